This is an optimization exercise on Yosys and OpenROAD, whose aim is small area and a short achievable clock period, not a production implementation.
At most, simulation tests tie the RTL to the original design; equivalence was not proved.
The runs stand in the order in which they began. Some may have run side by side, so a run need not build on the results above it, and the first need not be the original design.
Some runs may be left out. An edit can pass the tests and still lose a function that they never use.
For runs 2, 3, 7 to 10, 15 to 24, 26 to 29, 31 to 33, 36, 41 to 43, 46 to 50, 57, 59, 61, 62 and 65 to 69, only the layout was checked, not whether the RTL still works.

$ cat constraint.sdc
create_clock -name core_clock -period 7.2 [get_ports {clk}]
set_input_delay 1.4400 -clock core_clock [delete_from_list [all_inputs] [get_ports {clk}]]
set_output_delay 1.4400 -clock core_clock [all_outputs]
set_load 0.01 [all_outputs]
$ cat run.sh
#!/bin/bash
# synth_recipe.tcl (not shown) runs the flow's synth.tcl, then flattens the netlist and writes it again
# the make line also repeats each setting of config.mk as NAME=value (left out here)
make -C /OpenROAD-flow-scripts/flow DESIGN_CONFIG=/design/flow/config.mk WORK_HOME=/design/flow/orfs CLKGATE_MAP_FILE= SYNTH_SCRIPT=/design/flow/synth_recipe.tcl finish
$ cat config.mk
export PLATFORM = sky130hd
export DESIGN_NAME = alu16bit
export DESIGN_NICKNAME = alu16bit
export VERILOG_FILES = /design/flow/design.v
export SDC_FILE = /design/flow/constraint.sdc
export NUM_CORES = 4
export LEC_CHECK = 0
export CAP_MARGIN = 20
export CORE_MARGIN = 2
export CORE_UTILIZATION = 40
export SLEW_MARGIN = 20
$ cat design.v
module alu16bit (
  input clk,                 
  input reset,               
  input [2:0] operation,     
  input [15:0] operand_A,
  input [15:0] operand_B,
  output reg [31:0] result, 
  output reg carry_flag,
  output reg zero_flag
);
parameter [2:0] ADD  = 3'b000,
                SUB  = 3'b001,
                MUL  = 3'b010,
                AND  = 3'b011,
                OR   = 3'b100,
                NAND = 3'b101,
                NOR  = 3'b110,
                XOR  = 3'b111;
reg [31:0] alu_result;  
reg alu_carry;
reg alu_zero;
always @(*) begin
  alu_result = 32'b0;
  alu_carry  = 1'b0;
  alu_zero   = 1'b0;
  case (operation)
    ADD: begin
      {alu_carry, alu_result} = {1'b0, operand_A} + {1'b0, operand_B};
      alu_zero = (alu_result[15:0] == 16'b0);
    end
    SUB: begin
      {alu_carry, alu_result} = {1'b0, operand_A} - {1'b0, operand_B};
      alu_zero = (alu_result[15:0] == 16'b0);
    end
    MUL: begin
      alu_result = operand_A * operand_B;   
      alu_zero = (alu_result == 32'b0);
    end
    AND: begin
      alu_result = {16'b0, (operand_A & operand_B)};
      alu_zero = (alu_result[15:0] == 16'b0);
    end
    OR: begin
      alu_result = {16'b0, (operand_A | operand_B)};
      alu_zero = (alu_result[15:0] == 16'b0);
    end
    NAND: begin
      alu_result = {16'b0, ~(operand_A & operand_B)};
      alu_zero = (alu_result[15:0] == 16'b0);
    end
    NOR: begin
      alu_result = {16'b0, ~(operand_A | operand_B)};
      alu_zero = (alu_result[15:0] == 16'b0);
    end
    XOR: begin
      alu_result = {16'b0, (operand_A ^ operand_B)};
      alu_zero = (alu_result[15:0] == 16'b0);
    end
    default: begin
      alu_result = 32'b0;
      alu_carry  = 1'b0;
      alu_zero   = 1'b1;
    end
  endcase
end
always @(posedge clk) begin
  if (reset) begin
    result     <= 32'b0;
    carry_flag <= 1'b0;
    zero_flag  <= 1'b0;
  end else begin
    result     <= alu_result;
    carry_flag <= alu_carry;
    zero_flag  <= alu_zero;
  end
end
endmodule
==> results.tsv, run 1 <==
metric	value	unit
cts_tree	yes	
setup_violations	0	
fin_util	0.5454	
min_period_over_period	0.9787	
fmax	141.9	MHz
drt_pass1_iterations	6	
n_fill_cell	2911	
die_h	181.5	µm
synthArstFlopShare	0	
finalMaxSlewViolations	0	
gp_congestion	0.9970	
status	finished clean	
antenna_found_initial	0	
cts_buffers	5	
clock_path_buffers	2	
slew_headroom	0.4246	
hp-class	input port to flip-flop	
dpl.hpwl	39.58	mm
drt_wl_total	48.14	mm
crit_required	7.41	ns
grt_first_pass_wirelength	74.21	mm
critPathKind	input port to flip-flop	
synth_enable_flop_cells	0	
post-route-min-period	7.046	ns
ys.flop_type	dfxtp_1	
die_x	181.5	µm
multi_input_area	11080	µm²
finalNonFillerCells	2311	
h-tree-depth	2	
drc_errors	0	
worst_slew_pin_slew	0.8606	ns
grt_util_all_layers	0.2923	
synth_cell_types	79	
seq_area	680.7	µm²
critPathLaunchType	input port	
final_antenna_net_count	0	
synth_area_leaders	fa_1 (31%), ha_1 (15%), inv_1 (8.4%)	
seq_area_frac_synth	0.05401	
cp_data_arrival_time	7.26	ns
port_buffers	70	
wl_per_cell	20.83	µm
cts_root_buf	clkbuf_16	
drive_gt1_frac	0.2585	
syn_inst	1602	
synth_top_area_cell	fa_1	
initial_utilization	0.4088	
synth_seq_cells	34	
hold_violations	0	
rsz0062_at_grt	yes	
syn_to_final_growth	33.42	%
vias	12749	
cts.sinks	34	
grt_overflow	0	
postCtsHoldBufs	0	
avgSynthCellArea	7.866	µm²
cts.clk_slew.worst_paths	0.05	ns
finalNetCount	2299	
num_io_pins	71	
die-area	32940	µm²
dp.cells	2255	
viasPerCell	5.517	
syn_nets	1987	
synth_area	12600	µm²
fp-row-count	64	
grt_pass1_vias	13276	
crit_fanout	4	
drv_cap	0	
insertedDiodeCount	0	
core_area	30830	µm²
grt_max_degree	40	
yosysWarnings	1	
drt_iter0_markers	1039	
synth_top_area_share	0.3114	
cp-end-kind	flip-flop	
-- cell usage in the layout, fill, tap and decap left out, types with 10 or more instances in the layout --
cell type,instances
a21oi_1,58
a31oi_1,10
nor2_1,171
ha_4,13
a21o_1,12
o21ai_0,45
nand3_1,16
dfxtp_1,34
clkdlybuf4s50_1,38
o21a_1,12
a211oi_1,14
buf_12,12
or3_1,10
nor4_1,13
xnor2_1,29
fa_2,13
nand2_1,188
nor3_1,33
nand4_1,21
buf_6,25
nor2_2,12
xor2_1,22
inv_2,26
clkbuf_2,15
buf_4,271
fa_1,183
inv_1,252
ha_1,134
-- cells in the mapped netlist (all sizes together), types with 4 or more instances --
master   instances
a2111oi          4
a211oi          16
a21o            12
a21oi           70
a221oi           8
a22oi            4
a31oi           11
and4             4
buf             13
clkbuf          61
clkinv           7
dfxtp           34
fa             196
ha             152
inv            286
mux2i            8
nand2          194
nand2b           7
nand3           19
nand3b           4
nand4           21
nor2           187
nor2b            8
nor3            33
nor4            15
o2111ai          6
o211ai           8
o21a            12
o21ai           59
o21bai          10
o221ai           4
o311ai           4
o31ai            4
or2              4
or3             12
or4              4
xnor2           29
xor2            24
-- cells by family after synthesis --
group	count (synthesis)	synth area share
buf+inv	369	0.1153
mux	11	0.009035
fa+ha+maj	348	0.4623
flops	34	0.05401
xor+xnor	53	0.03683
compound gates	261	0.1378
simple gates	526	0.1848
-- registers in the layout, summed over array words and instances, names as in the netlist --
register    cells
result         32
carry_flag      1
zero_flag       1
-- layer usage --
metal	part of all wire	wire length [µm]	global-route usage
met1	0.43	20500	0.3870
met2	0.48	22890	0.4976
met3	0.067	3241	0.04192
met4	0.031	1507	0.08520
met5	0	0	0
-- timing repair --
action	4_1_cts	5_1_grt
setup buffers	23	23
cloned	3	2
endpoints found under the setup margin	18	14
pin swaps	53	66
resized for setup	160	143
-- per-stage QoR --
step | area [µm²] | setup slack [ns] | setup TNS (ns) | hold WS [ns]
after floorplan | 12610 | -0.01739 | -0.01739 | 1.722
after global placement | 15530 | -0.7762 | -9.616 | 2.176
after detailed placement | 15530 | -0.8637 | -10.19 | 2.175
final | 16810 | 0.1537 | 0 | 1.887
after global routing | 16810 | -0.04118 | -0.09659 | 1.918
after CTS | 16410 | 0.005824 | 0 | 2.183
-- final timing paths --
path,start,endpoint,slack (ns),depth (start not counted)
setup / recovery,operand_A[5],zero_flag,0.15,24
hold / removal,operation[0],result[15],1.89,4
-- critical path, stage by stage --
cell,delay [ns]
buf_2,0.18
buf_4,0.15
buf_4,0.12
nand2_1,0.08
fa_2,0.55
inv_1,0.06
fa_1,0.55
fa_2,0.47
fa_1,0.51
fa_1,0.51
inv_1,0.05
fa_1,0.52
inv_2,0.05
ha_4,0.25
nand3_4,0.08
nor2_4,0.06
a221oi_4,0.28
o221a_4,0.26
o21ai_2,0.07
xor2_1,0.17
or3_4,0.34
nor4_4,0.25
nand4_1,0.12
o21ai_1,0.13
-- cell type report --
type	instances	share of cell area
Tap cell	396	0.02947
Sequential cell	34	0.04048
Timing Repair inverter	1	0.0004465
Clock inverter	3	0.004093
Timing Repair Buffer	380	0.1913
Clock buffer	5	0.007442
Multi-Input combinational cell	1199	0.6591
Inverter	293	0.06764
Power of run 1 is not shown: default switching activity piles up to over one toggle a cycle in this logic, so the estimate is an artifact.
--- run 2: outline of the changes from run 1 ---
design.v: 77 -> 507 lines; modules unchanged: 0
  alu16bit: edited, 77 -> 507 lines, shown in part
==> module alu16bit, changes in run 2, first 33 of 576 lines <==
@@ -1,77 +1,507 @@
 module alu16bit (
-  input clk,                 
-  input reset,               
-  input [2:0] operation,     
+  input clk,
+  input reset,
+  input [2:0] operation,
   input [15:0] operand_A,
   input [15:0] operand_B,
-  output reg [31:0] result, 
+  output reg [31:0] result,
   output reg carry_flag,
   output reg zero_flag
 );
-parameter [2:0] ADD  = 3'b000,
-                SUB  = 3'b001,
-                MUL  = 3'b010,
-                AND  = 3'b011,
-                OR   = 3'b100,
-                NAND = 3'b101,
-                NOR  = 3'b110,
-                XOR  = 3'b111;
-reg [31:0] alu_result;  
-reg alu_carry;
-reg alu_zero;
-always @(*) begin
-  alu_result = 32'b0;
-  alu_carry  = 1'b0;
-  alu_zero   = 1'b0;
-  case (operation)
-    ADD: begin
-      {alu_carry, alu_result} = {1'b0, operand_A} + {1'b0, operand_B};
==> run 2 against run 1 <==
  * Still clean on timing, DRC and antenna
  * First-iteration DRC count fell by 21%
  * Sequential share of layout area rose by 0.57 points
  * Worst setup slack improved by 0.013 ns
  * Clock-buffer cell count rose by 3
  * Wire length fell by 27%
  * Non-clock buffer count fell by 29
  * Via count fell by 20%
  * Maximum frequency rose by 0.18%
  * Utilization rose by 0.32 points
  * Die area fell by 13%
  * Synthesized cell count fell by 19%
  * Critical endpoint is now result[29]
==> results.tsv, run 2 <==
metric	value	unit	change
seq_area	680.7	µm²	unchanged
slowest_delay	0.57	ns	+0.02 ns
grt-busiest-layer	met2		
critPathLaunchType	input port		
synthArstFlopShare	0		unchanged
seq_cells	34		unchanged
yosysWarnings	1		unchanged
tns	0	ns	unchanged
drt_iter0_markers	826		-21%
seq_area_frac_synth	0.06234		+0.008324
cts.clk_slew.worst_paths	0.05	ns	about the same
status	finished clean		
wl_per_cell	18.43	µm	-12%
cts_root_buf	clkbuf_16		
dr_wl_met2	16.03	mm	-30%
hp-class	input port to flip-flop		
cp.depth	23		-4.2%
cts.sinks	34		unchanged
h-tree-depth	2		unchanged
finalMaxSlewViolations	0		unchanged
viasPerCell	5.327		-3.4%
grt_first_pass_wirelength	55.08	mm	-26%
buffers_excl_clock	351		-7.6%
slew_headroom	0.6464		+0.2217
die-area	28640	µm²	-13%
drt_pass1_iterations	5		-1
grt_max_degree	52		+30%
mostFrequentLayoutCell	buf_4		
largest_register_ffs	32		unchanged
grt_overflow	0		unchanged
synth_cell_types	64		-19%
taps	341		-14%
clkbuf_count	8		+3
grt_util_all_layers	0.2461		-0.04619
cp_common_cell	fa_1		
setup_violations	0		unchanged
post-route-min-period	7.033	ns	-0.01288 ns
gp_congestion	0.9455		-5.2%
grt_use_met3	0.04011		-0.001805
drive_gt1_frac	0.2551		-0.003409
nonClkBufAreaFrac	0.2063		+0.01499
whs_path_depth	3		-1
drc_errors	0		unchanged
grt_pass1_vias	10208		-23%
synth_enable_flop_cells	0		unchanged
crit_fanout	4		unchanged
ys.flop_type	dfxtp_1		
antenna_found_initial	0		unchanged
drt_wl_total	35.34	mm	-27%
die_h	169.2	µm	-6.8%
core_area	26880	µm²	-13%
crit_buf_inv	7		+1
final_antenna_net_count	0		unchanged
dpl.hpwl	28.24	mm	-29%
syn_inst	1300		-19%
fp-row-count	60		-6.3%
synth_area_leaders	fa_1 (39%), ha_1 (9.1%), inv_1 (8.4%)		
synth_top_area_cell	fa_1		
synth_commonest_cells	inv_1 (243), fa_1 (212), nand2_1 (167), and3_1 (139), ha_1 (79)		
drt-met1-wl	15.38	mm	-25%
n_fill_cell	2497		-14%
yosysMostFrequentCell	inv_1		
cts_tree	yes		
avgSynthCellArea	8.399	µm²	+6.8%
largestRegisters	result: 32 flops, carry_flag: 1 flops, zero_flag: 1 flops		
grt_use_met1	0.3457		-0.04125
critPathKind	input port to flip-flop		
dominant-cell-class	multi-input gates		
worst_slew_pin_slew	0.5247	ns	-0.3359 ns
syn_to_final_growth	35.02	%	
clock_path_buffers	2		unchanged
-- run 2: cell count changes in the layout (fill, tap and decap cells not counted), moves of 14 or more --
cell / delta
and2_1: +14
buf_4: -17
inv_1: -30
and3_1: +137
nand2_1: -23
nor2_1: -139
fa_2: +14
dlymetal6s2s_1: +14
ha_1: -68
o21ai_0: -19
a21oi_1: -14
nor3_1: -27
clkbuf_2: -15
-- run 2: kinds of logic (layout without fill, tap and decap cells) --
| group | Yosys count | after routing | synth area share |
|---|---|---|---|
| simple gates | 427 | 427 | 0.1975 |
| buf+inv | 327 | 603 | 0.1130 |
| fa+ha+maj | 291 | 291 | 0.4792 |
| compound gates | 173 | 173 | 0.1071 |
| flops | 34 | 34 | 0.06234 |
| xor+xnor | 32 | 32 | 0.02567 |
| mux | 16 | 16 | 0.01513 |
-- run 2: per-stage QoR --
stage	std cells	util	hold slack (ns)	setup WS, ns	area, µm²
after floorplan	1300	-	1.512	-0.01729	11250
after global placement	1866	0.5148	2.175	-0.6326	13840
after detailed placement	1866	0.5148	2.175	-0.6872	13840
after CTS	1879	0.5263	1.921	0.001497	14140
after global routing	1917	0.5486	1.936	-0.02699	14740
final	1917	0.5486	1.914	0.1666	14740
-- run 2: repair_timing --
| action | in CTS | in global routing |
|---|---|---|
| cloned | 0 | 2 |
| setup endpoints to repair | 13 | 15 |
| endpoints found under the hold margin | 0 | 0 |
| pin swaps | 16 | 69 |
| hold buffers | 0 | 0 |
| gates resized for setup | 27 | 104 |
| buffers inserted | 5 | 36 |
-- run 2: path summary, 6_finish.rpt --
kind / start / end / slack [ns]
min: reset / result[16] / 1.91
max: operand_B[1] / result[29] / 0.17
Power of run 2 is not shown: the default activity estimate is doubtful for this run.
==> inputs of run 3 (changes only) <==
--- a/design.v
+++ b/design.v
@@ -487,7 +487,123 @@
   wire c452 = (pp[14][15] & pp[15][14]) | (pp[14][15] & c448) | (pp[15][14] & c448);
   wire [31:0] x = {1'b0, pp[15][15], c450, c446, c440, c432, c422, c410, c396, c380, c362, c342, c320, c296, c270, c242, c212, s209, c158, c134, c112, s109, c74, s71, s55, s41, s29, s19, s11, c4, cv[1], cv[0]};
   wire [31:0] y = {1'b0, c452, s451, s449, s445, s439, s431, s421, s409, s395, s379, s361, s341, s319, s295, s269, s241, s211, s183, s157, s133, s111, s91, s73, s57, s43, s31, s21, s13, s7, s3, s1};
-  wire [31:0] S = x + y;
+  wire [31:0] g = x & y;
+  wire [31:0] p = x ^ y;
+  wire G453 = g[1] | (p[1] & g[0]);
+  wire P454 = p[1] & p[0];
+  wire G455 = g[3] | (p[3] & g[2]);
+  wire P456 = p[3] & p[2];
+  wire G457 = g[5] | (p[5] & g[4]);
+  wire P458 = p[5] & p[4];
+  wire G459 = g[7] | (p[7] & g[6]);
+  wire P460 = p[7] & p[6];
+  wire G461 = g[9] | (p[9] & g[8]);
+  wire P462 = p[9] & p[8];
+  wire G463 = g[11] | (p[11] & g[10]);
+  wire P464 = p[11] & p[10];
+  wire G465 = g[13] | (p[13] & g[12]);
+  wire P466 = p[13] & p[12];
+  wire G467 = g[15] | (p[15] & g[14]);
+  wire P468 = p[15] & p[14];
+  wire G469 = g[17] | (p[17] & g[16]);
+  wire P470 = p[17] & p[16];
+  wire G471 = g[19] | (p[19] & g[18]);
+  wire P472 = p[19] & p[18];
+  wire G473 = g[21] | (p[21] & g[20]);
+  wire P474 = p[21] & p[20];
+  wire G475 = g[23] | (p[23] & g[22]);
+  wire P476 = p[23] & p[22];
+  wire G477 = g[25] | (p[25] & g[24]);
+  wire P478 = p[25] & p[24];
+  wire G479 = g[27] | (p[27] & g[26]);
+  wire P480 = p[27] & p[26];
+  wire G481 = g[29] | (p[29] & g[28]);
+  wire P482 = p[29] & p[28];
+  wire G483 = g[31] | (p[31] & g[30]);
+  wire P484 = p[31] & p[30];
+  wire G485 = G455 | (P456 & G453);
+  wire P486 = P456 & P454;
+  wire G487 = G459 | (P460 & G457);
+  wire P488 = P460 & P458;
+  wire G489 = G463 | (P464 & G461);
+  wire P490 = P464 & P462;
+  wire G491 = G467 | (P468 & G465);
+  wire P492 = P468 & P466;
+  wire G493 = G471 | (P472 & G469);
+  wire P494 = P472 & P470;
+  wire G495 = G475 | (P476 & G473);
+  wire P496 = P476 & P474;
+  wire G497 = G479 | (P480 & G477);
+  wire P498 = P480 & P478;
+  wire G499 = G483 | (P484 & G481);
+  wire P500 = P484 & P482;
+  wire G501 = G487 | (P488 & G485);
+  wire P502 = P488 & P486;
+  wire G503 = G491 | (P492 & G489);
+  wire P504 = P492 & P490;
+  wire G505 = G495 | (P496 & G493);
+  wire P506 = P496 & P494;
+  wire G507 = G499 | (P500 & G497);
+  wire P508 = P500 & P498;
+  wire G509 = G503 | (P504 & G501);
+  wire P510 = P504 & P502;
+  wire G511 = G507 | (P508 & G505);
+  wire P512 = P508 & P506;
+  wire G513 = G511 | (P512 & G509);
+  wire P514 = P512 & P510;
+  wire G515 = G505 | (P506 & G509);
+  wire P516 = P506 & P510;
+  wire G517 = G489 | (P490 & G501);
+  wire P518 = P490 & P502;
+  wire G519 = G493 | (P494 & G509);
+  wire P520 = P494 & P510;
+  wire G521 = G497 | (P498 & G515);
+  wire P522 = P498 & P516;
+  wire G523 = G457 | (P458 & G485);
+  wire P524 = P458 & P486;
+  wire G525 = G461 | (P462 & G501);
+  wire P526 = P462 & P502;
+  wire G527 = G465 | (P466 & G517);
+  wire P528 = P466 & P518;
+  wire G529 = G469 | (P470 & G509);
+  wire P530 = P470 & P510;
+  wire G531 = G473 | (P474 & G519);
+  wire P532 = P474 & P520;
+  wire G533 = G477 | (P478 & G515);
+  wire P534 = P478 & P516;
+  wire G535 = G481 | (P482 & G521);
+  wire P536 = P482 & P522;
+  wire G537 = g[2] | (p[2] & G453);
+  wire P538 = p[2] & P454;
+  wire G539 = g[4] | (p[4] & G485);
+  wire P540 = p[4] & P486;
+  wire G541 = g[6] | (p[6] & G523);
+  wire P542 = p[6] & P524;
+  wire G543 = g[8] | (p[8] & G501);
+  wire P544 = p[8] & P502;
+  wire G545 = g[10] | (p[10] & G525);
+  wire P546 = p[10] & P526;
+  wire G547 = g[12] | (p[12] & G517);
+  wire P548 = p[12] & P518;
+  wire G549 = g[14] | (p[14] & G527);
+  wire P550 = p[14] & P528;
+  wire G551 = g[16] | (p[16] & G509);
+  wire P552 = p[16] & P510;
+  wire G553 = g[18] | (p[18] & G529);
+  wire P554 = p[18] & P530;
+  wire G555 = g[20] | (p[20] & G519);
+  wire P556 = p[20] & P520;
+  wire G557 = g[22] | (p[22] & G531);
+  wire P558 = p[22] & P532;
+  wire G559 = g[24] | (p[24] & G515);
+  wire P560 = p[24] & P516;
+  wire G561 = g[26] | (p[26] & G533);
+  wire P562 = p[26] & P534;
+  wire G563 = g[28] | (p[28] & G521);
+  wire P564 = p[28] & P522;
+  wire G565 = g[30] | (p[30] & G535);
+  wire P566 = p[30] & P536;
+  wire [31:0] S = {p[31] ^ G565, p[30] ^ G535, p[29] ^ G563, p[28] ^ G521, p[27] ^ G561, p[26] ^ G533, p[25] ^ G559, p[24] ^ G515, p[23] ^ G557, p[22] ^ G531, p[21] ^ G555, p[20] ^ G519, p[19] ^ G553, p[18] ^ G529, p[17] ^ G551, p[16] ^ G509, p[15] ^ G549, p[14] ^ G527, p[13] ^ G547, p[12] ^ G517, p[11] ^ G545, p[10] ^ G525, p[9] ^ G543, p[8] ^ G501, p[7] ^ G541, p[6] ^ G523, p[5] ^ G539, p[4] ^ G485, p[3] ^ G537, p[2] ^ G453, p[1] ^ g[0], p[0]};
   wire borrow = is_sub & ~S[16];
   wire zero_lo = (S[15:0] == 16'd0);
   wire zero_mul = (a == 16'd0) | (b == 16'd0);
==> run 3 against run 2 <==
  * Still clean
  * Flip-flop and latch count unchanged
  * Die area decreased by 1.8%
  * Utilization decreased by 0.58 points
  * Non-clock buffer count decreased by 40
  * Worst hold slack got worse by 0.14 ns
  * Maximum frequency decreased by 1.1%
  * First-iteration DRC count decreased by 18%
  * Critical path depth increased by 4
  * Worst setup slack got worse by 0.075 ns
  * Global-route usage decreased by 0.57 points
  * Final cell count decreased by 5.9%
  * Largest cell class unchanged
==> results.tsv, run 3 <==
metric	value	unit	change
status	finished clean		
final_antenna_net_count	0		unchanged
drt-met1-wl	14.31	mm	-7.0%
critPathKind	input port to flip-flop		
synthArstFlopShare	0		unchanged
drt_wl_total	33.43	mm	-5.4%
grt_pass1_vias	9745		-4.5%
dpl_worst_slack	-0.7175	ns	-0.03030 ns
ys.flop_type	dfxtp_1		
synthSimpleGateAreaFrac	0.2080		+0.01044
syn_inst	1227		-5.6%
synth_commonest_cells	inv_1 (244), fa_1 (227), nand2_1 (162), and3_1 (130), ha_1 (77)		
synthAdderAreaFrac	0.5141		+0.03487
drt_iter0_markers	674		-18%
die-area	28110	µm²	-1.8%
worst_slew_pin_slew	0.7043	ns	+0.1796 ns
cp_common_cell	fa_1		
synth_area_leaders	fa_1 (42%), ha_1 (9.0%), inv_1 (8.5%)		
grt_overflow	0		unchanged
slew_headroom	0.5305		-0.1159
dp.cells	1746		-6.4%
fin_ws	0.09121	ns	-0.07537 ns
die_h	167.7	µm	-0.92%
seq_area_frac_synth	0.06353		+0.001194
final_cell_area	14220	µm²	-3.5%
synth_top_area_cell	fa_1		
setup_violations	0		unchanged
muxShareOfSynthArea	0.01144		-0.003681
cts_root_buf	clkbuf_16		
drc_errors	0		unchanged
postCtsHoldBufs	0		unchanged
finalMaxSlewViolations	0		unchanged
rsz0062_at_grt	yes		
tns	0	ns	unchanged
core_area	26210	µm²	-2.5%
synth_enable_flop_cells	0		unchanged
dpl.hpwl	26.72	mm	-5.4%
antenna_found_initial	0		unchanged
largest_register_ffs	32		unchanged
synth_cell_types	55		-14%
hp-class	input port to flip-flop		
crit_fanout	5		+1
n_fill_cell	2388		-4.4%
drt_pass1_iterations	7		+2
place_area	13090	µm²	-5.4%
die_x	167.7	µm	
gp_congestion	0.9650		+2.1%
cts.sinks	34		unchanged
drive_gt1_frac	0.2561		+0.001055
yosysMostFrequentCell	inv_1		
critPathLaunchType	input port		
seq_area	680.7	µm²	unchanged
post-route-min-period	7.109	ns	+0.07537 ns
fin_util	0.5428		-0.005802
hold_slack	1.777	ns	-0.1371 ns
synth_xor_area_frac	0.01880		-0.006866
clock_path_buffers	2		unchanged
wl_per_cell	18.54	µm	+0.58%
dr_wl_met2	15.72	mm	-2.0%
synth-compound-area-share	0.06820		-0.03894
cts_tree	yes		
viasPerCell	5.208		-2.2%
grt_first_pass_wirelength	52.16	mm	-5.3%
syn_to_final_growth	32.76	%	
avgSynthCellArea	8.732	µm²	+4.0%
grt_util_all_layers	0.2404		-0.005736
largestRegisters	result: 32 flops, carry_flag: 1 flops, zero_flag: 1 flops		
h-tree-depth	2		unchanged
yosysWarnings	1		unchanged
finalNonFillerCells	1803		-5.9%
mostFrequentLayoutCell	inv_1		
==> run 3: cell count changes after synthesis, moves of 10 or more <==
cell and delta:
xnor2_1 -14, fa_1 +15, buf_2 +10, o21ai_1 +10, clkbuf_1 -13, o21ai_0 -11, nor4_1 -17, nor2_1 +24
a21oi_1 -20
==> run 3: critical path: cells and delay by family <==
family,cells,cell delay [ns]
adder cells (fa/ha/maj),8,3.79
buffers and inverters,10,0.92
AND/OR/NAND/NOR,6,0.71
AO/OA/AOI/OAI,3,0.42
==> run 3: cell type report <==
cell class                      instances  area share
Sequential cell                        34     0.04785
Clock buffer                            7     0.01003
Inverter                              245     0.06518
Multi-Input combinational cell        870      0.6496
Clock inverter                          1   0.0003519
Tap cell                              335     0.02947
Timing Repair Buffer                  311      0.1975
==> run 3: layer usage <==
metal	global-route usage	vias up
li1	-	4306
met5	0	-
met3	0.04940	43
met4	0.05595	0
met2	0.3940	347
met1	0.3291	4694
==> run 3: what timing repair did <==
| action | in CTS | in global routing |
|---|---|---|
| gates resized for setup | 76 | 106 |
| buffers inserted | 32 | 14 |
| endpoints found under the setup margin | 19 | 18 |
| pin swaps | 44 | 49 |
| gates cloned | 2 | 1 |
==> run 3: worst paths after layout <==
path | slack [ns] | end | from
worst max-delay path | 0.09 | result[26] | operation[1]
worst min-delay path | 1.78 | zero_flag | operation[2]
Power of run 3 is not shown: the default activity estimate is doubtful for this run.
==> run 4: too many edits to list; what changed since run 3 <==
design.v: 623 -> 631 lines; modules unchanged: 0
  alu16bit: edited, 623 -> 623 lines, shown in part
  fa: new, 4 lines
  ha: new, 4 lines
==> module alu16bit as of run 4, first 15 of 623 lines <==
module alu16bit (
  input clk,
  input reset,
  input [2:0] operation,
  input [15:0] operand_A,
  input [15:0] operand_B,
  output reg [31:0] result,
  output reg carry_flag,
  output reg zero_flag
);
  wire [15:0] a = operand_A;
  wire [15:0] b = operand_B;
  wire is_add = (operation == 3'd0);
  wire is_sub = (operation == 3'd1);
  wire is_mul = (operation == 3'd2);
==> module fa as of run 4 <==
module fa (input a, input b, input c, output s, output co);
  assign s = a ^ b ^ c;
  assign co = (a & b) | (a & c) | (b & c);
endmodule
==> module ha as of run 4 <==
module ha (input a, input b, output s, output co);
  assign s = a ^ b;
  assign co = a & b;
endmodule
--- a/config.mk
+++ b/config.mk
@@ -8,4 +8,6 @@
 export CAP_MARGIN = 20
 export CORE_MARGIN = 2
 export CORE_UTILIZATION = 40
+export GPL_TIMING_DRIVEN = 0
 export SLEW_MARGIN = 20
+export SYNTH_HIERARCHICAL = 1
==> run 4 against run 3 <==
  * The layout now fails its checks (negative setup slack)
  * Final area decreased by 9.2%
  * Wire length increased by 6.3%
  * Worst hold slack improved by 0.061 ns
  * Sequential share of layout area increased by 0.48 points
  * Worst setup slack got worse by 0.17 ns
  * Die area decreased by 6.2%
  * Final cell count decreased by 19%
  * Global-route usage increased by 3.3 points
  * Critical path depth decreased by 7
  * Synthesized cell count decreased by 19%
==> results.tsv, run 4 <==
metric	value	unit	change
status	failed layout checks		
failed_checks	negative setup slack		
drt_iter0_markers	887		+32%
fin_util	0.5282		-0.01460
critPathLaunchType	input port		
final_cell_area	12920	µm²	-9.2%
dr_wl_met2	16.13	mm	+2.6%
drt-met1-wl	14.97	mm	+4.6%
postCtsHoldBufs	0		unchanged
place_area	11220	µm²	-14%
final_antenna_net_count	0		unchanged
rsz0062_at_grt	yes		
dpl.hpwl	26.69	mm	-0.11%
finalMaxSlewViolations	0		unchanged
grt_pass1_vias	8899		-8.7%
hp-class	input port to flip-flop		
grt_use_met2	0.4170		+0.02301
synthArstFlopShare	0		unchanged
wl_per_cell	24.47	µm	+32%
largestRegisters	result: 32 flops, carry_flag: 1 flops, zero_flag: 1 flops		
post-cts-setup-buffers	35		+9.4%
setup_violations	7		+7
hold_slack	1.838	ns	+0.06096 ns
drive_gt1_frac	0.2760		+0.01982
grt-busiest-layer	met2		
syn_inst	997		-19%
grt_overflow	0		unchanged
synth_commonest_cells	and3_1 (241), fa_1 (227), clkbuf_1 (82), ha_1 (77), inv_1 (39)		
crit_fanout	10		+5
synth_area_leaders	fa_1 (45%), and3_1 (15%), ha_1 (9.6%)		
startpoint	operand_A[1]		
synth_cell_types	52		-5.5%
dpl_worst_slack	-1.972	ns	-1.254 ns
clock_path_buffers	2		unchanged
cp_common_cell	fa_2		
die_x	162.4	µm	-3.1%
mostFrequentLayoutCell	and3_1		
yosysMostFrequentCell	and3_1		
avgSynthCellArea	10.06	µm²	+15%
cts_tree	yes		
worst_slew_pin_slew	1.043	ns	+0.3389 ns
grt_first_pass_wirelength	53.82	mm	+3.2%
die-area	26370	µm²	-6.2%
post-route-min-period	7.283	ns	+0.1740 ns
seq_area_frac_synth	0.06783		+0.004301
top_layer	met4		
post_cts_resized	326		+330%
tns	-0.3253	ns	-0.3253 ns
synth_enable_flop_cells	0		unchanged
h-tree-depth	2		unchanged
core_area	24460	µm²	-6.7%
critPathKind	input port to flip-flop		
antenna_found_initial	0		unchanged
endpoint	result[27]		
drt_wl_total	35.53	mm	+6.3%
hp-start	reset		
crit_required	7.34	ns	
largest_register_ffs	32		unchanged
grt_use_met1	0.3843		+0.05514
viasPerCell	5.935		+14%
slew_headroom	0.3045		-0.2259
syn_to_final_growth	28.75	%	
finalNonFillerCells	1452		-19%
cts.sinks	34		unchanged
synth_top_area_cell	fa_1		
fin_ws	-0.08277	ns	-0.1740 ns
grt_use_met3	0.06392		+0.01452
min_to	result[2]		
fmax	137.3	MHz	
dp.cells	1391		-20%
gp_congestion	0.9540		-1.1%
run 4: cell types whose count changed after synthesis, sizes merged, moves of 10 or more:
| cell | previous run | this run |
|---|---|---|
| xor2 | 17 | 0 |
| nor2 | 57 | 36 |
| nand2 | 162 | 33 |
| xnor2 | 6 | 16 |
| and3 | 130 | 242 |
| inv | 245 | 39 |
| nor4 | 23 | 9 |
| buf | 18 | 8 |
| a211oi | 3 | 13 |
| clkbuf | 60 | 82 |
| o21ai | 36 | 25 |
| mux2 | 0 | 14 |
run 4: logic make-up (layout without fill, tap and decap cells):
group                      after synthesis  count (layout)  share of synthesized area
other                                    0               1                          0
adders and majority gates              304             304                     0.5489
xor gates and xnor gates                16              16                    0.01396
DFF                                     34              34                    0.06783
buffers and inverters                  130             260                    0.04950
and+or+nand+nor                        379             379                     0.2191
muxes                                   19              19                    0.02070
AOI/OAI and AO/OA                      115             115                    0.08005
run 4: final cells by class:
type / count / area [µm²] / area share
timing repair buffer: 122 / 1119 / 0.08658
inverter: 40 / 162.7 / 0.01259
clock inverter: 2 / 10.01 / 0.0007747
clock buffer: 5 / 125.1 / 0.009684
tap: 324 / 405.4 / 0.03138
multi-input combinational: 833 / 9434 / 0.7302
sequential: 34 / 680.7 / 0.05268
buffer: 90 / 969.7 / 0.07505
timing repair inverter: 1 / 11.26 / 0.0008716
antenna: 1 / 2.502 / 0.0001937
run 4: worst max-delay path: cells and delay by family:
kind                     cells  cell delay (ns)
AO/OA/AOI/OAI                6             1.12
buffers and inverters        2             0.85
AND/OR/NAND/NOR              3             0.35
adder cells (fa/ha/maj)      8             3.53
XOR/XNOR                     1             0.13
Power of run 4 is not shown: the default activity estimate is doubtful for this run.
==> inputs of run 5 (changes only) <==
--- a/config.mk
+++ b/config.mk
@@ -5,9 +5,9 @@
 export SDC_FILE = /design/flow/constraint.sdc
 export NUM_CORES = 4
 export LEC_CHECK = 0
+export ABC_AREA = 1
 export CAP_MARGIN = 20
 export CORE_MARGIN = 2
 export CORE_UTILIZATION = 40
-export GPL_TIMING_DRIVEN = 0
 export SLEW_MARGIN = 20
 export SYNTH_HIERARCHICAL = 1
==> run 5 against run 4 <==
  * The run now finishes clean
  * Sequential share of layout area is 0.49 points higher
  * Die area is 9.7% lower
  * First-iteration DRC count is 54% lower
  * Synthesized cell count is 3.5% lower
  * Clock-buffer cell count is 2 higher
==> results.tsv, run 5 <==
metric	value	unit	change
status	finished clean		
largestRegisters	result: 32 flops, carry_flag: 1 flops, zero_flag: 1 flops		
synth_seq_cells	34		
post-cts-setup-buffers	0		-100%
h-tree-depth	2		unchanged
synth_commonest_cells	nor2_1 (300), fa_1 (227), ha_1 (77), inv_1 (62), nand2_1 (56)		
core_area	22430	µm²	-8.3%
cp_common_cell	fa_1		
postCtsHoldBufs	0		unchanged
avgSynthCellArea	9.397	µm²	-6.6%
post-route-min-period	7.035	ns	-0.2481 ns
synth_area	9040	µm²	
final_antenna_net_count	0		unchanged
drt_iter0_markers	411		-54%
largest_register_ffs	32		unchanged
viasPerCell	5.346		-9.9%
whs_path_depth	7		
crit_fanout	6		-4
cts_tree	yes		
grt_first_pass_wirelength	44.66	mm	-17%
hp-start	operand_A[13]		
cts_root_buf	clkbuf_16		
dr_wl_met2	14.37	mm	-11%
seq_area_frac_synth	0.07529		+0.007464
synth_area_leaders	fa_1 (50%), nor2_1 (12%), ha_1 (11%)		
synth_enable_flop_cells	0		unchanged
cts_buffers	5		
drive_gt1_frac	0.2336		-0.04240
setup_violations	0		-7
cp_data_arrival_time	7.20	ns	
syn_to_final_growth	30.67	%	
gp_congestion	0.8794		-7.8%
cts.sinks	34		unchanged
worst_slew_pin_slew	0.5623	ns	-0.4808 ns
die-area	23820	µm²	-9.7%
grt_use_met1	0.2865		-0.09776
synth_cell_types	33		-37%
clock_path_buffers	2		unchanged
initial_utilization	0.4030		
grt_use_met2	0.4416		+0.02458
grt-busiest-layer	met2		
synthArstFlopShare	0		unchanged
mostFrequentLayoutCell	nor2_1		
drt_wl_total	27.47	mm	-23%
antenna_found_initial	0		unchanged
crit_required	7.37	ns	+0.03 ns
syn_inst	962		-3.5%
die_x	154.3	µm	-5.0%
final_cell_area	11810	µm²	-8.6%
critPathKind	input port to flip-flop		
crit_family	adder cells		
place_area	11340	µm²	+1.1%
post_cts_resized	20		-94%
fin_util	0.5265		-0.001609
min_to	zero_flag		
grt_pass1_vias	8722		-2.0%
wl_per_cell	18.67	µm	-24%
critPathLaunchType	input port		
finalMaxSlewViolations	0		unchanged
synth_top_area_cell	fa_1		
grt_use_met3	0.03026		-0.03366
crit_buf_inv	7		+5
hp-class	input port to flip-flop		
drt-met1-wl	10.64	mm	-29%
grt_overflow	0		unchanged
insertedDiodeCount	0		-1
slew_headroom	0.6216		+0.3171
fmax	142.2	MHz	+3.5%
top_layer	met4		
dpl.hpwl	22.66	mm	-15%
yosysMostFrequentCell	nor2_1		
run 5: cell count changes in the layout (fill, tap and decap cells not counted), sizes merged, moves of 16 or more:
cell           before  now
a21oi              36   14
inv                40   67
buf                72  189
clkbuf             88    8
xnor2              16    0
and3              242    0
nor2               36  300
nand2              33   62
o21ai              25    8
and2               16    0
clkdlybuf4s50      36   65
run 5: layout make-up:
class / instances / area, µm²
repair buffers: 260 / 2247
clock buffers: 7 / 142.6
multi-input cells: 804 / 8074
fillers: 2096 / 10620
inverters: 80 / 306.5
flip-flops and latches: 34 / 680.7
well taps: 285 / 356.6
clock inverters: 1 / 5.005
run 5: kinds of logic after synthesis:
group	after synthesis	synth area share
simple gates	396	0.1761
fa+ha+maj	304	0.6093
buf+inv	124	0.05412
compound gates	91	0.07266
flops	34	0.07529
xor+xnor	13	0.01260
run 5: worst max-delay path by stage:
stage	startpoint	end	slack, ns	cells after the start
finish	operation[2]	result[30]	0.17	29
global route	operation[2]	result[30]	-0.06	29
CTS	operation[1]	result[29]	0.007	26
detailed placement	operation[2]	result[30]	-0.47	29
global placement	operation[2]	result[27]	-0.35	28
floorplan	operation[0]	result[19]	0.11	24
run 5: modules after synthesis (local to each module, per instance):
module | cells inside | area (µm²)
fa | 1 | 20.02
ha | 1 | 12.51
alu16bit | 736 | 4628
run 5: per-stage QoR:
step	hold slack [ns]	setup slack (ns)	setup TNS, ns	std cells
6_report	1.845	0.1653	0	1471
5_1_grt	1.907	-0.06038	-0.2507	1471
4_1_cts	1.947	0.006503	0	1465
3_5_place_dp	2.172	-0.4710	-6.761	1456
3_3_place_gp	2.174	-0.3491	-4.380	1456
2_1_floorplan	1.700	0.1085	0	962
Power of run 5 is not shown: the default activity estimate is doubtful for this run.
==> inputs of run 6 (changes only) <==
--- a/config.mk
+++ b/config.mk
@@ -9,5 +9,6 @@
 export CAP_MARGIN = 20
 export CORE_MARGIN = 2
 export CORE_UTILIZATION = 40
+export GPL_TIMING_DRIVEN = 0
 export SLEW_MARGIN = 20
 export SYNTH_HIERARCHICAL = 1
==> run 6 against run 5 <==
  * Still clean on timing, DRC and antenna
  * Critical path depth down 1
  * Worst setup slack better by 0.018 ns
  * Die area is the same
  * Synthesized area is the same
  * Maximum frequency up 0.26%
  * Final cell count shrank 9.1%
  * Utilization down 3.9 points
  * Wire length decreased by 4.3%
  * Critical endpoint unchanged
  * Largest cell class unchanged
==> results.tsv, run 6 <==
metric	value	unit	change
cts_buffers	5		unchanged
finalMaxSlewViolations	0		unchanged
synth_top_family_by_area	adder cells		
syn_to_final_growth	21.07	%	
core_area	22430	µm²	unchanged
wl_per_cell	19.67	µm	+5.3%
synth-compound-area-share	0.07266		unchanged
critPathLaunchType	input port		
grt_pass1_vias	7921		-9.2%
status	finished clean		
synth_commonest_cells	nor2_1 (300), fa_1 (227), ha_1 (77), inv_1 (62), nand2_1 (56)		
hp-class	input port to flip-flop		
worst_slew_pin_slew	0.7186	ns	+0.1563 ns
dpl.hpwl	21.60	mm	-4.7%
grt_use_met1	0.3060		+0.01945
fin_ws	0.1836	ns	+0.01830 ns
final_antenna_net_count	0		unchanged
hp-start	reset		
crit_required	7.34	ns	-0.03 ns
postCtsHoldBufs	0		unchanged
whs_path_depth	2		-5
drive_gt1_frac	0.1625		-0.07101
seq_area_frac_synth	0.07529		unchanged
crit_family	adder cells		
hold_slack	1.675	ns	-0.1698 ns
cts_tree	yes		
critPathKind	input port to flip-flop		
synth_top_area_cell	fa_1		
n_fill_cell	2138		+2.0%
synthSimpleGateAreaFrac	0.1761		unchanged
place_area	10090	µm²	-11%
initial_utilization	0.4030		unchanged
syn_inst	962		unchanged
insertedDiodeCount	0		unchanged
crit_buf_inv	5		-2
antenna_found_initial	0		unchanged
gp_congestion	0.8692		-1.2%
synth_seq_cells	34		unchanged
clock_path_buffers	2		unchanged
grt_use_met2	0.4173		-0.02434
drt_wl_total	26.29	mm	-4.3%
cts.sinks	34		unchanged
largest_register_ffs	32		unchanged
yosysMostFrequentCell	nor2_1		
cp_common_cell	fa_1		
cts_root_buf	clkbuf_16		
viasPerCell	5.466		+2.2%
mostFrequentLayoutCell	nor2_1		
synth_xor_area_frac	0.01260		unchanged
synth_area_leaders	fa_1 (50%), nor2_1 (12%), ha_1 (11%)		
synth_cell_types	33		unchanged
fin_util	0.4878		-0.03871
die_x	154.3	µm	unchanged
grt_first_pass_wirelength	43.42	mm	-2.8%
dpl_worst_slack	-1.644	ns	-1.173 ns
grt-busiest-layer	met2		
largestRegisters	result: 32 flops, carry_flag: 1 flops, zero_flag: 1 flops		
post-cts-setup-buffers	15		+15
post-route-min-period	7.016	ns	-0.01830 ns
avgSynthCellArea	9.397	µm²	unchanged
grt_overflow	0		unchanged
startpoint	operation[0]		
drt_iter0_markers	477		+16%
die-area	23820	µm²	unchanged
slew_headroom	0.5209		-0.1007
synth_area	9040	µm²	unchanged
synth_enable_flop_cells	0		unchanged
post_cts_resized	172		+760%
h-tree-depth	2		unchanged
setup_violations	0		unchanged
synthAdderAreaFrac	0.6093		unchanged
## run 6: cell counts after synthesis
Identical to the previous run, type by type.
## run 6: cells by family after synthesis
kind of cell,after synthesis
buffers and inverters,124
adders and majority gates,304
and+or+nand+nor,396
xor gates and xnor gates,13
AOI/OAI and AO/OA,91
DFF,34
## run 6: cell type report
| class | count | area (µm²) | share of cell area |
|---|---|---|---|
| Buffer | 36 | 322.8 | 0.02950 |
| Clock buffer | 7 | 142.6 | 0.01303 |
| Clock inverter | 1 | 5.005 | 0.0004573 |
| Inverter | 80 | 341.6 | 0.03121 |
| Multi-Input combinational cell | 804 | 8207 | 0.7499 |
| Sequential cell | 34 | 680.7 | 0.06219 |
| Tap cell | 285 | 356.6 | 0.03258 |
| Timing Repair Buffer | 90 | 888.4 | 0.08117 |
## run 6: metal layers
| layer | vias to the layer above | part of all wire | wire, µm |
|---|---|---|---|
| met5 | - | 0 | 0 |
| met4 | 0 | 0.025 | 653 |
| met3 | 47 | 0.063 | 1663 |
| met2 | 273 | 0.52 | 13800 |
| met1 | 3754 | 0.39 | 10180 |
| li1 | 3234 | - | - |
## run 6: stage by stage
stage / setup TNS, ns / cells
after detailed placement: -27.68 / 1316
final: 0 / 1337
after CTS: 0 / 1336
after global routing: -0.1261 / 1337
after floorplan: 0 / 962
after global placement: -27.41 / 1316
## run 6: per-module statistics from Yosys (local to each module, per instance)
| module | cells inside | times used | flops+latches |
|---|---|---|---|
| alu16bit | 736 | 1 | 34 |
| ha | 1 | 15 | 0 |
| fa | 1 | 211 | 0 |
## run 6: final timing paths
| check | endpoint |
|---|---|
| setup / recovery | result[30] |
| hold / removal | result[0] |
Power of run 6 is not shown: the default activity estimate is doubtful for this run.
--- run 7: outline of the changes from run 6 ---
design.v: 631 -> 708 lines; modules unchanged: 2
  alu16bit: edited, 623 -> 676 lines, shown in part
  xor2: new, 3 lines
  xnor2: new, 3 lines, not shown
  and2: new, 3 lines
  nand2: new, 3 lines, not shown
  nor2: new, 3 lines
  inv1: new, 3 lines
  aoi21: new, 3 lines, not shown
  oai21: new, 3 lines, not shown
==> module alu16bit as of run 7, first 13 of 676 lines <==
module alu16bit (
  input clk,
  input reset,
  input [2:0] operation,
  input [15:0] operand_A,
  input [15:0] operand_B,
  output reg [31:0] result,
  output reg carry_flag,
  output reg zero_flag
);
  wire [15:0] a = operand_A;
  wire [15:0] b = operand_B;
  wire is_add = (operation == 3'd0);
==> module xor2 as of run 7 <==
module xor2 (input a, input b, output y);
  assign y = a ^ b;
endmodule
==> module and2 as of run 7 <==
module and2 (input a, input b, output y);
  assign y = a & b;
endmodule
==> module nor2 as of run 7 <==
module nor2 (input a, input b, output y);
  assign y = ~(a | b);
endmodule
==> module inv1 as of run 7 <==
module inv1 (input a, output y);
  assign y = ~a;
endmodule
==> run 7 against run 6 <==
  * Flip-flop and latch count unchanged
  * Critical path depth stayed put
  * Worst setup slack improved by 0.12 ns
  * Still clean on timing, DRC and antenna
  * Die area up 0.46%
  * Synthesized cell count up 2.3%
  * Clock-buffer cell count down 1
==> results.tsv, run 7 <==
metric	value	unit	change
hp-class	input port to flip-flop		
synth_enable_flop_cells	0		unchanged
synth_seq_cells	34		unchanged
n_fill_cell	2166		+1.3%
drt_wl_total	26.64	mm	+1.3%
dpl_worst_slack	-1.344	ns	+0.2995 ns
crit_buf_inv	8		+3
slew_headroom	0.5091		-0.01179
syn_to_final_growth	19.49	%	
die-area	23930	µm²	+0.46%
antenna_found_initial	0		unchanged
die_h	154.7	µm	
seq_area_frac_synth	0.07494		-0.0003527
yosysMostFrequentCell	nor2_1		
cts_root_buf	clkbuf_16		
drt_iter0_markers	536		+12%
grt_first_pass_wirelength	42.90	mm	-1.2%
synth_area	9082	µm²	+0.47%
post_cts_resized	89		-48%
status	finished clean		
postCtsHoldBufs	0		unchanged
setup_violations	0		unchanged
route.met3.wl	1.889	mm	+14%
final_antenna_net_count	0		unchanged
critPathLaunchType	input port		
mostFrequentLayoutCell	nor2_1		
avgSynthCellArea	9.230	µm²	-1.8%
cts_buffers	5		unchanged
drt-met1-wl	10.57	mm	+3.8%
drive_gt1_frac	0.1534		-0.009128
drc_errors	0		
fin_ws	0.3041	ns	+0.1206 ns
synth_cell_types	36		+9.1%
initial_utilization	0.4049		+0.001896
wl_per_cell	19.49	µm	-0.92%
synth_commonest_cells	nor2_1 (314), fa_1 (216), ha_1 (87), nand2_1 (64), inv_1 (60)		
grt_use_met2	0.3971		-0.02015
die_x	154.7	µm	+0.23%
dr_wl_met2	13.31	mm	-3.5%
syn_nets	1324		
crit_required	7.43	ns	+0.09 ns
dpl.hpwl	21.37	mm	-1.0%
gp_congestion	0.9514		+9.5%
synth_top_area_cell	fa_1		
grt_pass1_vias	7717		-2.6%
slowest_delay	0.53	ns	
top_layer	met4		
crit_family	adder cells		
fin_util	0.4838		-0.004072
synth_area_leaders	fa_1 (48%), nor2_1 (13%), ha_1 (12%)		
finalMaxSlewViolations	0		unchanged
slowest_stage	fa_1		
largest_register_ffs	32		unchanged
critPathKind	input port to flip-flop		
cp_common_cell	fa_1		
core_area	22430	µm²	unchanged
cp-end-kind	flip-flop		
worst_slew_pin_slew	0.7363	ns	+0.01769 ns
clock_path_buffers	2		unchanged
h-tree-depth	2		unchanged
grt_overflow	0		unchanged
min_period_over_period	0.9578		
grt-busiest-layer	met2		
grt_use_met1	0.3120		+0.006084
cts_tree	yes		
largestRegisters	result: 32 flops, carry_flag: 1 flops, zero_flag: 1 flops		
post-route-min-period	6.896	ns	-0.1206 ns
insertedDiodeCount	0		unchanged
syn_inst	984		+2.3%
cts.sinks	34		unchanged
viasPerCell	5.416		-0.92%
-- run 7: cell types whose count changed in the layout (fill, tap and decap cells not counted), sizes merged, moves of 9 or more --
cell / change
a22oi: -13
fa: -11
xor2: -10
nor2: +24
clkdlybuf4s50: -10
a221oi: +12
ha: +10
dlymetal6s2s: +10
nand2: +16
o22a: -9
buf: +16
-- run 7: modules after synthesis, one instance, submodules excluded --
module	cells	cell area, µm²	flops+latches
alu16bit	727	4245	34
fa	1	20.02	0
ha	1	12.51	0
-- run 7: path summary, 6_finish.rpt --
check	start	endpoint	slack, ns	cells past startpoint
worst min-delay path	reset	result[12]	1.64	2
worst max-delay path	operation[2]	result[31]	0.30	28
-- run 7: through the flow --
step	cells	TNS [ns]	instance area [µm²]	hold slack, ns
floorplan	984	0	9082	1.706
global placement	1338	-18.87	10130	1.936
detailed placement	1338	-20.11	10130	1.932
CTS	1346	0	10480	1.634
global route	1367	-0.04173	10850	1.657
finish	1367	0	10850	1.640
-- run 7: kinds of logic after synthesis --
kind of cell / synth area share
adders and majority gates: 0.5959
AOI/OAI and AO/OA: 0.06282
xor gates and xnor gates: 0.004822
and+or+nand+nor: 0.1992
buffers and inverters: 0.06227
DFF: 0.07494
-- run 7: layout make-up --
cell class | instances | area [µm²] | share of cell area
multi-input cells | 826 | 8059 | 0.7426
repair buffers | 95 | 883.3 | 0.08139
repair inverters | 1 | 5.005 | 0.0004611
inverters | 80 | 371.6 | 0.03424
flip-flops and latches | 34 | 680.7 | 0.06272
well taps | 285 | 356.6 | 0.03286
clock buffers | 6 | 138.9 | 0.01280
plain buffers | 40 | 357.8 | 0.03297
Power of run 7 is not shown: the default activity estimate is doubtful for this run.
==> inputs of run 8 (changes only) <==
--- a/config.mk
+++ b/config.mk
@@ -9,6 +9,5 @@
 export CAP_MARGIN = 20
 export CORE_MARGIN = 2
 export CORE_UTILIZATION = 40
-export GPL_TIMING_DRIVEN = 0
 export SLEW_MARGIN = 20
 export SYNTH_HIERARCHICAL = 1
==> run 8 against run 7 <==
  * Still clean
  * Worst setup slack got worse by 0.12 ns
  * Worst hold slack improved by 0.31 ns
  * Synthesized area did not move
  * Maximum frequency fell by 1.7%
  * Final cell count rose by 7.3%
  * Utilization rose by 3.5 points
  * Global-route usage rose by 0.49 points
  * Via count rose by 5.2%
  * Critical endpoint is now result[24]
  * Largest cell class unchanged
  * Highest routed layer unchanged
==> results.tsv, run 8 <==
metric	value	unit	change
antenna_found_initial	0		unchanged
synth_xor_area_frac	0.004822		unchanged
min_period_over_period	0.9747		+0.01698
viasPerCell	5.309		-2.0%
seq_area_frac_synth	0.07494		unchanged
cts_tree	yes		
largestRegisters	result: 32 flops, carry_flag: 1 flops, zero_flag: 1 flops		
crit_buf_inv	6		-2
critPathLaunchType	input port		
crit_family	adder cells		
core_area	22430	µm²	unchanged
synth_area	9082	µm²	unchanged
drt_iter0_markers	356		-34%
synth_cell_types	36		unchanged
dp.cells	1448		+8.2%
cts_buffers	5		unchanged
grt_pass1_vias	8490		+10%
critPathKind	input port to flip-flop		
status	finished clean		
mostFrequentLayoutCell	nor2_1		
fin_ws	0.1819	ns	-0.1223 ns
synthAdderAreaFrac	0.5959		unchanged
yosysMostFrequentCell	nor2_1		
initial_utilization	0.4049		unchanged
place_area	11100	µm²	+9.6%
largest_register_ffs	32		unchanged
finalNetCount	1521		
syn_inst	984		unchanged
cts_root_buf	clkbuf_16		
grt_first_pass_wirelength	44.57	mm	+3.9%
cp-end-kind	flip-flop		
avgSynthCellArea	9.230	µm²	unchanged
drive_gt1_frac	0.2259		+0.07247
hp-class	input port to flip-flop		
synth_enable_flop_cells	0		unchanged
synthSimpleGateAreaFrac	0.1992		unchanged
clock_path_buffers	2		unchanged
gp_congestion	0.9012		-5.3%
cp_common_cell	nand2_1		
wl_per_cell	18.52	µm	-5.0%
drt_wl_total	27.16	mm	+2.0%
post-route-min-period	7.018	ns	+0.1223 ns
slowest_delay	0.55	ns	+0.02 ns
die_h	154.7	µm	unchanged
synth_top_family_by_area	adder cells		
die_x	154.7	µm	unchanged
synth_area_leaders	fa_1 (48%), nor2_1 (13%), ha_1 (12%)		
cts.sinks	34		unchanged
h-tree-depth	2		unchanged
drc_errors	0		unchanged
syn_to_final_growth	28.12	%	
postCtsHoldBufs	0		unchanged
final_antenna_net_count	0		unchanged
hold_violations	0		
cts.clk_slew.worst_paths	0.06	ns	
syn_nets	1324		unchanged
dpl_worst_slack	-0.4213	ns	+0.9230 ns
grt_overflow	0		unchanged
setup_violations	0		unchanged
slew_headroom	0.6764		+0.1673
fin_util	0.5187		+0.03491
synth_top_area_cell	fa_1		
synth_commonest_cells	nor2_1 (314), fa_1 (216), ha_1 (87), nand2_1 (64), inv_1 (60)		
insertedDiodeCount	0		unchanged
synth_seq_cells	34		unchanged
synth-compound-area-share	0.06282		unchanged
worst_slew_pin_slew	0.4848	ns	-0.2515 ns
final_cell_area	11640	µm²	+7.2%
crit_required	7.44	ns	about the same
die-area	23930	µm²	unchanged
slowest_stage	fa_2		
## run 8: cell counts after synthesis
Identical to the previous run, type by type.
## run 8: final timing paths
kind | startpoint | end | slack [ns] | cells past startpoint
worst min-delay path | operation[1] | zero_flag | 1.95 | 7
worst max-delay path | operand_B[13] | result[24] | 0.18 | 28
## run 8: layout make-up
cell class,instances,area (µm²)
Sequential cell,34,680.7
Tap cell,285,356.6
Fill cell,2083,10800
Clock inverter,1,5.005
Clock buffer,7,142.6
Multi-Input combinational cell,826,8087
Timing Repair inverter,1,6.256
Inverter,80,305.3
Timing Repair Buffer,233,2053
## run 8: kinds of logic after synthesis
group,Yosys count
adder cells (fa/ha/maj),303
buffers and inverters,124
AND/OR/NAND/NOR,436
flip-flops,34
AO/OA/AOI/OAI,82
XOR/XNOR,5
## run 8: per-layer routing
layer / routed length [µm] / share of wire / vias to the layer above / global-route usage
met4: 1277 / 0.047 / 0 / 0.08598
met1: 10820 / 0.40 / 3920 / 0.2996
met5: 0 / 0 / - / 0
met3: 1720 / 0.063 / 71 / 0.04343
li1: - / - / 3519 / -
met2: 13350 / 0.49 / 279 / 0.4194
## run 8: metrics by stage
step	setup TNS [ns]	hold WS, ns
floorplan	0	1.706
global placement	-3.554	2.175
detailed placement	-5.167	2.173
CTS	0	1.960
global route	-0.2148	1.993
finish	0	1.951
## run 8: Yosys stat by module, one instance, submodules excluded
module    cells  times used  flops+latches  cell area, µm²
alu16bit    727           1             34            4245
fa            1         216              0           20.02
ha            1          41              0           12.51
## run 8: repair_timing
item	4_1_cts	5_1_grt
endpoints found under the setup margin	9	18
gates cloned	0	1
pin swaps	0	25
gates resized for setup	3	82
setup buffers	0	10
Power of run 8 is not shown: the default activity estimate is doubtful for this run.
==> run 9: too many edits to list; what changed since run 8 <==
design.v: 708 -> 1304 lines; modules unchanged: 10
  alu16bit: edited, 676 -> 1272 lines, shown in part
==> module alu16bit as of run 9, first 20 of 1272 lines <==
module alu16bit (
  input clk,
  input reset,
  input [2:0] operation,
  input [15:0] operand_A,
  input [15:0] operand_B,
  output reg [31:0] result,
  output reg carry_flag,
  output reg zero_flag
);
  wire [15:0] a = operand_A;
  wire [15:0] b = operand_B;
  wire is_add = (operation == 3'd0);
  wire is_sub = (operation == 3'd1);
  wire is_mul = (operation == 3'd2);
  wire [15:0] m = is_mul ? b : {15'd0, is_add | is_sub};
  reg [15:0] cv;
  always @(*) begin
    case (operation)
      3'd0: cv = b;
--- a/config.mk
+++ b/config.mk
@@ -5,9 +5,11 @@
 export SDC_FILE = /design/flow/constraint.sdc
 export NUM_CORES = 4
 export LEC_CHECK = 0
-export ABC_AREA = 1
+export ABC_AREA = 0
 export CAP_MARGIN = 20
 export CORE_MARGIN = 2
-export CORE_UTILIZATION = 40
+export CORE_UTILIZATION = 65
+export GPL_TIMING_DRIVEN = 0
+export PLACE_DENSITY = 0.75
 export SLEW_MARGIN = 20
 export SYNTH_HIERARCHICAL = 1
==> run 9 against run 8 <==
  * Final area decreased by 1.5%
  * First-iteration DRC count rose to 2.6 times the previous value
  * Final cell count decreased by 14%
  * Flip-flop and latch count unchanged
  * Critical path depth fell by 3
  * Synthesized area shrank 0.30%
  * Die area decreased by 38%
  * Clock-buffer cell count unchanged
  * Non-clock buffer count down 86
==> results.tsv, run 9 <==
metric	value	unit	change
grt_use_met2	0.5960		+0.1766
syn_nets	1274		-3.8%
seq_area_frac_synth	0.07517		+0.0002278
synth_area	9055	µm²	-0.30%
crit_required	7.40	ns	-0.04 ns
cts_tree	yes		
die-area	14890	µm²	-38%
num_io_pins	71		
synth_seq_cells	34		unchanged
fin_util	0.8356		+0.3169
critPathKind	input port to flip-flop		
mostFrequentLayoutCell	nor2_1		
hold_violations	0		unchanged
n_fill_cell	807		-61%
cp_common_cell	fa_1		
cts.clk_slew.worst_paths	0.07	ns	about the same
grt-busiest-layer	met2		
yosysMostFrequentCell	nor2_1		
drive_gt1_frac	0.2292		+0.003317
hp-class	input port to flip-flop		
finalNetCount	1408		-7.4%
postCtsHoldBufs	0		unchanged
avgSynthCellArea	9.562	µm²	+3.6%
drt_wl_total	27.88	mm	+2.6%
wl_per_cell	22.09	µm	+19%
crit_family	adder cells		
worst_slew_pin_slew	0.8748	ns	+0.3900 ns
grt_pass1_vias	8203		-3.4%
slowest_delay	0.61	ns	+0.06 ns
largestRegisters	result: 32 flops, carry_flag: 1 flops, zero_flag: 1 flops		
synth_commonest_cells	nor2_1 (305), fa_1 (216), ha_1 (74), nand2_1 (45), inv_1 (43)		
cts_buffers	5		unchanged
cts_root_buf	clkbuf_16		
seq_area	680.7	µm²	unchanged
final_antenna_net_count	0		unchanged
synth_cell_types	39		+8.3%
antenna_found_initial	1		+1
largest_register_ffs	32		unchanged
drc_errors	0		unchanged
multi_input_area	8833	µm²	+9.2%
h-tree-depth	2		unchanged
cp-end-kind	flip-flop		
post_cts_resized	131		+128
critPathLaunchType	input port		
drt_iter0_markers	922		+160%
synth_enable_flop_cells	0		unchanged
grt_overflow	0		unchanged
grt_use_met3	0.1175		+0.07408
slowest_stage	fa_1		
finalMaxSlewViolations	0		
min_period_over_period	0.9885		+0.01372
syn_to_final_growth	26.60	%	
grt_use_met1	0.4937		+0.1941
setup_violations	0		unchanged
crit_buf_inv	6		unchanged
post-cts-setup-buffers	30		+30
die_x	122.0	µm	-21%
slew_headroom	0.4168		-0.2597
status	finished clean		
cts.sinks	34		unchanged
initial_utilization	0.6600		+0.2552
synth_area_leaders	fa_1 (48%), nor2_1 (13%), ha_1 (10%)		
synth_top_area_cell	fa_1		
insertedDiodeCount	0		unchanged
clock_path_buffers	2		unchanged
die_h	122.0	µm	-21%
core_area	13720	µm²	-39%
viasPerCell	6.394		+20%
post-route-min-period	7.117	ns	+0.09878 ns
grt_first_pass_wirelength	42.50	mm	-4.6%
gp_congestion	0.9821		+9.0%
-- run 9: area by class of cell --
class,count,area share
repair buffers,124,0.1051
multi-input cells,848,0.7706
clock inverters,1,0.0004366
clock buffers,7,0.01244
plain buffers,23,0.01277
well taps,180,0.01965
flip-flops and latches,34,0.05938
inverters,45,0.01965
-- run 9: per-module statistics from Yosys, one instance, submodules excluded, excerpt --
module	area (µm²)	flip-flops and latches	times used	cells
aoi21	8.758	0	30	1
fa	20.02	0	216	1
inv1	3.754	0	9	1
nor2	3.754	0	261	1
xnor2	8.758	0	16	1
xor2	8.758	0	9	1
-- run 9: cells by family (layout without fill, tap and decap cells) --
logic type | count (synthesis) | count (layout) | share of synthesized area
buffers and inverters | 68 | 200 | 0.03081
AO/OA/AOI/OAI | 109 | 109 | 0.08595
adder cells (fa/ha/maj) | 290 | 290 | 0.5798
flip-flops | 34 | 34 | 0.07517
XOR/XNOR | 27 | 27 | 0.02612
AND/OR/NAND/NOR | 399 | 402 | 0.1792
multiplexers | 20 | 20 | 0.02294
-- run 9: per-stage QoR --
stage	std cells	setup TNS [ns]	cell area, µm²	setup slack, ns
detailed placement	1196	-23.91	9971	-1.514
CTS	1237	0	10940	0.01834
global placement	1196	-22.13	9971	-1.427
global route	1262	-0.3025	11460	-0.08585
floorplan	947	0	9055	0.08193
finish	1262	0	11460	0.08308
-- run 9: final timing paths --
path / cells after the start / start / end
min: 4 / operand_A[15] / zero_flag
max: 25 / operation[2] / zero_flag
-- run 9: layer usage --
layer	routed length, µm	vias up	share of wire
li1	-	3362	-
met1	10410	4011	0.37
met2	13020	578	0.47
met3	3197	118	0.11
met4	1245	0	0.045
met5	0	-	0
Power of run 9 is not shown: the default activity estimate is doubtful for this run.
==> inputs of run 10 (changes only) <==
--- a/config.mk
+++ b/config.mk
@@ -8,8 +8,7 @@
 export ABC_AREA = 0
 export CAP_MARGIN = 20
 export CORE_MARGIN = 2
-export CORE_UTILIZATION = 65
+export CORE_UTILIZATION = 40
 export GPL_TIMING_DRIVEN = 0
-export PLACE_DENSITY = 0.75
 export SLEW_MARGIN = 20
 export SYNTH_HIERARCHICAL = 1
==> run 10 against run 9 <==
  * Still clean
  * Utilization down 32 points
  * Synthesized area unchanged
  * Wire length up 4.4%
  * Via count down 3.3%
  * Maximum frequency down 0.36%
  * Worst hold slack worse by 0.048 ns
  * Flip-flop and latch count unchanged
  * Die area up 60%
  * Non-clock buffer count up 15
  * Final cell count up 9.6%
==> results.tsv, run 10 <==
metric	value	unit	change
crit_family	adder cells		
die_x	154.5	µm	+27%
synth_area_leaders	fa_1 (48%), nor2_1 (13%), ha_1 (10%)		
post-route-min-period	7.143	ns	+0.02585 ns
finalNonFillerCells	1383		+9.6%
syn_to_final_growth	28.93	%	
grt_first_pass_wirelength	45.82	mm	+7.8%
drt_iter0_markers	532		-42%
critPathKind	input port to flip-flop		
seq_cells	34		unchanged
seq_area_frac_synth	0.07517		unchanged
crit_buf_inv	7		+1
seq_share	0.05830		-0.001075
finalNetCount	1424		+1.1%
clkbuf_count	7		unchanged
gp_congestion	0.9568		-2.6%
cts.clk_slew.worst_paths	0.07	ns	about the same
crit_required	7.40	ns	about the same
synth_commonest_cells	nor2_1 (305), fa_1 (216), ha_1 (74), nand2_1 (45), inv_1 (43)		
dp.cells	1301		+8.8%
clock_area_frac	0.01265		-0.0002332
buffers_excl_clock	162		+10%
multi_input_area_share	0.7565		-0.01406
cts.sinks	34		unchanged
dominant-cell-class	multi-input gates		
largestRegisters	result: 32 flops, carry_flag: 1 flops, zero_flag: 1 flops		
taps	285		+58%
cts_tree	yes		
mostFrequentLayoutCell	nor2_1		
wl_per_cell	21.05	µm	-4.7%
status	finished clean		
final_antenna_net_count	0		unchanged
grt_max_degree	18		
worst_slew_pin_slew	0.8034	ns	-0.07143 ns
n_fill_cell	2056		+150%
grt_overflow	0		unchanged
insertedDiodeCount	0		unchanged
drive_gt1_frac	0.2240		-0.005161
final_cell_area	11670	µm²	+1.8%
largest_register_ffs	32		unchanged
syn_nets	1274		unchanged
grt_pass1_vias	8432		+2.8%
drc_errors	0		unchanged
h-tree-depth	2		unchanged
die-area	23860	µm²	+60%
synth_seq_cells	34		unchanged
nNonClkInverters	45		unchanged
min_period_over_period	0.9921		+0.003591
die_h	154.5	µm	+27%
drt_wl_total	29.11	mm	+4.4%
synth_cell_types	39		unchanged
num_io_pins	71		unchanged
multi_input_area	8832	µm²	about the same
synth_area	9055	µm²	unchanged
slowest_stage	fa_1		
nonClkBufAreaFrac	0.1224		+0.004510
slowest_delay	0.56	ns	-0.05 ns
setup_violations	0		unchanged
clock_path_buffers	2		unchanged
viasPerCell	5.644		-12%
synth_enable_flop_cells	0		unchanged
synth_top_area_cell	fa_1		
slew_headroom	0.4644		+0.04762
place_area	10100	µm²	+1.3%
hold_violations	0		unchanged
critPathLaunchType	input port		
cts_buffers	5		unchanged
cts_root_buf	clkbuf_16		
antenna_found_initial	0		-1
avgSynthCellArea	9.562	µm²	unchanged
hp-class	input port to flip-flop		
==> run 10: cell counts after synthesis <==
Identical to the previous run, type by type.
==> run 10: modules after synthesis (local to each module, per instance) <==
module	cell area, µm²	cells
nor2	3.754	1
oai21	5.005	1
inv1	3.754	1
ha	12.51	1
xor2	8.758	1
fa	20.02	1
aoi21	8.758	1
nand2	3.754	1
alu16bit	2600	337
xnor2	8.758	1
==> run 10: final timing paths <==
| path | startpoint | cells after the start | end |
|---|---|---|---|
| setup / recovery | operation[2] | 25 | zero_flag |
| hold / removal | operand_A[13] | 4 | zero_flag |
==> run 10: cells by family after synthesis <==
logic type / count (synthesis) / synth area share
AO/OA/AOI/OAI: 109 / 0.08595
AND/OR/NAND/NOR: 399 / 0.1792
XOR/XNOR: 27 / 0.02612
adder cells (fa/ha/maj): 290 / 0.5798
buffers and inverters: 68 / 0.03081
flip-flops: 34 / 0.07517
multiplexers: 20 / 0.02294
==> run 10: metal layers <==
metal | up-vias | track usage | wire length (µm)
met3 | 83 | 0.04091 | 2281
met5 | - | 0 | 0
met2 | 349 | 0.4354 | 14460
met1 | 3993 | 0.3116 | 11170
li1 | 3381 | - | -
met4 | 0 | 0.09832 | 1191
==> run 10: repair_timing <==
item,in CTS,in global routing
hold buffers,0,0
setup endpoints to repair,21,18
setup buffers,44,25
gates cloned,2,3
gates resized for setup,143,57
pin swaps,23,21
endpoints found under the hold margin,0,0
==> run 10: through the flow <==
stage                      TNS (ns)  utilization
after global routing         -1.032       0.5204
after global placement       -23.48       0.4503
final                             0       0.5204
after floorplan                   0            -
after detailed placement     -24.18       0.4503
after CTS                 -0.006126       0.5005
Power of run 10 is not shown: the default activity estimate is doubtful for this run.
--- run 11: outline of the changes from run 10 ---
design.v: 1304 -> 1247 lines; modules unchanged: 10
  alu16bit: edited, 1272 -> 1215 lines, shown in part
==> module alu16bit, changes in run 11, first 20 of 1113 lines <==
@@ -543,716 +543,659 @@
   wire p256;
   nor2 up256 (an[15], mn[15], p256);
   wire n257, n258;
-  ha un257 (cin, p1, n257, n258);
+  ha un257 (p13, p28, n257, n258);
   wire n259, n260;
-  fa un259 (p2, p17, cv[1], n259, n260);
+  fa un259 (p14, p29, p44, n259, n260);
   wire n261, n262;
-  fa un261 (p3, p18, p33, n261, n262);
+  ha un261 (p59, p74, n261, n262);
   wire n263, n264;
-  ha un263 (cv[2], n261, n263, n264);
+  fa un263 (p15, p30, p45, n263, n264);
   wire n265, n266;
-  fa un265 (p4, p19, p34, n265, n266);
+  fa un265 (p60, p75, p90, n265, n266);
   wire n267, n268;
-  fa un267 (p49, cv[3], n262, n267, n268);
--- a/config.mk
+++ b/config.mk
@@ -5,7 +5,7 @@
 export SDC_FILE = /design/flow/constraint.sdc
 export NUM_CORES = 4
 export LEC_CHECK = 0
-export ABC_AREA = 0
+export ABC_AREA = 1
 export CAP_MARGIN = 20
 export CORE_MARGIN = 2
 export CORE_UTILIZATION = 40
==> run 11 against run 10 <==
  * Worst hold slack got worse by 0.14 ns
  * Critical path type unchanged
  * Maximum frequency rose by 2.9%
  * Synthesized cell count fell by 1.8%
  * Worst setup slack improved by 0.20 ns
  * Final cell count fell by 4.5%
  * Non-clock buffer count fell by 47
==> results.tsv, run 11 <==
metric	value	unit	change
grt_use_met3	0.03157		-0.009338
largest_register_ffs	32		unchanged
critPathLaunchType	input port		
slew_headroom	0.3995		-0.06487
cts_buffers	5		unchanged
syn_nets	1282		+0.63%
endpoint	zero_flag		
synth_area_leaders	fa_1 (49%), ha_1 (14%), nor2_1 (13%)		
grt_first_pass_wirelength	40.61	mm	-11%
grt_max_degree	19		+1
crit_buf_inv	2		-5
seq_area_frac_synth	0.07750		+0.002335
min_to	result[18]		
synth_xor_area_frac	0		-0.02612
die_h	152.2	µm	-1.5%
synthAdderAreaFrac	0.6334		+0.05363
crit_family	adder cells		
clock_path_buffers	2		unchanged
die_x	152.2	µm	-1.5%
drc_errors	0		unchanged
cp.depth	23		-8.0%
drt_wl_total	25.75	mm	-12%
synth_top_family_by_area	adder cells		
wl_per_cell	19.49	µm	-7.4%
grt_use_met2	0.3902		-0.04520
synth_seq_cells	34		unchanged
status	finished clean		
dr_wl_met2	13.36	mm	-7.6%
worst_slew_pin_slew	0.8997	ns	+0.09632 ns
muxShareOfSynthArea	0		-0.02294
hold_violations	0		unchanged
cts_tree	yes		
cts.sinks	34		unchanged
grt_overflow	0		unchanged
critPathKind	input port to flip-flop		
synth_area	8782	µm²	-3.0%
largestRegisters	result: 32 flops, carry_flag: 1 flops, zero_flag: 1 flops		
drv_cap	0		
slowest_stage	clkdlybuf4s50_1		
synthSimpleGateAreaFrac	0.1825		+0.003287
crit_required	7.42	ns	+0.02 ns
grt-busiest-layer	met2		
drive_gt1_frac	0.09414		-0.1299
viasPerCell	5.562		-1.5%
mostFrequentLayoutCell	nor2_1		
slowest_delay	0.62	ns	+0.06 ns
final_antenna_net_count	0		unchanged
gp_congestion	0.8740		-8.7%
hp-class	input port to flip-flop		
drt_iter0_markers	567		+6.6%
postCtsHoldBufs	0		unchanged
synth_top_area_cell	fa_1		
fin_util	0.4844		-0.03599
insertedDiodeCount	0		unchanged
avgSynthCellArea	9.443	µm²	-1.2%
grt_pass1_vias	7920		-6.1%
synth_enable_flop_cells	0		unchanged
finalNetCount	1392		-2.2%
fmax	144.0	MHz	
h-tree-depth	2		unchanged
top_layer	met4		
synth_cell_types	31		-21%
whs_path_depth	2		-2
antenna_found_initial	0		unchanged
route.met3.wl	1.612	mm	-29%
cts_root_buf	clkbuf_16		
syn_to_final_growth	19.63	%	
num_io_pins	71		unchanged
drt-met1-wl	9.764	mm	-13%
die-area	23160	µm²	-2.9%
synth_commonest_cells	nor2_1 (303), fa_1 (216), ha_1 (99), nand2_1 (75), inv_1 (68)		
run 11: changes by cell type after synthesis, sizes merged, moves of 13 or more:
cell and delta:
nand2 +34, inv +26, ha +25, nor2b -23, xnor2 -18, o21ai -17
a21oi -15, mux2i -14, o2111ai +13
run 11: stage by stage:
| stage | cell area, µm² | hold slack, ns | instances | setup slack [ns] |
|---|---|---|---|---|
| finish | 10510 | 1.503 | 1321 | 0.2559 |
| global route | 10510 | 1.554 | 1321 | -0.009352 |
| CTS | 10210 | 1.504 | 1295 | 0.007772 |
| detailed placement | 9838 | 1.800 | 1281 | -1.484 |
| global placement | 9823 | 1.797 | 1279 | -1.415 |
| floorplan | 8782 | 1.710 | 930 | 0.3874 |
run 11: logic make-up (layout without fill, tap and decap cells):
kind of cell | Yosys count | in the layout
adders and majority gates | 315 | 315
AOI/OAI and AO/OA | 93 | 93
buffers and inverters | 82 | 193
DFF | 34 | 34
and+or+nand+nor | 406 | 406
run 11: final cells by class:
class,instances,area (µm²)
fillers,2078,11180
multi-input cells,814,7949
repair buffers,103,992.2
flip-flops and latches,34,680.7
well taps,280,350.3
inverters,70,304.0
clock buffers,7,142.6
plain buffers,12,82.58
clock inverters,1,5.005
run 11: Yosys stat by module, one instance, submodules excluded:
module	cells inside	flops+latches	cell area [µm²]
alu16bit	392	34	2671
nor2	1	0	3.754
fa	1	0	20.02
ha	1	0	12.51
run 11: what timing repair did:
item | in CTS | in global routing
setup endpoints to repair | 21 | 17
pin swaps | 2 | 2
endpoints found under the hold margin | 0 | 0
gates cloned | 0 | 2
gates resized for setup | 41 | 24
buffers inserted | 6 | 24
Power of run 11 is not shown: the default activity estimate is doubtful for this run.
==> inputs of run 12 (changes only) <==
--- a/config.mk
+++ b/config.mk
@@ -9,6 +9,7 @@
 export CAP_MARGIN = 20
 export CORE_MARGIN = 2
 export CORE_UTILIZATION = 40
+export CTS_BUF_LIST = sky130_fd_sc_hd__clkbuf_4
 export GPL_TIMING_DRIVEN = 0
 export SLEW_MARGIN = 20
 export SYNTH_HIERARCHICAL = 1
==> run 12 against run 11 <==
  * Sequential share of layout area hardly changed
  * Global-route usage is 0.095 points lower
  * Highest routed layer unchanged
  * Die area stayed put
  * Maximum frequency is 0.26% lower
  * Final area hardly changed
  * Wire length is 0.27% higher
  * Worst setup slack worse by 0.018 ns
  * Non-clock buffer count is 3 higher
  * Clock-buffer cell count is 1 lower
==> results.tsv, run 12 <==
metric	value	unit	change
crit_required	7.50	ns	+0.08 ns
grt_max_degree	19		unchanged
synth_cell_types	31		unchanged
synth_seq_cells	34		unchanged
largest_register_ffs	32		unchanged
grt_pass1_vias	7852		-0.86%
slowest_delay	0.61	ns	about the same
synth_commonest_cells	nor2_1 (303), fa_1 (216), ha_1 (99), nand2_1 (75), inv_1 (68)		
synth_top_area_cell	fa_1		
drt-met1-wl	9.780	mm	+0.16%
slowest_stage	inv_1		
crit_family	adder cells		
num_io_pins	71		unchanged
syn_nets	1282		unchanged
hold_violations	0		unchanged
postCtsHoldBufs	0		unchanged
mostFrequentLayoutCell	nor2_1		
syn_to_final_growth	19.72	%	about the same
finalNonFillerCells	1324		+0.23%
grt_first_pass_wirelength	40.53	mm	-0.20%
synth_enable_flop_cells	0		unchanged
largestRegisters	result: 32 flops, carry_flag: 1 flops, zero_flag: 1 flops		
antenna_found_initial	0		unchanged
insertedDiodeCount	0		unchanged
viasPerCell	5.568		+0.11%
cts_tree	yes		
status	finished clean		
dr_wl_met2	13.55	mm	+1.4%
route.met3.wl	1.685	mm	+4.5%
final_antenna_net_count	0		unchanged
die_x	152.2	µm	unchanged
critPathLaunchType	input port		
grt_use_met3	0.03015		-0.001422
wl_per_cell	19.50	µm	about the same
dpl_worst_slack	-1.484	ns	unchanged
avgSynthCellArea	9.443	µm²	unchanged
crit_fanout	18		
die-area	23160	µm²	unchanged
synth_area_leaders	fa_1 (49%), ha_1 (14%), nor2_1 (13%)		
critPathKind	input port to flip-flop		
seq_area_frac_synth	0.07750		unchanged
multi_input_area	8014	µm²	+0.82%
drc_errors	0		unchanged
drt_pass1_iterations	7		
synth_area	8782	µm²	unchanged
cts.sinks	34		unchanged
drt_iter0_markers	524		-7.6%
worst_slew_pin_slew	0.8996	ns	-0.00006616 ns
hold_slack	1.435	ns	-0.06790 ns
drv_cap	0		unchanged
drt_wl_total	25.82	mm	+0.27%
grt-busiest-layer	met2		
hp-class	input port to flip-flop		
fin_ws	0.2381	ns	-0.01783 ns
drive_gt1_frac	0.1025		+0.008350
vias	7372		
die_h	152.2	µm	unchanged
ys.flop_type	dfxtp_1		
slew_headroom	0.3996		about the same
crit_buf_inv	2		unchanged
n_fill_cell	2071		-0.34%
mostFrequentLayoutCells	nor2_1 (290), fa_1 (213), ha_1 (97)		
dp.cells	1281		unchanged
cts_buffers	5		unchanged
grt_util_all_layers	0.2208		
cts_root_buf	clkbuf_4		
gp_congestion	0.8740		unchanged
h-tree-depth	2		unchanged
seq_area	680.7	µm²	unchanged
clock_path_buffers	2		unchanged
grt_overflow	0		unchanged
[run 12: logic make-up (layout without fill, tap and decap cells)]
logic type | after synthesis | after routing | share of synthesized area
AND/OR/NAND/NOR | 406 | 406 | 0.1825
adder cells (fa/ha/maj) | 315 | 315 | 0.6334
AO/OA/AOI/OAI | 93 | 93 | 0.07038
buffers and inverters | 82 | 196 | 0.03619
flip-flops | 34 | 34 | 0.07750
[run 12: metrics by stage]
step | util | instance area (µm²)
after floorplan | - | 8782
after global placement | 0.4529 | 9823
after detailed placement | 0.4536 | 9838
after CTS | 0.4627 | 10030
after global routing | 0.4848 | 10510
final | 0.4848 | 10510
[run 12: worst paths after layout]
check | from | endpoint | slack [ns] | cells past startpoint
setup / recovery | operand_A[9] | zero_flag | 0.24 | 22
hold / removal | reset | result[18] | 1.44 | 2
[run 12: timing repair]
item | 4_1_cts | 5_1_grt
resized for setup | 28 | 49
pin swaps | 2 | 2
buffers inserted | 4 | 29
cloned | 0 | 2
setup endpoints to repair | 20 | 17
[run 12: area by class of cell]
type / instances / share of cell area
plain buffers: 12 / 0.007854
inverters: 70 / 0.02820
flip-flops and latches: 34 / 0.06474
clock buffers: 6 / 0.004284
multi-input cells: 814 / 0.7622
well taps: 280 / 0.03332
clock inverters: 2 / 0.0008330
repair buffers: 106 / 0.09854
[run 12: modules after synthesis, one instance, submodules excluded]
module | cells inside | cell area, µm²
nor2 | 1 | 3.754
ha | 1 | 12.51
fa | 1 | 20.02
alu16bit | 392 | 2671
Power of run 12 is not shown: the default activity estimate is doubtful for this run.
==> inputs of run 13 (changes only) <==
--- a/config.mk
+++ b/config.mk
@@ -9,7 +9,8 @@
 export CAP_MARGIN = 20
 export CORE_MARGIN = 2
 export CORE_UTILIZATION = 40
-export CTS_BUF_LIST = sky130_fd_sc_hd__clkbuf_4
+export CTS_BUF_LIST = sky130_fd_sc_hd__clkbuf_8
+export CTS_CLUSTER_SIZE = 40
 export GPL_TIMING_DRIVEN = 0
 export SLEW_MARGIN = 20
 export SYNTH_HIERARCHICAL = 1
==> run 13 against run 12 <==
  * Wire length fell by 0.58%
  * Die area is the same
  * Sequential share of layout area up 0.054 points
  * Final cell count shrank 0.45%
  * Non-clock buffer count shrank 6
  * Clock-buffer cell count stayed put
  * Critical path depth increased by 1
  * Critical endpoint unchanged
  * Largest cell class unchanged
==> results.tsv, run 13 <==
metric	value	unit	change
synth_area	8782	µm²	unchanged
syn_to_final_growth	18.72	%	
grt_pass1_vias	7894		+0.53%
die-area	23160	µm²	unchanged
crit_family	adder cells		
crit_required	7.44	ns	-0.06 ns
mostFrequentLayoutCells	nor2_1 (298), fa_1 (213), ha_1 (98)		
synth_area_leaders	fa_1 (49%), ha_1 (14%), nor2_1 (13%)		
final_cell_area	10430	µm²	-0.83%
seq_area_frac_synth	0.07750		unchanged
drt_iter0_markers	553		+5.5%
cts_root_buf	clkbuf_8		
startpoint	operand_B[1]		
drt_wl_total	25.67	mm	-0.58%
die_h	152.2	µm	unchanged
wl_per_cell	19.47	µm	-0.13%
status	finished clean		
place_area	9838	µm²	unchanged
slowest_stage	clkdlybuf4s50_1		
grt_overflow	0		unchanged
syn_nets	1282		unchanged
hp-start	reset		
grt_first_pass_wirelength	40.60	mm	+0.17%
drive_gt1_frac	0.08960		-0.01290
critPathLaunchType	input port		
largestRegisters	result: 32 flops, carry_flag: 1 flops, zero_flag: 1 flops		
largest_register_ffs	32		unchanged
core_area	21690	µm²	
drc_errors	0		unchanged
cp_common_cell	fa_1		
hp-class	input port to flip-flop		
finalNonFillerCells	1318		-0.45%
dp.cells	1281		unchanged
final_antenna_net_count	0		unchanged
slowest_delay	0.62	ns	about the same
vias	7388		+0.22%
synth_enable_flop_cells	0		unchanged
grt_max_degree	19		unchanged
antenna_found_initial	0		unchanged
n_fill_cell	2083		+0.58%
insertedDiodeCount	0		unchanged
cts_tree	yes		
synth_commonest_cells	nor2_1 (303), fa_1 (216), ha_1 (99), nand2_1 (75), inv_1 (68)		
avgSynthCellArea	9.443	µm²	unchanged
gp_congestion	0.8740		unchanged
hold_violations	0		unchanged
critPathKind	input port to flip-flop		
synth_top_area_share	0.4924		
synth_seq_cells	34		unchanged
viasPerCell	5.605		+0.67%
synth_cell_types	31		unchanged
dpl_worst_slack	-1.484	ns	unchanged
cts.sinks	34		unchanged
die_x	152.2	µm	unchanged
clock_path_buffers	2		unchanged
fin_util	0.4807		-0.004038
drv_cap	0		unchanged
ys.flop_type	dfxtp_1		
cts_buffers	5		unchanged
crit_buf_inv	2		unchanged
mostFrequentLayoutCell	nor2_1		
grt_util_all_layers	0.2216		+0.0008738
fin_ws	0.2221	ns	-0.01598 ns
yosysMostFrequentCell	nor2_1		
crit_fanout	5		-13
drt_pass1_iterations	7		unchanged
slew_headroom	0.3961		-0.003487
num_io_pins	71		unchanged
synth_top_area_cell	fa_1		
hold_slack	1.492	ns	+0.05671 ns
worst_slew_pin_slew	0.9049	ns	+0.005225 ns
==> run 13: cell counts after synthesis <==
Identical to the previous run, type by type.
==> run 13: kinds of logic after synthesis <==
group,synth area share
DFF,0.07750
buffers and inverters,0.03619
adders and majority gates,0.6334
AOI/OAI and AO/OA,0.07038
and+or+nand+nor,0.1825
==> run 13: what timing repair did <==
item | 4_1_cts | 5_1_grt
endpoints found under the setup margin | 21 | 17
gates resized for setup | 41 | 22
hold endpoints to repair | 0 | 0
hold buffers | 0 | 0
gates cloned | 0 | 2
setup buffers | 6 | 21
pin swaps | 2 | 2
==> run 13: layout make-up <==
class	instances	area (µm²)	share of cell area
multi-input combinational	814	7943	0.7618
timing repair buffer	100	974.7	0.09348
sequential	34	680.7	0.06528
tap	280	350.3	0.03360
inverter	70	304.0	0.02916
clock buffer	6	82.58	0.007920
buffer	12	82.58	0.007920
clock inverter	2	8.758	0.0008400
==> run 13: routing by layer <==
layer  global-route usage  wire length [µm]  part of all wire  vias up
met2               0.3910             13550              0.53      310
met4              0.08500               842             0.033        0
met1               0.2759              9612              0.37     3805
li1                     -                 -                 -     3206
met3              0.03185              1660             0.065       67
met5                    0                 0                 0        -
==> run 13: worst paths after layout <==
path,to,slack (ns),cells after the start
worst min-delay path,result[18],1.49,2
worst max-delay path,zero_flag,0.22,23
==> run 13: modules after synthesis (local to each module, per instance) <==
module / cells inside / times used / area [µm²]
nor2: 1 / 256 / 3.754
fa: 1 / 216 / 20.02
alu16bit: 392 / 1 / 2671
ha: 1 / 66 / 12.51
Power of run 13 is not shown: the default activity estimate is doubtful for this run.
==> inputs of run 14 (changes only) <==
==> flow/run.sh (new file) <==
#!/bin/bash
# The standard layout, with the port buffers made of plain buffers (sky130
# buf_1, which the resizer may upsize) instead of the delay-cell buffers that
# buffer_ports picks by default.
set -euo pipefail
export BUFFER_PORTS_ARGS="-buffer_cell sky130_fd_sc_hd__buf_1"
bash standard.sh > standard.log 2>&1
==> standard.sh (new file) <==
#!/bin/bash
# synth_recipe.tcl (not shown) runs the flow's synth.tcl, then flattens the netlist and writes it again
# the make line also repeats each setting of config.mk as NAME=value (left out here)
make -C /OpenROAD-flow-scripts/flow DESIGN_CONFIG=/design/flow/config.mk WORK_HOME=/design/flow/orfs CLKGATE_MAP_FILE= SYNTH_SCRIPT=/design/flow/synth_recipe.tcl "${@:-finish}"
--- a/config.mk
+++ b/config.mk
@@ -9,8 +9,6 @@
 export CAP_MARGIN = 20
 export CORE_MARGIN = 2
 export CORE_UTILIZATION = 40
-export CTS_BUF_LIST = sky130_fd_sc_hd__clkbuf_8
-export CTS_CLUSTER_SIZE = 40
 export GPL_TIMING_DRIVEN = 0
 export SLEW_MARGIN = 20
 export SYNTH_HIERARCHICAL = 1
removed: run.sh
==> run 14 against run 13 <==
  * Still clean
  * Maximum frequency rose by 1.6%
  * Critical path depth grew 3
  * First-iteration DRC count decreased by 11%
  * Critical path type unchanged
  * Critical endpoint is now result[28]
  * Largest cell class unchanged
==> results.tsv, run 14 <==
metric	value	unit	change
drt_pass1_iterations	5		-2
synthArstFlopShare	0		
seq_area_frac_synth	0.07750		unchanged
avgSynthCellArea	9.443	µm²	unchanged
slew_headroom	0.3936		-0.002499
antenna_found_initial	0		unchanged
fin_util	0.4537		-0.02706
synth_seq_cells	34		unchanged
dpl_worst_slack	-1.095	ns	+0.3888 ns
h-tree-depth	2		
fp-row-count	54		
port_buffers	69		
wl_per_cell	19.26	µm	-1.1%
cts_tree	yes		
dpl.hpwl	18.93	mm	
num_io_pins	71		unchanged
synth_cell_types	31		unchanged
grt_pass1_vias	7782		-1.4%
largest_register_ffs	32		unchanged
die-area	23160	µm²	unchanged
slowest_stage	fa_1		
post-route-min-period	6.869	ns	
syn_nets	1282		unchanged
finalNetCount	1379		
drive_gt1_frac	0.07393		-0.01567
cts.clk_slew.worst_paths	0.05	ns	
critPathKind	input port to flip-flop		
drt_wl_total	25.20	mm	-1.8%
hp-start	reset		
synth_area_leaders	fa_1 (49%), ha_1 (14%), nor2_1 (13%)		
crit_required	7.41	ns	-0.03 ns
mostFrequentLayoutCells	nor2_1 (298), fa_1 (216), ha_1 (99)		
critPathLaunchType	input port		
largestRegisters	result: 32 flops, carry_flag: 1 flops, zero_flag: 1 flops		
grt_first_pass_wirelength	40.54	mm	-0.14%
setup_violations	0		
vias	7209		-2.4%
slowest_delay	0.52	ns	-0.10 ns
synth_area	8782	µm²	unchanged
initial_utilization	0.4049		
whs_path_depth	2		unchanged
grt_util_all_layers	0.2217		about the same
mostFrequentLayoutCell	nor2_1		
synth_top_area_cell	fa_1		
hold_violations	0		unchanged
insertedDiodeCount	0		unchanged
fin_ws	0.3307	ns	+0.1086 ns
syn_to_final_growth	12.04	%	
cts_root_buf	clkbuf_16		
core_area	21690	µm²	unchanged
top_register	result		
rsz0062_at_grt	no		
crit_fanout	16		+11
die_h	152.2	µm	unchanged
hp-class	input port to flip-flop		
yosysMostFrequentCell	nor2_1		
die_x	152.2	µm	unchanged
gp_congestion	0.8554		-2.1%
cts.sinks	34		unchanged
hold_slack	1.492	ns	-0.0004800 ns
status	finished clean		
drc_errors	0		unchanged
synth_enable_flop_cells	0		unchanged
syn_inst	930		
place_area	9407	µm²	-4.4%
grt_max_degree	19		unchanged
n_fill_cell	2135		+2.5%
dp.cells	1281		unchanged
synth_commonest_cells	nor2_1 (303), fa_1 (216), ha_1 (99), nand2_1 (75), inv_1 (68)		
tns	0	ns	
drv_cap	0		unchanged
finalMaxSlewViolations	0		
finalNonFillerCells	1308		-0.76%
yosysWarnings	7		
postCtsHoldBufs	0		unchanged
drt_iter0_markers	494		-11%
cp_data_arrival_time	7.08	ns	
worst_slew_pin_slew	0.9086	ns	+0.003745 ns
cp-end-kind	flip-flop		
viasPerCell	5.511		-1.7%
ys.flop_type	dfxtp_1		
grt_overflow	0		unchanged
min_to	result[18]		
multi_input_area	7890	µm²	-0.66%
synth_top_area_share	0.4924		unchanged
cts_buffers	5		unchanged
clock_path_buffers	2		unchanged
final_antenna_net_count	0		unchanged
final_cell_area	9839	µm²	-5.6%
min_period_over_period	0.9541		
seq_area	680.7	µm²	unchanged
fmax	145.6	MHz	
[run 14: area by class of cell]
cell class / instances / share of cell area
Clock buffer: 7 / 0.01450
Buffer: 12 / 0.006740
Timing Repair Buffer: 90 / 0.04260
Tap cell: 280 / 0.03561
Multi-Input combinational cell: 814 / 0.8019
Sequential cell: 34 / 0.06918
Inverter: 70 / 0.02899
Clock inverter: 1 / 0.0005086
[run 14: timing repair]
action / 4_1_cts / 5_1_grt
gates resized for setup: 12 / 35
pin swaps: 1 / 3
setup buffers: 2 / 17
endpoints found under the setup margin: 18 / 17
[run 14: metal layers]
metal,track usage,share of wire,vias up
met5,0,0,-
li1,-,-,3182
met2,0.3861,0.52,263
met1,0.2817,0.38,3709
met4,0.07521,0.034,0
met3,0.03612,0.060,55
[run 14: how the worst max path moves through the flow]
stage | start | endpoint | slack (ns) | cells past startpoint
final | operation[1] | result[28] | 0.33 | 26
after global routing | operation[1] | result[28] | 0.004 | 26
after CTS | operation[1] | result[25] | 0.007 | 23
after global placement | operation[1] | result[25] | -1.02 | 23
after detailed placement | operation[1] | result[25] | -1.10 | 23
after floorplan | operation[1] | result[17] | 0.39 | 22
[run 14: worst max-delay path, delay by kind of cell]
kind	cells	cell delay [ns]
simple gates	12	1.50
compound gates	2	0.20
fa+ha+maj	8	3.35
buf+inv	4	0.56
[run 14: kinds of logic after synthesis]
family                     Yosys count  synth area share
AOI/OAI and AO/OA                   93           0.07038
adders and majority gates          315            0.6334
buffers and inverters               82           0.03619
DFF                                 34           0.07750
and+or+nand+nor                    406            0.1825
Power of run 14 is not shown: the default activity estimate is doubtful for this run.
## Run 15: large edit since run 14, in outline
design.v: 1247 -> 1209 lines; modules unchanged: 3
  alu16bit: edited, 1215 -> 1198 lines, shown in part
  removed: xor2, xnor2, and2, nand2, inv1, aoi21, oai21
==> module alu16bit, changes in run 15, first 28 of 1084 lines <==
@@ -543,659 +543,642 @@
   wire p256;
   nor2 up256 (an[15], mn[15], p256);
   wire n257, n258;
-  ha un257 (p13, p28, n257, n258);
+  ha un257 (p14, p29, n257, n258);
   wire n259, n260;
-  fa un259 (p14, p29, p44, n259, n260);
+  fa un259 (p15, p30, p45, n259, n260);
   wire n261, n262;
-  ha un261 (p59, p74, n261, n262);
+  ha un261 (p60, p75, n261, n262);
   wire n263, n264;
-  fa un263 (p15, p30, p45, n263, n264);
+  fa un263 (p16, p31, p46, n263, n264);
   wire n265, n266;
-  fa un265 (p60, p75, p90, n265, n266);
+  fa un265 (p61, p76, p91, n265, n266);
   wire n267, n268;
-  ha un267 (p105, p120, n267, n268);
+  ha un267 (p106, p121, n267, n268);
   wire n269, n270;
-  fa un269 (p16, p31, p46, n269, n270);
+  fa un269 (p32, p47, p62, n269, n270);
   wire n271, n272;
-  fa un271 (p61, p76, p91, n271, n272);
+  fa un271 (p77, p92, p107, n271, n272);
   wire n273, n274;
==> run 15 against run 14 <==
  * Critical path depth fell by 3
  * Flip-flop and latch count did not move
  * Synthesized area fell by 2.5%
  * Final cell count fell by 2.1%
  * Synthesized cell count fell by 0.54%
  * Global-route usage rose by 1.9 points
  * Worst setup slack got worse by 0.050 ns
  * Clock-buffer cell count fell by 2
  * Critical endpoint is now result[22]
==> results.tsv, run 15 <==
metric	value	unit	change
status	finished clean		
syn_nets	1261		-1.6%
fin_ws	0.2810	ns	-0.04973 ns
mostFrequentLayoutCells	nor2_1 (314), fa_1 (201), ha_1 (98)		
postCtsHoldBufs	0		unchanged
cts_tree	yes		
die_x	150.3	µm	-1.2%
drive_gt1_frac	0.05865		-0.01528
cts_root_buf	clkbuf_16		
num_io_pins	71		unchanged
drt_iter0_markers	412		-17%
synth_area	8563	µm²	-2.5%
initial_utilization	0.4074		+0.002430
synth_cell_types	37		+19%
top_register	result		
crit_family	adder cells		
synth_seq_cells	34		unchanged
synth_commonest_cells	nor2_1 (314), fa_1 (201), ha_1 (98), inv_1 (65), nand2_1 (61)		
dp.cells	1269		-0.94%
crit_buf_inv	6		+2
port_buffers	69		unchanged
cts.clk_slew.worst_paths	0.05	ns	about the same
core_area	21020	µm²	-3.1%
insertedDiodeCount	0		unchanged
cts.sinks	34		unchanged
hold_slack	1.494	ns	+0.002490 ns
drt_wl_total	26.17	mm	+3.8%
antenna_found_initial	0		unchanged
hold_violations	0		unchanged
crit_required	7.33	ns	-0.08 ns
drc_errors	0		unchanged
place_area	9166	µm²	-2.6%
n_fill_cell	2105		-1.4%
avgSynthCellArea	9.258	µm²	-2.0%
finalNonFillerCells	1281		-2.1%
largest_register_ffs	32		unchanged
hp-class	input port to flip-flop		
yosysWarnings	7		unchanged
fmax	144.5	MHz	-0.72%
synth_area_leaders	fa_1 (47%), ha_1 (14%), nor2_1 (14%)		
grt_util_all_layers	0.2407		+0.01899
fp-row-count	53		-1.9%
wl_per_cell	20.43	µm	+6.0%
synth_top_area_cell	fa_1		
yosysMostFrequentCell	nor2_1		
die-area	22590	µm²	-2.4%
syn_to_final_growth	10.51	%	
finalMaxSlewViolations	0		unchanged
drv_cap	0		unchanged
grt_overflow	0		unchanged
syn_inst	925		-0.54%
cts_buffers	5		unchanged
clock_path_buffers	2		unchanged
dpl_worst_slack	-0.9746	ns	+0.1204 ns
vias	7122		-1.2%
seq_area_frac_synth	0.07949		+0.001982
largestRegisters	result: 32 flops, carry_flag: 1 flops, zero_flag: 1 flops		
post-cts-setup-buffers	3		+1
grt_first_pass_wirelength	40.90	mm	+0.87%
synthArstFlopShare	0		unchanged
cp_data_arrival_time	7.05	ns	-0.03 ns
dpl.hpwl	19.31	mm	+2.0%
gp_congestion	0.8720		+1.9%
ys.flop_type	dfxtp_1		
finalNetCount	1342		-2.7%
critPathKind	input port to flip-flop		
cp-end-kind	flip-flop		
post-route-min-period	6.919	ns	+0.04973 ns
grt_pass1_vias	7575		-2.7%
slew_headroom	0.4053		+0.01168
final_antenna_net_count	0		unchanged
## run 15: path summary, 6_finish.rpt
path,from,end,slack [ns],cells past startpoint
hold / removal,reset,result[20],1.49,2
setup / recovery,operation[1],result[22],0.28,23
## run 15: final cells by class
cell class	instances	area, µm²	share of cell area
Timing Repair Buffer	74	299.0	0.03160
Multi-Input combinational cell	806	7661	0.8096
Clock buffer	5	125.1	0.01322
Clock inverter	2	10.01	0.001058
Inverter	72	274.0	0.02896
Buffer	13	68.82	0.007272
Sequential cell	34	680.7	0.07193
Tap cell	275	344.1	0.03636
## run 15: kinds of logic after synthesis
group                    synth area share
AO/OA/AOI/OAI                     0.06926
buffers and inverters             0.03872
flip-flops                        0.07949
AND/OR/NAND/NOR                    0.1994
adder cells (fa/ha/maj)            0.6131
## run 15: Yosys stat by module, one instance, submodules excluded
module | cell area, µm² | cells | copies in the design | flops+latches
alu16bit | 2765 | 403 | 1 | 34
ha | 12.51 | 1 | 65 | 0
fa | 20.02 | 1 | 201 | 0
nor2 | 3.754 | 1 | 256 | 0
## run 15: metrics by stage
step,TNS [ns],utilization
after floorplan,0,-
after global placement,-13.56,0.4360
after detailed placement,-14.41,0.4360
after CTS,0,0.4462
after global routing,-0.003671,0.4502
final,0,0.4502
## run 15: per-layer routing
| metal | track usage | wire length, µm | vias to the layer above |
|---|---|---|---|
| met3 | 0.04091 | 1499 | 48 |
| met2 | 0.4173 | 13150 | 267 |
| met4 | 0.07264 | 796 | 0 |
| met1 | 0.3081 | 10720 | 3668 |
| met5 | 0 | 0 | - |
| li1 | - | - | 3139 |
Power of run 15 is not shown: the default activity estimate is doubtful for this run.
--- run 16: outline of the changes from run 15 ---
design.v: 1209 -> 1226 lines; modules unchanged: 3
  alu16bit: edited, 1198 -> 1215 lines, shown in part
==> module alu16bit, changes in run 16, first 29 of 430 lines <==
@@ -977,212 +977,229 @@
   wire o689 = n642 | cv[13];
   wire o690 = n644 | cv[14];
   wire o691 = n646 | cv[15];
-  wire n692, n693;
-  fa un692 (cin, p1, cv[0], n692, n693);
-  wire n694, n695;
-  fa un694 (p2, o677, n693, n694, n695);
-  wire n696, n697;
-  fa un696 (o678, n621, n695, n696, n697);
-  wire n698, n699;
-  fa un698 (o679, n623, n697, n698, n699);
-  wire n700, n701;
-  fa un700 (o680, n625, n699, n700, n701);
-  wire n702, n703;
-  fa un702 (o681, n627, n701, n702, n703);
-  wire n704, n705;
-  ha un704 (n629, o682, n704, n705);
-  wire n706, n707;
-  ha un706 (n631, o683, n706, n707);
-  wire n708, n709;
-  ha un708 (n633, o684, n708, n709);
-  wire n710, n711;
-  ha un710 (n635, o685, n710, n711);
-  wire n712, n713;
-  ha un712 (n637, o686, n712, n713);
-  wire n714, n715;
-  ha un714 (n639, o687, n714, n715);
-  wire n716, n717;
==> run 16 against run 15 <==
  * Via count up 0.51%
  * Critical endpoint is now result[31]
  * Sequential share of layout area is 0.078 points lower
  * Global-route usage rose by 0.34 points
  * Critical path type unchanged
==> results.tsv, run 16 <==
metric	value	unit	change
status	finished clean		
seq_area_frac_synth	0.07882		-0.0006679
cts_root_buf	clkbuf_16		
grt_overflow	0		unchanged
startpoint	operand_B[0]		
synth_area	8636	µm²	+0.85%
crit_required	7.36	ns	+0.03 ns
grt-busiest-layer	met2		
dpl.hpwl	19.40	mm	+0.43%
synth_commonest_cells	nor2_1 (315), fa_1 (201), ha_1 (98), inv_1 (69), nand2_1 (51)		
grt_use_met2	0.3914		-0.02591
vias	7158		+0.51%
drive_gt1_frac	0.07086		+0.01221
crit_family	adder cells		
hold_violations	0		unchanged
cts_buffers	5		unchanged
largestRegisters	result: 32 flops, carry_flag: 1 flops, zero_flag: 1 flops		
fmax	145.4	MHz	+0.62%
yosysMostFrequentCell	nor2_1		
drv_cap	0		unchanged
cts.sinks	34		unchanged
cp_data_arrival_time	7.04	ns	about the same
grt_first_pass_wirelength	41.97	mm	+2.6%
ys.flop_type	dfxtp_1		
syn_inst	925		unchanged
cp.depth	26		+13%
endpoint	result[31]		
grt_use_met3	0.04217		+0.001260
synth_top_area_cell	fa_1		
grt_pass1_vias	7768		+2.5%
cts_tree	yes		
avgSynthCellArea	9.336	µm²	+0.85%
crit_buf_inv	3		-3
synth_cell_types	34		-8.1%
insertedDiodeCount	0		unchanged
post-cts-setup-buffers	2		-1
largest_register_ffs	32		unchanged
core_area	21090	µm²	+0.32%
place_area	9231	µm²	+0.71%
post-route-min-period	6.877	ns	-0.04237 ns
syn_to_final_growth	10.78	%	
grt_max_degree	18		
hp-class	input port to flip-flop		
drt_wl_total	25.83	mm	-1.3%
grt_use_met1	0.3396		+0.03149
synth_area_leaders	fa_1 (47%), ha_1 (14%), nor2_1 (14%)		
drc_errors	0		unchanged
antenna_found_initial	0		unchanged
synthArstFlopShare	0		unchanged
initial_utilization	0.4095		+0.002160
fp-row-count	53		unchanged
cts.clk_slew.worst_paths	0.06	ns	about the same
critPathKind	input port to flip-flop		
yosysWarnings	7		unchanged
die-area	22780	µm²	+0.83%
wl_per_cell	20.22	µm	-0.99%
finalMaxSlewViolations	0		unchanged
top_register	result		
multi_input_area	7757	µm²	+1.3%
synth_seq_cells	34		unchanged
port_buffers	67		-2.9%
seq_area	680.7	µm²	unchanged
slew_headroom	0.4082		+0.002925
die_h	150.9	µm	
num_io_pins	71		unchanged
cp-end-kind	flip-flop		
finalNetCount	1337		-0.37%
drt_iter0_markers	583		+42%
postCtsHoldBufs	0		unchanged
gp_congestion	0.8927		+2.4%
mostFrequentLayoutCells	nor2_1 (309), fa_1 (201), ha_1 (98)		
run 16: final cells by class:
| type | instances | share of cell area |
|---|---|---|
| clock inverter | 1 | 0.0005231 |
| sequential | 34 | 0.07115 |
| buffer | 15 | 0.009940 |
| clock buffer | 7 | 0.01491 |
| tap | 275 | 0.03597 |
| multi-input combinational | 805 | 0.8109 |
| timing repair buffer | 69 | 0.02877 |
| inverter | 71 | 0.02786 |
run 16: worst min-delay path by stage:
stage	from	endpoint	cells past startpoint
final	reset	result[27]	2
after global routing	reset	result[23]	2
after CTS	reset	result[27]	2
after detailed placement	result[0]	result[0]	1
after global placement	result[15]	result[15]	1
after floorplan	reset	result[23]	2
run 16: kinds of logic after synthesis:
kind of cell,share of synthesized area
simple gates,0.2094
buf+inv,0.04115
compound gates,0.06274
fa+ha+maj,0.6079
flops,0.07882
run 16: through the flow:
step | std cells | setup WS (ns) | util | hold WS, ns | TNS [ns]
floorplan | 925 | 0.3613 | - | 1.704 | 0
global placement | 1267 | -0.7721 | 0.4378 | 1.828 | -9.270
detailed placement | 1267 | -0.7982 | 0.4378 | 1.827 | -9.743
CTS | 1277 | 0.07456 | 0.4474 | 1.556 | 0
global route | 1277 | 0.008493 | 0.4537 | 1.587 | 0
finish | 1277 | 0.3234 | 0.4537 | 1.541 | 0
run 16: routing by layer:
| metal | vias to the layer above | wire (µm) |
|---|---|---|
| met5 | - | 0 |
| met1 | 3660 | 11020 |
| met3 | 49 | 1892 |
| met4 | 0 | 550 |
| met2 | 318 | 12370 |
| li1 | 3131 | - |
run 16: per-module statistics from Yosys, one instance, submodules excluded:
module,cell area [µm²],cells inside
alu16bit,2825,402
fa,20.02,1
ha,12.51,1
nor2,3.754,1
Power of run 16 is not shown: the default activity estimate is doubtful for this run.
==> inputs of run 17 (changes only) <==
--- a/design.v
+++ b/design.v
@@ -29,7 +29,25 @@
   end
   wire cin = is_sub;
   wire [15:0] an = ~a;
-  wire [15:0] mn = ~m;
+  wire op_mz = ~(operation[2] | operation[0]);
+  wire [15:0] mn;
+  wire op_an = ~(operation[2] | operation[1]);
+  a31oi um0 (b[0], operation[1], op_mz, op_an, mn[0]);
+  nand3 um1 (b[1], operation[1], op_mz, mn[1]);
+  nand3 um2 (b[2], operation[1], op_mz, mn[2]);
+  nand3 um3 (b[3], operation[1], op_mz, mn[3]);
+  nand3 um4 (b[4], operation[1], op_mz, mn[4]);
+  nand3 um5 (b[5], operation[1], op_mz, mn[5]);
+  nand3 um6 (b[6], operation[1], op_mz, mn[6]);
+  nand3 um7 (b[7], operation[1], op_mz, mn[7]);
+  nand3 um8 (b[8], operation[1], op_mz, mn[8]);
+  nand3 um9 (b[9], operation[1], op_mz, mn[9]);
+  nand3 um10 (b[10], operation[1], op_mz, mn[10]);
+  nand3 um11 (b[11], operation[1], op_mz, mn[11]);
+  nand3 um12 (b[12], operation[1], op_mz, mn[12]);
+  nand3 um13 (b[13], operation[1], op_mz, mn[13]);
+  nand3 um14 (b[14], operation[1], op_mz, mn[14]);
+  nand3 um15 (b[15], operation[1], op_mz, mn[15]);
   wire p1;
   nor2 up1 (an[0], mn[0], p1);
   wire p2;
@@ -1224,3 +1242,9 @@
 module nor2 (input a, input b, output y);
   assign y = ~(a | b);
 endmodule
+module a31oi (input a, input b, input c, input d, output y);
+  assign y = ~((a & b & c) | d);
+endmodule
+module nand3 (input a, input b, input c, output y);
+  assign y = ~(a & b & c);
+endmodule
==> run 17 against run 16 <==
  * Critical path depth increased by 3
  * Non-clock buffer count increased by 7
  * Utilization decreased by 0.25 points
  * Sequential share of layout area decreased by 0.18 points
==> results.tsv, run 17 <==
metric	value	unit	change
ys.flop_type	dfxtp_1		
fmax	143.8	MHz	-1.1%
synth_commonest_cells	nor2_1 (313), fa_1 (201), ha_1 (98), inv_1 (65), dfxtp_1 (34)		
yosysWarnings	7		unchanged
finalNetCount	1351		+1.0%
yosysMostFrequentCell	nor2_1		
grt_pass1_vias	7902		+1.7%
slew_headroom	0.3655		-0.04274
cts_buffers	5		unchanged
insertedDiodeCount	0		unchanged
crit_required	7.35	ns	about the same
num_io_pins	71		unchanged
synth_xor_area_frac	0		unchanged
largest_register_ffs	32		unchanged
grt_first_pass_wirelength	42.58	mm	+1.4%
avgSynthCellArea	9.498	µm²	+1.7%
synthAdderAreaFrac	0.5931		-0.01487
synth_area_leaders	fa_1 (45%), ha_1 (14%), nor2_1 (13%)		
drive_gt1_frac	0.1063		+0.03544
hp-class	input port to flip-flop		
crit_family	adder cells		
critPathKind	input port to flip-flop		
post-route-min-period	6.953	ns	+0.07597 ns
cts.clk_slew.worst_paths	0.05	ns	about the same
slowest_stage	fa_1		
synth_cell_types	38		+12%
drc_errors	0		unchanged
initial_utilization	0.4069		-0.002627
hold_violations	0		unchanged
n_fill_cell	2123		
cts_root_buf	clkbuf_16		
die_h	152.8	µm	+1.2%
synth_seq_cells	34		unchanged
core_area	21760	µm²	+3.2%
synthArstFlopShare	0		unchanged
fin_ws	0.2474	ns	-0.07597 ns
status	finished clean		
fin_util	0.4512		-0.002488
crit_buf_inv	5		+2
dpl.hpwl	19.44	mm	+0.20%
muxShareOfSynthArea	0		unchanged
dpl_worst_slack	-0.9402	ns	-0.1420 ns
largestRegisters	result: 32 flops, carry_flag: 1 flops, zero_flag: 1 flops		
drt_wl_total	26.57	mm	+2.9%
top_register	result		
synth_top_area_cell	fa_1		
die-area	23340	µm²	+2.4%
wl_per_cell	20.50	µm	+1.4%
port_buffers	67		unchanged
synth_top_family_by_area	adder cells		
synth-compound-area-share	0.06770		+0.004968
drv_cap	0		unchanged
mostFrequentLayoutCells	nor2_1 (312), fa_1 (201), ha_1 (98)		
seq_area_frac_synth	0.07689		-0.001927
syn_inst	932		+0.76%
cts.sinks	34		unchanged
grt_max_degree	19		+1
tns	0	ns	unchanged
cts_tree	yes		
synthSimpleGateAreaFrac	0.2216		+0.01227
drt_iter0_markers	586		+0.51%
antenna_found_initial	0		unchanged
fp-row-count	54		+1.9%
synth_area	8852	µm²	+2.5%
syn_to_final_growth	10.88	%	about the same
vias	7264		+1.5%
cp_data_arrival_time	7.10	ns	+0.06 ns
synth_enable_flop_cells	0		
finalMaxSlewViolations	0		unchanged
gp_congestion	0.8831		-1.1%
cp-end-kind	flip-flop		
## run 17: repair_timing
item,in CTS,in global routing
endpoints found under the hold margin,0,0
pin swaps,1,0
gates resized for setup,23,4
buffers inserted,9,0
setup endpoints to repair,16,7
## run 17: per-module statistics from Yosys (local to each module, per instance)
module,times used,flops+latches
fa,201,0
nand3,15,0
a31oi,1,0
alu16bit,1,34
nor2,256,0
ha,66,0
## run 17: cell type report
cell class	count	area (µm²)	share of cell area
plain buffers	15	101.3	0.01033
clock inverters	2	12.51	0.001275
repair buffers	76	347.8	0.03544
flip-flops and latches	34	680.7	0.06934
multi-input cells	814	7921	0.8070
clock buffers	6	138.9	0.01415
well taps	280	350.3	0.03569
inverters	69	262.8	0.02677
## run 17: cells by family (layout without fill, tap and decap cells)
kind of cell / count (synthesis) / count (layout)
AOI/OAI and AO/OA: 75 / 75
buffers and inverters: 84 / 168
DFF: 34 / 34
and+or+nand+nor: 440 / 440
adders and majority gates: 299 / 299
## run 17: path summary, 6_finish.rpt
kind	from	slack (ns)	end	cells past startpoint
setup / recovery	operation[0]	0.25	result[31]	29
hold / removal	reset	1.55	result[23]	2
## run 17: stage by stage
step,instance area (µm²),instances,hold slack (ns)
5_1_grt,9816,1296,1.588
4_1_cts,9806,1296,1.562
3_3_place_gp,9457,1279,1.828
6_report,9816,1296,1.549
3_5_place_dp,9457,1279,1.827
2_1_floorplan,8855,932,1.704
## run 17: metal layers
metal,global-route usage,routed length (µm),share of wire,vias up
li1,-,-,-,3172
met1,0.3115,10600,0.40,3669
met2,0.3876,12710,0.48,359
met3,0.03385,2057,0.077,64
met4,0.09480,1202,0.045,0
met5,0,0,0,-
Power of run 17 is not shown: the default activity estimate is doubtful for this run.
## Run 18: large edit since run 17, in outline
design.v: 1250 -> 1278 lines; modules unchanged: 3
  alu16bit: edited, 1233 -> 1267 lines, shown in part
  removed: a31oi, nand3
==> module alu16bit, changes in run 18, first 21 of 319 lines <==
@@ -29,25 +29,7 @@
   end
   wire cin = is_sub;
   wire [15:0] an = ~a;
-  wire op_mz = ~(operation[2] | operation[0]);
-  wire [15:0] mn;
-  wire op_an = ~(operation[2] | operation[1]);
-  a31oi um0 (b[0], operation[1], op_mz, op_an, mn[0]);
-  nand3 um1 (b[1], operation[1], op_mz, mn[1]);
-  nand3 um2 (b[2], operation[1], op_mz, mn[2]);
-  nand3 um3 (b[3], operation[1], op_mz, mn[3]);
-  nand3 um4 (b[4], operation[1], op_mz, mn[4]);
-  nand3 um5 (b[5], operation[1], op_mz, mn[5]);
-  nand3 um6 (b[6], operation[1], op_mz, mn[6]);
-  nand3 um7 (b[7], operation[1], op_mz, mn[7]);
-  nand3 um8 (b[8], operation[1], op_mz, mn[8]);
-  nand3 um9 (b[9], operation[1], op_mz, mn[9]);
-  nand3 um10 (b[10], operation[1], op_mz, mn[10]);
-  nand3 um11 (b[11], operation[1], op_mz, mn[11]);
-  nand3 um12 (b[12], operation[1], op_mz, mn[12]);
-  nand3 um13 (b[13], operation[1], op_mz, mn[13]);
==> run 18 against run 17 <==
  * Synthesized cell count up 12%
  * Sequential share of layout area shrank 0.072 points
  * Critical endpoint is now result[26]
  * Utilization rose by 0.19 points
  * Final cell count grew 8.6%
  * Worst hold slack better by 0.0027 ns
  * Clock-buffer cell count shrank 1
  * Critical path type unchanged
  * Largest cell class unchanged
==> results.tsv, run 18 <==
metric	value	unit	change
status	finished clean		
avgSynthCellArea	8.560	µm²	-9.9%
cp_data_arrival_time	7.06	ns	-0.04 ns
fmax	144.8	MHz	+0.67%
grt_first_pass_wirelength	43.51	mm	+2.2%
cts_root_buf	clkbuf_16		
drt_iter0_markers	440		-25%
die-area	23640	µm²	+1.3%
hp-class	input port to flip-flop		
drt_wl_total	26.69	mm	+0.45%
grt_max_degree	19		unchanged
finalNetCount	1462		+8.2%
final_cell_area	9918	µm²	+1.0%
post-route-min-period	6.907	ns	-0.04609 ns
synth_seq_cells	34		unchanged
vias	7594		+4.5%
dpl.hpwl	19.74	mm	+1.6%
place_area	9580	µm²	+1.3%
core_area	21890	µm²	+0.62%
finalMaxSlewViolations	0		unchanged
critPathKind	input port to flip-flop		
synth_commonest_cells	nor2_1 (323), fa_1 (201), nand2_1 (115), inv_1 (104), ha_1 (98)		
drive_gt1_frac	0.05413		-0.05217
startpoint	operation[1]		
slowest_delay	0.48	ns	
slew_headroom	0.3644		-0.001012
synth_area_leaders	fa_1 (45%), ha_1 (14%), nor2_1 (14%)		
gp_congestion	0.8432		-4.5%
wl_per_cell	18.97	µm	-7.5%
hold_slack	1.552	ns	+0.002700 ns
antenna_found_initial	0		unchanged
hold_violations	0		unchanged
num_io_pins	71		unchanged
synth_top_area_cell	fa_1		
fin_ws	0.2935	ns	+0.04609 ns
port_buffers	69		+3.0%
fp-row-count	54		unchanged
top_register	result		
fin_util	0.4531		+0.001902
hp-start	reset		
insertedDiodeCount	0		unchanged
synthArstFlopShare	0		unchanged
grt_pass1_vias	8236		+4.2%
synth_enable_flop_cells	0		unchanged
cts_tree	yes		
yosysWarnings	7		unchanged
drc_errors	0		unchanged
tns	0	ns	unchanged
finalNonFillerCells	1407		+8.6%
synth_area	8971	µm²	+1.3%
dpl_worst_slack	-0.9907	ns	-0.05045 ns
dp.cells	1397		+9.2%
slowest_stage	fa_1		
grt_util_all_layers	0.2360		
die_h	153.8	µm	+0.65%
initial_utilization	0.4098		+0.002918
largestRegisters	result: 32 flops, carry_flag: 1 flops, zero_flag: 1 flops		
yosysMostFrequentCell	nor2_1		
critPathLaunchType	input port		
crit_required	7.35	ns	about the same
cts.sinks	34		unchanged
cts_buffers	5		unchanged
cts.clk_slew.worst_paths	0.05	ns	about the same
ys.flop_type	dfxtp_1		
largest_register_ffs	32		unchanged
syn_inst	1048		+12%
drv_cap	0		unchanged
cp-end-kind	flip-flop		
syn_to_final_growth	10.56	%	
seq_area_frac_synth	0.07587		-0.001019
synth_cell_types	31		-18%
run 18: cell count changes in the layout (fill, tap and decap cells not counted), moves of 10 or more:
cell      before  now
nor2_1       312  323
a21oi_1       16   43
o21ai_0        3   26
nand2_1       30   99
buf_4         13    3
inv_1         64  104
nand3_2       12    0
a221oi_1      20    0
run 18: critical path: cells and delay by family:
kind / cells / cell delay (ns)
adder cells (fa/ha/maj): 7 / 2.91
AND/OR/NAND/NOR: 11 / 1.58
buffers and inverters: 7 / 0.91
AO/OA/AOI/OAI: 1 / 0.18
run 18: final timing paths:
path,to,slack [ns],cells past startpoint
worst max-delay path,result[26],0.29,26
worst min-delay path,result[26],1.55,2
run 18: cells by family (layout without fill, tap and decap cells):
| group | Yosys count | after routing | synth area share |
|---|---|---|---|
| simple gates | 499 | 499 | 0.2275 |
| fa+ha+maj | 299 | 299 | 0.5852 |
| buf+inv | 122 | 201 | 0.05509 |
| compound gates | 94 | 94 | 0.05635 |
| flops | 34 | 34 | 0.07587 |
run 18: layer usage:
layer  GRT usage  vias to the layer above  part of all wire
met4      0.1048                        0             0.049
met3     0.03354                       72             0.062
li1            -                     3424                 -
met5           0                        -                 0
met1      0.2971                     3796              0.40
met2      0.4049                      302              0.49
run 18: what timing repair did:
action                     CTS  global route
setup endpoints to repair   20            12
pin swaps                    1             0
resized for setup           16            16
setup buffers                2             0
run 18: final cells by class:
cell class	count	area, µm²
Inverter	108	405.4
Clock buffer	5	125.1
Timing Repair Buffer	71	287.8
Multi-Input combinational cell	892	7905
Sequential cell	34	680.7
Clock inverter	3	68.82
Tap cell	280	350.3
Buffer	14	95.09
Fill cell	2244	11970
Power of run 18 is not shown: the default activity estimate is doubtful for this run.
--- run 19: outline of the changes from run 18 ---
design.v: 1278 -> 1337 lines; modules unchanged: 3
  alu16bit: edited, 1267 -> 1326 lines, shown in part
==> module alu16bit, changes in run 19, first 25 of 450 lines <==
@@ -1055,199 +1055,258 @@
   wire n767, n768;
   ha un767 (n676, o706, n767, n768);
   wire n769 = ~((n719 & n718) | n720);
-  wire n770 = ~((n723 & n722) | n724);
-  wire n771 = ~(n723 & n721);
-  wire n772 = ~((n727 & n726) | n728);
-  wire n773 = ~(n727 & n725);
-  wire n774 = ~((n731 & n730) | n732);
-  wire n775 = ~(n731 & n729);
-  wire n776 = ~((n735 & n734) | n736);
-  wire n777 = ~(n735 & n733);
-  wire n778 = ~((n739 & n738) | n740);
-  wire n779 = ~(n739 & n737);
-  wire n780 = ~((n743 & n742) | n744);
-  wire n781 = ~(n743 & n741);
-  wire n782 = ~((n747 & n746) | n748);
-  wire n783 = ~(n747 & n745);
-  wire n784 = ~((n751 & n750) | n752);
-  wire n785 = ~(n751 & n749);
-  wire n786 = ~((n755 & n754) | n756);
-  wire n787 = ~(n755 & n753);
-  wire n788 = ~((n759 & n758) | n760);
-  wire n789 = ~(n759 & n757);
-  wire n790 = ~((n763 & n762) | n764);
==> run 19 against run 18 <==
  * Non-clock buffer count rose by 1
  * Die area fell by 0.94%
  * Final area rose by 0.68%
  * First-iteration DRC count rose by 21%
  * Critical path depth fell by 3
  * Largest cell class unchanged
==> results.tsv, run 19 <==
metric	value	unit	change
synth_area	8885	µm²	-0.96%
synthArstFlopShare	0		unchanged
drt_iter0_markers	533		+21%
post-route-min-period	6.851	ns	-0.05515 ns
cp-end-kind	flip-flop		
hold_slack	1.473	ns	-0.07917 ns
grt_pass1_vias	8037		-2.4%
muxShareOfSynthArea	0		unchanged
top_register	result		
grt_use_met1	0.3114		+0.01438
largestRegisters	result: 32 flops, carry_flag: 1 flops, zero_flag: 1 flops		
synth_area_leaders	fa_1 (45%), ha_1 (14%), nor2_1 (13%)		
yosysMostFrequentCell	nor2_1		
insertedDiodeCount	0		unchanged
critPathLaunchType	input port		
multi_input_gates	821		-8.0%
wl_per_cell	20.34	µm	+7.2%
whs_path_depth	2		unchanged
cts_tree	yes		
synth_enable_flop_cells	0		unchanged
synth_commonest_cells	nor2_1 (318), fa_1 (201), ha_1 (98), inv_1 (73), nand2_1 (38)		
finalMaxSlewViolations	0		unchanged
synth_cell_types	41		+32%
synthAdderAreaFrac	0.5909		+0.005687
critPathKind	input port to flip-flop		
buffers_excl_clock	86		+1.2%
dpl.hpwl	19.72	mm	-0.14%
cts.clk_slew.worst_paths	0.05	ns	about the same
hold_violations	0		unchanged
drt_wl_total	26.63	mm	-0.22%
synth_top_family_by_area	adder cells		
seq_cells	34		unchanged
die_h	153.0	µm	-0.47%
nNonClkInverters	80		-26%
antenna_found_initial	0		unchanged
taps	280		unchanged
avgSynthCellArea	9.343	µm²	+9.1%
synth-compound-area-share	0.07013		+0.01379
grt_use_met2	0.4024		-0.002444
port_buffers	67		-2.9%
final_cell_area	9986	µm²	+0.68%
place_area	9487	µm²	-0.98%
drive_gt1_frac	0.09815		+0.04403
multi_input_area_share	0.8108		+0.01378
cts_buffers	5		unchanged
synth_xor_area_frac	0		unchanged
synthSimpleGateAreaFrac	0.2184		-0.009056
tns	0	ns	unchanged
finalNetCount	1364		-6.7%
cts_root_buf	clkbuf_16		
num_io_pins	71		unchanged
syn_inst	951		-9.3%
multi_input_area	8097	µm²	+2.4%
dpl_worst_slack	-0.9325	ns	+0.05819 ns
n_fill_cell	2154		-4.0%
seq_area	680.7	µm²	unchanged
cts.sinks	34		unchanged
drv_cap	0		unchanged
seq_share	0.06816		-0.0004644
grt_use_met3	0.03232		-0.001218
grt_max_degree	18		-1
synth_seq_cells	34		unchanged
ys.flop_type	dfxtp_1		
core_area	21820	µm²	-0.31%
die-area	23420	µm²	-0.94%
dominant-cell-class	multi-input gates		
yosysWarnings	7		unchanged
fp-row-count	54		unchanged
status	finished clean		
seq_area_frac_synth	0.07661		+0.0007372
synth_top_area_cell	fa_1		
==> run 19: changes by cell type after synthesis, moves of 6 or more <==
cell | before | now
inv_1 | 104 | 73
or2_2 | 15 | 6
o21ai_0 | 26 | 5
nand2_4 | 1 | 7
a21oi_2 | 0 | 9
nand2_1 | 115 | 38
nand2_2 | 1 | 9
or2_1 | 0 | 9
a21oi_1 | 43 | 13
nor4_1 | 0 | 10
a221oi_1 | 0 | 29
==> run 19: worst paths after layout <==
check / startpoint / to
worst max-delay path: operation[1] / result[31]
worst min-delay path: reset / result[5]
==> run 19: what timing repair did <==
item / in CTS / in global routing
setup buffers: 2 / 0
gates resized for setup: 29 / 39
gates cloned: 0 / 1
pin swaps: 1 / 1
endpoints found under the setup margin: 15 / 8
==> run 19: modules after synthesis (local to each module, per instance) <==
| module | flip-flops and latches | cells | area, µm² |
|---|---|---|---|
| nor2 | 0 | 1 | 3.754 |
| ha | 0 | 1 | 12.51 |
| alu16bit | 34 | 428 | 3074 |
| fa | 0 | 1 | 20.02 |
==> run 19: critical path, stage by stage <==
cell      delay (ns)
clkbuf_2        0.16
inv_2           0.10
nor3_4          0.23
buf_4           0.20
buf_12          0.17
nand2_8         0.13
nor2_1          0.19
fa_1            0.47
fa_1            0.54
fa_1            0.44
fa_1            0.55
fa_1            0.45
or2_1           0.25
ha_1            0.34
nand2_1         0.15
o21ai_4         0.24
a21oi_1         0.15
nor2_1          0.15
nand2_1         0.11
o21ai_1         0.17
a21oi_2         0.05
ha_1            0.27
nor2_1          0.04
==> run 19: metal layers <==
layer,vias to the layer above,part of all wire
met2,342,0.48
met1,3663,0.41
li1,3220,-
met5,-,0
met4,0,0.040
met3,64,0.070
Power of run 19 is not shown: the default activity estimate is doubtful for this run.
## Run 20: large edit since run 19, in outline
design.v: 1337 -> 1246 lines; modules unchanged: 3
  alu16bit: edited, 1326 -> 1229 lines, shown in part
  a31oi: new, 3 lines
  nand3: new, 3 lines
==> module alu16bit, changes in run 20, first 23 of 463 lines <==
@@ -10,12 +10,14 @@
 );
   wire [15:0] a = operand_A;
   wire [15:0] b = operand_B;
-  wire is_add = (operation == 3'd0);
-  wire is_sub = (operation == 3'd1);
-  wire is_mul = (operation == 3'd2);
+  wire is_add = ~reset & (operation == 3'd0);
+  wire is_sub = ~reset & (operation == 3'd1);
+  wire is_mul = ~reset & (operation == 3'd2);
   wire [15:0] m = is_mul ? b : {15'd0, is_add | is_sub};
   reg [15:0] cv;
   always @(*) begin
+    if (reset) cv = 16'd0;
+    else
     case (operation)
       3'd0: cv = b;
       3'd1: cv = ~b;
@@ -29,7 +31,25 @@
   end
   wire cin = is_sub;
   wire [15:0] an = ~a;
-  wire [15:0] mn = ~m;
==> module a31oi as of run 20 <==
module a31oi (input a, input b, input c, input d, output y);
  assign y = ~((a & b & c) | d);
endmodule
==> module nand3 as of run 20 <==
module nand3 (input a, input b, input c, output y);
  assign y = ~(a & b & c);
endmodule
==> run 20 against run 19 <==
  * Still clean on timing, DRC and antenna
  * Clock-buffer cell count fell by 2
  * Synthesized area fell by 2.5%
  * Via count fell by 1.7%
  * Wire length fell by 4.9%
  * Non-clock buffer count rose by 23
  * Global-route usage fell by 0.17 points
  * Final area fell by 0.11%
  * Critical path depth rose by 5
  * Critical path type unchanged
==> results.tsv, run 20 <==
metric	value	unit	change
die-area	22850	µm²	-2.4%
synth_commonest_cells	nor2_1 (283), fa_1 (201), inv_1 (101), ha_1 (98), nand2_1 (51)		
syn_inst	954		+0.32%
drt_iter0_markers	506		-5.1%
largestRegisters	result: 32 flops, carry_flag: 1 flops, zero_flag: 1 flops		
drv_cap	0		unchanged
min_to	carry_flag		
crit_required	7.42	ns	
synth_seq_cells	34		unchanged
wl_per_cell	18.96	µm	-6.8%
endpoint	result[30]		
cts_tree	yes		
synth_top_area_share	0.4645		
hp-class	input port to flip-flop		
num_io_pins	71		unchanged
postCtsHoldBufs	0		
dpl.hpwl	18.86	mm	-4.4%
cts.clk_slew.worst_paths	0.08	ns	+0.03 ns
critPathKind	input port to flip-flop		
antenna_found_initial	0		unchanged
hp-start	reset		
synth_area	8663	µm²	-2.5%
top_register	result		
worst_slew_pin_slew	0.9385	ns	
core_area	21150	µm²	-3.1%
drive_gt1_frac	0.1065		+0.008350
ys.flop_type	dfxtp_1		
grt_overflow	0		
rsz0062_at_grt	yes		
die_x	151.2	µm	
dpl_worst_slack	-1.161	ns	-0.2286 ns
crit_family	adder cells		
synth_enable_flop_cells	0		unchanged
drt_pass1_iterations	5		
drc_errors	0		
initial_utilization	0.4095		
min_period_over_period	0.9586		
avgSynthCellArea	9.081	µm²	-2.8%
cp_data_arrival_time	7.12	ns	
grt_first_pass_wirelength	40.50	mm	
final_antenna_net_count	0		
dp.cells	1298		
finalMaxSlewViolations	0		unchanged
synthArstFlopShare	0		unchanged
crit_fanout	10		
cp.depth	28		+22%
hold_slack	1.507	ns	+0.03462 ns
port_buffers	69		+3.0%
gp_congestion	0.8859		
fmax	144.9	MHz	
setup_violations	0		
drt_wl_total	25.34	mm	-4.9%
synth_area_leaders	fa_1 (46%), ha_1 (14%), nor2_1 (12%)		
yosysWarnings	7		unchanged
hold_violations	0		unchanged
finalNonFillerCells	1336		
insertedDiodeCount	0		unchanged
critPathLaunchType	input port		
vias	7162		
post_cts_resized	23		-21%
grt_util_all_layers	0.2347		
die_h	151.2	µm	-1.2%
mostFrequentLayoutCells	nor2_1 (275), fa_1 (197), inv_1 (100)		
yosysMostFrequentCell	nor2_1		
grt_pass1_vias	7563		-5.9%
slowest_delay	0.56	ns	about the same
cts.sinks	34		unchanged
cp-end-kind	flip-flop		
post-cts-setup-buffers	8		+6
syn_nets	1290		
crit_buf_inv	5		+1
fp-row-count	53		-1.9%
viasPerCell	5.361		
n_fill_cell	1996		-7.3%
largest_register_ffs	32		
status	finished clean		
synth_cell_types	28		-32%
cts_root_buf	clkbuf_16		
mostFrequentLayoutCell	nor2_1		
h-tree-depth	2		
whs_path_depth	2		unchanged
grt_max_degree	23		+5
cts_buffers	5		unchanged
startpoint	reset		
clock_path_buffers	2		
finalNetCount	1396		+2.3%
synth_top_area_cell	fa_1		
seq_area_frac_synth	0.07857		+0.001958
slew_headroom	0.3686		
cp_common_cell	nand2_2		
slowest_stage	fa_2		
fin_ws	0.2984	ns	
post-route-min-period	6.902	ns	+0.05026 ns
syn_to_final_growth	15.14	%	
-- run 20: cell count changes in the layout (fill, tap and decap cells not counted), moves of 11 or more --
cell / previous run / this run
nor2_1: 308 / 275
a221oi_1: 29 / 0
nand2_1: 21 / 49
inv_1: 73 / 100
buf_4: 5 / 30
o22ai_1: 15 / 32
nand3b_1: 14 / 0
nor4_1: 10 / 24
nand2_8: 13 / 0
o21bai_1: 4 / 17
a21oi_1: 12 / 23
nand3_4: 0 / 11
-- run 20: stage by stage --
stage / TNS (ns) / area, µm² / util
floorplan: 0 / 8666 / -
global placement: -14.00 / 9269 / 0.4382
detailed placement: -14.78 / 9269 / 0.4382
CTS: -0.006323 / 9653 / 0.4563
global route: -0.004015 / 9975 / 0.4715
finish: 0 / 9975 / 0.4715
-- run 20: area by class of cell --
class	count	area (µm²)	area share
plain buffers	10	62.56	0.006272
clock buffers	5	125.1	0.01254
clock inverters	3	68.82	0.006899
inverters	103	390.4	0.03914
multi-input cells	807	7789	0.7809
flip-flops and latches	34	680.7	0.06824
well taps	275	344.1	0.03450
repair buffers	99	514.2	0.05156
-- run 20: logic make-up after synthesis --
| kind of cell | share of synthesized area |
|---|---|
| AOI/OAI and AO/OA | 0.06557 |
| adders and majority gates | 0.6060 |
| buffers and inverters | 0.05141 |
| DFF | 0.07857 |
| and+or+nand+nor | 0.1984 |
-- run 20: layer usage --
metal	global-route usage	share of wire	vias to the layer above
li1	-	-	3253
met1	0.3062	0.42	3610
met2	0.3836	0.48	265
met3	0.05753	0.080	34
met4	0.08037	0.022	0
met5	0	0	-
Power of run 20 is not shown: the default activity estimate is doubtful for this run.
==> inputs of run 21 (changes only) <==
--- a/design.v
+++ b/design.v
@@ -31,25 +31,7 @@
   end
   wire cin = is_sub;
   wire [15:0] an = ~a;
-  wire op_mz = ~(operation[2] | operation[0] | reset);
-  wire [15:0] mn;
-  wire op_an = ~(operation[2] | operation[1] | reset);
-  a31oi um0 (b[0], operation[1], op_mz, op_an, mn[0]);
-  nand3 um1 (b[1], operation[1], op_mz, mn[1]);
-  nand3 um2 (b[2], operation[1], op_mz, mn[2]);
-  nand3 um3 (b[3], operation[1], op_mz, mn[3]);
-  nand3 um4 (b[4], operation[1], op_mz, mn[4]);
-  nand3 um5 (b[5], operation[1], op_mz, mn[5]);
-  nand3 um6 (b[6], operation[1], op_mz, mn[6]);
-  nand3 um7 (b[7], operation[1], op_mz, mn[7]);
-  nand3 um8 (b[8], operation[1], op_mz, mn[8]);
-  nand3 um9 (b[9], operation[1], op_mz, mn[9]);
-  nand3 um10 (b[10], operation[1], op_mz, mn[10]);
-  nand3 um11 (b[11], operation[1], op_mz, mn[11]);
-  nand3 um12 (b[12], operation[1], op_mz, mn[12]);
-  nand3 um13 (b[13], operation[1], op_mz, mn[13]);
-  nand3 um14 (b[14], operation[1], op_mz, mn[14]);
-  nand3 um15 (b[15], operation[1], op_mz, mn[15]);
+  wire [15:0] mn = ~m;
   wire p1;
   nor2 up1 (an[0], mn[0], p1);
   wire p2;
@@ -1238,9 +1220,3 @@
 module nor2 (input a, input b, output y);
   assign y = ~(a | b);
 endmodule
-module a31oi (input a, input b, input c, input d, output y);
-  assign y = ~((a & b & c) | d);
-endmodule
-module nand3 (input a, input b, input c, output y);
-  assign y = ~(a & b & c);
-endmodule
==> run 21 against run 20 <==
  * Worst setup slack got worse by 0.066 ns
  * Still clean on timing, DRC and antenna
  * Synthesized cell count is 2.5% lower
  * Sequential share of layout area about the same
  * Critical path depth is 1 higher
  * Synthesized area up 2.1%
  * Largest cell class unchanged
  * Wire length increased by 3.0%
==> results.tsv, run 21 <==
metric	value	unit	change
status	finished clean		
critPathKind	input port to flip-flop		
seq_area_frac_synth	0.07697		-0.001601
largestRegisters	result: 32 flops, carry_flag: 1 flops, zero_flag: 1 flops		
synthArstFlopShare	0		unchanged
viasPerCell	5.511		+2.8%
synth_top_area_share	0.4550		-0.009463
top_register	result		
whs_path_depth	2		unchanged
grt_max_degree	18		-22%
largest_register_ffs	32		unchanged
die_h	152.7	µm	+1.0%
die_x	152.7	µm	+1.0%
port_buffers	69		unchanged
crit_fanout	16		+6
drv_cap	0		unchanged
hp-class	input port to flip-flop		
tns	0	ns	unchanged
drt_iter0_markers	535		+5.7%
core_area	21760	µm²	+2.8%
worst_slew_pin_slew	0.9726	ns	+0.03416 ns
insertedDiodeCount	0		unchanged
fp-row-count	54		+1.9%
synth_enable_flop_cells	0		unchanged
min_period_over_period	0.9677		+0.009113
final_antenna_net_count	0		unchanged
synth_area	8843	µm²	+2.1%
die-area	23310	µm²	+2.0%
dpl.hpwl	19.16	mm	+1.6%
mostFrequentLayoutCell	nor2_1		
post_cts_resized	27		+17%
cp_data_arrival_time	7.18	ns	+0.06 ns
cp.depth	29		+3.6%
post-cts-setup-buffers	4		-4
crit_buf_inv	4		-1
syn_inst	930		-2.5%
grt_overflow	0		unchanged
grt_pass1_vias	7713		+2.0%
post-route-min-period	6.967	ns	+0.06561 ns
cts_buffers	5		unchanged
finalMaxSlewViolations	0		unchanged
syn_to_final_growth	13.13	%	
synth_seq_cells	34		unchanged
yosysWarnings	7		unchanged
finalNetCount	1363		-2.4%
critPathLaunchType	input port		
n_fill_cell	2130		+6.7%
slowest_stage	fa_1		
cts.clk_slew.worst_paths	0.08	ns	about the same
yosysMostFrequentCell	nor2_1		
vias	7209		+0.66%
antenna_found_initial	0		unchanged
synth_commonest_cells	nor2_1 (268), fa_1 (201), ha_1 (98), nand2_1 (69), inv_1 (67)		
grt_first_pass_wirelength	42.05	mm	+3.8%
num_io_pins	71		unchanged
drt_wl_total	26.10	mm	+3.0%
ys.flop_type	dfxtp_1		
synth_area_leaders	fa_1 (46%), ha_1 (14%), nor2_1 (11%)		
hold_violations	0		unchanged
clock_path_buffers	2		unchanged
synth_cell_types	41		+46%
wl_per_cell	19.96	µm	+5.2%
avgSynthCellArea	9.509	µm²	+4.7%
cts.sinks	34		unchanged
crit_family	adder cells		
drive_gt1_frac	0.1333		+0.02677
drc_errors	0		unchanged
h-tree-depth	2		unchanged
fmax	143.5	MHz	-0.94%
cp-end-kind	flip-flop		
gp_congestion	0.8611		-2.8%
cts_root_buf	clkbuf_16		
initial_utilization	0.4065		-0.003047
slew_headroom	0.3456		-0.02298
slowest_delay	0.52	ns	-0.04 ns
syn_nets	1266		-1.9%
grt_util_all_layers	0.2317		-0.003053
setup_violations	0		unchanged
postCtsHoldBufs	0		unchanged
synth_top_area_cell	fa_1		
drt_pass1_iterations	5		unchanged
crit_required	7.41	ns	about the same
cts_tree	yes		
mostFrequentLayoutCells	nor2_1 (265), fa_1 (198), ha_1 (97)		
run 21: final timing paths:
path	start	to	slack, ns
worst min-delay path	reset	carry_flag	1.51
worst max-delay path	operation[1]	result[31]	0.23
run 21: modules after synthesis, one instance, submodules excluded:
module / flip-flops and latches / times used / area, µm²
fa: 0 / 201 / 20.02
alu16bit: 34 / 1 / 3033
nor2: 0 / 256 / 3.754
ha: 0 / 66 / 12.51
run 21: cell type report:
class / count / area, µm² / area share
Multi-Input combinational cell: 809 / 7964 / 0.7960
Timing Repair Buffer: 90 / 419.2 / 0.04190
Clock buffer: 5 / 125.1 / 0.01251
Tap cell: 280 / 350.3 / 0.03502
Buffer: 13 / 138.9 / 0.01388
Sequential cell: 34 / 680.7 / 0.06803
Inverter: 74 / 281.5 / 0.02814
Clock inverter: 3 / 45.04 / 0.004502
run 21: cell families after synthesis:
family | count (synthesis) | share of synthesized area
simple gates | 415 | 0.2001
fa+ha+maj | 299 | 0.5937
compound gates | 95 | 0.08446
buf+inv | 87 | 0.04485
flops | 34 | 0.07697
run 21: per-layer routing:
metal	GRT usage	share of wire
met3	0.05034	0.082
met1	0.3103	0.42
met5	0	0
met2	0.3741	0.47
met4	0.07937	0.028
run 21: through the flow:
step | hold WS, ns | setup WS (ns) | std cells | instance area, µm² | utilization
floorplan | 1.697 | 0.2864 | 930 | 8843 | -
CTS | 1.527 | 0.08578 | 1292 | 9749 | 0.4481
detailed placement | 1.825 | -0.9106 | 1280 | 9460 | 0.4348
global route | 1.533 | -0.01058 | 1308 | 10000 | 0.4599
global placement | 1.826 | -0.9237 | 1279 | 9453 | 0.4345
finish | 1.513 | 0.2328 | 1308 | 10000 | 0.4599
Power of run 21 is not shown: the default activity estimate is doubtful for this run.
==> inputs of run 22 (changes only) <==
--- a/config.mk
+++ b/config.mk
@@ -10,5 +10,6 @@
 export CORE_MARGIN = 2
 export CORE_UTILIZATION = 40
 export GPL_TIMING_DRIVEN = 0
+export SETUP_SLACK_MARGIN = 0.5
 export SLEW_MARGIN = 20
 export SYNTH_HIERARCHICAL = 1
==> run 22 against run 21 <==
  * Final area increased by 5.8%
  * Synthesized cell count is the same
  * Critical path type unchanged
  * First-iteration DRC count down 0.93%
  * Critical path depth is 1 lower
  * Sequential share of layout area shrank 0.37 points
  * Wire length up 2.5%
  * Via count is 2.2% higher
  * Highest routed layer unchanged
  * Final cell count is 2.0% higher
  * Worst hold slack got worse by 0.045 ns
  * Synthesized area stayed put
  * Worst setup slack better by 0.25 ns
  * Global-route usage increased by 0.18 points
==> results.tsv, run 22 <==
metric	value	unit	change
synth_area	8843	µm²	unchanged
drv_cap	0		unchanged
num_io_pins	71		unchanged
grt_max_degree	18		unchanged
yosysMostFrequentCell	nor2_1		
hp-start	reset		
grt_first_pass_wirelength	42.28	mm	+0.54%
fin_ws	0.4830	ns	+0.2502 ns
grt_overflow	0		unchanged
cp-end-kind	flip-flop		
drive_gt1_frac	0.1954		+0.06218
syn_to_final_growth	19.67	%	
synth_top_area_share	0.4550		unchanged
ys.flop_type	dfxtp_1		
synth_top_area_cell	fa_1		
post-route-min-period	6.717	ns	-0.2502 ns
viasPerCell	5.524		+0.23%
final_antenna_net_count	0		unchanged
die_x	152.7	µm	unchanged
hp-class	input port to flip-flop		
critPathKind	input port to flip-flop		
status	finished clean		
grt_use_met3	0.05859		+0.008248
slowest_delay	0.61	ns	+0.09 ns
largest_register_ffs	32		unchanged
dpl_worst_slack	-0.6406	ns	+0.2700 ns
grt_use_met1	0.3140		+0.003732
finalNetCount	1389		+1.9%
synthArstFlopShare	0		unchanged
die-area	23310	µm²	unchanged
h-tree-depth	2		unchanged
route.met3.wl	2.493	mm	+17%
finalMaxSlewViolations	0		unchanged
drt-met1-wl	10.97	mm	+0.98%
grt_pass1_vias	7584		-1.7%
gp_congestion	0.8610		about the same
fmax	148.9	MHz	+3.7%
antenna_found_initial	0		unchanged
crit_required	7.43	ns	+0.02 ns
syn_inst	930		unchanged
mostFrequentLayoutCell	nor2_1		
startpoint	operation[0]		
top_layer	met4		
cp_data_arrival_time	6.94	ns	-0.24 ns
insertedDiodeCount	0		unchanged
synth_commonest_cells	nor2_1 (268), fa_1 (201), ha_1 (98), nand2_1 (69), inv_1 (67)		
yosysWarnings	7		unchanged
dpl.hpwl	19.11	mm	-0.26%
fp-row-count	54		unchanged
dr_wl_met2	12.55	mm	+1.3%
cts_buffers	5		unchanged
port_buffers	69		unchanged
initial_utilization	0.4065		unchanged
syn_nets	1266		unchanged
clock_path_buffers	2		unchanged
drt_iter0_markers	530		-0.93%
drt_pass1_iterations	5		unchanged
crit_fanout	4		-12
mostFrequentLayoutCells	nor2_1 (253), fa_1 (189), ha_1 (90)		
min_period_over_period	0.9329		-0.03475
die_h	152.7	µm	unchanged
crit_family	adder cells		
setup_violations	0		unchanged
cts.sinks	34		unchanged
grt_util_all_layers	0.2335		+0.001844
synth_area_leaders	fa_1 (46%), ha_1 (14%), nor2_1 (11%)		
synth_enable_flop_cells	0		unchanged
cts_tree	yes		
cts_root_buf	clkbuf_16		
critPathLaunchType	input port		
largestRegisters	result: 32 flops, carry_flag: 1 flops, zero_flag: 1 flops		
run 22: changes by cell type in the layout (fill, tap and decap cells not counted), moves of 4 or more:
cell     change
buf_4       +23
nor2_1      -12
fa_1         -9
fa_2         +9
ha_1         -7
nand2_4      +7
ha_4         +6
nor2_2       +6
nor2_4       +6
buf_12       +5
inv_1        -4
nand2_1      -4
nand2_2      -4
run 22: stage by stage:
stage	util	hold slack (ns)	TNS (ns)	instances	cell area, µm²
finish	0.4864	1.468	0	1334	10580
floorplan	-	1.697	0	930	8870
detailed placement	0.4360	1.825	-6.336	1280	9487
global route	0.4864	1.477	0	1334	10580
CTS	0.4674	1.457	0	1312	10170
global placement	0.4357	1.826	-6.533	1279	9479
run 22: cells by family after synthesis:
group,count (synthesis),synth area share
adders and majority gates,299,0.5937
buffers and inverters,87,0.04485
DFF,34,0.07697
AOI/OAI and AO/OA,95,0.08446
and+or+nand+nor,415,0.2001
run 22: path summary, 6_finish.rpt:
path,endpoint,depth (start not counted),slack (ns)
setup / recovery,result[30],28,0.48
hold / removal,carry_flag,2,1.47
run 22: final cells by class:
class	count	area, µm²
fillers	2061	11170
multi-input cells	809	8228
repair buffers	116	693.2
flip-flops and latches	34	680.7
well taps	280	350.3
inverters	74	291.5
plain buffers	13	145.1
clock buffers	5	125.1
clock inverters	3	68.82
run 22: what timing repair did:
item,4_1_cts,5_1_grt
gates resized for setup,63,52
setup buffers,24,22
endpoints found under the setup margin,18,10
pin swaps,3,35
run 22: per-module statistics from Yosys (local to each module, per instance):
module    flops+latches  cells inside  area [µm²]  times used
nor2                  0             1       3.754         256
ha                    0             1       12.51          66
alu16bit             34           407        3033           1
fa                    0             1       20.02         201
Power of run 22 is not shown: the default activity estimate is doubtful for this run.
==> inputs of run 23 (changes only) <==
--- a/config.mk
+++ b/config.mk
@@ -10,6 +10,6 @@
 export CORE_MARGIN = 2
 export CORE_UTILIZATION = 40
 export GPL_TIMING_DRIVEN = 0
-export SETUP_SLACK_MARGIN = 0.5
+export SETUP_SLACK_MARGIN = 1.0
 export SLEW_MARGIN = 20
 export SYNTH_HIERARCHICAL = 1
==> run 23 against run 22 <==
  * Still clean
  * Worst setup slack improved by 0.22 ns
  * Worst hold slack worse by 0.029 ns
  * Utilization rose by 3.0 points
  * Critical endpoint unchanged
  * Highest routed layer unchanged
==> results.tsv, run 23 <==
metric	value	unit	change
grt_overflow	0		unchanged
die-area	23310	µm²	unchanged
final_antenna_net_count	0		unchanged
syn_inst	930		unchanged
crit_family	adder cells		
final_cell_area	11240	µm²	+6.2%
finalNetCount	1418		+2.1%
slowest_delay	0.54	ns	-0.07 ns
largestRegisters	result: 32 flops, carry_flag: 1 flops, zero_flag: 1 flops		
gp_congestion	0.8672		+0.72%
critPathLaunchType	input port		
min_to	carry_flag		
num_io_pins	71		unchanged
synth_top_area_share	0.4550		unchanged
fmax	153.9	MHz	+3.4%
ys.flop_type	dfxtp_1		
die_h	152.7	µm	unchanged
clock_path_buffers	2		unchanged
fp-row-count	54		unchanged
drive_gt1_frac	0.2807		+0.08526
synth_area_leaders	fa_1 (46%), ha_1 (14%), nor2_1 (11%)		
whs_path_depth	2		unchanged
synth_area	8843	µm²	unchanged
syn_to_final_growth	27.14	%	
grt_pass1_vias	7885		+4.0%
synth_enable_flop_cells	0		unchanged
cts.sinks	34		unchanged
finalMaxSlewViolations	0		unchanged
yosysWarnings	7		unchanged
port_buffers	69		unchanged
mostFrequentLayoutCell	nor2_1		
cts.clk_slew.worst_paths	0.08	ns	
synth_commonest_cells	nor2_1 (268), fa_1 (201), ha_1 (98), nand2_1 (69), inv_1 (67)		
rsz0062_at_grt	yes		
synthAdderAreaFrac	0.5937		unchanged
crit_required	7.42	ns	about the same
drt_wl_total	27.84	mm	
drt_iter0_markers	569		+7.4%
cts_buffers	5		unchanged
yosysMostFrequentCell	nor2_1		
status	finished clean		
viasPerCell	5.497		-0.49%
synth_top_family_by_area	adder cells		
hp-class	input port to flip-flop		
cp-end-kind	flip-flop		
hp-start	reset		
cts_tree	yes		
synth_xor_area_frac	0		unchanged
largest_register_ffs	32		unchanged
critPathKind	input port to flip-flop		
synthSimpleGateAreaFrac	0.2001		unchanged
post-route-min-period	6.499	ns	-0.2181 ns
drt_pass1_iterations	5		unchanged
drv_cap	0		unchanged
cp.depth	28		unchanged
grt_max_degree	18		unchanged
min_period_over_period	0.9026		-0.03029
initial_utilization	0.4065		unchanged
cp_data_arrival_time	6.72	ns	-0.22 ns
top_register	result		
crit_fanout	7		+3
mostFrequentLayoutCells	nor2_1 (236), fa_1 (177), ha_1 (81)		
place_area	9738	µm²	+2.7%
synth-compound-area-share	0.08447		unchanged
synth_top_area_cell	fa_1		
cts_root_buf	clkbuf_16		
h-tree-depth	2		unchanged
synthArstFlopShare	0		unchanged
muxShareOfSynthArea	0		unchanged
die_x	152.7	µm	unchanged
grt_first_pass_wirelength	43.84	mm	+3.7%
[run 23: changes by cell type in the layout (fill, tap and decap cells not counted), sizes merged, moves of 3 or more]
cell | before | now
buf | 124 | 149
clkinvlp | 3 | 9
inv | 71 | 66
nand2 | 87 | 90
[run 23: final cells by class]
cell class	instances	area, µm²
multi-input combinational	812	8646
fill	2021	10510
timing repair buffer	142	894.6
clock buffer	5	125.1
buffer	13	156.4
antenna	1	2.502
sequential	34	680.7
clock inverter	3	45.04
tap	280	350.3
inverter	74	342.8
[run 23: worst max path at each step]
stage / from / endpoint
after detailed placement: operation[1] / zero_flag
final: operation[1] / result[30]
after CTS: operation[2] / zero_flag
after global placement: operation[1] / zero_flag
after floorplan: operation[1] / result[31]
after global routing: operation[1] / result[30]
[run 23: stage by stage]
step | instances | setup WS (ns) | util | TNS (ns)
after detailed placement | 1281 | -0.4580 | 0.4476 | -3.229
after floorplan | 930 | 0.7030 | - | 0
after CTS | 1333 | 0.6842 | 0.4868 | 0
after global routing | 1363 | 0.5697 | 0.5167 | 0
after global placement | 1279 | -0.7833 | 0.4469 | -7.247
final | 1364 | 0.7011 | 0.5168 | 0
[run 23: cells by family after synthesis]
group	after synthesis
buf+inv	87
compound gates	95
fa+ha+maj	299
flops	34
simple gates	415
[run 23: what timing repair did]
item / in CTS / in global routing
gates resized for setup: 75 / 92
gates cloned: 3 / 1
setup buffers: 41 / 29
pin swaps: 24 / 35
endpoints found under the setup margin: 21 / 18
[run 23: layer usage]
metal  up-vias  wire [µm]  global-route usage
met2       330      13350              0.3978
li1       3306          -                   -
met5         -          0                   0
met4         0        720             0.05688
met3        48       2344             0.06542
met1      3814      11430              0.3167
Power of run 23 is not shown: the default activity estimate is doubtful for this run.
--- run 24: outline of the changes from run 23 ---
design.v: 1222 -> 1201 lines; modules unchanged: 3
  alu16bit: edited, 1211 -> 1187 lines, shown in part
  o21ai: new, 3 lines
==> module alu16bit, changes in run 24, first 18 of 795 lines <==
@@ -10,14 +10,12 @@
 );
   wire [15:0] a = operand_A;
   wire [15:0] b = operand_B;
-  wire is_add = ~reset & (operation == 3'd0);
-  wire is_sub = ~reset & (operation == 3'd1);
-  wire is_mul = ~reset & (operation == 3'd2);
+  wire is_add = (operation == 3'd0);
+  wire is_sub = (operation == 3'd1);
+  wire is_mul = (operation == 3'd2);
   wire [15:0] m = is_mul ? b : {15'd0, is_add | is_sub};
   reg [15:0] cv;
   always @(*) begin
-    if (reset) cv = 16'd0;
-    else
     case (operation)
       3'd0: cv = b;
       3'd1: cv = ~b;
==> module o21ai as of run 24 <==
module o21ai (input a, input b, input c, output y);
  assign y = ~((a | b) & c);
endmodule
--- a/config.mk
+++ b/config.mk
@@ -10,6 +10,5 @@
 export CORE_MARGIN = 2
 export CORE_UTILIZATION = 40
 export GPL_TIMING_DRIVEN = 0
-export SETUP_SLACK_MARGIN = 1.0
 export SLEW_MARGIN = 20
 export SYNTH_HIERARCHICAL = 1
==> run 24 against run 23 <==
  * Still clean on timing, DRC and antenna
  * Worst setup slack got worse by 0.35 ns
  * Sequential share of layout area increased by 0.94 points
  * Global-route usage decreased by 1.8 points
  * Final area decreased by 13%
  * Critical path type unchanged
==> results.tsv, run 24 <==
metric	value	unit	change
synth_area_leaders	fa_1 (46%), ha_1 (14%), nor2_1 (12%)		
slowest_delay	0.59	ns	+0.05 ns
critPathKind	input port to flip-flop		
largestRegisters	result: 32 flops, carry_flag: 1 flops, zero_flag: 1 flops		
h-tree-depth	2		unchanged
place_area	9306	µm²	-4.4%
ys.flop_type	dfxtp_1		
min_to	result[21]		
status	finished clean		
drt-met1-wl	10.01	mm	-12%
synth_top_family_by_area	adder cells		
synth_enable_flop_cells	0		unchanged
synthSimpleGateAreaFrac	0.1690		-0.03106
cts_tree	yes		
top_register	result		
route.met3.wl	1.681	mm	-28%
post-route-min-period	6.848	ns	+0.3487 ns
insertedDiodeCount	0		-1
initial_utilization	0.4109		+0.004408
hp-start	reset		
largest_register_ffs	32		unchanged
mostFrequentLayoutCell	nor2_1		
port_buffers	68		-1.4%
cp_data_arrival_time	7.05	ns	+0.33 ns
muxShareOfSynthArea	0		unchanged
die-area	22930	µm²	-1.7%
cp-end-kind	flip-flop		
drt_iter0_markers	517		-9.1%
die_x	151.4	µm	-0.84%
yosysMostFrequentCell	nor2_1		
cts_buffers	5		unchanged
grt_first_pass_wirelength	38.67	mm	-12%
drive_gt1_frac	0.09593		-0.1848
viasPerCell	5.477		-0.37%
synth_area	8692	µm²	-1.7%
synth_top_area_cell	fa_1		
setup_violations	0		
top_layer	met4		
mostFrequentLayoutCells	nor2_1 (265), fa_1 (201), ha_1 (98)		
gp_congestion	0.9013		+3.9%
drt_pass1_iterations	5		unchanged
crit_required	7.40	ns	-0.02 ns
finalMaxSlewViolations	0		unchanged
synth_top_area_share	0.4629		+0.007925
syn_inst	937		+0.75%
syn_to_final_growth	11.90	%	
finalNonFillerCells	1307		-4.2%
final_cell_area	9727	µm²	-13%
post_cts_resized	20		-73%
grt_pass1_vias	7426		-5.8%
rsz0062_at_grt	no		
drt_wl_total	24.68	mm	-11%
synth_commonest_cells	nor2_1 (267), fa_1 (201), inv_1 (103), ha_1 (98), nand2_1 (57)		
drv_cap	0		unchanged
whs_path_depth	2		unchanged
synthArstFlopShare	0		unchanged
synth_xor_area_frac	0		unchanged
grt_max_degree	25		+7
clock_path_buffers	2		unchanged
num_io_pins	71		unchanged
critPathLaunchType	input port		
dp.cells	1282		+0.078%
finalNetCount	1367		-3.6%
die_h	151.4	µm	-0.84%
crit_fanout	18		+11
dr_wl_met2	12.41	mm	-7.0%
cts.sinks	34		unchanged
tns	0	ns	unchanged
fmax	146.0	MHz	-5.1%
cts.clk_slew.worst_paths	0.06	ns	-0.02 ns
hp-class	input port to flip-flop		
[run 24: changes by cell type after synthesis, moves of 7 or more]
| cell | previous run | this run |
|---|---|---|
| inv_1 | 67 | 103 |
| o22ai_1 | 4 | 33 |
| o21ai_1 | 3 | 31 |
| or2_2 | 14 | 0 |
| a2111oi_2 | 0 | 13 |
| nand2_1 | 69 | 57 |
| nor4_1 | 13 | 3 |
| nand4_1 | 4 | 13 |
| nand3_1 | 13 | 6 |
[run 24: worst max-delay path: cells and delay by family]
family                   cells  cell delay, ns
buffers and inverters        4            0.81
adder cells (fa/ha/maj)      7            2.71
AND/OR/NAND/NOR              9            1.17
AO/OA/AOI/OAI                5            0.92
[run 24: metal layers]
layer	global-route usage	up-vias
met5	0	-
met2	0.3864	264
met1	0.2812	3659
met3	0.04458	47
li1	-	3188
met4	0.06916	0
[run 24: stage by stage]
step	worst slack [ns]	util
6_report	0.3523	0.4598
5_1_grt	0.01692	0.4598
4_1_cts	0.04149	0.4516
3_5_place_dp	-0.7797	0.4399
3_3_place_gp	-0.8247	0.4392
2_1_floorplan	0.5082	-
[run 24: worst max path at each step]
stage	startpoint	endpoint	slack [ns]
after floorplan	operation[2]	result[31]	0.51
after global placement	operation[1]	zero_flag	-0.82
after detailed placement	operation[1]	zero_flag	-0.78
after CTS	operand_A[10]	zero_flag	0.04
after global routing	operand_A[1]	zero_flag	0.02
final	operand_A[1]	zero_flag	0.35
[run 24: final cells by class]
class,count,area [µm²]
flip-flops and latches,34,680.7
clock inverters,2,12.51
inverters,106,427.9
repair buffers,87,400.4
plain buffers,12,76.32
well taps,275,344.1
multi-input cells,785,7646
fillers,2074,11430
clock buffers,6,138.9
Power of run 24 is not shown: the default activity estimate is doubtful for this run.
==> inputs of run 25 (changes only) <==
--- a/design.v
+++ b/design.v
@@ -10,12 +10,14 @@
 );
   wire [15:0] a = operand_A;
   wire [15:0] b = operand_B;
-  wire is_add = (operation == 3'd0);
-  wire is_sub = (operation == 3'd1);
-  wire is_mul = (operation == 3'd2);
+  wire is_add = ~reset & (operation == 3'd0);
+  wire is_sub = ~reset & (operation == 3'd1);
+  wire is_mul = ~reset & (operation == 3'd2);
   wire [15:0] m = is_mul ? b : {15'd0, is_add | is_sub};
   reg [15:0] cv;
   always @(*) begin
+    if (reset) cv = 16'd0;
+    else
     case (operation)
       3'd0: cv = b;
       3'd1: cv = ~b;
@@ -1172,17 +1174,11 @@
   wire zero_lo = (s[15:0] == 16'd0);
   wire zero_mul = (a == 16'd0) | (b == 16'd0);
   wire [31:0] r = s;
-  wire z = is_mul ? zero_mul : zero_lo;
+  wire z = ~reset & (is_mul ? zero_mul : zero_lo);
   always @(posedge clk) begin
-    if (reset) begin
-      result     <= 32'b0;
-      carry_flag <= 1'b0;
-      zero_flag  <= 1'b0;
-    end else begin
-      result     <= r;
-      carry_flag <= borrow;
-      zero_flag  <= z;
-    end
+    result     <= r;
+    carry_flag <= borrow;
+    zero_flag  <= z;
   end
 endmodule
 module fa (input a, input b, input c, output s, output co);
==> run 25 against run 24 <==
  * Global-route usage about the same
  * Clock-buffer cell count up 2
  * Critical path type unchanged
  * Via count shrank 2.9%
  * Still clean
  * Largest cell class unchanged
==> results.tsv, run 25 <==
metric	value	unit	change
status	finished clean		
clock_path_buffers	2		unchanged
drt-met1-wl	9.823	mm	-1.8%
syn_inst	900		-3.9%
ys.flop_type	dfxtp_1		
grt_use_met3	0.03872		-0.005859
grt_use_met2	0.3757		-0.01074
slowest_delay	0.54	ns	-0.05 ns
fmax	145.8	MHz	-0.18%
drv_cap	0		unchanged
finalNetCount	1321		-3.4%
grt_first_pass_wirelength	38.23	mm	-1.1%
tns	0	ns	unchanged
die_h	149.6	µm	-1.2%
drt_iter0_markers	477		-7.7%
crit_required	7.39	ns	about the same
grt_max_degree	18		-28%
crit_fanout	16		-2
min_to	zero_flag		
syn_to_final_growth	11.26	%	
grt_use_met1	0.2967		+0.01544
largest_register_ffs	32		unchanged
cp_data_arrival_time	7.05	ns	about the same
finalMaxSlewViolations	0		unchanged
yosysWarnings	7		
cts_tree	yes		
cts_buffers	5		unchanged
hp-class	input port to flip-flop		
cts.clk_slew.worst_paths	0.06	ns	about the same
num_io_pins	71		unchanged
synth_area	8476	µm²	-2.5%
top_layer	met4		
insertedDiodeCount	0		unchanged
dr_wl_met2	12.06	mm	-2.8%
cp-end-kind	flip-flop		
critPathKind	input port to flip-flop		
drive_gt1_frac	0.06795		-0.02798
drt_wl_total	24.13	mm	-2.2%
die_x	149.6	µm	-1.2%
dp.cells	1246		-2.8%
crit_buf_inv	3		-1
port_buffers	70		+2.9%
n_fill_cell	2077		+0.14%
critPathLaunchType	input port		
post-route-min-period	6.860	ns	+0.01260 ns
crit_family	adder cells		
cts.sinks	34		unchanged
synth_top_area_share	0.4748		+0.01182
whs_path_depth	6		+4
route.met3.wl	1.690	mm	+0.54%
seq_area	680.7	µm²	unchanged
h-tree-depth	2		unchanged
synthArstFlopShare	0		unchanged
setup_violations	0		unchanged
largestRegisters	result: 32 flops, carry_flag: 1 flops, zero_flag: 1 flops		
mostFrequentLayoutCells	nor2_1 (239), fa_1 (201), ha_1 (98)		
synth_area_leaders	fa_1 (47%), ha_1 (14%), nor2_1 (11%)		
die-area	22370	µm²	-2.4%
viasPerCell	5.511		+0.64%
initial_utilization	0.4058		-0.005145
top_register	result		
synth_enable_flop_cells	0		unchanged
synth_commonest_cells	nor2_1 (240), fa_1 (201), ha_1 (98), nand2_1 (76), inv_1 (75)		
grt-busiest-layer	met2		
drt_pass1_iterations	6		+1
synth_top_area_cell	fa_1		
gp_congestion	0.9138		+1.4%
mostFrequentLayoutCell	nor2_1		
finalNonFillerCells	1261		-3.5%
yosysMostFrequentCell	nor2_1		
multi_input_area	7556	µm²	-1.2%
run 25: worst max-delay path by stage:
stage	start	end	slack, ns	cells past startpoint
floorplan	operation[1]	result[31]	0.67	23
global placement	operation[1]	zero_flag	-0.45	21
detailed placement	operation[1]	zero_flag	-0.50	25
CTS	operation[1]	zero_flag	0.004	25
global route	operation[0]	result[31]	-0.01	27
finish	reset	result[31]	0.34	27
run 25: through the flow:
step / hold slack [ns] / utilization / instance area [µm²] / worst slack [ns]
after floorplan: 1.697 / - / 8476 / 0.6713
after global placement: 1.826 / 0.4348 / 9082 / -0.4461
after detailed placement: 1.826 / 0.4352 / 9090 / -0.4997
after CTS: 1.615 / 0.4437 / 9269 / 0.004052
after global routing: 1.728 / 0.4515 / 9430 / -0.01265
final: 1.633 / 0.4515 / 9430 / 0.3397
run 25: cell families after synthesis:
group,synth area share
AOI/OAI and AO/OA,0.09374
DFF,0.08031
buffers and inverters,0.04001
and+or+nand+nor,0.1665
adders and majority gates,0.6194
run 25: per-module statistics from Yosys, one instance, submodules excluded:
module / times used / area (µm²) / cells inside / flops+latches
fa: 201 / 20.02 / 1 / 0
o21ai: 30 / 5.005 / 1 / 0
alu16bit: 1 / 2628 / 377 / 34
ha: 66 / 12.51 / 1 / 0
nor2: 226 / 3.754 / 1 / 0
run 25: repair_timing:
item,CTS,global route
setup endpoints to repair,4,12
hold buffers,0,0
buffers inserted,0,7
gates resized for setup,5,30
pin swaps,0,1
run 25: final cells by class:
type	instances	area share
repair buffers	78	0.03463
plain buffers	7	0.005573
flip-flops and latches	34	0.07218
inverters	79	0.03224
multi-input cells	780	0.8012
clock buffers	8	0.01765
well taps	275	0.03649
Power of run 25 is not shown: the default activity estimate is doubtful for this run.
==> run 26: too many edits to list; what changed since run 25 <==
design.v: 1197 -> 1256 lines; modules unchanged: 3
  alu16bit: edited, 1183 -> 1245 lines, shown in part
  removed: o21ai
==> module alu16bit, changes in run 26, first 33 of 817 lines <==
@@ -30,10 +30,9 @@
     endcase
   end
   wire cin = is_sub;
-  wire [15:0] cvn = ~cv;
-  wire is_sub_n = ~is_sub;
+  wire [15:0] a_as = a & {16{is_add | is_sub}};
   wire [15:0] an = ~a;
-  wire [15:0] mn = ~m;
+  wire [15:0] mn = ~b;    
   wire p1;
   nor2 up1 (an[0], mn[0], p1);
   wire p2;
@@ -67,35 +66,35 @@
   wire p16;
   nor2 up16 (an[15], mn[0], p16);
   wire p17;
-  o21ai up17 (an[0], mn[1], cvn[1], p17);
+  nor2 up17 (an[0], mn[1], p17);
   wire p18;
-  o21ai up18 (an[1], mn[1], cvn[2], p18);
+  nor2 up18 (an[1], mn[1], p18);
   wire p19;
-  o21ai up19 (an[2], mn[1], cvn[3], p19);
+  nor2 up19 (an[2], mn[1], p19);
   wire p20;
-  o21ai up20 (an[3], mn[1], cvn[4], p20);
+  nor2 up20 (an[3], mn[1], p20);
   wire p21;
-  o21ai up21 (an[4], mn[1], cvn[5], p21);
+  nor2 up21 (an[4], mn[1], p21);
   wire p22;
-  o21ai up22 (an[5], mn[1], cvn[6], p22);
==> run 26 against run 25 <==
  * Still clean
  * Worst hold slack worse by 0.0049 ns
  * Final cell count is 9.8% higher
  * Worst setup slack better by 0.11 ns
  * Global-route usage is 2.4 points higher
  * Clock-buffer cell count is 3 lower
  * First-iteration DRC count is 27% higher
  * Critical path type unchanged
==> results.tsv, run 26 <==
metric	value	unit	change
avgSynthCellArea	8.762	µm²	
dpl_worst_slack	0.1731	ns	+0.6728 ns
insertedDiodeCount	0		unchanged
post_cts_resized	0		-5
fin_util	0.4443		-0.007179
syn_nets	1364		
min_period_over_period	0.9371		
drt_iter0_markers	605		+27%
cts.sinks	34		unchanged
cts.clk_slew.worst_paths	0.05	ns	about the same
critPathLaunchType	input port		
grt_max_degree	20		+2
vias	7766		
synth_top_area_share	0.4467		-0.02803
synth_top_area_cell	fa_1		
seq_area_frac_synth	0.07557		
synthArstFlopShare	0		unchanged
status	finished clean		
num_io_pins	71		unchanged
dpl.hpwl	20.48	mm	
initial_utilization	0.4102		+0.004449
h-tree-depth	2		unchanged
drt_pass1_iterations	5		-1
yosysWarnings	7		unchanged
cts_buffers	5		unchanged
synth_area	9007	µm²	+6.3%
mostFrequentLayoutCell	nor2_1		
postCtsHoldBufs	0		unchanged
cp-end-kind	flip-flop		
syn_to_final_growth	8.307	%	
crit_required	7.38	ns	about the same
hp-class	input port to flip-flop		
ys.flop_type	dfxtp_1		
grt_util_all_layers	0.2477		
die_x	154.1	µm	+3.0%
fp-row-count	54		
crit_fanout	17		+1
hold_violations	0		
drt_wl_total	28.01	mm	+16%
cp_data_arrival_time	6.93	ns	-0.12 ns
fin_ws	0.4527	ns	+0.1129 ns
largestRegisters	result: 32 flops, carry_flag: 1 flops, zero_flag: 1 flops		
tns	0	ns	unchanged
cts_root_buf	clkbuf_16		
grt_first_pass_wirelength	45.13	mm	+18%
die-area	23730	µm²	+6.1%
antenna_found_initial	0		
synth_seq_cells	34		
drc_errors	0		
critPathKind	input port to flip-flop		
drive_gt1_frac	0.04163		-0.02632
synth_commonest_cells	nor2_1 (282), fa_1 (201), inv_1 (144), ha_1 (98), nand2_1 (66)		
drv_cap	0		unchanged
slew_headroom	0.3337		
synth_area_leaders	fa_1 (45%), ha_1 (14%), nor2_1 (12%)		
final_antenna_net_count	0		
die_h	154.1	µm	+3.0%
largest_register_ffs	32		unchanged
top_register	result		
syn_inst	1028		+14%
finalNetCount	1441		+9.1%
worst_slew_pin_slew	0.9984	ns	
cts_tree	yes		
finalMaxSlewViolations	0		unchanged
core_area	21960	µm²	
post-cts-setup-buffers	0		unchanged
rsz0062_at_grt	no		
grt_overflow	0		
clock_path_buffers	2		unchanged
gp_congestion	1.017		+11%
synth_cell_types	35		
setup_violations	0		unchanged
grt_pass1_vias	8306		
synth_enable_flop_cells	0		unchanged
mostFrequentLayoutCells	nor2_1 (282), fa_1 (201), inv_1 (144)		
wl_per_cell	20.22	µm	
port_buffers	70		unchanged
yosysMostFrequentCell	nor2_1		
fmax	148.2	MHz	+1.7%
post-route-min-period	6.747	ns	-0.1129 ns
viasPerCell	5.607		+1.7%
run 26: final timing paths:
check         start          to  slack, ns  cells past startpoint
max    operand_B[2]  result[30]       0.45                     25
min           reset   zero_flag       1.63                      4
run 26: per-layer routing:
metal	part of all wire	track usage	vias up
met5	0	0	-
met2	0.48	0.4147	364
met3	0.078	0.03777	84
met4	0.044	0.09924	0
li1	-	-	3406
met1	0.40	0.3237	3912
run 26: area by class of cell:
cell class / count / area, µm²
fill: 2156 / 12200
timing repair buffer: 70 / 262.8
buffer: 15 / 98.84
sequential: 34 / 680.7
clock inverter: 2 / 10.01
clock buffer: 5 / 125.1
inverter: 149 / 559.3
multi-input combinational: 830 / 7669
tap: 280 / 350.3
run 26: worst max-delay path, stage by stage:
cell,delay [ns]
buf_1,0.13
inv_1,0.68
nor2_1,0.15
fa_1,0.55
fa_1,0.44
fa_1,0.46
fa_1,0.39
fa_1,0.54
fa_1,0.42
inv_1,0.06
nor2_1,0.04
ha_1,0.33
nand2_1,0.06
inv_1,0.06
nand3_1,0.10
nor3_1,0.19
nand2_2,0.08
nand2_2,0.12
nand2_1,0.08
nand2_2,0.09
nand2_2,0.06
nand2_2,0.07
a21oi_1,0.07
ha_1,0.27
inv_1,0.03
run 26: kinds of logic after synthesis:
kind of cell               Yosys count  synth area share
and+or+nand+nor                    399            0.1799
adders and majority gates          299            0.5829
AOI/OAI and AO/OA                  132           0.08862
DFF                                 34           0.07557
buffers and inverters              164           0.07306
run 26: per-stage QoR:
stage	std cells	area (µm²)	hold slack, ns
after floorplan	1028	9007	1.626
after CTS	1385	9756	1.635
after detailed placement	1378	9620	1.825
final	1385	9756	1.628
after global routing	1385	9756	1.680
after global placement	1378	9620	1.827
Power of run 26 is not shown: the default activity estimate is doubtful for this run.
## Run 27: large edit since run 26, in outline
design.v: 1256 -> 1225 lines; modules unchanged: 3
  alu16bit: edited, 1245 -> 1202 lines, shown in part
  nand2: new, 3 lines
  dmul: new, 3 lines
  a21oi: new, 3 lines
  o21ai: new, 3 lines
==> module alu16bit, changes in run 27, first 14 of 836 lines <==
@@ -30,9 +30,29 @@
     endcase
   end
   wire cin = is_sub;
-  wire [15:0] a_as = a & {16{is_add | is_sub}};
+  wire [15:0] cvn = ~cv;
+  wire is_sub_n = ~is_sub;
   wire [15:0] an = ~a;
-  wire [15:0] mn = ~b;    
+  wire [1:0] ism;
+  wire [15:0] mn;
+  dmul ud0 (operation, reset, ism[0]);
+  dmul ud1 (operation, reset, ism[1]);
+  a21oi um0 (b[0], ism[0], is_add | is_sub, mn[0]);
==> module nand2 as of run 27 <==
module nand2 (input a, input b, output y);
  assign y = ~(a & b);
endmodule
==> module dmul as of run 27 <==
module dmul (input [2:0] op, input rst, output y);
  assign y = ~rst & (op == 3'd2);
endmodule
==> module a21oi as of run 27 <==
module a21oi (input a, input b, input c, output y);
  assign y = ~((a & b) | c);
endmodule
==> module o21ai as of run 27 <==
module o21ai (input a, input b, input c, output y);
  assign y = ~((a | b) & c);
endmodule
==> run 27 against run 26 <==
  * First-iteration DRC count is 3.1% lower
  * Final cell count decreased by 6.1%
  * Synthesized area decreased by 3.3%
  * Utilization grew 0.38 points
  * Non-clock buffer count up 3
  * Worst setup slack worse by 0.090 ns
  * Sequential share of layout area about the same
  * Wire length shrank 13%
  * Die area is 3.2% lower
  * Clock-buffer cell count stayed put
  * Highest routed layer unchanged
==> results.tsv, run 27 <==
metric	value	unit	change
status	finished clean		
grt_use_met3	0.03533		-0.002438
cts_root_buf	clkbuf_16		
mostFrequentLayoutCell	nor2_1		
rsz0062_at_grt	no		
grt_use_met2	0.3692		-0.04546
h-tree-depth	2		unchanged
wl_per_cell	18.75	µm	-7.3%
synthAdderAreaFrac	0.6024		+0.01958
grt-busiest-layer	met2		
drt_iter0_markers	586		-3.1%
synth_area_leaders	fa_1 (46%), ha_1 (14%), nor2_1 (10%)		
synth_xor_area_frac	0		unchanged
insertedDiodeCount	0		unchanged
crit_buf_inv	3		-2
post-route-min-period	6.838	ns	+0.09047 ns
top_register	result		
startpoint	operand_A[13]		
syn_to_final_growth	11.17	%	
synth_seq_cells	34		unchanged
grt_use_met1	0.2879		-0.03576
cts.clk_slew.worst_paths	0.06	ns	about the same
core_area	21620	µm²	-1.5%
initial_utilization	0.4031		-0.007132
place_area	9328	µm²	-3.0%
cts.sinks	34		unchanged
top_layer	met4		
die_h	151.6	µm	-1.6%
cts_buffers	5		unchanged
fmax	146.2	MHz	-1.3%
drc_errors	0		unchanged
dpl.hpwl	18.06	mm	-12%
setup_violations	0		unchanged
synthSimpleGateAreaFrac	0.1747		-0.005155
avgSynthCellArea	9.350	µm²	+6.7%
n_fill_cell	2115		-1.9%
critPathLaunchType	input port		
grt_util_all_layers	0.2175		-0.03025
fp-row-count	54		unchanged
drt_wl_total	24.40	mm	-13%
cts_tree	yes		
synth-compound-area-share	0.09088		+0.002260
drive_gt1_frac	0.08129		+0.03966
tns	0	ns	unchanged
yosysMostFrequentCell	nor2_1		
cp_cell_sequence	buf_1 -> inv_1 -> ha_1 -> inv_1 -> o22ai_1 -> o31ai_1 -> o21ai_1 -> fa_1 -> fa_1 -> fa_1 -> fa_1 -> fa_1 -> ha_1 -> nand2_1 -> nand2_1 -> a31o_2 -> ha_1 -> nor4_1 -> nand3_1 -> o21ai_0 -> nand2_1 -> nor2_1		
viasPerCell	5.470		-2.4%
cp_data_arrival_time	7.05	ns	+0.12 ns
cp_common_cell	fa_1		
slowest_delay	0.54	ns	-0.14 ns
fin_ws	0.3622	ns	-0.09047 ns
fin_util	0.4481		+0.003816
cp-end-kind	flip-flop		
gp_congestion	0.8701		-14%
cp.depth	22		-12%
finalMaxSlewViolations	0		unchanged
hold_violations	0		unchanged
drt-met1-wl	9.869	mm	-12%
largest_register_ffs	32		unchanged
hp-class	input port to flip-flop		
hold_slack	1.720	ns	+0.09263 ns
grt_overflow	0		unchanged
worst_slew_pin_slew	0.8680	ns	-0.1304 ns
crit_required	7.42	ns	+0.04 ns
critPathKind	input port to flip-flop		
largestRegisters	result: 32 flops, carry_flag: 1 flops, zero_flag: 1 flops		
synth_enable_flop_cells	0		unchanged
synthArstFlopShare	0		unchanged
muxShareOfSynthArea	0.001149		+0.001149
vias	7117		-8.4%
ys.flop_type	dfxtp_1		
-- run 27: Yosys stat by module (local to each module, per instance) --
module | cells inside | times used | flops+latches
a21oi | 1 | 1 | 0
alu16bit | 381 | 1 | 34
dmul | 6 | 2 | 0
fa | 1 | 201 | 0
ha | 1 | 66 | 0
nand2 | 1 | 15 | 0
nor2 | 1 | 226 | 0
o21ai | 1 | 30 | 0
-- run 27: worst min-delay path, stage by stage --
cell	delay (ns)
buf_1	0.16
nor2_4	0.23
ha_1	0.16
-- run 27: cell families (layout without fill, tap and decap cells) --
family	Yosys count	after routing
adder cells (fa/ha/maj)	299	299
multiplexers	1	1
buffers and inverters	116	205
flip-flops	34	34
AO/OA/AOI/OAI	122	122
AND/OR/NAND/NOR	360	360
-- run 27: how the worst min path moves through the flow --
stage,startpoint,to,slack (ns),depth (start not counted)
after detailed placement,result[6],result[6],1.82,1
final,reset,result[31],1.72,3
after global placement,result[5],result[5],1.83,1
after CTS,reset,result[31],1.70,3
after floorplan,operation[1],zero_flag,1.66,3
after global routing,reset,result[31],1.73,3
-- run 27: area by class of cell --
type	instances	area, µm²	area share
Multi-Input combinational cell	782	7660	0.7907
Timing Repair Buffer	81	357.8	0.03694
Inverter	109	424.2	0.04378
Clock buffer	5	125.1	0.01291
Buffer	7	50.05	0.005166
Clock inverter	3	40.04	0.004133
Sequential cell	34	680.7	0.07026
Tap cell	280	350.3	0.03616
-- run 27: timing repair --
item,4_1_cts,5_1_grt
setup buffers,0,11
endpoints found under the setup margin,11,13
gates resized for setup,10,18
pin swaps,0,2
Power of run 27 is not shown: the default activity estimate is doubtful for this run.
==> inputs of run 28 (changes only) <==
--- a/design.v
+++ b/design.v
@@ -33,26 +33,28 @@
   wire [15:0] cvn = ~cv;
   wire is_sub_n = ~is_sub;
   wire [15:0] an = ~a;
-  wire [1:0] ism;
+  wire [3:0] ism;
   wire [15:0] mn;
   dmul ud0 (operation, reset, ism[0]);
   dmul ud1 (operation, reset, ism[1]);
+  dmul ud2 (operation, reset, ism[2]);
+  dmul ud3 (operation, reset, ism[3]);
   a21oi um0 (b[0], ism[0], is_add | is_sub, mn[0]);
   nand2 um1 (b[1], ism[0], mn[1]);
   nand2 um2 (b[2], ism[0], mn[2]);
   nand2 um3 (b[3], ism[0], mn[3]);
-  nand2 um4 (b[4], ism[0], mn[4]);
-  nand2 um5 (b[5], ism[0], mn[5]);
-  nand2 um6 (b[6], ism[0], mn[6]);
-  nand2 um7 (b[7], ism[0], mn[7]);
-  nand2 um8 (b[8], ism[1], mn[8]);
-  nand2 um9 (b[9], ism[1], mn[9]);
-  nand2 um10 (b[10], ism[1], mn[10]);
-  nand2 um11 (b[11], ism[1], mn[11]);
-  nand2 um12 (b[12], ism[1], mn[12]);
-  nand2 um13 (b[13], ism[1], mn[13]);
-  nand2 um14 (b[14], ism[1], mn[14]);
-  nand2 um15 (b[15], ism[1], mn[15]);
+  nand2 um4 (b[4], ism[1], mn[4]);
+  nand2 um5 (b[5], ism[1], mn[5]);
+  nand2 um6 (b[6], ism[1], mn[6]);
+  nand2 um7 (b[7], ism[1], mn[7]);
+  nand2 um8 (b[8], ism[2], mn[8]);
+  nand2 um9 (b[9], ism[2], mn[9]);
+  nand2 um10 (b[10], ism[2], mn[10]);
+  nand2 um11 (b[11], ism[2], mn[11]);
+  nand2 um12 (b[12], ism[3], mn[12]);
+  nand2 um13 (b[13], ism[3], mn[13]);
+  nand2 um14 (b[14], ism[3], mn[14]);
+  nand2 um15 (b[15], ism[3], mn[15]);
   wire p1;
   nor2 up1 (an[0], mn[0], p1);
   wire p2;
==> run 28 against run 27 <==
  * Clock-buffer cell count stayed put
  * Utilization is 0.27 points lower
  * Final area is 0.30% lower
  * Non-clock buffer count is 6 lower
  * Global-route usage is 0.25 points lower
  * Critical path depth is 4 higher
  * Synthesized area is 0.52% higher
  * Via count is 0.21% lower
  * Critical path type unchanged
==> results.tsv, run 28 <==
metric	value	unit	change
dominant-cell-class	multi-input gates		
worst_slew_pin_slew	0.9266	ns	+0.05861 ns
seq_share	0.07047		+0.0002093
core_area	21690	µm²	+0.31%
seq_cells	34		unchanged
top_register	result		
largestRegisters	result: 32 flops, carry_flag: 1 flops, zero_flag: 1 flops		
nNonClkInverters	115		+5.5%
dp.cells	1294		
fmax	144.4	MHz	-1.3%
drive_gt1_frac	0.07011		-0.01119
grt_util_all_layers	0.2150		-0.002501
finalNonFillerCells	1307		
largest_register_ffs	32		unchanged
critPathKind	input port to flip-flop		
finalMaxSlewViolations	0		unchanged
die_h	152.0	µm	+0.25%
multi_input_gates	788		+0.77%
rsz0062_at_grt	no		
drt_wl_total	24.59	mm	+0.78%
critPathLaunchType	input port		
grt_overflow	0		unchanged
cts.sinks	34		unchanged
synth_area_leaders	fa_1 (46%), ha_1 (14%), nor2_1 (10%)		
buffers_excl_clock	82		-6.8%
viasPerCell	5.434		-0.67%
crit_required	7.39	ns	-0.03 ns
post-route-min-period	6.927	ns	+0.08896 ns
hold_slack	1.840	ns	+0.1202 ns
n_fill_cell	2140		+1.2%
setup_violations	0		unchanged
ys.flop_type	dfxtp_1		
syn_to_final_growth	10.27	%	
mostFrequentLayoutCell	nor2_1		
grt_pass1_vias	7201		
cts_tree	yes		
nonClkBufAreaFrac	0.03627		-0.005833
multi_input_area	7677	µm²	+0.23%
multi_input_area_share	0.7948		+0.004169
dpl.hpwl	18.20	mm	+0.74%
h-tree-depth	2		unchanged
place_area	9373	µm²	+0.48%
avgSynthCellArea	9.279	µm²	-0.76%
startpoint	operand_A[14]		
fin_ws	0.2732	ns	-0.08896 ns
synth_seq_cells	34		unchanged
crit_fanout	18		
cts_buffers	5		unchanged
hp-class	input port to flip-flop		
synthArstFlopShare	0		unchanged
cp-end-kind	flip-flop		
clkbuf_count	5		unchanged
fin_util	0.4454		-0.002723
cts.clk_slew.worst_paths	0.06	ns	about the same
synth_enable_flop_cells	0		unchanged
vias	7102		-0.21%
taps	280		unchanged
cp_data_arrival_time	7.12	ns	+0.07 ns
gp_congestion	0.8940		+2.7%
clock_area_frac	0.01710		+0.00005079
fp-row-count	54		unchanged
initial_utilization	0.4039		+0.0008212
cts_root_buf	clkbuf_16		
drc_errors	0		unchanged
seq_area	680.7	µm²	unchanged
tns	0	ns	unchanged
status	finished clean		
mostFrequentLayoutCells	nor2_1 (239), fa_1 (201), inv_1 (109)		
hold_violations	0		unchanged
insertedDiodeCount	0		unchanged
yosysMostFrequentCell	nor2_1		
-- run 28: critical path: stages --
cell     delay, ns
buf_1         0.10
inv_1         0.49
ha_1          0.34
inv_1         0.06
o22ai_1       0.08
o41ai_1       0.52
o21ai_1       0.19
fa_1          0.48
fa_1          0.54
fa_1          0.40
fa_1          0.52
fa_1          0.42
ha_1          0.32
nand2_1       0.08
inv_1         0.07
nand2_1       0.09
nand2_2       0.08
a21oi_4       0.15
nand2_4       0.10
nand2_4       0.07
nand2_4       0.06
nand2_4       0.08
nand2_4       0.05
nand2_2       0.08
nand2_2       0.05
ha_1          0.26
-- run 28: metal layers --
layer,global-route usage,share of wire
met1,0.2977,0.42
met2,0.3535,0.50
met3,0.03052,0.063
met4,0.06275,0.019
met5,0,0
-- run 28: cells by family (layout without fill, tap and decap cells) --
logic type / Yosys count / count (layout) / synth area share
flops: 34 / 34 / 0.07770
fa+ha+maj: 299 / 299 / 0.5993
mux: 1 / 1 / 0.001143
compound gates: 122 / 122 / 0.09041
buf+inv: 122 / 205 / 0.05499
simple gates: 366 / 366 / 0.1764
-- run 28: how the worst min path moves through the flow --
stage | startpoint | to | slack (ns) | depth (start not counted)
6_report | reset | result[31] | 1.84 | 3
5_1_grt | reset | result[31] | 1.85 | 3
4_1_cts | reset | result[31] | 1.76 | 3
3_5_place_dp | result[21] | result[21] | 1.83 | 1
3_3_place_gp | result[9] | result[9] | 1.83 | 1
2_1_floorplan | operation[1] | zero_flag | 1.66 | 3
-- run 28: repair_timing --
| item | in CTS | in global routing |
|---|---|---|
| gates resized for setup | 0 | 23 |
| buffers inserted | 0 | 5 |
| endpoints found under the hold margin | 0 | 0 |
| endpoints found under the setup margin | 0 | 15 |
Power of run 28 is not shown: the default activity estimate is doubtful for this run.
## Run 29: large edit since run 28, in outline
design.v: 1227 -> 1312 lines; modules unchanged: 5
  alu16bit: edited, 1204 -> 1283 lines, shown in part
  inv1: new, 3 lines
  mux2i: new, 3 lines, not shown
  aoi21: new, 3 lines
  oai21: new, 3 lines
  removed: dmul, a21oi
==> module alu16bit, changes in run 29, first 7 of 369 lines <==
@@ -30,31 +30,21 @@
     endcase
   end
   wire cin = is_sub;
-  wire [15:0] cvn = ~cv;
+  wire [15:0] cvn;
+  wire t00 = ~(is_sub | (~reset & (operation == 3'd5 || operation == 3'd6)));
==> module inv1 as of run 29 <==
module inv1 (input a, output y);
  assign y = ~a;
endmodule
==> module aoi21 as of run 29 <==
module aoi21 (input a, input b, input c, output y);
  assign y = ~((a & b) | c);
endmodule
==> module oai21 as of run 29 <==
module oai21 (input a, input b, input c, output y);
  assign y = ~((a | b) & c);
endmodule
--- a/config.mk
+++ b/config.mk
@@ -5,7 +5,7 @@
 export SDC_FILE = /design/flow/constraint.sdc
 export NUM_CORES = 4
 export LEC_CHECK = 0
-export ABC_AREA = 1
+export ABC_AREA = 0
 export CAP_MARGIN = 20
 export CORE_MARGIN = 2
 export CORE_UTILIZATION = 40
==> run 29 against run 28 <==
  * Still clean
  * Final area shrank 7.3%
  * Utilization rose by 1.3 points
  * Sequential share of layout area grew 0.55 points
  * Worst hold slack lost 0.25 ns
  * Final cell count shrank 14%
  * Non-clock buffer count shrank 4
  * Die area fell by 8.8%
  * Maximum frequency rose by 0.89%
  * Via count shrank 14%
  * Clock-buffer cell count grew 1
  * Largest cell class unchanged
==> results.tsv, run 29 <==
metric	value	unit	change
antenna_found_initial	0		
cts.sinks	34		unchanged
synth_enable_flop_cells	0		unchanged
syn_to_final_growth	12.42	%	
crit_fanout	16		-2
crit_required	7.40	ns	about the same
synth_top_family_by_area	adder cells		
muxShareOfSynthArea	0.05778		+0.05664
largestRegisters	result: 32 flops, carry_flag: 1 flops, zero_flag: 1 flops		
top_layer	met4		
fp-row-count	51		-5.6%
viasPerCell	5.447		+0.24%
ys.flop_type	dfxtp_1		
grt_overflow	0		unchanged
synth_area_leaders	fa_1 (50%), nor2_1 (11%), ha_1 (11%)		
synthSimpleGateAreaFrac	0.1493		-0.02709
cts_root_buf	clkbuf_16		
grt_util_all_layers	0.2241		+0.009127
cts_tree	yes		
post-route-min-period	6.865	ns	-0.06147 ns
synth_xor_area_frac	0		unchanged
whs_path_depth	3		unchanged
hold_slack	1.586	ns	-0.2549 ns
synthAdderAreaFrac	0.6117		+0.01237
hp-class	input port to flip-flop		
h-tree-depth	2		unchanged
drt_wl_total	22.32	mm	-9.2%
critPathLaunchType	input port		
finalMaxSlewViolations	0		unchanged
core_area	19530	µm²	-10%
mostFrequentLayoutCells	nor2_1 (230), fa_1 (201), ha_1 (68)		
worst_slew_pin_slew	0.7742	ns	-0.1524 ns
cp_data_arrival_time	7.06	ns	-0.06 ns
tns	0	ns	unchanged
hold_violations	0		unchanged
place_area	8556	µm²	-8.7%
hp-start	reset		
drive_gt1_frac	0.09836		+0.02825
status	finished clean		
cp-end-kind	flip-flop		
min_to	carry_flag		
critPathKind	input port to flip-flop		
synthArstFlopShare	0		unchanged
synth-compound-area-share	0.07018		-0.02023
dpl.hpwl	16.56	mm	-9.0%
finalNonFillerCells	1119		-14%
cts.clk_slew.worst_paths	0.06	ns	about the same
drt-met1-wl	9.276	mm	-10%
grt_pass1_vias	6759		-6.1%
yosysMostFrequentCell	nor2_1		
insertedDiodeCount	0		unchanged
avgSynthCellArea	10.32	µm²	+11%
mostFrequentLayoutCell	nor2_1		
synth_seq_cells	34		unchanged
synth_top_area_share	0.5049		
rsz0062_at_grt	no		
route.met3.wl	1.524	mm	-0.97%
cts_buffers	5		unchanged
setup_violations	0		unchanged
top_register	result		
initial_utilization	0.4081		+0.004224
fmax	145.7	MHz	+0.89%
drc_errors	0		unchanged
die_h	145.1	µm	-4.5%
dp.cells	1104		-15%
largest_register_ffs	32		unchanged
startpoint	operation[1]		
vias	6095		-14%
gp_congestion	0.8721		-2.4%
slew_headroom	0.4833		
dr_wl_met2	10.79	mm	-12%
run 29: cell count changes in the layout (fill, tap and decap cells not counted), sizes merged, moves of 8 or more:
cell,change
inv,-71
nand2,-66
mux2i,+45
ha,-30
o22ai,-26
o31ai,-14
o211ai,-13
o21ai,+10
a21oi,+8
nor2,-8
run 29: cell type report:
class,count,area (µm²)
fill,1861,10570
multi-input combinational,690,7234
sequential,34,680.7
tap,265,331.6
timing repair buffer,74,305.3
buffer,4,38.79
clock inverter,2,60.06
inverter,44,168.9
clock buffer,6,138.9
run 29: critical path: stages:
cell and delay (ns):
clkbuf_2 0.19, nand2b_4 0.10, nor3_4 0.19, buf_4 0.19
buf_6 0.22, nand2_4 0.19, nor2_1 0.16, ha_1 0.26
fa_1 0.50, fa_1 0.45, fa_1 0.41, fa_1 0.57
fa_1 0.44, ha_1 0.35, nand2_1 0.11, nor2_2 0.15
nand2_1 0.12, o21ai_4 0.24, buf_4 0.17, inv_1 0.03
o21ai_1 0.20, a21oi_2 0.08, ha_1 0.27, inv_1 0.03
run 29: timing repair:
action / 4_1_cts / 5_1_grt
endpoints found under the hold margin: 0 / 0
setup endpoints to repair: 12 / 10
gates cloned: 0 / 0
buffers inserted: 4 / 3
resized for setup: 18 / 23
pin swaps: 1 / 1
run 29: through the flow:
step                      utilization  worst slack, ns
after floorplan                     -           0.3271
after CTS                      0.4528          0.01640
after global routing           0.4588        0.0005236
after global placement         0.4380          -0.9472
after detailed placement       0.4382          -0.9995
final                          0.4588           0.3347
run 29: per-layer routing:
metal  GRT usage  vias up
li1            -     2659
met1      0.2952     3126
met2      0.3724      261
met3     0.04057       49
met4     0.08088        0
met5           0        -
Power of run 29 is not shown: the default activity estimate is doubtful for this run.
==> inputs of run 30 (changes only) <==
--- a/design.v
+++ b/design.v
@@ -1185,91 +1185,59 @@
   aoi21 un810 (n735, n782, n736, n810);
   wire n811;
   aoi21 un811 (is_sub, n794, 1'b0, n811);
-  wire n812, n813;
-  ha un812 (n689, n688, n812, n813);
-  wire n814, n815;
-  ha un814 (n691, n739, n814, n815);
+  wire n812;
+  xor2 un812 (n689, n688, n812);
+  wire n813;
+  xnor2 un813 (n691, n739, n813);
+  wire n814;
+  xnor2 un814 (n693, n796, n814);
+  wire n815;
+  xor2 un815 (n695, n764, n815);
   wire n816;
-  inv1 un816 (n814, n816);
-  wire n817, n818;
-  ha un817 (n693, n796, n817, n818);
+  xnor2 un816 (n697, n797, n816);
+  wire n817;
+  xor2 un817 (n699, n787, n817);
+  wire n818;
+  xnor2 un818 (n701, n798, n818);
   wire n819;
-  inv1 un819 (n817, n819);
-  wire n820, n821;
-  ha un820 (n695, n764, n820, n821);
-  wire n822, n823;
-  ha un822 (n697, n797, n822, n823);
+  xnor2 un819 (n703, n775, n819);
+  wire n820;
+  xnor2 un820 (n705, n800, n820);
+  wire n821;
+  xor2 un821 (n707, n788, n821);
+  wire n822;
+  xnor2 un822 (n709, n801, n822);
+  wire n823;
+  xnor2 un823 (n711, n784, n823);
   wire n824;
-  inv1 un824 (n822, n824);
-  wire n825, n826;
-  ha un825 (n699, n787, n825, n826);
-  wire n827, n828;
-  ha un827 (n701, n798, n827, n828);
+  xnor2 un824 (n713, n803, n824);
+  wire n825;
+  xor2 un825 (n715, n789, n825);
+  wire n826;
+  xnor2 un826 (n717, n804, n826);
+  wire n827;
+  xor2 un827 (n719, n780, n827);
+  wire n828;
+  xnor2 un828 (n721, n805, n828);
   wire n829;
-  inv1 un829 (n827, n829);
-  wire n830, n831;
-  ha un830 (n703, n775, n830, n831);
+  xor2 un829 (n723, n791, n829);
+  wire n830;
+  xnor2 un830 (n725, n806, n830);
+  wire n831;
+  xnor2 un831 (n727, n785, n831);
   wire n832;
-  inv1 un832 (n830, n832);
-  wire n833, n834;
-  ha un833 (n705, n800, n833, n834);
+  xnor2 un832 (n729, n808, n832);
+  wire n833;
+  xor2 un833 (n731, n792, n833);
+  wire n834;
+  xnor2 un834 (n733, n809, n834);
   wire n835;
-  inv1 un835 (n833, n835);
-  wire n836, n837;
-  ha un836 (n707, n788, n836, n837);
-  wire n838, n839;
-  ha un838 (n709, n801, n838, n839);
-  wire n840;
-  inv1 un840 (n838, n840);
-  wire n841, n842;
-  ha un841 (n711, n784, n841, n842);
-  wire n843;
-  inv1 un843 (n841, n843);
-  wire n844, n845;
-  ha un844 (n713, n803, n844, n845);
-  wire n846;
-  inv1 un846 (n844, n846);
-  wire n847, n848;
-  ha un847 (n715, n789, n847, n848);
-  wire n849, n850;
-  ha un849 (n717, n804, n849, n850);
-  wire n851;
-  inv1 un851 (n849, n851);
-  wire n852, n853;
-  ha un852 (n719, n780, n852, n853);
-  wire n854, n855;
-  ha un854 (n721, n805, n854, n855);
-  wire n856;
-  inv1 un856 (n854, n856);
-  wire n857, n858;
-  ha un857 (n723, n791, n857, n858);
-  wire n859, n860;
-  ha un859 (n725, n806, n859, n860);
-  wire n861;
-  inv1 un861 (n859, n861);
-  wire n862, n863;
-  ha un862 (n727, n785, n862, n863);
-  wire n864;
-  inv1 un864 (n862, n864);
-  wire n865, n866;
-  ha un865 (n729, n808, n865, n866);
-  wire n867;
-  inv1 un867 (n865, n867);
-  wire n868, n869;
-  ha un868 (n731, n792, n868, n869);
-  wire n870, n871;
-  ha un870 (n733, n809, n870, n871);
-  wire n872;
-  inv1 un872 (n870, n872);
-  wire n873, n874;
-  ha un873 (n735, n782, n873, n874);
-  wire n875, n876;
-  ha un875 (n737, n810, n875, n876);
-  wire n877;
-  inv1 un877 (n875, n877);
-  wire n878, n879;
-  ha un878 (is_sub, n794, n878, n879);
-  wire [31:0] s = {n878, n877, n873, n872, n868, n867, n864, n861, n857, n856, n852, n851, n847, n846, n843, n840, n836, n835, n832, n829, n825, n824, n820, n819, n816, n812, n687, n685, n683, n681, n679, n677};
+  xor2 un835 (n735, n782, n835);
+  wire n836;
+  xnor2 un836 (n737, n810, n836);
+  wire n837;
+  xor2 un837 (is_sub, n794, n837);
+  wire [31:0] s = {n837, n836, n835, n834, n833, n832, n831, n830, n829, n828, n827, n826, n825, n824, n823, n822, n821, n820, n819, n818, n817, n816, n815, n814, n813, n812, n687, n685, n683, n681, n679, n677};
   wire borrow = is_sub & s[16];
   wire zero_lo = (s[15:0] == 16'd0);
   wire zero_mul = (a == 16'd0) | (b == 16'd0);
@@ -1289,6 +1257,12 @@
   assign s = a ^ b;
   assign co = a & b;
 endmodule
+module xor2 (input a, input b, output y);
+  assign y = a ^ b;
+endmodule
+module xnor2 (input a, input b, output y);
+  assign y = ~(a ^ b);
+endmodule
 module nand2 (input a, input b, output y);
   assign y = ~(a & b);
 endmodule
==> run 30 against run 29 <==
  * Synthesized area fell by 2.0%
  * Sequential share of layout area rose by 0.18 points
  * Maximum frequency fell by 0.86%
  * Die area fell by 1.9%
  * First-iteration DRC count rose by 47%
  * Still clean
  * Flip-flop and latch count did not move
  * Critical path depth fell by 2
  * Non-clock buffer count fell by 1
  * Wire length rose by 1.4%
  * Final cell count fell by 1.5%
  * Via count rose by 0.21%
==> results.tsv, run 30 <==
metric	value	unit	change
status	finished clean		
place_area	8398	µm²	-1.8%
crit_family	adder cells		
synth_seq_cells	34		unchanged
drt-met1-wl	9.364	mm	+0.95%
post-route-min-period	6.925	ns	+0.05961 ns
synth_top_family_by_area	adder cells		
grt_pass1_vias	6634		-1.8%
drt_pass1_iterations	5		
hold_violations	0		unchanged
drive_gt1_frac	0.09319		-0.005171
grt_overflow	0		unchanged
crit_required	7.35	ns	-0.05 ns
largestRegisters	result: 32 flops, carry_flag: 1 flops, zero_flag: 1 flops		
crit_fanout	16		unchanged
synth_xor_area_frac	0.02915		+0.02915
startpoint	operation[1]		
critPathLaunchType	input port		
setup_violations	0		unchanged
drt_wl_total	22.63	mm	+1.4%
clock_path_buffers	2		
h-tree-depth	2		unchanged
critPathKind	input port to flip-flop		
synthAdderAreaFrac	0.5824		-0.02930
rsz0062_at_grt	no		
top_layer	met4		
antenna_found_initial	0		unchanged
grt_util_all_layers	0.2344		+0.01033
synth-compound-area-share	0.07160		+0.001416
min_to	result[31]		
vias	6108		+0.21%
cts_tree	yes		
cp_cell_sequence	clkbuf_2 -> nand2b_4 -> nor3_4 -> buf_4 -> buf_6 -> nand2_2 -> nor2_1 -> fa_1 -> fa_1 -> fa_1 -> fa_1 -> fa_1 -> ha_1 -> nand2_1 -> nor2_1 -> nand2_1 -> o21ai_4 -> inv_1 -> o21ai_2 -> inv_1 -> o21ai_1 -> xor2_1		
worst_slew_pin_slew	0.7845	ns	+0.01035 ns
crit_buf_inv	5		-1
die_h	143.7	µm	-0.97%
ys.flop_type	dfxtp_1		
insertedDiodeCount	0		unchanged
synthSimpleGateAreaFrac	0.1523		+0.003014
slowest_delay	0.56	ns	about the same
grt_use_met2	0.3957		+0.02336
initial_utilization	0.4040		-0.004113
muxShareOfSynthArea	0.05895		+0.001166
largest_register_ffs	32		unchanged
cts_buffers	5		unchanged
finalMaxSlewViolations	0		unchanged
drc_errors	0		unchanged
synth_top_area_share	0.5151		+0.01019
hp-class	input port to flip-flop		
cp_data_arrival_time	7.07	ns	about the same
route.met3.wl	1.584	mm	+3.9%
top_register	result		
hp-start	reset		
grt-busiest-layer	met2		
cp_common_cell	fa_1		
synthArstFlopShare	0		unchanged
gp_congestion	0.8570		-1.7%
fmax	144.4	MHz	-0.86%
viasPerCell	5.543		+1.8%
cp-end-kind	flip-flop		
mostFrequentLayoutCells	nor2_1 (234), fa_1 (201), buf_1 (66)		
cts.clk_slew.worst_paths	0.06	ns	about the same
avgSynthCellArea	10.33	µm²	about the same
cts_root_buf	clkbuf_16		
core_area	19330	µm²	-0.98%
dpl.hpwl	16.52	mm	-0.26%
grt_use_met3	0.03599		-0.004578
cts.sinks	34		unchanged
grt_use_met1	0.3135		+0.01828
mostFrequentLayoutCell	nor2_1		
finalNetCount	1116		
run 30: cell types whose count changed in the layout (fill, tap and decap cells not counted), moves of 3 or more:
| cell | delta |
|---|---|
| xor2_1 | +10 |
| nor2_2 | -3 |
| ha_1 | -26 |
| inv_1 | -17 |
| xnor2_1 | +16 |
| nor2_1 | +4 |
run 30: timing repair:
action / in CTS / in global routing
resized for setup: 18 / 14
setup endpoints to repair: 12 / 7
pin swaps: 1 / 0
buffers inserted: 2 / 4
run 30: metrics by stage:
stage               instances  hold slack (ns)  TNS [ns]  setup slack, ns
finish                   1102            1.573         0           0.2751
detailed placement       1088            1.826    -8.065           -1.028
global placement         1088            1.826    -6.927          -0.9280
floorplan                 756            1.724         0           0.3691
CTS                      1098            1.551         0         0.009572
global route             1102            1.580         0         0.004431
run 30: cell type report:
type / instances / area, µm²
Fill cell: 1906 / 10580
Multi-Input combinational cell: 690 / 7098
Sequential cell: 34 / 680.7
Tap cell: 265 / 331.6
Timing Repair Buffer: 73 / 297.8
Clock buffer: 5 / 125.1
Inverter: 28 / 112.6
Clock inverter: 3 / 68.82
Buffer: 4 / 38.79
run 30: worst max-delay path by stage:
stage | end | slack, ns | cells after the start
floorplan | result[31] | 0.37 | 21
global placement | result[31] | -0.93 | 21
detailed placement | result[31] | -1.03 | 21
CTS | result[31] | 0.01 | 23
global route | result[31] | 0.004 | 23
finish | result[31] | 0.28 | 22
run 30: per-module statistics from Yosys (local to each module, per instance):
module	flops+latches	times used
alu16bit	34	1
fa	0	201
ha	0	40
mux2i	0	45
aoi21	0	30
xnor2	0	16
xor2	0	10
o21ai	0	30
oai21	0	14
inv1	0	9
nand2	0	14
nor2	0	231
Power of run 30 is not shown: the default activity estimate is doubtful for this run.
==> inputs of run 31 (changes only) <==
--- a/design.v
+++ b/design.v
@@ -37,10 +37,7 @@
   wire t11 = ~(is_add | (~reset & (operation == 3'd3 || operation == 3'd4)));
   genvar cb;
   generate for (cb = 0; cb < 16; cb = cb + 1) begin : g_cv
-    wire u0, u1;
-    mux2i ucu0 (b[cb], t01, t00, u0);
-    mux2i ucu1 (b[cb], t11, t10, u1);
-    mux2i ucv (a[cb], u1, u0, cvn[cb]);
+    cvbit ucv (a[cb], b[cb], t00, t01, t10, t11, cvn[cb]);
   end endgenerate
   wire is_sub_n = ~is_sub;
   wire [15:0] an = ~a;
@@ -990,9 +987,9 @@
   wire n687, n688;
   fa un687 (n626, n627, n686, n687, n688);
   wire n689, n690;
-  ha un689 (n628, n629, n689, n690);
+  fa un689 (n628, n629, n688, n689, n690);
   wire n691, n692;
-  ha un691 (n630, n631, n691, n692);
+  fa un691 (n630, n631, n690, n691, n692);
   wire n693, n694;
   ha un693 (n632, n633, n693, n694);
   wire n695, n696;
@@ -1040,204 +1037,190 @@
   wire n737, n738;
   ha un737 (n676, p256, n737, n738);
   wire n739;
-  aoi21 un739 (n689, n688, n690, n739);
+  aoi21 un739 (n693, n692, n694, n739);
   wire n740;
-  aoi21 un740 (n693, n692, n694, n740);
+  aoi21 un740 (n697, n696, n698, n740);
   wire n741;
-  nand2 un741 (n693, n691, n741);
+  nand2 un741 (n697, n695, n741);
   wire n742;
-  aoi21 un742 (n697, n696, n698, n742);
+  aoi21 un742 (n701, n700, n702, n742);
   wire n743;
-  nand2 un743 (n697, n695, n743);
+  nand2 un743 (n701, n699, n743);
   wire n744;
-  aoi21 un744 (n701, n700, n702, n744);
+  aoi21 un744 (n705, n704, n706, n744);
   wire n745;
-  nand2 un745 (n701, n699, n745);
+  nand2 un745 (n705, n703, n745);
   wire n746;
-  aoi21 un746 (n705, n704, n706, n746);
+  aoi21 un746 (n709, n708, n710, n746);
   wire n747;
-  nand2 un747 (n705, n703, n747);
+  nand2 un747 (n709, n707, n747);
   wire n748;
-  aoi21 un748 (n709, n708, n710, n748);
+  aoi21 un748 (n713, n712, n714, n748);
   wire n749;
-  nand2 un749 (n709, n707, n749);
+  nand2 un749 (n713, n711, n749);
   wire n750;
-  aoi21 un750 (n713, n712, n714, n750);
+  aoi21 un750 (n717, n716, n718, n750);
   wire n751;
-  nand2 un751 (n713, n711, n751);
+  nand2 un751 (n717, n715, n751);
   wire n752;
-  aoi21 un752 (n717, n716, n718, n752);
+  aoi21 un752 (n721, n720, n722, n752);
   wire n753;
-  nand2 un753 (n717, n715, n753);
+  nand2 un753 (n721, n719, n753);
   wire n754;
-  aoi21 un754 (n721, n720, n722, n754);
+  aoi21 un754 (n725, n724, n726, n754);
   wire n755;
-  nand2 un755 (n721, n719, n755);
+  nand2 un755 (n725, n723, n755);
   wire n756;
-  aoi21 un756 (n725, n724, n726, n756);
+  aoi21 un756 (n729, n728, n730, n756);
   wire n757;
-  nand2 un757 (n725, n723, n757);
+  nand2 un757 (n729, n727, n757);
   wire n758;
-  aoi21 un758 (n729, n728, n730, n758);
+  aoi21 un758 (n733, n732, n734, n758);
   wire n759;
-  nand2 un759 (n729, n727, n759);
+  nand2 un759 (n733, n731, n759);
   wire n760;
-  aoi21 un760 (n733, n732, n734, n760);
+  aoi21 un760 (n737, n736, n738, n760);
   wire n761;
-  nand2 un761 (n733, n731, n761);
+  nand2 un761 (n737, n735, n761);
   wire n762;
-  aoi21 un762 (n737, n736, n738, n762);
+  oai21 un762 (n741, n739, n740, n762);
   wire n763;
-  nand2 un763 (n737, n735, n763);
+  oai21 un763 (n745, n742, n744, n763);
   wire n764;
-  oai21 un764 (n741, n739, n740, n764);
+  nor2 un764 (n745, n743, n764);
   wire n765;
-  oai21 un765 (n745, n742, n744, n765);
+  oai21 un765 (n749, n746, n748, n765);
   wire n766;
-  nor2 un766 (n745, n743, n766);
+  nor2 un766 (n749, n747, n766);
   wire n767;
-  oai21 un767 (n749, n746, n748, n767);
+  oai21 un767 (n753, n750, n752, n767);
   wire n768;
-  nor2 un768 (n749, n747, n768);
+  nor2 un768 (n753, n751, n768);
   wire n769;
-  oai21 un769 (n753, n750, n752, n769);
+  oai21 un769 (n757, n754, n756, n769);
   wire n770;
-  nor2 un770 (n753, n751, n770);
+  nor2 un770 (n757, n755, n770);
   wire n771;
-  oai21 un771 (n757, n754, n756, n771);
+  oai21 un771 (n761, n758, n760, n771);
   wire n772;
-  nor2 un772 (n757, n755, n772);
+  nor2 un772 (n761, n759, n772);
   wire n773;
-  oai21 un773 (n761, n758, n760, n773);
+  aoi21 un773 (n764, n762, n763, n773);
   wire n774;
-  nor2 un774 (n761, n759, n774);
+  aoi21 un774 (n768, n765, n767, n774);
   wire n775;
-  aoi21 un775 (n766, n764, n765, n775);
+  nand2 un775 (n768, n766, n775);
   wire n776;
-  aoi21 un776 (n770, n767, n769, n776);
+  aoi21 un776 (n772, n769, n771, n776);
   wire n777;
-  nand2 un777 (n770, n768, n777);
+  nand2 un777 (n772, n770, n777);
   wire n778;
-  aoi21 un778 (n774, n771, n773, n778);
+  oai21 un778 (n775, n773, n774, n778);
   wire n779;
-  nand2 un779 (n774, n772, n779);
+  inv1 un779 (n778, n779);
   wire n780;
-  oai21 un780 (n777, n775, n776, n780);
+  oai21 un780 (n777, n779, n776, n780);
   wire n781;
-  inv1 un781 (n780, n781);
+  inv1 un781 (n773, n781);
   wire n782;
-  oai21 un782 (n779, n781, n778, n782);
+  aoi21 un782 (n766, n781, n765, n782);
   wire n783;
-  inv1 un783 (n775, n783);
+  aoi21 un783 (n770, n778, n769, n783);
   wire n784;
-  aoi21 un784 (n768, n783, n767, n784);
+  inv1 un784 (n762, n784);
   wire n785;
-  aoi21 un785 (n772, n780, n771, n785);
+  oai21 un785 (n743, n784, n742, n785);
   wire n786;
-  inv1 un786 (n764, n786);
+  oai21 un786 (n747, n773, n746, n786);
   wire n787;
-  oai21 un787 (n743, n786, n742, n787);
+  oai21 un787 (n751, n782, n750, n787);
   wire n788;
-  oai21 un788 (n747, n775, n746, n788);
+  inv1 un788 (n778, n788);
   wire n789;
-  oai21 un789 (n751, n784, n750, n789);
+  oai21 un789 (n755, n788, n754, n789);
   wire n790;
-  inv1 un790 (n780, n790);
+  oai21 un790 (n759, n783, n758, n790);
   wire n791;
-  oai21 un791 (n755, n790, n754, n791);
+  inv1 un791 (n739, n791);
   wire n792;
-  oai21 un792 (n759, n785, n758, n792);
+  aoi21 un792 (n695, n791, n696, n792);
   wire n793;
-  inv1 un793 (n782, n793);
+  aoi21 un793 (n699, n762, n700, n793);
   wire n794;
-  oai21 un794 (n763, n793, n762, n794);
+  aoi21 un794 (n703, n785, n704, n794);
   wire n795;
-  inv1 un795 (n739, n795);
+  inv1 un795 (n773, n795);
   wire n796;
-  aoi21 un796 (n691, n795, n692, n796);
+  aoi21 un796 (n707, n795, n708, n796);
   wire n797;
-  aoi21 un797 (n695, n764, n696, n797);
+  aoi21 un797 (n711, n786, n712, n797);
   wire n798;
-  aoi21 un798 (n699, n787, n700, n798);
+  inv1 un798 (n782, n798);
   wire n799;
-  inv1 un799 (n775, n799);
+  aoi21 un799 (n715, n798, n716, n799);
   wire n800;
-  aoi21 un800 (n703, n799, n704, n800);
+  aoi21 un800 (n719, n787, n720, n800);
   wire n801;
-  aoi21 un801 (n707, n788, n708, n801);
+  aoi21 un801 (n723, n778, n724, n801);
   wire n802;
-  inv1 un802 (n784, n802);
+  aoi21 un802 (n727, n789, n728, n802);
   wire n803;
-  aoi21 un803 (n711, n802, n712, n803);
+  inv1 un803 (n783, n803);
   wire n804;
-  aoi21 un804 (n715, n789, n716, n804);
+  aoi21 un804 (n731, n803, n732, n804);
   wire n805;
-  aoi21 un805 (n719, n780, n720, n805);
+  aoi21 un805 (n735, n790, n736, n805);
   wire n806;
-  aoi21 un806 (n723, n791, n724, n806);
+  aoi21 un806 (is_sub, n780, 1'b0, n806);
   wire n807;
-  inv1 un807 (n785, n807);
+  xor2 un807 (n693, n692, n807);
   wire n808;
-  aoi21 un808 (n727, n807, n728, n808);
+  xnor2 un808 (n695, n739, n808);
   wire n809;
-  aoi21 un809 (n731, n792, n732, n809);
+  xnor2 un809 (n697, n792, n809);
   wire n810;
-  aoi21 un810 (n735, n782, n736, n810);
+  xor2 un810 (n699, n762, n810);
   wire n811;
-  aoi21 un811 (is_sub, n794, 1'b0, n811);
+  xnor2 un811 (n701, n793, n811);
   wire n812;
-  xor2 un812 (n689, n688, n812);
+  xor2 un812 (n703, n785, n812);
   wire n813;
-  xnor2 un813 (n691, n739, n813);
+  xnor2 un813 (n705, n794, n813);
   wire n814;
-  xnor2 un814 (n693, n796, n814);
+  xnor2 un814 (n707, n773, n814);
   wire n815;
-  xor2 un815 (n695, n764, n815);
+  xnor2 un815 (n709, n796, n815);
   wire n816;
-  xnor2 un816 (n697, n797, n816);
+  xor2 un816 (n711, n786, n816);
   wire n817;
-  xor2 un817 (n699, n787, n817);
+  xnor2 un817 (n713, n797, n817);
   wire n818;
-  xnor2 un818 (n701, n798, n818);
+  xnor2 un818 (n715, n782, n818);
   wire n819;
-  xnor2 un819 (n703, n775, n819);
+  xnor2 un819 (n717, n799, n819);
   wire n820;
-  xnor2 un820 (n705, n800, n820);
+  xor2 un820 (n719, n787, n820);
   wire n821;
-  xor2 un821 (n707, n788, n821);
+  xnor2 un821 (n721, n800, n821);
   wire n822;
-  xnor2 un822 (n709, n801, n822);
+  xor2 un822 (n723, n778, n822);
   wire n823;
-  xnor2 un823 (n711, n784, n823);
+  xnor2 un823 (n725, n801, n823);
   wire n824;
-  xnor2 un824 (n713, n803, n824);
+  xor2 un824 (n727, n789, n824);
   wire n825;
-  xor2 un825 (n715, n789, n825);
+  xnor2 un825 (n729, n802, n825);
   wire n826;
-  xnor2 un826 (n717, n804, n826);
+  xnor2 un826 (n731, n783, n826);
   wire n827;
-  xor2 un827 (n719, n780, n827);
+  xnor2 un827 (n733, n804, n827);
   wire n828;
-  xnor2 un828 (n721, n805, n828);
+  xor2 un828 (n735, n790, n828);
   wire n829;
-  xor2 un829 (n723, n791, n829);
+  xnor2 un829 (n737, n805, n829);
   wire n830;
-  xnor2 un830 (n725, n806, n830);
-  wire n831;
-  xnor2 un831 (n727, n785, n831);
-  wire n832;
-  xnor2 un832 (n729, n808, n832);
-  wire n833;
-  xor2 un833 (n731, n792, n833);
-  wire n834;
-  xnor2 un834 (n733, n809, n834);
-  wire n835;
-  xor2 un835 (n735, n782, n835);
-  wire n836;
-  xnor2 un836 (n737, n810, n836);
-  wire n837;
-  xor2 un837 (is_sub, n794, n837);
-  wire [31:0] s = {n837, n836, n835, n834, n833, n832, n831, n830, n829, n828, n827, n826, n825, n824, n823, n822, n821, n820, n819, n818, n817, n816, n815, n814, n813, n812, n687, n685, n683, n681, n679, n677};
+  xor2 un830 (is_sub, n780, n830);
+  wire [31:0] s = {n830, n829, n828, n827, n826, n825, n824, n823, n822, n821, n820, n819, n818, n817, n816, n815, n814, n813, n812, n811, n810, n809, n808, n807, n691, n689, n687, n685, n683, n681, n679, n677};
   wire borrow = is_sub & s[16];
   wire zero_lo = (s[15:0] == 16'd0);
   wire zero_mul = (a == 16'd0) | (b == 16'd0);
@@ -1272,8 +1255,8 @@
 module inv1 (input a, output y);
   assign y = ~a;
 endmodule
-module mux2i (input s, input d1, input d0, output y);
-  assign y = ~(s ? d1 : d0);
+module cvbit (input a, input b, input t00, input t01, input t10, input t11, output y);
+  assign y = a ? (b ? t11 : t10) : (b ? t01 : t00);
 endmodule
 module aoi21 (input a, input b, input c, output y);
   assign y = ~((a & b) | c);
==> run 31 against run 30 <==
  * Sequential share of layout area up 0.21 points
  * Synthesized cell count down 4.9%
  * Worst setup slack worse by 0.030 ns
  * Non-clock buffer count down 1
  * Critical path depth down 1
  * Critical endpoint is now result[30]
  * Synthesized area down 1.9%
  * Still clean
  * Utilization up 0.17 points
==> results.tsv, run 31 <==
metric	value	unit	change
status	finished clean		
synth_top_area_share	0.5301		+0.01498
ys.flop_type	dfxtp_1		
grt_pass1_vias	6259		-5.7%
setup_violations	0		unchanged
tns	0	ns	unchanged
critPathKind	input port to flip-flop		
drc_errors	0		unchanged
synth_seq_cells	34		unchanged
drt_iter0_markers	407		
hold_violations	0		unchanged
startpoint	operation[1]		
finalMaxSlewViolations	0		unchanged
dp.cells	1020		-6.3%
gp_congestion	0.8402		-2.0%
worst_slew_pin_slew	0.8119	ns	+0.02735 ns
postCtsHoldBufs	0		
mostFrequentLayoutCells	nor2_1 (235), fa_1 (202), buf_1 (64)		
drt_wl_total	21.15	mm	-6.5%
hp-class	input port to flip-flop		
crit_family	adder cells		
endpoint	result[30]		
h-tree-depth	2		unchanged
grt_overflow	0		unchanged
yosysMostFrequentCell	nor2_1		
fmax	143.8	MHz	-0.44%
core_area	18770	µm²	-2.9%
cts.sinks	34		unchanged
grt_util_all_layers	0.2220		-0.01238
mostFrequentLayoutCell	nor2_1		
drive_gt1_frac	0.1178		+0.02460
syn_nets	999		
post-route-min-period	6.955	ns	+0.03040 ns
place_area	8210	µm²	-2.2%
fin_ws	0.2447	ns	-0.03040 ns
cts_buffers	5		unchanged
die_h	142.4	µm	-0.90%
clock_path_buffers	2		unchanged
vias	5854		-4.2%
cp_common_cell	fa_1		
largestRegisters	result: 32 flops, carry_flag: 1 flops, zero_flag: 1 flops		
seq_area_frac_synth	0.08879		
insertedDiodeCount	0		unchanged
finalNetCount	1078		-3.4%
slowest_delay	0.56	ns	about the same
dpl_worst_slack	-0.8700	ns	+0.1583 ns
synthArstFlopShare	0		unchanged
dpl.hpwl	15.68	mm	-5.1%
crit_buf_inv	3		-2
top_register	result		
synth_area_leaders	fa_1 (53%), nor2_1 (12%), dfxtp_1 (8.9%)		
antenna_found_initial	0		unchanged
synth_top_area_cell	fa_1		
rsz0062_at_grt	no		
crit_fanout	16		unchanged
critPathLaunchType	input port		
cp_data_arrival_time	7.14	ns	+0.07 ns
cts_root_buf	clkbuf_16		
avgSynthCellArea	10.66	µm²	+3.2%
cts_tree	yes		
viasPerCell	5.672		+2.3%
crit_required	7.38	ns	+0.03 ns
drt_pass1_iterations	5		unchanged
cp_cell_sequence	clkbuf_2 -> nand2b_4 -> nor3_4 -> buf_4 -> buf_6 -> nand2_1 -> nor2_1 -> fa_1 -> fa_1 -> fa_1 -> fa_1 -> fa_1 -> ha_1 -> nand2_1 -> nor2_1 -> nand2_1 -> o21ai_2 -> a21oi_2 -> o21ai_1 -> a21oi_2 -> xnor2_1		
initial_utilization	0.4085		+0.004467
largest_register_ffs	32		unchanged
cp.depth	21		-4.5%
cts.clk_slew.worst_paths	0.06	ns	about the same
finalNonFillerCells	1032		-6.4%
hold_slack	1.556	ns	-0.01739 ns
cp-end-kind	flip-flop		
[run 31: cell count changes in the layout (fill, tap and decap cells not counted), sizes merged]
cell      change
xnor2         -1
mux4         +15
clkinvlp      -1
nand2         -1
fa            +2
clkinv        -1
bufinv        -1
mux2i        -45
ha            -2
a21oi         -2
xor2          -1
o21ai         -1
clkbuf        +3
buf           -3
[run 31: cell type report]
cell class,instances,area (µm²)
clock inverters,1,30.03
flip-flops and latches,34,680.7
inverters,27,105.1
repair buffers,72,292.8
well taps,234,292.8
clock buffers,6,138.9
multi-input cells,654,6949
plain buffers,4,38.79
fillers,1795,10240
[run 31: how the worst min path moves through the flow]
stage	from	endpoint
after floorplan	operand_B[15]	zero_flag
after detailed placement	result[10]	result[10]
after global placement	result[18]	result[18]
after global routing	reset	result[31]
final	reset	result[31]
after CTS	reset	result[31]
[run 31: layer usage]
layer	global-route usage	vias to the layer above	share of wire
met5	0	-	0
met4	0.06722	0	0.025
met3	0.05215	42	0.092
met2	0.3618	300	0.49
met1	0.2965	3016	0.39
li1	-	2496	-
[run 31: kinds of logic (layout without fill, tap and decap cells)]
| group | count (synthesis) | count (layout) | synth area share |
|---|---|---|---|
| mux | 16 | 16 | 0.04537 |
| buf+inv | 31 | 110 | 0.01828 |
| flops | 34 | 34 | 0.08879 |
| simple gates | 290 | 290 | 0.1547 |
| compound gates | 81 | 81 | 0.07002 |
| fa+ha+maj | 243 | 243 | 0.5954 |
| xor+xnor | 24 | 24 | 0.02742 |
[run 31: repair_timing]
item | in CTS | in global routing
setup endpoints to repair | 14 | 10
resized for setup | 21 | 11
pin swaps | 0 | 2
setup buffers | 1 | 4
Power of run 31 is not shown: the default activity estimate is doubtful for this run.
==> inputs of run 32 (changes only) <==
--- a/design.v
+++ b/design.v
@@ -12,7 +12,7 @@
   wire [15:0] b = operand_B;
   wire is_add = ~reset & (operation == 3'd0);
   wire is_sub = ~reset & (operation == 3'd1);
-  wire is_mul = ~reset & (operation == 3'd2);
+  wire is_mul = (operation == 3'd2);
   wire [15:0] m = is_mul ? b : {15'd0, is_add | is_sub};
   reg [15:0] cv;
   always @(*) begin
@@ -40,7 +40,7 @@
     cvbit ucv (a[cb], b[cb], t00, t01, t10, t11, cvn[cb]);
   end endgenerate
   wire is_sub_n = ~is_sub;
-  wire [15:0] an = ~a;
+  wire [15:0] an = ~(a & {16{~reset}});    
   wire [15:0] mn = ~m;
   wire p1;
   nor2 up1 (an[0], mn[0], p1);
==> run 32 against run 31 <==
  * Worst setup slack lost 0.086 ns
  * Global-route usage up 0.56 points
  * Flip-flop and latch count is the same
  * Critical path type unchanged
  * Clock-buffer cell count grew 1
  * Largest cell class unchanged
  * Maximum frequency decreased by 1.2%
  * Critical path depth down 2
  * Wire length rose by 2.0%
  * Final area increased by 1.6%
==> results.tsv, run 32 <==
metric	value	unit	change
status	finished clean		
viasPerCell	5.599		-1.3%
hp-class	input port to flip-flop		
vias	5969		+2.0%
drc_errors	0		unchanged
drt_wl_total	21.57	mm	+2.0%
worst_slew_pin_slew	0.8763	ns	+0.06447 ns
postCtsHoldBufs	0		unchanged
cp_data_arrival_time	7.22	ns	+0.08 ns
cts_buffers	5		unchanged
gp_congestion	0.8536		+1.6%
grt_util_all_layers	0.2276		+0.005552
drt_iter0_markers	446		+9.6%
cts.sinks	34		unchanged
crit_family	adder cells		
syn_nets	1003		+0.40%
syn_inst	723		
synth_seq_cells	34		unchanged
cts_tree	yes		
slowest_delay	0.74	ns	+0.18 ns
buffers_excl_clock	81		+6.6%
taps	260		+11%
largestRegisters	result: 32 flops, carry_flag: 1 flops, zero_flag: 1 flops		
antenna_found_initial	0		unchanged
hold_violations	0		unchanged
tns	0	ns	unchanged
critPathKind	input port to flip-flop		
nNonClkInverters	11		-59%
n_fill_cell	1802		+0.39%
multi_input_area_share	0.8215		+0.006696
place_area	8304	µm²	+1.1%
core_area	18830	µm²	+0.33%
synth_area_leaders	fa_1 (53%), nor2_1 (11%), dfxtp_1 (8.8%)		
finalNetCount	1085		+0.65%
synthArstFlopShare	0		unchanged
drive_gt1_frac	0.1390		+0.02116
clkbuf_count	7		+1
top_register	result		
multi_input_area	7119	µm²	+2.4%
cp_common_cell	fa_1		
critPathLaunchType	input port		
seq_share	0.07854		-0.001268
seq_area	680.7	µm²	unchanged
setup_violations	0		unchanged
seq_area_frac_synth	0.08808		-0.0007044
avgSynthCellArea	10.69	µm²	+0.24%
finalMaxSlewViolations	0		unchanged
multi_input_gates	672		+2.8%
cts.clk_slew.worst_paths	0.06	ns	about the same
fmax	142.0	MHz	-1.2%
h-tree-depth	2		unchanged
hp-start	operation[1]		
nonClkBufAreaFrac	0.04057		+0.001693
die-area	20450	µm²	
seq_cells	34		unchanged
mostFrequentLayoutCell	nor2_1		
grt_overflow	0		unchanged
clock_path_buffers	2		unchanged
yosysWarnings	7		
dpl.hpwl	16.07	mm	+2.5%
largest_register_ffs	32		unchanged
rsz0062_at_grt	yes		
crit_required	7.38	ns	about the same
clock_area_frac	0.01704		-0.002769
initial_utilization	0.4104		+0.001899
drt_pass1_iterations	5		unchanged
cp_cell_sequence	buf_1 -> clkbuf_1 -> nand2b_1 -> nor2_1 -> fa_1 -> fa_1 -> fa_1 -> fa_1 -> fa_1 -> ha_1 -> nand2_1 -> o21ai_1 -> a21oi_4 -> buf_4 -> o21ai_2 -> a21oi_2 -> o21ai_1 -> a21oi_2 -> xnor2_1		
synth_top_area_share	0.5259		-0.004206
fp-row-count	50		
cts_root_buf	clkbuf_16		
yosysMostFrequentCell	nor2_1		
run 32: repair_timing:
| item | in CTS | in global routing |
|---|---|---|
| gates resized for setup | 11 | 36 |
| pin swaps | 3 | 5 |
| setup buffers | 6 | 2 |
| setup endpoints to repair | 13 | 10 |
run 32: worst max-delay path by stage:
stage                 start  depth (start not counted)         end
2_1_floorplan  operation[1]                         22   zero_flag
3_3_place_gp          reset                         20   zero_flag
6_report              reset                         19  result[30]
3_5_place_dp          reset                         20   zero_flag
4_1_cts        operand_A[0]                         24   zero_flag
5_1_grt        operation[2]                         19  result[30]
run 32: stage by stage:
| step | cells | hold WS (ns) | setup WS [ns] | utilization |
|---|---|---|---|---|
| 6_report | 1066 | 1.605 | 0.1586 | 0.4602 |
| 5_1_grt | 1066 | 1.635 | -0.03723 | 0.4602 |
| 4_1_cts | 1064 | 1.594 | 0.005652 | 0.4534 |
| 3_5_place_dp | 1050 | 1.826 | -0.9204 | 0.4410 |
| 3_3_place_gp | 1050 | 1.827 | -0.9116 | 0.4410 |
| 2_1_floorplan | 723 | 1.633 | 0.4605 | - |
run 32: kinds of logic after synthesis:
logic type,count (synthesis),synth area share
mux,16,0.04566
xor+xnor,25,0.02834
flops,34,0.08808
compound gates,78,0.06784
buf+inv,17,0.01004
fa+ha+maj,243,0.5907
simple gates,310,0.1694
run 32: metal layers:
layer | track usage | up-vias | wire (µm)
met5 | 0 | - | 0
met4 | 0.06514 | 0 | 416
met2 | 0.3704 | 301 | 10590
met1 | 0.3108 | 3096 | 8748
met3 | 0.04561 | 35 | 1821
li1 | - | 2537 | -
Power of run 32 is not shown: the default activity estimate is doubtful for this run.
==> inputs of run 33 (changes only) <==
--- a/design.v
+++ b/design.v
@@ -987,9 +987,9 @@
   wire n687, n688;
   fa un687 (n626, n627, n686, n687, n688);
   wire n689, n690;
-  fa un689 (n628, n629, n688, n689, n690);
+  ha un689 (n628, n629, n689, n690);
   wire n691, n692;
-  fa un691 (n630, n631, n690, n691, n692);
+  ha un691 (n630, n631, n691, n692);
   wire n693, n694;
   ha un693 (n632, n633, n693, n694);
   wire n695, n696;
@@ -1037,190 +1037,204 @@
   wire n737, n738;
   ha un737 (n676, p256, n737, n738);
   wire n739;
-  aoi21 un739 (n693, n692, n694, n739);
+  aoi21 un739 (n689, n688, n690, n739);
   wire n740;
-  aoi21 un740 (n697, n696, n698, n740);
+  aoi21 un740 (n693, n692, n694, n740);
   wire n741;
-  nand2 un741 (n697, n695, n741);
+  nand2 un741 (n693, n691, n741);
   wire n742;
-  aoi21 un742 (n701, n700, n702, n742);
+  aoi21 un742 (n697, n696, n698, n742);
   wire n743;
-  nand2 un743 (n701, n699, n743);
+  nand2 un743 (n697, n695, n743);
   wire n744;
-  aoi21 un744 (n705, n704, n706, n744);
+  aoi21 un744 (n701, n700, n702, n744);
   wire n745;
-  nand2 un745 (n705, n703, n745);
+  nand2 un745 (n701, n699, n745);
   wire n746;
-  aoi21 un746 (n709, n708, n710, n746);
+  aoi21 un746 (n705, n704, n706, n746);
   wire n747;
-  nand2 un747 (n709, n707, n747);
+  nand2 un747 (n705, n703, n747);
   wire n748;
-  aoi21 un748 (n713, n712, n714, n748);
+  aoi21 un748 (n709, n708, n710, n748);
   wire n749;
-  nand2 un749 (n713, n711, n749);
+  nand2 un749 (n709, n707, n749);
   wire n750;
-  aoi21 un750 (n717, n716, n718, n750);
+  aoi21 un750 (n713, n712, n714, n750);
   wire n751;
-  nand2 un751 (n717, n715, n751);
+  nand2 un751 (n713, n711, n751);
   wire n752;
-  aoi21 un752 (n721, n720, n722, n752);
+  aoi21 un752 (n717, n716, n718, n752);
   wire n753;
-  nand2 un753 (n721, n719, n753);
+  nand2 un753 (n717, n715, n753);
   wire n754;
-  aoi21 un754 (n725, n724, n726, n754);
+  aoi21 un754 (n721, n720, n722, n754);
   wire n755;
-  nand2 un755 (n725, n723, n755);
+  nand2 un755 (n721, n719, n755);
   wire n756;
-  aoi21 un756 (n729, n728, n730, n756);
+  aoi21 un756 (n725, n724, n726, n756);
   wire n757;
-  nand2 un757 (n729, n727, n757);
+  nand2 un757 (n725, n723, n757);
   wire n758;
-  aoi21 un758 (n733, n732, n734, n758);
+  aoi21 un758 (n729, n728, n730, n758);
   wire n759;
-  nand2 un759 (n733, n731, n759);
+  nand2 un759 (n729, n727, n759);
   wire n760;
-  aoi21 un760 (n737, n736, n738, n760);
+  aoi21 un760 (n733, n732, n734, n760);
   wire n761;
-  nand2 un761 (n737, n735, n761);
+  nand2 un761 (n733, n731, n761);
   wire n762;
-  oai21 un762 (n741, n739, n740, n762);
+  aoi21 un762 (n737, n736, n738, n762);
   wire n763;
-  oai21 un763 (n745, n742, n744, n763);
+  nand2 un763 (n737, n735, n763);
   wire n764;
-  nor2 un764 (n745, n743, n764);
+  oai21 un764 (n741, n739, n740, n764);
   wire n765;
-  oai21 un765 (n749, n746, n748, n765);
+  oai21 un765 (n745, n742, n744, n765);
   wire n766;
-  nor2 un766 (n749, n747, n766);
+  nor2 un766 (n745, n743, n766);
   wire n767;
-  oai21 un767 (n753, n750, n752, n767);
+  oai21 un767 (n749, n746, n748, n767);
   wire n768;
-  nor2 un768 (n753, n751, n768);
+  nor2 un768 (n749, n747, n768);
   wire n769;
-  oai21 un769 (n757, n754, n756, n769);
+  oai21 un769 (n753, n750, n752, n769);
   wire n770;
-  nor2 un770 (n757, n755, n770);
+  nor2 un770 (n753, n751, n770);
   wire n771;
-  oai21 un771 (n761, n758, n760, n771);
+  oai21 un771 (n757, n754, n756, n771);
   wire n772;
-  nor2 un772 (n761, n759, n772);
+  nor2 un772 (n757, n755, n772);
   wire n773;
-  aoi21 un773 (n764, n762, n763, n773);
+  oai21 un773 (n761, n758, n760, n773);
   wire n774;
-  aoi21 un774 (n768, n765, n767, n774);
+  nor2 un774 (n761, n759, n774);
   wire n775;
-  nand2 un775 (n768, n766, n775);
+  aoi21 un775 (n766, n764, n765, n775);
   wire n776;
-  aoi21 un776 (n772, n769, n771, n776);
+  aoi21 un776 (n770, n767, n769, n776);
   wire n777;
-  nand2 un777 (n772, n770, n777);
+  nand2 un777 (n770, n768, n777);
   wire n778;
-  oai21 un778 (n775, n773, n774, n778);
+  aoi21 un778 (n774, n771, n773, n778);
   wire n779;
-  inv1 un779 (n778, n779);
+  nand2 un779 (n774, n772, n779);
   wire n780;
-  oai21 un780 (n777, n779, n776, n780);
+  oai21 un780 (n777, n775, n776, n780);
   wire n781;
-  inv1 un781 (n773, n781);
+  inv1 un781 (n780, n781);
   wire n782;
-  aoi21 un782 (n766, n781, n765, n782);
+  oai21 un782 (n779, n781, n778, n782);
   wire n783;
-  aoi21 un783 (n770, n778, n769, n783);
+  inv1 un783 (n775, n783);
   wire n784;
-  inv1 un784 (n762, n784);
+  aoi21 un784 (n768, n783, n767, n784);
   wire n785;
-  oai21 un785 (n743, n784, n742, n785);
+  aoi21 un785 (n772, n780, n771, n785);
   wire n786;
-  oai21 un786 (n747, n773, n746, n786);
+  inv1 un786 (n764, n786);
   wire n787;
-  oai21 un787 (n751, n782, n750, n787);
+  oai21 un787 (n743, n786, n742, n787);
   wire n788;
-  inv1 un788 (n778, n788);
+  oai21 un788 (n747, n775, n746, n788);
   wire n789;
-  oai21 un789 (n755, n788, n754, n789);
+  oai21 un789 (n751, n784, n750, n789);
   wire n790;
-  oai21 un790 (n759, n783, n758, n790);
+  inv1 un790 (n780, n790);
   wire n791;
-  inv1 un791 (n739, n791);
+  oai21 un791 (n755, n790, n754, n791);
   wire n792;
-  aoi21 un792 (n695, n791, n696, n792);
+  oai21 un792 (n759, n785, n758, n792);
   wire n793;
-  aoi21 un793 (n699, n762, n700, n793);
+  inv1 un793 (n782, n793);
   wire n794;
-  aoi21 un794 (n703, n785, n704, n794);
+  oai21 un794 (n763, n793, n762, n794);
   wire n795;
-  inv1 un795 (n773, n795);
+  inv1 un795 (n739, n795);
   wire n796;
-  aoi21 un796 (n707, n795, n708, n796);
+  aoi21 un796 (n691, n795, n692, n796);
   wire n797;
-  aoi21 un797 (n711, n786, n712, n797);
+  aoi21 un797 (n695, n764, n696, n797);
   wire n798;
-  inv1 un798 (n782, n798);
+  aoi21 un798 (n699, n787, n700, n798);
   wire n799;
-  aoi21 un799 (n715, n798, n716, n799);
+  inv1 un799 (n775, n799);
   wire n800;
-  aoi21 un800 (n719, n787, n720, n800);
+  aoi21 un800 (n703, n799, n704, n800);
   wire n801;
-  aoi21 un801 (n723, n778, n724, n801);
+  aoi21 un801 (n707, n788, n708, n801);
   wire n802;
-  aoi21 un802 (n727, n789, n728, n802);
+  inv1 un802 (n784, n802);
   wire n803;
-  inv1 un803 (n783, n803);
+  aoi21 un803 (n711, n802, n712, n803);
   wire n804;
-  aoi21 un804 (n731, n803, n732, n804);
+  aoi21 un804 (n715, n789, n716, n804);
   wire n805;
-  aoi21 un805 (n735, n790, n736, n805);
+  aoi21 un805 (n719, n780, n720, n805);
   wire n806;
-  aoi21 un806 (is_sub, n780, 1'b0, n806);
+  aoi21 un806 (n723, n791, n724, n806);
   wire n807;
-  xor2 un807 (n693, n692, n807);
+  inv1 un807 (n785, n807);
   wire n808;
-  xnor2 un808 (n695, n739, n808);
+  aoi21 un808 (n727, n807, n728, n808);
   wire n809;
-  xnor2 un809 (n697, n792, n809);
+  aoi21 un809 (n731, n792, n732, n809);
   wire n810;
-  xor2 un810 (n699, n762, n810);
+  aoi21 un810 (n735, n782, n736, n810);
   wire n811;
-  xnor2 un811 (n701, n793, n811);
+  aoi21 un811 (is_sub, n794, 1'b0, n811);
   wire n812;
-  xor2 un812 (n703, n785, n812);
+  xor2 un812 (n689, n688, n812);
   wire n813;
-  xnor2 un813 (n705, n794, n813);
+  xnor2 un813 (n691, n739, n813);
   wire n814;
-  xnor2 un814 (n707, n773, n814);
+  xnor2 un814 (n693, n796, n814);
   wire n815;
-  xnor2 un815 (n709, n796, n815);
+  xor2 un815 (n695, n764, n815);
   wire n816;
-  xor2 un816 (n711, n786, n816);
+  xnor2 un816 (n697, n797, n816);
   wire n817;
-  xnor2 un817 (n713, n797, n817);
+  xor2 un817 (n699, n787, n817);
   wire n818;
-  xnor2 un818 (n715, n782, n818);
+  xnor2 un818 (n701, n798, n818);
   wire n819;
-  xnor2 un819 (n717, n799, n819);
+  xnor2 un819 (n703, n775, n819);
   wire n820;
-  xor2 un820 (n719, n787, n820);
+  xnor2 un820 (n705, n800, n820);
   wire n821;
-  xnor2 un821 (n721, n800, n821);
+  xor2 un821 (n707, n788, n821);
   wire n822;
-  xor2 un822 (n723, n778, n822);
+  xnor2 un822 (n709, n801, n822);
   wire n823;
-  xnor2 un823 (n725, n801, n823);
+  xnor2 un823 (n711, n784, n823);
   wire n824;
-  xor2 un824 (n727, n789, n824);
+  xnor2 un824 (n713, n803, n824);
   wire n825;
-  xnor2 un825 (n729, n802, n825);
+  xor2 un825 (n715, n789, n825);
   wire n826;
-  xnor2 un826 (n731, n783, n826);
+  xnor2 un826 (n717, n804, n826);
   wire n827;
-  xnor2 un827 (n733, n804, n827);
+  xor2 un827 (n719, n780, n827);
   wire n828;
-  xor2 un828 (n735, n790, n828);
+  xnor2 un828 (n721, n805, n828);
   wire n829;
-  xnor2 un829 (n737, n805, n829);
+  xor2 un829 (n723, n791, n829);
   wire n830;
-  xor2 un830 (is_sub, n780, n830);
-  wire [31:0] s = {n830, n829, n828, n827, n826, n825, n824, n823, n822, n821, n820, n819, n818, n817, n816, n815, n814, n813, n812, n811, n810, n809, n808, n807, n691, n689, n687, n685, n683, n681, n679, n677};
+  xnor2 un830 (n725, n806, n830);
+  wire n831;
+  xnor2 un831 (n727, n785, n831);
+  wire n832;
+  xnor2 un832 (n729, n808, n832);
+  wire n833;
+  xor2 un833 (n731, n792, n833);
+  wire n834;
+  xnor2 un834 (n733, n809, n834);
+  wire n835;
+  xor2 un835 (n735, n782, n835);
+  wire n836;
+  xnor2 un836 (n737, n810, n836);
+  wire n837;
+  xor2 un837 (is_sub, n794, n837);
+  wire [31:0] s = {n837, n836, n835, n834, n833, n832, n831, n830, n829, n828, n827, n826, n825, n824, n823, n822, n821, n820, n819, n818, n817, n816, n815, n814, n813, n812, n687, n685, n683, n681, n679, n677};
   wire borrow = is_sub & s[16];
   wire zero_lo = (s[15:0] == 16'd0);
   wire zero_mul = (a == 16'd0) | (b == 16'd0);
==> run 33 against run 32 <==
  * Worst setup slack improved by 0.19 ns
  * Wire length fell by 3.0%
  * Worst hold slack got worse by 0.022 ns
  * Utilization rose by 0.40 points
  * Via count fell by 0.87%
  * Critical path depth rose by 2
  * Final area rose by 1.2%
  * Synthesized cell count rose by 0.97%
  * Non-clock buffer count rose by 1
  * Flip-flop and latch count did not move
  * Clock-buffer cell count did not move
  * Die area rose by 0.41%
  * Largest cell class unchanged
==> results.tsv, run 33 <==
metric	value	unit	change
status	finished clean		
ys.flop_type	dfxtp_1		
hp-start	operation[1]		
synth_top_area_share	0.5185		-0.007364
grt_overflow	0		unchanged
synth_seq_cells	34		unchanged
top_register	result		
grt_util_all_layers	0.2249		-0.002711
setup_violations	0		unchanged
clock_path_buffers	2		unchanged
vias	5917		-0.87%
endpoint	zero_flag		
n_fill_cell	1796		-0.33%
dp.cells	1057		+0.67%
num_io_pins	71		
synth_area_leaders	fa_1 (52%), nor2_1 (11%), dfxtp_1 (8.8%)		
drt_pass1_iterations	5		unchanged
slowest_delay	0.51	ns	-0.23 ns
synthArstFlopShare	0		unchanged
critPathKind	input port to flip-flop		
hold_violations	0		unchanged
largest_register_ffs	32		unchanged
seq_area_frac_synth	0.08771		-0.0003693
finalNetCount	1093		+0.74%
drt_wl_total	20.92	mm	-3.0%
cts.clk_slew.worst_paths	0.07	ns	about the same
hp-class	input port to flip-flop		
finalNonFillerCells	1074		+0.75%
cts.sinks	34		unchanged
avgSynthCellArea	10.63	µm²	-0.54%
finalMaxSlewViolations	0		unchanged
core_area	18890	µm²	+0.33%
cts_tree	yes		
cp_cell_sequence	buf_6 -> nand2b_4 -> nor2_8 -> clkbuf_4 -> nand2_4 -> nor2_1 -> fa_1 -> fa_1 -> fa_1 -> fa_1 -> fa_1 -> ha_1 -> nand2_1 -> nor2_1 -> a21oi_4 -> o21ai_1 -> xor2_1 -> nor4_2 -> and4_1 -> nor2_1 -> a311oi_2		
cts_root_buf	clkbuf_16		
initial_utilization	0.4107		about the same
dpl.hpwl	15.79	mm	-1.7%
syn_inst	730		+0.97%
antenna_found_initial	0		unchanged
postCtsHoldBufs	0		unchanged
dpl_worst_slack	-0.8547	ns	+0.06563 ns
fp-row-count	50		unchanged
yosysWarnings	7		unchanged
cp.depth	21		+2
drt_iter0_markers	425		-4.7%
hold_slack	1.583	ns	-0.02250 ns
die-area	20530	µm²	+0.41%
syn_nets	1010		+0.70%
crit_required	7.38	ns	about the same
gp_congestion	0.8965		+5.0%
critPathLaunchType	input port		
rsz0062_at_grt	no		
slowest_stage	fa_1		
cts_buffers	5		unchanged
fmax	145.9	MHz	+2.7%
yosysMostFrequentCell	nor2_1		
fin_util	0.4642		+0.003973
viasPerCell	5.509		-1.6%
drive_gt1_frac	0.1339		-0.005051
mostFrequentLayoutCells	nor2_1 (232), fa_1 (201), buf_1 (67)		
h-tree-depth	2		unchanged
drc_errors	0		unchanged
worst_slew_pin_slew	0.6360	ns	-0.2403 ns
cp_common_cell	fa_1		
grt_max_degree	17		
largestRegisters	result: 32 flops, carry_flag: 1 flops, zero_flag: 1 flops		
fin_ws	0.3465	ns	+0.1880 ns
startpoint	operation[0]		
cp_data_arrival_time	7.03	ns	-0.19 ns
crit_family	adder cells		
tns	0	ns	unchanged
run 33: kinds of logic after synthesis:
kind of cell | after synthesis | share of synthesized area
compound gates | 81 | 0.07046
buf+inv | 18 | 0.01048
simple gates | 311 | 0.1691
flops | 34 | 0.08771
fa+ha+maj | 243 | 0.5863
xor+xnor | 27 | 0.03047
mux | 16 | 0.04547
run 33: routing by layer:
layer,global-route usage,vias up,wire [µm]
met1,0.3013,3080,8575
met5,0,-,0
li1,-,2562,-
met4,0.07069,0,456
met3,0.03521,35,1342
met2,0.3772,240,10540
run 33: cell type report:
type / instances / area (µm²) / area share
Multi-Input combinational cell: 678 / 7183 / 0.8191
Sequential cell: 34 / 680.7 / 0.07761
Timing Repair Buffer: 76 / 331.6 / 0.03781
Tap cell: 260 / 325.3 / 0.03710
Clock buffer: 7 / 132.6 / 0.01512
Inverter: 12 / 45.04 / 0.005136
Buffer: 6 / 41.29 / 0.004708
Clock inverter: 1 / 30.03 / 0.003424
run 33: how the worst min path moves through the flow:
stage | slack (ns) | cells past startpoint | end
finish | 1.58 | 3 | result[31]
global route | 1.62 | 3 | result[31]
CTS | 1.59 | 3 | result[31]
detailed placement | 1.82 | 1 | result[7]
global placement | 1.83 | 1 | result[15]
floorplan | 1.63 | 2 | result[31]
run 33: repair_timing:
action | 4_1_cts | 5_1_grt
setup buffers | 4 | 5
setup endpoints to repair | 10 | 6
endpoints found under the hold margin | 0 | 0
pin swaps | 0 | 2
resized for setup | 21 | 35
Power of run 33 is not shown: the default activity estimate is doubtful for this run.
==> inputs of run 34 (changes only) <==
--- a/design.v
+++ b/design.v
@@ -12,7 +12,7 @@
   wire [15:0] b = operand_B;
   wire is_add = ~reset & (operation == 3'd0);
   wire is_sub = ~reset & (operation == 3'd1);
-  wire is_mul = (operation == 3'd2);
+  wire is_mul = ~reset & (operation == 3'd2);
   wire [15:0] m = is_mul ? b : {15'd0, is_add | is_sub};
   reg [15:0] cv;
   always @(*) begin
@@ -40,7 +40,7 @@
     cvbit ucv (a[cb], b[cb], t00, t01, t10, t11, cvn[cb]);
   end endgenerate
   wire is_sub_n = ~is_sub;
-  wire [15:0] an = ~(a & {16{~reset}});    
+  wire [15:0] an = ~a;
   wire [15:0] mn = ~m;
   wire p1;
   nor2 up1 (an[0], mn[0], p1);
==> run 34 against run 33 <==
  * Wire length grew 3.9%
  * Final area shrank 2.1%
  * First-iteration DRC count shrank 12%
  * Critical path type unchanged
==> results.tsv, run 34 <==
metric	value	unit	change
worst_slew_pin_slew	0.7665	ns	+0.1304 ns
hold_slack	1.548	ns	-0.03536 ns
drt_iter0_markers	374		-12%
slowest_stage	fa_1		
muxShareOfSynthArea	0.04518		-0.0002880
viasPerCell	5.729		+4.0%
num_io_pins	71		unchanged
rsz0062_at_grt	no		
seq_area	680.7	µm²	unchanged
fmax	146.3	MHz	+0.24%
core_area	18770	µm²	-0.66%
hold_violations	0		unchanged
synth_seq_cells	34		unchanged
mostFrequentLayoutCells	nor2_1 (235), fa_1 (201), buf_1 (66)		
avgSynthCellArea	10.60	µm²	-0.24%
syn_nets	1006		-0.40%
seq_share	0.07929		+0.001674
critPathLaunchType	input port		
seq_cells	34		unchanged
grt_util_all_layers	0.2265		+0.001624
dominant-cell-class	multi-input gates		
cp_common_cell	fa_1		
cts_tree	yes		
status	finished clean		
largest_register_ffs	32		unchanged
critPathKind	input port to flip-flop		
wl_per_cell	20.90	µm	
antenna_found_initial	0		unchanged
cp_cell_sequence	buf_6 -> nand2b_4 -> nor3_4 -> buf_12 -> nand2_2 -> nor2_1 -> fa_1 -> fa_1 -> fa_1 -> fa_1 -> fa_1 -> fa_1 -> ha_1 -> nand2_1 -> nor2_1 -> nand2_1 -> o21ai_4 -> inv_1 -> o21ai_2 -> inv_1 -> o21ai_1 -> xor2_1		
clock_path_buffers	2		unchanged
multi_input_area	6972	µm²	-2.9%
dpl.hpwl	16.10	mm	+1.9%
finalNetCount	1084		-0.82%
taps	234		-10%
synth_enable_flop_cells	0		
crit_required	7.42	ns	+0.04 ns
cts.sinks	34		unchanged
yosysWarnings	7		unchanged
nNonClkInverters	28		+16
h-tree-depth	2		unchanged
cts.clk_slew.worst_paths	0.06	ns	about the same
die-area	20370	µm²	-0.77%
synthSimpleGateAreaFrac	0.1546		-0.01458
vias	5958		+0.69%
multi_input_gates	660		-2.7%
fp-row-count	50		unchanged
cts_root_buf	clkbuf_16		
multi_input_area_share	0.8121		-0.006963
drive_gt1_frac	0.1093		-0.02459
setup_violations	0		unchanged
synth_xor_area_frac	0.02958		-0.0008950
syn_inst	726		-0.55%
finalMaxSlewViolations	0		unchanged
synth_top_family_by_area	adder cells		
yosysMostFrequentCell	nor2_1		
initial_utilization	0.4102		-0.0005284
ys.flop_type	dfxtp_1		
seq_area_frac_synth	0.08841		+0.0006985
drc_errors	0		unchanged
grt_max_degree	18		+1
drt_wl_total	21.74	mm	+3.9%
slowest_delay	0.54	ns	+0.03 ns
nonClkBufAreaFrac	0.03892		-0.003601
min_period_over_period	0.9496		
clock_area_frac	0.02259		+0.004044
grt_overflow	0		unchanged
clkbuf_count	5		-2
buffers_excl_clock	75		-8.5%
synthAdderAreaFrac	0.5909		+0.004669
largestRegisters	result: 32 flops, carry_flag: 1 flops, zero_flag: 1 flops		
fin_util	0.4574		-0.006772
run 34: cell count changes in the layout (fill, tap and decap cells not counted), sizes merged, moves of 2 or more:
cell    delta
inv       +15
nand2      -2
buf        -5
nand3b     -3
nand2b    -14
clkbuf     -4
run 34: final timing paths:
kind,startpoint,end,slack [ns],depth (start not counted)
setup / recovery,operation[0],result[31],0.36,22
hold / removal,reset,result[31],1.55,3
run 34: critical path: cells and delay by family:
family,cells,cell delay (ns)
AOI/OAI and AO/OA,3,0.64
xor gates and xnor gates,1,0.16
adders and majority gates,7,3.10
buffers and inverters,4,0.41
and+or+nand+nor,7,1.32
run 34: what timing repair did:
| item | CTS | global route |
|---|---|---|
| pin swaps | 1 | 0 |
| setup endpoints to repair | 11 | 9 |
| hold buffers | 0 | 0 |
| gates cloned | 0 | 0 |
| resized for setup | 12 | 16 |
| endpoints found under the hold margin | 0 | 0 |
| buffers inserted | 4 | 0 |
run 34: metrics by stage:
step / instances / worst slack, ns / cell area [µm²] / TNS [ns]
finish: 1040 / 0.3632 / 8584 / 0
global route: 1039 / 0.01755 / 8582 / 0
CTS: 1039 / 0.01880 / 8518 / 0
detailed placement: 1027 / -0.8253 / 8243 / -6.564
global placement: 1027 / -0.7637 / 8243 / -5.961
floorplan: 726 / 0.3691 / 7699 / 0
run 34: per-layer routing:
layer  track usage  vias to the layer above  wire length (µm)
met4       0.06618                        0               702
li1              -                     2533                 -
met1        0.2984                     3127              8869
met3       0.04058                       49              1439
met5             0                        -                 0
met2        0.3849                      249             10730
Power of run 34 is not shown: the default activity estimate is doubtful for this run.
==> inputs of run 35 (changes only) <==
--- a/config.mk
+++ b/config.mk
@@ -8,7 +8,7 @@
 export ABC_AREA = 0
 export CAP_MARGIN = 20
 export CORE_MARGIN = 2
-export CORE_UTILIZATION = 40
+export CORE_UTILIZATION = 60
 export GPL_TIMING_DRIVEN = 0
 export SLEW_MARGIN = 20
 export SYNTH_HIERARCHICAL = 1
==> run 35 against run 34 <==
  * Via count increased by 1.1%
  * Critical path depth increased by 1
  * Synthesized cell count unchanged
  * Utilization increased by 21 points
  * Synthesized area unchanged
  * Largest cell class unchanged
  * Global-route usage increased by 11 points
  * Worst hold slack got worse by 0.0094 ns
  * Sequential share of layout area increased by 0.14 points
  * Non-clock buffer count unchanged
  * Critical endpoint unchanged
  * Still clean on timing, DRC and antenna
==> results.tsv, run 35 <==
metric	value	unit	change
finalNonFillerCells	977		-6.1%
drt_wl_total	21.10	mm	-2.9%
h-tree-depth	2		unchanged
critPathKind	input port to flip-flop		
drt-met1-wl	7.996	mm	-9.8%
yosysWarnings	7		unchanged
fin_util	0.6712		+0.2138
crit_buf_inv	5		+1
synth_xor_area_frac	0.02958		unchanged
fmax	143.5	MHz	-1.9%
crit_family	adder cells		
cp.depth	23		+4.5%
mostFrequentLayoutCells	nor2_1 (234), fa_1 (201), buf_1 (66)		
hold_violations	0		unchanged
synth_enable_flop_cells	0		unchanged
synth_top_family_by_area	adder cells		
cts.clk_slew.worst_paths	0.06	ns	about the same
dpl.hpwl	16.31	mm	+1.4%
drive_gt1_frac	0.1081		-0.001242
syn_nets	1006		unchanged
initial_utilization	0.6125		+0.2023
largest_register_ffs	32		unchanged
worst_slew_pin_slew	0.7512	ns	-0.01529 ns
synth_seq_cells	34		unchanged
grt_first_pass_wirelength	34.20	mm	
route.met3.wl	1.545	mm	+7.4%
final_antenna_net_count	0		
post_cts_resized	15		+3
postCtsHoldBufs	0		unchanged
dr_wl_met2	10.72	mm	about the same
post-cts-setup-buffers	2		-2
core_area	12570	µm²	-33%
largestRegisters	result: 32 flops, carry_flag: 1 flops, zero_flag: 1 flops		
finalMaxSlewViolations	0		unchanged
num_io_pins	71		unchanged
slowest_stage	fa_1		
status	finished clean		
ys.flop_type	dfxtp_1		
whs_path_depth	3		unchanged
place_area	8165	µm²	-0.94%
vias	6024		+1.1%
cts_root_buf	clkbuf_16		
fp-row-count	41		-18%
crit_required	7.36	ns	-0.06 ns
top_layer	met4		
die-area	13750	µm²	-32%
clock_path_buffers	2		unchanged
grt_overflow	0		unchanged
synthSimpleGateAreaFrac	0.1546		unchanged
grt_util_all_layers	0.3377		+0.1112
dp.cells	965		-6.0%
final_cell_area	8436	µm²	-1.7%
cp_common_cell	fa_1		
min_period_over_period	0.9680		+0.01848
avgSynthCellArea	10.60	µm²	unchanged
grt_use_met1	0.4365		+0.1380
grt-busiest-layer	met2		
muxShareOfSynthArea	0.04518		unchanged
drc_errors	0		unchanged
setup_violations	0		unchanged
slowest_delay	0.56	ns	+0.02 ns
drt_iter0_markers	466		+25%
wl_per_cell	21.60	µm	+3.3%
yosysMostFrequentCell	nor2_1		
grt_max_degree	18		unchanged
syn_inst	726		unchanged
viasPerCell	6.166		+7.6%
critPathLaunchType	input port		
synth_top_area_share	0.5227		
seq_area_frac_synth	0.08841		unchanged
cts_tree	yes		
## run 35: tightest hold or removal path, delay by kind of cell
kind          cells  cell delay (ns)
buf+inv           1             0.13
simple gates      1             0.10
xor+xnor          1             0.12
## run 35: final cells by class
cell class / instances / area (µm²)
plain buffers: 4 / 38.79
multi-input cells: 660 / 6967
well taps: 172 / 215.2
fillers: 1007 / 4133
flip-flops and latches: 34 / 680.7
clock buffers: 6 / 128.9
clock inverters: 2 / 13.76
repair buffers: 71 / 282.8
inverters: 28 / 108.9
## run 35: stage by stage
| step | setup WS, ns | TNS, ns | hold WS (ns) |
|---|---|---|---|
| finish | 0.2302 | 0 | 1.538 |
| global route | -0.03368 | -0.03368 | 1.579 |
| CTS | 0.004635 | 0 | 1.592 |
| detailed placement | -0.8745 | -7.259 | 1.825 |
| global placement | -0.7187 | -5.250 | 1.828 |
| floorplan | 0.3691 | 0 | 1.724 |
## run 35: worst paths after layout
| check | from | to | slack (ns) |
|---|---|---|---|
| worst max-delay path | operation[1] | result[31] | 0.23 |
| worst min-delay path | reset | result[31] | 1.54 |
## run 35: modules after synthesis (local to each module, per instance)
| module | cell area, µm² | times used |
|---|---|---|
| aoi21 | 8.758 | 30 |
| inv1 | 3.754 | 9 |
| o21ai | 5.005 | 30 |
| alu16bit | 1172 | 1 |
| xnor2 | 8.758 | 16 |
| nand2 | 3.754 | 14 |
| ha | 12.51 | 40 |
| cvbit | 22.52 | 15 |
| nor2 | 3.754 | 231 |
| oai21 | 5.005 | 14 |
| fa | 20.02 | 201 |
| xor2 | 8.758 | 10 |
Power of run 35 is not shown: the default activity estimate is doubtful for this run.
==> run 36: too many edits to list; what changed since run 35 <==
design.v: 1283 -> 1317 lines; modules unchanged: 11
  alu16bit: edited, 1248 -> 1282 lines, not shown
--- a/config.mk
+++ b/config.mk
@@ -8,7 +8,7 @@
 export ABC_AREA = 0
 export CAP_MARGIN = 20
 export CORE_MARGIN = 2
-export CORE_UTILIZATION = 60
+export CORE_UTILIZATION = 40
 export GPL_TIMING_DRIVEN = 0
 export SLEW_MARGIN = 20
 export SYNTH_HIERARCHICAL = 1
==> run 36 against run 35 <==
  * Flip-flop and latch count did not move
  * Die area rose by 48%
  * Synthesized area rose by 0.18%
  * Sequential share of layout area fell by 0.15 points
==> results.tsv, run 36 <==
metric	value	unit	change
dr_wl_met2	10.52	mm	-1.8%
critPathLaunchType	input port		
fmax	144.8	MHz	+0.94%
core_area	18830	µm²	+50%
nNonClkInverters	27		-3.6%
hold_violations	0		unchanged
hold_slack	1.615	ns	+0.07637 ns
status	finished clean		
clock_path_buffers	2		unchanged
yosysWarnings	7		unchanged
synth_seq_cells	34		unchanged
fp-row-count	50		+22%
grt_use_met1	0.3030		-0.1335
synth_top_area_share	0.5217		-0.0009327
seq_cells	34		unchanged
min_period_over_period	0.9590		-0.009054
dp.cells	1073		+11%
n_fill_cell	1833		+82%
largestRegisters	result: 32 flops, carry_flag: 1 flops, zero_flag: 1 flops		
die-area	20410	µm²	+48%
syn_inst	744		+2.5%
postCtsHoldBufs	0		unchanged
h-tree-depth	2		unchanged
drt_iter0_markers	439		-5.8%
grt-busiest-layer	met2		
synth_commonest_cells	nor2_1 (237), fa_1 (201), nand2_1 (50), o21ai_1 (46), ha_1 (42)		
cts.clk_slew.worst_paths	0.06	ns	about the same
multi_input_area_share	0.8154		-0.01048
drive_gt1_frac	0.1019		-0.006133
ys.flop_type	dfxtp_1		
route.met3.wl	1.480	mm	-4.2%
critPathKind	input port to flip-flop		
grt_max_degree	17		-1
taps	260		+51%
seq_area	680.7	µm²	unchanged
mostFrequentLayoutCells	nor2_1 (237), fa_1 (201), buf_1 (68)		
multi_input_area	7013	µm²	+0.66%
finalNonFillerCells	1084		+11%
avgSynthCellArea	10.37	µm²	-2.2%
setup_violations	0		unchanged
top_layer	met4		
vias	5956		-1.1%
largest_register_ffs	32		unchanged
viasPerCell	5.494		-11%
clkbuf_count	5		-1
cts_tree	yes		
seq_area_frac_synth	0.08825		-0.0001578
wl_per_cell	19.68	µm	-8.9%
finalMaxSlewViolations	0		unchanged
num_io_pins	71		unchanged
final_cell_area	8601	µm²	+2.0%
final_antenna_net_count	0		unchanged
cts_root_buf	clkbuf_16		
slowest_stage	fa_1		
clock_area_frac	0.01702		+0.0001117
crit_required	7.38	ns	+0.02 ns
multi_input_gates	679		+2.9%
dominant-cell-class	multi-input gates		
cp_common_cell	fa_1		
synth_enable_flop_cells	0		unchanged
slowest_delay	0.55	ns	about the same
post_cts_resized	11		-4
grt_overflow	0		unchanged
mostFrequentLayoutCell	nor2_1		
place_area	8302	µm²	+1.7%
seq_share	0.07914		-0.001549
nonClkBufAreaFrac	0.03884		+0.0007228
yosysMostFrequentCell	nor2_1		
tns	0	ns	unchanged
grt_first_pass_wirelength	34.26	mm	+0.16%
syn_nets	1024		+1.8%
run 36: cell count changes after synthesis, sizes merged, moves of 2 or more:
cell and delta:
o21ai +4, nand2b -2, a21oi -2, nor2 +2, nand2 +19
run 36: cells by family after synthesis:
| group | Yosys count | synth area share |
|---|---|---|
| AOI/OAI and AO/OA | 82 | 0.06879 |
| xor gates and xnor gates | 26 | 0.02953 |
| adders and majority gates | 243 | 0.5899 |
| buffers and inverters | 31 | 0.01639 |
| and+or+nand+nor | 311 | 0.1592 |
| DFF | 34 | 0.08825 |
| muxes | 17 | 0.04802 |
run 36: metrics by stage:
step	worst slack [ns]	util
global route	0.02507	0.4567
floorplan	0.04253	-
detailed placement	-1.413	0.4409
finish	0.2954	0.4567
CTS	0.006810	0.4514
global placement	-1.368	0.4409
run 36: critical path: cells and delay by family:
| family | cells | cell delay [ns] |
|---|---|---|
| and+or+nand+nor | 6 | 1.49 |
| AOI/OAI and AO/OA | 3 | 0.54 |
| xor gates and xnor gates | 1 | 0.13 |
| buffers and inverters | 5 | 0.71 |
| adders and majority gates | 6 | 2.74 |
run 36: final timing paths:
kind	startpoint	end	cells past startpoint
setup / recovery	operation[2]	result[24]	21
hold / removal	operation[0]	result[31]	4
run 36: Yosys stat by module, one instance, submodules excluded:
module	flops+latches	cells inside	area, µm²	times used
nor2	0	1	3.754	231
fa	0	1	20.02	201
o21ai	0	1	5.005	30
inv1	0	1	3.754	9
nand2	0	1	3.754	45
ha	0	1	12.51	40
alu16bit	34	103	1070	1
aoi21	0	1	8.758	30
xnor2	0	1	8.758	16
xor2	0	1	8.758	10
cvbit	0	1	22.52	15
oai21	0	1	5.005	14
Power of run 36 is not shown: the default activity estimate is doubtful for this run.
==> inputs of run 37 (changes only) <==
==> design.v: back to that of run 34 <==
--- a/config.mk
+++ b/config.mk
@@ -9,6 +9,7 @@
 export CAP_MARGIN = 20
 export CORE_MARGIN = 2
 export CORE_UTILIZATION = 40
+export CTS_BUF_LIST = sky130_fd_sc_hd__clkbuf_4 sky130_fd_sc_hd__clkbuf_8
 export GPL_TIMING_DRIVEN = 0
 export SLEW_MARGIN = 20
 export SYNTH_HIERARCHICAL = 1
==> run 37 against run 36 <==
  * Critical path depth unchanged
  * Maximum frequency fell by 0.37%
  * Via count decreased by 1.1%
  * Utilization is 0.29 points lower
  * Worst hold slack got worse by 0.079 ns
  * Synthesized cell count decreased by 2.4%
  * Synthesized area is 0.18% lower
  * Flip-flop and latch count unchanged
  * Global-route usage grew 0.33 points
  * Final cell count shrank 4.1%
  * Non-clock buffer count down 1
  * Clock-buffer cell count stayed put
  * Highest routed layer unchanged
==> results.tsv, run 37 <==
metric	value	unit	change
status	finished clean		
slowest_stage	a21oi_2		
ys.flop_type	dfxtp_1		
cts.clk_slew.worst_paths	0.09	ns	+0.03 ns
finalNetCount	1084		
mostFrequentLayoutCells	nor2_1 (235), fa_1 (201), buf_1 (66)		
dpl_worst_slack	-0.8253	ns	+0.5879 ns
fin_ws	0.2699	ns	-0.02547 ns
grt_max_degree	18		+1
die_h	142.7	µm	
min_period_over_period	0.9625		+0.003537
synth_top_area_share	0.5227		+0.0009327
clock_path_buffers	2		unchanged
syn_inst	726		-2.4%
drt_wl_total	21.50	mm	
drive_gt1_frac	0.1081		+0.006133
core_area	18770	µm²	-0.33%
cp-end-kind	flip-flop		
hold_slack	1.536	ns	-0.07875 ns
tns	0	ns	unchanged
drv_cap	0		
drt_iter0_markers	389		-11%
critPathLaunchType	input port		
cts_tree	yes		
antenna_found_initial	0		
syn_nets	1006		-1.8%
fmax	144.3	MHz	-0.37%
grt_overflow	0		unchanged
grt_first_pass_wirelength	34.80	mm	+1.6%
multi_input_area	6964	µm²	-0.70%
dp.cells	1027		-4.3%
hold_violations	0		unchanged
place_area	8243	µm²	-0.71%
yosysMostFrequentCell	nor2_1		
die-area	20370	µm²	-0.17%
wl_per_cell	20.67	µm	+5.1%
largest_register_ffs	32		unchanged
synth_enable_flop_cells	0		unchanged
vias	5892		-1.1%
viasPerCell	5.665		+3.1%
cts_buffers	5		
avgSynthCellArea	10.60	µm²	+2.3%
cp_data_arrival_time	7.18	ns	
whs_path_depth	3		-1
yosysWarnings	7		unchanged
seq_area	680.7	µm²	unchanged
critPathKind	input port to flip-flop		
seq_area_frac_synth	0.08841		+0.0001578
largestRegisters	result: 32 flops, carry_flag: 1 flops, zero_flag: 1 flops		
cp_common_cell	fa_1		
final_antenna_net_count	0		unchanged
grt_pass1_vias	6554		
cts_root_buf	clkbuf_8		
port_buffers	67		
final_cell_area	8517	µm²	-0.97%
num_io_pins	71		unchanged
finalNonFillerCells	1040		-4.1%
top_register	result		
setup_violations	0		unchanged
fin_util	0.4538		-0.002944
finalMaxSlewViolations	0		unchanged
n_fill_cell	1792		-2.2%
slew_headroom	0.4964		
crit_required	7.45	ns	+0.07 ns
h-tree-depth	2		unchanged
slowest_delay	0.55	ns	about the same
synth_commonest_cells	nor2_1 (235), fa_1 (201), o21ai_1 (44), ha_1 (42), dfxtp_1 (34)		
postCtsHoldBufs	0		unchanged
fp-row-count	50		unchanged
synth_seq_cells	34		unchanged
mostFrequentLayoutCell	nor2_1		
-- run 37: cell count changes after synthesis, sizes merged, moves of 2 or more --
| cell | delta |
|---|---|
| nand2 | -19 |
| nor2 | -2 |
| a21oi | +2 |
| nand2b | +2 |
| o21ai | -4 |
-- run 37: timing repair --
action                     4_1_cts  5_1_grt
pin swaps                        1        0
gates resized for setup         12       14
setup endpoints to repair       10        9
buffers inserted                 4        0
-- run 37: path summary, 6_finish.rpt --
| kind | start | to |
|---|---|---|
| max | operand_A[0] | zero_flag |
| min | reset | carry_flag |
-- run 37: critical path: cells and delay by family --
family / cells / cell delay (ns)
compound gates: 7 / 1.61
xor+xnor: 1 / 0.16
fa+ha+maj: 7 / 2.74
buf+inv: 3 / 0.70
simple gates: 3 / 0.51
-- run 37: final cells by class --
class / count / share of cell area
multi-input combinational: 660 / 0.8177
timing repair buffer: 71 / 0.03467
buffer: 4 / 0.004554
clock inverter: 3 / 0.008080
clock buffer: 5 / 0.008080
sequential: 34 / 0.07992
antenna: 1 / 0.0002938
inverter: 28 / 0.01234
tap: 234 / 0.03438
-- run 37: per-layer routing --
layer / part of all wire / global-route usage / vias up
li1: - / - / 2527
met2: 0.50 / 0.3806 / 256
met5: 0 / 0 / -
met4: 0.027 / 0.07191 / 0
met1: 0.41 / 0.3006 / 3069
met3: 0.069 / 0.03655 / 40
-- run 37: cell families after synthesis --
group                      synth area share
AOI/OAI and AO/OA                   0.07265
xor gates and xnor gates            0.02958
adders and majority gates            0.5909
buffers and inverters               0.01869
DFF                                 0.08841
muxes                               0.04518
and+or+nand+nor                      0.1546
Power of run 37 is not shown: the default activity estimate is doubtful for this run.
==> inputs of run 38 (changes only) <==
--- a/config.mk
+++ b/config.mk
@@ -9,7 +9,7 @@
 export CAP_MARGIN = 20
 export CORE_MARGIN = 2
 export CORE_UTILIZATION = 40
-export CTS_BUF_LIST = sky130_fd_sc_hd__clkbuf_4 sky130_fd_sc_hd__clkbuf_8
+export CTS_BUF_LIST = sky130_fd_sc_hd__clkbuf_8
 export GPL_TIMING_DRIVEN = 0
 export SLEW_MARGIN = 20
 export SYNTH_HIERARCHICAL = 1
==> run 38 against run 37 <==
  * Still clean
  * Utilization unchanged
  * Final cell count unchanged
  * Worst setup slack unchanged
  * Critical path depth unchanged
  * Clock-buffer cell count unchanged
  * Maximum frequency unchanged
  * Flip-flop and latch count unchanged
  * Non-clock buffer count unchanged
  * Sequential share of layout area unchanged
  * Critical endpoint unchanged
  * Largest cell class unchanged
==> results.tsv, run 38 <==
metric	value	unit	change
vias	5892		unchanged
yosysWarnings	7		unchanged
cts_tree	yes		
dpl_worst_slack	-0.8253	ns	unchanged
seq_area	680.7	µm²	unchanged
ys.flop_type	dfxtp_1		
hold_violations	0		unchanged
slew_headroom	0.4964		unchanged
cts_root_buf	clkbuf_8		
avgSynthCellArea	10.60	µm²	unchanged
grt_first_pass_wirelength	34.80	mm	unchanged
cp_data_arrival_time	7.18	ns	about the same
drv_cap	0		unchanged
setup_violations	0		unchanged
slowest_delay	0.55	ns	about the same
synth_enable_flop_cells	0		unchanged
finalNetCount	1084		unchanged
synth_seq_cells	34		unchanged
critPathLaunchType	input port		
dp.cells	1027		unchanged
synth_xor_area_frac	0.02958		unchanged
endpoint	zero_flag		
n_fill_cell	1792		unchanged
finalNonFillerCells	1040		unchanged
hold_slack	1.536	ns	unchanged
wl_per_cell	20.67	µm	unchanged
synth_top_area_share	0.5227		unchanged
critPathKind	input port to flip-flop		
synth_top_family_by_area	adder cells		
cp-end-kind	flip-flop		
die-area	20370	µm²	unchanged
startpoint	operand_A[0]		
drt_iter0_markers	389		unchanged
antenna_found_initial	0		unchanged
largestRegisters	result: 32 flops, carry_flag: 1 flops, zero_flag: 1 flops		
drive_gt1_frac	0.1081		unchanged
clock_path_buffers	2		unchanged
fin_util	0.4538		unchanged
cts_buffers	5		unchanged
cp_common_cell	fa_1		
fin_ws	0.2699	ns	unchanged
multi_input_area	6964	µm²	unchanged
mostFrequentLayoutCells	nor2_1 (235), fa_1 (201), buf_1 (66)		
mostFrequentLayoutCell	nor2_1		
top_register	result		
drt_wl_total	21.50	mm	unchanged
status	finished clean		
largest_register_ffs	32		unchanged
grt_max_degree	18		unchanged
post-cts-setup-buffers	4		unchanged
fp-row-count	50		unchanged
post_cts_resized	12		unchanged
seq_area_frac_synth	0.08841		unchanged
die_h	142.7	µm	unchanged
viasPerCell	5.665		unchanged
synth-compound-area-share	0.07265		unchanged
grt_pass1_vias	6554		unchanged
syn_inst	726		unchanged
syn_nets	1006		unchanged
yosysMostFrequentCell	nor2_1		
grt_overflow	0		unchanged
num_io_pins	71		unchanged
final_antenna_net_count	0		unchanged
fmax	144.3	MHz	unchanged
synthSimpleGateAreaFrac	0.1546		unchanged
synthAdderAreaFrac	0.5909		unchanged
muxShareOfSynthArea	0.04518		unchanged
crit_required	7.45	ns	about the same
postCtsHoldBufs	0		unchanged
min_period_over_period	0.9625		unchanged
finalMaxSlewViolations	0		unchanged
[run 38: cell counts in the layout (fill, tap and decap cells not counted)]
Identical to the previous run, type by type.
[run 38: cell families after synthesis]
group,after synthesis
mux,16
fa+ha+maj,243
buf+inv,32
flops,34
compound gates,84
xor+xnor,26
simple gates,291
[run 38: layer usage]
metal / track usage / share of wire / vias up
li1: - / - / 2527
met1: 0.3006 / 0.41 / 3069
met2: 0.3806 / 0.50 / 256
met3: 0.03655 / 0.069 / 40
met4: 0.07191 / 0.027 / 0
met5: 0 / 0 / -
[run 38: final cells by class]
type,instances,area share
Antenna cell,1,0.0002938
Buffer,4,0.004554
Clock buffer,5,0.008080
Clock inverter,3,0.008080
Inverter,28,0.01234
Multi-Input combinational cell,660,0.8177
Sequential cell,34,0.07992
Tap cell,234,0.03438
Timing Repair Buffer,71,0.03467
[run 38: how the worst min path moves through the flow]
stage / from / end / slack [ns] / cells after the start
3_5_place_dp: result[14] / result[14] / 1.82 / 1
6_report: reset / carry_flag / 1.54 / 3
2_1_floorplan: operand_B[15] / zero_flag / 1.72 / 4
5_1_grt: reset / carry_flag / 1.54 / 3
4_1_cts: reset / result[31] / 1.56 / 3
3_3_place_gp: result[16] / result[16] / 1.83 / 1
[run 38: critical path, delay by kind of cell]
kind | cells | cell delay (ns)
fa+ha+maj | 7 | 2.74
buf+inv | 3 | 0.70
compound gates | 7 | 1.61
simple gates | 3 | 0.51
xor+xnor | 1 | 0.16
[run 38: metrics by stage]
stage	TNS, ns	instance area, µm²
after CTS	0	8462
after detailed placement	-6.564	8243
after floorplan	0	7699
final	0	8517
after global routing	0	8514
after global placement	-5.961	8243
Power of run 38 is not shown: the default activity estimate is doubtful for this run.
==> inputs of run 39 (changes only) <==
--- a/config.mk
+++ b/config.mk
@@ -9,7 +9,7 @@
 export CAP_MARGIN = 20
 export CORE_MARGIN = 2
 export CORE_UTILIZATION = 40
-export CTS_BUF_LIST = sky130_fd_sc_hd__clkbuf_8
 export GPL_TIMING_DRIVEN = 0
+export PLACE_DENSITY = 0.8
 export SLEW_MARGIN = 20
 export SYNTH_HIERARCHICAL = 1
==> run 39 against run 38 <==
  * Flip-flop and latch count is the same
  * Highest routed layer unchanged
  * Utilization grew 0.23 points
  * Worst setup slack gained 0.037 ns
  * Critical endpoint is now result[31]
  * Still clean
==> results.tsv, run 39 <==
metric	value	unit	change
top_register	result		
wl_per_cell	20.62	µm	-0.28%
largestRegisters	result: 32 flops, carry_flag: 1 flops, zero_flag: 1 flops		
final_cell_area	8559	µm²	+0.50%
min_period_over_period	0.9573		-0.005188
place_area	8243	µm²	unchanged
cp-end-kind	flip-flop		
dr_wl_met2	10.21	mm	-4.2%
n_fill_cell	1708		-4.7%
slew_headroom	0.4606		-0.03585
synth_top_area_share	0.5227		unchanged
fmax	145.1	MHz	+0.54%
yosysWarnings	7		unchanged
critPathKind	input port to flip-flop		
grt_overflow	0		unchanged
whs_path_depth	3		unchanged
drive_gt1_frac	0.1071		-0.0009762
drt_wl_total	21.38	mm	-0.56%
grt_max_degree	18		unchanged
setup_violations	0		unchanged
yosysMostFrequentCell	nor2_1		
antenna_found_initial	0		unchanged
slowest_delay	0.53	ns	-0.02 ns
mostFrequentLayoutCells	nor2_1 (234), fa_1 (201), buf_1 (66)		
finalNetCount	1082		-0.18%
seq_area_frac_synth	0.08841		unchanged
hold_violations	0		unchanged
fp-row-count	50		unchanged
clock_path_buffers	2		unchanged
min_to	result[31]		
avgSynthCellArea	10.60	µm²	unchanged
finalMaxSlewViolations	0		unchanged
final_antenna_net_count	0		unchanged
critPathLaunchType	input port		
synth_seq_cells	34		unchanged
top_layer	met4		
grt_pass1_vias	6721		+2.5%
syn_inst	726		unchanged
cp_common_cell	fa_1		
crit_family	adder cells		
insertedDiodeCount	0		-1
die_h	142.7	µm	unchanged
tns	0	ns	unchanged
postCtsHoldBufs	0		unchanged
vias	6206		+5.3%
crit_required	7.35	ns	-0.10 ns
crit_buf_inv	5		+2
cts_buffers	5		unchanged
cts_tree	yes		
status	finished clean		
cp_data_arrival_time	7.04	ns	-0.14 ns
drt-met1-wl	7.663	mm	-13%
num_io_pins	71		unchanged
drt_iter0_markers	518		+33%
dpl_worst_slack	-0.7991	ns	+0.02616 ns
die-area	20370	µm²	unchanged
ys.flop_type	dfxtp_1		
synth_enable_flop_cells	0		unchanged
cts_root_buf	clkbuf_16		
fin_ws	0.3073	ns	+0.03735 ns
hp-start	reset		
finalNonFillerCells	1037		-0.29%
fin_util	0.4561		+0.002267
largest_register_ffs	32		unchanged
drv_cap	0		unchanged
viasPerCell	5.985		+5.6%
syn_nets	1006		unchanged
hold_slack	1.580	ns	+0.04418 ns
grt_first_pass_wirelength	34.21	mm	-1.7%
startpoint	operation[1]		
dp.cells	1027		unchanged
==> run 39: cell counts after synthesis <==
Identical to the previous run, type by type.
==> run 39: Yosys stat by module (local to each module, per instance), excerpt <==
module	flip-flops and latches	cells inside
alu16bit	34	116
aoi21	0	1
cvbit	0	1
fa	0	1
ha	0	1
inv1	0	1
nand2	0	1
nor2	0	1
o21ai	0	1
oai21	0	1
xor2	0	1
==> run 39: layout make-up <==
type / instances / share of cell area
Timing Repair Buffer: 69 / 0.03274
Tap cell: 234 / 0.03421
Multi-Input combinational cell: 660 / 0.8141
Clock inverter: 3 / 0.008040
Inverter: 28 / 0.01228
Sequential cell: 34 / 0.07952
Clock buffer: 5 / 0.01462
Buffer: 4 / 0.004532
==> run 39: what timing repair did <==
action,in CTS,in global routing
pin swaps,1,0
endpoints found under the setup margin,10,9
gates resized for setup,17,10
setup buffers,2,0
cloned,0,0
==> run 39: logic make-up (layout without fill, tap and decap cells) <==
family,count (synthesis),in the layout,share of synthesized area
AND/OR/NAND/NOR,291,291,0.1546
buffers and inverters,32,109,0.01869
flip-flops,34,34,0.08841
XOR/XNOR,26,26,0.02958
adder cells (fa/ha/maj),243,243,0.5909
AO/OA/AOI/OAI,84,84,0.07265
multiplexers,16,16,0.04518
==> run 39: worst max-delay path by stage <==
stage                            end  slack (ns)  depth (start not counted)
after floorplan           result[31]        0.37                         21
after global placement    result[31]       -0.73                         20
after detailed placement  result[31]       -0.80                         20
after CTS                 result[31]        0.03                         23
after global routing      result[31]      -0.003                         23
final                     result[31]        0.31                         23
==> run 39: metal layers <==
metal,GRT usage,up-vias
li1,-,2524
met1,0.2741,3118
met2,0.3591,480
met3,0.06539,84
met4,0.08859,0
met5,0,-
Power of run 39 is not shown: the default activity estimate is doubtful for this run.
==> inputs of run 40 (changes only) <==
--- a/config.mk
+++ b/config.mk
@@ -9,7 +9,6 @@
 export CAP_MARGIN = 20
 export CORE_MARGIN = 2
 export CORE_UTILIZATION = 40
-export GPL_TIMING_DRIVEN = 0
-export PLACE_DENSITY = 0.8
+export GPL_TIMING_DRIVEN = 1
 export SLEW_MARGIN = 20
 export SYNTH_HIERARCHICAL = 1
==> run 40 against run 39 <==
  * Still clean on timing, DRC and antenna
  * Utilization grew 0.53 points
  * Die area unchanged
  * Maximum frequency grew 0.15%
==> results.tsv, run 40 <==
metric	value	unit	change
critPathKind	input port to flip-flop		
tns	0	ns	unchanged
cp.depth	23		unchanged
crit_required	7.42	ns	+0.07 ns
finalMaxSlewViolations	0		unchanged
buffers_excl_clock	110		+51%
vias	6008		-3.2%
synth_seq_cells	34		unchanged
fp-row-count	50		unchanged
slew_headroom	0.5413		+0.08074
whs_path_depth	5		+2
grt_use_met1	0.2988		+0.02465
cts_buffers	5		unchanged
top_register	result		
gp_congestion	0.8779		
grt_pass1_vias	6600		-1.8%
nonClkBufAreaFrac	0.06503		+0.02775
cp-end-kind	flip-flop		
final_cell_area	8658	µm²	+1.2%
syn_nets	1006		unchanged
crit_buf_inv	5		unchanged
finalNetCount	1119		+3.4%
n_fill_cell	1801		+5.4%
synth_top_area_share	0.5227		unchanged
grt-busiest-layer	met2		
seq_share	0.07861		-0.0009078
cts_root_buf	clkbuf_16		
min_period_over_period	0.9559		-0.001431
taps	234		unchanged
num_io_pins	71		unchanged
multi_input_gates	660		unchanged
crit_family	adder cells		
grt_use_met2	0.3963		+0.03720
cp_data_arrival_time	7.10	ns	+0.06 ns
fmax	145.3	MHz	+0.15%
viasPerCell	5.594		-6.5%
min_to	zero_flag		
die-area	20370	µm²	unchanged
drt_pass1_iterations	6		
grt_overflow	0		unchanged
synth_enable_flop_cells	0		unchanged
cts_tree	yes		
seq_area_frac_synth	0.08841		unchanged
avgSynthCellArea	10.60	µm²	unchanged
grt_use_met3	0.03353		-0.03186
yosysMostFrequentCell	nor2_1		
place_area	8516	µm²	+3.3%
cp_common_cell	fa_1		
largestRegisters	result: 32 flops, carry_flag: 1 flops, zero_flag: 1 flops		
slowest_delay	0.55	ns	+0.02 ns
ys.flop_type	dfxtp_1		
hold_violations	0		unchanged
setup_violations	0		unchanged
drt_iter0_markers	365		-30%
clock_area_frac	0.01647		-0.006183
post-cts-setup-buffers	0		-2
largest_register_ffs	32		unchanged
status	finished clean		
mostFrequentLayoutCells	nor2_1 (235), fa_1 (201), buf_1 (70)		
clock_path_buffers	2		unchanged
hold_slack	1.686	ns	+0.1061 ns
drt_wl_total	22.14	mm	+3.6%
post_cts_resized	0		-17
yosysWarnings	7		unchanged
grt_max_degree	17		-1
die_h	142.7	µm	unchanged
drv_cap	0		unchanged
hp-start	operand_A[5]		
wl_per_cell	20.62	µm	about the same
critPathLaunchType	input port		
antenna_found_initial	0		unchanged
==> run 40: per-module statistics from Yosys, one instance, submodules excluded <==
module	area (µm²)	flip-flops and latches	times used	cells
alu16bit	1172	34	1	116
nand2	3.754	0	14	1
inv1	3.754	0	9	1
aoi21	8.758	0	30	1
nor2	3.754	0	231	1
oai21	5.005	0	14	1
ha	12.51	0	40	1
cvbit	22.52	0	15	1
xor2	8.758	0	10	1
xnor2	8.758	0	16	1
fa	20.02	0	201	1
o21ai	5.005	0	30	1
==> run 40: how the worst max path moves through the flow <==
stage | startpoint | to
finish | operation[1] | result[31]
global route | operation[2] | result[31]
global placement | operation[2] | result[31]
floorplan | operation[0] | result[31]
detailed placement | operation[1] | result[31]
CTS | operation[1] | result[31]
==> run 40: cell families (layout without fill, tap and decap cells) <==
group                    count (synthesis)  count (layout)  synth area share
AND/OR/NAND/NOR                        291             291            0.1546
adder cells (fa/ha/maj)                243             243            0.5909
AO/OA/AOI/OAI                           84              84           0.07265
flip-flops                              34              34           0.08841
buffers and inverters                   32             146           0.01869
XOR/XNOR                                26              26           0.02958
multiplexers                            16              16           0.04518
==> run 40: stage by stage <==
| step | cells | setup slack (ns) |
|---|---|---|
| finish | 1074 | 0.3176 |
| global route | 1074 | 0.006118 |
| CTS | 1074 | 0.3473 |
| detailed placement | 1066 | 0.06250 |
| global placement | 1066 | 0.1313 |
| floorplan | 726 | 0.3691 |
==> run 40: per-layer routing <==
metal,part of all wire,up-vias
met1,0.40,3089
met5,0,-
li1,-,2590
met3,0.064,56
met2,0.51,273
met4,0.033,0
Power of run 40 is not shown: the default activity estimate is doubtful for this run.
--- run 41: outline of the changes from run 40 ---
design.v: 1283 -> 1521 lines; modules unchanged: 11
  alu16bit: edited, 1248 -> 1486 lines, shown in part
==> module alu16bit, changes in run 41, first 22 of 540 lines <==
@@ -1039,202 +1039,440 @@
   wire n739;
   aoi21 un739 (n689, n688, n690, n739);
   wire n740;
-  aoi21 un740 (n693, n692, n694, n740);
+  aoi21 un740 (n691, n690, n692, n740);
   wire n741;
-  nand2 un741 (n693, n691, n741);
+  nand2 un741 (n691, n689, n741);
   wire n742;
-  aoi21 un742 (n697, n696, n698, n742);
+  aoi21 un742 (n693, n692, n694, n742);
   wire n743;
-  nand2 un743 (n697, n695, n743);
+  nand2 un743 (n693, n691, n743);
   wire n744;
-  aoi21 un744 (n701, n700, n702, n744);
+  aoi21 un744 (n695, n694, n696, n744);
   wire n745;
-  nand2 un745 (n701, n699, n745);
+  nand2 un745 (n695, n693, n745);
   wire n746;
--- a/config.mk
+++ b/config.mk
@@ -9,6 +9,6 @@
 export CAP_MARGIN = 20
 export CORE_MARGIN = 2
 export CORE_UTILIZATION = 40
-export GPL_TIMING_DRIVEN = 1
+export GPL_TIMING_DRIVEN = 0
 export SLEW_MARGIN = 20
 export SYNTH_HIERARCHICAL = 1
==> run 41 against run 40 <==
  * Still clean
  * Clock-buffer cell count shrank 1
  * Final cell count increased by 10%
  * Non-clock buffer count is 35 lower
  * Synthesized area increased by 7.6%
  * Via count increased by 13%
  * Critical path depth fell by 4
  * Flip-flop and latch count stayed put
  * Die area grew 7.4%
  * Sequential share of layout area shrank 0.41 points
  * Wire length rose by 14%
  * Maximum frequency is essentially flat
  * Worst setup slack improved by 0.0016 ns
==> results.tsv, run 41 <==
metric	value	unit	change
status	finished clean		
synth-compound-area-share	0.1130		+0.04031
gp_congestion	0.9080		+3.4%
vias	6773		+13%
crit_family	adder cells		
cp_data_arrival_time	7.12	ns	+0.02 ns
antenna_found_initial	0		unchanged
cp-end-kind	flip-flop		
cts_root_buf	clkbuf_16		
grt_use_met3	0.05401		+0.02048
seq_area_frac_synth	0.08215		-0.006262
synthAdderAreaFrac	0.5491		-0.04185
top_register	result		
min_to	result[31]		
num_io_pins	71		unchanged
cts_buffers	5		unchanged
yosysMostFrequentCell	nor2_1		
synth_top_area_share	0.4857		-0.03702
drt_iter0_markers	516		+41%
die-area	21880	µm²	+7.4%
clock_path_buffers	2		unchanged
finalNonFillerCells	1186		+10%
crit_buf_inv	1		-4
drv_cap	0		unchanged
synth_top_area_cell	fa_1		
dp.cells	1174		+10%
cts_tree	yes		
dpl_worst_slack	-0.4163	ns	-0.4788 ns
fin_ws	0.3192	ns	+0.001633 ns
final_cell_area	9140	µm²	+5.6%
fp-row-count	52		+4.0%
min_period_over_period	0.9557		about the same
synth_top_family_by_area	adder cells		
cp_common_cell	fa_1		
drt_pass1_iterations	4		-2
largest_register_ffs	32		unchanged
muxShareOfSynthArea	0.04198		-0.003200
place_area	8875	µm²	+4.2%
grt-busiest-layer	met2		
hp-start	reset		
mostFrequentLayoutCells	nor2_1 (262), fa_1 (201), o21ai_1 (72)		
crit_required	7.44	ns	+0.02 ns
synth_seq_cells	34		unchanged
grt_use_met2	0.3633		-0.03300
fmax	145.3	MHz	about the same
die_h	147.9	µm	+3.6%
syn_nets	1117		+11%
viasPerCell	5.711		+2.1%
slowest_delay	0.82	ns	+0.27 ns
largestRegisters	result: 32 flops, carry_flag: 1 flops, zero_flag: 1 flops		
hold_violations	0		unchanged
grt_pass1_vias	7200		+9.1%
avgSynthCellArea	9.899	µm²	-6.7%
synthSimpleGateAreaFrac	0.1685		+0.01397
drt_wl_total	25.23	mm	+14%
synth_enable_flop_cells	0		unchanged
whs_path_depth	3		-2
grt_overflow	0		unchanged
setup_violations	0		unchanged
grt_use_met1	0.3512		+0.05246
n_fill_cell	1997		+11%
synth_xor_area_frac	0.02748		-0.002095
finalNetCount	1195		+6.8%
grt_max_degree	18		+1
tns	0	ns	unchanged
slew_headroom	0.2912		-0.2501
finalMaxSlewViolations	0		unchanged
ys.flop_type	dfxtp_1		
wl_per_cell	21.27	µm	+3.2%
critPathLaunchType	input port		
critPathKind	input port to flip-flop		
-- run 41: cell count changes in the layout (fill, tap and decap cells not counted), sizes merged, moves of 2 or more --
cell,previous run,this run
nand2,31,59
nor2,235,262
buf,110,74
a21oi,32,59
bufinv,0,2
o21ai,45,73
-- run 41: worst max-delay path by stage --
stage | startpoint | endpoint | slack (ns) | cells past startpoint
5_1_grt | operation[1] | zero_flag | -0.004 | 22
4_1_cts | operation[1] | zero_flag | 0.05 | 21
3_5_place_dp | operation[1] | zero_flag | -0.42 | 21
6_report | operation[1] | zero_flag | 0.32 | 19
2_1_floorplan | operation[0] | zero_flag | 0.79 | 21
3_3_place_gp | operation[1] | zero_flag | -0.39 | 21
-- run 41: area by class of cell --
class	count	area (µm²)	area share
Buffer	4	38.79	0.004244
Clock inverter	3	68.82	0.007529
Timing Repair Buffer	71	282.8	0.03094
Clock buffer	5	125.1	0.01369
Tap cell	270	337.8	0.03696
Sequential cell	34	680.7	0.07447
Multi-Input combinational cell	770	7497	0.8203
Inverter	29	108.9	0.01191
-- run 41: metrics by stage --
stage / hold WS (ns) / utilization
after floorplan: 1.724 / -
after global placement: 1.827 / 0.4372
after detailed placement: 1.825 / 0.4372
after CTS: 1.561 / 0.4476
after global routing: 1.593 / 0.4503
final: 1.565 / 0.4503
-- run 41: per-layer routing --
metal  vias up  share of wire  wire length [µm]
met3        47          0.087              2183
li1       2921              -                 -
met2       305           0.45             11450
met5         -              0                 0
met1      3500           0.44             11020
met4         0          0.023               571
-- run 41: repair_timing --
action,CTS,global route
buffers inserted,0,4
pin swaps,0,1
resized for setup,6,9
setup endpoints to repair,2,14
cloned,0,0
Power of run 41 is not shown: the default activity estimate is doubtful for this run.
--- run 42: outline of the changes from run 41 ---
design.v: 1521 -> 1291 lines; modules unchanged: 11
  alu16bit: edited, 1486 -> 1253 lines, shown in part
  a31o: new, 3 lines
==> module alu16bit, changes in run 42, first 26 of 551 lines <==
@@ -1039,445 +1039,212 @@
   wire n739;
   aoi21 un739 (n689, n688, n690, n739);
   wire n740;
-  aoi21 un740 (n691, n690, n692, n740);
+  aoi21 un740 (n693, n692, n694, n740);
   wire n741;
-  nand2 un741 (n691, n689, n741);
+  nand2 un741 (n693, n691, n741);
   wire n742;
-  aoi21 un742 (n693, n692, n694, n742);
+  aoi21 un742 (n697, n696, n698, n742);
   wire n743;
-  nand2 un743 (n693, n691, n743);
+  nand2 un743 (n697, n695, n743);
   wire n744;
-  aoi21 un744 (n695, n694, n696, n744);
+  aoi21 un744 (n701, n700, n702, n744);
   wire n745;
-  nand2 un745 (n695, n693, n745);
+  nand2 un745 (n701, n699, n745);
   wire n746;
-  aoi21 un746 (n697, n696, n698, n746);
+  aoi21 un746 (n705, n704, n706, n746);
   wire n747;
-  nand2 un747 (n697, n695, n747);
==> module a31o as of run 42 <==
module a31o (input a, input b, input c, input d, output y);
  assign y = (a & b & c) | d;
endmodule
==> run 42 against run 41 <==
  * Flip-flop and latch count did not move
  * Worst hold slack improved by 0.066 ns
  * Final cell count fell by 12%
  * First-iteration DRC count fell by 33%
  * Worst setup slack got worse by 0.014 ns
  * Maximum frequency fell by 0.20%
  * Synthesized area fell by 7.1%
  * Non-clock buffer count fell by 2
  * Clock-buffer cell count did not move
  * Via count fell by 13%
  * Synthesized cell count fell by 13%
  * Still clean on timing, DRC and antenna
  * Critical endpoint is now result[31]
==> results.tsv, run 42 <==
metric	value	unit	change
min_period_over_period	0.9576		+0.001951
status	finished clean		
ys.flop_type	dfxtp_1		
slew_headroom	0.4787		+0.1875
viasPerCell	5.678		-0.57%
muxShareOfSynthArea	0.04521		+0.003229
dpl.hpwl	16.04	mm	
drv_cap	0		unchanged
avgSynthCellArea	10.55	µm²	+6.6%
dominant-cell-class	multi-input gates		
synth_seq_cells	34		unchanged
cts_buffers	5		unchanged
grt_max_degree	18		unchanged
seq_share	0.08004		+0.005566
finalMaxSlewViolations	0		unchanged
fmax	145.0	MHz	-0.20%
cp_data_arrival_time	7.12	ns	about the same
clock_area_frac	0.01721		-0.004005
synth_top_area_share	0.5230		+0.03736
synth_enable_flop_cells	0		unchanged
grt_use_met3	0.04292		-0.01109
cts_root_buf	clkbuf_16		
drt_iter0_markers	346		-33%
taps	234		-13%
cp-end-kind	flip-flop		
drt_pass1_iterations	5		+1
vias	5911		-13%
grt_util_all_layers	0.2267		
nonClkBufAreaFrac	0.03619		+0.001011
grt_use_met2	0.3783		+0.01503
nNonClkInverters	27		-6.9%
fp-row-count	50		-3.8%
seq_area_frac_synth	0.08847		+0.006319
hp-start	operation[0]		
post_cts_resized	19		+13
synthAdderAreaFrac	0.5913		+0.04224
syn_nets	1009		-9.7%
multi_input_area_share	0.8202		about the same
cts_tree	yes		
whs_path_depth	3		unchanged
wl_per_cell	20.83	µm	-2.1%
num_io_pins	71		unchanged
route.met3.wl	1.614	mm	-26%
antenna_found_initial	0		unchanged
synth_top_family_by_area	adder cells		
synth_xor_area_frac	0.03074		+0.003253
gp_congestion	0.8458		-6.9%
yosysMostFrequentCell	nor2_1		
largest_register_ffs	32		unchanged
grt_pass1_vias	6527		-9.3%
buffers_excl_clock	73		-2.7%
critPathKind	input port to flip-flop		
crit_required	7.43	ns	about the same
critPathLaunchType	input port		
grt_use_met1	0.3005		-0.05070
post-cts-setup-buffers	1		+1
drt-met1-wl	8.796	mm	-20%
grt-busiest-layer	met2		
mostFrequentLayoutCells	nor2_1 (237), fa_1 (201), buf_1 (68)		
top_layer	met4		
place_area	8245	µm²	-7.1%
die_h	142.7	µm	-3.5%
synth_top_area_cell	fa_1		
grt_overflow	0		unchanged
multi_input_gates	665		-14%
crit_fanout	15		
multi_input_area	6975	µm²	-7.0%
startpoint	operation[2]		
n_fill_cell	1834		-8.2%
drt_wl_total	21.69	mm	-14%
seq_area	680.7	µm²	unchanged
[run 42: cell types whose count changed after synthesis, sizes merged, moves of 2 or more]
cell    before  now
a31oi        0    2
nor2       262  237
a21oi       59   33
xnor2       15   17
nand2       59   32
and2b        0    2
nand2b       5    1
o21ai       73   45
or2          1    3
inv         29   27
[run 42: per-stage QoR]
step / util / setup TNS [ns] / std cells / setup WS (ns) / hold slack [ns]
final: 0.4531 / 0 / 1041 / 0.3052 / 1.631
after global routing: 0.4531 / 0 / 1041 / 0.004784 / 1.654
after CTS: 0.4515 / 0 / 1041 / 0.007627 / 1.628
after detailed placement: 0.4393 / -5.354 / 1032 / -0.8013 / 1.825
after global placement: 0.4393 / -4.819 / 1032 / -0.7659 / 1.826
after floorplan: - / 0 / 729 / 0.4174 / 1.674
[run 42: final timing paths]
kind    endpoint  slack (ns)
max   result[31]        0.31
min   carry_flag        1.63
[run 42: modules after synthesis (local to each module, per instance), a selection]
module	cells inside	flip-flops and latches	cell area [µm²]
alu16bit	116	34	1151
cvbit	1	0	22.52
ha	1	0	12.51
nor2	1	0	3.754
o21ai	1	0	5.005
oai21	1	0	5.005
xor2	1	0	8.758
[run 42: worst max-delay path, stage by stage]
cell and delay, ns:
buf_1 0.19, buf_2 0.25, a21oi_1 0.09, or2_2 0.42, mux4_2 0.49, o21ai_1 0.13
fa_1 0.51, fa_1 0.52, fa_1 0.39, fa_1 0.51, fa_1 0.41, ha_1 0.35
nand2_1 0.08, nor2_1 0.18, nand2_1 0.12, o21ai_4 0.29, inv_1 0.09, o21ai_2 0.23
inv_1 0.06, o21ai_1 0.19, xor2_1 0.16
Power of run 42 is not shown: the default activity estimate is doubtful for this run.
--- run 43: outline of the changes from run 42 ---
design.v: 1291 -> 1529 lines; modules unchanged: 12
  alu16bit: edited, 1253 -> 1491 lines, shown in part
==> module alu16bit, changes in run 43, first 30 of 540 lines <==
@@ -1039,202 +1039,440 @@
   wire n739;
   aoi21 un739 (n689, n688, n690, n739);
   wire n740;
-  aoi21 un740 (n693, n692, n694, n740);
+  aoi21 un740 (n691, n690, n692, n740);
   wire n741;
-  nand2 un741 (n693, n691, n741);
+  nand2 un741 (n691, n689, n741);
   wire n742;
-  aoi21 un742 (n697, n696, n698, n742);
+  aoi21 un742 (n693, n692, n694, n742);
   wire n743;
-  nand2 un743 (n697, n695, n743);
+  nand2 un743 (n693, n691, n743);
   wire n744;
-  aoi21 un744 (n701, n700, n702, n744);
+  aoi21 un744 (n695, n694, n696, n744);
   wire n745;
-  nand2 un745 (n701, n699, n745);
+  nand2 un745 (n695, n693, n745);
   wire n746;
-  aoi21 un746 (n705, n704, n706, n746);
+  aoi21 un746 (n697, n696, n698, n746);
   wire n747;
-  nand2 un747 (n705, n703, n747);
+  nand2 un747 (n697, n695, n747);
   wire n748;
-  aoi21 un748 (n709, n708, n710, n748);
+  aoi21 un748 (n699, n698, n700, n748);
==> run 43 against run 42 <==
  * Maximum frequency down 0.85%
  * Still clean on timing, DRC and antenna
  * Clock-buffer cell count up 2
  * Flip-flop and latch count unchanged
  * Sequential share of layout area down 0.50 points
==> results.tsv, run 43 <==
metric	value	unit	change
mostFrequentLayoutCells	nor2_1 (264), fa_1 (201), o21ai_1 (72)		
dpl.hpwl	19.62	mm	+22%
tns	0	ns	unchanged
fmax	143.8	MHz	-0.85%
crit_fanout	17		+2
grt_use_met3	0.05340		+0.01047
slowest_stage	fa_1		
finalMaxSlewViolations	0		unchanged
grt_use_met1	0.3401		+0.03957
fin_ws	0.2462	ns	-0.05900 ns
largest_register_ffs	32		unchanged
ys.flop_type	dfxtp_1		
postCtsHoldBufs	0		
cts_tree	yes		
synth_top_family_by_area	adder cells		
finalNonFillerCells	1187		+14%
endpoint	zero_flag		
synthAdderAreaFrac	0.5494		-0.04190
die_h	147.9	µm	+3.6%
crit_required	7.42	ns	about the same
slowest_delay	0.55	ns	+0.03 ns
wl_per_cell	21.34	µm	+2.4%
dpl_worst_slack	-0.2513	ns	+0.5500 ns
avgSynthCellArea	9.858	µm²	-6.6%
route.met3.wl	2.394	mm	+48%
fp-row-count	52		+4.0%
top_register	result		
mostFrequentLayoutCell	nor2_1		
drt_wl_total	25.33	mm	+17%
seq_area_frac_synth	0.08220		-0.006270
drt-met1-wl	10.40	mm	+18%
drv_cap	0		unchanged
grt_overflow	0		unchanged
synth_enable_flop_cells	0		unchanged
critPathKind	input port to flip-flop		
slew_headroom	0.4474		-0.03131
synth_xor_area_frac	0.02856		-0.002178
cp_data_arrival_time	7.17	ns	+0.05 ns
dp.cells	1179		+14%
cp_cell_sequence	buf_1 -> inv_1 -> ha_1 -> nand2_1 -> o32a_1 -> a31oi_1 -> fa_1 -> fa_1 -> fa_1 -> fa_1 -> fa_1 -> fa_1 -> a21oi_2 -> o21ai_1 -> xor2_1 -> nor4_1 -> nand3_1 -> nor2_1 -> a31o_1		
muxShareOfSynthArea	0.04201		-0.003204
top_layer	met4		
viasPerCell	5.730		+0.90%
final_cell_area	9066	µm²	
initial_utilization	0.4079		
yosysMostFrequentCell	nor2_1		
grt_util_all_layers	0.2411		+0.01442
cts_buffers	5		unchanged
num_io_pins	71		unchanged
min_period_over_period	0.9658		+0.008194
critPathLaunchType	input port		
synth_top_area_share	0.4859		-0.03706
yosysWarnings	7		
hold_slack	1.650	ns	+0.01929 ns
vias	6801		+15%
cp-end-kind	flip-flop		
grt-busiest-layer	met2		
status	finished clean		
drt_pass1_iterations	5		unchanged
synth_top_area_cell	fa_1		
drt_iter0_markers	587		+70%
cp_common_cell	fa_1		
place_area	8877	µm²	+7.7%
cts_root_buf	clkbuf_16		
syn_nets	1120		+11%
synth_seq_cells	34		unchanged
grt_use_met2	0.3751		-0.003173
grt_max_degree	18		unchanged
grt_pass1_vias	7228		+11%
fin_util	0.4466		-0.006511
antenna_found_initial	0		unchanged
[run 43: cell count changes after synthesis, moves of 27 or more]
cell / change
nor2_1: +27
a21oi_2: +27
o21ai_1: +28
nand2_1: +28
[run 43: logic make-up after synthesis]
| family | after synthesis |
|---|---|
| compound gates | 140 |
| xor+xnor | 27 |
| fa+ha+maj | 243 |
| buf+inv | 31 |
| flops | 34 |
| mux | 16 |
| simple gates | 349 |
[run 43: area by class of cell]
type	instances	area [µm²]
flip-flops and latches	34	680.7
repair buffers	70	279.0
multi-input cells	775	7503
inverters	28	105.1
fillers	1994	11230
clock buffers	7	132.6
plain buffers	3	27.53
well taps	270	337.8
[run 43: worst min-delay path by stage]
stage                            start    endpoint  slack (ns)  cells after the start
final                     operation[0]  carry_flag        1.65                      3
after global routing      operation[0]  carry_flag        1.67                      3
after floorplan                  reset  carry_flag        1.67                      2
after detailed placement     result[4]   result[4]        1.83                      1
after CTS                 operation[0]  carry_flag        1.64                      3
after global placement      result[14]  result[14]        1.83                      1
[run 43: timing repair]
| item | in CTS | in global routing |
|---|---|---|
| setup buffers | 0 | 1 |
| endpoints found under the setup margin | 0 | 14 |
| gates resized for setup | 0 | 13 |
[run 43: worst max-delay path, delay by kind of cell]
| kind | cells | cell delay, ns |
|---|---|---|
| AND/OR/NAND/NOR | 4 | 0.90 |
| buffers and inverters | 2 | 0.62 |
| adder cells (fa/ha/maj) | 7 | 2.92 |
| AO/OA/AOI/OAI | 5 | 1.05 |
| XOR/XNOR | 1 | 0.23 |
Power of run 43 is not shown: the default activity estimate is doubtful for this run.
==> inputs of run 44 (changes only) <==
==> design.v: back to that of run 34 <==
==> flow/run.sh (replaced) <==
#!/bin/bash
# The standard layout, with two changes to how it is made:
# - the port buffers are plain buffers (sky130 buf_1, which the resizer may
#   upsize) instead of the delay-cell buffers that buffer_ports picks;
# - after global routing, ORFS's power recovery downsizes gates on paths
#   with positive slack (RECOVER_POWER percent of them).
set -euo pipefail
export BUFFER_PORTS_ARGS="-buffer_cell sky130_fd_sc_hd__buf_1"
export RECOVER_POWER=100
bash standard.sh > standard.log 2>&1
==> run 44 against run 43 <==
  * Sequential share of layout area up 0.45 points
  * Non-clock buffer count up 2
  * Wire length down 14%
  * Clock-buffer cell count decreased by 2
  * Flip-flop and latch count unchanged
  * Via count is 13% lower
  * Utilization up 0.89 points
  * Worst setup slack better by 0.070 ns
  * Die area down 6.8%
  * Critical path type unchanged
==> results.tsv, run 44 <==
metric	value	unit	change
multi_input_gates	660		-15%
ys.flop_type	dfxtp_1		
hp-start	reset		
fin_ws	0.3164	ns	+0.07021 ns
grt_max_degree	18		unchanged
drt_iter0_markers	388		-34%
slew_headroom	0.4913		+0.04391
crit_buf_inv	3		+1
syn_nets	1006		-10%
drv_cap	0		unchanged
synth_top_area_cell	fa_1		
slowest_delay	0.43	ns	-0.12 ns
taps	234		-13%
cp_common_cell	fa_1		
dominant-cell-class	multi-input gates		
synth_seq_cells	34		unchanged
endpoint	zero_flag		
avgSynthCellArea	10.60	µm²	+7.6%
min_period_over_period	0.9561		-0.009752
largest_register_ffs	32		unchanged
cts_root_buf	clkbuf_16		
crit_required	7.43	ns	about the same
drt_pass1_iterations	5		unchanged
synth_enable_flop_cells	0		unchanged
synth_top_area_share	0.5227		+0.03672
initial_utilization	0.4102		+0.002286
die_h	142.7	µm	-3.5%
seq_share	0.07961		+0.004538
cts_buffers	5		unchanged
critPathKind	input port to flip-flop		
status	finished clean		
yosysWarnings	7		unchanged
min_to	result[31]		
grt_util_all_layers	0.2265		-0.01465
nNonClkInverters	28		unchanged
crit_fanout	17		unchanged
grt_pass1_vias	6570		-9.1%
synth_cell_types	33		
drt_wl_total	21.69	mm	-14%
yosysMostFrequentCell	nor2_1		
seq_area	680.7	µm²	unchanged
antenna_found_initial	0		unchanged
nonClkBufAreaFrac	0.03908		+0.005263
cp_data_arrival_time	7.12	ns	-0.05 ns
vias	5940		-13%
top_register	result		
finalMaxSlewViolations	0		unchanged
cp.depth	21		+2
critPathLaunchType	input port		
cts_tree	yes		
dpl_worst_slack	-0.8253	ns	-0.5739 ns
whs_path_depth	3		unchanged
post_cts_resized	12		+12
viasPerCell	5.712		-0.31%
mostFrequentLayoutCells	nor2_1 (235), fa_1 (201), buf_1 (66)		
seq_cells	34		unchanged
dpl.hpwl	16.10	mm	-18%
slowest_stage	fa_1		
multi_input_area	6937	µm²	-7.6%
num_io_pins	71		unchanged
tns	0	ns	unchanged
buffers_excl_clock	75		+2.7%
hold_slack	1.545	ns	-0.1053 ns
clock_area_frac	0.02268		+0.008055
seq_area_frac_synth	0.08841		+0.006212
postCtsHoldBufs	0		unchanged
fp-row-count	50		-3.8%
clkbuf_count	5		-2
n_fill_cell	1800		-9.7%
wl_per_cell	20.86	µm	-2.2%
crit_family	adder cells		
run 44: cell types whose count changed in the layout (fill, tap and decap cells not counted), moves of 4 or more:
cell | before | now
a21oi_1 | 3 | 8
a21oi_2 | 57 | 23
nand2_1 | 47 | 17
nand2_2 | 13 | 9
nand2_4 | 0 | 5
nor2_1 | 264 | 235
o21ai_1 | 72 | 39
run 44: kinds of logic after synthesis:
kind of cell,Yosys count,synth area share
simple gates,291,0.1546
fa+ha+maj,243,0.5909
compound gates,84,0.07265
flops,34,0.08841
buf+inv,32,0.01869
xor+xnor,26,0.02958
mux,16,0.04518
run 44: metal layers:
metal  GRT usage  vias to the layer above  wire [µm]  part of all wire
met1      0.2984                     3095       8668              0.40
met2      0.3849                      266      10670              0.49
li1            -                     2532          -                 -
met3     0.04058                       47       1684             0.078
met4     0.06618                        0        674             0.031
met5           0                        -          0                 0
run 44: per-stage QoR:
stage / cell area, µm² / utilization / cells
after floorplan: 7699 / - / 726
after global placement: 8243 / 0.4392 / 1027
after detailed placement: 8243 / 0.4392 / 1027
after CTS: 8518 / 0.4539 / 1039
after global routing: 8547 / 0.4554 / 1039
final: 8549 / 0.4555 / 1040
run 44: Yosys stat by module (local to each module, per instance):
module,flops+latches,cells,copies in the design,area [µm²]
nand2,0,1,14,3.754
ha,0,1,40,12.51
fa,0,1,201,20.02
xnor2,0,1,16,8.758
aoi21,0,1,30,8.758
alu16bit,34,116,1,1172
nor2,0,1,231,3.754
xor2,0,1,10,8.758
o21ai,0,1,30,5.005
inv1,0,1,9,3.754
cvbit,0,1,15,22.52
oai21,0,1,14,5.005
Power of run 44 is not shown: the default activity estimate is doubtful for this run.
==> inputs of run 45 (changes only) <==
--- a/flow/run.sh
+++ b/flow/run.sh
@@ -6,5 +6,5 @@
 #   with positive slack (RECOVER_POWER percent of them).
 set -euo pipefail
 export BUFFER_PORTS_ARGS="-buffer_cell sky130_fd_sc_hd__buf_1"
-export RECOVER_POWER=100
+export RECOVER_POWER=30
 bash standard.sh > standard.log 2>&1
==> run 45 against run 44 <==
  * Non-clock buffer count is the same
  * Critical path depth grew 1
  * First-iteration DRC count shrank 3.6%
  * Via count grew 0.30%
  * Maximum frequency grew 0.69%
  * Wire length grew 0.19%
  * Synthesized cell count is the same
  * Clock-buffer cell count is the same
  * Final cell count is the same
  * Critical endpoint is now result[31]
  * Worst setup slack gained 0.047 ns
  * Final area grew 0.41%
  * Still clean on timing, DRC and antenna
==> results.tsv, run 45 <==
metric	value	unit	change
largestRegisters	result: 32 flops, carry_flag: 1 flops, zero_flag: 1 flops		
fp-row-count	50		unchanged
synth_area_leaders	fa_1 (52%), nor2_1 (11%), dfxtp_1 (8.8%)		
syn_nets	1006		unchanged
cp-end-kind	flip-flop		
fin_ws	0.3632	ns	+0.04685 ns
seq_area_frac_synth	0.08841		unchanged
viasPerCell	5.729		+0.30%
drt_iter0_markers	374		-3.6%
critPathKind	input port to flip-flop		
dp.cells	1027		unchanged
grt_max_degree	18		unchanged
postCtsHoldBufs	0		unchanged
antenna_found_initial	0		unchanged
fin_util	0.4574		+0.001867
yosysWarnings	7		unchanged
ys.flop_type	dfxtp_1		
yosysMostFrequentCell	nor2_1		
num_io_pins	71		unchanged
mostFrequentLayoutCells	nor2_1 (235), fa_1 (201), buf_1 (66)		
cp_common_cell	fa_1		
top_register	result		
vias	5958		+0.30%
crit_fanout	16		-1
initial_utilization	0.4102		unchanged
finalNonFillerCells	1040		unchanged
die-area	20370	µm²	
hold_slack	1.548	ns	+0.002990 ns
cts_root_buf	clkbuf_16		
final_cell_area	8584	µm²	+0.41%
setup_violations	0		
grt_pass1_vias	6570		unchanged
synth_top_area_share	0.5227		unchanged
synthArstFlopShare	0		
status	finished clean		
wl_per_cell	20.90	µm	+0.19%
die_h	142.7	µm	unchanged
drv_cap	0		unchanged
drt_pass1_iterations	5		unchanged
final_antenna_net_count	0		
finalMaxSlewViolations	0		unchanged
cp_cell_sequence	buf_6 -> nand2b_4 -> nor3_4 -> buf_12 -> nand2_2 -> nor2_1 -> fa_1 -> fa_1 -> fa_1 -> fa_1 -> fa_1 -> fa_1 -> ha_1 -> nand2_1 -> nor2_1 -> nand2_1 -> o21ai_4 -> inv_1 -> o21ai_2 -> inv_1 -> o21ai_1 -> xor2_1		
synth_cell_types	33		unchanged
min_period_over_period	0.9496		-0.006507
cp_data_arrival_time	7.05	ns	-0.07 ns
worst_slew_pin_slew	0.7665	ns	
synth_commonest_cells	nor2_1 (235), fa_1 (201), o21ai_1 (44), ha_1 (42), dfxtp_1 (34)		
synth_enable_flop_cells	0		unchanged
endpoint	result[31]		
core_area	18770	µm²	
place_area	8243	µm²	unchanged
crit_required	7.42	ns	about the same
post_cts_resized	12		unchanged
avgSynthCellArea	10.60	µm²	unchanged
synth_top_area_cell	fa_1		
dpl_worst_slack	-0.8253	ns	unchanged
cts_tree	yes		
synth_seq_cells	34		unchanged
cts_buffers	5		unchanged
drt_wl_total	21.74	mm	+0.19%
slew_headroom	0.4885		-0.002826
largest_register_ffs	32		unchanged
grt_util_all_layers	0.2265		unchanged
cts.clk_slew.worst_paths	0.06	ns	
post-cts-setup-buffers	4		
critPathLaunchType	input port		
slowest_delay	0.54	ns	+0.11 ns
slowest_stage	fa_1		
tns	0	ns	unchanged
die_x	142.7	µm	
dpl.hpwl	16.10	mm	unchanged
## run 45: cell counts after synthesis
No cell type changed its count.
## run 45: how the worst min path moves through the flow
| stage | from | end | slack, ns | cells after the start |
|---|---|---|---|---|
| after floorplan | operand_B[15] | zero_flag | 1.72 | 4 |
| after global placement | result[16] | result[16] | 1.83 | 1 |
| after detailed placement | result[14] | result[14] | 1.82 | 1 |
| after global routing | reset | carry_flag | 1.57 | 3 |
| final | reset | result[31] | 1.55 | 3 |
| after CTS | reset | result[31] | 1.59 | 3 |
## run 45: per-layer routing
metal  global-route usage  up-vias  part of all wire
met5                    0        -                 0
met4              0.06618        0             0.032
met3              0.04058       49             0.066
met2               0.3849      249              0.49
met1               0.2984     3127              0.41
li1                     -     2533                 -
## run 45: layout make-up
class | count | area [µm²]
Fill cell | 1790 | 10180
Tap cell | 234 | 292.8
Clock inverter | 3 | 68.82
Buffer | 4 | 38.79
Multi-Input combinational cell | 660 | 6972
Clock buffer | 5 | 125.1
Sequential cell | 34 | 680.7
Timing Repair Buffer | 71 | 295.3
Inverter | 28 | 108.9
Antenna cell | 1 | 2.502
## run 45: critical path, delay by kind of cell
family                   cells  cell delay, ns
adder cells (fa/ha/maj)      7            3.10
AO/OA/AOI/OAI                3            0.64
buffers and inverters        4            0.41
XOR/XNOR                     1            0.16
AND/OR/NAND/NOR              7            1.32
## run 45: cell families (layout without fill, tap and decap cells)
group	Yosys count	count (layout)	share of synthesized area
AOI/OAI and AO/OA	84	84	0.07265
xor gates and xnor gates	26	26	0.02958
adders and majority gates	243	243	0.5909
buffers and inverters	32	111	0.01869
DFF	34	34	0.08841
muxes	16	16	0.04518
other	0	1	0
and+or+nand+nor	291	291	0.1546
Power of run 45 is not shown: the default activity estimate is doubtful for this run.
--- run 46: outline of the changes from run 45 ---
design.v: 1283 -> 1325 lines; modules unchanged: 11
  alu16bit: edited, 1248 -> 1287 lines, not shown
  a31o: new, 3 lines
==> module a31o as of run 46 <==
module a31o (input a, input b, input c, input d, output y);
  assign y = (a & b & c) | d;
endmodule
==> flow/run.sh (replaced) <==
#!/bin/bash
# The standard layout, with the port buffers made of plain buffers (sky130
# buf_1, which the resizer may upsize) instead of the delay-cell buffers that
# buffer_ports picks by default.
set -euo pipefail
export BUFFER_PORTS_ARGS="-buffer_cell sky130_fd_sc_hd__buf_1"
bash standard.sh > standard.log 2>&1
==> run 46 against run 45 <==
  * Utilization rose by 0.12 points
  * Non-clock buffer count is 3 higher
  * Wire length about the same
  * Synthesized area rose by 0.54%
  * Maximum frequency is 0.37% lower
  * Worst hold slack better by 0.077 ns
  * Die area is 0.53% higher
  * Highest routed layer unchanged
==> results.tsv, run 46 <==
metric	value	unit	change
die-area	20480	µm²	+0.53%
grt_pass1_vias	6539		-0.47%
grt_max_degree	18		unchanged
viasPerCell	5.573		-2.7%
synthArstFlopShare	0		unchanged
grt_use_met3	0.03622		-0.004359
cts_root_buf	clkbuf_16		
top_register	result		
slowest_delay	0.57	ns	+0.03 ns
mostFrequentLayoutCells	nor2_1 (236), fa_1 (201), buf_1 (68)		
postCtsHoldBufs	0		unchanged
vias	6086		+2.1%
setup_violations	0		unchanged
antenna_found_initial	0		unchanged
synth_cell_types	33		unchanged
cts_buffers	5		unchanged
critPathLaunchType	input port		
synthSimpleGateAreaFrac	0.1584		+0.003863
muxShareOfSynthArea	0.04365		-0.001534
fin_util	0.4586		+0.001205
grt_use_met2	0.3639		-0.02098
crit_buf_inv	5		+1
synth_seq_cells	34		unchanged
die_x	143.1	µm	+0.26%
final_antenna_net_count	0		unchanged
crit_fanout	15		-1
synth-compound-area-share	0.07695		+0.004300
slowest_stage	fa_1		
cts.clk_slew.worst_paths	0.06	ns	about the same
yosysWarnings	7		unchanged
dpl.hpwl	16.34	mm	+1.5%
syn_to_final_growth	11.57	%	
post-cts-setup-buffers	1		-3
worst_slew_pin_slew	0.8802	ns	+0.1138 ns
crit_family	adder cells		
synthAdderAreaFrac	0.5878		-0.003152
avgSynthCellArea	10.33	µm²	-2.6%
synth_area_leaders	fa_1 (52%), nor2_1 (12%), dfxtp_1 (8.8%)		
grt_use_met1	0.3123		+0.01387
slew_headroom	0.4118		-0.07670
grt-busiest-layer	met2		
critPathKind	input port to flip-flop		
drt-met1-wl	8.738	mm	-1.5%
n_fill_cell	1812		+1.2%
cp_data_arrival_time	7.03	ns	-0.02 ns
initial_utilization	0.4110		+0.0008299
top_layer	met4		
syn_nets	1029		+2.3%
yosysMostFrequentCell	nor2_1		
cts_tree	yes		
drt_wl_total	21.74	mm	about the same
synth_enable_flop_cells	0		unchanged
synth_top_area_cell	fa_1		
crit_required	7.37	ns	-0.05 ns
largest_register_ffs	32		unchanged
core_area	18830	µm²	+0.33%
drv_cap	0		unchanged
wl_per_cell	19.91	µm	-4.8%
cp_cell_sequence	buf_1 -> buf_2 -> inv_2 -> or2_1 -> a21o_2 -> mux4_2 -> o21ai_1 -> fa_1 -> fa_1 -> fa_1 -> fa_1 -> fa_1 -> ha_1 -> nand2_1 -> nor2_2 -> nand2_1 -> o21ai_4 -> inv_1 -> o21ai_2 -> inv_1 -> o21ai_1 -> xor2_1		
status	finished clean		
dr_wl_met2	10.41	mm	-2.9%
seq_area_frac_synth	0.08794		-0.0004716
synth_top_family_by_area	adder cells		
route.met3.wl	1.687	mm	+17%
drt_iter0_markers	431		+15%
ys.flop_type	dfxtp_1		
largestRegisters	result: 32 flops, carry_flag: 1 flops, zero_flag: 1 flops		
finalMaxSlewViolations	0		unchanged
num_io_pins	71		unchanged
min_period_over_period	0.9531		+0.003558
fp-row-count	50		unchanged
-- run 46: cell count changes after synthesis, moves of 2 or more --
cell	change
nand2_1	+17
buf_6	-3
nor2_1	+3
a21oi_1	-2
clkbuf_1	+2
nand2b_4	-2
nor2b_1	+2
nor3_1	+2
nor4_2	-2
o21ai_0	+2
-- run 46: layout make-up --
type / count / area, µm² / area share
tap: 260 / 325.3 / 0.03767
clock buffer: 5 / 125.1 / 0.01449
multi-input combinational: 683 / 7042 / 0.8154
buffer: 4 / 20.02 / 0.002318
inverter: 28 / 108.9 / 0.01260
sequential: 34 / 680.7 / 0.07882
antenna: 1 / 2.502 / 0.0002898
timing repair buffer: 74 / 310.3 / 0.03593
clock inverter: 3 / 21.27 / 0.002463
-- run 46: path summary, 6_finish.rpt --
kind  cells after the start          to  slack (ns)    startpoint
max                      22  result[31]        0.34  operation[2]
min                       4  result[31]        1.62  operation[0]
-- run 46: Yosys stat by module, one instance, submodules excluded, a selection --
module / times used / cells / flip-flops and latches
ha: 40 / 1 / 0
inv1: 9 / 1 / 0
cvbit: 15 / 1 / 0
oai21: 14 / 1 / 0
nor2: 233 / 1 / 0
xnor2: 16 / 1 / 0
nand2: 45 / 1 / 0
-- run 46: metrics by stage --
step	instance area, µm²	setup WS [ns]	instances	hold slack, ns	setup TNS [ns]
global route	8633	0.02604	1091	1.654	0
floorplan	7745	0.01523	749	1.744	0
global placement	8329	-1.402	1078	1.826	-14.58
finish	8636	0.3376	1092	1.625	0
CTS	8549	0.05159	1087	1.600	0
detailed placement	8329	-1.497	1078	1.824	-16.43
Power of run 46 is not shown: the default activity estimate is doubtful for this run.
--- run 47: outline of the changes from run 46 ---
design.v: 1325 -> 1287 lines; modules unchanged: 12
  alu16bit: edited, 1287 -> 1249 lines, shown in part
==> module alu16bit as of run 47, first 34 of 1249 lines <==
module alu16bit (
  input clk,
  input reset,
  input [2:0] operation,
  input [15:0] operand_A,
  input [15:0] operand_B,
  output reg [31:0] result,
  output reg carry_flag,
  output reg zero_flag
);
  wire [15:0] a = operand_A;
  wire [15:0] b = operand_B;
  wire is_add = ~reset & (operation == 3'd0);
  wire is_sub = ~reset & (operation == 3'd1);
  wire is_mul = ~reset & (operation == 3'd2);
  wire [15:0] m = is_mul ? b : {15'd0, is_add | is_sub};
  reg [15:0] cv;
  always @(*) begin
    if (reset) cv = 16'd0;
    else
    case (operation)
      3'd0: cv = b;
      3'd1: cv = ~b;
      3'd3: cv = a & b;
      3'd4: cv = a | b;
      3'd5: cv = ~(a & b);
      3'd6: cv = ~(a | b);
      3'd7: cv = a ^ b;
      default: cv = 16'd0;
    endcase
  end
  wire cin = is_sub;
  wire [15:0] cvn;
  wire t00 = ~(is_sub | (~reset & (operation == 3'd5 || operation == 3'd6)));
==> run 47 against run 46 <==
  * Utilization fell by 0.25 points
  * Highest routed layer unchanged
  * Worst setup slack improved by 0.040 ns
  * Largest cell class unchanged
  * Flip-flop and latch count did not move
  * Global-route usage fell by 0.13 points
  * Worst hold slack worse by 0.016 ns
  * Maximum frequency is 0.59% higher
  * Synthesized area decreased by 0.89%
  * Critical path type unchanged
  * Sequential share of layout area up 0.069 points
==> results.tsv, run 47 <==
metric	value	unit	change
fin_ws	0.3779	ns	+0.04026 ns
dr_wl_met2	10.67	mm	+2.5%
vias	5959		-2.1%
drv_cap	0		unchanged
initial_utilization	0.4087		-0.002297
status	finished clean		
synth_cell_types	32		-3.0%
synth_area_leaders	fa_1 (53%), nor2_1 (12%), dfxtp_1 (8.9%)		
wl_per_cell	20.71	µm	+4.0%
final_cell_area	8561	µm²	-0.87%
grt_pass1_vias	6609		+1.1%
cts_tree	yes		
dpl.hpwl	15.78	mm	-3.4%
largestRegisters	result: 32 flops, carry_flag: 1 flops, zero_flag: 1 flops		
dp.cells	1027		-4.7%
drt-met1-wl	8.696	mm	-0.48%
route.met3.wl	1.671	mm	-0.95%
fp-row-count	50		unchanged
gp_congestion	0.8473		
synthArstFlopShare	0		unchanged
synthSimpleGateAreaFrac	0.1551		-0.003309
cts.clk_slew.worst_paths	0.06	ns	about the same
hold_slack	1.608	ns	-0.01640 ns
synthAdderAreaFrac	0.5940		+0.006251
syn_to_final_growth	11.60	%	about the same
whs_path_depth	3		-1
die-area	20300	µm²	-0.86%
muxShareOfSynthArea	0.04534		+0.001696
finalMaxSlewViolations	0		unchanged
mostFrequentLayoutCell	nor2_1		
yosysMostFrequentCell	nor2_1		
dpl_worst_slack	-0.7077	ns	+0.7893 ns
num_io_pins	71		unchanged
synth_top_family_by_area	adder cells		
cts_root_buf	clkbuf_16		
place_area	8223	µm²	-1.3%
insertedDiodeCount	0		-1
drive_gt1_frac	0.1103		
top_layer	met4		
final_antenna_net_count	0		unchanged
synth-compound-area-share	0.07079		-0.006160
grt_use_met1	0.3007		-0.01158
fin_util	0.4561		-0.002472
crit_fanout	15		unchanged
core_area	18770	µm²	-0.33%
top_register	result		
cp_data_arrival_time	7.01	ns	-0.02 ns
grt_max_degree	18		unchanged
viasPerCell	5.724		+2.7%
largest_register_ffs	32		unchanged
critPathKind	input port to flip-flop		
grt_use_met3	0.03600		-0.0002146
grt-busiest-layer	met2		
grt_use_met2	0.3839		+0.01997
setup_violations	0		unchanged
die_x	142.5	µm	-0.43%
critPathLaunchType	input port		
ys.flop_type	dfxtp_1		
antenna_found_initial	0		unchanged
worst_slew_pin_slew	0.8041	ns	-0.07610 ns
slew_headroom	0.4633		+0.05157
crit_required	7.39	ns	+0.02 ns
drt_iter0_markers	383		-11%
postCtsHoldBufs	0		unchanged
synth_seq_cells	34		unchanged
yosysWarnings	7		unchanged
seq_area_frac_synth	0.08873		+0.0007889
syn_inst	724		
synth_enable_flop_cells	0		unchanged
mostFrequentLayoutCells	nor2_1 (237), fa_1 (202), buf_1 (68)		
drt_wl_total	21.56	mm	-0.84%
-- run 47: critical path, stage by stage --
cell     delay (ns)
buf_1          0.16
buf_2          0.24
a21oi_1        0.09
or2_2          0.41
mux4_2         0.49
o21ai_1        0.11
fa_1           0.47
fa_1           0.49
fa_1           0.40
fa_1           0.57
fa_1           0.43
ha_1           0.35
nand2_1        0.10
nor2_1         0.23
nand2_1        0.13
o21ai_4        0.30
a21oi_2        0.13
o21ai_1        0.24
a21oi_2        0.09
xnor2_1        0.13
-- run 47: what timing repair did --
action,4_1_cts,5_1_grt
endpoints found under the setup margin,9,11
buffers inserted,0,6
gates resized for setup,17,8
pin swaps,0,1
-- run 47: per-module statistics from Yosys (local to each module, per instance), excerpt --
| module | flip-flops and latches | area [µm²] | cells inside |
|---|---|---|---|
| a31o | 0 | 8.758 | 1 |
| alu16bit | 34 | 1151 | 116 |
| aoi21 | 0 | 8.758 | 1 |
| cvbit | 0 | 22.52 | 1 |
| fa | 0 | 20.02 | 1 |
| ha | 0 | 12.51 | 1 |
| inv1 | 0 | 3.754 | 1 |
| nand2 | 0 | 3.754 | 1 |
| nor2 | 0 | 3.754 | 1 |
| xnor2 | 0 | 8.758 | 1 |
| xor2 | 0 | 8.758 | 1 |
-- run 47: final timing paths --
kind	to	startpoint	slack (ns)
worst max-delay path	result[29]	operation[2]	0.38
worst min-delay path	carry_flag	operation[0]	1.61
-- run 47: final cells by class --
cell class / count / area, µm²
plain buffers: 3 / 27.53
clock buffers: 5 / 125.1
clock inverters: 3 / 68.82
fillers: 1783 / 10210
inverters: 26 / 101.3
multi-input cells: 661 / 6947
flip-flops and latches: 34 / 680.7
well taps: 234 / 292.8
repair buffers: 75 / 317.8
Power of run 47 is not shown: the default activity estimate is doubtful for this run.
==> inputs of run 48 (changes only) <==
--- a/design.v
+++ b/design.v
@@ -985,9 +985,9 @@
   wire n685, n686;
   fa un685 (n624, n625, n684, n685, n686);
   wire n687, n688;
-  fa un687 (n626, n627, n686, n687, n688);
+  ha un687 (n626, n627, n687, n688);
   wire n689, n690;
-  fa un689 (n628, n629, n688, n689, n690);
+  ha un689 (n628, n629, n689, n690);
   wire n691, n692;
   ha un691 (n630, n631, n691, n692);
   wire n693, n694;
@@ -1037,200 +1037,216 @@
   wire n737, n738;
   ha un737 (n676, p256, n737, n738);
   wire n739;
-  aoi21 un739 (n691, n690, n692, n739);
+  aoi21 un739 (n687, n686, n688, n739);
   wire n740;
-  aoi21 un740 (n695, n694, n696, n740);
+  aoi21 un740 (n691, n690, n692, n740);
   wire n741;
-  nand2 un741 (n695, n693, n741);
+  nand2 un741 (n691, n689, n741);
   wire n742;
-  aoi21 un742 (n699, n698, n700, n742);
+  aoi21 un742 (n695, n694, n696, n742);
   wire n743;
-  nand2 un743 (n699, n697, n743);
+  nand2 un743 (n695, n693, n743);
   wire n744;
-  aoi21 un744 (n703, n702, n704, n744);
+  aoi21 un744 (n699, n698, n700, n744);
   wire n745;
-  nand2 un745 (n703, n701, n745);
+  nand2 un745 (n699, n697, n745);
   wire n746;
-  aoi21 un746 (n707, n706, n708, n746);
+  aoi21 un746 (n703, n702, n704, n746);
   wire n747;
-  nand2 un747 (n707, n705, n747);
+  nand2 un747 (n703, n701, n747);
   wire n748;
-  aoi21 un748 (n711, n710, n712, n748);
+  aoi21 un748 (n707, n706, n708, n748);
   wire n749;
-  nand2 un749 (n711, n709, n749);
+  nand2 un749 (n707, n705, n749);
   wire n750;
-  aoi21 un750 (n715, n714, n716, n750);
+  aoi21 un750 (n711, n710, n712, n750);
   wire n751;
-  nand2 un751 (n715, n713, n751);
+  nand2 un751 (n711, n709, n751);
   wire n752;
-  aoi21 un752 (n719, n718, n720, n752);
+  aoi21 un752 (n715, n714, n716, n752);
   wire n753;
-  nand2 un753 (n719, n717, n753);
+  nand2 un753 (n715, n713, n753);
   wire n754;
-  aoi21 un754 (n723, n722, n724, n754);
+  aoi21 un754 (n719, n718, n720, n754);
   wire n755;
-  nand2 un755 (n723, n721, n755);
+  nand2 un755 (n719, n717, n755);
   wire n756;
-  aoi21 un756 (n727, n726, n728, n756);
+  aoi21 un756 (n723, n722, n724, n756);
   wire n757;
-  nand2 un757 (n727, n725, n757);
+  nand2 un757 (n723, n721, n757);
   wire n758;
-  aoi21 un758 (n731, n730, n732, n758);
+  aoi21 un758 (n727, n726, n728, n758);
   wire n759;
-  nand2 un759 (n731, n729, n759);
+  nand2 un759 (n727, n725, n759);
   wire n760;
-  aoi21 un760 (n735, n734, n736, n760);
+  aoi21 un760 (n731, n730, n732, n760);
   wire n761;
-  nand2 un761 (n735, n733, n761);
+  nand2 un761 (n731, n729, n761);
   wire n762;
-  aoi21 un762 (is_sub, n738, 1'b0, n762);
+  aoi21 un762 (n735, n734, n736, n762);
   wire n763;
-  nand2 un763 (is_sub, n737, n763);
+  nand2 un763 (n735, n733, n763);
   wire n764;
-  oai21 un764 (n741, n739, n740, n764);
+  aoi21 un764 (is_sub, n738, 1'b0, n764);
   wire n765;
-  oai21 un765 (n745, n742, n744, n765);
+  nand2 un765 (is_sub, n737, n765);
   wire n766;
-  nor2 un766 (n745, n743, n766);
+  oai21 un766 (n741, n739, n740, n766);
   wire n767;
-  oai21 un767 (n749, n746, n748, n767);
+  oai21 un767 (n745, n742, n744, n767);
   wire n768;
-  nor2 un768 (n749, n747, n768);
+  nor2 un768 (n745, n743, n768);
   wire n769;
-  oai21 un769 (n753, n750, n752, n769);
+  oai21 un769 (n749, n746, n748, n769);
   wire n770;
-  nor2 un770 (n753, n751, n770);
+  nor2 un770 (n749, n747, n770);
   wire n771;
-  oai21 un771 (n757, n754, n756, n771);
+  oai21 un771 (n753, n750, n752, n771);
   wire n772;
-  nor2 un772 (n757, n755, n772);
+  nor2 un772 (n753, n751, n772);
   wire n773;
-  oai21 un773 (n761, n758, n760, n773);
+  oai21 un773 (n757, n754, n756, n773);
   wire n774;
-  nor2 un774 (n761, n759, n774);
+  nor2 un774 (n757, n755, n774);
   wire n775;
-  aoi21 un775 (n766, n764, n765, n775);
+  oai21 un775 (n761, n758, n760, n775);
   wire n776;
-  aoi21 un776 (n770, n767, n769, n776);
+  nor2 un776 (n761, n759, n776);
   wire n777;
-  nand2 un777 (n770, n768, n777);
+  oai21 un777 (n765, n762, n764, n777);
   wire n778;
-  aoi21 un778 (n774, n771, n773, n778);
+  nor2 un778 (n765, n763, n778);
   wire n779;
-  nand2 un779 (n774, n772, n779);
+  aoi21 un779 (n768, n766, n767, n779);
   wire n780;
-  oai21 un780 (n777, n775, n776, n780);
+  aoi21 un780 (n772, n769, n771, n780);
   wire n781;
-  inv1 un781 (n780, n781);
+  nand2 un781 (n772, n770, n781);
   wire n782;
-  oai21 un782 (n779, n781, n778, n782);
+  aoi21 un782 (n776, n773, n775, n782);
   wire n783;
-  inv1 un783 (n775, n783);
+  nand2 un783 (n776, n774, n783);
   wire n784;
-  aoi21 un784 (n768, n783, n767, n784);
+  oai21 un784 (n781, n779, n780, n784);
   wire n785;
-  aoi21 un785 (n772, n780, n771, n785);
+  inv1 un785 (n784, n785);
   wire n786;
-  inv1 un786 (n764, n786);
+  oai21 un786 (n783, n785, n782, n786);
   wire n787;
-  oai21 un787 (n743, n786, n742, n787);
+  inv1 un787 (n779, n787);
   wire n788;
-  oai21 un788 (n747, n775, n746, n788);
+  aoi21 un788 (n770, n787, n769, n788);
   wire n789;
-  oai21 un789 (n751, n784, n750, n789);
+  aoi21 un789 (n774, n784, n773, n789);
   wire n790;
-  inv1 un790 (n780, n790);
+  aoi21 un790 (n778, n786, n777, n790);
   wire n791;
-  oai21 un791 (n755, n790, n754, n791);
+  inv1 un791 (n766, n791);
   wire n792;
-  oai21 un792 (n759, n785, n758, n792);
+  oai21 un792 (n743, n791, n742, n792);
   wire n793;
-  inv1 un793 (n782, n793);
+  oai21 un793 (n747, n779, n746, n793);
   wire n794;
-  oai21 un794 (n763, n793, n762, n794);
+  oai21 un794 (n751, n788, n750, n794);
   wire n795;
-  inv1 un795 (n739, n795);
+  inv1 un795 (n784, n795);
   wire n796;
-  aoi21 un796 (n693, n795, n694, n796);
+  oai21 un796 (n755, n795, n754, n796);
   wire n797;
-  aoi21 un797 (n697, n764, n698, n797);
+  oai21 un797 (n759, n789, n758, n797);
   wire n798;
-  aoi21 un798 (n701, n787, n702, n798);
+  inv1 un798 (n786, n798);
   wire n799;
-  inv1 un799 (n775, n799);
+  oai21 un799 (n763, n798, n762, n799);
   wire n800;
-  aoi21 un800 (n705, n799, n706, n800);
+  inv1 un800 (n739, n800);
   wire n801;
-  aoi21 un801 (n709, n788, n710, n801);
+  aoi21 un801 (n689, n800, n690, n801);
   wire n802;
-  inv1 un802 (n784, n802);
+  aoi21 un802 (n693, n766, n694, n802);
   wire n803;
-  aoi21 un803 (n713, n802, n714, n803);
+  aoi21 un803 (n697, n792, n698, n803);
   wire n804;
-  aoi21 un804 (n717, n789, n718, n804);
+  inv1 un804 (n779, n804);
   wire n805;
-  aoi21 un805 (n721, n780, n722, n805);
+  aoi21 un805 (n701, n804, n702, n805);
   wire n806;
-  aoi21 un806 (n725, n791, n726, n806);
+  aoi21 un806 (n705, n793, n706, n806);
   wire n807;
-  inv1 un807 (n785, n807);
+  inv1 un807 (n788, n807);
   wire n808;
-  aoi21 un808 (n729, n807, n730, n808);
+  aoi21 un808 (n709, n807, n710, n808);
   wire n809;
-  aoi21 un809 (n733, n792, n734, n809);
+  aoi21 un809 (n713, n794, n714, n809);
   wire n810;
-  aoi21 un810 (n737, n782, n738, n810);
+  aoi21 un810 (n717, n784, n718, n810);
   wire n811;
-  xor2 un811 (n691, n690, n811);
+  aoi21 un811 (n721, n796, n722, n811);
   wire n812;
-  xnor2 un812 (n693, n739, n812);
+  inv1 un812 (n789, n812);
   wire n813;
-  xnor2 un813 (n695, n796, n813);
+  aoi21 un813 (n725, n812, n726, n813);
   wire n814;
-  xor2 un814 (n697, n764, n814);
+  aoi21 un814 (n729, n797, n730, n814);
   wire n815;
-  xnor2 un815 (n699, n797, n815);
+  aoi21 un815 (n733, n786, n734, n815);
   wire n816;
-  xor2 un816 (n701, n787, n816);
+  aoi21 un816 (n737, n799, n738, n816);
   wire n817;
-  xnor2 un817 (n703, n798, n817);
+  xor2 un817 (n687, n686, n817);
   wire n818;
-  xnor2 un818 (n705, n775, n818);
+  xnor2 un818 (n689, n739, n818);
   wire n819;
-  xnor2 un819 (n707, n800, n819);
+  xnor2 un819 (n691, n801, n819);
   wire n820;
-  xor2 un820 (n709, n788, n820);
+  xor2 un820 (n693, n766, n820);
   wire n821;
-  xnor2 un821 (n711, n801, n821);
+  xnor2 un821 (n695, n802, n821);
   wire n822;
-  xnor2 un822 (n713, n784, n822);
+  xor2 un822 (n697, n792, n822);
   wire n823;
-  xnor2 un823 (n715, n803, n823);
+  xnor2 un823 (n699, n803, n823);
   wire n824;
-  xor2 un824 (n717, n789, n824);
+  xnor2 un824 (n701, n779, n824);
   wire n825;
-  xnor2 un825 (n719, n804, n825);
+  xnor2 un825 (n703, n805, n825);
   wire n826;
-  xor2 un826 (n721, n780, n826);
+  xor2 un826 (n705, n793, n826);
   wire n827;
-  xnor2 un827 (n723, n805, n827);
+  xnor2 un827 (n707, n806, n827);
   wire n828;
-  xor2 un828 (n725, n791, n828);
+  xnor2 un828 (n709, n788, n828);
   wire n829;
-  xnor2 un829 (n727, n806, n829);
+  xnor2 un829 (n711, n808, n829);
   wire n830;
-  xnor2 un830 (n729, n785, n830);
+  xor2 un830 (n713, n794, n830);
   wire n831;
-  xnor2 un831 (n731, n808, n831);
+  xnor2 un831 (n715, n809, n831);
   wire n832;
-  xor2 un832 (n733, n792, n832);
+  xor2 un832 (n717, n784, n832);
   wire n833;
-  xnor2 un833 (n735, n809, n833);
+  xnor2 un833 (n719, n810, n833);
   wire n834;
-  xor2 un834 (n737, n782, n834);
+  xor2 un834 (n721, n796, n834);
   wire n835;
-  xnor2 un835 (is_sub, n810, n835);
-  wire [31:0] s = {n835, n834, n833, n832, n831, n830, n829, n828, n827, n826, n825, n824, n823, n822, n821, n820, n819, n818, n817, n816, n815, n814, n813, n812, n811, n689, n687, n685, n683, n681, n679, n677};
+  xnor2 un835 (n723, n811, n835);
+  wire n836;
+  xnor2 un836 (n725, n789, n836);
+  wire n837;
+  xnor2 un837 (n727, n813, n837);
+  wire n838;
+  xor2 un838 (n729, n797, n838);
+  wire n839;
+  xnor2 un839 (n731, n814, n839);
+  wire n840;
+  xor2 un840 (n733, n786, n840);
+  wire n841;
+  xnor2 un841 (n735, n815, n841);
+  wire n842;
+  xor2 un842 (n737, n799, n842);
+  wire n843;
+  xnor2 un843 (is_sub, n816, n843);
+  wire [31:0] s = {n843, n842, n841, n840, n839, n838, n837, n836, n835, n834, n833, n832, n831, n830, n829, n828, n827, n826, n825, n824, n823, n822, n821, n820, n819, n818, n817, n685, n683, n681, n679, n677};
   wire borrow = is_sub & s[16];
   wire zero_lo = (s[15:0] == 16'd0);
   wire zero_mul = (a == 16'd0) | (b == 16'd0);
==> run 48 against run 47 <==
  * Still clean on timing, DRC and antenna
  * Worst setup slack lost 0.091 ns
  * Final area grew 1.3%
  * Global-route usage shrank 0.057 points
  * Non-clock buffer count grew 3
  * Synthesized area grew 0.42%
  * First-iteration DRC count grew 7.6%
  * Die area grew 0.41%
  * Critical path type unchanged
  * Highest routed layer unchanged
==> results.tsv, run 48 <==
metric	value	unit	change
synth_area_leaders	fa_1 (52%), nor2_1 (12%), dfxtp_1 (8.8%)		
grt_use_met1	0.3048		+0.004091
postCtsHoldBufs	0		unchanged
synth_seq_cells	34		unchanged
synthSimpleGateAreaFrac	0.1549		-0.0001678
slowest_stage	fa_1		
dpl.hpwl	16.12	mm	+2.2%
muxShareOfSynthArea	0.04515		-0.0001915
final_cell_area	8668	µm²	+1.3%
grt-busiest-layer	met2		
route.met3.wl	1.715	mm	+2.6%
synth_top_family_by_area	adder cells		
finalMaxSlewViolations	0		unchanged
drt-met1-wl	8.890	mm	+2.2%
slew_headroom	0.4666		+0.003252
insertedDiodeCount	0		unchanged
fp-row-count	50		unchanged
place_area	8288	µm²	+0.79%
syn_inst	731		+0.97%
syn_to_final_growth	12.52	%	
yosysMostFrequentCell	nor2_1		
grt_max_degree	18		unchanged
synth_enable_flop_cells	0		unchanged
n_fill_cell	1788		+0.28%
worst_slew_pin_slew	0.7992	ns	-0.004873 ns
synth-compound-area-share	0.07341		+0.002625
initial_utilization	0.4091		about the same
post-cts-setup-buffers	3		+3
drive_gt1_frac	0.1212		+0.01089
largestRegisters	result: 32 flops, carry_flag: 1 flops, zero_flag: 1 flops		
mostFrequentLayoutCells	nor2_1 (234), fa_1 (200), buf_1 (68)		
grt_use_met2	0.3722		-0.01164
num_io_pins	71		unchanged
synthArstFlopShare	0		unchanged
vias	5975		+0.27%
core_area	18830	µm²	+0.33%
dr_wl_met2	10.66	mm	about the same
synth_cell_types	32		unchanged
status	finished clean		
crit_family	adder cells		
yosysWarnings	7		unchanged
drt_wl_total	21.86	mm	+1.4%
viasPerCell	5.548		-3.1%
cp_common_cell	fa_1		
die_x	142.8	µm	+0.20%
cts.clk_slew.worst_paths	0.06	ns	about the same
synthAdderAreaFrac	0.5896		-0.004457
cp_cell_sequence	buf_6 -> nand2b_4 -> nor3_4 -> buf_4 -> nand2_4 -> nor2_1 -> fa_1 -> fa_1 -> fa_1 -> fa_1 -> fa_1 -> fa_1 -> ha_1 -> nand2_1 -> nor2_1 -> nand2_1 -> o21ai_4 -> inv_1 -> o21ai_2 -> inv_1 -> o21ai_2 -> a21oi_2 -> xnor2_1		
wl_per_cell	20.29	µm	-2.0%
crit_required	7.37	ns	-0.02 ns
setup_violations	0		unchanged
slowest_delay	0.55	ns	-0.02 ns
final_antenna_net_count	0		unchanged
critPathKind	input port to flip-flop		
cts_root_buf	clkbuf_16		
grt_use_met3	0.04091		+0.004909
cp_data_arrival_time	7.09	ns	+0.08 ns
largest_register_ffs	32		unchanged
crit_fanout	16		+1
cts_tree	yes		
drv_cap	0		unchanged
critPathLaunchType	input port		
drt_iter0_markers	412		+7.6%
gp_congestion	0.8468		about the same
top_layer	met4		
crit_buf_inv	4		+2
mostFrequentLayoutCell	nor2_1		
grt_first_pass_wirelength	35.02	mm	
antenna_found_initial	0		unchanged
post_cts_resized	23		+6
grt_pass1_vias	6530		-1.2%
[run 48: changes by cell type after synthesis, sizes merged]
cell | previous run | this run
o21ai | 44 | 45
xnor2 | 17 | 18
ha | 41 | 43
inv | 26 | 27
nand2 | 31 | 32
fa | 202 | 200
xor2 | 9 | 10
a21oi | 32 | 34
[run 48: per-stage QoR]
step                      utilization  setup WS (ns)  hold slack [ns]  cells
after floorplan                     -         0.2632            1.674    731
after global placement         0.4401        -0.9554            1.827   1060
after detailed placement       0.4401         -1.011            1.826   1060
after CTS                      0.4555       0.008345            1.609   1071
after global routing           0.4603       0.001529            1.646   1077
final                          0.4603         0.2871            1.619   1077
[run 48: worst paths after layout]
kind | slack, ns | from | cells past startpoint | to
hold / removal | 1.62 | operation[0] | 3 | carry_flag
setup / recovery | 0.29 | operation[0] | 23 | result[31]
[run 48: per-module statistics from Yosys, one instance, submodules excluded, excerpt]
module	flip-flops and latches	copies in the design	cells	cell area, µm²
xor2	0	10	1	8.758
o21ai	0	30	1	5.005
cvbit	0	15	1	22.52
fa	0	200	1	20.02
nand2	0	14	1	3.754
ha	0	41	1	12.51
xnor2	0	17	1	8.758
[run 48: final cells by class]
cell class / instances / area (µm²) / area share
multi-input combinational: 667 / 6993 / 0.8067
clock buffer: 5 / 125.1 / 0.01443
tap: 260 / 325.3 / 0.03753
clock inverter: 3 / 68.82 / 0.007939
inverter: 27 / 105.1 / 0.01212
sequential: 34 / 680.7 / 0.07852
timing repair buffer: 78 / 340.3 / 0.03926
buffer: 3 / 30.03 / 0.003464
Power of run 48 is not shown: the default activity estimate is doubtful for this run.
==> inputs of run 49 (changes only) <==
--- a/design.v
+++ b/design.v
@@ -985,9 +985,9 @@
   wire n685, n686;
   fa un685 (n624, n625, n684, n685, n686);
   wire n687, n688;
-  ha un687 (n626, n627, n687, n688);
+  fa un687 (n626, n627, n686, n687, n688);
   wire n689, n690;
-  ha un689 (n628, n629, n689, n690);
+  fa un689 (n628, n629, n688, n689, n690);
   wire n691, n692;
   ha un691 (n630, n631, n691, n692);
   wire n693, n694;
@@ -1037,216 +1037,224 @@
   wire n737, n738;
   ha un737 (n676, p256, n737, n738);
   wire n739;
-  aoi21 un739 (n687, n686, n688, n739);
+  aoi21 un739 (n691, n690, n692, n739);
   wire n740;
-  aoi21 un740 (n691, n690, n692, n740);
+  aoi21 un740 (n695, n694, n696, n740);
   wire n741;
-  nand2 un741 (n691, n689, n741);
+  nand2 un741 (n695, n693, n741);
   wire n742;
-  aoi21 un742 (n695, n694, n696, n742);
+  aoi21 un742 (n699, n698, n700, n742);
   wire n743;
-  nand2 un743 (n695, n693, n743);
+  nand2 un743 (n699, n697, n743);
   wire n744;
-  aoi21 un744 (n699, n698, n700, n744);
+  aoi21 un744 (n703, n702, n704, n744);
   wire n745;
-  nand2 un745 (n699, n697, n745);
+  nand2 un745 (n703, n701, n745);
   wire n746;
-  aoi21 un746 (n703, n702, n704, n746);
+  aoi21 un746 (n707, n706, n708, n746);
   wire n747;
-  nand2 un747 (n703, n701, n747);
+  nand2 un747 (n707, n705, n747);
   wire n748;
-  aoi21 un748 (n707, n706, n708, n748);
+  aoi21 un748 (n711, n710, n712, n748);
   wire n749;
-  nand2 un749 (n707, n705, n749);
+  nand2 un749 (n711, n709, n749);
   wire n750;
-  aoi21 un750 (n711, n710, n712, n750);
+  aoi21 un750 (n715, n714, n716, n750);
   wire n751;
-  nand2 un751 (n711, n709, n751);
+  nand2 un751 (n715, n713, n751);
   wire n752;
-  aoi21 un752 (n715, n714, n716, n752);
+  aoi21 un752 (n719, n718, n720, n752);
   wire n753;
-  nand2 un753 (n715, n713, n753);
+  nand2 un753 (n719, n717, n753);
   wire n754;
-  aoi21 un754 (n719, n718, n720, n754);
+  aoi21 un754 (n723, n722, n724, n754);
   wire n755;
-  nand2 un755 (n719, n717, n755);
+  nand2 un755 (n723, n721, n755);
   wire n756;
-  aoi21 un756 (n723, n722, n724, n756);
+  aoi21 un756 (n727, n726, n728, n756);
   wire n757;
-  nand2 un757 (n723, n721, n757);
+  nand2 un757 (n727, n725, n757);
   wire n758;
-  aoi21 un758 (n727, n726, n728, n758);
+  aoi21 un758 (n731, n730, n732, n758);
   wire n759;
-  nand2 un759 (n727, n725, n759);
+  nand2 un759 (n731, n729, n759);
   wire n760;
-  aoi21 un760 (n731, n730, n732, n760);
+  aoi21 un760 (n735, n734, n736, n760);
   wire n761;
-  nand2 un761 (n731, n729, n761);
+  nand2 un761 (n735, n733, n761);
   wire n762;
-  aoi21 un762 (n735, n734, n736, n762);
+  aoi21 un762 (is_sub, n738, 1'b0, n762);
   wire n763;
-  nand2 un763 (n735, n733, n763);
+  nand2 un763 (is_sub, n737, n763);
   wire n764;
-  aoi21 un764 (is_sub, n738, 1'b0, n764);
+  oai21 un764 (n741, n739, n740, n764);
   wire n765;
-  nand2 un765 (is_sub, n737, n765);
+  oai21 un765 (n745, n742, n744, n765);
   wire n766;
-  oai21 un766 (n741, n739, n740, n766);
+  nor2 un766 (n745, n743, n766);
   wire n767;
-  oai21 un767 (n745, n742, n744, n767);
+  oai21 un767 (n749, n746, n748, n767);
   wire n768;
-  nor2 un768 (n745, n743, n768);
+  nor2 un768 (n749, n747, n768);
   wire n769;
-  oai21 un769 (n749, n746, n748, n769);
+  oai21 un769 (n753, n750, n752, n769);
   wire n770;
-  nor2 un770 (n749, n747, n770);
+  nor2 un770 (n753, n751, n770);
   wire n771;
-  oai21 un771 (n753, n750, n752, n771);
+  oai21 un771 (n757, n754, n756, n771);
   wire n772;
-  nor2 un772 (n753, n751, n772);
+  nor2 un772 (n757, n755, n772);
   wire n773;
-  oai21 un773 (n757, n754, n756, n773);
+  oai21 un773 (n761, n758, n760, n773);
   wire n774;
-  nor2 un774 (n757, n755, n774);
+  nor2 un774 (n761, n759, n774);
   wire n775;
-  oai21 un775 (n761, n758, n760, n775);
+  aoi21 un775 (n766, n764, n765, n775);
   wire n776;
-  nor2 un776 (n761, n759, n776);
+  aoi21 un776 (n770, n767, n769, n776);
   wire n777;
-  oai21 un777 (n765, n762, n764, n777);
+  nand2 un777 (n770, n768, n777);
   wire n778;
-  nor2 un778 (n765, n763, n778);
+  aoi21 un778 (n774, n771, n773, n778);
   wire n779;
-  aoi21 un779 (n768, n766, n767, n779);
+  nand2 un779 (n774, n772, n779);
   wire n780;
-  aoi21 un780 (n772, n769, n771, n780);
+  oai21 un780 (n777, n775, n776, n780);
   wire n781;
-  nand2 un781 (n772, n770, n781);
+  inv1 un781 (n778, n781);
   wire n782;
-  aoi21 un782 (n776, n773, n775, n782);
+  inv1 un782 (n779, n782);
   wire n783;
-  nand2 un783 (n776, n774, n783);
+  aoi21 un783 (n782, n780, n781, n783);
   wire n784;
-  oai21 un784 (n781, n779, n780, n784);
+  inv1 un784 (n775, n784);
   wire n785;
-  inv1 un785 (n784, n785);
+  aoi21 un785 (n768, n784, n767, n785);
   wire n786;
-  oai21 un786 (n783, n785, n782, n786);
+  aoi21 un786 (n772, n780, n771, n786);
   wire n787;
-  inv1 un787 (n779, n787);
+  inv1 un787 (n742, n787);
   wire n788;
-  aoi21 un788 (n770, n787, n769, n788);
+  inv1 un788 (n743, n788);
   wire n789;
-  aoi21 un789 (n774, n784, n773, n789);
+  aoi21 un789 (n788, n764, n787, n789);
   wire n790;
-  aoi21 un790 (n778, n786, n777, n790);
+  oai21 un790 (n747, n775, n746, n790);
   wire n791;
-  inv1 un791 (n766, n791);
+  oai21 un791 (n751, n785, n750, n791);
   wire n792;
-  oai21 un792 (n743, n791, n742, n792);
+  inv1 un792 (n754, n792);
   wire n793;
-  oai21 un793 (n747, n779, n746, n793);
+  inv1 un793 (n755, n793);
   wire n794;
-  oai21 un794 (n751, n788, n750, n794);
+  aoi21 un794 (n793, n780, n792, n794);
   wire n795;
-  inv1 un795 (n784, n795);
+  oai21 un795 (n759, n786, n758, n795);
   wire n796;
-  oai21 un796 (n755, n795, n754, n796);
+  oai21 un796 (n763, n783, n762, n796);
   wire n797;
-  oai21 un797 (n759, n789, n758, n797);
+  inv1 un797 (n694, n797);
   wire n798;
-  inv1 un798 (n786, n798);
+  inv1 un798 (n693, n798);
   wire n799;
-  oai21 un799 (n763, n798, n762, n799);
+  oai21 un799 (n798, n739, n797, n799);
   wire n800;
-  inv1 un800 (n739, n800);
+  aoi21 un800 (n697, n764, n698, n800);
   wire n801;
-  aoi21 un801 (n689, n800, n690, n801);
+  inv1 un801 (n702, n801);
   wire n802;
-  aoi21 un802 (n693, n766, n694, n802);
+  inv1 un802 (n701, n802);
   wire n803;
-  aoi21 un803 (n697, n792, n698, n803);
+  oai21 un803 (n802, n789, n801, n803);
   wire n804;
-  inv1 un804 (n779, n804);
+  inv1 un804 (n706, n804);
   wire n805;
-  aoi21 un805 (n701, n804, n702, n805);
+  inv1 un805 (n705, n805);
   wire n806;
-  aoi21 un806 (n705, n793, n706, n806);
+  oai21 un806 (n805, n775, n804, n806);
   wire n807;
-  inv1 un807 (n788, n807);
+  aoi21 un807 (n709, n790, n710, n807);
   wire n808;
-  aoi21 un808 (n709, n807, n710, n808);
+  inv1 un808 (n714, n808);
   wire n809;
-  aoi21 un809 (n713, n794, n714, n809);
+  inv1 un809 (n713, n809);
   wire n810;
-  aoi21 un810 (n717, n784, n718, n810);
+  oai21 un810 (n809, n785, n808, n810);
   wire n811;
-  aoi21 un811 (n721, n796, n722, n811);
+  aoi21 un811 (n717, n791, n718, n811);
   wire n812;
-  inv1 un812 (n789, n812);
+  aoi21 un812 (n721, n780, n722, n812);
   wire n813;
-  aoi21 un813 (n725, n812, n726, n813);
+  inv1 un813 (n726, n813);
   wire n814;
-  aoi21 un814 (n729, n797, n730, n814);
+  inv1 un814 (n725, n814);
   wire n815;
-  aoi21 un815 (n733, n786, n734, n815);
+  oai21 un815 (n814, n794, n813, n815);
   wire n816;
-  aoi21 un816 (n737, n799, n738, n816);
+  inv1 un816 (n730, n816);
   wire n817;
-  xor2 un817 (n687, n686, n817);
+  inv1 un817 (n729, n817);
   wire n818;
-  xnor2 un818 (n689, n739, n818);
+  oai21 un818 (n817, n786, n816, n818);
   wire n819;
-  xnor2 un819 (n691, n801, n819);
+  aoi21 un819 (n733, n795, n734, n819);
   wire n820;
-  xor2 un820 (n693, n766, n820);
+  inv1 un820 (n738, n820);
   wire n821;
-  xnor2 un821 (n695, n802, n821);
+  inv1 un821 (n737, n821);
   wire n822;
-  xor2 un822 (n697, n792, n822);
+  oai21 un822 (n821, n783, n820, n822);
   wire n823;
-  xnor2 un823 (n699, n803, n823);
+  xor2 un823 (n691, n690, n823);
   wire n824;
-  xnor2 un824 (n701, n779, n824);
+  xnor2 un824 (n693, n739, n824);
   wire n825;
-  xnor2 un825 (n703, n805, n825);
+  xor2 un825 (n695, n799, n825);
   wire n826;
-  xor2 un826 (n705, n793, n826);
+  xor2 un826 (n697, n764, n826);
   wire n827;
-  xnor2 un827 (n707, n806, n827);
+  xnor2 un827 (n699, n800, n827);
   wire n828;
-  xnor2 un828 (n709, n788, n828);
+  xnor2 un828 (n701, n789, n828);
   wire n829;
-  xnor2 un829 (n711, n808, n829);
+  xor2 un829 (n703, n803, n829);
   wire n830;
-  xor2 un830 (n713, n794, n830);
+  xnor2 un830 (n705, n775, n830);
   wire n831;
-  xnor2 un831 (n715, n809, n831);
+  xor2 un831 (n707, n806, n831);
   wire n832;
-  xor2 un832 (n717, n784, n832);
+  xor2 un832 (n709, n790, n832);
   wire n833;
-  xnor2 un833 (n719, n810, n833);
+  xnor2 un833 (n711, n807, n833);
   wire n834;
-  xor2 un834 (n721, n796, n834);
+  xnor2 un834 (n713, n785, n834);
   wire n835;
-  xnor2 un835 (n723, n811, n835);
+  xor2 un835 (n715, n810, n835);
   wire n836;
-  xnor2 un836 (n725, n789, n836);
+  xor2 un836 (n717, n791, n836);
   wire n837;
-  xnor2 un837 (n727, n813, n837);
+  xnor2 un837 (n719, n811, n837);
   wire n838;
-  xor2 un838 (n729, n797, n838);
+  xor2 un838 (n721, n780, n838);
   wire n839;
-  xnor2 un839 (n731, n814, n839);
+  xnor2 un839 (n723, n812, n839);
   wire n840;
-  xor2 un840 (n733, n786, n840);
+  xnor2 un840 (n725, n794, n840);
   wire n841;
-  xnor2 un841 (n735, n815, n841);
+  xor2 un841 (n727, n815, n841);
   wire n842;
-  xor2 un842 (n737, n799, n842);
+  xnor2 un842 (n729, n786, n842);
   wire n843;
-  xnor2 un843 (is_sub, n816, n843);
-  wire [31:0] s = {n843, n842, n841, n840, n839, n838, n837, n836, n835, n834, n833, n832, n831, n830, n829, n828, n827, n826, n825, n824, n823, n822, n821, n820, n819, n818, n817, n685, n683, n681, n679, n677};
+  xor2 un843 (n731, n818, n843);
+  wire n844;
+  xor2 un844 (n733, n795, n844);
+  wire n845;
+  xnor2 un845 (n735, n819, n845);
+  wire n846;
+  xnor2 un846 (n737, n783, n846);
+  wire n847;
+  xor2 un847 (is_sub, n822, n847);
+  wire [31:0] s = {n847, n846, n845, n844, n843, n842, n841, n840, n839, n838, n837, n836, n835, n834, n833, n832, n831, n830, n829, n828, n827, n826, n825, n824, n823, n689, n687, n685, n683, n681, n679, n677};
   wire borrow = is_sub & s[16];
   wire zero_lo = (s[15:0] == 16'd0);
   wire zero_mul = (a == 16'd0) | (b == 16'd0);
==> run 49 against run 48 <==
  * Flip-flop and latch count unchanged
  * Synthesized area about the same
  * Worst setup slack improved by 0.047 ns
  * Final cell count increased by 0.37%
  * Critical path depth decreased by 2
  * Wire length decreased by 1.9%
  * Maximum frequency increased by 0.69%
==> results.tsv, run 49 <==
metric	value	unit	change
status	finished clean		
route.met3.wl	1.730	mm	+0.87%
fp-row-count	50		unchanged
top_register	result		
hold_violations	0		
grt-busiest-layer	met2		
startpoint	operation[1]		
yosysWarnings	7		unchanged
cts_root_buf	clkbuf_16		
place_area	8289	µm²	about the same
drt_wl_total	21.44	mm	-1.9%
critPathKind	input port to flip-flop		
dr_wl_met2	10.35	mm	-2.9%
die_x	142.8	µm	about the same
grt_use_met1	0.2980		-0.006771
final_cell_area	8627	µm²	-0.48%
rsz0062_at_grt	no		
grt_use_met2	0.3717		-0.0005061
yosysMostFrequentCell	nor2_1		
grt_max_degree	18		unchanged
antenna_found_initial	0		unchanged
ys.flop_type	dfxtp_1		
hp-start	operation[0]		
mostFrequentLayoutCells	nor2_1 (237), fa_1 (202), buf_1 (68)		
wl_per_cell	19.83	µm	-2.3%
gp_congestion	0.8829		+4.3%
cp_data_arrival_time	7.05	ns	-0.04 ns
syn_inst	737		+0.82%
cts_buffers	5		
grt_pass1_vias	6564		+0.52%
insertedDiodeCount	0		unchanged
cts.clk_slew.worst_paths	0.06	ns	about the same
synthArstFlopShare	0		unchanged
crit_fanout	16		unchanged
worst_slew_pin_slew	0.7868	ns	-0.01243 ns
dpl.hpwl	15.96	mm	-1.0%
synth_top_area_cell	fa_1		
grt_use_met3	0.03454		-0.006372
critPathLaunchType	input port		
crit_buf_inv	2		-2
syn_nets	1017		
cts_tree	yes		
syn_to_final_growth	11.97	%	
initial_utilization	0.4092		about the same
drt-met1-wl	8.613	mm	-3.1%
slowest_delay	0.53	ns	-0.02 ns
slowest_stage	fa_1		
synth_area_leaders	fa_1 (52%), nor2_1 (12%), dfxtp_1 (8.8%)		
drt_iter0_markers	377		-8.5%
cp_common_cell	fa_1		
synth_cell_types	32		unchanged
crit_required	7.39	ns	+0.02 ns
finalMaxSlewViolations	0		unchanged
crit_family	adder cells		
drv_cap	0		unchanged
num_io_pins	71		unchanged
cp_cell_sequence	clkbuf_2 -> nand2b_4 -> nor3_4 -> buf_6 -> nand2_2 -> nor2_1 -> ha_1 -> fa_1 -> fa_1 -> fa_1 -> fa_1 -> fa_1 -> ha_1 -> nand2_1 -> nor2_1 -> nand2_1 -> o21ai_4 -> a21oi_2 -> o21ai_1 -> a21oi_2 -> xnor2_1		
synth_seq_cells	34		unchanged
setup_violations	0		unchanged
hold_slack	1.604	ns	-0.01502 ns
mostFrequentLayoutCell	nor2_1		
largestRegisters	result: 32 flops, carry_flag: 1 flops, zero_flag: 1 flops		
viasPerCell	5.529		-0.34%
slew_headroom	0.4749		+0.008296
top_layer	met4		
grt_first_pass_wirelength	34.88	mm	-0.39%
synth_enable_flop_cells	0		unchanged
tns	0	ns	
final_antenna_net_count	0		unchanged
drive_gt1_frac	0.1048		-0.01642
largest_register_ffs	32		unchanged
## run 49: cell types whose count changed after synthesis
cell and change:
nand2_1 -1, inv_1 +12, xnor2_1 -5, a21oi_2 -6
o21ai_1 +3, ha_1 -2, xor2_1 +3, fa_1 +2
## run 49: worst paths after layout
path	endpoint	slack (ns)	cells after the start
worst max-delay path	result[29]	0.33	21
worst min-delay path	carry_flag	1.60	3
## run 49: kinds of logic (layout without fill, tap and decap cells)
family / Yosys count / count (layout) / synth area share
muxes: 16 / 16 / 0.04514
xor gates and xnor gates: 26 / 26 / 0.02956
AOI/OAI and AO/OA: 83 / 83 / 0.06853
adders and majority gates: 243 / 243 / 0.5914
and+or+nand+nor: 293 / 293 / 0.1544
buffers and inverters: 42 / 126 / 0.02257
DFF: 34 / 34 / 0.08834
## run 49: what timing repair did
action	4_1_cts	5_1_grt
gates resized for setup	18	8
hold buffers	0	0
buffers inserted	0	7
pin swaps	0	2
setup endpoints to repair	11	9
## run 49: cell type report
cell class              count  area, µm²
plain buffers               3      27.53
clock buffers               5      125.1
clock inverters             3      68.82
fillers                  1781      10200
inverters                  39      150.1
multi-input cells         661       6937
flip-flops and latches     34      680.7
well taps                 260      325.3
repair buffers             76      312.8
## run 49: per-stage QoR
step / util / cells / setup slack, ns
after floorplan: - / 737 / 0.4420
after global placement: 0.4402 / 1066 / -0.7115
after detailed placement: 0.4402 / 1066 / -0.7265
after CTS: 0.4534 / 1074 / 0.01922
after global routing: 0.4581 / 1081 / 0.08395
final: 0.4581 / 1081 / 0.3343
Power of run 49 is not shown: the default activity estimate is doubtful for this run.
--- run 50: outline of the changes from run 49 ---
design.v: 1311 -> 1439 lines; modules unchanged: 11
  alu16bit: edited, 1273 -> 1398 lines, shown in part
  and2: new, 3 lines
  a21o: new, 3 lines
  removed: o21ai
==> module alu16bit, changes in run 50, first 12 of 1045 lines <==
@@ -30,18 +30,19 @@
     endcase
   end
   wire cin = is_sub;
+  wire [15:0] a_as = a & {16{is_add | is_sub}};
   wire [15:0] cvn;
-  wire t00 = ~(is_sub | (~reset & (operation == 3'd5 || operation == 3'd6)));
-  wire t01 = ~(is_add | (~reset & (operation == 3'd4 || operation == 3'd5 || operation == 3'd7)));
-  wire t10 = ~(is_sub | (~reset & (operation == 3'd4 || operation == 3'd5 || operation == 3'd7)));
-  wire t11 = ~(is_add | (~reset & (operation == 3'd3 || operation == 3'd4)));
+  wire t00 = (is_sub | (~reset & (operation == 3'd5 || operation == 3'd6)));
+  wire t01 = (is_add | (~reset & (operation == 3'd4 || operation == 3'd5 || operation == 3'd7)));
==> module and2 as of run 50 <==
module and2 (input a, input b, output y);
  assign y = a & b;
endmodule
==> module a21o as of run 50 <==
module a21o (input a, input b, input c, output y);
  assign y = (a & b) | c;
endmodule
==> run 50 against run 49 <==
  * Final area is 4.0% higher
  * Global-route usage is 0.67 points higher
  * First-iteration DRC count is 19% higher
  * Critical endpoint unchanged
  * Via count is 7.2% higher
  * Worst hold slack worse by 0.086 ns
  * Die area is 4.9% higher
  * Synthesized area is 5.1% higher
  * Utilization is 1.0 points lower
  * Largest cell class unchanged
  * Still clean on timing, DRC and antenna
  * Worst setup slack worse by 0.058 ns
  * Flip-flop and latch count stayed put
  * Sequential share of layout area is 0.30 points lower
  * Non-clock buffer count is 5 lower
==> results.tsv, run 50 <==
metric	value	unit	change
status	finished clean		
gp_congestion	0.8425		-4.6%
crit_fanout	16		unchanged
fp-row-count	52		+4.0%
viasPerCell	5.583		+0.97%
yosysWarnings	7		unchanged
grt_max_degree	27		+9
finalNonFillerCells	1148		+6.2%
num_io_pins	71		unchanged
largest_register_ffs	32		unchanged
cts_root_buf	clkbuf_16		
mostFrequentLayoutCell	nor2_1		
slowest_delay	0.53	ns	about the same
synthAdderAreaFrac	0.5597		-0.03170
dp.cells	1139		+6.8%
mostFrequentLayoutCells	nor2_1 (263), fa_1 (202), buf_1 (68)		
setup_violations	0		unchanged
syn_nets	1075		+5.7%
grt_first_pass_wirelength	38.14	mm	+9.4%
cp_cell_sequence	buf_1 -> nand2b_1 -> nand2_1 -> a21oi_2 -> mux4_2 -> fa_1 -> fa_1 -> fa_1 -> fa_1 -> fa_1 -> fa_1 -> fa_1 -> a21oi_2 -> o21ai_2 -> a21oi_4 -> o21ai_2 -> a21oi_2 -> o21ai_1 -> a21oi_2 -> xnor2_1		
hold_violations	0		unchanged
synth_cell_types	29		-9.4%
top_register	result		
fin_ws	0.2763	ns	-0.05798 ns
finalMaxSlewViolations	0		unchanged
synth_top_area_cell	fa_1		
insertedDiodeCount	0		unchanged
synthSimpleGateAreaFrac	0.1739		+0.01942
hold_slack	1.518	ns	-0.08598 ns
wl_per_cell	20.56	µm	+3.6%
synth_top_family_by_area	adder cells		
syn_to_final_growth	10.83	%	
crit_buf_inv	1		-1
n_fill_cell	1942		+9.0%
drt_wl_total	23.60	mm	+10%
cts_tree	yes		
cp_common_cell	fa_1		
slowest_stage	mux4_2		
rsz0062_at_grt	no		
syn_inst	797		+8.1%
final_cell_area	8974	µm²	+4.0%
antenna_found_initial	0		unchanged
drv_cap	0		unchanged
final_antenna_net_count	0		unchanged
drive_gt1_frac	0.07745		-0.02730
synth_seq_cells	34		unchanged
place_area	8733	µm²	+5.4%
synth-compound-area-share	0.08561		+0.01708
worst_slew_pin_slew	0.8418	ns	+0.05496 ns
## run 50: repair_timing
item,4_1_cts,5_1_grt
buffers inserted,1,0
resized for setup,4,5
hold buffers,0,0
gates cloned,0,0
pin swaps,1,1
endpoints found under the setup margin,11,10
## run 50: per-stage QoR
step                        util  TNS (ns)
after floorplan                -         0
after global placement    0.4340    -12.53
after detailed placement  0.4358    -6.258
after CTS                 0.4468         0
after global routing      0.4478         0
final                     0.4478         0
## run 50: kinds of logic (layout without fill, tap and decap cells)
kind of cell    count (synthesis)  count (layout)
mux                            16              16
fa+ha+maj                     241             241
buf+inv                        54             135
xor+xnor                       25              25
simple gates                  332             332
compound gates                 95              95
flops                          34              34
## run 50: worst paths after layout
check | startpoint | to | slack [ns] | depth (start not counted)
max | operation[1] | result[29] | 0.28 | 20
min | operation[0] | carry_flag | 1.52 | 2
## run 50: metal layers
| layer | part of all wire | global-route usage | vias to the layer above |
|---|---|---|---|
| li1 | - | - | 2726 |
| met4 | 0.032 | 0.08107 | 0 |
| met5 | 0 | 0 | - |
| met2 | 0.48 | 0.3807 | 338 |
| met1 | 0.41 | 0.3073 | 3280 |
| met3 | 0.078 | 0.04625 | 65 |
## run 50: area by class of cell
class / count / area [µm²] / area share
clock inverter: 3 / 68.82 / 0.007669
buffer: 1 / 5.005 / 0.0005577
sequential: 34 / 680.7 / 0.07585
clock buffer: 5 / 125.1 / 0.01394
multi-input combinational: 709 / 7254 / 0.8084
inverter: 53 / 198.9 / 0.02217
timing repair buffer: 73 / 302.8 / 0.03374
tap: 270 / 337.8 / 0.03765
Power of run 50 is not shown: the default activity estimate is doubtful for this run.
==> run 51: too many edits to list; what changed since run 50 <==
design.v: 1439 -> 1315 lines; modules unchanged: 11
  alu16bit: edited, 1398 -> 1277 lines, shown in part
  o21ai: new, 3 lines
  removed: and2, a21o
==> module alu16bit, changes in run 51, first 13 of 1049 lines <==
@@ -30,19 +30,18 @@
     endcase
   end
   wire cin = is_sub;
-  wire [15:0] a_as = a & {16{is_add | is_sub}};
   wire [15:0] cvn;
-  wire t00 = (is_sub | (~reset & (operation == 3'd5 || operation == 3'd6)));
-  wire t01 = (is_add | (~reset & (operation == 3'd4 || operation == 3'd5 || operation == 3'd7)));
-  wire t10 = (is_sub | (~reset & (operation == 3'd4 || operation == 3'd5 || operation == 3'd7)));
-  wire t11 = (is_add | (~reset & (operation == 3'd3 || operation == 3'd4)));
+  wire t00 = ~(is_sub | (~reset & (operation == 3'd5 || operation == 3'd6)));
+  wire t01 = ~(is_add | (~reset & (operation == 3'd4 || operation == 3'd5 || operation == 3'd7)));
+  wire t10 = ~(is_sub | (~reset & (operation == 3'd4 || operation == 3'd5 || operation == 3'd7)));
==> module o21ai as of run 51 <==
module o21ai (input a, input b, input c, output y);
  assign y = ~((a | b) & c);
endmodule
==> run 51 against run 50 <==
  * Critical endpoint is now result[28]
  * Flip-flop and latch count did not move
  * Still clean
  * Utilization grew 0.59 points
  * Largest cell class unchanged
  * Wire length shrank 9.7%
==> results.tsv, run 51 <==
metric	value	unit	change
gp_congestion	0.8493		+0.81%
crit_fanout	16		unchanged
synthAdderAreaFrac	0.5890		+0.02929
synth_seq_cells	34		unchanged
synth_top_family_by_area	adder cells		
hp-class	input port to flip-flop		
vias	5957		
critPathKind	input port to flip-flop		
synthSimpleGateAreaFrac	0.1545		-0.01931
synth_area	7724	µm²	
grt_first_pass_wirelength	34.53	mm	-9.5%
drv_cap	0		unchanged
viasPerCell	5.521		-1.1%
initial_utilization	0.4102		
cp_common_cell	fa_1		
drt_wl_total	21.31	mm	-9.7%
mostFrequentLayoutCell	nor2_1		
final_antenna_net_count	0		unchanged
place_area	8308	µm²	-4.9%
synth_top_area_share	0.5210		
antenna_found_initial	0		unchanged
worst_slew_pin_slew	0.7960	ns	-0.04575 ns
fp-row-count	50		-3.8%
cp.depth	22		+10%
cts_tree	yes		
dpl.hpwl	16.11	mm	
syn_nets	1021		-5.0%
clock_path_buffers	2		
mostFrequentLayoutCells	nor2_1 (237), fa_1 (201), buf_1 (68)		
synth_enable_flop_cells	0		
crit_family	adder cells		
wl_per_cell	19.75	µm	-3.9%
grt_max_degree	18		-33%
critPathLaunchType	input port		
n_fill_cell	1818		-6.4%
cts_root_buf	clkbuf_16		
hold_violations	0		unchanged
synth_xor_area_frac	0.03062		
synth_top_area_cell	fa_1		
yosysWarnings	7		unchanged
insertedDiodeCount	0		unchanged
rsz0062_at_grt	no		
syn_to_final_growth	10.61	%	
synth_cell_types	32		+10%
slowest_delay	0.55	ns	+0.02 ns
finalMaxSlewViolations	0		unchanged
final_cell_area	8543	µm²	-4.8%
tns	0	ns	unchanged
cts.sinks	34		
startpoint	operation[1]		
hp-start	operation[0]		
core_area	18830	µm²	
largestRegisters	result: 32 flops, carry_flag: 1 flops, zero_flag: 1 flops		
cp_data_arrival_time	7.02	ns	
largest_register_ffs	32		unchanged
num_io_pins	71		unchanged
min_to	carry_flag		
slowest_stage	fa_1		
grt_overflow	0		
drive_gt1_frac	0.09646		+0.01901
crit_buf_inv	3		+2
endpoint	result[28]		
syn_inst	741		-7.0%
setup_violations	0		unchanged
hold_slack	1.637	ns	+0.1194 ns
top_register	result		
whs_path_depth	3		+1
status	finished clean		
synth-compound-area-share	0.07014		-0.01547
cp_cell_sequence	clkbuf_2 -> nand2b_4 -> nor3_4 -> buf_12 -> buf_6 -> nand2_2 -> nor2_1 -> fa_1 -> fa_1 -> fa_1 -> fa_1 -> fa_1 -> fa_1 -> ha_1 -> nand2_1 -> nor2_1 -> nand2_1 -> o21ai_4 -> a21oi_2 -> o21ai_1 -> a21oi_2 -> xnor2_1		
grt_util_all_layers	0.2240		
[run 51: metal layers]
layer / global-route usage / up-vias / part of all wire
li1: - / 2559 / -
met1: 0.3062 / 3113 / 0.42
met2: 0.3755 / 250 / 0.50
met3: 0.03152 / 35 / 0.058
met4: 0.06097 / 0 / 0.024
met5: 0 / - / 0
[run 51: modules after synthesis (local to each module, per instance), excerpt]
module  times used  flip-flops and latches
a31o             1                       0
cvbit           15                       0
fa             201                       0
ha              40                       0
inv1            21                       0
nor2           233                       0
oai21           18                       0
xnor2           12                       0
[run 51: cell type report]
cell class              count  area, µm²  area share
clock inverters             3      21.27    0.002490
multi-input cells         665       6937      0.8120
flip-flops and latches     34      680.7     0.07967
clock buffers               5      125.1     0.01465
well taps                 260      325.3     0.03808
inverters                  39      146.4     0.01714
plain buffers               3      27.53    0.003222
repair buffers             70      280.3     0.03281
[run 51: repair_timing]
| item | in CTS | in global routing |
|---|---|---|
| setup endpoints to repair | 10 | 6 |
| pin swaps | 0 | 1 |
| cloned | 0 | 0 |
| resized for setup | 10 | 12 |
| buffers inserted | 0 | 1 |
| hold buffers | 0 | 0 |
[run 51: stage by stage]
stage               worst slack [ns]    util  instances
floorplan                     0.4182       -        741
global placement             -0.6677  0.4412       1070
detailed placement           -0.7556  0.4412       1070
global route                  0.1124  0.4537       1079
finish                        0.3599  0.4537       1079
CTS                          0.08485  0.4506       1078
Power of run 51 is not shown: the default activity estimate is doubtful for this run.
==> inputs of run 52 (changes only) <==
--- a/config.mk
+++ b/config.mk
@@ -10,5 +10,6 @@
 export CORE_MARGIN = 2
 export CORE_UTILIZATION = 40
 export GPL_TIMING_DRIVEN = 0
+export SETUP_SLACK_MARGIN = 0.2
 export SLEW_MARGIN = 20
 export SYNTH_HIERARCHICAL = 1
==> run 52 against run 51 <==
  * Utilization rose by 0.080 points
  * Clock-buffer cell count did not move
  * Maximum frequency rose by 1.3%
  * First-iteration DRC count fell by 9.9%
  * Synthesized cell count did not move
  * Final area rose by 0.18%
  * Flip-flop and latch count did not move
  * Via count rose by 0.67%
  * Worst hold slack improved by 0.0062 ns
  * Synthesized area did not move
  * Final cell count rose by 0.19%
  * Critical endpoint unchanged
  * Largest cell class unchanged
==> results.tsv, run 52 <==
metric	value	unit	change
status	finished clean		
insertedDiodeCount	0		unchanged
synth_seq_cells	34		unchanged
fin_util	0.4545		+0.0007970
num_io_pins	71		unchanged
mostFrequentLayoutCells	nor2_1 (237), fa_1 (201), buf_1 (68)		
final_cell_area	8558	µm²	+0.18%
initial_utilization	0.4102		unchanged
final_antenna_net_count	0		unchanged
critPathLaunchType	input port		
synth_top_area_share	0.5210		unchanged
place_area	8308	µm²	unchanged
hp-start	operation[0]		
viasPerCell	5.548		+0.49%
postCtsHoldBufs	0		unchanged
syn_to_final_growth	10.81	%	
cp_common_cell	fa_1		
mostFrequentLayoutCell	nor2_1		
hp-class	input port to flip-flop		
cp_cell_sequence	buf_1 -> nor3_4 -> buf_12 -> buf_6 -> nand2_2 -> nor2_1 -> fa_1 -> fa_1 -> fa_1 -> fa_1 -> fa_1 -> fa_1 -> ha_1 -> nand2_1 -> nor2_1 -> nand2_1 -> o21ai_4 -> a21oi_2 -> o21ai_1 -> a21oi_2 -> xnor2_1		
hold_slack	1.643	ns	+0.006240 ns
synth_top_area_cell	fa_1		
antenna_found_initial	0		unchanged
syn_nets	1021		unchanged
die-area	20440	µm²	
syn_inst	741		unchanged
core_area	18830	µm²	unchanged
dpl_worst_slack	-0.7556	ns	unchanged
grt_first_pass_wirelength	34.63	mm	+0.28%
cts_root_buf	clkbuf_16		
synth_cell_types	32		unchanged
hold_violations	0		unchanged
crit_fanout	16		unchanged
crit_buf_inv	3		unchanged
grt_overflow	0		unchanged
drive_gt1_frac	0.09866		+0.002201
yosysWarnings	7		unchanged
vias	5997		+0.67%
slowest_delay	0.54	ns	about the same
dp.cells	1070		unchanged
drt_wl_total	21.43	mm	+0.55%
cts_tree	yes		
drv_cap	0		unchanged
largestRegisters	result: 32 flops, carry_flag: 1 flops, zero_flag: 1 flops		
critPathKind	input port to flip-flop		
startpoint	reset		
dpl.hpwl	16.11	mm	unchanged
fp-row-count	50		unchanged
rsz0062_at_grt	no		
finalNonFillerCells	1081		+0.19%
whs_path_depth	3		unchanged
synth_enable_flop_cells	0		unchanged
largest_register_ffs	32		unchanged
grt_util_all_layers	0.2246		+0.0006510
crit_family	adder cells		
top_register	result		
tns	0	ns	unchanged
finalMaxSlewViolations	0		unchanged
slowest_stage	fa_1		
wl_per_cell	19.82	µm	+0.37%
synth_area	7724	µm²	unchanged
gp_congestion	0.8493		unchanged
clock_path_buffers	2		unchanged
post_cts_resized	18		+8
fin_ws	0.4474	ns	+0.08757 ns
setup_violations	0		unchanged
cp_data_arrival_time	6.94	ns	-0.08 ns
grt_max_degree	18		unchanged
finalNetCount	1100		
min_to	carry_flag		
cts.sinks	34		unchanged
run 52: cell counts after synthesis:
Identical to the previous run, type by type.
run 52: Yosys stat by module, one instance, submodules excluded, a selection:
module / cells / flip-flops and latches / times used
cvbit: 1 / 0 / 15
fa: 1 / 0 / 201
inv1: 1 / 0 / 21
nand2: 1 / 0 / 14
nor2: 1 / 0 / 233
o21ai: 1 / 0 / 30
oai21: 1 / 0 / 18
xnor2: 1 / 0 / 12
run 52: logic make-up (layout without fill, tap and decap cells):
group	after synthesis	after routing	synth area share
fa+ha+maj	243	243	0.5890
compound gates	85	85	0.07014
buf+inv	42	122	0.02252
simple gates	294	294	0.1545
flops	34	34	0.08813
xor+xnor	27	27	0.03062
mux	16	16	0.04503
run 52: how the worst max path moves through the flow:
stage,slack (ns),cells after the start,end
6_report,0.45,21,result[28]
3_5_place_dp,-0.76,20,result[28]
2_1_floorplan,0.42,20,result[28]
4_1_cts,0.21,21,result[28]
3_3_place_gp,-0.67,20,result[28]
5_1_grt,0.20,22,result[28]
run 52: metal layers:
layer | GRT usage | wire length [µm] | vias to the layer above | part of all wire
met4 | 0.05628 | 484 | 0 | 0.023
met3 | 0.03353 | 1446 | 41 | 0.067
li1 | - | - | 2567 | -
met2 | 0.3787 | 10730 | 252 | 0.50
met5 | 0 | 0 | - | 0
met1 | 0.3060 | 8768 | 3137 | 0.41
run 52: area by class of cell:
type | instances | area (µm²)
clock inverter | 3 | 21.27
clock buffer | 5 | 125.1
timing repair buffer | 72 | 295.3
multi-input combinational | 665 | 6937
buffer | 3 | 27.53
sequential | 34 | 680.7
tap | 260 | 325.3
inverter | 39 | 146.4
fill | 1817 | 10270
Power of run 52 is not shown: the default activity estimate is doubtful for this run.
==> inputs of run 53 (changes only) <==
--- a/config.mk
+++ b/config.mk
@@ -10,6 +10,6 @@
 export CORE_MARGIN = 2
 export CORE_UTILIZATION = 40
 export GPL_TIMING_DRIVEN = 0
-export SETUP_SLACK_MARGIN = 0.2
+export SETUP_SLACK_MARGIN = 0.3
 export SLEW_MARGIN = 20
 export SYNTH_HIERARCHICAL = 1
==> run 53 against run 52 <==
  * Non-clock buffer count grew 1
  * Synthesized cell count is the same
  * Largest cell class unchanged
  * Global-route usage is the same
  * Critical endpoint is now result[31]
  * Still clean
  * Worst setup slack gained 0.036 ns
  * Utilization grew 0.23 points
  * Sequential share of layout area is essentially flat
  * Clock-buffer cell count is the same
  * Critical path type unchanged
  * First-iteration DRC count grew 11%
  * Critical path depth shrank 1
  * Final cell count is essentially flat
==> results.tsv, run 53 <==
metric	value	unit	change
grt_util_all_layers	0.2246		unchanged
synth_enable_flop_cells	0		unchanged
synth_cell_types	32		unchanged
setup_violations	0		unchanged
synth_seq_cells	34		unchanged
hp-class	input port to flip-flop		
fp-row-count	50		unchanged
mostFrequentLayoutCell	nor2_1		
cp_common_cell	fa_1		
drt_wl_total	21.48	mm	+0.27%
synth_xor_area_frac	0.03062		unchanged
crit_fanout	15		-1
num_io_pins	71		unchanged
wl_per_cell	19.86	µm	+0.18%
die_h	143.0	µm	
antenna_found_initial	0		unchanged
status	finished clean		
synth_top_area_cell	fa_1		
vias	6000		+0.050%
slowest_delay	0.56	ns	+0.02 ns
grt_overflow	0		unchanged
clock_path_buffers	2		unchanged
finalMaxSlewViolations	0		unchanged
n_fill_cell	1818		+0.055%
crit_buf_inv	3		unchanged
drive_gt1_frac	0.1022		+0.003530
largestRegisters	result: 32 flops, carry_flag: 1 flops, zero_flag: 1 flops		
grt_first_pass_wirelength	34.63	mm	unchanged
synth_top_family_by_area	adder cells		
min_period_over_period	0.9329		
crit_family	adder cells		
place_area	8308	µm²	unchanged
syn_nets	1021		unchanged
hold_violations	0		unchanged
slowest_stage	fa_1		
grt_max_degree	18		unchanged
cts_root_buf	clkbuf_16		
core_area	18830	µm²	unchanged
synth_area	7724	µm²	unchanged
cp_data_arrival_time	6.88	ns	-0.06 ns
yosysWarnings	7		unchanged
critPathKind	input port to flip-flop		
whs_path_depth	3		unchanged
final_antenna_net_count	0		unchanged
insertedDiodeCount	0		unchanged
ys.flop_type	dfxtp_1		
die-area	20440	µm²	unchanged
largest_register_ffs	32		unchanged
cp_cell_sequence	buf_1 -> clkbuf_4 -> a21oi_1 -> or2_2 -> mux4_2 -> o21ai_1 -> fa_1 -> fa_1 -> fa_1 -> fa_1 -> fa_1 -> ha_1 -> a21oi_2 -> o21ai_1 -> a21oi_2 -> o21ai_4 -> buf_4 -> a21oi_2 -> o21ai_1 -> xor2_1		
synth-compound-area-share	0.07014		unchanged
rsz0062_at_grt	yes		
synthSimpleGateAreaFrac	0.1545		unchanged
mostFrequentLayoutCells	nor2_1 (236), fa_1 (201), buf_1 (68)		
drv_cap	0		unchanged
initial_utilization	0.4102		unchanged
seq_area_frac_synth	0.08813		
dpl.hpwl	16.11	mm	unchanged
cts.sinks	34		unchanged
final_cell_area	8602	µm²	+0.51%
postCtsHoldBufs	0		unchanged
muxShareOfSynthArea	0.04503		unchanged
post-route-min-period	6.717	ns	
syn_to_final_growth	11.37	%	
viasPerCell	5.545		about the same
top_register	result		
cp.depth	20		-4.8%
critPathLaunchType	input port		
synth_top_area_share	0.5210		unchanged
finalNetCount	1101		+0.091%
syn_inst	741		unchanged
hold_slack	1.640	ns	-0.003400 ns
==> run 53: cells by family (layout without fill, tap and decap cells) <==
logic type,Yosys count,in the layout
flops,34,34
fa+ha+maj,243,243
compound gates,85,85
mux,16,16
xor+xnor,27,27
buf+inv,42,123
simple gates,294,294
==> run 53: area by class of cell <==
class | count | area [µm²] | share of cell area
repair buffers | 73 | 302.8 | 0.03520
well taps | 260 | 325.3 | 0.03782
flip-flops and latches | 34 | 680.7 | 0.07913
plain buffers | 3 | 30.03 | 0.003491
inverters | 39 | 150.1 | 0.01745
multi-input cells | 665 | 6967 | 0.8099
clock inverters | 3 | 21.27 | 0.002473
clock buffers | 5 | 125.1 | 0.01455
==> run 53: per-layer routing <==
metal  up-vias  global-route usage  part of all wire
met5         -                   0                 0
met4         0             0.05628             0.021
met3        41             0.03353             0.071
met2       289              0.3787              0.51
met1      3105              0.3060              0.40
li1       2565                   -                 -
==> run 53: per-stage QoR <==
stage          utilization  setup slack (ns)  std cells  setup TNS (ns)
2_1_floorplan            -            0.4182        741               0
6_report            0.4568            0.4833       1082               0
3_3_place_gp        0.4412           -0.6677       1070          -4.778
3_5_place_dp        0.4412           -0.7556       1070          -5.752
4_1_cts             0.4534            0.3693       1079               0
5_1_grt             0.4568            0.2546       1082               0
==> run 53: path summary, 6_finish.rpt <==
| check | startpoint | end | slack (ns) |
|---|---|---|---|
| worst max-delay path | operation[2] | result[31] | 0.48 |
| worst min-delay path | operation[0] | carry_flag | 1.64 |
==> run 53: timing repair <==
action / in CTS / in global routing
pin swaps: 1 / 1
buffers inserted: 1 / 3
gates resized for setup: 21 / 9
setup endpoints to repair: 11 / 5
Power of run 53 is not shown: the default activity estimate is doubtful for this run.
==> inputs of run 54 (changes only) <==
--- a/config.mk
+++ b/config.mk
@@ -10,6 +10,6 @@
 export CORE_MARGIN = 2
 export CORE_UTILIZATION = 40
 export GPL_TIMING_DRIVEN = 0
-export SETUP_SLACK_MARGIN = 0.3
+export SETUP_SLACK_MARGIN = 0.4
 export SLEW_MARGIN = 20
 export SYNTH_HIERARCHICAL = 1
==> run 54 against run 53 <==
  * Still clean
  * Global-route usage is 0.058 points higher
  * First-iteration DRC count is 25% lower
  * Worst setup slack better by 0.12 ns
  * Sequential share of layout area is 0.098 points lower
  * Non-clock buffer count is 2 higher
  * Maximum frequency is 1.8% higher
  * Critical endpoint unchanged
  * Utilization is 0.57 points higher
  * Critical path depth stayed put
==> results.tsv, run 54 <==
metric	value	unit	change
postCtsHoldBufs	0		unchanged
critPathKind	input port to flip-flop		
dpl.hpwl	16.11	mm	unchanged
synth_seq_cells	34		unchanged
synthArstFlopShare	0		
cp_common_cell	fa_1		
syn_nets	1021		unchanged
fin_util	0.4625		+0.005714
drv_cap	0		unchanged
hold_violations	0		unchanged
initial_utilization	0.4102		unchanged
min_period_over_period	0.9167		-0.01619
cp_cell_sequence	buf_1 -> clkbuf_4 -> a21oi_1 -> or2_4 -> mux4_2 -> o21ai_1 -> fa_1 -> fa_1 -> fa_1 -> fa_1 -> fa_1 -> ha_1 -> a21oi_2 -> o21ai_1 -> a21oi_2 -> o21ai_4 -> buf_4 -> a21oi_2 -> o21ai_1 -> xor2_1		
yosysWarnings	7		unchanged
die-area	20440	µm²	unchanged
finalNonFillerCells	1084		+0.18%
vias	6018		+0.30%
hp-class	input port to flip-flop		
post-route-min-period	6.600	ns	-0.1165 ns
antenna_found_initial	0		unchanged
crit_buf_inv	3		unchanged
finalMaxSlewViolations	0		unchanged
drt_wl_total	21.59	mm	+0.47%
synth_cell_types	32		unchanged
synth_top_area_cell	fa_1		
place_area	8308	µm²	unchanged
drt_iter0_markers	312		
synth_enable_flop_cells	0		unchanged
tns	0	ns	unchanged
crit_family	adder cells		
dp.cells	1070		unchanged
setup_violations	0		unchanged
hold_slack	1.638	ns	-0.001300 ns
fp-row-count	50		unchanged
status	finished clean		
die_h	143.0	µm	unchanged
seq_area_frac_synth	0.08813		unchanged
grt_overflow	0		unchanged
crit_fanout	15		unchanged
cts_tree	yes		
mostFrequentLayoutCells	nor2_1 (230), fa_1 (201), buf_1 (67)		
largestRegisters	result: 32 flops, carry_flag: 1 flops, zero_flag: 1 flops		
synth_area	7724	µm²	unchanged
critPathLaunchType	input port		
slowest_stage	fa_1		
drt_pass1_iterations	5		
num_io_pins	71		unchanged
cts.sinks	34		unchanged
fin_ws	0.5999	ns	+0.1165 ns
slowest_delay	0.56	ns	about the same
cts_root_buf	clkbuf_16		
avgSynthCellArea	10.42	µm²	
drive_gt1_frac	0.1153		+0.01310
syn_inst	741		unchanged
grt_util_all_layers	0.2252		+0.0005787
synth_top_area_share	0.5210		unchanged
mostFrequentLayoutCell	nor2_1		
core_area	18830	µm²	unchanged
grt_max_degree	18		unchanged
syn_to_final_growth	12.77	%	
largest_register_ffs	32		unchanged
finalNetCount	1103		+0.18%
top_register	result		
wl_per_cell	19.91	µm	+0.29%
synth_area_leaders	fa_1 (52%), nor2_1 (12%), dfxtp_1 (8.8%)		
ys.flop_type	dfxtp_1		
clock_path_buffers	2		unchanged
insertedDiodeCount	0		unchanged
viasPerCell	5.552		+0.11%
grt_first_pass_wirelength	34.71	mm	+0.22%
final_cell_area	8710	µm²	+1.3%
## run 54: cell counts after synthesis
No cell type changed its count.
## run 54: path summary, 6_finish.rpt
check | from | to | slack (ns) | depth (start not counted)
max | operation[2] | result[31] | 0.60 | 20
min | operation[0] | carry_flag | 1.64 | 3
## run 54: timing repair
item	in CTS	in global routing
resized for setup	25	28
endpoints found under the setup margin	15	11
pin swaps	1	1
setup buffers	1	5
gates cloned	0	0
## run 54: kinds of logic after synthesis
logic type | Yosys count | share of synthesized area
compound gates | 85 | 0.07014
simple gates | 294 | 0.1545
mux | 16 | 0.04503
buf+inv | 42 | 0.02252
xor+xnor | 27 | 0.03062
flops | 34 | 0.08813
fa+ha+maj | 243 | 0.5890
## run 54: modules after synthesis, one instance, submodules excluded, excerpt
module	cell area, µm²	cells inside
cvbit	22.52	1
inv1	3.754	1
fa	20.02	1
alu16bit	1151	116
o21ai	5.005	1
a31o	8.758	1
xor2	8.758	1
nand2	3.754	1
oai21	5.005	1
nor2	3.754	1
xnor2	8.758	1
## run 54: area by class of cell
| class | instances | area, µm² |
|---|---|---|
| buffer | 3 | 33.78 |
| clock buffer | 5 | 125.1 |
| multi-input combinational | 665 | 7051 |
| tap | 260 | 325.3 |
| sequential | 34 | 680.7 |
| fill | 1806 | 10120 |
| inverter | 39 | 153.9 |
| timing repair buffer | 75 | 319.1 |
| clock inverter | 3 | 21.27 |
## run 54: layer usage
metal	vias up	share of wire	GRT usage
li1	2570	-	-
met1	3120	0.40	0.3062
met2	290	0.50	0.3808
met3	38	0.076	0.03320
met4	0	0.021	0.05628
met5	-	0	0
Power of run 54 is not shown: the default activity estimate is doubtful for this run.
==> inputs of run 55 (changes only) <==
--- a/config.mk
+++ b/config.mk
@@ -10,6 +10,6 @@
 export CORE_MARGIN = 2
 export CORE_UTILIZATION = 40
 export GPL_TIMING_DRIVEN = 0
-export SETUP_SLACK_MARGIN = 0.4
+export SETUP_SLACK_MARGIN = 0.8
 export SLEW_MARGIN = 20
 export SYNTH_HIERARCHICAL = 1
==> run 55 against run 54 <==
  * Worst hold slack worse by 0.022 ns
  * Still clean
  * Maximum frequency is 3.7% higher
  * Clock-buffer cell count stayed put
==> results.tsv, run 55 <==
metric	value	unit	change
status	finished clean		
vias	6249		+3.8%
drt_wl_total	23.03	mm	+6.7%
synth_area_leaders	fa_1 (52%), nor2_1 (12%), dfxtp_1 (8.8%)		
hp-class	input port to flip-flop		
grt_first_pass_wirelength	35.92	mm	+3.5%
top_register	result		
grt_overflow	0		unchanged
cp.depth	23		+15%
synth_seq_cells	34		unchanged
final_cell_area	9767	µm²	+12%
fin_ws	0.8343	ns	+0.2344 ns
viasPerCell	5.525		-0.48%
synth_top_area_share	0.5210		unchanged
largestRegisters	result: 32 flops, carry_flag: 1 flops, zero_flag: 1 flops		
finalNetCount	1150		+4.3%
postCtsHoldBufs	0		unchanged
crit_fanout	14		-1
port_buffers	69		
synth_enable_flop_cells	0		unchanged
cts_tree	yes		
grt_max_degree	17		-1
slowest_stage	fa_1		
avgSynthCellArea	10.42	µm²	unchanged
core_area	18830	µm²	unchanged
setup_violations	0		unchanged
cts_root_buf	clkbuf_16		
synthArstFlopShare	0		unchanged
post_cts_resized	49		+96%
slowest_delay	0.59	ns	+0.03 ns
synth-compound-area-share	0.07014		unchanged
insertedDiodeCount	0		unchanged
post-route-min-period	6.366	ns	-0.2344 ns
antenna_found_initial	0		unchanged
die_h	143.0	µm	unchanged
synth_area	7724	µm²	unchanged
cts.sinks	34		unchanged
drt_iter0_markers	457		+46%
mostFrequentLayoutCells	fa_1 (190), nor2_1 (187), buf_1 (66)		
grt_pass1_vias	6771		
finalMaxSlewViolations	0		unchanged
syn_inst	741		unchanged
wl_per_cell	20.36	µm	+2.2%
drv_cap	0		unchanged
largest_register_ffs	32		unchanged
min_period_over_period	0.8841		-0.03255
muxShareOfSynthArea	0.04503		unchanged
hold_violations	0		unchanged
dpl.hpwl	16.39	mm	+1.7%
startpoint	operation[0]		
synth_xor_area_frac	0.03062		unchanged
initial_utilization	0.4102		unchanged
yosysWarnings	7		unchanged
crit_family	adder cells		
hp-start	reset		
cp_cell_sequence	buf_8 -> nand2b_4 -> nor3_4 -> buf_12 -> buf_16 -> nand2_8 -> nor2_4 -> ha_4 -> fa_1 -> fa_1 -> fa_2 -> fa_1 -> fa_1 -> ha_4 -> a21oi_2 -> o21ai_2 -> a21oi_2 -> o21ai_4 -> buf_12 -> a21oi_4 -> o21ai_2 -> a21oi_2 -> xnor2_1		
synth_top_family_by_area	adder cells		
drt_pass1_iterations	5		unchanged
syn_to_final_growth	26.45	%	
critPathKind	input port to flip-flop		
fin_util	0.5187		+0.05615
post-cts-setup-buffers	13		+12
critPathLaunchType	input port		
num_io_pins	71		unchanged
synthAdderAreaFrac	0.5890		unchanged
mostFrequentLayoutCell	fa_1		
crit_buf_inv	4		+1
fp-row-count	50		unchanged
ys.flop_type	dfxtp_1		
synth_cell_types	32		unchanged
syn_nets	1021		unchanged
-- run 55: final timing paths --
kind                          to  slack (ns)
worst min-delay path  carry_flag        1.62
worst max-delay path  result[28]        0.83
-- run 55: area by class of cell --
| class | instances | area, µm² |
|---|---|---|
| repair buffers | 120 | 743.2 |
| flip-flops and latches | 34 | 680.7 |
| clock buffers | 5 | 125.1 |
| fillers | 1664 | 9064 |
| well taps | 260 | 325.3 |
| inverters | 39 | 165.2 |
| clock inverters | 3 | 21.27 |
| plain buffers | 3 | 50.05 |
| multi-input cells | 667 | 7656 |
-- run 55: Yosys stat by module (local to each module, per instance) --
module	times used	cells inside	cell area, µm²	flip-flops and latches
inv1	21	1	3.754	0
aoi21	26	1	8.758	0
alu16bit	1	116	1151	34
xnor2	12	1	8.758	0
a31o	1	1	8.758	0
o21ai	30	1	5.005	0
nand2	14	1	3.754	0
oai21	18	1	5.005	0
xor2	14	1	8.758	0
ha	40	1	12.51	0
cvbit	15	1	22.52	0
fa	201	1	20.02	0
nor2	233	1	3.754	0
-- run 55: routing by layer --
| layer | GRT usage | vias to the layer above | routed length (µm) |
|---|---|---|---|
| met5 | 0 | - | 0 |
| met4 | 0.08807 | 0 | 685 |
| met3 | 0.05064 | 34 | 1737 |
| met2 | 0.3896 | 311 | 11550 |
| met1 | 0.2942 | 3236 | 9049 |
| li1 | - | 2668 | - |
-- run 55: through the flow --
stage	TNS (ns)	std cells
2_1_floorplan	0	741
3_3_place_gp	-0.5578	1070
3_5_place_dp	-0.5054	1070
4_1_cts	0	1092
5_1_grt	0	1131
6_report	0	1131
Power of run 55 is not shown: the default activity estimate is doubtful for this run.
==> inputs of run 56 (changes only) <==
--- a/config.mk
+++ b/config.mk
@@ -10,6 +10,6 @@
 export CORE_MARGIN = 2
 export CORE_UTILIZATION = 40
 export GPL_TIMING_DRIVEN = 0
-export SETUP_SLACK_MARGIN = 0.8
+export SETUP_SLACK_MARGIN = 0.6
 export SLEW_MARGIN = 20
 export SYNTH_HIERARCHICAL = 1
==> run 56 against run 55 <==
  * Final area is 8.4% lower
  * Via count shrank 4.0%
  * Still clean
  * Worst setup slack lost 0.077 ns
  * Global-route usage is 0.29 points lower
  * Die area did not move
  * Synthesized cell count is the same
  * Non-clock buffer count shrank 44
  * Largest cell class unchanged
==> results.tsv, run 56 <==
metric	value	unit	change
syn_inst	741		unchanged
drt_wl_total	22.06	mm	-4.2%
num_io_pins	71		unchanged
min_period_over_period	0.8948		+0.01064
finalNonFillerCells	1085		-4.1%
grt_use_met1	0.3018		+0.007630
cts_root_buf	clkbuf_16		
initial_utilization	0.4102		unchanged
crit_fanout	16		+2
post_cts_resized	16		-67%
insertedDiodeCount	0		unchanged
viasPerCell	5.532		+0.12%
synth_enable_flop_cells	0		unchanged
ys.flop_type	dfxtp_1		
slowest_delay	0.57	ns	-0.02 ns
synth_area	7724	µm²	unchanged
grt-busiest-layer	met2		
crit_required	7.38	ns	
hp-class	input port to flip-flop		
top_register	result		
mostFrequentLayoutCells	nor2_1 (225), fa_1 (199), buf_1 (67)		
mostFrequentLayoutCell	nor2_1		
post-route-min-period	6.442	ns	+0.07662 ns
grt_use_met3	0.05231		+0.001677
fmax	155.2	MHz	
largestRegisters	result: 32 flops, carry_flag: 1 flops, zero_flag: 1 flops		
drt_pass1_iterations	4		-1
wl_per_cell	20.33	µm	-0.15%
cts.sinks	34		unchanged
rsz0062_at_grt	no		
crit_family	adder cells		
cts_tree	yes		
port_buffers	69		unchanged
syn_to_final_growth	15.78	%	
core_area	18830	µm²	unchanged
fp-row-count	50		unchanged
cts.clk_slew.worst_paths	0.06	ns	
synth_top_area_share	0.5210		unchanged
vias	6002		-4.0%
critPathKind	input port to flip-flop		
grt_overflow	0		unchanged
dp.cells	1070		unchanged
critPathLaunchType	input port		
setup_violations	0		unchanged
synthArstFlopShare	0		unchanged
drt_iter0_markers	437		-4.4%
avgSynthCellArea	10.42	µm²	unchanged
drv_cap	0		unchanged
largest_register_ffs	32		unchanged
slew_headroom	0.4784		
cp_cell_sequence	buf_6 -> nand2b_4 -> nor3_4 -> buf_12 -> nand2_4 -> nor2_4 -> fa_1 -> fa_1 -> fa_1 -> fa_1 -> fa_1 -> fa_1 -> ha_4 -> nand2_1 -> nor2_2 -> nand2_1 -> o21ai_4 -> buf_12 -> a21oi_4 -> o21ai_2 -> a21oi_2 -> xnor2_1		
antenna_found_initial	0		unchanged
synth_seq_cells	34		unchanged
grt_use_met2	0.3722		-0.01738
crit_buf_inv	3		-1
post-cts-setup-buffers	3		-10
slowest_stage	fa_1		
grt_pass1_vias	6563		-3.1%
die_h	143.0	µm	unchanged
dpl.hpwl	16.34	mm	-0.27%
grt_max_degree	18		+1
synth_cell_types	32		unchanged
postCtsHoldBufs	0		unchanged
yosysWarnings	7		unchanged
grt_first_pass_wirelength	35.20	mm	-2.0%
syn_nets	1021		unchanged
status	finished clean		
finalMaxSlewViolations	0		unchanged
synth_area_leaders	fa_1 (52%), nor2_1 (12%), dfxtp_1 (8.8%)		
finalNetCount	1104		-4.0%
hold_violations	0		unchanged
==> run 56: Yosys stat by module, one instance, submodules excluded <==
module	times used	cells
fa	201	1
cvbit	15	1
nand2	14	1
ha	40	1
xor2	14	1
inv1	21	1
o21ai	30	1
aoi21	26	1
nor2	233	1
alu16bit	1	116
xnor2	12	1
oai21	18	1
a31o	1	1
==> run 56: cells by family after synthesis <==
logic type / synth area share
flip-flops: 0.08813
XOR/XNOR: 0.03062
buffers and inverters: 0.02252
multiplexers: 0.04503
AND/OR/NAND/NOR: 0.1545
adder cells (fa/ha/maj): 0.5890
AO/OA/AOI/OAI: 0.07014
==> run 56: layer usage <==
| metal | wire [µm] | part of all wire |
|---|---|---|
| met1 | 8543 | 0.39 |
| met2 | 10910 | 0.49 |
| met3 | 1914 | 0.087 |
| met4 | 693 | 0.031 |
| met5 | 0 | 0 |
==> run 56: area by class of cell <==
cell class              count  area, µm²
fillers                  1780       9888
multi-input cells         665       7256
flip-flops and latches     34      680.7
repair buffers             76      341.6
well taps                 260      325.3
inverters                  39      153.9
clock buffers               5      125.1
plain buffers               3      38.79
clock inverters             3      21.27
==> run 56: through the flow <==
step	utilization	worst slack (ns)	setup TNS [ns]	hold slack (ns)	cell area, µm²
after floorplan	-	0.6005	0	1.674	7851
after global placement	0.4480	-0.3499	-2.141	1.826	8436
after detailed placement	0.4480	-0.3817	-2.634	1.824	8436
after CTS	0.4608	0.5839	0	1.604	8677
after global routing	0.4749	0.5977	0	1.651	8942
final	0.4749	0.7576	0	1.615	8942
==> run 56: final timing paths <==
check / depth (start not counted) / from / slack, ns / to
setup / recovery: 22 / operation[0] / 0.76 / result[28]
hold / removal: 3 / operation[0] / 1.61 / carry_flag
Power of run 56 is not shown: the default activity estimate is doubtful for this run.
==> inputs of run 57 (changes only) <==
==> design.v: back to that of run 43 <==
==> run 57 against run 56 <==
  * Via count up 14%
  * Final cell count up 9.8%
  * Critical path depth down 3
  * Non-clock buffer count down 2
  * Sequential share of layout area down 0.39 points
  * First-iteration DRC count up 43%
  * Wire length up 16%
  * Utilization down 1.1 points
  * Synthesized area up 7.2%
  * Final area up 5.3%
  * Worst setup slack worse by 0.046 ns
  * Critical path type unchanged
  * Highest routed layer unchanged
==> results.tsv, run 57 <==
metric	value	unit	change
status	finished clean		
dr_wl_met2	12.25	mm	+12%
setup_violations	0		unchanged
viasPerCell	5.729		+3.6%
crit_required	7.37	ns	about the same
grt_overflow	0		unchanged
synthAdderAreaFrac	0.5494		-0.03961
top_register	result		
synth_seq_cells	34		unchanged
initial_utilization	0.4079		-0.002252
n_fill_cell	1955		+9.8%
fmax	154.1	MHz	-0.70%
ys.flop_type	dfxtp_1		
drt_wl_total	25.51	mm	+16%
postCtsHoldBufs	0		unchanged
slowest_stage	fa_1		
slew_headroom	0.4511		-0.02735
cts_root_buf	clkbuf_16		
synth_cell_types	32		unchanged
dpl.hpwl	19.62	mm	+20%
insertedDiodeCount	0		unchanged
cp.depth	19		-14%
num_io_pins	71		unchanged
drv_cap	0		unchanged
clock_area_frac	0.01408		-0.002290
multi_input_gates	775		+17%
hold_slack	1.653	ns	+0.03822 ns
critPathLaunchType	input port		
whs_path_depth	3		unchanged
port_buffers	69		unchanged
crit_family	adder cells		
cts.clk_slew.worst_paths	0.05	ns	about the same
drt_iter0_markers	623		+43%
syn_to_final_growth	13.75	%	
rsz0062_at_grt	yes		
avgSynthCellArea	9.858	µm²	-5.4%
critPathKind	input port to flip-flop		
grt_max_degree	17		-1
seq_cells	34		unchanged
synth_top_family_by_area	adder cells		
route.met3.wl	2.029	mm	+6.0%
post-route-min-period	6.488	ns	+0.04576 ns
multi_input_area_share	0.8285		+0.01712
finalMaxSlewViolations	0		unchanged
min_period_over_period	0.9011		+0.006355
drt_pass1_iterations	5		+1
syn_inst	840		+13%
clkbuf_count	7		+2
synth-compound-area-share	0.1127		+0.04258
largest_register_ffs	32		unchanged
syn_nets	1120		+9.7%
synthSimpleGateAreaFrac	0.1691		+0.01454
wl_per_cell	21.42	µm	+5.4%
crit_fanout	15		-1
multi_input_area	7804	µm²	+7.6%
grt_first_pass_wirelength	40.84	mm	+16%
muxShareOfSynthArea	0.04201		-0.003028
nonClkBufAreaFrac	0.03733		-0.005208
antenna_found_initial	0		unchanged
drt-met1-wl	10.83	mm	+27%
taps	270		+3.8%
cts.sinks	34		unchanged
synth_top_area_share	0.4859		-0.03503
cts_tree	yes		
seq_area	680.7	µm²	unchanged
mostFrequentLayoutCells	nor2_1 (251), fa_1 (201), buf_1 (66)		
synthArstFlopShare	0		unchanged
yosysWarnings	7		unchanged
hold_violations	0		unchanged
dominant-cell-class	multi-input gates		
core_area	20300	µm²	+7.8%
-- run 57: cell count changes in the layout (fill, tap and decap cells not counted), sizes merged, moves of 2 or more --
| cell | delta |
|---|---|
| o21ai | +24 |
| nand2 | +28 |
| buf | -2 |
| a21oi | +31 |
| xor2 | -3 |
| clkinv | -2 |
| inv | -11 |
| xnor2 | +3 |
| nor2 | +27 |
| clkbuf | +2 |
-- run 57: what timing repair did --
action | 4_1_cts | 5_1_grt
setup endpoints to repair | 20 | 15
pin swaps | 1 | 4
resized for setup | 32 | 60
buffers inserted | 2 | 3
-- run 57: path summary, 6_finish.rpt --
check,startpoint,to,slack [ns]
setup / recovery,operation[1],zero_flag,0.71
hold / removal,operation[0],carry_flag,1.65
-- run 57: metrics by stage --
stage	worst slack (ns)	cells	util	TNS (ns)	cell area (µm²)
2_1_floorplan	0.8596	840	-	0	8280
3_3_place_gp	-0.1957	1179	0.4373	-0.3828	8877
3_5_place_dp	-0.2513	1179	0.4373	-0.8053	8877
4_1_cts	0.6387	1188	0.4501	0	9138
5_1_grt	0.5504	1191	0.4640	0	9419
6_report	0.7119	1191	0.4640	0	9419
-- run 57: routing by layer --
layer | up-vias | global-route usage
met2 | 332 | 0.3849
li1 | 2945 | -
met1 | 3506 | 0.3455
met5 | - | 0
met3 | 40 | 0.04660
met4 | 0 | 0.05571
-- run 57: cells by family after synthesis --
logic type,after synthesis
fa+ha+maj,243
xor+xnor,27
simple gates,349
compound gates,140
mux,16
buf+inv,31
flops,34
Power of run 57 is not shown: the default activity estimate is doubtful for this run.
==> inputs of run 58 (changes only) <==
==> design.v: back to that of run 51 <==
--- a/config.mk
+++ b/config.mk
@@ -10,6 +10,6 @@
 export CORE_MARGIN = 2
 export CORE_UTILIZATION = 40
 export GPL_TIMING_DRIVEN = 0
-export SETUP_SLACK_MARGIN = 0.6
+export SETUP_SLACK_MARGIN = 0.5
 export SLEW_MARGIN = 20
 export SYNTH_HIERARCHICAL = 1
==> run 58 against run 57 <==
  * Synthesized area is 6.7% lower
  * First-iteration DRC count decreased by 39%
  * Die area fell by 6.6%
  * Utilization up 0.26 points
  * Worst setup slack worse by 0.0030 ns
  * Critical endpoint is now result[24]
  * Maximum frequency about the same
  * Sequential share of layout area up 0.52 points
  * Still clean
  * Clock-buffer cell count fell by 2
  * Synthesized cell count down 12%
  * Global-route usage shrank 1.8 points
  * Flip-flop and latch count is the same
==> results.tsv, run 58 <==
metric	value	unit	change
min_to	carry_flag		
critPathKind	input port to flip-flop		
grt_first_pass_wirelength	34.69	mm	-15%
hold_violations	0		unchanged
nonClkBufAreaFrac	0.04371		+0.006386
drt_pass1_iterations	7		+2
die-area	20440	µm²	
drt_wl_total	21.61	mm	-15%
dominant-cell-class	multi-input gates		
synth_seq_cells	34		unchanged
avgSynthCellArea	10.42	µm²	+5.7%
slew_headroom	0.4649		+0.01378
hold_slack	1.628	ns	-0.02553 ns
post-cts-setup-buffers	3		+1
clock_area_frac	0.01666		+0.002579
synth_top_area_share	0.5210		+0.03503
worst_slew_pin_slew	0.8018	ns	
grt-busiest-layer	met2		
port_buffers	69		unchanged
grt_use_met1	0.3088		-0.03670
grt_use_met2	0.3619		-0.02301
seq_area	680.7	µm²	unchanged
num_io_pins	71		unchanged
grt_overflow	0		unchanged
wl_per_cell	19.90	µm	-7.1%
fmax	154.1	MHz	about the same
cts.sinks	34		unchanged
core_area	18830	µm²	-7.2%
dr_wl_met2	10.58	mm	-14%
drive_gt1_frac	0.1271		
synthArstFlopShare	0		unchanged
dp.cells	1070		-9.2%
multi_input_gates	665		-14%
setup_violations	0		unchanged
largest_register_ffs	32		unchanged
hp-start	operation[0]		
final_cell_area	8787	µm²	-6.7%
seq_area_frac_synth	0.08813		
top_register	result		
grt_use_met3	0.03387		-0.01274
dpl_worst_slack	-0.4243	ns	-0.1730 ns
tns	0	ns	unchanged
post_cts_resized	28		-13%
whs_path_depth	3		unchanged
taps	260		-3.7%
crit_required	7.38	ns	about the same
critPathLaunchType	input port		
viasPerCell	5.603		-2.2%
cts.clk_slew.worst_paths	0.06	ns	about the same
finalMaxSlewViolations	0		unchanged
antenna_found_initial	0		unchanged
die_x	143.0	µm	
min_period_over_period	0.9015		about the same
drt-met1-wl	8.808	mm	-19%
dpl.hpwl	15.86	mm	-19%
post-route-min-period	6.491	ns	+0.003021 ns
cts_tree	yes		
clkbuf_count	5		-2
status	finished clean		
crit_fanout	15		unchanged
syn_to_final_growth	13.77	%	about the same
insertedDiodeCount	0		unchanged
place_area	8312	µm²	-6.4%
rsz0062_at_grt	no		
postCtsHoldBufs	0		unchanged
drv_cap	0		unchanged
ys.flop_type	dfxtp_1		
fin_ws	0.7089	ns	-0.003021 ns
grt_util_all_layers	0.2238		
syn_nets	1021		-8.8%
grt_max_degree	18		+1
run 58: cell count changes after synthesis, moves of 11 or more:
| cell | change |
|---|---|
| a21oi_2 | -31 |
| inv_1 | +11 |
| nand2_1 | -28 |
| nor2_1 | -27 |
| o21ai_1 | -24 |
run 58: worst max-delay path by stage:
| stage | start | endpoint | slack, ns | cells past startpoint |
|---|---|---|---|---|
| after floorplan | operation[0] | result[28] | 0.54 | 20 |
| after global placement | operation[1] | result[28] | -0.45 | 20 |
| after detailed placement | operation[1] | result[28] | -0.42 | 20 |
| after CTS | operation[2] | result[28] | 0.49 | 20 |
| after global routing | operation[0] | result[24] | 0.51 | 22 |
| final | operation[1] | result[24] | 0.71 | 20 |
run 58: cells by family after synthesis:
kind of cell | Yosys count | synth area share
AO/OA/AOI/OAI | 85 | 0.07014
flip-flops | 34 | 0.08813
AND/OR/NAND/NOR | 294 | 0.1545
buffers and inverters | 42 | 0.02252
XOR/XNOR | 27 | 0.03062
adder cells (fa/ha/maj) | 243 | 0.5890
multiplexers | 16 | 0.04503
run 58: worst max-delay path: stages:
cell and delay (ns):
clkbuf_4 0.16, and2b_2 0.26, a21oi_1 0.05, or2_4 0.30
mux4_2 0.48, o21ai_1 0.11, fa_1 0.46, fa_1 0.48
fa_1 0.40, fa_1 0.55, fa_1 0.43, ha_1 0.33
a21oi_2 0.20, o21ai_2 0.11, a21oi_2 0.18, o21ai_4 0.11
buf_4 0.18, a21oi_2 0.15, o21ai_1 0.10, xor2_1 0.16
Power of run 58 is not shown: the default activity estimate is doubtful for this run.
==> inputs of run 59 (changes only) <==
==> design.v: back to that of run 47 <==
==> run 59 against run 58 <==
  * Still clean
  * Final cell count fell by 4.0%
  * Worst hold slack got worse by 0.0075 ns
  * Clock-buffer cell count did not move
  * Non-clock buffer count did not move
  * Maximum frequency fell by 0.39%
  * Global-route usage rose by 0.18 points
  * Sequential share of layout area fell by 0.13 points
  * Wire length rose by 0.71%
  * Via count fell by 1.9%
  * Critical endpoint is now result[25]
==> results.tsv, run 59 <==
metric	value	unit	change
clock_area_frac	0.02169		+0.005034
grt_use_met3	0.02961		-0.004260
hp-start	operation[0]		
avgSynthCellArea	10.60	µm²	+1.7%
synth_top_area_share	0.5272		+0.006179
cts.clk_slew.worst_paths	0.07	ns	about the same
cp_cell_sequence	buf_6 -> nand2b_4 -> nor3_4 -> buf_12 -> nand2_8 -> nor2_2 -> fa_1 -> fa_1 -> fa_1 -> fa_1 -> fa_1 -> fa_1 -> ha_4 -> nand2_1 -> nor2_4 -> nand2_1 -> o21ai_4 -> buf_4 -> inv_1 -> o21ai_2 -> a21oi_2 -> xnor2_1		
drv_cap	0		unchanged
die_x	142.5	µm	-0.33%
dp.cells	1027		-4.0%
fmax	153.5	MHz	-0.39%
rsz0062_at_grt	yes		
nonClkBufAreaFrac	0.04619		+0.002473
antenna_found_initial	0		unchanged
viasPerCell	5.721		+2.1%
grt-busiest-layer	met2		
min_to	carry_flag		
dpl.hpwl	15.82	mm	-0.26%
top_register	result		
slowest_stage	fa_1		
whs_path_depth	3		unchanged
crit_fanout	16		+1
taps	234		-10%
postCtsHoldBufs	0		unchanged
grt_util_all_layers	0.2255		+0.001784
status	finished clean		
port_buffers	69		unchanged
clkbuf_count	5		unchanged
drive_gt1_frac	0.1483		+0.02121
drt_pass1_iterations	5		-2
syn_nets	1004		-1.7%
cts_tree	yes		
cts.sinks	34		unchanged
vias	5967		
largestRegisters	result: 32 flops, carry_flag: 1 flops, zero_flag: 1 flops		
critPathKind	input port to flip-flop		
nNonClkInverters	26		
core_area	18770	µm²	-0.33%
slowest_delay	0.52	ns	-0.03 ns
worst_slew_pin_slew	0.7947	ns	-0.007178 ns
crit_required	7.39	ns	about the same
drt_wl_total	21.77	mm	+0.71%
grt_use_met2	0.3672		+0.005282
dominant-cell-class	multi-input gates		
ys.flop_type	dfxtp_1		
critPathLaunchType	input port		
largest_register_ffs	32		unchanged
min_period_over_period	0.9050		+0.003499
seq_area_frac_synth	0.08873		+0.0006037
multi_input_gates	661		-0.60%
syn_to_final_growth	16.54	%	
setup_violations	0		unchanged
die-area	20300	µm²	-0.66%
seq_area	680.7	µm²	unchanged
post-cts-setup-buffers	6		+3
insertedDiodeCount	0		unchanged
post_cts_resized	32		+14%
num_io_pins	71		unchanged
finalMaxSlewViolations	0		unchanged
slew_headroom	0.4696		+0.004791
wl_per_cell	20.87	µm	+4.9%
synthArstFlopShare	0		unchanged
grt_max_degree	17		-1
startpoint	operation[0]		
grt_overflow	0		unchanged
cp_common_cell	fa_1		
grt_first_pass_wirelength	34.78	mm	+0.28%
grt_use_met1	0.3118		+0.002976
endpoint	result[25]		
synth_seq_cells	34		unchanged
post-route-min-period	6.516	ns	+0.02520 ns
-- run 59: cell count changes after synthesis, sizes merged --
cell	previous run	this run
a21oi	29	32
xor2	14	9
xnor2	13	17
o21ai	49	44
ha	42	41
inv	39	26
nand2	32	31
fa	201	202
-- run 59: per-module statistics from Yosys, one instance, submodules excluded, a selection --
module  flops+latches  cells  cell area, µm²
a31o                0      1           8.758
aoi21               0      1           8.758
cvbit               0      1           22.52
inv1                0      1           3.754
nor2                0      1           3.754
xor2                0      1           8.758
-- run 59: stage by stage --
stage	worst slack, ns	hold WS (ns)	TNS (ns)	instance area (µm²)	utilization
final	0.6837	1.620	0	8940	0.4763
after global placement	-0.6097	1.827	-4.952	8233	0.4387
after detailed placement	-0.6786	1.825	-5.077	8233	0.4387
after global routing	0.4550	1.638	0	8940	0.4763
after floorplan	0.5265	1.674	0	7681	-
after CTS	0.5051	1.605	0	8603	0.4584
-- run 59: logic make-up after synthesis --
group | count (synthesis) | synth area share
buffers and inverters | 29 | 0.01631
DFF | 34 | 0.08873
adders and majority gates | 243 | 0.5940
xor gates and xnor gates | 26 | 0.02969
and+or+nand+nor | 293 | 0.1551
AOI/OAI and AO/OA | 83 | 0.07079
muxes | 16 | 0.04534
-- run 59: worst max-delay path: cells and delay by family --
family          cells  cell delay [ns]
xor+xnor            1             0.12
buf+inv             4             0.55
simple gates        7             1.01
compound gates      3             0.48
fa+ha+maj           7             3.10
-- run 59: routing by layer --
metal | share of wire | vias up | routed length [µm]
li1 | - | 2536 | -
met1 | 0.40 | 3100 | 8740
met2 | 0.49 | 284 | 10770
met3 | 0.069 | 47 | 1507
met4 | 0.034 | 0 | 748
met5 | 0 | - | 0
Power of run 59 is not shown: the default activity estimate is doubtful for this run.
==> inputs of run 60 (changes only) <==
==> design.v: back to that of run 34 <==
==> run 60 against run 59 <==
  * Via count rose by 1.1%
  * Sequential share of layout area barely moved
  * Largest cell class unchanged
  * Critical endpoint is now result[24]
  * Final cell count rose by 1.3%
  * Die area rose by 0.34%
  * Synthesized cell count rose by 0.28%
  * Synthesized area rose by 0.36%
  * Global-route usage rose by 0.21 points
  * Worst setup slack improved by 0.023 ns
  * First-iteration DRC count rose by 16%
  * Wire length rose by 0.84%
  * Utilization rose by 0.25 points
  * Still clean on timing, DRC and antenna
  * Final area rose by 0.52%
==> results.tsv, run 60 <==
metric	value	unit	change
status	finished clean		
crit_buf_inv	4		unchanged
fin_util	0.4788		+0.002467
insertedDiodeCount	0		unchanged
antenna_found_initial	0		unchanged
grt-busiest-layer	met2		
cts.sinks	34		unchanged
top_register	result		
route.met3.wl	1.569	mm	+4.1%
avgSynthCellArea	10.60	µm²	about the same
post-route-min-period	6.494	ns	-0.02267 ns
critPathKind	input port to flip-flop		
worst_slew_pin_slew	0.8256	ns	+0.03099 ns
cts_tree	yes		
slew_headroom	0.4490		-0.02068
hold_slack	1.575	ns	-0.04485 ns
num_io_pins	71		unchanged
largest_register_ffs	32		unchanged
die_x	142.7	µm	+0.17%
crit_fanout	13		-3
synth_seq_cells	34		unchanged
final_cell_area	8986	µm²	+0.52%
largestRegisters	result: 32 flops, carry_flag: 1 flops, zero_flag: 1 flops		
grt_use_met3	0.03387		+0.004260
fmax	154.0	MHz	+0.35%
cts.clk_slew.worst_paths	0.06	ns	about the same
critPathLaunchType	input port		
grt_first_pass_wirelength	35.31	mm	+1.5%
finalMaxSlewViolations	0		unchanged
slowest_stage	fa_2		
dr_wl_met2	10.87	mm	+0.88%
die-area	20370	µm²	+0.34%
grt_use_met1	0.3114		-0.0003748
top_layer	met4		
dp.cells	1027		unchanged
synth_top_area_share	0.5227		-0.004485
port_buffers	67		-2.9%
synthArstFlopShare	0		unchanged
seq_area_frac_synth	0.08841		-0.0003173
syn_nets	1006		+0.20%
viasPerCell	5.706		-0.27%
core_area	18770	µm²	unchanged
drt_pass1_iterations	5		unchanged
slowest_delay	0.56	ns	+0.04 ns
wl_per_cell	20.77	µm	-0.49%
ys.flop_type	dfxtp_1		
crit_family	adder cells		
drive_gt1_frac	0.1592		+0.01084
setup_violations	0		unchanged
## run 60: layout make-up
type,count,area (µm²),area share
multi-input cells,660,7209,0.8023
inverters,28,112.6,0.01253
plain buffers,4,47.55,0.005291
flip-flops and latches,34,680.7,0.07574
repair buffers,89,449.2,0.04999
clock inverters,3,68.82,0.007658
well taps,234,292.8,0.03258
clock buffers,5,125.1,0.01392
## run 60: worst min-delay path, cell delays in order
cell	delay, ns
buf_6	0.13
nor3_4	0.10
xor2_1	0.15
## run 60: metrics by stage
| stage | setup TNS, ns | setup slack [ns] |
|---|---|---|
| 6_report | 0 | 0.7063 |
| 5_1_grt | 0 | 0.4748 |
| 4_1_cts | 0 | 0.5122 |
| 3_5_place_dp | -3.568 | -0.5186 |
| 3_3_place_gp | -3.905 | -0.5469 |
| 2_1_floorplan | 0 | 0.5066 |
## run 60: logic make-up (layout without fill, tap and decap cells)
logic type | count (synthesis) | count (layout) | share of synthesized area
DFF | 34 | 34 | 0.08841
buffers and inverters | 32 | 129 | 0.01869
and+or+nand+nor | 291 | 291 | 0.1546
xor gates and xnor gates | 26 | 26 | 0.02958
adders and majority gates | 243 | 243 | 0.5909
AOI/OAI and AO/OA | 84 | 84 | 0.07265
muxes | 16 | 16 | 0.04518
## run 60: repair_timing
item,in CTS,in global routing
hold endpoints to repair,0,0
setup buffers,5,17
gates resized for setup,38,36
hold buffers,0,0
endpoints found under the setup margin,20,10
pin swaps,3,6
## run 60: path summary, 6_finish.rpt
check | from | endpoint | slack, ns | cells after the start
worst max-delay path | operation[0] | result[24] | 0.71 | 22
worst min-delay path | reset | result[31] | 1.58 | 3
Power of run 60 is not shown: the default activity estimate is doubtful for this run.
==> inputs of run 61 (changes only) <==
==> design.v: back to that of run 46 <==
==> run 61 against run 60 <==
  * Global-route usage grew 0.55 points
  * Synthesized cell count grew 3.2%
  * Wire length grew 3.5%
  * Utilization grew 2.3 points
  * Still clean on timing, DRC and antenna
  * Critical path depth is the same
  * Critical path type unchanged
  * Worst setup slack lost 0.026 ns
  * Clock-buffer cell count is the same
  * Final cell count grew 7.3%
  * Highest routed layer unchanged
  * Non-clock buffer count grew 28
  * Sequential share of layout area shrank 0.37 points
  * First-iteration DRC count shrank 4.5%
  * Synthesized area grew 0.54%
==> results.tsv, run 61 <==
metric	value	unit	change
status	finished clean		
muxShareOfSynthArea	0.04365		-0.001534
grt_first_pass_wirelength	36.16	mm	+2.4%
synth_commonest_cells	nor2_1 (238), fa_1 (201), nand2_1 (48), o21ai_1 (45), ha_1 (42)		
synth_top_family_by_area	adder cells		
die_h	143.1	µm	
core_area	18830	µm²	+0.33%
viasPerCell	5.500		-3.6%
synth_enable_flop_cells	0		
cts.clk_slew.worst_paths	0.06	ns	about the same
cts_root_buf	clkbuf_16		
grt_util_all_layers	0.2332		
cp.depth	22		unchanged
gp_congestion	0.8272		
crit_buf_inv	3		-1
clock_path_buffers	2		
initial_utilization	0.4110		
critPathLaunchType	input port		
largestRegisters	result: 32 flops, carry_flag: 1 flops, zero_flag: 1 flops		
port_buffers	69		+3.0%
synthArstFlopShare	0		unchanged
insertedDiodeCount	0		unchanged
synthAdderAreaFrac	0.5878		-0.003152
crit_required	7.38	ns	
fmax	153.4	MHz	-0.40%
ys.flop_type	dfxtp_1		
cts.sinks	34		unchanged
postCtsHoldBufs	0		unchanged
largest_register_ffs	32		unchanged
post-route-min-period	6.520	ns	+0.02616 ns
mostFrequentLayoutCells	nor2_1 (227), fa_1 (198), buf_1 (66)		
slew_headroom	0.4210		-0.02800
num_io_pins	71		unchanged
cts_tree	yes		
slowest_stage	fa_1		
syn_nets	1029		+2.3%
synth-compound-area-share	0.07695		+0.004300
antenna_found_initial	0		unchanged
min_period_over_period	0.9055		
fin_util	0.5019		+0.02313
cp-end-kind	flip-flop		
drt_iter0_markers	406		
top_register	result		
cp_common_cell	fa_1		
vias	6237		
worst_slew_pin_slew	0.8665	ns	+0.04081 ns
synth_xor_area_frac	0.02942		-0.0001578
crit_family	adder cells		
synth_seq_cells	34		unchanged
crit_fanout	8		-5
yosysWarnings	7		
drt_pass1_iterations	5		unchanged
drive_gt1_frac	0.2037		+0.04449
drc_errors	0		
synthSimpleGateAreaFrac	0.1584		+0.003863
die-area	20480	µm²	+0.53%
dpl.hpwl	16.58	mm	
setup_violations	0		unchanged
synth_top_area_share	0.5199		-0.002788
whs_path_depth	4		+1
rsz0062_at_grt	no		
slowest_delay	0.55	ns	about the same
fp-row-count	50		
grt_max_degree	18		
wl_per_cell	20.04	µm	-3.5%
die_x	143.1	µm	+0.26%
seq_area_frac_synth	0.08794		-0.0004716
critPathKind	input port to flip-flop		
finalNetCount	1153		
finalMaxSlewViolations	0		unchanged
avgSynthCellArea	10.33	µm²	-2.6%
==> run 61: final timing paths <==
path,start,end,slack (ns)
worst max-delay path,operation[0],result[28],0.68
worst min-delay path,operation[0],result[31],1.59
==> run 61: cells by family after synthesis <==
family / after synthesis
and+or+nand+nor: 311
adders and majority gates: 243
AOI/OAI and AO/OA: 88
DFF: 34
buffers and inverters: 32
xor gates and xnor gates: 26
muxes: 15
==> run 61: what timing repair did <==
| action | CTS | global route |
|---|---|---|
| setup buffers | 10 | 38 |
| resized for setup | 33 | 72 |
| pin swaps | 5 | 29 |
| endpoints found under the setup margin | 22 | 13 |
| endpoints found under the hold margin | 0 | 0 |
==> run 61: layout make-up <==
class                      instances  area [µm²]
buffer                             4       35.03
clock buffer                       5       125.1
clock inverter                     3       21.27
fill                            1738        9379
inverter                          28       110.1
multi-input combinational        683        7473
sequential                        34       680.7
tap                              260       325.3
timing repair buffer             117       680.7
==> run 61: metrics by stage <==
step / std cells / cell area, µm² / hold WS, ns / setup slack (ns) / setup TNS (ns)
2_1_floorplan: 749 / 7869 / 1.744 / 0.4259 / 0
5_1_grt: 1134 / 9452 / 1.605 / 0.4743 / 0
6_report: 1134 / 9452 / 1.592 / 0.6802 / 0
4_1_cts: 1096 / 8812 / 1.652 / 0.5123 / 0
3_5_place_dp: 1078 / 8453 / 1.824 / -0.7980 / -9.846
3_3_place_gp: 1078 / 8453 / 1.826 / -0.7723 / -8.625
==> run 61: routing by layer <==
metal	vias to the layer above	wire length (µm)	GRT usage
met2	254	11310	0.3916
met3	52	1598	0.03521
met4	0	710	0.07973
li1	2697	-	-
met5	-	0	0
met1	3234	9100	0.3096
Power of run 61 is not shown: the default activity estimate is doubtful for this run.
==> inputs of run 62 (changes only) <==
==> design.v: back to that of run 50 <==
==> run 62 against run 61 <==
  * Still clean
  * Sequential share of layout area hardly changed
  * Critical path depth is 1 lower
  * Worst hold slack lost 0.10 ns
  * Wire length increased by 4.9%
  * Final cell count up 4.6%
  * Die area grew 4.5%
  * Final area decreased by 0.49%
  * Synthesized cell count up 6.4%
  * Non-clock buffer count shrank 10
==> results.tsv, run 62 <==
metric	value	unit	change
drt_iter0_markers	495		+22%
cts.sinks	34		unchanged
drive_gt1_frac	0.1408		-0.06283
slowest_delay	0.50	ns	-0.05 ns
worst_slew_pin_slew	0.8345	ns	-0.03198 ns
viasPerCell	5.423		-1.4%
tns	0	ns	unchanged
crit_required	7.37	ns	about the same
grt_max_degree	27		+9
seq_area_frac_synth	0.08407		-0.003873
hp-class	input port to flip-flop		
finalNetCount	1193		+3.5%
critPathKind	input port to flip-flop		
port_buffers	70		+1.4%
die_x	146.3	µm	+2.2%
syn_nets	1075		+4.5%
wl_per_cell	20.10	µm	+0.31%
slowest_stage	mux4_2		
post-route-min-period	6.517	ns	-0.002719 ns
top_layer	met4		
largestRegisters	result: 32 flops, carry_flag: 1 flops, zero_flag: 1 flops		
initial_utilization	0.4040		-0.006996
fmax	153.4	MHz	about the same
status	finished clean		
cp_common_cell	fa_1		
drt_pass1_iterations	5		unchanged
fin_util	0.4693		-0.03258
fin_ws	0.6829	ns	+0.002719 ns
avgSynthCellArea	10.16	µm²	-1.7%
dpl.hpwl	17.14	mm	+3.4%
fp-row-count	52		+4.0%
antenna_found_initial	0		unchanged
seq_area	680.7	µm²	unchanged
grt_first_pass_wirelength	38.40	mm	+6.2%
vias	6432		+3.1%
die-area	21390	µm²	+4.5%
largest_register_ffs	32		unchanged
slew_headroom	0.4431		+0.02211
gp_congestion	0.8425		+1.8%
yosysWarnings	7		unchanged
mostFrequentLayoutCells	nor2_1 (263), fa_1 (199), buf_1 (65)		
top_register	result		
n_fill_cell	1892		+8.9%
grt_use_met3	0.04625		+0.01104
core_area	20040	µm²	+6.4%
rsz0062_at_grt	no		
drc_errors	0		unchanged
grt-busiest-layer	met2		
setup_violations	0		unchanged
hp-start	operation[0]		
grt_overflow	0		
grt_util_all_layers	0.2327		-0.0004536
cts_tree	yes		
die_h	146.3	µm	+2.2%
crit_fanout	16		+8
synth_seq_cells	34		unchanged
cts_root_buf	clkbuf_16		
multi_input_area	7322	µm²	-2.0%
route.met3.wl	1.940	mm	+21%
grt_use_met2	0.3821		-0.009514
critPathLaunchType	input port		
min_period_over_period	0.9052		about the same
ys.flop_type	dfxtp_1		
finalMaxSlewViolations	0		unchanged
postCtsHoldBufs	0		unchanged
synth_enable_flop_cells	0		unchanged
synth_commonest_cells	nor2_1 (263), fa_1 (202), inv_1 (53), a21o_1 (46), ha_1 (39)		
crit_buf_inv	3		unchanged
grt_use_met1	0.3105		+0.0009111
drt-met1-wl	9.712	mm	+6.7%
clock_path_buffers	2		unchanged
run 62: cell types whose count changed in the layout (fill, tap and decap cells not counted), moves of 7 or more:
| cell | change |
|---|---|
| nor2_1 | +36 |
| inv_1 | +13 |
| o21ai_2 | -9 |
| nor2_4 | -9 |
| and2_1 | +30 |
| nand2_8 | -10 |
| nand2_2 | -13 |
| a21o_1 | +46 |
| clkinvlp_4 | +13 |
| o21ai_1 | -19 |
| nand2_1 | -8 |
| ha_4 | -7 |
run 62: kinds of logic after synthesis:
| group | after synthesis | synth area share |
|---|---|---|
| buffers and inverters | 54 | 0.02519 |
| multiplexers | 16 | 0.04451 |
| adder cells (fa/ha/maj) | 241 | 0.5597 |
| flip-flops | 34 | 0.08407 |
| AND/OR/NAND/NOR | 332 | 0.1739 |
| XOR/XNOR | 25 | 0.02704 |
| AO/OA/AOI/OAI | 95 | 0.08561 |
run 62: worst paths after layout:
path,cells past startpoint,slack (ns),to
max,21,0.68,result[31]
min,2,1.49,carry_flag
run 62: what timing repair did:
| action | 4_1_cts | 5_1_grt |
|---|---|---|
| resized for setup | 18 | 23 |
| endpoints found under the setup margin | 20 | 10 |
| pin swaps | 1 | 4 |
| cloned | 0 | 1 |
| setup buffers | 3 | 35 |
run 62: metrics by stage:
stage,instances,area (µm²)
after global routing,1186,9405
final,1186,9405
after CTS,1150,9022
after detailed placement,1139,8733
after floorplan,797,8097
after global placement,1137,8697
run 62: final cells by class:
type	instances	area share
multi-input combinational	709	0.7785
sequential	34	0.07237
timing repair buffer	110	0.06479
tap	270	0.03592
inverter	53	0.02674
clock buffer	5	0.01330
clock inverter	3	0.007317
buffer	1	0.0005321
timing repair inverter	1	0.0005321
Power of run 62 is not shown: the default activity estimate is doubtful for this run.
==> inputs of run 63 (changes only) <==
==> design.v: back to that of run 51 <==
--- a/config.mk
+++ b/config.mk
@@ -8,7 +8,7 @@
 export ABC_AREA = 0
 export CAP_MARGIN = 20
 export CORE_MARGIN = 2
-export CORE_UTILIZATION = 40
+export CORE_UTILIZATION = 55
 export GPL_TIMING_DRIVEN = 0
 export SETUP_SLACK_MARGIN = 0.5
 export SLEW_MARGIN = 20
==> run 63 against run 62 <==
  * Utilization increased by 17 points
  * Maximum frequency fell by 0.19%
  * Final area down 6.0%
  * Critical path type unchanged
  * Largest cell class unchanged
==> results.tsv, run 63 <==
metric	value	unit	change
slew_headroom	0.4724		+0.02928
cp_common_cell	fa_1		
vias	6011		-6.5%
drt-met1-wl	8.822	mm	-9.2%
wl_per_cell	21.68	µm	+7.9%
min_period_over_period	0.9069		+0.001764
grt_use_met2	0.5365		+0.1544
syn_nets	1021		-5.0%
dp.cells	990		-13%
crit_required	7.37	ns	about the same
grt_first_pass_wirelength	34.76	mm	-9.5%
finalNonFillerCells	1010		-15%
finalNetCount	1109		-7.0%
rsz0062_at_grt	yes		
top_layer	met4		
mostFrequentLayoutCells	nor2_1 (223), fa_1 (199), buf_1 (66)		
fmax	153.1	MHz	-0.19%
avgSynthCellArea	10.42	µm²	+2.6%
muxShareOfSynthArea	0.04503		+0.0005286
cts_tree	yes		
grt_use_met1	0.4288		+0.1183
status	finished clean		
gp_congestion	0.9852		+17%
crit_buf_inv	2		-1
drt_pass1_iterations	5		unchanged
slowest_stage	fa_1		
initial_utilization	0.5608		+0.1567
hp-class	input port to flip-flop		
dpl.hpwl	16.52	mm	-3.6%
synth_top_family_by_area	adder cells		
n_fill_cell	1145		-39%
synth_cell_types	32		
drc_errors	0		unchanged
grt_util_all_layers	0.3111		+0.07842
cts_root_buf	clkbuf_16		
synthAdderAreaFrac	0.5890		+0.02929
largestRegisters	result: 32 flops, carry_flag: 1 flops, zero_flag: 1 flops		
drive_gt1_frac	0.1422		+0.001339
synth-compound-area-share	0.07014		-0.01547
fp-row-count	43		-17%
seq_area	680.7	µm²	unchanged
die_h	122.5	µm	-16%
die_x	122.5	µm	-16%
synth_seq_cells	34		unchanged
synthSimpleGateAreaFrac	0.1545		-0.01931
die-area	15010	µm²	-30%
grt_overflow	0		unchanged
viasPerCell	5.951		+9.7%
critPathKind	input port to flip-flop		
port_buffers	69		-1.4%
post-route-min-period	6.530	ns	+0.01270 ns
cts_buffers	5		
multi_input_area	7186	µm²	-1.9%
setup_violations	0		unchanged
yosysWarnings	7		unchanged
antenna_found_initial	0		unchanged
top_register	result		
synth_enable_flop_cells	0		unchanged
cp_data_arrival_time	6.70	ns	
ys.flop_type	dfxtp_1		
cts.sinks	34		unchanged
core_area	13770	µm²	-31%
grt_use_met3	0.03485		-0.01140
clock_path_buffers	2		unchanged
seq_area_frac_synth	0.08813		+0.004058
synth_area	7724	µm²	
route.met3.wl	1.397	mm	-28%
worst_slew_pin_slew	0.7906	ns	-0.04387 ns
drt_iter0_markers	457		-7.7%
synth_xor_area_frac	0.03062		+0.003573
largest_register_ffs	32		unchanged
-- run 63: cell types whose count changed after synthesis, sizes merged, moves of 3 or more --
cell	delta
a21o	-46
and2	-31
buf	+3
ha	+3
inv	-14
nand2	+17
nor2	-26
o21ai	+32
-- run 63: kinds of logic after synthesis --
group / Yosys count
AND/OR/NAND/NOR: 294
adder cells (fa/ha/maj): 243
AO/OA/AOI/OAI: 85
buffers and inverters: 42
flip-flops: 34
XOR/XNOR: 27
multiplexers: 16
-- run 63: worst paths after layout --
| path | endpoint | cells after the start |
|---|---|---|
| setup / recovery | result[31] | 20 |
| hold / removal | carry_flag | 3 |
-- run 63: cell type report --
| class | instances | area share |
|---|---|---|
| multi-input combinational | 665 | 0.8130 |
| sequential | 34 | 0.07701 |
| timing repair buffer | 81 | 0.04516 |
| clock buffer | 6 | 0.01571 |
| tap | 180 | 0.02548 |
| clock inverter | 2 | 0.001416 |
| buffer | 3 | 0.005238 |
| inverter | 39 | 0.01699 |
-- run 63: repair_timing --
action | CTS | global route
buffers inserted | 3 | 8
gates cloned | 0 | 1
pin swaps | 2 | 6
resized for setup | 30 | 48
setup endpoints to repair | 17 | 15
hold buffers | 0 | 0
-- run 63: stage by stage --
step           hold slack, ns  TNS [ns]    util  instance area [µm²]  setup WS, ns
2_1_floorplan           1.674         0       -                 7727        0.5441
3_3_place_gp            1.828    -2.231  0.5962                 8212       -0.4312
3_5_place_dp            1.824    -3.338  0.5962                 8212       -0.5234
4_1_cts                 1.610         0  0.6173                 8502        0.4711
5_1_grt                 1.643         0  0.6417                 8838        0.4604
6_report                1.624         0  0.6417                 8838        0.6702
Power of run 63 is not shown: the default activity estimate is doubtful for this run.
==> inputs of run 64 (changes only) <==
--- a/config.mk
+++ b/config.mk
@@ -8,8 +8,8 @@
 export ABC_AREA = 0
 export CAP_MARGIN = 20
 export CORE_MARGIN = 2
-export CORE_UTILIZATION = 55
-export GPL_TIMING_DRIVEN = 0
+export CORE_UTILIZATION = 40
+export GPL_TIMING_DRIVEN = 1
 export SETUP_SLACK_MARGIN = 0.5
 export SLEW_MARGIN = 20
 export SYNTH_HIERARCHICAL = 1
==> run 64 against run 63 <==
  * Clock-buffer cell count down 1
  * Critical path depth up 1
  * Final cell count up 12%
  * Critical endpoint is now result[28]
  * First-iteration DRC count up 2.8%
  * Worst hold slack better by 0.11 ns
  * Via count up 1.1%
  * Synthesized area unchanged
==> results.tsv, run 64 <==
metric	value	unit	change
seq_area_frac_synth	0.08813		unchanged
yosysWarnings	7		unchanged
largestRegisters	result: 32 flops, carry_flag: 1 flops, zero_flag: 1 flops		
vias	6080		+1.1%
muxShareOfSynthArea	0.04503		unchanged
synth-compound-area-share	0.07014		unchanged
min_period_over_period	0.9030		-0.003890
grt_util_all_layers	0.2350		-0.07617
cp_common_cell	fa_1		
die_h	143.0	µm	+17%
syn_nets	1021		unchanged
synthSimpleGateAreaFrac	0.1545		unchanged
synth_commonest_cells	nor2_1 (237), fa_1 (201), o21ai_1 (48), ha_1 (42), inv_1 (39)		
post-route-min-period	6.502	ns	-0.02801 ns
port_buffers	70		+1.4%
ys.flop_type	dfxtp_1		
finalMaxSlewViolations	0		
hp-class	input port to flip-flop		
cp_data_arrival_time	6.72	ns	+0.02 ns
wl_per_cell	19.73	µm	-9.0%
synth_area	7724	µm²	unchanged
syn_inst	741		
drt_iter0_markers	470		+2.8%
cts_root_buf	clkbuf_16		
initial_utilization	0.4102		-0.1506
finalNetCount	1146		+3.3%
crit_buf_inv	2		unchanged
hold_slack	1.733	ns	+0.1095 ns
drc_errors	0		unchanged
drt_pass1_iterations	5		unchanged
syn_to_final_growth	15.57	%	
viasPerCell	5.395		-9.4%
synthAdderAreaFrac	0.5890		unchanged
synth_seq_cells	34		unchanged
slowest_stage	fa_1		
core_area	18830	µm²	+37%
place_area	8648	µm²	+5.3%
slew_headroom	0.5504		+0.07804
cts_tree	yes		
tns	0	ns	unchanged
synth_enable_flop_cells	0		unchanged
dpl.hpwl	18.22	mm	+10%
synth_top_area_cell	fa_1		
grt_overflow	0		unchanged
synth_cell_types	32		unchanged
n_fill_cell	1806		+58%
critPathKind	input port to flip-flop		
cts_buffers	5		unchanged
final_cell_area	8926	µm²	+0.99%
top_register	result		
synth_top_family_by_area	adder cells		
antenna_found_initial	0		unchanged
largest_register_ffs	32		unchanged
clock_path_buffers	2		unchanged
grt_max_degree	17		
crit_required	7.42	ns	+0.05 ns
fmax	153.8	MHz	+0.43%
die-area	20440	µm²	+36%
die_x	143.0	µm	+17%
status	finished clean		
worst_slew_pin_slew	0.6737	ns	-0.1169 ns
grt_first_pass_wirelength	36.09	mm	+3.8%
setup_violations	0		unchanged
avgSynthCellArea	10.42	µm²	unchanged
drive_gt1_frac	0.1384		-0.003760
h-tree-depth	2		
grt_pass1_vias	6781		
synth_xor_area_frac	0.03062		unchanged
drv_cap	0		
fp-row-count	50		+16%
cts.sinks	34		unchanged
[run 64: through the flow]
| stage | utilization | worst slack (ns) | std cells |
|---|---|---|---|
| final | 0.4740 | 0.6982 | 1127 |
| after global routing | 0.4740 | 0.4576 | 1127 |
| after CTS | 0.4696 | 0.5460 | 1125 |
| after detailed placement | 0.4593 | 0.06383 | 1116 |
| after global placement | 0.4593 | 0.1312 | 1116 |
| after floorplan | - | 0.5441 | 741 |
[run 64: layer usage]
layer | wire length [µm] | GRT usage | part of all wire | up-vias
met4 | 801 | 0.09484 | 0.036 | 0
met5 | 0 | 0 | 0 | -
li1 | - | - | - | 2655
met3 | 1659 | 0.04359 | 0.075 | 40
met1 | 8448 | 0.2969 | 0.38 | 3117
met2 | 11330 | 0.3991 | 0.51 | 268
[run 64: final timing paths]
check | end | depth (start not counted)
setup / recovery | result[28] | 21
hold / removal | carry_flag | 4
[run 64: timing repair]
action                                  CTS  global route
hold buffers                              0             0
endpoints found under the setup margin    5             6
setup buffers                             1             2
gates resized for setup                   2            16
pin swaps                                 1             4
[run 64: layout make-up]
cell class / instances / area [µm²] / area share
Clock buffer: 5 / 125.1 / 0.01402
Clock inverter: 3 / 45.04 / 0.005046
Inverter: 39 / 146.4 / 0.01640
Multi-Input combinational cell: 665 / 6934 / 0.7768
Sequential cell: 34 / 680.7 / 0.07625
Tap cell: 260 / 325.3 / 0.03645
Timing Repair Buffer: 121 / 669.4 / 0.07499
Power of run 64 is not shown: the default activity estimate is doubtful for this run.
==> inputs of run 65 (changes only) <==
--- a/design.v
+++ b/design.v
@@ -605,7 +605,7 @@
   wire n305, n306;
   fa un305 (p149, p164, p179, n305, n306);
   wire n307, n308;
-  fa un307 (p194, p209, p29, n307, n308);
+  fa un307 (p194, p209, n257, n307, n308);
   wire n309, n310;
   fa un309 (p105, p120, p135, n309, n310);
   wire n311, n312;
@@ -613,15 +613,15 @@
   wire n313, n314;
   fa un313 (p195, p210, p225, n313, n314);
   wire n315, n316;
-  fa un315 (p30, n258, n261, n315, n316);
+  fa un315 (n258, n261, p30, n315, n316);
   wire n317, n318;
   fa un317 (p151, p166, p181, n317, n318);
   wire n319, n320;
   fa un319 (p196, p211, p226, n319, n320);
   wire n321, n322;
-  fa un321 (p241, p31, n262, n321, n322);
+  fa un321 (p241, n262, n267, n321, n322);
   wire n323, n324;
-  fa un323 (n267, n260, n263, n323, n324);
+  fa un323 (n260, p31, n263, n323, n324);
   wire n325, n326;
   fa un325 (p152, p167, p182, n325, n326);
   wire n327, n328;
@@ -683,43 +683,43 @@
   wire n383, n384;
   fa un383 (p100, p115, p130, n383, n384);
   wire n385, n386;
-  fa un385 (p145, p25, n281, n385, n386);
+  fa un385 (p145, n281, p25, n385, n386);
   wire n387, n388;
   fa un387 (p101, p116, p131, n387, n388);
   wire n389, n390;
-  fa un389 (p146, p161, p26, n389, n390);
+  fa un389 (p146, p161, n282, n389, n390);
   wire n391, n392;
-  fa un391 (n282, n285, n283, n391, n392);
+  fa un391 (n285, p26, n283, n391, n392);
   wire n393, n394;
   fa un393 (p147, p162, p177, n393, n394);
   wire n395, n396;
-  fa un395 (p27, n286, n291, n395, n396);
+  fa un395 (n286, n291, n284, n395, n396);
   wire n397, n398;
-  fa un397 (n284, n287, n289, n397, n398);
+  fa un397 (p27, n287, n289, n397, n398);
   wire n399, n400;
-  fa un399 (p193, p28, n292, n399, n400);
+  fa un399 (p193, n292, n299, n399, n400);
   wire n401, n402;
-  fa un401 (n299, n288, n290, n401, n402);
+  fa un401 (n288, n290, p28, n401, n402);
   wire n403, n404;
   fa un403 (n293, n295, n297, n403, n404);
   wire n405, n406;
-  fa un405 (n300, n257, n294, n405, n406);
+  fa un405 (n300, n294, n296, n405, n406);
   wire n407, n408;
-  fa un407 (n296, n298, n301, n407, n408);
+  fa un407 (n298, p29, n301, n407, n408);
   wire n409, n410;
   fa un409 (n303, n305, n307, n409, n410);
   wire n411, n412;
   fa un411 (n302, n304, n306, n411, n412);
   wire n413, n414;
-  fa un413 (n308, n259, n309, n413, n414);
+  fa un413 (n259, n309, n311, n413, n414);
   wire n415, n416;
-  fa un415 (n311, n313, n315, n415, n416);
+  fa un415 (n313, n308, n315, n415, n416);
   wire n417, n418;
   fa un417 (n310, n312, n314, n417, n418);
   wire n419, n420;
   fa un419 (n265, n317, n319, n419, n420);
   wire n421, n422;
-  fa un421 (n316, n321, n323, n421, n422);
+  fa un421 (n321, n316, n323, n421, n422);
   wire n423, n424;
   fa un423 (n318, n320, n271, n423, n424);
   wire n425, n426;
@@ -783,15 +783,15 @@
   wire n483, n484;
   fa un483 (p52, p67, p82, n483, n484);
   wire n485, n486;
-  fa un485 (p97, p22, n369, n485, n486);
+  fa un485 (p97, n369, p22, n485, n486);
   wire n487, n488;
-  fa un487 (p98, p113, p23, n487, n488);
+  fa un487 (p98, p113, n370, n487, n488);
   wire n489, n490;
-  fa un489 (n370, n373, n371, n489, n490);
+  fa un489 (n373, p23, n371, n489, n490);
   wire n491, n492;
-  fa un491 (p24, n374, n379, n491, n492);
+  fa un491 (n374, n379, n372, n491, n492);
   wire n493, n494;
-  fa un493 (n372, n375, n377, n493, n494);
+  fa un493 (p24, n375, n377, n493, n494);
   wire n495, n496;
   fa un495 (n380, n376, n378, n495, n496);
   wire n497, n498;
@@ -801,11 +801,11 @@
   wire n501, n502;
   fa un501 (n389, n386, n391, n501, n502);
   wire n503, n504;
-  fa un503 (n388, n390, n393, n503, n504);
+  fa un503 (n388, n393, n390, n503, n504);
   wire n505, n506;
-  fa un505 (n395, n392, n397, n505, n506);
+  fa un505 (n392, n395, n397, n505, n506);
   wire n507, n508;
-  fa un507 (n394, n396, n399, n507, n508);
+  fa un507 (n394, n399, n396, n507, n508);
   wire n509, n510;
   fa un509 (n398, n401, n403, n509, n510);
   wire n511, n512;
@@ -815,7 +815,7 @@
   wire n515, n516;
   fa un515 (n406, n408, n411, n515, n516);
   wire n517, n518;
-  fa un517 (n410, n413, n415, n517, n518);
+  fa un517 (n413, n410, n415, n517, n518);
   wire n519, n520;
   fa un519 (n412, n414, n417, n519, n520);
   wire n521, n522;
@@ -869,15 +869,15 @@
   wire n569, n570;
   ha un569 (p4, p34, n569, n570);
   wire n571, n572;
-  fa un571 (p50, p65, p20, n571, n572);
+  fa un571 (p50, p65, n477, n571, n572);
   wire n573, n574;
-  fa un573 (p21, n478, n481, n573, n574);
+  fa un573 (n478, n481, p21, n573, n574);
   wire n575, n576;
   fa un575 (n482, n480, n483, n575, n576);
   wire n577, n578;
   fa un577 (n484, n487, n486, n577, n578);
   wire n579, n580;
-  fa un579 (n488, n491, n490, n579, n580);
+  fa un579 (n488, n490, n491, n579, n580);
   wire n581, n582;
   fa un581 (n492, n494, n495, n581, n582);
   wire n583, n584;
@@ -897,7 +897,7 @@
   wire n597, n598;
   fa un597 (n524, n527, n526, n597, n598);
   wire n599, n600;
-  fa un599 (n528, n531, n533, n599, n600);
+  fa un599 (n531, n528, n533, n599, n600);
   wire n601, n602;
   fa un601 (n532, n535, n534, n601, n602);
   wire n603, n604;
@@ -921,11 +921,11 @@
   wire n621, n622;
   ha un621 (p3, p33, n621, n622);
   wire n623, n624;
-  fa un623 (p49, p19, n569, n623, n624);
+  fa un623 (p49, n569, p19, n623, n624);
   wire n625, n626;
-  fa un625 (n570, n477, n571, n625, n626);
+  fa un625 (n570, p20, n571, n625, n626);
   wire n627, n628;
-  fa un627 (n572, n479, n573, n627, n628);
+  fa un627 (n479, n572, n573, n627, n628);
   wire n629, n630;
   fa un629 (n574, n485, n575, n629, n630);
   wire n631, n632;
@@ -933,7 +933,7 @@
   wire n633, n634;
   fa un633 (n493, n578, n579, n633, n634);
   wire n635, n636;
-  fa un635 (n497, n580, n581, n635, n636);
+  fa un635 (n580, n581, n497, n635, n636);
   wire n637, n638;
   fa un637 (n582, n501, n583, n637, n638);
   wire n639, n640;
@@ -943,9 +943,9 @@
   wire n643, n644;
   fa un643 (n513, n588, n589, n643, n644);
   wire n645, n646;
-  fa un645 (n517, n590, n591, n645, n646);
+  fa un645 (n590, n517, n591, n645, n646);
   wire n647, n648;
-  fa un647 (n592, n521, n593, n647, n648);
+  fa un647 (n521, n592, n593, n647, n648);
   wire n649, n650;
   fa un649 (n525, n594, n595, n649, n650);
   wire n651, n652;
@@ -979,7 +979,7 @@
   wire n679, n680;
   fa un679 (p2, p17, n678, n679, n680);
   wire n681, n682;
-  fa un681 (p18, n621, n680, n681, n682);
+  fa un681 (n621, p18, n680, n681, n682);
   wire n683, n684;
   fa un683 (n622, n623, n682, n683, n684);
   wire n685, n686;
--- a/config.mk
+++ b/config.mk
@@ -9,7 +9,7 @@
 export CAP_MARGIN = 20
 export CORE_MARGIN = 2
 export CORE_UTILIZATION = 40
-export GPL_TIMING_DRIVEN = 1
+export GPL_TIMING_DRIVEN = 0
 export SETUP_SLACK_MARGIN = 0.5
 export SLEW_MARGIN = 20
 export SYNTH_HIERARCHICAL = 1
==> run 65 against run 64 <==
  * Die area did not move
  * Non-clock buffer count fell by 41
  * Via count fell by 0.18%
  * Wire length fell by 1.1%
  * Sequential share of layout area rose by 0.065 points
  * Worst hold slack got worse by 0.13 ns
  * Flip-flop and latch count did not move
  * First-iteration DRC count rose by 17%
  * Final area fell by 0.84%
  * Critical path depth did not move
  * Clock-buffer cell count did not move
  * Critical path type unchanged
  * Largest cell class unchanged
==> results.tsv, run 65 <==
metric	value	unit	change
drv_cap	0		unchanged
avgSynthCellArea	10.42	µm²	unchanged
slew_headroom	0.4828		-0.06763
initial_utilization	0.4102		unchanged
drc_errors	0		unchanged
muxShareOfSynthArea	0.04503		unchanged
setup_violations	0		unchanged
synth_xor_area_frac	0.03062		unchanged
fmax	154.2	MHz	+0.25%
slowest_stage	fa_1		
final_cell_area	8851	µm²	-0.84%
syn_inst	741		unchanged
drive_gt1_frac	0.1295		-0.008868
dpl.hpwl	16.25	mm	-11%
ys.flop_type	dfxtp_1		
synth_top_area_cell	fa_1		
cts_buffers	5		unchanged
synth_commonest_cells	nor2_1 (237), fa_1 (201), o21ai_1 (48), ha_1 (42), inv_1 (39)		
cp_data_arrival_time	6.67	ns	-0.05 ns
final_antenna_net_count	0		
h-tree-depth	2		unchanged
yosysWarnings	7		unchanged
synthSimpleGateAreaFrac	0.1545		unchanged
synth_seq_cells	34		unchanged
syn_nets	1021		unchanged
crit_buf_inv	3		+1
slowest_delay	0.55	ns	
finalMaxSlewViolations	0		unchanged
cts.clk_slew.worst_paths	0.06	ns	
die_h	143.0	µm	unchanged
synthArstFlopShare	0		
cts_root_buf	clkbuf_16		
worst_slew_pin_slew	0.7750	ns	+0.1013 ns
core_area	18830	µm²	unchanged
crit_required	7.38	ns	-0.04 ns
largest_register_ffs	32		unchanged
vias	6069		-0.18%
cts_tree	yes		
seq_area_frac_synth	0.08813		unchanged
syn_to_final_growth	14.60	%	
viasPerCell	5.588		+3.6%
synth_top_family_by_area	adder cells		
min_period_over_period	0.9008		-0.002230
grt_util_all_layers	0.2291		-0.005903
die-area	20440	µm²	unchanged
port_buffers	69		-1.4%
wl_per_cell	20.26	µm	+2.7%
synth_area	7724	µm²	unchanged
finalNetCount	1105		-3.6%
drt_pass1_iterations	5		unchanged
status	finished clean		
synthAdderAreaFrac	0.5890		unchanged
cp_common_cell	fa_1		
grt_first_pass_wirelength	35.13	mm	-2.7%
fp-row-count	50		unchanged
cts.sinks	34		unchanged
synth_enable_flop_cells	0		unchanged
top_register	result		
die_x	143.0	µm	unchanged
tns	0	ns	unchanged
synth_cell_types	32		unchanged
drt_iter0_markers	550		+17%
critPathKind	input port to flip-flop		
grt_max_degree	17		unchanged
clock_path_buffers	2		unchanged
hp-class	input port to flip-flop		
antenna_found_initial	0		unchanged
post-route-min-period	6.486	ns	-0.01606 ns
grt_pass1_vias	6608		-2.6%
grt_overflow	0		unchanged
postCtsHoldBufs	0		unchanged
==> run 65: cell counts after synthesis <==
Identical to the previous run, type by type.
==> run 65: repair_timing <==
item / in CTS / in global routing
pin swaps: 2 / 2
endpoints found under the setup margin: 17 / 10
resized for setup: 27 / 46
buffers inserted: 3 / 4
cloned: 0 / 1
==> run 65: metrics by stage <==
step	hold WS (ns)	util	worst slack (ns)	std cells
after floorplan	1.674	-	0.5441	741
after global placement	1.827	0.4414	-0.4284	1070
after detailed placement	1.825	0.4414	-0.4921	1070
after CTS	1.598	0.4562	0.4502	1081
after global routing	1.625	0.4700	0.4967	1086
final	1.602	0.4700	0.7143	1086
==> run 65: tightest hold or removal path, cell delays in order <==
cell     delay, ns
buf_6         0.11
and2b_2       0.17
and3_1        0.15
==> run 65: layout make-up <==
class	count	area (µm²)
clock inverter	3	21.27
timing repair buffer	77	354.1
sequential	34	680.7
inverter	39	153.9
fill	1761	9980
clock buffer	5	125.1
buffer	3	46.29
multi-input combinational	665	7144
tap	260	325.3
==> run 65: per-layer routing <==
layer | routed length (µm) | global-route usage | vias to the layer above
met5 | 0 | 0 | -
met4 | 781 | 0.09015 | 0
met3 | 1806 | 0.04494 | 47
met2 | 10520 | 0.3672 | 325
met1 | 8887 | 0.3081 | 3115
li1 | - | - | 2582
==> run 65: worst paths after layout <==
path / start / to / slack [ns] / cells past startpoint
setup / recovery: operation[0] / result[24] / 0.71 / 21
hold / removal: operation[0] / carry_flag / 1.60 / 3
Power of run 65 is not shown: the default activity estimate is doubtful for this run.
## Run 66: large edit since run 65, in outline
design.v: 1315 -> 1309 lines; modules unchanged: 12
  alu16bit: edited, 1277 -> 1271 lines, shown in part
==> module alu16bit, changes in run 66, first 29 of 376 lines <==
@@ -613,7 +613,7 @@
   wire n313, n314;
   fa un313 (p195, p210, p225, n313, n314);
   wire n315, n316;
-  fa un315 (n258, n261, p30, n315, n316);
+  fa un315 (n258, n261, n259, n315, n316);
   wire n317, n318;
   fa un317 (p151, p166, p181, n317, n318);
   wire n319, n320;
@@ -621,7 +621,7 @@
   wire n321, n322;
   fa un321 (p241, n262, n267, n321, n322);
   wire n323, n324;
-  fa un323 (n260, p31, n263, n323, n324);
+  fa un323 (n260, n263, n265, n323, n324);
   wire n325, n326;
   fa un325 (p152, p167, p182, n325, n326);
   wire n327, n328;
@@ -689,37 +689,37 @@
   wire n389, n390;
   fa un389 (p146, p161, n282, n389, n390);
   wire n391, n392;
-  fa un391 (n285, p26, n283, n391, n392);
+  fa un391 (n285, n283, p26, n391, n392);
   wire n393, n394;
   fa un393 (p147, p162, p177, n393, n394);
   wire n395, n396;
   fa un395 (n286, n291, n284, n395, n396);
   wire n397, n398;
==> run 66 against run 65 <==
  * Die area down 0.14%
  * Still clean on timing, DRC and antenna
  * Global-route usage down 0.65 points
  * Non-clock buffer count up 2
  * Sequential share of layout area about the same
==> results.tsv, run 66 <==
metric	value	unit	change
postCtsHoldBufs	0		unchanged
final_antenna_net_count	0		unchanged
dp.cells	1067		-0.28%
fp-row-count	50		unchanged
cp_common_cell	fa_1		
cts.clk_slew.worst_paths	0.06	ns	about the same
drv_cap	0		unchanged
endpoint	result[24]		
fmax	153.5	MHz	-0.47%
syn_to_final_growth	15.22	%	
grt_overflow	0		unchanged
dpl_worst_slack	-0.6076	ns	-0.1154 ns
post-route-min-period	6.516	ns	+0.03030 ns
synth_enable_flop_cells	0		unchanged
seq_area	680.7	µm²	unchanged
drc_errors	0		unchanged
grt_first_pass_wirelength	34.33	mm	-2.3%
clock_path_buffers	2		unchanged
final_cell_area	8886	µm²	+0.40%
grt_max_degree	17		unchanged
setup_violations	0		unchanged
synth_seq_cells	34		unchanged
die_x	142.9	µm	about the same
ys.flop_type	dfxtp_1		
synth_commonest_cells	nor2_1 (237), fa_1 (201), o21ai_1 (48), ha_1 (42), inv_1 (36)		
die_h	142.9	µm	about the same
tns	0	ns	unchanged
synth_cell_types	32		unchanged
n_fill_cell	1770		+0.51%
finalNonFillerCells	1085		-0.092%
port_buffers	69		unchanged
antenna_found_initial	0		unchanged
syn_inst	738		-0.40%
synth_area_leaders	fa_1 (52%), nor2_1 (12%), dfxtp_1 (8.8%)		
slowest_stage	fa_1		
cts.sinks	34		unchanged
status	finished clean		
cts_buffers	5		unchanged
synth_area	7712	µm²	-0.15%
core_area	18830	µm²	unchanged
critPathKind	input port to flip-flop		
cts_root_buf	clkbuf_16		
fin_ws	0.6840	ns	-0.03030 ns
grt_util_all_layers	0.2226		-0.006499
cts_tree	yes		
startpoint	operation[0]		
mostFrequentLayoutCell	nor2_1		
finalNetCount	1104		-0.090%
hp-class	input port to flip-flop		
drt_iter0_markers	251		-54%
initial_utilization	0.4096		-0.0005980
synthArstFlopShare	0		unchanged
slowest_delay	0.57	ns	+0.02 ns
syn_nets	1018		-0.29%
largest_register_ffs	32		unchanged
yosysWarnings	7		unchanged
drive_gt1_frac	0.1309		+0.001369
seq_area_frac_synth	0.08825		+0.0001287
fin_util	0.4719		+0.001861
finalMaxSlewViolations	0		unchanged
worst_slew_pin_slew	0.7536	ns	-0.02137 ns
dpl.hpwl	16.23	mm	-0.18%
die-area	20410	µm²	-0.14%
crit_required	7.39	ns	about the same
vias	5940		-2.1%
grt_pass1_vias	6411		-3.0%
viasPerCell	5.475		-2.0%
cp_data_arrival_time	6.70	ns	+0.03 ns
h-tree-depth	2		unchanged
drt_pass1_iterations	5		unchanged
avgSynthCellArea	10.45	µm²	+0.26%
==> run 66: worst min-delay path by stage <==
stage,startpoint,slack (ns),to,depth (start not counted)
after floorplan,reset,1.67,carry_flag,2
after global placement,result[6],1.83,result[6],1
after detailed placement,result[6],1.82,result[6],1
after CTS,operation[0],1.59,carry_flag,3
after global routing,operation[0],1.63,carry_flag,3
final,operation[0],1.60,carry_flag,3
==> run 66: repair_timing <==
action,CTS,global route
endpoints found under the setup margin,18,12
gates resized for setup,30,36
pin swaps,2,5
setup buffers,3,7
==> run 66: critical path, delay by kind of cell <==
kind	cells	cell delay [ns]
and+or+nand+nor	5	0.76
buffers and inverters	4	0.65
AOI/OAI and AO/OA	5	0.64
adders and majority gates	7	3.03
xor gates and xnor gates	1	0.16
==> run 66: area by class of cell <==
type	count	area share
Clock buffer	5	0.01408
Multi-Input combinational cell	665	0.8030
Buffer	3	0.004928
Clock inverter	3	0.007744
Timing Repair Buffer	79	0.04097
Tap cell	260	0.03661
Inverter	36	0.01605
Sequential cell	34	0.07660
==> run 66: kinds of logic (layout without fill, tap and decap cells) <==
family                     Yosys count  after routing  synth area share
and+or+nand+nor                    294            294            0.1548
adders and majority gates          243            243            0.5899
AOI/OAI and AO/OA                   85             85           0.07025
buffers and inverters               39            126           0.02109
DFF                                 34             34           0.08825
xor gates and xnor gates            27             27           0.03066
muxes                               16             16           0.04510
==> run 66: layer usage <==
layer | wire [µm] | track usage | vias to the layer above
li1 | - | - | 2570
met1 | 8987 | 0.3005 | 3077
met2 | 10660 | 0.3699 | 257
met3 | 1375 | 0.02985 | 36
met4 | 635 | 0.08077 | 0
met5 | 0 | 0 | -
Power of run 66 is not shown: the default activity estimate is doubtful for this run.
## Run 67: large edit since run 66, in outline
design.v: 1309 -> 1318 lines; modules unchanged: 11
  alu16bit: edited, 1271 -> 1280 lines, shown in part
  mux2i: new, 3 lines
  removed: cvbit
==> module alu16bit, changes in run 67, first 23 of 440 lines <==
@@ -37,7 +37,10 @@
   wire t11 = ~(is_add | (~reset & (operation == 3'd3 || operation == 3'd4)));
   genvar cb;
   generate for (cb = 0; cb < 16; cb = cb + 1) begin : g_cv
-    cvbit ucv (a[cb], b[cb], t00, t01, t10, t11, cvn[cb]);
+    wire u0, u1;
+    mux2i ucu0 (b[cb], t01, t00, u0);
+    mux2i ucu1 (b[cb], t11, t10, u1);
+    mux2i ucv (a[cb], u1, u0, cvn[cb]);
   end endgenerate
   wire is_sub_n = ~is_sub;
   wire [15:0] an = ~a;
@@ -605,7 +608,7 @@
   wire n305, n306;
   fa un305 (p149, p164, p179, n305, n306);
   wire n307, n308;
-  fa un307 (p194, p209, n257, n307, n308);
+  fa un307 (p194, p209, p29, n307, n308);
   wire n309, n310;
   fa un309 (p105, p120, p135, n309, n310);
   wire n311, n312;
@@ -613,15 +616,15 @@
   wire n313, n314;
==> module mux2i as of run 67 <==
module mux2i (input s, input d1, input d0, output y);
  assign y = ~(s ? d1 : d0);
endmodule
==> run 67 against run 66 <==
  * Sequential share of layout area about the same
  * Worst setup slack worse by 0.027 ns
  * Highest routed layer unchanged
  * Maximum frequency down 0.41%
  * Still clean
==> results.tsv, run 67 <==
metric	value	unit	change
num_io_pins	71		
synth_enable_flop_cells	0		unchanged
fp-row-count	51		+2.0%
cts_buffers	5		unchanged
initial_utilization	0.4053		-0.004275
seq_area	680.7	µm²	unchanged
cp_data_arrival_time	6.72	ns	+0.02 ns
worst_slew_pin_slew	0.8086	ns	+0.05501 ns
cts_tree	yes		
cp_common_cell	fa_1		
min_to	carry_flag		
crit_required	7.38	ns	about the same
dp.cells	1105		+3.6%
dpl.hpwl	16.31	mm	+0.53%
ys.flop_type	dfxtp_1		
vias	6095		+2.6%
drt_iter0_markers	409		+63%
whs_path_depth	3		unchanged
finalMaxSlewViolations	0		unchanged
clock_path_buffers	2		unchanged
post-route-min-period	6.543	ns	+0.02703 ns
crit_family	adder cells		
port_buffers	69		unchanged
final_antenna_net_count	0		unchanged
grt_pass1_vias	6706		+4.6%
n_fill_cell	1875		+5.9%
final_cell_area	8902	µm²	+0.18%
status	finished clean		
slowest_stage	fa_1		
largest_register_ffs	32		unchanged
syn_to_final_growth	13.60	%	
slowest_delay	0.56	ns	about the same
die_x	144.0	µm	+0.78%
synthArstFlopShare	0		unchanged
setup_violations	0		unchanged
grt_first_pass_wirelength	35.98	mm	+4.8%
synth_commonest_cells	nor2_1 (237), fa_1 (201), o21ai_1 (48), mux2i_1 (46), ha_1 (42)		
dpl_worst_slack	-0.4849	ns	+0.1227 ns
synth_area_leaders	fa_1 (51%), nor2_1 (11%), dfxtp_1 (8.7%)		
fin_ws	0.6569	ns	-0.02703 ns
drt_pass1_iterations	5		unchanged
hp-start	operation[0]		
startpoint	operation[0]		
mostFrequentLayoutCell	nor2_1		
viasPerCell	5.447		-0.51%
critPathKind	input port to flip-flop		
drv_cap	0		unchanged
die_h	144.0	µm	+0.78%
cts_root_buf	clkbuf_16		
core_area	19330	µm²	+2.7%
cts.sinks	34		unchanged
die-area	20730	µm²	+1.6%
tns	0	ns	unchanged
drc_errors	0		unchanged
hp-class	input port to flip-flop		
endpoint	result[24]		
finalNonFillerCells	1119		+3.1%
synth_cell_types	31		-3.1%
grt_overflow	0		unchanged
h-tree-depth	2		unchanged
antenna_found_initial	0		unchanged
seq_area_frac_synth	0.08686		-0.001395
cp.depth	22		unchanged
synth_top_area_cell	fa_1		
grt_util_all_layers	0.2304		+0.007845
syn_inst	771		+4.5%
cts.clk_slew.worst_paths	0.06	ns	about the same
drive_gt1_frac	0.1019		-0.02904
finalNetCount	1133		+2.6%
yosysWarnings	7		unchanged
crit_buf_inv	4		unchanged
run 67: changes by cell type after synthesis, sizes merged:
| cell | before | now |
|---|---|---|
| mux2i | 1 | 46 |
| mux4 | 15 | 0 |
| inv | 36 | 39 |
run 67: timing repair:
action                                  in CTS  in global routing
resized for setup                           28                 32
pin swaps                                    2                  2
setup buffers                                4                  2
endpoints found under the setup margin      17                  9
endpoints found under the hold margin        0                  0
run 67: kinds of logic after synthesis:
logic type / Yosys count / share of synthesized area
AND/OR/NAND/NOR: 294 / 0.1523
adder cells (fa/ha/maj): 243 / 0.5806
AO/OA/AOI/OAI: 85 / 0.06913
multiplexers: 46 / 0.05876
buffers and inverters: 42 / 0.02219
flip-flops: 34 / 0.08686
XOR/XNOR: 27 / 0.03018
run 67: layer usage:
| metal | up-vias | global-route usage | part of all wire |
|---|---|---|---|
| li1 | 2662 | - | - |
| met1 | 3135 | 0.3111 | 0.42 |
| met2 | 256 | 0.3722 | 0.49 |
| met3 | 42 | 0.04265 | 0.071 |
| met4 | 0 | 0.08462 | 0.026 |
| met5 | - | 0 | 0 |
run 67: cell type report:
cell class                 count  area share
buffer                         3    0.004076
multi-input combinational    695      0.8110
clock inverter                 2    0.001827
timing repair buffer          75     0.03654
sequential                    34     0.07646
inverter                      39     0.01729
clock buffer                   6     0.01560
tap                          265     0.03725
run 67: per-module statistics from Yosys (local to each module, per instance), a selection:
module	area [µm²]	flip-flops and latches
nor2	3.754	0
oai21	5.005	0
a31o	8.758	0
xnor2	8.758	0
inv1	3.754	0
mux2i	10.01	0
aoi21	8.758	0
xor2	8.758	0
nand2	3.754	0
fa	20.02	0
Power of run 67 is not shown: the default activity estimate is doubtful for this run.
--- run 68: outline of the changes from run 67 ---
design.v: 1318 -> 1307 lines; modules unchanged: 11
  alu16bit: edited, 1280 -> 1269 lines, shown in part
  cvbit: new, 3 lines
  removed: mux2i
==> module alu16bit, changes in run 68, first 21 of 360 lines <==
@@ -37,10 +37,7 @@
   wire t11 = ~(is_add | (~reset & (operation == 3'd3 || operation == 3'd4)));
   genvar cb;
   generate for (cb = 0; cb < 16; cb = cb + 1) begin : g_cv
-    wire u0, u1;
-    mux2i ucu0 (b[cb], t01, t00, u0);
-    mux2i ucu1 (b[cb], t11, t10, u1);
-    mux2i ucv (a[cb], u1, u0, cvn[cb]);
+    cvbit ucv (a[cb], b[cb], t00, t01, t10, t11, cvn[cb]);
   end endgenerate
   wire is_sub_n = ~is_sub;
   wire [15:0] an = ~a;
@@ -990,9 +987,9 @@
   wire n687, n688;
   fa un687 (n626, n627, n686, n687, n688);
   wire n689, n690;
-  ha un689 (n628, n629, n689, n690);
+  fa un689 (n628, n629, n688, n689, n690);
   wire n691, n692;
-  ha un691 (n630, n631, n691, n692);
+  fa un691 (n630, n631, n690, n691, n692);
==> module cvbit as of run 68 <==
module cvbit (input a, input b, input t00, input t01, input t10, input t11, output y);
  assign y = a ? (b ? t11 : t10) : (b ? t01 : t00);
endmodule
==> run 68 against run 67 <==
  * Still clean
  * Worst setup slack improved by 0.019 ns
  * Clock-buffer cell count unchanged
  * Maximum frequency up 0.30%
  * Die area shrank 1.7%
  * Global-route usage shrank 0.47 points
  * Non-clock buffer count up 10
  * Via count decreased by 0.97%
  * Wire length is 1.9% lower
  * First-iteration DRC count decreased by 5.6%
  * Final cell count is 2.7% lower
  * Sequential share of layout area hardly changed
==> results.tsv, run 68 <==
metric	value	unit	change
status	finished clean		
clock_area_frac	0.01601		-0.001417
tns	0	ns	unchanged
finalNonFillerCells	1089		-2.7%
yosysWarnings	7		unchanged
min_to	carry_flag		
hp-class	input port to flip-flop		
initial_utilization	0.4090		+0.003743
post-route-min-period	6.524	ns	-0.01929 ns
mostFrequentLayoutCell	nor2_1		
grt_pass1_vias	6513		-2.9%
ys.flop_type	dfxtp_1		
cp_common_cell	fa_1		
crit_required	7.39	ns	about the same
dominant-cell-class	multi-input gates		
dpl.hpwl	15.99	mm	-2.0%
synth_cell_types	32		+3.2%
synth_area_leaders	fa_1 (53%), nor2_1 (12%), dfxtp_1 (8.8%)		
hp-start	reset		
slowest_delay	0.54	ns	-0.02 ns
synth_enable_flop_cells	0		unchanged
multi_input_area_share	0.8006		-0.01040
taps	260		-1.9%
drt_pass1_iterations	6		+1
synthArstFlopShare	0		unchanged
crit_family	adder cells		
seq_cells	34		unchanged
drv_cap	0		unchanged
cts.sinks	34		unchanged
seq_area_frac_synth	0.08837		+0.001510
cp_data_arrival_time	6.71	ns	about the same
cts.clk_slew.worst_paths	0.06	ns	about the same
fin_ws	0.6762	ns	+0.01929 ns
die_h	142.8	µm	-0.83%
drt_wl_total	21.77	mm	
synth_commonest_cells	nor2_1 (237), fa_1 (203), o21ai_1 (46), ha_1 (40), inv_1 (40)		
nNonClkInverters	40		+2.6%
grt_util_all_layers	0.2257		-0.004739
clock_path_buffers	2		unchanged
final_cell_area	8909	µm²	about the same
core_area	18830	µm²	-2.6%
final_antenna_net_count	0		unchanged
critPathKind	input port to flip-flop		
worst_slew_pin_slew	0.7656	ns	-0.04308 ns
whs_path_depth	3		unchanged
largest_register_ffs	32		unchanged
fp-row-count	50		-2.0%
setup_violations	0		unchanged
antenna_found_initial	0		unchanged
syn_to_final_growth	15.66	%	
drc_errors	0		unchanged
multi_input_gates	659		-5.2%
h-tree-depth	2		unchanged
die_x	142.8	µm	-0.83%
n_fill_cell	1785		-4.8%
cts_root_buf	clkbuf_16		
drive_gt1_frac	0.1435		+0.04167
finalNetCount	1108		-2.2%
num_io_pins	71		unchanged
port_buffers	69		unchanged
seq_area	680.7	µm²	unchanged
crit_buf_inv	3		-1
viasPerCell	5.543		+1.8%
nonClkBufAreaFrac	0.05281		+0.01219
vias	6036		-0.97%
die-area	20380	µm²	-1.7%
cts_buffers	5		unchanged
finalMaxSlewViolations	0		unchanged
grt_first_pass_wirelength	34.49	mm	-4.1%
grt_overflow	0		unchanged
slowest_stage	fa_1		
run 68: logic make-up after synthesis:
logic type,synth area share
compound gates,0.06790
xor+xnor,0.02843
fa+ha+maj,0.5926
buf+inv,0.02307
flops,0.08837
mux,0.04516
simple gates,0.1545
run 68: routing by layer:
layer | global-route usage | part of all wire | up-vias
met5 | 0 | 0 | -
met4 | 0.1047 | 0.037 | 0
met3 | 0.04527 | 0.077 | 45
met2 | 0.3646 | 0.48 | 308
met1 | 0.2944 | 0.40 | 3117
li1 | - | - | 2566
run 68: worst max-delay path by stage:
stage / endpoint / depth (start not counted) / slack (ns) / startpoint
after floorplan: result[30] / 21 / 0.53 / operand_A[0]
after CTS: result[30] / 22 / 0.51 / operation[0]
after global placement: result[30] / 21 / -0.73 / operation[2]
final: result[26] / 21 / 0.68 / operation[0]
after detailed placement: result[30] / 22 / -0.77 / operand_A[0]
after global routing: result[30] / 22 / 0.48 / operation[0]
run 68: Yosys stat by module, one instance, submodules excluded, excerpt:
| module | area, µm² | cells inside | flip-flops and latches | times used |
|---|---|---|---|---|
| oai21 | 5.005 | 1 | 0 | 16 |
| xor2 | 8.758 | 1 | 0 | 12 |
| inv1 | 3.754 | 1 | 0 | 22 |
| o21ai | 5.005 | 1 | 0 | 30 |
| xnor2 | 8.758 | 1 | 0 | 12 |
| nand2 | 3.754 | 1 | 0 | 13 |
| alu16bit | 1151 | 116 | 34 | 1 |
| a31o | 8.758 | 1 | 0 | 1 |
run 68: timing repair:
action	in CTS	in global routing
resized for setup	33	44
pin swaps	7	7
hold buffers	0	0
buffers inserted	8	8
setup endpoints to repair	20	13
Power of run 68 is not shown: the default activity estimate is doubtful for this run.
==> run 69: too many edits to list; what changed since run 68 <==
design.v: 1307 -> 1407 lines; modules unchanged: 12
  alu16bit: edited, 1269 -> 1369 lines, shown in part
==> module alu16bit, changes in run 69, first 29 of 441 lines <==
@@ -987,9 +987,9 @@
   wire n687, n688;
   fa un687 (n626, n627, n686, n687, n688);
   wire n689, n690;
-  fa un689 (n628, n629, n688, n689, n690);
+  ha un689 (n628, n629, n689, n690);
   wire n691, n692;
-  fa un691 (n630, n631, n690, n691, n692);
+  ha un691 (n630, n631, n691, n692);
   wire n693, n694;
   ha un693 (n632, n633, n693, n694);
   wire n695, n696;
@@ -1037,220 +1037,320 @@
   wire n737, n738;
   ha un737 (n676, p256, n737, n738);
   wire n739;
-  aoi21 un739 (n693, n692, n694, n739);
+  aoi21 un739 (n689, n688, n690, n739);
   wire n740;
-  aoi21 un740 (n697, n696, n698, n740);
+  aoi21 un740 (n693, n692, n694, n740);
   wire n741;
-  nand2 un741 (n697, n695, n741);
+  nand2 un741 (n693, n691, n741);
   wire n742;
-  aoi21 un742 (n701, n700, n702, n742);
+  aoi21 un742 (n697, n696, n698, n742);
   wire n743;
-  nand2 un743 (n701, n699, n743);
==> run 69 against run 68 <==
  * Final area up 0.22%
  * Synthesized area up 2.9%
  * Wire length up 1.6%
  * Sequential share of layout area about the same
  * Synthesized cell count up 6.0%
  * Highest routed layer unchanged
  * Die area up 2.8%
  * Still clean
==> results.tsv, run 69 <==
metric	value	unit	change
grt_first_pass_wirelength	36.08	mm	+4.6%
cts_root_buf	clkbuf_16		
cp_common_cell	fa_1		
drv_cap	0		unchanged
cts.sinks	34		unchanged
post-route-min-period	6.496	ns	-0.02795 ns
final_cell_area	8929	µm²	+0.22%
grt_use_met3	0.03422		-0.01105
clock_area_frac	0.02172		+0.005710
clock_path_buffers	2		unchanged
worst_slew_pin_slew	0.8017	ns	+0.03616 ns
slowest_stage	fa_1		
seq_cells	34		unchanged
yosysWarnings	7		unchanged
dominant-cell-class	multi-input gates		
vias	6137		+1.7%
grt_util_all_layers	0.2277		+0.002011
status	finished clean		
cts_tree	yes		
taps	265		+1.9%
yosysMostFrequentCell	nor2_1		
setup_violations	0		unchanged
drive_gt1_frac	0.1217		-0.02188
finalMaxSlewViolations	0		unchanged
fin_ws	0.7042	ns	+0.02795 ns
seq_area_frac_synth	0.08586		-0.002510
cts.clk_slew.worst_paths	0.06	ns	about the same
die_x	144.8	µm	+1.4%
fp-row-count	51		+2.0%
grt_use_met2	0.3677		+0.003051
synth_area_leaders	fa_1 (51%), nor2_1 (11%), dfxtp_1 (8.6%)		
synth_enable_flop_cells	0		unchanged
mostFrequentLayoutCell	nor2_1		
core_area	19460	µm²	+3.4%
nonClkBufAreaFrac	0.04008		-0.01273
initial_utilization	0.4073		-0.001708
cp_data_arrival_time	6.68	ns	-0.03 ns
seq_area	680.7	µm²	unchanged
nNonClkInverters	52		+30%
num_io_pins	71		unchanged
drt_pass1_iterations	5		-1
antenna_found_initial	0		unchanged
crit_required	7.38	ns	about the same
multi_input_area_share	0.8021		+0.001568
synth_commonest_cells	nor2_1 (242), fa_1 (201), inv_1 (52), o21ai_1 (50), ha_1 (42)		
finalNetCount	1142		+3.1%
finalNonFillerCells	1128		+3.6%
drc_errors	0		unchanged
syn_inst	780		
largest_register_ffs	32		unchanged
die_h	144.8	µm	+1.4%
grt_use_met1	0.3125		+0.01803
grt_pass1_vias	6679		+2.5%
crit_family	adder cells		
drt_wl_total	22.12	mm	+1.6%
port_buffers	69		unchanged
dpl.hpwl	16.58	mm	+3.7%
ys.flop_type	dfxtp_1		
syn_to_final_growth	12.63	%	
grt-busiest-layer	met2		
hp-class	input port to flip-flop		
crit_buf_inv	3		unchanged
synthArstFlopShare	0		unchanged
multi_input_gates	691		+4.9%
slowest_delay	0.52	ns	-0.02 ns
synth_top_area_share	0.5076		
grt_overflow	0		unchanged
viasPerCell	5.441		-1.8%
die-area	20960	µm²	+2.8%
critPathKind	input port to flip-flop		
n_fill_cell	1879		+5.3%
-- run 69: cell count changes in the layout (fill, tap and decap cells not counted), moves of 8 or more --
| cell | before | now |
|---|---|---|
| nand2_1 | 15 | 24 |
| a21oi_2 | 23 | 36 |
| buf_4 | 14 | 4 |
| nand2_2 | 2 | 10 |
| nor2_1 | 227 | 238 |
| inv_1 | 38 | 50 |
-- run 69: metal layers --
metal / vias up / wire [µm]
met1: 3159 / 9357
met5: - / 0
met2: 244 / 10660
met3: 43 / 1397
met4: 0 / 715
li1: 2691 / -
-- run 69: repair_timing --
item                       4_1_cts  5_1_grt
setup endpoints to repair       16       13
pin swaps                        2        0
buffers inserted                 4        2
resized for setup               23       15
-- run 69: Yosys stat by module (local to each module, per instance), a selection --
module    flops+latches  copies in the design  cell area [µm²]
o21ai                 0                    30            5.005
oai21                 0                    20            5.005
alu16bit             34                     1             1151
a31o                  0                     1            8.758
xnor2                 0                    15            8.758
inv1                  0                    34            3.754
cvbit                 0                    15            22.52
nand2                 0                    22            3.754
-- run 69: final timing paths --
kind / from / endpoint / cells past startpoint
hold / removal: operation[0] / carry_flag / 3
setup / recovery: operation[2] / result[23] / 19
-- run 69: logic make-up (layout without fill, tap and decap cells) --
| group | Yosys count | count (layout) | share of synthesized area |
|---|---|---|---|
| compound gates | 98 | 98 | 0.08175 |
| xor+xnor | 27 | 27 | 0.02983 |
| fa+ha+maj | 243 | 243 | 0.5739 |
| buf+inv | 55 | 138 | 0.02809 |
| flops | 34 | 34 | 0.08586 |
| mux | 16 | 16 | 0.04388 |
| simple gates | 307 | 307 | 0.1567 |
Power of run 69 is not shown: the default activity estimate is doubtful for this run.
==> inputs of run 70 (changes only) <==
==> design.v: back to that of run 51 <==
--- a/config.mk
+++ b/config.mk
@@ -13,3 +13,4 @@
 export SETUP_SLACK_MARGIN = 0.5
 export SLEW_MARGIN = 20
 export SYNTH_HIERARCHICAL = 1
+export TNS_END_PERCENT = 0
==> run 70 against run 69 <==
  * Worst hold slack better by 0.014 ns
  * Worst setup slack better by 0.0046 ns
  * Clock-buffer cell count unchanged
  * Utilization up 0.76 points
  * Final area down 1.7%
  * Global-route usage down 0.39 points
  * Synthesized cell count down 5.0%
  * Critical path depth up 1
==> results.tsv, run 70 <==
metric	value	unit	change
core_area	18830	µm²	-3.2%
post-route-min-period	6.491	ns	-0.004593 ns
grt_util_all_layers	0.2238		-0.003928
status	finished clean		
grt_overflow	0		unchanged
ys.flop_type	dfxtp_1		
die_h	143.0	µm	-1.3%
synthAdderAreaFrac	0.5890		+0.01515
die_x	143.0	µm	-1.3%
synth_area_leaders	fa_1 (52%), nor2_1 (12%), dfxtp_1 (8.8%)		
clock_path_buffers	2		unchanged
drc_errors	0		unchanged
mostFrequentLayoutCell	nor2_1		
largest_register_ffs	32		unchanged
drt_pass1_iterations	7		+2
dominant-cell-class	multi-input gates		
syn_to_final_growth	13.69	%	
clock_area_frac	0.01667		-0.005049
fmax	154.1	MHz	
final_cell_area	8781	µm²	-1.7%
hp-class	input port to flip-flop		
synth_top_area_share	0.5210		+0.01340
die-area	20440	µm²	-2.5%
cts_root_buf	clkbuf_16		
cts.sinks	34		unchanged
cts_buffers	5		
post-cts-setup-buffers	3		-1
grt_first_pass_wirelength	34.69	mm	-3.9%
taps	260		-1.9%
synthSimpleGateAreaFrac	0.1545		-0.002180
synth_enable_flop_cells	0		unchanged
worst_slew_pin_slew	0.8047	ns	+0.002982 ns
antenna_found_initial	0		unchanged
synth_top_family_by_area	adder cells		
crit_required	7.38	ns	about the same
num_io_pins	71		unchanged
seq_cells	34		unchanged
whs_path_depth	3		unchanged
yosysMostFrequentCell	nor2_1		
finalNonFillerCells	1086		-3.7%
muxShareOfSynthArea	0.04503		+0.001159
nNonClkInverters	39		-25%
seq_area	680.7	µm²	unchanged
nonClkBufAreaFrac	0.04374		+0.003666
cts.clk_slew.worst_paths	0.06	ns	about the same
grt_pass1_vias	6403		-4.1%
mostFrequentLayoutCells	nor2_1 (227), fa_1 (201), buf_1 (66)		
viasPerCell	5.585		+2.6%
n_fill_cell	1838		-2.2%
syn_nets	1021		
synthArstFlopShare	0		unchanged
fp-row-count	50		-2.0%
synth-compound-area-share	0.07014		-0.01161
seq_area_frac_synth	0.08813		+0.002267
finalNetCount	1105		-3.2%
drt_wl_total	21.61	mm	-2.3%
multi_input_area_share	0.8075		+0.005365
cp_data_arrival_time	6.67	ns	about the same
synth_xor_area_frac	0.03062		+0.0007877
drv_cap	0		unchanged
cts_tree	yes		
initial_utilization	0.4102		+0.002837
multi_input_gates	665		-3.8%
critPathKind	input port to flip-flop		
fin_ws	0.7088	ns	+0.004593 ns
synth_commonest_cells	nor2_1 (237), fa_1 (201), o21ai_1 (48), ha_1 (42), inv_1 (39)		
vias	6065		-1.2%
finalMaxSlewViolations	0		unchanged
dpl.hpwl	15.86	mm	-4.3%
post_cts_resized	27		+17%
syn_inst	741		-5.0%
run 70: final timing paths:
kind	start	endpoint	slack [ns]
worst min-delay path	operation[0]	carry_flag	1.63
worst max-delay path	operation[1]	result[24]	0.71
run 70: modules after synthesis (local to each module, per instance):
| module | cells | flops+latches | area [µm²] | times used |
|---|---|---|---|---|
| oai21 | 1 | 0 | 5.005 | 18 |
| aoi21 | 1 | 0 | 8.758 | 26 |
| cvbit | 1 | 0 | 22.52 | 15 |
| a31o | 1 | 0 | 8.758 | 1 |
| nand2 | 1 | 0 | 3.754 | 14 |
| ha | 1 | 0 | 12.51 | 40 |
| fa | 1 | 0 | 20.02 | 201 |
| alu16bit | 116 | 34 | 1151 | 1 |
| o21ai | 1 | 0 | 5.005 | 30 |
| nor2 | 1 | 0 | 3.754 | 233 |
| xnor2 | 1 | 0 | 8.758 | 12 |
| xor2 | 1 | 0 | 8.758 | 14 |
| inv1 | 1 | 0 | 3.754 | 21 |
run 70: layer usage:
layer	wire [µm]	up-vias	GRT usage
li1	-	2575	-
met1	8895	3170	0.3088
met2	10580	277	0.3619
met3	1527	43	0.03387
met4	602	0	0.07764
met5	0	-	0
run 70: worst max-delay path: stages:
cell      delay (ns)
clkbuf_4        0.16
and2b_2         0.26
a21oi_1         0.05
or2_4           0.30
mux4_2          0.48
o21ai_1         0.11
fa_1            0.46
fa_1            0.48
fa_1            0.40
fa_1            0.55
fa_1            0.43
ha_1            0.33
a21oi_2         0.20
o21ai_2         0.11
a21oi_2         0.18
o21ai_4         0.11
buf_4           0.18
a21oi_2         0.15
o21ai_1         0.10
xor2_1          0.16
Power of run 70 is not shown: the default activity estimate is doubtful for this run.
==> inputs of run 71 (changes only) <==
--- a/config.mk
+++ b/config.mk
@@ -13,4 +13,4 @@
 export SETUP_SLACK_MARGIN = 0.5
 export SLEW_MARGIN = 20
 export SYNTH_HIERARCHICAL = 1
-export TNS_END_PERCENT = 0
+export TNS_END_PERCENT = 50
==> run 71 against run 70 <==
  * Synthesized area unchanged
  * Largest cell class unchanged
  * Non-clock buffer count did not move
  * Still clean
  * Critical path depth unchanged
  * Global-route usage is the same
  * Die area did not move
  * First-iteration DRC count did not move
  * Critical path type unchanged
  * Critical endpoint unchanged
==> results.tsv, run 71 <==
metric	value	unit	change
status	finished clean		
core_area	18830	µm²	unchanged
synth_top_area_share	0.5210		unchanged
synthArstFlopShare	0		unchanged
synth_enable_flop_cells	0		unchanged
slowest_stage	fa_1		
finalMaxSlewViolations	0		unchanged
cp_common_cell	fa_1		
crit_family	adder cells		
cts_buffers	5		unchanged
muxShareOfSynthArea	0.04503		unchanged
drc_errors	0		unchanged
syn_to_final_growth	13.69	%	unchanged
drt_wl_total	21.61	mm	unchanged
finalNetCount	1105		unchanged
mostFrequentLayoutCells	nor2_1 (227), fa_1 (201), buf_1 (66)		
port_buffers	69		
fin_ws	0.7088	ns	unchanged
cts_tree	yes		
synth_top_family_by_area	adder cells		
syn_inst	741		unchanged
dpl.hpwl	15.86	mm	unchanged
cp_data_arrival_time	6.67	ns	about the same
dpl_worst_slack	-0.4243	ns	
die-area	20440	µm²	unchanged
synth_xor_area_frac	0.03062		unchanged
synthSimpleGateAreaFrac	0.1545		unchanged
initial_utilization	0.4102		unchanged
die_x	143.0	µm	unchanged
synth_commonest_cells	nor2_1 (237), fa_1 (201), o21ai_1 (48), ha_1 (42), inv_1 (39)		
drv_cap	0		unchanged
setup_violations	0		
syn_nets	1021		unchanged
synth-compound-area-share	0.07014		unchanged
viasPerCell	5.585		unchanged
grt_util_all_layers	0.2238		unchanged
fp-row-count	50		unchanged
final_antenna_net_count	0		
drive_gt1_frac	0.1259		
synthAdderAreaFrac	0.5890		unchanged
insertedDiodeCount	0		
num_io_pins	71		unchanged
crit_required	7.38	ns	about the same
largest_register_ffs	32		unchanged
die_h	143.0	µm	unchanged
grt_overflow	0		unchanged
vias	6065		unchanged
ys.flop_type	dfxtp_1		
antenna_found_initial	0		unchanged
grt_first_pass_wirelength	34.69	mm	unchanged
cts.sinks	34		unchanged
worst_slew_pin_slew	0.8047	ns	unchanged
crit_buf_inv	2		unchanged
critPathKind	input port to flip-flop		
hp-class	input port to flip-flop		
post-route-min-period	6.491	ns	unchanged
fmax	154.1	MHz	unchanged
cts_root_buf	clkbuf_16		
h-tree-depth	2		
grt_pass1_vias	6403		unchanged
yosysMostFrequentCell	nor2_1		
mostFrequentLayoutCell	nor2_1		
seq_area_frac_synth	0.08813		unchanged
top_register	result		
slowest_delay	0.55	ns	about the same
min_period_over_period	0.9016		
synth_area_leaders	fa_1 (52%), nor2_1 (12%), dfxtp_1 (8.8%)		
cp_cell_sequence	clkbuf_4 -> and2b_2 -> a21oi_1 -> or2_4 -> mux4_2 -> o21ai_1 -> fa_1 -> fa_1 -> fa_1 -> fa_1 -> fa_1 -> ha_1 -> a21oi_2 -> o21ai_2 -> a21oi_2 -> o21ai_4 -> buf_4 -> a21oi_2 -> o21ai_1 -> xor2_1		
drt_pass1_iterations	7		unchanged
cts.clk_slew.worst_paths	0.06	ns	about the same
clock_path_buffers	2		unchanged
[run 71: final timing paths]
path | startpoint | to | slack, ns | depth (start not counted)
max | operation[1] | result[24] | 0.71 | 20
min | operation[0] | carry_flag | 1.63 | 3
[run 71: logic make-up after synthesis]
| group | after synthesis |
|---|---|
| XOR/XNOR | 27 |
| buffers and inverters | 42 |
| AO/OA/AOI/OAI | 85 |
| multiplexers | 16 |
| AND/OR/NAND/NOR | 294 |
| flip-flops | 34 |
| adder cells (fa/ha/maj) | 243 |
[run 71: stage by stage]
stage               hold WS, ns  std cells  setup TNS [ns]    util  instance area, µm²
floorplan                 1.674        741               0       -                7727
global placement          1.826       1070          -2.418  0.4414                8312
detailed placement        1.824       1070          -2.063  0.4414                8312
CTS                       1.620       1081               0  0.4561                8589
global route              1.642       1086               0  0.4663                8781
finish                    1.628       1086               0  0.4663                8781
[run 71: what timing repair did]
| action | in CTS | in global routing |
|---|---|---|
| setup buffers | 3 | 5 |
| pin swaps | 2 | 4 |
| resized for setup | 27 | 40 |
| setup endpoints to repair | 16 | 12 |
[run 71: per-layer routing]
| layer | GRT usage | vias up | share of wire |
|---|---|---|---|
| met5 | 0 | - | 0 |
| met1 | 0.3088 | 3170 | 0.41 |
| li1 | - | 2575 | - |
| met3 | 0.03387 | 43 | 0.071 |
| met2 | 0.3619 | 277 | 0.49 |
| met4 | 0.07764 | 0 | 0.028 |
[run 71: cell type report]
cell class	count	area [µm²]
fillers	1838	10050
multi-input cells	665	7091
flip-flops and latches	34	680.7
repair buffers	77	337.8
well taps	260	325.3
inverters	39	153.9
clock buffers	5	125.1
plain buffers	3	46.29
clock inverters	3	21.27
Power of run 71 is not shown: the default activity estimate is doubtful for this run.

-- what the ideal ports hide --
Ports are ideal in the flow. The routed layouts listed here were re-timed in OpenROAD. Step 1 (the two cells are an assumption about what drives the block):
set clk [get_ports {clk}]
set_driving_cell -lib_cell sky130_fd_sc_hd__clkbuf_16 $clk
set_driving_cell -lib_cell sky130_fd_sc_hd__buf_2 [delete_from_list [all_inputs] $clk]
Step 2, shift: input delay + t, output delay - t, t = (earliest + latest rising clock arrival at the registers) / 2. This alone moves slack from input paths to output paths. Slacks: ideal ports / drivers / drivers and shift; pairs: ideal ports / drivers.
| run | t, ns | setup slack, ns | worst hold slack (ns) | worst data-port slew with drivers (ns) |
|---|---|---|---|---|
| run 1 | 0.314 | 0.154 / 0.164 / -0.150 | 1.887 / 1.874 / 2.188 | 0.04 |
| run 2 | 0.315 | 0.167 / 0.178 / -0.137 | 1.914 / 1.900 / 2.189 | 0.04 |
| run 3 | 0.336 | 0.091 / 0.068 / -0.268 | 1.777 / 1.797 / 2.132 | 0.07 |
| run 4 | 0.336 | -0.083 / -0.073 / -0.409 | 1.838 / 1.815 / 2.150 | 0.05 |
| run 5 | 0.330 | 0.165 / 0.190 / -0.140 | 1.845 / 1.826 / 2.156 | 0.05 |
| run 6 | 0.327 | 0.184 / 0.200 / -0.127 | 1.675 / 1.657 / 1.984 | 0.03 |
| run 7 | 0.340 | 0.304 / 0.329 / -0.011 | 1.640 / 1.618 / 1.958 | 0.04 |
| run 8 | 0.334 | 0.182 / 0.200 / -0.133 | 1.951 / 1.928 / 2.188 | 0.05 |
| run 9 | 0.335 | 0.083 / 0.101 / -0.233 | 1.693 / 1.673 / 2.007 | 0.04 |
| run 10 | 0.337 | 0.057 / 0.080 / -0.256 | 1.644 / 1.629 / 1.965 | 0.04 |
| run 11 | 0.318 | 0.256 / 0.269 / -0.049 | 1.503 / 1.493 / 1.811 | 0.04 |
| run 12 | 0.380 | 0.238 / 0.246 / -0.134 | 1.435 / 1.432 / 1.812 | 0.04 |
| run 13 | 0.326 | 0.222 / 0.235 / -0.091 | 1.492 / 1.483 / 1.809 | 0.04 |
| run 14 | 0.316 | 0.331 / 0.350 / 0.034 | 1.492 / 1.478 / 1.794 | 0.04 |
| run 15 | 0.312 | 0.281 / 0.286 / -0.027 | 1.494 / 1.485 / 1.797 | 0.05 |
| run 16 | 0.330 | 0.323 / 0.340 / 0.010 | 1.541 / 1.521 / 1.840 | 0.05 |
| run 17 | 0.314 | 0.247 / 0.252 / -0.062 | 1.549 / 1.536 / 1.844 | 0.07 |
| run 18 | 0.313 | 0.293 / 0.296 / -0.017 | 1.552 / 1.540 / 1.843 | 0.04 |
| run 19 | 0.317 | 0.349 / 0.348 / 0.031 | 1.473 / 1.458 / 1.775 | 0.08 |
| run 20 | 0.352 | 0.298 / 0.324 / -0.028 | 1.507 / 1.484 / 1.836 | 0.04 |
| run 21 | 0.354 | 0.233 / 0.251 / -0.103 | 1.513 / 1.491 / 1.842 | 0.04 |
| run 22 | 0.351 | 0.483 / 0.474 / 0.123 | 1.468 / 1.456 / 1.807 | 0.07 |
| run 23 | 0.351 | 0.701 / 0.678 / 0.328 | 1.439 / 1.425 / 1.775 | 0.07 |
| run 24 | 0.339 | 0.352 / 0.375 / 0.037 | 1.603 / 1.577 / 1.842 | 0.04 |
| run 25 | 0.343 | 0.340 / 0.359 / 0.016 | 1.633 / 1.615 / 1.844 | 0.05 |
| run 26 | 0.312 | 0.453 / 0.468 / 0.156 | 1.628 / 1.612 / 1.842 | 0.05 |
| run 27 | 0.341 | 0.362 / 0.386 / 0.045 | 1.720 / 1.695 / 1.841 | 0.05 |
| run 28 | 0.346 | 0.273 / 0.301 / -0.045 | 1.840 / 1.813 / 1.844 | 0.04 |
| run 29 | 0.340 | 0.335 / 0.350 / 0.010 | 1.586 / 1.585 / 1.842 | 0.04 |
| run 30 | 0.342 | 0.275 / 0.294 / -0.048 | 1.573 / 1.568 / 1.843 | 0.04 |
| run 31 | 0.333 | 0.245 / 0.267 / -0.066 | 1.556 / 1.550 / 1.841 | 0.04 |
| run 32 | 0.332 | 0.159 / 0.176 / -0.156 | 1.605 / 1.590 / 1.844 | 0.04 |
| run 33 | 0.335 | 0.347 / 0.357 / 0.022 | 1.583 / 1.571 / 1.836 | 0.04 |
| run 34 | 0.332 | 0.363 / 0.375 / 0.043 | 1.548 / 1.541 / 1.846 | 0.04 |
| run 35 | 0.326 | 0.230 / 0.241 / -0.085 | 1.538 / 1.541 / 1.842 | 0.04 |
| run 36 | 0.338 | 0.295 / 0.319 / -0.019 | 1.615 / 1.592 / 1.843 | 0.05 |
| run 37 | 0.343 | 0.270 / 0.289 / -0.054 | 1.536 / 1.533 / 1.846 | 0.04 |
| run 38 | 0.343 | 0.270 / 0.289 / -0.054 | 1.536 / 1.533 / 1.846 | 0.04 |
| run 39 | 0.331 | 0.307 / 0.316 / -0.015 | 1.580 / 1.580 / 1.842 | 0.04 |
| run 40 | 0.326 | 0.318 / 0.333 / 0.008 | 1.686 / 1.672 / 1.840 | 0.04 |
| run 41 | 0.317 | 0.319 / 0.329 / 0.012 | 1.565 / 1.572 / 1.843 | 0.04 |
| run 42 | 0.336 | 0.305 / 0.327 / -0.009 | 1.631 / 1.624 / 1.845 | 0.04 |
| run 43 | 0.313 | 0.246 / 0.260 / -0.053 | 1.650 / 1.658 / 1.839 | 0.05 |
| run 44 | 0.330 | 0.316 / 0.338 / 0.008 | 1.545 / 1.539 / 1.844 | 0.04 |
| run 45 | 0.332 | 0.363 / 0.375 / 0.043 | 1.548 / 1.541 / 1.846 | 0.04 |
| run 46 | 0.337 | 0.338 / 0.360 / 0.023 | 1.625 / 1.603 / 1.844 | 0.04 |
| run 47 | 0.341 | 0.378 / 0.396 / 0.056 | 1.608 / 1.602 / 1.845 | 0.04 |
| run 48 | 0.332 | 0.287 / 0.297 / -0.035 | 1.619 / 1.615 / 1.844 | 0.04 |
| run 49 | 0.340 | 0.334 / 0.353 / 0.014 | 1.604 / 1.600 / 1.844 | 0.04 |
| run 50 | 0.339 | 0.276 / 0.295 / -0.044 | 1.518 / 1.495 / 1.833 | 0.04 |
| run 51 | 0.335 | 0.360 / 0.378 / 0.043 | 1.637 / 1.629 / 1.845 | 0.04 |
| run 52 | 0.336 | 0.447 / 0.465 / 0.129 | 1.643 / 1.635 / 1.845 | 0.04 |
| run 53 | 0.335 | 0.483 / 0.505 / 0.170 | 1.640 / 1.632 / 1.845 | 0.04 |
| run 54 | 0.335 | 0.600 / 0.622 / 0.288 | 1.638 / 1.630 / 1.846 | 0.04 |
| run 55 | 0.335 | 0.834 / 0.834 / 0.499 | 1.617 / 1.601 / 1.844 | 0.05 |
| run 56 | 0.336 | 0.758 / 0.771 / 0.435 | 1.615 / 1.609 / 1.846 | 0.04 |
| run 57 | 0.311 | 0.712 / 0.725 / 0.414 | 1.653 / 1.661 / 1.840 | 0.05 |
| run 58 | 0.340 | 0.709 / 0.731 / 0.391 | 1.628 / 1.622 / 1.844 | 0.04 |
| run 59 | 0.340 | 0.684 / 0.695 / 0.355 | 1.620 / 1.615 / 1.845 | 0.04 |
| run 60 | 0.326 | 0.706 / 0.714 / 0.389 | 1.575 / 1.573 / 1.846 | 0.04 |
| run 61 | 0.332 | 0.680 / 0.700 / 0.368 | 1.592 / 1.572 / 1.845 | 0.05 |
| run 62 | 0.341 | 0.683 / 0.708 / 0.367 | 1.492 / 1.468 / 1.808 | 0.04 |
| run 63 | 0.328 | 0.670 / 0.682 / 0.355 | 1.624 / 1.628 / 1.842 | 0.04 |
| run 64 | 0.340 | 0.698 / 0.721 / 0.381 | 1.733 / 1.717 / 1.840 | 0.04 |
| run 65 | 0.339 | 0.714 / 0.724 / 0.385 | 1.602 / 1.600 / 1.845 | 0.04 |
| run 66 | 0.340 | 0.684 / 0.692 / 0.352 | 1.597 / 1.596 / 1.846 | 0.04 |
| run 67 | 0.336 | 0.657 / 0.668 / 0.332 | 1.604 / 1.599 / 1.845 | 0.04 |
| run 68 | 0.339 | 0.676 / 0.687 / 0.348 | 1.620 / 1.606 / 1.845 | 0.04 |
| run 69 | 0.336 | 0.704 / 0.721 / 0.385 | 1.614 / 1.608 / 1.845 | 0.04 |
| run 70 | 0.340 | 0.709 / 0.731 / 0.391 | 1.628 / 1.622 / 1.843 | 0.04 |
| run 71 | 0.340 | 0.709 / 0.731 / 0.391 | 1.628 / 1.622 / 1.843 | 0.04 |
With both steps, setup timing fails in 30 of these runs, where it was met with ideal ports. For run 23, which loses most, drivers alone change the setup slack by -0.023 ns; drivers and shift together by -0.373 ns.
